What follows belongs to an exercise in optimizing a design on an open flow for small area and a short achievable clock period; a production flow would make more cautious choices.
Where RTL was checked, it was by simulation tests only, not by an equivalence proof against the original.
Order is by start time. A run may have started before the one above it ended, and the first run may already hold edits.
Some runs may be left out. An edit can pass the tests and still lose a function that they never use.
No functional check of the RTL was part of runs 2 to 15, 18, 26, 30 and 31.
No activity file was given, so power comes from the tool's default toggle rates.

File: flow/run.sh
#!/bin/bash
# synth_recipe.tcl (not shown) runs the flow's synth.tcl, then flattens the netlist and writes it again
# the make line also repeats each setting of config.mk as NAME=value (left out here)
make -C /OpenROAD-flow-scripts/flow DESIGN_CONFIG=/design/flow/config.mk WORK_HOME=/design/flow/orfs CLKGATE_MAP_FILE= SYNTH_SCRIPT=/design/flow/synth_recipe.tcl finish
File: flow/config.mk
export PLATFORM = sky130hd
export DESIGN_NAME = multiplier
export DESIGN_NICKNAME = multiplier
export VERILOG_FILES = /design/flow/design.v
export SDC_FILE = /design/flow/constraint.sdc
export NUM_CORES = 4
export LEC_CHECK = 0
export CAP_MARGIN = 20
export CORE_MARGIN = 2
export CORE_UTILIZATION = 40
export SLEW_MARGIN = 20
File: flow/constraint.sdc
create_clock -name core_clock -period 3.6 [get_ports {CLK}]
set_input_delay 0.7200 -clock core_clock [delete_from_list [all_inputs] [get_ports {CLK}]]
set_output_delay 0.7200 -clock core_clock [all_outputs]
set_load 0.01 [all_outputs]
File: flow/design.v
module multiplier #(parameter N = 32) (
    input logic CLK, EN_mult, EN_blockRead, rst_n,
    input logic [15:0] mult_input0, 
    input logic [15:0] mult_input1,
    input logic [N - 1:0] readMem_val,
    output logic RDY_mult, EN_readMem, EN_writeMem, VALID_memVal,
    output logic [N - 1:0] writeMem_val, memVal_data,
    output logic [5:0] writeMem_addr, readMem_addr
    );
    typedef enum logic [1:0]{
        INIT,
        IDLE_WRITE,
        FULL,
        READ
    } state_t;
    state_t curr_state, next_state;
    logic [5:0] write_addr_reg, read_addr_reg;
    logic mem_full_flag;
	logic [7:0] p0r0, p0r1, p0r2, p0r3, p0r4, p0r5, p0r6, p0r7;
	logic [7:0] p0r8, p0r9, p0r10, p0r11, p0r12, p0r13, p0r14, p0r15;
	logic [19:0] p1sum0, p1sum1, p1sum2, p1sum3;
	logic [31:0] p2sum0, p2sum1;
	logic [31:0] p3out;
    logic pipe0_en, pipe1_en, pipe2_en, pipe3_en;
    logic valid_read_reg;
    assign memVal_data = readMem_val;
    always_ff @(posedge CLK) begin
		if (!rst_n) begin
			curr_state <= INIT;
			pipe0_en <= 0;
			pipe1_en <= 0;
			pipe2_en <= 0;
			pipe3_en <= 0;
			mem_full_flag <= 1'b0;
			write_addr_reg <= 6'b0;
			read_addr_reg <= 6'b0;
			valid_read_reg <= 1'b0;
		end else begin
			curr_state <= next_state;
			pipe0_en <= EN_mult;
			pipe1_en <= pipe0_en;
			pipe2_en <= pipe1_en;
			pipe3_en <= pipe2_en;
			p0r0 <= mult_input0[3:0]  * mult_input1[3:0];
			p0r1 <= mult_input0[3:0]  * mult_input1[7:4];
			p0r2 <= mult_input0[3:0]  * mult_input1[11:8];
			p0r3 <= mult_input0[3:0]  * mult_input1[15:12];
			p0r4 <= mult_input0[7:4]  * mult_input1[3:0];
			p0r5 <= mult_input0[7:4]  * mult_input1[7:4];
			p0r6 <= mult_input0[7:4]  * mult_input1[11:8];
			p0r7 <= mult_input0[7:4]  * mult_input1[15:12];
			p0r8 <= mult_input0[11:8]  * mult_input1[3:0];
			p0r9 <= mult_input0[11:8]  * mult_input1[7:4];
			p0r10 <= mult_input0[11:8]  * mult_input1[11:8];
			p0r11 <= mult_input0[11:8]  * mult_input1[15:12];
			p0r12 <= mult_input0[15:12]  * mult_input1[3:0];
			p0r13 <= mult_input0[15:12]  * mult_input1[7:4];
			p0r14 <= mult_input0[15:12]  * mult_input1[11:8];
			p0r15 <= mult_input0[15:12]  * mult_input1[15:12];
			p1sum0 <= {12'b0, p0r0} +
					  {8'b0, p0r1, 4'b0} +
					  {4'b0, p0r2, 8'b0} +
					  {p0r3, 12'b0};
			p1sum1 <= {12'b0, p0r4} +
					  {8'b0, p0r5, 4'b0} +
					  {4'b0, p0r6, 8'b0} +
					  {p0r7, 12'b0};
			p1sum2 <= {12'b0, p0r8} +
					  {8'b0, p0r9, 4'b0} +
					  {4'b0, p0r10, 8'b0} +
					  {p0r11, 12'b0};
			p1sum3 <= {12'b0, p0r12} +
					  {8'b0, p0r13, 4'b0} +
					  {4'b0, p0r14, 8'b0} +
					  {p0r15, 12'b0};
			p2sum0 <= {8'b0, ({4'b0, p1sum0} + {p1sum1, 4'b0})};
			p2sum1 <= ({4'b0, p1sum2} + {p1sum3, 4'b0}) << 8;
			p3out <= p2sum0 + p2sum1;
			valid_read_reg <= 1'b0;
			case (curr_state)
				INIT: begin
					valid_read_reg <= 1'b0;
					write_addr_reg <= 6'b0;
					read_addr_reg <= 6'b0;
					mem_full_flag <= 1'b0;
				end
				IDLE_WRITE: begin
					valid_read_reg <= 1'b0;
					if (pipe3_en && ~mem_full_flag) begin
						write_addr_reg <= write_addr_reg + 1;
						if (write_addr_reg == 6'h3f) begin
							read_addr_reg <= 6'b0;
							mem_full_flag <= 1'b1;
						end
					end
				end
				FULL: begin
					write_addr_reg <= 6'b0;
				end
				READ: begin
					valid_read_reg <= 1'b1;
					if (read_addr_reg == 6'h3f) begin
						write_addr_reg <= 6'b0;
						mem_full_flag <= 1'b0;
					end else begin
						read_addr_reg <= read_addr_reg + 1;
					end
				end
				default: begin
				end
			endcase 
		end
    end
    always_comb begin
        next_state = curr_state;
        RDY_mult = 1'b0;
        EN_writeMem = 1'b0;
        EN_readMem = 1'b0;
        writeMem_val = p3out;
        writeMem_addr = write_addr_reg;
        readMem_addr = read_addr_reg;
        VALID_memVal = valid_read_reg;
        case (curr_state)
            INIT: begin
                RDY_mult = 1'b0;
                if (~mem_full_flag)
                    next_state = IDLE_WRITE;
            end
            IDLE_WRITE: begin
                RDY_mult = 1'b1;
                if (pipe3_en && ~mem_full_flag)
                    EN_writeMem = 1'b1;
                if (mem_full_flag) begin 
                    RDY_mult = 1'b0;
                    next_state = FULL;
                end
            end
            FULL: begin
                RDY_mult = 1'b0;
                if (EN_blockRead && mem_full_flag)
                    next_state = READ;
            end
            READ: begin
                RDY_mult = 1'b0;
                EN_readMem = 1'b1;
                if (read_addr_reg == 6'h3f)
                    next_state = IDLE_WRITE;
            end
            default:
                next_state = INIT;
        endcase
    end
endmodule
==> run notes, run 1 <==
status = no timing/DRC/antenna violations
largest net degree at the start of global routing = 89
crit-path max FO = 16
Post-synth ARST share = 0%
Post-CTS Setup Bufs = 0
1st-iter DRT viols = 793
Mapped Area = 21,300 µm²
clock root buffer = clkbuf_16
die height = 235 µm
TritonCTS Buffers = 37
CTS tree = yes
I/O Buffers = 83
Starting Density = 40.5%
Max-slew headroom = 44.3%
min Tclk post-route = 3410 ps
Power Dens Cells = 615 nW/µm²
hold endpoint = p1sum1[1]$_DFFE_PP_
Routed WL = 41.7 mm
Mapped Cells = 1,878
Largest regs = p3out (32), p2sum0 (24), p2sum1 (24)
EDFF count, synth = 288
GPL Wtd Cong = 0.849
HP Class = reg -> reg
Fillers = 4,664
global route overflow = 0
via count = 13,700
post-synthesis sequential area ratio = 42.5%
yosys warns = 1
Via-to-Cell Ratio = 4.92
Worst VDD drop = 0.291 mV
DIE WIDTH = 235 µm
fin. max-slew vios = 0
wire per inst = 15.0 µm
maximum capacitance violations = 0
setup violators final = 0
max reg flops = 32
FF-to-FF End = p3out[30]$_DFFE_PP_
most common cell after layout, fill and taps aside = ha_1
post-route cell area = 25,200 µm²
arrival time worst endpoint = 3700 ps
number of global-route vias before repair = 13,700
Hold Violations, Final = 0
clock slew at reported path FFs = 60 ps
register-to-register setup slack = 680 ps
share of cells above drive strength 1 = 9.89%
Post-CTS Hold Buffers = 0
Mean Syn Cell Area = 11.3 µm²
worst hold path stage count = 0
Hold Slack = 415 ps
CTS resizes = 0
Final #Nets = 2,500
area post-placement = 23,900 µm²
H-Tree Level Count = 2
most frequent cells in the layout = ha_1 (295), edfxtp_1 (288), and2_1 (202)
DR pass1 iterations = 5
library cells used by synthesis = 66
n_diodes = 0
clock buffer depth = 3
clk_skew = 25.3 ps
Layout Cells excl Fill = 2,780
Critical Path RT = 3890 ps
clk sinks = 308
worst setup path class = in -> reg
global-route wire length before repair = 69.5 mm
I/O pin count = 148
synthesized flop and latch total = 308
hpwl dp = 32.1 mm
HP Start = p0r4[1]$_DFFE_PP_
Final ANT Viol Nets = 0
row cnt = 84
Die Area = 55,100 µm²
final core occ = 47.9%
Worst Tran Pin Value = 832 ps
CORE AREA = 52,700 µm²
layout overhead on the synthesized area = 18.5%
Clock Latency Late Sink = 560 ps
Final Cycle Share = 94.6%
Most flops, register = p3out
nature of the critical path endpoint = flop
drt drc = 0
r2r startpoint = p2sum0[8]$_DFFE_PP_
leakage = 11.0 nW
most common flop cell mapped by yosys = edfxtp_1
Global Route Usage Sum = 15.4%
fmax = 0.294 GHz
startpoint types = input port
initial antenna violation count = 1
dpl cells = 2,715
RSZ-0062 raised after global routing = no
cells on worst reg2reg path = 10
-- critical path: stages --
cell,delay (ps)
clkdlybuf4s50_1,500
buf_12,160
nand2_1,90
fa_1,540
inv_1,60
fa_1,530
ha_1,320
a21o_1,170
a21oi_1,210
o21bai_1,100
a21oi_1,200
xnor2_1,90
-- synth_stat cells, types with 4 or more instances --
cell / number / share of area (%)
a211oi_1: 18 / 0.63
a21boi_0: 4 / 0.14
a21o_1: 51 / 1.8
a21oi_1: 137 / 3.2
a31oi_1: 9 / 0.26
a41oi_1: 5 / 0.21
and2_1: 202 / 5.9
and3_1: 8 / 0.23
buf_4: 32 / 1.1
clkbuf_1: 37 / 0.65
dfxtp_1: 20 / 1.9
edfxtp_1: 288 / 41
fa_1: 71 / 6.7
ha_1: 295 / 17
inv_1: 130 / 2.3
nand2_1: 128 / 2.3
nand3_1: 17 / 0.40
nand4_1: 8 / 0.23
nor2_1: 62 / 1.1
nor2b_1: 19 / 0.56
nor3_1: 14 / 0.33
nor3b_1: 4 / 0.14
o21a_1: 17 / 0.60
o21ai_0: 45 / 1.1
o21ai_1: 4 / 0.094
o21bai_1: 27 / 0.95
o31a_1: 4 / 0.16
or2_2: 4 / 0.12
xnor2_1: 125 / 5.1
xor2_1: 38 / 1.6
-- metal layers --
layer	global-route usage [%]	vias to the layer above	part of all wire, %
met2	24.4	224	44
met1	21.5	6371	50
met3	3.02	53	3.8
met4	4.41	0	2.4
li1	-	7027	-
met5	0	-	0
-- power by group --
part	switching, mW	leakage (nW)	internal (mW)	total [mW]
Combinational	3.21	7.45	2.77	5.98
Sequential	0.357	2.97	5.21	5.57
Clock	1.46	0.630	2.51	3.97
Total	5.03	11.0	10.5	15.5
-- how the worst max path moves through the flow --
stage,start,endpoint,depth (start not counted)
after floorplan,mult_input1[3],p0r8[7]$_DFFE_PP_,11
after global placement,mult_input0[0],p0r2[7]$_DFFE_PP_,12
after detailed placement,mult_input1[11],p0r10[7]$_DFFE_PP_,12
after CTS,mult_input1[11],p0r10[7]$_DFFE_PP_,12
after global routing,mult_input1[11],p0r10[7]$_DFFE_PP_,12
final,mult_input1[11],p0r10[7]$_DFFE_PP_,12
-- metrics by stage --
| stage | power (mW) | setup TNS, ps | worst slack [ps] |
|---|---|---|---|
| global placement | 11.5 | -7660 | -241 |
| detailed placement | 11.6 | -10300 | -331 |
| CTS | 15.7 | 0 | 240 |
| floorplan | 9.78 | 0 | 222 |
| global route | 16.7 | 0 | 65.6 |
| finish | 15.5 | 0 | 193 |
-- final cells by class --
| cell class | count | area [µm²] | share of cell area (%) |
|---|---|---|---|
| well taps | 688 | 861 | 3.41 |
| inverters | 130 | 488 | 1.93 |
| clock inverters | 22 | 337 | 1.33 |
| multi-input cells | 1371 | 11400 | 45.1 |
| clock buffers | 43 | 970 | 3.84 |
| repair buffers | 218 | 2150 | 8.52 |
| flip-flops and latches | 308 | 9050 | 35.8 |
-- kinds of logic (layout without fill, tap and decap cells) --
family	Yosys count	after routing	share of synthesized area [%]
AOI/OAI and AO/OA	362	362	10.9
adders and majority gates	366	366	24.0
and+or+nand+nor	479	479	11.8
xor gates and xnor gates	163	163	6.70
DFF	308	308	42.5
muxes	1	1	0.0470
buffers and inverters	199	413	4.07
--- run 2: outline of the changes from run 1 ---
flow/design.v: 153 -> 1568 lines; modules unchanged: 0
  multiplier: edited, 153 -> 1560 lines, shown in part
  mul_fa: new, 4 lines
  mul_ha: new, 4 lines
==> module multiplier, changes in run 2, first 55 of 1701 lines <==
@@ -1,5 +1,5 @@
 module multiplier #(parameter N = 32) (
     input logic CLK, EN_mult, EN_blockRead, rst_n,
-    input logic [15:0] mult_input0, 
+    input logic [15:0] mult_input0,
     input logic [15:0] mult_input1,
     input logic [N - 1:0] readMem_val,
@@ -8,146 +8,1553 @@
     output logic [5:0] writeMem_addr, readMem_addr
     );
-    typedef enum logic [1:0]{
-        INIT,
-        IDLE_WRITE,
-        FULL,
-        READ
-    } state_t;
-    state_t curr_state, next_state;
-    logic [5:0] write_addr_reg, read_addr_reg;
-    logic mem_full_flag;
-	logic [7:0] p0r0, p0r1, p0r2, p0r3, p0r4, p0r5, p0r6, p0r7;
-	logic [7:0] p0r8, p0r9, p0r10, p0r11, p0r12, p0r13, p0r14, p0r15;
-	logic [19:0] p1sum0, p1sum1, p1sum2, p1sum3;
-	logic [31:0] p2sum0, p2sum1;
-	logic [31:0] p3out;
-    logic pipe0_en, pipe1_en, pipe2_en, pipe3_en;
-    logic valid_read_reg;
-    assign memVal_data = readMem_val;
+    logic st_init, st_w, st_wf, st_f, st_r;
+    logic [3:0] pipe_en;
+    logic [5:0] wa, ra;
+    logic vld;
+    wire wr = st_w & pipe_en[3];
     always_ff @(posedge CLK) begin
-		if (!rst_n) begin
-			curr_state <= INIT;
-			pipe0_en <= 0;
-			pipe1_en <= 0;
-			pipe2_en <= 0;
-			pipe3_en <= 0;
-			mem_full_flag <= 1'b0;
-			write_addr_reg <= 6'b0;
-			read_addr_reg <= 6'b0;
-			valid_read_reg <= 1'b0;
-		end else begin
-			curr_state <= next_state;
-			pipe0_en <= EN_mult;
-			pipe1_en <= pipe0_en;
-			pipe2_en <= pipe1_en;
-			pipe3_en <= pipe2_en;
-			p0r0 <= mult_input0[3:0]  * mult_input1[3:0];
-			p0r1 <= mult_input0[3:0]  * mult_input1[7:4];
-			p0r2 <= mult_input0[3:0]  * mult_input1[11:8];
-			p0r3 <= mult_input0[3:0]  * mult_input1[15:12];
-			p0r4 <= mult_input0[7:4]  * mult_input1[3:0];
-			p0r5 <= mult_input0[7:4]  * mult_input1[7:4];
==> module mul_fa as of run 2 <==
module mul_fa (input logic a, b, c, output logic s, co);
    assign s = a ^ b ^ c;
    assign co = (a & b) | (a & c) | (b & c);
endmodule
==> module mul_ha as of run 2 <==
module mul_ha (input logic a, b, output logic s, co);
    assign s = a ^ b;
    assign co = a & b;
endmodule
--- a/flow/config.mk
+++ b/flow/config.mk
@@ -10,2 +10,4 @@
 export CORE_UTILIZATION = 40
 export SLEW_MARGIN = 20
+export SYNTH_HIERARCHICAL = 1
+export SYNTH_MINIMUM_KEEP_SIZE = 0
==> run 2 against run 1 <==
Against the previous run:
- setup slack worse by 12 ps
- die area is 41% lower
- maximum frequency is 0.36% lower
- routed wire length is 39% lower
- global-route usage is 0.70 points higher
- sequential cell count is 102 lower
- power is 25% lower
- critical endpoint is now s0_671$_DFF_P_
- largest cell class unchanged
- largest power group unchanged
- highest routed layer unchanged
==> run notes, run 2 <==
via count = 7,100
post-synthesis sequential area ratio = 33.4%
Critical Path RT = 3970 ps
Sum Neg Setup Slack = 0 ps
Global Route Usage Sum = 16.1%
arrival time worst endpoint = 3790 ps
Max-slew headroom = 67.7%
global-route wire length before repair = 41.7 mm
CTS resizes = 0
wire per inst = 16.8 µm
Hold Violations, Final = 0
synth top area cells = dfxtp_1 (33%), fa_1 (32%), and2_1 (13%)
fin. max-slew vios = 0
fmax = 0.292 GHz
Final ANT Viol Nets = 0
clk sinks = 206
Power Dens Cells = 814 nW/µm²
largest net degree at the start of global routing = 17
most frequent cells in the layout = and2_1 (264), dfxtp_1 (206), fa_1 (196)
most common flop cell mapped by yosys = dfxtp_1
Sw Ratio = 36.6%
leakage = 6.11 nW
met3 wire length = 1.34 mm
metal2 WL = 11.3 mm
Mapped Cells = 1,049
n_diodes = 0
clock share of power = 21.0%
layout overhead on the synthesized area = 15.8%
setup violators final = 0
Largest regs = ra (6), wa (6), pipe_en (4)
I/O Buffers = 83
top post-synthesis cells by count = and2_1 (264), dfxtp_1 (206), fa_1 (196)
global route overflow = 0
CP startpoint = mult_input0[4]
min Tclk post-route = 3420 ps
Final Cycle Share = 95.0%
net switching power = 4.26 mW
largest family of logic cells by synthesized area = adder cells
synthesized flop and latch total = 206
initial antenna violation count = 0
DIE WIDTH = 180 µm
Post-synth ARST share = 0%
share of cells above drive strength 1 = 8.09%
EDFF count, synth = 0
highest metal used = met4
post-synthesis xor/xnor area fraction = 1.99%
pre-CTS setup slack = -338 ps
1st-iter DRT viols = 294
status = no timing/DRC/antenna violations
Starting Density = 40.4%
Worst Tran Pin Value = 484 ps
DR pass1 iterations = 4
Clock Latency Late Sink = 500 ps
hpwl dp = 19.7 mm
die height = 180 µm
adder-cell share of the synthesized area = 36.6%
most common cell in the synthesized netlist = and2_1
GPL Wtd Cong = 0.827
clock root buffer = clkbuf_16
post-synthesis compound-gate area fraction = 5.60%
TritonCTS Buffers = 22
mux contribution to synthesized area = 0.162%
maximum capacitance violations = 0
startpoint types = input port
Die Area = 32,300 µm²
CORE AREA = 30,500 µm²
Yosys top cell by area = dfxtp_1
simple-gate share of the synthesized area = 16.8%
nature of the critical path endpoint = flop
library cells used by synthesis = 52
combinational share of power = 49.0%
Metal-1 WL = 12.2 mm
row cnt = 64
I/O pin count = 148
HP Start = s1_775$_DFF_P_
Via-to-Cell Ratio = 4.71
RSZ-0062 raised after global routing = no
Worst VDD drop = 0.467 mV
internal cell power = 7.38 mW
drt drc = 0
Mapped Area = 12,300 µm²
number of global-route vias before repair = 7,755
Post-CTS Hold Buffers = 0
post-synth top area share = 33.4%
Routed WL = 25.3 mm
worst setup path class = in -> reg
Reg power frac = 30.0%
r2r startpoint = s0_645$_DFF_P_
Post-CTS Setup Bufs = 0
most common cell after layout, fill and taps aside = and2_1
Final #Nets = 1,408
HP Class = reg -> reg
Mean Syn Cell Area = 11.8 µm²
fin worst setup slack = 180 ps
crit-path max FO = 6
CTS tree = yes
H-Tree Level Count = 1
final core occ = 46.8%
clock buffer depth = 3
clk_skew = 12.0 ps
clock slew at reported path FFs = 60 ps
yosys warns = 7
run 2: modules after synthesis, one instance, submodules excluded:
| module | cell area, µm² | cells inside |
|---|---|---|
| mul_ha | 12.5 | 1 |
| multiplier | 8250 | 839 |
| mul_fa | 20.0 | 1 |
run 2: critical path, cell delays in order:
cell and delay, ps:
clkdlybuf4s50_1 510, and2_1 230, fa_1 560, fa_1 430, fa_1 460, fa_1 410, fa_1 470
run 2: final cells by class:
type                            count  area, µm²
Fill cell                        2807      16200
Multi-Input combinational cell    728       7540
Sequential cell                   206       4120
Timing Repair Buffer              127       1300
Clock buffer                       27        591
Tap cell                          396        495
Clock inverter                     12        200
Inverter                           12       45.0
run 2: kinds of logic (layout without fill, tap and decap cells):
kind of cell	after synthesis	count (layout)
compound gates	99	99
xor+xnor	28	28
fa+ha+maj	243	243
buf+inv	115	178
flops	206	206
mux	2	2
simple gates	356	356
run 2: stage by stage:
stage,power [mW],instances,cell area [µm²],hold slack [ps]
final,11.6,1508,14300,323
after global routing,12.6,1508,14300,328
after CTS,11.8,1508,14300,323
after detailed placement,9.27,1469,13500,312
after global placement,9.19,1469,13500,310
after floorplan,7.88,1049,12300,310
run 2: metal layers:
metal / track usage (%) / up-vias
li1: - / 3398
met1: 22.8 / 3490
met2: 25.6 / 177
met3: 2.71 / 35
met4: 4.72 / 0
met5: 0 / -
run 2: final timing paths:
| check | cells after the start | slack (ps) | to |
|---|---|---|---|
| max | 7 | 180 | s0_671$_DFF_P_ |
| min | 0 | 320 | s2_807$_DFF_P_ |
| max reg2reg | 9 | 650 | s1_798$_DFF_P_ |
| min reg2reg | 0 | 320 | s2_807$_DFF_P_ |
run 2: power by group through the flow:
stage / combinational, mW / sequential (mW) / clock [mW]
after floorplan: 4.42 / 3.46 / 0
after global placement: 5.66 / 3.53 / 0
after detailed placement: 5.72 / 3.55 / 0
after CTS: 5.77 / 3.50 / 2.51
after global routing: 6.46 / 3.58 / 2.59
final: 5.71 / 3.49 / 2.44
--- run 3: outline of the changes from run 2 ---
flow/design.v: 1568 -> 1764 lines; modules unchanged: 2
  multiplier: edited, 1560 -> 1756 lines, shown in part
==> module multiplier as of run 3, first 63 of 1756 lines <==
module multiplier #(parameter N = 32) (
    input logic CLK, EN_mult, EN_blockRead, rst_n,
    input logic [15:0] mult_input0,
    input logic [15:0] mult_input1,
    input logic [N - 1:0] readMem_val,
    output logic RDY_mult, EN_readMem, EN_writeMem, VALID_memVal,
    output logic [N - 1:0] writeMem_val, memVal_data,
    output logic [5:0] writeMem_addr, readMem_addr
    );
    logic st_init, st_w, st_wf, st_f, st_r;
    logic [3:0] pipe_en;
    logic [5:0] wa, ra;
    logic vld;
    wire wr = st_w & pipe_en[3];
    always_ff @(posedge CLK) begin
        if (!rst_n) begin
            st_init <= 1'b1; st_w <= 1'b0; st_wf <= 1'b0; st_f <= 1'b0; st_r <= 1'b0;
            pipe_en <= 4'b0;
            wa <= 6'd0;
            ra <= 6'd0;
            vld <= 1'b0;
        end else begin
            pipe_en <= {pipe_en[2:0], EN_mult};
            st_init <= 1'b0;
            st_w  <= st_init | (st_w & ~(pipe_en[3] & (&wa))) | (st_r & (&ra));
            st_wf <= wr & (&wa);
            st_f  <= st_wf | (st_f & ~EN_blockRead);
            st_r  <= (st_f & EN_blockRead) | (st_r & ~(&ra));
            if (wr) wa <= wa + 6'd1;
            if (st_r) ra <= ra + 6'd1;
            vld <= st_r;
        end
    end
    assign RDY_mult = st_w;
    assign EN_writeMem = wr;
    assign EN_readMem = st_r;
    assign VALID_memVal = vld;
    assign writeMem_addr = wa;
    assign readMem_addr = ra;
    assign memVal_data = readMem_val;
    logic pp1;
    logic pp2;
    logic pp3;
    logic pp4;
    logic pp5;
    logic pp6;
    logic pp7;
    logic pp8;
    logic pp9;
    logic pp10;
    logic pp11;
    logic pp12;
    logic pp13;
    logic pp14;
    logic pp15;
    logic pp16;
    logic pp17;
    logic pp18;
    logic pp19;
    logic pp20;
    logic pp21;
    logic pp22;
    logic pp23;
==> run 3 against run 2 <==
Against the previous run:
- still clean
- global-route usage grew 1.3 points
- sequential cell count grew 98
- sequential share of layout area up 7.5 points
- clock skew grew 1.7 ps
- routed wire length rose by 26%
- clock power grew 42%
- combinational power down 15%
- largest power group unchanged
==> run notes, run 3 <==
Global Route Usage Sum = 17.4%
Post-synth ARST share = 0%
global route overflow = 0
EDFF count, synth = 0
I/O Buffers = 83
Final ANT Viol Nets = 0
largest net degree at the start of global routing = 17
fin. max-slew vios = 0
die height = 195 µm
status = no timing/DRC/antenna violations
drt drc = 0
clk_skew = 13.7 ps
maximum capacitance violations = 0
nature of the critical path endpoint = flop
H-Tree Level Count = 2
initial antenna violation count = 0
CP startpoint = mult_input1[14]
crit-path max FO = 9
Final Cycle Share = 76.8%
Worst Tran Pin Value = 765 ps
Starting Density = 40.2%
Mapped Area = 14,600 µm²
clock root buffer = clkbuf_16
Hold Violations, Final = 0
Mean Syn Cell Area = 12.2 µm²
Post-CTS Hold Buffers = 0
wire per inst = 18.6 µm
yosys warns = 7
Mapped Cells = 1,194
worst setup path class = in -> reg
multi-input gate area in the final layout = 7810 µm²
Fillers = 3,303
most common cell after layout, fill and taps aside = dfxtp_1
internal cell power = 8.56 mW
library cells used by synthesis = 55
arrival time worst endpoint = 3140 ps
clock slew at reported path FFs = 60 ps
r2r startpoint = s1_835$_DFF_P_
min Tclk post-route = 2760 ps
Post-CTS Setup Bufs = 0
row cnt = 70
Die Area = 38,100 µm²
via count = 8,273
top post-synthesis cells by count = dfxtp_1 (304), and2_1 (264), fa_1 (196)
post-synthesis sequential area ratio = 41.6%
Worst VDD drop = 0.284 mV
clock buffer depth = 3
Sw Ratio = 33.8%
clk sinks = 304
HP Start = s2_912$_DFF_P_
register-to-register setup slack = 1160 ps
final core occ = 46.0%
n_diodes = 0
CTS resizes = 0
combinational share of power = 37.5%
Critical Path RT = 3970 ps
synth top area cells = dfxtp_1 (42%), fa_1 (27%), and2_1 (11%)
GPL Wtd Cong = 0.888
TritonCTS Buffers = 34
cells on worst reg2reg path = 8
Max-slew headroom = 48.8%
Power Dens Cells = 773 nW/µm²
CORE AREA = 36,300 µm²
layout overhead on the synthesized area = 14.4%
Reg power frac = 35.7%
clock share of power = 26.8%
hpwl dp = 23.7 mm
most common cell in the synthesized netlist = dfxtp_1
hold endpoint = s3_944$_DFF_P_
FF-to-FF End = s2_927$_DFF_P_
leakage = 7.02 nW
I/O pin count = 148
net switching power = 4.37 mW
Routed WL = 32.0 mm
DIE WIDTH = 195 µm
share of cells above drive strength 1 = 8.03%
Clock Latency Late Sink = 500 ps
Yosys top cell by area = dfxtp_1
Largest regs = ra (6), wa (6), pipe_en (4)
CP endpoint = s0_557$_DFF_P_
Sum Neg Setup Slack = 0 ps
1st-iter DRT viols = 335
RSZ-0062 raised after global routing = no
FF/Latch Area = 6090 µm²
synthesized flop and latch total = 304
Via-to-Cell Ratio = 4.79
HP Class = reg -> reg
worst hold path stage count = 0
number of global-route vias before repair = 9,163
most frequent cells in the layout = dfxtp_1 (304), and2_1 (264), fa_1 (196)
startpoint types = input port
most common flop cell mapped by yosys = dfxtp_1
setup violators final = 0
Final #Nets = 1,544
fmax = 0.362 GHz
post-synth top area share = 41.6%
global-route wire length before repair = 51.4 mm
CTS tree = yes
DR pass1 iterations = 4
-- run 3: cell types whose count changed after synthesis, sizes merged, moves of 4 or more --
cell / before / now
nor3: 9 / 5
o211ai: 1 / 5
a21oi: 28 / 46
a21o: 13 / 9
dfxtp: 206 / 304
a311oi: 0 / 4
o21bai: 3 / 7
nand4: 7 / 11
nor2: 31 / 26
nand2: 26 / 31
o21a: 3 / 8
o21ai: 26 / 22
-- run 3: cell type report --
type                       count  share of cell area [%]
inverter                      14                   0.314
clock buffer                  47                    5.81
timing repair buffer         112                    6.27
clock inverter                14                   0.988
sequential                   304                    36.4
multi-input combinational    767                    46.7
tap                          468                    3.50
-- run 3: metrics by stage --
| step | hold WS [ps] | total power [mW] | setup slack, ps | area, µm² | instances |
|---|---|---|---|---|---|
| floorplan | 310 | 8.18 | 1050 | 14600 | 1194 |
| global placement | 311 | 9.46 | 396 | 15600 | 1665 |
| detailed placement | 312 | 9.55 | 373 | 15600 | 1665 |
| CTS | 319 | 13.1 | 892 | 16700 | 1726 |
| global route | 331 | 13.9 | 835 | 16700 | 1726 |
| finish | 323 | 12.9 | 837 | 16700 | 1726 |
-- run 3: Yosys stat by module (local to each module, per instance) --
module,cells inside,cell area (µm²),times used,flip-flops and latches
multiplier,984,10500,1,304
mul_ha,1,12.5,15,0
mul_fa,1,20.0,195,0
-- run 3: worst max-delay path, cell delays in order --
cell	delay (ps)
clkdlybuf4s50_1	750
and2_1	240
fa_1	450
fa_1	560
fa_1	420
-- run 3: logic make-up (layout without fill, tap and decap cells) --
family,after synthesis,after routing,share of synthesized area [%]
AND/OR/NAND/NOR,362,362,14.5
flip-flops,304,304,41.6
adder cells (fa/ha/maj),243,243,30.9
AO/OA/AOI/OAI,129,129,6.08
buffers and inverters,123,187,4.95
XOR/XNOR,31,31,1.86
multiplexers,2,2,0.137
-- run 3: power by group through the flow --
stage	combinational [mW]	sequential [mW]	clock, mW
final	4.85	4.61	3.47
after global routing	5.48	4.70	3.72
after CTS	4.88	4.63	3.58
after detailed placement	4.85	4.70	0
after global placement	4.77	4.69	0
after floorplan	3.58	4.60	0
-- run 3: routing by layer --
metal	up-vias	wire length, µm	track usage [%]	part of all wire, %
li1	3861	-	-	-
met1	4161	15200	24.0	47
met2	203	14900	28.7	47
met3	48	1380	2.92	4.3
met4	0	580	4.44	1.8
met5	-	0	0	0
## Run 4: large edit since run 3, in outline
flow/design.v: 1764 -> 1618 lines; modules unchanged: 2
  multiplier: edited, 1756 -> 1610 lines, shown in part
==> module multiplier, changes in run 4, first 100 of 2391 lines <==
@@ -39,36 +39,36 @@
     assign readMem_addr = ra;
     assign memVal_data = readMem_val;
-    logic pp1;
-    logic pp2;
-    logic pp3;
-    logic pp4;
-    logic pp5;
-    logic pp6;
-    logic pp7;
-    logic pp8;
-    logic pp9;
-    logic pp10;
-    logic pp11;
-    logic pp12;
-    logic pp13;
-    logic pp14;
-    logic pp15;
-    logic pp16;
-    logic pp17;
-    logic pp18;
-    logic pp19;
-    logic pp20;
-    logic pp21;
-    logic pp22;
-    logic pp23;
-    logic pp24;
-    logic pp25;
-    logic pp26;
-    logic pp27;
-    logic pp28;
-    logic pp29;
-    logic pp30;
-    logic pp31;
-    logic pp32;
+    logic s0_1;
+    logic s0_2;
+    logic s0_3;
+    logic s0_4;
+    logic s0_5;
+    logic s0_6;
+    logic s0_7;
+    logic s0_8;
+    logic s0_9;
+    logic s0_10;
+    logic s0_11;
+    logic s0_12;
+    logic s0_13;
+    logic s0_14;
+    logic s0_15;
+    logic s0_16;
+    logic s0_17;
+    logic s0_18;
+    logic s0_19;
+    logic s0_20;
+    logic s0_21;
+    logic s0_22;
+    logic s0_23;
+    logic s0_24;
+    logic s0_25;
+    logic s0_26;
+    logic s0_27;
+    logic s0_28;
+    logic s0_29;
+    logic s0_30;
+    logic s0_31;
+    logic s0_32;
     logic pp33;
     logic pp34;
@@ -295,42 +295,42 @@
     logic pp255;
     logic pp256;
-    logic hs257;
-    logic hc258;
-    logic fs259;
-    logic fc260;
-    logic hs261;
-    logic hc262;
-    logic fs263;
-    logic fc264;
-    logic fs265;
-    logic fc266;
-    logic hs267;
-    logic hc268;
-    logic fs269;
-    logic fc270;
-    logic fs271;
-    logic fc272;
-    logic hs273;
-    logic hc274;
-    logic fs275;
-    logic fc276;
-    logic fs277;
-    logic fc278;
-    logic fs279;
-    logic fc280;
-    logic hs281;
-    logic hc282;
-    logic fs283;
-    logic fc284;
==> run 4 against run 3 <==
Against the previous run:
- core utilization fell by 0.12 points
- hold slack improved by 1.3 ps
- final cell count fell by 7.4%
- combinational power rose by 58%
- synthesized cell count fell by 7.4%
- global-route usage fell by 0.36 points
- sequential cell count fell by 73
- register-to-register slack got worse by 920 ps
- power rose by 6.1%
- critical path type is now reg -> reg
- via count fell by 7.6%
- area after synthesis fell by 11%
==> run notes, run 4 <==
status = no timing/DRC/antenna violations
fmax = 0.298 GHz
maximum capacitance violations = 0
Sum Neg Setup Slack = 0 ps
synth top area cells = dfxtp_1 (35%), fa_1 (30%), and2_1 (13%)
HP Start = s2_826$_DFF_P_
post-synth top area share = 35.4%
Worst Tran Pin Value = 803 ps
die height = 185 µm
Largest regs = ra (6), wa (6), pipe_en (4)
HP Class = reg -> reg
CTS tree = yes
clock root buffer = clkbuf_16
via count = 7,646
Final #Nets = 1,452
Power Dens Cells = 924 nW/µm²
Die Area = 34,100 µm²
Global Route Usage Sum = 17.0%
layout overhead on the synthesized area = 13.7%
H-Tree Level Count = 1
Mapped Cells = 1,106
n_diodes = 0
Post-CTS Hold Buffers = 0
EDFF count, synth = 0
leakage = 6.26 nW
Final ANT Viol Nets = 0
most frequent cells in the layout = and2_1 (263), dfxtp_1 (231), fa_1 (196)
final core occ = 45.9%
nature of the critical path endpoint = flop
worst setup path class = reg -> reg
RSZ-0062 raised after global routing = no
library cells used by synthesis = 53
initial antenna violation count = 1
GPL Wtd Cong = 0.813
number of global-route vias before repair = 8,472
top post-synthesis cells by count = and2_1 (263), dfxtp_1 (231), fa_1 (196)
share of cells above drive strength 1 = 7.52%
crit-path max FO = 7
r2r startpoint = s1_647$_DFF_P_
synthesized flop and latch total = 231
Hold Violations, Final = 0
min Tclk post-route = 3360 ps
CP startpoint = s1_647$_DFF_P_
I/O pin count = 148
1st-iter DRT viols = 304
clk sinks = 231
largest net degree at the start of global routing = 17
most common cell after layout, fill and taps aside = and2_1
global-route wire length before repair = 45.4 mm
I/O Buffers = 83
Final Cycle Share = 93.2%
clock buffer depth = 3
setup violators final = 0
Via-to-Cell Ratio = 4.78
Clock Latency Late Sink = 520 ps
most common cell in the synthesized netlist = and2_1
wire per inst = 17.4 µm
row cnt = 66
fin. max-slew vios = 0
CORE AREA = 32,400 µm²
Mapped Area = 13,100 µm²
drt drc = 0
most common flop cell mapped by yosys = dfxtp_1
DIE WIDTH = 185 µm
DR pass1 iterations = 5
yosys warns = 7
Post-synth ARST share = 0%
hpwl dp = 21.6 mm
clock slew at reported path FFs = 60 ps
Yosys top cell by area = dfxtp_1
Critical Path RT = 4000 ps
arrival time worst endpoint = 3760 ps
Worst VDD drop = 0.652 mV
post-synthesis sequential area ratio = 35.4%
TritonCTS Buffers = 26
Mean Syn Cell Area = 11.8 µm²
Starting Density = 40.4%
Routed WL = 27.8 mm
global route overflow = 0
Max-slew headroom = 46.4%
clk_skew = 9.73 ps
startpoint types = flop
post-route cell area = 14,900 µm²
area post-placement = 14,000 µm²
[run 4: layout make-up]
cell class | count | area [µm²]
multi-input cells | 757 | 7770
clock inverters | 11 | 72.6
flip-flops and latches | 231 | 4620
repair buffers | 114 | 1060
well taps | 442 | 553
clock buffers | 33 | 728
fillers | 2984 | 17500
inverters | 11 | 41.3
[run 4: worst max-delay path, stage by stage, from the launching register on]
cell       delay [ps]
dfxtp_1           310
fa_1              540
fa_1              410
ha_1              490
nand4_1           180
nor3_1            340
o2111ai_1         260
a311oi_2          300
buf_4             180
a311o_1           160
nand3_1            70
[run 4: modules after synthesis (local to each module, per instance)]
module,copies in the design,flops+latches,cells
multiplier,1,231,896
mul_fa,195,0,1
mul_ha,15,0,1
[run 4: stage by stage]
step	worst slack, ps	power [mW]	hold WS, ps	std cells
2_1_floorplan	518	9.35	310	1106
3_3_place_gp	245	11.1	310	1555
3_5_place_dp	207	11.2	312	1555
4_1_cts	198	13.7	326	1599
5_1_grt	1.84	14.9	330	1599
6_report	244	13.7	325	1599
[run 4: where the power goes]
| group | leakage (nW) | internal (mW) | switching (mW) |
|---|---|---|---|
| registers | 1.93 | 3.33 | 0.302 |
| clock network | 0.387 | 1.42 | 1.03 |
| logic | 3.95 | 3.32 | 4.31 |
| total | 6.26 | 8.08 | 5.65 |
[run 4: worst paths after layout]
kind / end / slack, ps / cells past startpoint
worst max-delay path: s2_851$_DFF_P_ / 240 / 10
worst min-delay path: s3_858$_DFF_P_ / 320 / 0
worst max register to register: s2_851$_DFF_P_ / 240 / 10
worst min register to register: s3_858$_DFF_P_ / 320 / 0
[run 4: cell families after synthesis]
kind of cell,Yosys count,synth area share (%)
muxes,3,0.230
buffers and inverters,118,5.25
AOI/OAI and AO/OA,109,5.97
DFF,231,35.4
xor gates and xnor gates,30,2.01
and+or+nand+nor,372,16.6
adders and majority gates,243,34.5
[run 4: timing repair]
action	4_1_cts	5_1_grt
endpoints found under the setup margin	0	1
buffers inserted	0	0
gates resized for setup	0	2
[run 4: layer usage]
layer,global-route usage [%],share of wire [%],up-vias
met5,0,0,-
met4,4.83,2.4,0
met3,2.61,5.1,60
met2,28.6,46,185
met1,23.0,46,3829
li1,-,-,3572
--- run 5: outline of the changes from run 4 ---
flow/design.v: 1618 -> 2028 lines; modules unchanged: 2
  multiplier: edited, 1610 -> 2020 lines, shown in part
==> module multiplier, changes in run 5, first 100 of 2980 lines <==
@@ -39,36 +39,36 @@
     assign readMem_addr = ra;
     assign memVal_data = readMem_val;
-    logic s0_1;
-    logic s0_2;
-    logic s0_3;
-    logic s0_4;
-    logic s0_5;
-    logic s0_6;
-    logic s0_7;
-    logic s0_8;
-    logic s0_9;
-    logic s0_10;
-    logic s0_11;
-    logic s0_12;
-    logic s0_13;
-    logic s0_14;
-    logic s0_15;
-    logic s0_16;
-    logic s0_17;
-    logic s0_18;
-    logic s0_19;
-    logic s0_20;
-    logic s0_21;
-    logic s0_22;
-    logic s0_23;
-    logic s0_24;
-    logic s0_25;
-    logic s0_26;
-    logic s0_27;
-    logic s0_28;
-    logic s0_29;
-    logic s0_30;
-    logic s0_31;
-    logic s0_32;
+    logic pp1;
+    logic pp2;
+    logic pp3;
+    logic pp4;
+    logic pp5;
+    logic pp6;
+    logic pp7;
+    logic pp8;
+    logic pp9;
+    logic pp10;
+    logic pp11;
+    logic pp12;
+    logic pp13;
+    logic pp14;
+    logic pp15;
+    logic pp16;
+    logic pp17;
+    logic pp18;
+    logic pp19;
+    logic pp20;
+    logic pp21;
+    logic pp22;
+    logic pp23;
+    logic pp24;
+    logic pp25;
+    logic pp26;
+    logic pp27;
+    logic pp28;
+    logic pp29;
+    logic pp30;
+    logic pp31;
+    logic pp32;
     logic pp33;
     logic pp34;
@@ -295,42 +295,42 @@
     logic pp255;
     logic pp256;
-    logic pp257;
-    logic pp258;
-    logic pp259;
-    logic pp260;
-    logic pp261;
-    logic pp262;
-    logic pp263;
-    logic pp264;
-    logic pp265;
-    logic pp266;
-    logic pp267;
-    logic pp268;
-    logic pp269;
-    logic pp270;
-    logic pp271;
-    logic pp272;
-    logic pp273;
-    logic pp274;
-    logic pp275;
-    logic pp276;
-    logic pp277;
-    logic pp278;
-    logic pp279;
-    logic pp280;
-    logic pp281;
-    logic pp282;
-    logic pp283;
-    logic pp284;
==> run 5 against run 4 <==
Against the previous run:
- final cell count grew 19%
- first-iteration DRC count grew 56%
- global-route usage shrank 0.61 points
- die area grew 30%
- design area grew 32%
- count of clock-buffer cells in the layout grew 31
- register-to-register slack gained 700 ps
- setup slack gained 700 ps
- area after synthesis grew 31%
- routed wire length grew 27%
- synthesized cell count grew 16%
- critical endpoint is now s3_1079$_DFF_P_
- largest cell class is now registers
- largest power group is now registers
- highest routed layer unchanged
==> run notes, run 5 <==
status = no timing/DRC/antenna violations
Yosys top cell by area = dfxtp_1
number of global-route vias before repair = 9,508
most common cell after layout, fill and taps aside = dfxtp_1
RSZ-0062 raised after global routing = no
library cells used by synthesis = 51
drt drc = 0
clock buffer depth = 3
Mean Syn Cell Area = 13.3 µm²
Via-to-Cell Ratio = 4.60
most frequent cells in the layout = dfxtp_1 (436), and2_1 (264), fa_1 (196)
Global Route Usage Sum = 16.4%
Layout Cells excl Fill = 1,897
Reg power frac = 40.7%
GPL Wtd Cong = 0.806
post-route cell area = 19,600 µm²
most common flop cell mapped by yosys = dfxtp_1
Final ANT Viol Nets = 0
dpl cells = 1,812
CTS tree = yes
EDFF count, synth = 0
die height = 211 µm
leakage = 8.38 nW
Die Area = 44,400 µm²
initial antenna violation count = 0
Critical-path top delay cell = a311oi_1
Routed WL = 35.3 mm
register-to-register setup slack = 940 ps
1st-iter DRT viols = 473
CP Buf/Inv Count = 0
TritonCTS Buffers = 46
arrival time worst endpoint = 3110 ps
setup violators final = 0
startpoint types = flop
row cnt = 75
DIE WIDTH = 211 µm
H-Tree Level Count = 2
clk_skew = 20.1 ps
min Tclk post-route = 2660 ps
fmax = 0.376 GHz
share of cells above drive strength 1 = 8.25%
Mapped Area = 17,100 µm²
combinational share of power = 27.8%
global-route wire length before repair = 55.1 mm
synth top area cells = dfxtp_1 (51%), fa_1 (23%), and2_1 (9.7%)
post-synth top area share = 51.1%
Hold Violations, Final = 0
Post-CTS Setup Bufs = 0
hold endpoint = s2_998$_DFF_P_
Worst VDD drop = 0.377 mV
hpwl dp = 25.6 mm
Pwr Total = 15.4 mW
Critical Path RT = 4050 ps
largest net degree at the start of global routing = 17
cells on worst reg2reg path = 9
Worst path top cell family by delay = compound AO/OA/AOI/OAI gates
Mapped Cells = 1,284
n_diodes = 0
net switching power = 4.68 mW
Hold Slack = 325 ps
Sw Ratio = 30.5%
synthesized flop and latch total = 436
clock root buffer = clkbuf_16
yosys warns = 7
Final #Nets = 1,632
layout overhead on the synthesized area = 14.9%
pre-CTS setup slack = 661 ps
CTS resizes = 0
maximum capacitance violations = 0
HP Class = reg -> reg
I/O pin count = 148
post-synthesis sequential area ratio = 51.1%
nature of the critical path endpoint = flop
r2r startpoint = s2_999$_DFF_P_
worst hold path stage count = 0
I/O Buffers = 83
final core occ = 46.7%
clk sinks = 436
Final Cycle Share = 73.8%
Power Dens Cells = 783 nW/µm²
clock share of power = 31.5%
Clock Latency Late Sink = 570 ps
clock slew at reported path FFs = 70 ps
HP Start = s1_777$_DFF_P_
Critical Path, Cell by Cell = ha_1 -> fa_1 -> a211o_1 -> a21oi_4 -> o21ba_2 -> a21oi_2 -> a311oi_1 -> o21ai_1 -> xor2_1
internal cell power = 10.7 mW
wire per inst = 18.6 µm
Largest regs = ra (6), wa (6), pipe_en (4)
Post-synth ARST share = 0%
most common cell in the synthesized netlist = dfxtp_1
Post-CTS Hold Buffers = 0
Sum Neg Setup Slack = 0 ps
top post-synthesis cells by count = dfxtp_1 (436), and2_1 (264), fa_1 (196)
fin worst setup slack = 943 ps
worst setup path class = reg -> reg
global route overflow = 0
FF-to-FF End = s3_1079$_DFF_P_
crit-path max FO = 3
Worst Tran Pin Value = 810 ps
Max-slew headroom = 45.8%
CP max stage delay = 480 ps
DR pass1 iterations = 4
CORE AREA = 42,000 µm²
via count = 8,723
fin. max-slew vios = 0
area post-placement = 18,000 µm²
Starting Density = 40.6%
## run 5: cell count changes after synthesis, sizes merged, moves of 3 or more
cell    previous run  this run
a21o               9        20
o31ai              0         3
clkbuf            43        40
nor2              36        32
nand2             27        19
and4               4         0
or3                7         2
a21oi             37        28
buf               64        67
dfxtp            231       436
## run 5: worst max-delay path by stage
stage          depth (start not counted)            from  slack (ps)              end
3_3_place_gp                           4  mult_input0[2]         740   s0_494$_DFF_P_
2_1_floorplan                          9  s2_999$_DFF_P_        1210  s3_1079$_DFF_P_
5_1_grt                                9  s2_999$_DFF_P_         830  s3_1079$_DFF_P_
4_1_cts                                9  s2_999$_DFF_P_         930  s3_1079$_DFF_P_
6_report                               9  s2_999$_DFF_P_         940  s3_1079$_DFF_P_
3_5_place_dp                           4  mult_input0[2]         660   s0_494$_DFF_P_
## run 5: final cells by class
class / instances / area (µm²)
clock buffers: 64 / 1340
clock inverters: 21 / 245
fillers: 3734 / 22400
inverters: 12 / 45.0
multi-input cells: 729 / 7670
flip-flops and latches: 436 / 8730
well taps: 539 / 674
repair buffers: 96 / 928
## run 5: kinds of logic (layout without fill, tap and decap cells)
family / after synthesis / in the layout / synth area share [%]
mux: 2 / 2 / 0.117
simple gates: 348 / 348 / 12.1
xor+xnor: 33 / 33 / 1.69
fa+ha+maj: 243 / 243 / 26.4
compound gates: 103 / 103 / 4.60
flops: 436 / 436 / 51.1
buf+inv: 119 / 193 / 4.03
## run 5: layer usage
metal,share of wire (%),track usage (%)
met1,50,23.9
met2,42,24.3
met3,6.0,4.27
met4,2.1,4.74
met5,0,0
## run 5: worst register-to-register path: cells and delay by family (launching register included)
kind,cells,cell delay [ps]
adder cells (fa/ha/maj),2,670
flip-flops,1,300
XOR/XNOR,1,160
AO/OA/AOI/OAI,6,1420
## run 5: Yosys stat by module, one instance, submodules excluded
module | cells | flops+latches | copies in the design | area [µm²]
mul_fa | 1 | 0 | 195 | 20.0
multiplier | 1074 | 436 | 1 | 13000
mul_ha | 1 | 0 | 15 | 12.5
## run 5: power by group through the flow
stage	clock (mW)	sequential (mW)	combinational [mW]
finish	4.84	6.25	4.28
floorplan	0	6.25	3.15
CTS	4.99	6.27	4.34
detailed placement	0	6.37	4.33
global route	5.17	6.36	4.85
global placement	0	6.35	4.28
==> run 6: changes to the inputs <==
==> flow/design.v: back to that of run 3 <==
--- a/flow/config.mk
+++ b/flow/config.mk
@@ -9,4 +9,5 @@
 export CORE_MARGIN = 2
 export CORE_UTILIZATION = 40
+export SETUP_SLACK_MARGIN = 1.5
 export SLEW_MARGIN = 20
 export SYNTH_HIERARCHICAL = 1
==> run 6 against run 5 <==
Against the previous run:
- design area shrank 12%
- maximum frequency grew 25%
- non-clock buffer count grew 31
- routed wire length shrank 7.8%
- final cell count shrank 8.2%
- clock skew shrank 11 ps
- combinational power grew about 20%
- die area shrank 14%
- global-route usage grew 1.1 points
- via count shrank 4.7%
- synthesized cell count shrank 7.0%
- sequential power shrank 26%
==> run notes, run 6 <==
most common cell in the synthesized netlist = dfxtp_1
Mapped Cells = 1,194
Final ANT Viol Nets = 0
Sum Neg Setup Slack = 0 ps
grt met3 use = 3.02%
Power Dens Cells = 777 nW/µm²
clock slew at reported path FFs = 60 ps
initial antenna violation count = 0
post-synthesis sequential area ratio = 41.6%
Die Area = 38,100 µm²
Yosys top cell by area = dfxtp_1
Layout Cells excl Fill = 1,742
yosys warns = 7
clock buffer depth = 3
startpoint types = flop
RSZ-0062 raised after global routing = yes
largest net degree at the start of global routing = 17
row cnt = 70
Max-slew headroom = 48.6%
post-synth top area share = 41.6%
global route overflow = 0
global-route wire length before repair = 51.6 mm
layout overhead on the synthesized area = 18.2%
EDFF count, synth = 0
most common cell after layout, fill and taps aside = dfxtp_1
Global Route Usage Sum = 17.5%
dpl cells = 1,663
most frequent cells in the layout = dfxtp_1 (300), and2_1 (243), fa_1 (186)
worst setup path class = reg -> reg
min Tclk post-route = 2120 ps
leakage = 7.43 nW
Worst VDD drop = 0.408 mV
CP max stage delay = 370 ps
gr busiest metal = met2
fin. max-slew vios = 0
Fillers = 3,253
clock root buffer = clkbuf_16
Critical-path top delay cell = fa_2
CORE AREA = 36,300 µm²
via count = 8,310
crit-path max FO = 5
multi-input gate area in the final layout = 8120 µm²
HP Class = reg -> reg
DIE WIDTH = 195 µm
H-Tree Level Count = 2
Post-synth ARST share = 0%
clk sinks = 304
DR pass1 iterations = 5
CTS tree = yes
hpwl dp = 23.5 mm
die height = 195 µm
TritonCTS Buffers = 35
GPL Wtd Cong = 0.882
Via-to-Cell Ratio = 4.77
status = no timing/DRC/antenna violations
Final #Nets = 1,560
number of global-route vias before repair = 9,294
1st-iter DRT viols = 397
setup violators final = 0
arrival time worst endpoint = 2550 ps
met1 Resource Use GR = 23.9%
Clock Latency Late Sink = 520 ps
Critical Path, Cell by Cell = ha_4 -> fa_2 -> a211oi_2 -> o211ai_1 -> nand2_2 -> a2111oi_4 -> o31a_1 -> a311oi_2
I/O Buffers = 83
maximum capacitance violations = 0
Hold Violations, Final = 0
Final Cycle Share = 58.9%
top post-synthesis cells by count = dfxtp_1 (304), and2_1 (264), fa_1 (196)
Hold Slack = 324 ps
library cells used by synthesis = 55
met2 GRT Util = 28.0%
nature of the critical path endpoint = flop
fmax = 0.472 GHz
n_diodes = 0
Post-CTS Hold Buffers = 0
most common flop cell mapped by yosys = dfxtp_1
share of cells above drive strength 1 = 17.0%
Worst Tran Pin Value = 762 ps
synthesized flop and latch total = 304
clk_skew = 9.38 ps
I/O pin count = 148
synth top area cells = dfxtp_1 (42%), fa_1 (27%), and2_1 (11%)
wire per inst = 18.7 µm
Critical Path RT = 4030 ps
Mean Syn Cell Area = 12.2 µm²
drt drc = 0
Mapped Area = 14,600 µm²
Starting Density = 40.2%
FF/Latch Area = 6090 µm²
Routed WL = 32.5 mm
Largest regs = ra (6), wa (6), pipe_en (4)
-- run 6: metal layers --
layer	share of wire, %	up-vias
met5	0	-
met4	2.8	0
met1	47	4135
met3	5.0	62
met2	46	217
li1	-	3896
-- run 6: what timing repair did --
action,in CTS,in global routing
cloned,0,2
endpoints found under the setup margin,124,38
buffers inserted,8,7
endpoints found under the hold margin,0,0
gates resized for setup,179,73
pin swaps,19,27
-- run 6: through the flow --
stage	power (mW)	area (µm²)	setup slack [ps]	util, %
final	13.4	17300	1480	47.6
after CTS	13.3	17000	1440	46.7
after global routing	14.4	17300	1360	47.6
after detailed placement	9.53	15600	370	43.0
after floorplan	8.20	14700	1090	-
after global placement	9.46	15600	427	43.0
-- run 6: per-module statistics from Yosys (local to each module, per instance) --
module,cells,copies in the design,area (µm²)
multiplier,984,1,10500
mul_fa,1,195,20.0
mul_ha,1,15,12.5
-- run 6: cells by family (layout without fill, tap and decap cells) --
group	Yosys count	count (layout)	synth area share [%]
adders and majority gates	243	243	30.9
and+or+nand+nor	362	362	14.5
buffers and inverters	123	203	4.95
DFF	304	304	41.6
muxes	2	2	0.137
xor gates and xnor gates	31	31	1.86
AOI/OAI and AO/OA	129	129	6.08
-- run 6: worst max-delay path: cells and delay by family, from the launching register on --
family | cells | cell delay [ps]
AOI/OAI and AO/OA | 5 | 950
adders and majority gates | 2 | 530
DFF | 1 | 330
and+or+nand+nor | 1 | 220
-- run 6: final cells by class --
type,count,share of cell area [%]
inverters,14,0.304
multi-input cells,767,47.0
repair buffers,127,7.01
well taps,468,3.39
clock inverters,14,0.977
flip-flops and latches,304,35.3
clock buffers,48,6.06
-- run 6: path summary, 6_finish.rpt --
kind | cells after the start | end | slack, ps | startpoint
worst max register to register | 8 | s2_927$_DFF_P_ | 1480 | s1_836$_DFF_P_
worst max-delay path | 8 | s2_927$_DFF_P_ | 1480 | s1_836$_DFF_P_
worst min register to register | 0 | s3_954$_DFF_P_ | 320 | s2_922$_DFF_P_
worst min-delay path | 0 | s3_954$_DFF_P_ | 320 | s2_922$_DFF_P_
-- run 6: power breakdown --
group / switching, mW / internal, mW
combinational: 2.86 / 2.26
clock: 1.42 / 2.26
sequential: 0.323 / 4.31
==> run 7: changes to the inputs <==
--- a/flow/config.mk
+++ b/flow/config.mk
@@ -9,5 +9,5 @@
 export CORE_MARGIN = 2
 export CORE_UTILIZATION = 40
-export SETUP_SLACK_MARGIN = 1.5
+export SETUP_SLACK_MARGIN = 1.0
 export SLEW_MARGIN = 20
 export SYNTH_HIERARCHICAL = 1
==> run 7 against run 6 <==
Against the previous run:
- register-to-register slack worse by 220 ps
- non-clock buffer count down 15
- final cell count down 0.92%
- core utilization down 1.6 points
- sequential cell count unchanged
- critical path depth down 3
- clock power down 5.7%
- maximum frequency down 18%
- largest power group unchanged
==> run notes, run 7 <==
most common cell in the synthesized netlist = dfxtp_1
I/O Buffers = 83
cells on worst reg2reg path = 8
yosys warns = 7
area post-placement = 15,600 µm²
post-synthesis xor/xnor area fraction = 1.86%
simple-gate share of the synthesized area = 14.5%
Critical-path top delay cell = fa_1
status = no timing/DRC/antenna violations
Metal-1 WL = 15.2 mm
Mean Syn Cell Area = 12.2 µm²
adder-cell share of the synthesized area = 30.9%
HP Start = s2_912$_DFF_P_
post-synth top area share = 41.6%
hold endpoint = s3_944$_DFF_P_
TritonCTS Buffers = 34
clk sinks = 304
Post-CTS Setup Bufs = 0
setup violators final = 0
Crit path top cell by count = fa_1
DR pass1 iterations = 4
crit-path max FO = 6
synth top area cells = dfxtp_1 (42%), fa_1 (27%), and2_1 (11%)
Mapped Cells = 1,194
nature of the critical path endpoint = flop
top post-synthesis cells by count = dfxtp_1 (304), and2_1 (264), fa_1 (196)
maximum capacitance violations = 0
final core occ = 46.0%
FF-to-FF End = s2_927$_DFF_P_
mux contribution to synthesized area = 0.137%
Worst VDD drop = 0.283 mV
Hold Violations, Final = 0
Clock Latency Late Sink = 500 ps
Sum Neg Setup Slack = 0 ps
I/O pin count = 148
RSZ-0062 raised after global routing = yes
highest metal used = met4
Max-slew headroom = 47.6%
EDFF count, synth = 0
r2r startpoint = s1_835$_DFF_P_
n_diodes = 0
Critical Path, Cell by Cell = clkdlybuf4s50_1 -> and2_1 -> fa_1 -> fa_1 -> fa_1
min Tclk post-route = 2570 ps
wire per inst = 18.6 µm
Global Route Usage Sum = 17.4%
worst hold path stage count = 0
largest family of logic cells by synthesized area = adder cells
Final #Nets = 1,544
HP Class = reg -> reg
Die Area = 38,100 µm²
most frequent cells in the layout = dfxtp_1 (304), and2_1 (264), fa_1 (196)
Routed WL = 32.0 mm
fmax = 0.389 GHz
met3 wire length = 1.33 mm
number of global-route vias before repair = 9,163
die height = 195 µm
Final ANT Viol Nets = 0
layout overhead on the synthesized area = 14.3%
Starting Density = 40.2%
H-Tree Level Count = 2
CP Buf/Inv Count = 1
hpwl dp = 23.7 mm
Yosys top cell by area = dfxtp_1
1st-iter DRT viols = 367
via count = 8,276
clk_skew = 13.9 ps
Worst path top cell family by delay = adder cells
global route overflow = 0
post-route cell area = 16,700 µm²
DIE WIDTH = 195 µm
Critical Path RT = 3980 ps
Post-synth ARST share = 0%
metal2 WL = 14.9 mm
fin. max-slew vios = 0
drt drc = 0
post-synthesis sequential area ratio = 41.6%
Power Dens Cells = 774 nW/µm²
GPL Wtd Cong = 0.888
clock root buffer = clkbuf_16
most common flop cell mapped by yosys = dfxtp_1
CTS tree = yes
global-route wire length before repair = 51.4 mm
Mapped Area = 14,600 µm²
Largest regs = ra (6), wa (6), pipe_en (4)
leakage = 7.04 nW
startpoint types = input port
most common cell after layout, fill and taps aside = dfxtp_1
synthesized flop and latch total = 304
post-synthesis compound-gate area fraction = 6.08%
Final Cycle Share = 71.4%
clock buffer depth = 3
CORE AREA = 36,300 µm²
Post-CTS Hold Buffers = 0
worst setup path class = in -> reg
register-to-register setup slack = 1260 ps
Via-to-Cell Ratio = 4.79
share of cells above drive strength 1 = 8.11%
initial antenna violation count = 0
clock slew at reported path FFs = 60 ps
largest net degree at the start of global routing = 17
Worst Tran Pin Value = 783 ps
library cells used by synthesis = 55
arrival time worst endpoint = 2950 ps
CP max stage delay = 560 ps
row cnt = 70
[run 7: cell counts after synthesis]
No cell type changed its count.
[run 7: worst max path at each step]
stage	from	to	slack (ps)	cells after the start
5_1_grt	mult_input0[6]	s0_569$_DFF_P_	990	5
3_5_place_dp	mult_input1[14]	s0_557$_DFF_P_	370	5
4_1_cts	mult_input0[4]	s0_569$_DFF_P_	1010	5
2_1_floorplan	mult_input1[15]	s0_563$_DFF_P_	1050	5
6_report	mult_input0[0]	s0_557$_DFF_P_	1030	5
3_3_place_gp	mult_input1[14]	s0_551$_DFF_P_	400	5
[run 7: worst register-to-register path, delay by kind of cell (launching register included)]
kind                       cells  cell delay [ps]
AOI/OAI and AO/OA              5             1120
DFF                            1              300
adders and majority gates      2              680
and+or+nand+nor                1              170
[run 7: cell families after synthesis]
group                    Yosys count
AND/OR/NAND/NOR                  362
multiplexers                       2
buffers and inverters            123
adder cells (fa/ha/maj)          243
AO/OA/AOI/OAI                    129
XOR/XNOR                          31
flip-flops                       304
[run 7: timing repair]
action / 4_1_cts / 5_1_grt
gates cloned: 0 / 0
gates resized for setup: 8 / 2
endpoints found under the setup margin: 10 / 7
[run 7: metal layers]
layer	vias to the layer above	track usage [%]
met2	205	28.7
met5	-	0
met3	50	2.92
met1	4159	24.0
met4	0	4.44
li1	3862	-
[run 7: final cells by class]
class | instances | area [µm²]
fillers | 3312 | 19600
multi-input cells | 767 | 7820
flip-flops and latches | 304 | 6090
repair buffers | 112 | 1040
clock buffers | 47 | 971
well taps | 468 | 586
clock inverters | 14 | 165
inverters | 14 | 52.6
[run 7: power by group]
part / switching, mW / internal (mW)
Sequential: 0.304 / 4.31
Combinational: 2.71 / 2.14
Clock: 1.35 / 2.11
[run 7: Yosys stat by module (local to each module, per instance)]
module	flip-flops and latches	cell area, µm²
multiplier	304	10500
mul_ha	0	12.5
mul_fa	0	20.0
[run 7: metrics by stage]
stage               instances  worst slack, ps  power (mW)  hold WS (ps)
finish                   1726             1030        12.9           323
global route             1726              991        13.9           331
CTS                      1726             1010        13.1           319
detailed placement       1665              373        9.55           312
global placement         1665              396        9.46           311
floorplan                1194             1050        8.18           310
==> run 8: changes to the inputs <==
--- a/flow/config.mk
+++ b/flow/config.mk
@@ -9,5 +9,5 @@
 export CORE_MARGIN = 2
 export CORE_UTILIZATION = 40
-export SETUP_SLACK_MARGIN = 1.0
+export SETUP_SLACK_MARGIN = 2.0
 export SLEW_MARGIN = 20
 export SYNTH_HIERARCHICAL = 1
==> run 8 against run 7 <==
Against the previous run:
- area after synthesis unchanged
- routed wire length increased by 9.2%
- maximum frequency rose by 22%
- final cell count up 4.9%
- critical endpoint is now s2_927$_DFF_P_
==> run notes, run 8 <==
synth top area cells = dfxtp_1 (42%), fa_1 (27%), and2_1 (11%)
Fillers = 3,046
global-route wire length before repair = 54.4 mm
n_diodes = 0
post-route cell area = 19,000 µm²
H-Tree Level Count = 2
final core occ = 52.1%
hold endpoint = s3_937$_DFF_P_
fin worst setup slack = 1500 ps
global route overflow = 0
setup violators final = 0
Via-to-Cell Ratio = 4.85
RSZ-0062 raised after global routing = yes
Post-synth ARST share = 0%
Clock Latency Late Sink = 520 ps
Worst Tran Pin Value = 726 ps
clk sinks = 304
largest net degree at the start of global routing = 17
EDFF count, synth = 0
Starting Density = 40.2%
clock slew at reported path FFs = 60 ps
post-synth top area share = 41.6%
clk_skew = 14.2 ps
1st-iter DRT viols = 353
Die Area = 38,100 µm²
die height = 195 µm
clock root buffer = clkbuf_16
Sum Neg Setup Slack = 0 ps
Largest regs = ra (6), wa (6), pipe_en (4)
FF-to-FF End = s2_927$_DFF_P_
Mean Syn Cell Area = 12.2 µm²
Critical Path RT = 4010 ps
r2r startpoint = s1_835$_DFF_P_
area post-placement = 16,300 µm²
initial antenna violation count = 1
worst setup path class = reg -> reg
most common cell in the synthesized netlist = dfxtp_1
min Tclk post-route = 2100 ps
pre-CTS setup slack = 358 ps
share of cells above drive strength 1 = 45.9%
CTS tree = yes
Mapped Area = 14,600 µm²
arrival time worst endpoint = 2510 ps
clock buffer depth = 3
multi-input gate area in the final layout = 8990 µm²
drt drc = 0
FF/Latch Area = 6190 µm²
HP Class = reg -> reg
register-to-register setup slack = 1500 ps
Yosys top cell by area = dfxtp_1
worst hold path stage count = 0
I/O Buffers = 83
Power Dens Cells = 779 nW/µm²
Final #Nets = 1,629
I/O pin count = 148
startpoint types = flop
crit-path max FO = 4
synthesized flop and latch total = 304
Routed WL = 35.0 mm
most frequent cells in the layout = dfxtp_1 (233), and2_1 (188), fa_2 (131)
Max-slew headroom = 51.1%
post-synthesis sequential area ratio = 41.6%
cells on worst reg2reg path = 8
hpwl dp = 24.6 mm
CORE AREA = 36,300 µm²
Pwr Total = 14.8 mW
layout overhead on the synthesized area = 29.6%
DIE WIDTH = 195 µm
yosys warns = 7
via count = 8,784
DR pass1 iterations = 4
fin. max-slew vios = 0
row cnt = 70
Final Cycle Share = 58.4%
status = no timing/DRC/antenna violations
most common flop cell mapped by yosys = dfxtp_1
Mapped Cells = 1,194
Post-CTS Hold Buffers = 0
TritonCTS Buffers = 35
library cells used by synthesis = 55
fmax = 0.476 GHz
top post-synthesis cells by count = dfxtp_1 (304), and2_1 (264), fa_1 (196)
nature of the critical path endpoint = flop
number of global-route vias before repair = 9,510
Global Route Usage Sum = 18.7%
leakage = 7.76 nW
maximum capacitance violations = 0
most common cell after layout, fill and taps aside = dfxtp_1
Hold Violations, Final = 0
wire per inst = 19.3 µm
HP Start = s2_905$_DFF_P_
GPL Wtd Cong = 0.849
Worst VDD drop = 0.364 mV
Final ANT Viol Nets = 0
## run 8: cell counts after synthesis
Identical to the previous run, type by type.
## run 8: kinds of logic after synthesis
logic type                 after synthesis  synth area share [%]
AOI/OAI and AO/OA                      129                  6.08
xor gates and xnor gates                31                  1.86
adders and majority gates              243                  30.9
buffers and inverters                  123                  4.95
DFF                                    304                  41.6
muxes                                    2                 0.137
and+or+nand+nor                        362                  14.5
## run 8: metrics by stage
stage,instances,hold WS (ps)
4_1_cts,1790,321
3_5_place_dp,1669,312
5_1_grt,1811,324
6_report,1811,320
3_3_place_gp,1669,312
2_1_floorplan,1194,310
## run 8: worst max path at each step
stage / end / startpoint / slack [ps] / cells after the start
finish: s2_927$_DFF_P_ / s1_835$_DFF_P_ / 1500 / 8
detailed placement: s0_557$_DFF_P_ / mult_input1[15] / 360 / 5
CTS: s2_927$_DFF_P_ / s1_835$_DFF_P_ / 1460 / 8
global route: s2_921$_DFF_P_ / s1_835$_DFF_P_ / 1440 / 9
global placement: s0_557$_DFF_P_ / mult_input1[15] / 380 / 5
floorplan: s0_563$_DFF_P_ / mult_input1[10] / 1090 / 5
## run 8: critical path, stage by stage, from the launching register on
cell and delay [ps]:
dfxtp_2 330, ha_4 160, fa_2 370, a211oi_4 230
o211ai_1 120, nand2_2 180, a2111oi_4 110, o31a_1 260
a311oi_2 220
## run 8: layer usage
layer / share of wire (%) / track usage, %
met3: 5.6 / 3.82
met2: 45 / 29.1
met5: 0 / 0
met4: 3.6 / 7.69
met1: 46 / 25.6
## run 8: timing repair
item	in CTS	in global routing
setup buffers	55	21
setup endpoints to repair	226	177
pin swaps	78	66
cloned	4	0
resized for setup	605	67
## run 8: cell type report
class                           count  share of cell area, %
Multi-Input combinational cell    767                   47.4
Sequential cell                   304                   32.6
Inverter                           14                  0.277
Clock buffer                       51                   5.53
Clock inverter                     11                  0.852
Tap cell                          468                   3.09
Timing Repair Buffer              196                   10.2
## run 8: where the power goes
part | internal [mW] | total [mW] | switching (mW)
Combinational | 3.09 | 6.30 | 3.21
Clock | 2.31 | 3.68 | 1.38
Sequential | 4.35 | 4.79 | 0.438
## run 8: modules after synthesis (local to each module, per instance)
| module | area (µm²) | flops+latches | copies in the design | cells |
|---|---|---|---|---|
| mul_fa | 20.0 | 0 | 195 | 1 |
| mul_ha | 12.5 | 0 | 15 | 1 |
| multiplier | 10500 | 304 | 1 | 984 |
==> run 9: changes to the inputs <==
==> flow/design.v: back to that of run 5 <==
==> run 9 against run 8 <==
Against the previous run:
- still clean
- sequential share of layout area is 9.9 points higher
- sequential power is 32% higher
- via count is 2.0% higher
- area after synthesis is 17% higher
- synthesized cell count is 7.5% higher
- critical path type unchanged
- largest power group is now registers
==> run notes, run 9 <==
DIE WIDTH = 211 µm
n_diodes = 0
Post-synth ARST share = 0%
global route overflow = 0
hold endpoint = s1_885$_DFF_P_
CTS tree = yes
fmax = 0.431 GHz
Mapped Cells = 1,284
HP Class = reg -> reg
clock root buffer = clkbuf_16
clock buffer depth = 3
I/O Buffers = 83
post-synthesis sequential area ratio = 51.1%
Worst VDD drop = 0.343 mV
Largest regs = ra (6), wa (6), pipe_en (4)
synth top area cells = dfxtp_1 (51%), fa_1 (23%), and2_1 (9.7%)
clock slew at reported path FFs = 60 ps
status = no timing/DRC/antenna violations
Worst Tran Pin Value = 577 ps
via count = 8,958
Pwr Total = 16.5 mW
1st-iter DRT viols = 413
post-synth top area share = 51.1%
share of cells above drive strength 1 = 26.5%
maximum capacitance violations = 0
Die Area = 44,400 µm²
clk sinks = 436
crit-path max FO = 4
Clock Latency Late Sink = 570 ps
largest net degree at the start of global routing = 17
most common flop cell mapped by yosys = dfxtp_1
nature of the critical path endpoint = flop
leakage = 8.95 nW
H-Tree Level Count = 2
clk_skew = 16.6 ps
DR pass1 iterations = 4
initial antenna violation count = 1
Sum Neg Setup Slack = 0 ps
fin. max-slew vios = 0
drt drc = 0
min Tclk post-route = 2320 ps
Max-slew headroom = 61.6%
Post-CTS Hold Buffers = 0
Global Route Usage Sum = 16.6%
synthesized flop and latch total = 436
Layout Cells excl Fill = 1,947
Hold Violations, Final = 0
EDFF count, synth = 0
worst setup path class = reg -> reg
Starting Density = 40.6%
Power Dens Cells = 799 nW/µm²
Via-to-Cell Ratio = 4.60
Mapped Area = 17,100 µm²
Mean Syn Cell Area = 13.3 µm²
number of global-route vias before repair = 9,736
dpl cells = 1,816
global-route wire length before repair = 55.8 mm
arrival time worst endpoint = 2750 ps
HP Start = s0_573$_DFF_P_
Yosys top cell by area = dfxtp_1
startpoint types = flop
hpwl dp = 25.2 mm
Final Cycle Share = 64.5%
I/O pin count = 148
Critical Path RT = 4030 ps
TritonCTS Buffers = 45
top post-synthesis cells by count = dfxtp_1 (436), and2_1 (264), fa_1 (196)
Routed WL = 35.9 mm
yosys warns = 7
worst hold path stage count = 0
r2r startpoint = s2_1000$_DFF_P_
Final #Nets = 1,682
FF/Latch Area = 8790 µm²
wire per inst = 18.4 µm
layout overhead on the synthesized area = 20.8%
Fillers = 3,696
row cnt = 75
FF-to-FF End = s3_1088$_DFF_P_
Hold Slack = 324 ps
library cells used by synthesis = 51
die height = 211 µm
GPL Wtd Cong = 0.807
most common cell after layout, fill and taps aside = dfxtp_1
most common cell in the synthesized netlist = dfxtp_1
multi-input gate area in the final layout = 8120 µm²
cells on worst reg2reg path = 13
CORE AREA = 42,000 µm²
RSZ-0062 raised after global routing = yes
Final ANT Viol Nets = 0
most frequent cells in the layout = dfxtp_1 (394), and2_1 (226), fa_1 (180)
register-to-register setup slack = 1280 ps
setup violators final = 0
final core occ = 49.1%
[run 9: report_power, final]
part	total [mW]	leakage (nW)	switching [mW]	internal, mW
logic	5.05	4.50	2.65	2.41
clock network	5.13	0.812	1.94	3.19
registers	6.31	3.65	0.446	5.87
total	16.5	8.95	5.03	11.5
[run 9: what timing repair did]
item,CTS,global route
endpoints found under the setup margin,164,86
resized for setup,415,59
setup buffers,30,17
pin swaps,34,24
[run 9: area by class of cell]
| class | instances | share of cell area (%) |
|---|---|---|
| Sequential cell | 436 | 42.6 |
| Multi-Input combinational cell | 729 | 39.3 |
| Timing Repair Buffer | 147 | 6.50 |
| Clock buffer | 61 | 6.48 |
| Tap cell | 539 | 3.27 |
| Clock inverter | 23 | 1.64 |
| Inverter | 12 | 0.218 |
[run 9: cell families (layout without fill, tap and decap cells)]
kind of cell | count (synthesis) | in the layout | share of synthesized area [%]
muxes | 2 | 2 | 0.117
and+or+nand+nor | 348 | 348 | 12.1
DFF | 436 | 436 | 51.1
buffers and inverters | 119 | 243 | 4.03
xor gates and xnor gates | 33 | 33 | 1.69
adders and majority gates | 243 | 243 | 26.4
AOI/OAI and AO/OA | 103 | 103 | 4.60
[run 9: Yosys stat by module (local to each module, per instance)]
module      flops+latches  cells  copies in the design
mul_fa                  0      1                   195
multiplier            436   1074                     1
mul_ha                  0      1                    15
[run 9: worst max path at each step]
stage / startpoint / end / slack (ps)
floorplan: s2_999$_DFF_P_ / s3_1079$_DFF_P_ / 1330
global placement: mult_input0[4] / s0_485$_DFF_P_ / 660
detailed placement: mult_input0[4] / s0_485$_DFF_P_ / 580
CTS: s2_999$_DFF_P_ / s3_1093$_DFF_P_ / 1250
global route: s2_999$_DFF_P_ / s3_1085$_DFF_P_ / 1190
finish: s2_1000$_DFF_P_ / s3_1088$_DFF_P_ / 1280
[run 9: layer usage]
layer	GRT usage, %	share of wire [%]
met5	0	0
met4	5.63	2.3
met3	3.29	5.5
met2	25.5	44
met1	23.6	48
[run 9: critical path, cell delays in order, from the launching register on]
cell and delay (ps):
dfxtp_1 320, ha_4 160, buf_4 130, buf_6 100, buf_6 100, buf_6 100
buf_6 110, a211oi_4 250, o21ai_2 110, nand4_1 140, o211ai_4 160, a21oi_4 250
o31ai_2 90, xor2_1 170
[run 9: metrics by stage]
stage,instance area [µm²],worst slack [ps]
after CTS,20300,1250
after detailed placement,18200,580
final,20600,1280
after global routing,20600,1190
after floorplan,17300,1330
after global placement,18200,657
==> run 10: too many edits to list; what changed since run 9 <==
flow/design.v: 2028 -> 2264 lines; modules unchanged: 2
  multiplier: edited, 2020 -> 2223 lines, shown in part
  mul_gn: new, 3 lines
  mul_gp: new, 3 lines
  mul_gpn: new, 4 lines
  mul_gpp: new, 4 lines, not shown
  mul_inv: new, 3 lines
  mul_nand: new, 3 lines
  mul_nor: new, 3 lines
  mul_pg0: new, 4 lines
  mul_xnor: new, 3 lines
  mul_xor: new, 3 lines
==> module multiplier, changes in run 10, first 33 of 2892 lines <==
@@ -9,19 +9,23 @@
     );
     logic st_init, st_w, st_wf, st_f, st_r;
-    logic [3:0] pipe_en;
+    logic [2:0] pipe_en;
     logic [5:0] wa, ra;
     logic vld;
-    wire wr = st_w & pipe_en[3];
+    logic wr;          
+    logic nxt_w;
+    assign nxt_w = st_init | (st_w & ~(wr & (&wa))) | (st_r & (&ra));
     always_ff @(posedge CLK) begin
         if (!rst_n) begin
             st_init <= 1'b1; st_w <= 1'b0; st_wf <= 1'b0; st_f <= 1'b0; st_r <= 1'b0;
-            pipe_en <= 4'b0;
+            pipe_en <= 3'b0;
+            wr <= 1'b0;
             wa <= 6'd0;
             ra <= 6'd0;
             vld <= 1'b0;
         end else begin
-            pipe_en <= {pipe_en[2:0], EN_mult};
+            pipe_en <= {pipe_en[1:0], EN_mult};
+            wr <= pipe_en[2] & nxt_w;
             st_init <= 1'b0;
-            st_w  <= st_init | (st_w & ~(pipe_en[3] & (&wa))) | (st_r & (&ra));
+            st_w  <= nxt_w;
             st_wf <= wr & (&wa);
             st_f  <= st_wf | (st_f & ~EN_blockRead);
@@ -295,22 +299,22 @@
     logic pp255;
     logic pp256;
-    logic hs257;
==> module mul_gn as of run 10 <==
module mul_gn (input logic gh, th, gl, output logic gn);
    assign gn = ~(gh | (th & gl));
endmodule
==> module mul_gp as of run 10 <==
module mul_gp (input logic ghn, thn, gln, output logic g);
    assign g = ~(ghn & (thn | gln));
endmodule
==> module mul_gpn as of run 10 <==
module mul_gpn (input logic gh, th, gl, tl, output logic gn, tn);
    assign gn = ~(gh | (th & gl));
    assign tn = ~(th & tl);
endmodule
==> module mul_inv as of run 10 <==
module mul_inv (input logic x, output logic y);
    assign y = ~x;
endmodule
==> module mul_nand as of run 10 <==
module mul_nand (input logic x, y, output logic z);
    assign z = ~(x & y);
endmodule
==> module mul_nor as of run 10 <==
module mul_nor (input logic x, y, output logic z);
    assign z = ~(x | y);
endmodule
==> module mul_pg0 as of run 10 <==
module mul_pg0 (input logic x, y, output logic gn, tn);
    assign gn = ~(x & y);
    assign tn = ~(x | y);
endmodule
==> module mul_xnor as of run 10 <==
module mul_xnor (input logic x, y, output logic s);
    assign s = ~(x ^ y);
endmodule
==> module mul_xor as of run 10 <==
module mul_xor (input logic x, y, output logic s);
    assign s = x ^ y;
endmodule
--- a/flow/config.mk
+++ b/flow/config.mk
@@ -9,5 +9,5 @@
 export CORE_MARGIN = 2
 export CORE_UTILIZATION = 40
-export SETUP_SLACK_MARGIN = 2.0
+export SETUP_SLACK_MARGIN = 1.6
 export SLEW_MARGIN = 20
 export SYNTH_HIERARCHICAL = 1
==> run 10 against run 9 <==
Against the previous run:
- combinational power rose by 2%
- sequential power fell by 34%
- core utilization up 1.8 points
- die area down 20%
- hold slack lost 3.8 ps
- setup slack gained 79 ps
- design area decreased by 17%
- clock power down 49%
- count of clock-buffer cells in the layout down 29
- final cell count is 8.7% lower
==> run notes, run 10 <==
CORE AREA = 33,400 µm²
nature of the critical path endpoint = flop
RSZ-0062 raised after global routing = yes
share of cells above drive strength 1 = 39.2%
Clock Latency Late Sink = 520 ps
CP max stage delay = 560 ps
HP Class = reg -> reg
n_diodes = 0
Largest regs = ra (6), wa (6), pipe_en (3)
leakage = 7.10 nW
hpwl dp = 23.8 mm
I/O Buffers = 83
Power Dens Cells = 701 nW/µm²
combinational share of power = 43.1%
die height = 188 µm
Via-to-Cell Ratio = 4.82
status = no timing/DRC/antenna violations
Critical Path RT = 3990 ps
CTS tree = yes
internal cell power = 7.42 mW
1st-iter DRT viols = 527
startpoint types = input port
Starting Density = 40.6%
net switching power = 4.52 mW
Worst Tran Pin Value = 442 ps
Hold Violations, Final = 0
Critical Path, Cell by Cell = buf_12 -> buf_12 -> buf_16 -> and2_4 -> fa_2 -> fa_2 -> fa_2
number of global-route vias before repair = 9,559
row cnt = 67
Critical-path top delay cell = fa_2
clock slew at reported path FFs = 60 ps
min Tclk post-route = 2240 ps
DR pass1 iterations = 5
clock share of power = 21.8%
Final ANT Viol Nets = 0
Max-slew headroom = 70.4%
Die Area = 35,400 µm²
fmax = 0.446 GHz
Pwr Total = 11.9 mW
Routed WL = 35.3 mm
Final Cycle Share = 62.3%
GPL Wtd Cong = 0.909
maximum capacitance violations = 0
DIE WIDTH = 188 µm
most frequent cells in the layout = dfxtp_1 (236), and2_1 (161), fa_2 (133)
Final #Nets = 1,592
clk sinks = 243
clk_skew = 12.7 ps
Post-CTS Hold Buffers = 0
arrival time worst endpoint = 2630 ps
H-Tree Level Count = 1
clock root buffer = clkbuf_16
worst setup path class = in -> reg
setup violators final = 0
Sw Ratio = 37.8%
yosys warns = 7
drt drc = 0
Crit path top cell by count = fa_2
layout overhead on the synthesized area = 25.6%
Fillers = 2,951
dpl cells = 1,655
clock buffer depth = 3
global route overflow = 0
wire per inst = 19.8 µm
Reg power frac = 35.1%
fin. max-slew vios = 0
Global Route Usage Sum = 20.3%
Layout Cells excl Fill = 1,777
Mapped Area = 13,600 µm²
Sum Neg Setup Slack = 0 ps
via count = 8,568
fin worst setup slack = 1360 ps
TritonCTS Buffers = 26
most common cell after layout, fill and taps aside = dfxtp_1
initial antenna violation count = 0
crit-path max FO = 7
Mapped Cells = 1,194
pre-CTS setup slack = 143 ps
global-route wire length before repair = 54.9 mm
largest net degree at the start of global routing = 18
Worst VDD drop = 0.464 mV
Mean Syn Cell Area = 11.4 µm²
I/O pin count = 148
[run 10: power by group through the flow]
| stage | Sequential, mW | Clock [mW] | Combinational, mW |
|---|---|---|---|
| after detailed placement | 4.28 | 0 | 5.10 |
| after floorplan | 4.14 | 0 | 3.75 |
| after global routing | 4.32 | 2.80 | 5.76 |
| after global placement | 4.27 | 0 | 5.04 |
| final | 4.19 | 2.61 | 5.14 |
| after CTS | 4.21 | 2.68 | 5.17 |
[run 10: layout make-up]
| class | count | area [µm²] | area share, % |
|---|---|---|---|
| clock buffer | 32 | 714 | 4.19 |
| clock inverter | 13 | 134 | 0.785 |
| inverter | 19 | 71.3 | 0.418 |
| multi-input combinational | 833 | 8610 | 50.5 |
| sequential | 243 | 4880 | 28.6 |
| tap | 448 | 561 | 3.29 |
| timing repair buffer | 189 | 2080 | 12.2 |
[run 10: path summary, 6_finish.rpt]
check	startpoint	end	slack [ps]	cells past startpoint
worst min register to register	s2_1196$_DFF_P_	s3_1228$_DFF_P_	320	0
worst min-delay path	s2_1196$_DFF_P_	s3_1228$_DFF_P_	320	0
worst max-delay path	mult_input1[6]	s0_583$_DFF_P_	1360	7
worst max register to register	s1_777$_DFF_P_	s2_1196$_DFF_P_	1720	9
[run 10: metrics by stage]
stage	hold slack [ps]	cell area, µm²	util [%]
finish	320	17000	51.0
global route	330	17000	51.0
CTS	321	16900	50.5
detailed placement	312	15000	44.8
global placement	312	15000	44.8
floorplan	310	14200	-
[run 10: critical path, delay by kind of cell]
kind,cells,cell delay (ps)
AND/OR/NAND/NOR,1,160
buffers and inverters,3,360
adder cells (fa/ha/maj),3,1390
[run 10: routing by layer]
layer,wire length (µm),track usage [%]
met5,0,0
met4,1490,9.69
met3,2380,3.46
met2,16100,32.6
met1,15300,26.8
[run 10: timing repair]
action                     4_1_cts  5_1_grt
setup endpoints to repair      144       56
gates resized for setup        377       36
pin swaps                       85       51
setup buffers                   50        5
hold endpoints to repair         0        0
cloned                          22        0
## Run 11: large edit since run 10, in outline
flow/design.v: 2264 -> 2382 lines; modules unchanged: 12
  multiplier: edited, 2223 -> 2341 lines, shown in part
==> module multiplier, changes in run 11, first 98 of 1827 lines <==
@@ -549,68 +549,68 @@
     logic fs505;
     logic fc506;
-    logic fs507;
-    logic fc508;
-    logic fs509;
-    logic fc510;
-    logic fs511;
-    logic fc512;
-    logic fs513;
-    logic fc514;
-    logic fs515;
-    logic fc516;
-    logic fs517;
-    logic fc518;
-    logic fs519;
-    logic fc520;
-    logic fs521;
-    logic fc522;
-    logic fs523;
-    logic fc524;
-    logic fs525;
-    logic fc526;
-    logic fs527;
-    logic fc528;
-    logic fs529;
-    logic fc530;
-    logic fs531;
-    logic fc532;
-    logic fs533;
-    logic fc534;
-    logic fs535;
-    logic fc536;
-    logic fs537;
-    logic fc538;
-    logic fs539;
-    logic fc540;
-    logic fs541;
-    logic fc542;
-    logic fs543;
-    logic fc544;
-    logic fs545;
-    logic fc546;
-    logic fs547;
-    logic fc548;
-    logic fs549;
-    logic fc550;
-    logic fs551;
-    logic fc552;
-    logic fs553;
-    logic fc554;
-    logic fs555;
-    logic fc556;
-    logic fs557;
-    logic fc558;
-    logic fs559;
-    logic fc560;
-    logic fs561;
-    logic fc562;
-    logic fs563;
-    logic fc564;
-    logic fs565;
-    logic fc566;
-    logic fs567;
-    logic fc568;
-    logic fs569;
-    logic fc570;
+    logic s0_507;
+    logic s0_508;
+    logic s0_509;
+    logic s0_510;
+    logic s0_511;
+    logic s0_512;
+    logic s0_513;
+    logic s0_514;
+    logic s0_515;
+    logic s0_516;
+    logic s0_517;
+    logic s0_518;
+    logic s0_519;
+    logic s0_520;
+    logic s0_521;
+    logic s0_522;
+    logic s0_523;
+    logic s0_524;
+    logic s0_525;
+    logic s0_526;
+    logic s0_527;
+    logic s0_528;
+    logic s0_529;
+    logic s0_530;
+    logic s0_531;
+    logic s0_532;
+    logic s0_533;
+    logic s0_534;
+    logic s0_535;
+    logic s0_536;
+    logic s0_537;
--- a/flow/config.mk
+++ b/flow/config.mk
@@ -9,5 +9,5 @@
 export CORE_MARGIN = 2
 export CORE_UTILIZATION = 40
-export SETUP_SLACK_MARGIN = 1.6
+export SETUP_SLACK_MARGIN = 2.0
 export SLEW_MARGIN = 20
 export SYNTH_HIERARCHICAL = 1
==> run 11 against run 10 <==
Against the previous run:
- clock power rose by 41%
- power rose by 19%
- global-route usage fell by 1.0 points
- sequential cell count rose by 60
- largest power group unchanged
- register-to-register slack got worse by 70 ps
==> run notes, run 11 <==
Sum Neg Setup Slack = 0 ps
hpwl dp = 24.5 mm
CORE AREA = 36,400 µm²
HP Class = reg -> reg
area post-placement = 16,200 µm²
Worst Tran Pin Value = 320 ps
Global Route Usage Sum = 19.3%
clock buffer depth = 3
Final #Nets = 1,619
Crit path top cell by count = fa_2
RSZ-0062 raised after global routing = yes
DR pass1 iterations = 4
arrival time worst endpoint = 2410 ps
H-Tree Level Count = 2
row cnt = 70
CP max stage delay = 570 ps
Via-to-Cell Ratio = 4.75
Final ANT Viol Nets = 0
Critical-path top delay cell = fa_2
Post-CTS Hold Buffers = 0
Max-slew headroom = 78.6%
CTS tree = yes
nature of the critical path endpoint = flop
via count = 8,698
leakage = 7.74 nW
n_diodes = 0
Mapped Area = 14,700 µm²
final core occ = 52.3%
most frequent cells in the layout = dfxtp_1 (238), fa_2 (143), and2_1 (131)
Hold Slack = 324 ps
I/O Buffers = 83
worst setup path class = reg -> reg
largest net degree at the start of global routing = 18
global route overflow = 0
Die Area = 38,300 µm²
Critical Path, Cell by Cell = fa_2 -> fa_2 -> fa_2
startpoint types = flop
dpl cells = 1,720
Largest regs = ra (6), wa (6), pipe_en (3)
fmax = 0.513 GHz
Hold Violations, Final = 0
maximum capacitance violations = 0
TritonCTS Buffers = 35
die height = 196 µm
Worst VDD drop = 0.338 mV
layout overhead on the synthesized area = 29.6%
clk sinks = 303
Power Dens Cells = 747 nW/µm²
Clock Latency Late Sink = 520 ps
Layout Cells excl Fill = 1,832
status = no timing/DRC/antenna violations
register-to-register setup slack = 1650 ps
I/O pin count = 148
1st-iter DRT viols = 392
clk_skew = 19.2 ps
yosys warns = 7
setup violators final = 0
wire per inst = 19.8 µm
GPL Wtd Cong = 0.859
Starting Density = 40.4%
Mapped Cells = 1,249
number of global-route vias before repair = 9,537
initial antenna violation count = 0
Final Cycle Share = 54.1%
clock root buffer = clkbuf_16
post-route cell area = 19,100 µm²
drt drc = 0
Mean Syn Cell Area = 11.8 µm²
clock slew at reported path FFs = 60 ps
most common cell after layout, fill and taps aside = dfxtp_1
DIE WIDTH = 196 µm
Critical Path RT = 4060 ps
global-route wire length before repair = 55.4 mm
fin. max-slew vios = 0
share of cells above drive strength 1 = 53.2%
min Tclk post-route = 1950 ps
Routed WL = 36.2 mm
crit-path max FO = 1
-- run 11: path summary, 6_finish.rpt --
check / from / endpoint / cells after the start
min reg2reg: s1_778$_DFF_P_ / s2_872$_DFF_P_ / 0
max: s0_581$_DFF_P_ / s1_808$_DFF_P_ / 3
min: s1_778$_DFF_P_ / s2_872$_DFF_P_ / 0
max reg2reg: s0_581$_DFF_P_ / s1_808$_DFF_P_ / 3
-- run 11: area by class of cell --
class	count	area (µm²)
Timing Repair Buffer	152	1940
Clock inverter	18	256
Fill cell	3113	17400
Clock buffer	44	961
Sequential cell	303	6180
Inverter	26	97.6
Multi-Input combinational cell	821	9050
Tap cell	468	586
-- run 11: layer usage --
| metal | GRT usage, % | routed length (µm) |
|---|---|---|
| met5 | 0 | 0 |
| met4 | 7.69 | 1300 |
| met3 | 3.64 | 2330 |
| met2 | 31.2 | 16800 |
| met1 | 25.7 | 15800 |
-- run 11: timing repair --
| action | 4_1_cts | 5_1_grt |
|---|---|---|
| buffers inserted | 26 | 8 |
| cloned | 15 | 1 |
| gates resized for setup | 645 | 144 |
| pin swaps | 91 | 67 |
| endpoints found under the setup margin | 223 | 146 |
-- run 11: report_power, final --
part	internal, mW	switching [mW]	total, mW
clock network	2.27	1.39	3.67
logic	2.35	3.08	5.43
registers	4.49	0.654	5.15
total	9.12	5.12	14.2
-- run 11: stage by stage --
step | total power [mW] | setup slack (ps)
6_report | 14.2 | 1650
5_1_grt | 15.2 | 1620
4_1_cts | 13.9 | 1660
3_5_place_dp | 9.90 | 534
3_3_place_gp | 9.81 | 554
2_1_floorplan | 8.39 | 1520
-- run 11: worst max-delay path: cells and delay by family, from the launching register on --
| family | cells | cell delay (ps) |
|---|---|---|
| flip-flops | 1 | 360 |
| adder cells (fa/ha/maj) | 3 | 1540 |
==> run 12: changes to the inputs <==
==> flow/design.v: back to that of run 10 <==
--- a/flow/config.mk
+++ b/flow/config.mk
@@ -8,6 +8,6 @@
 export CAP_MARGIN = 20
 export CORE_MARGIN = 2
-export CORE_UTILIZATION = 40
-export SETUP_SLACK_MARGIN = 2.0
+export CORE_UTILIZATION = 65
+export SETUP_SLACK_MARGIN = 1.3
 export SLEW_MARGIN = 20
 export SYNTH_HIERARCHICAL = 1
==> run 12 against run 11 <==
Against the previous run:
- clock skew fell by 11 ps
- sequential cell count decreased by 60
- area after synthesis is 7.8% lower
- core utilization rose by 25 points
- clock power is 28% lower
- die area shrank 42%
- global-route usage grew 11 points
- sequential power decreased by 18%
- maximum frequency decreased by 14%
- routed wire length decreased by 12%
==> run notes, run 12 <==
fmax = 0.439 GHz
Fillers = 1,352
most common cell after layout, fill and taps aside = dfxtp_1
pre-CTS setup slack = 206 ps
Via-to-Cell Ratio = 5.45
Critical Path RT = 4040 ps
Starting Density = 66.6%
area post-placement = 14,700 µm²
fin. max-slew vios = 0
CORE AREA = 20,400 µm²
startpoint types = input port
wire per inst = 20.5 µm
global route overflow = 0
DIE WIDTH = 148 µm
gr busiest metal = met2
largest net degree at the start of global routing = 18
grt met3 use = 6.66%
leakage = 6.52 nW
worst setup path class = in -> reg
global-route wire length before repair = 50.0 mm
Hold Violations, Final = 0
cells on worst reg2reg path = 9
Final ANT Viol Nets = 0
Pwr Total = 11.9 mW
status = no timing/DRC/antenna violations
initial antenna violation count = 1
fin worst setup slack = 1320 ps
clk sinks = 243
Max-slew headroom = 75.4%
number of global-route vias before repair = 9,162
Mean Syn Cell Area = 11.4 µm²
DR pass1 iterations = 4
I/O Buffers = 83
Mapped Cells = 1,194
HP Class = reg -> reg
Hold Slack = 324 ps
crit-path max FO = 8
post-route cell area = 15,800 µm²
most frequent cells in the layout = dfxtp_1 (241), and2_1 (212), fa_2 (110)
arrival time worst endpoint = 2720 ps
TritonCTS Buffers = 25
dpl cells = 1,477
Final Cycle Share = 63.2%
Layout Cells excl Fill = 1,556
CP startpoint = mult_input1[10]
min Tclk post-route = 2280 ps
Largest regs = ra (6), wa (6), pipe_en (3)
Global Route Usage Sum = 30.2%
setup violators final = 0
clock root buffer = clkbuf_16
drt drc = 0
met2 GRT Util = 48.8%
Final #Nets = 1,551
register-to-register setup slack = 1530 ps
CTS tree = yes
Worst Tran Pin Value = 366 ps
Routed WL = 31.9 mm
nature of the critical path endpoint = flop
FF-to-FF End = s2_1196$_DFF_P_
Post-CTS Hold Buffers = 0
layout overhead on the synthesized area = 16.6%
1st-iter DRT viols = 578
maximum capacitance violations = 0
Clock Latency Late Sink = 500 ps
n_diodes = 0
row cnt = 52
clk_skew = 8.33 ps
CP endpoint = s0_593$_DFF_P_
final core occ = 77.7%
Worst VDD drop = 0.421 mV
die height = 148 µm
r2r startpoint = s1_777$_DFF_P_
Power Dens Cells = 754 nW/µm²
Mapped Area = 13,600 µm²
clock slew at reported path FFs = 60 ps
via count = 8,485
share of cells above drive strength 1 = 30.7%
GPL Wtd Cong = 0.877
RSZ-0062 raised after global routing = yes
clock buffer depth = 3
met1 Resource Use GR = 40.6%
multi-input gate area in the final layout = 8400 µm²
hpwl dp = 22.0 mm
H-Tree Level Count = 1
I/O pin count = 148
FF/Latch Area = 4870 µm²
yosys warns = 7
Sum Neg Setup Slack = 0 ps
Die Area = 22,000 µm²
## run 12: per-layer routing
metal | up-vias | wire, µm
li1 | 3816 | -
met1 | 4163 | 13300
met4 | 2 | 1220
met2 | 402 | 14800
met3 | 102 | 2500
met5 | - | 13
## run 12: power breakdown
group | switching, mW | total [mW] | internal (mW)
Clock | 0.999 | 2.64 | 1.64
Sequential | 0.497 | 4.22 | 3.72
Combinational | 2.91 | 5.07 | 2.16
Total | 4.41 | 11.9 | 7.52
## run 12: worst min path at each step
stage / slack, ps / cells past startpoint / start / endpoint
after floorplan: 310 / 0 / s0_571$_DFF_P_ / s1_776$_DFF_P_
after global placement: 310 / 0 / s2_1181$_DFF_P_ / s3_1213$_DFF_P_
after detailed placement: 310 / 0 / s2_1180$_DFF_P_ / s3_1212$_DFF_P_
after CTS: 320 / 0 / s2_1185$_DFF_P_ / s3_1217$_DFF_P_
after global routing: 330 / 0 / s2_1177$_DFF_P_ / s3_1209$_DFF_P_
final: 320 / 0 / s2_1185$_DFF_P_ / s3_1217$_DFF_P_
## run 12: critical path, cell delays in order
cell	delay [ps]
buf_2	140
buf_6	150
and2_4	160
fa_2	570
fa_2	440
fa_2	530
## run 12: cell type report
type                       count  share of cell area (%)
tap                          270                    2.14
clock buffer                  32                    4.37
timing repair buffer         149                    8.17
inverter                      19                   0.451
multi-input combinational    833                    53.1
clock inverter                10                    1.02
sequential                   243                    30.8
## run 12: timing repair
action,CTS,global route
endpoints found under the setup margin,87,12
pin swaps,17,11
setup buffers,17,1
gates cloned,18,1
endpoints found under the hold margin,0,0
gates resized for setup,178,16
==> run 13: changes to the inputs <==
--- a/flow/config.mk
+++ b/flow/config.mk
@@ -9,4 +9,5 @@
 export CORE_MARGIN = 2
 export CORE_UTILIZATION = 65
+export CTS_BUF_LIST = sky130_fd_sc_hd__clkbuf_4 sky130_fd_sc_hd__clkbuf_8
 export SETUP_SLACK_MARGIN = 1.3
 export SLEW_MARGIN = 20
==> run 13 against run 12 <==
Against the previous run:
- combinational power fell by 1%
- first-iteration DRC count fell by 11%
- clock power fell by 7%
- via count rose by 0.11%
- critical path depth did not move
- area after synthesis did not move
- critical endpoint is now s0_610$_DFF_P_
==> run notes, run 13 <==
status = no timing/DRC/antenna violations
largest net degree at the start of global routing = 18
Fillers = 1,367
via count = 8,494
Die Area = 22,000 µm²
fmax = 0.428 GHz
most frequent cells in the layout = dfxtp_1 (240), and2_1 (214), fa_2 (110)
clk sinks = 243
startpoint types = input port
Hold Violations, Final = 0
pre-CTS setup slack = 206 ps
Global Route Usage Sum = 29.7%
most common cell after layout, fill and taps aside = dfxtp_1
TritonCTS Buffers = 38
wire per inst = 19.7 µm
DR pass1 iterations = 5
leakage = 6.53 nW
yosys warns = 7
H-Tree Level Count = 2
fin. max-slew vios = 0
1st-iter DRT viols = 516
clock slew at reported path FFs = 60 ps
hpwl dp = 22.0 mm
Final #Nets = 1,562
HP Class = reg -> reg
Mapped Area = 13,600 µm²
I/O pin count = 148
Routed WL = 31.1 mm
Power Dens Cells = 739 nW/µm²
Sum Neg Setup Slack = 0 ps
arrival time worst endpoint = 2740 ps
worst setup path class = in -> reg
area post-placement = 14,700 µm²
setup violators final = 0
Mean Syn Cell Area = 11.4 µm²
Final Cycle Share = 64.9%
Critical Path RT = 4000 ps
GPL Wtd Cong = 0.877
Worst VDD drop = 0.372 mV
Mapped Cells = 1,194
DIE WIDTH = 148 µm
number of global-route vias before repair = 9,121
Final ANT Viol Nets = 0
Largest regs = ra (6), wa (6), pipe_en (3)
layout overhead on the synthesized area = 16.3%
multi-input gate area in the final layout = 8400 µm²
Starting Density = 66.6%
clock buffer depth = 3
FF/Latch Area = 4870 µm²
CORE AREA = 20,400 µm²
Max-slew headroom = 75.5%
Worst Tran Pin Value = 365 ps
Clock Latency Late Sink = 530 ps
I/O Buffers = 83
initial antenna violation count = 0
clock root buffer = clkbuf_8
RSZ-0062 raised after global routing = yes
die height = 148 µm
min Tclk post-route = 2340 ps
maximum capacitance violations = 0
n_diodes = 0
row cnt = 52
clk_skew = 29.9 ps
share of cells above drive strength 1 = 31.8%
Via-to-Cell Ratio = 5.39
post-route cell area = 15,800 µm²
CTS tree = yes
drt drc = 0
crit-path max FO = 7
fin worst setup slack = 1260 ps
global-route wire length before repair = 49.1 mm
nature of the critical path endpoint = flop
global route overflow = 0
==> run 13: layout make-up <==
cell class	instances	share of cell area, %
multi-input combinational	833	53.2
sequential	243	30.9
timing repair buffer	147	8.18
clock buffer	53	4.31
tap	270	2.14
clock inverter	10	0.841
inverter	19	0.452
==> run 13: what timing repair did <==
action                     4_1_cts  5_1_grt
pin swaps                       15       22
gates cloned                    17        0
setup endpoints to repair       81       22
buffers inserted                18        0
resized for setup              159       22
hold buffers                     0        0
==> run 13: worst paths after layout <==
| path | from | slack, ps | cells past startpoint | to |
|---|---|---|---|---|
| worst max-delay path | mult_input1[3] | 1260 | 6 | s0_610$_DFF_P_ |
| worst min-delay path | s2_1174$_DFF_P_ | 320 | 0 | s3_1206$_DFF_P_ |
| worst max register to register | s1_777$_DFF_P_ | 1560 | 9 | s2_1196$_DFF_P_ |
| worst min register to register | s2_1174$_DFF_P_ | 320 | 0 | s3_1206$_DFF_P_ |
==> run 13: per-stage QoR <==
| stage | cells | hold WS, ps | util, % | power [mW] |
|---|---|---|---|---|
| floorplan | 1194 | 310 | - | 7.87 |
| global placement | 1477 | 310 | 72.2 | 9.07 |
| detailed placement | 1477 | 312 | 72.2 | 9.23 |
| CTS | 1575 | 325 | 77.7 | 11.8 |
| global route | 1575 | 328 | 77.5 | 12.5 |
| finish | 1575 | 325 | 77.5 | 11.7 |
==> run 13: where the power goes <==
| group | leakage (nW) | total (mW) | internal [mW] | switching (mW) |
|---|---|---|---|---|
| combinational | 4.07 | 5.01 | 2.14 | 2.87 |
| sequential | 2.04 | 4.21 | 3.72 | 0.486 |
| clock | 0.431 | 2.45 | 1.44 | 1.01 |
==> run 13: critical path, stage by stage <==
cell	delay [ps]
dlygate4sd2_1	260
buf_6	150
and2_4	140
fa_2	570
fa_1	430
fa_1	460
==> run 13: layer usage <==
layer	vias up	routed length, µm	part of all wire (%)	track usage (%)
li1	3843	-	-	-
met1	4155	13200	43	40.3
met2	390	14100	45	46.4
met3	106	2470	8.0	7.09
met4	0	1290	4.1	12.4
met5	-	0	0	0
--- run 14: outline of the changes from run 13 ---
flow/design.v: 2264 -> 1640 lines; modules unchanged: 2
  multiplier: edited, 2223 -> 1632 lines, shown in part
  removed: mul_gn, mul_gp, mul_gpn, mul_gpp, mul_inv, mul_nand, mul_nor, mul_pg0, mul_xnor, mul_xor
==> module multiplier, changes in run 14, first 98 of 1190 lines <==
@@ -712,20 +712,20 @@
     logic s0_668;
     logic s0_669;
-    logic hs670;
-    logic hc671;
-    logic hs672;
-    logic hc673;
-    logic hs674;
-    logic hc675;
-    logic hs676;
-    logic hc677;
+    logic fs670;
+    logic fc671;
+    logic fs672;
+    logic fc673;
+    logic fs674;
+    logic fc675;
+    logic fs676;
+    logic fc677;
     logic fs678;
     logic fc679;
-    logic hs680;
-    logic hc681;
+    logic fs680;
+    logic fc681;
     logic fs682;
     logic fc683;
-    logic hs684;
-    logic hc685;
+    logic fs684;
+    logic fc685;
     logic fs686;
     logic fc687;
@@ -734,14 +734,14 @@
     logic fs690;
     logic fc691;
-    logic fs692;
-    logic fc693;
+    logic hs692;
+    logic hc693;
     logic fs694;
     logic fc695;
-    logic hs696;
-    logic hc697;
-    logic hs698;
-    logic hc699;
-    logic hs700;
-    logic hc701;
+    logic fs696;
+    logic fc697;
+    logic fs698;
+    logic fc699;
+    logic fs700;
+    logic fc701;
     logic fs702;
     logic fc703;
@@ -772,10 +772,10 @@
     logic fs728;
     logic fc729;
-    logic hs730;
-    logic hc731;
-    logic hs732;
-    logic hc733;
-    logic hs734;
-    logic hc735;
+    logic fs730;
+    logic fc731;
+    logic fs732;
+    logic fc733;
+    logic fs734;
+    logic fc735;
     logic fs736;
     logic fc737;
@@ -790,20 +790,20 @@
     logic fs746;
     logic fc747;
-    logic fs748;
-    logic fc749;
-    logic fs750;
-    logic fc751;
-    logic fs752;
-    logic fc753;
-    logic fs754;
-    logic fc755;
-    logic fs756;
-    logic fc757;
-    logic fs758;
-    logic fc759;
-    logic fs760;
-    logic fc761;
-    logic fs762;
-    logic fc763;
+    logic hs748;
+    logic hc749;
+    logic hs750;
+    logic hc751;
+    logic hs752;
+    logic hc753;
--- a/flow/config.mk
+++ b/flow/config.mk
@@ -9,5 +9,4 @@
 export CORE_MARGIN = 2
 export CORE_UTILIZATION = 65
-export CTS_BUF_LIST = sky130_fd_sc_hd__clkbuf_4 sky130_fd_sc_hd__clkbuf_8
 export SETUP_SLACK_MARGIN = 1.3
 export SLEW_MARGIN = 20
==> run 14 against run 13 <==
Against the previous run:
- non-clock buffer count grew 23
- via count shrank 9.6%
- highest routed layer unchanged
- clock skew shrank 18 ps
- still clean on timing, DRC and antenna
- hold slack lost 2.9 ps
- first-iteration DRC count shrank 15%
- clock power grew 6%
- setup slack gained 27 ps
- core utilization grew 1.5 points
- area after synthesis shrank 5.9%
- final cell count shrank 9.7%
==> run notes, run 14 <==
status = no timing/DRC/antenna violations
I/O Buffers = 83
fmax = 0.433 GHz
final core occ = 79.0%
layout overhead on the synthesized area = 19.9%
H-Tree Level Count = 1
library cells used by synthesis = 44
worst setup path class = in -> reg
RSZ-0062 raised after global routing = yes
number of global-route vias before repair = 8,098
die height = 144 µm
Global Route Usage Sum = 29.1%
DIE WIDTH = 144 µm
post-synth top area share = 37.6%
most frequent cells in the layout = dfxtp_1 (238), and2_1 (204), fa_2 (105)
clk_skew = 11.6 ps
initial antenna violation count = 0
Metal-1 WL = 12.6 mm
Final #Nets = 1,444
Worst Tran Pin Value = 455 ps
Hold Violations, Final = 0
Clock Latency Late Sink = 500 ps
via count = 7,676
crit-path max FO = 7
wire per inst = 20.4 µm
arrival time worst endpoint = 2690 ps
Worst VDD drop = 0.457 mV
startpoint types = input port
Layout Cells excl Fill = 1,422
nature of the critical path endpoint = flop
fin. max-slew vios = 0
post-synthesis compound-gate area fraction = 3.63%
EDFF count, synth = 0
FF/Latch Area = 4810 µm²
CTS tree = yes
n_diodes = 0
I/O pin count = 148
clock root buffer = clkbuf_16
Hold Slack = 322 ps
adder-cell share of the synthesized area = 35.0%
Routed WL = 29.0 mm
Sum Neg Setup Slack = 0 ps
largest family of logic cells by synthesized area = adder cells
Max-slew headroom = 69.5%
Yosys top cell by area = dfxtp_1
hpwl dp = 18.6 mm
Mean Syn Cell Area = 12.3 µm²
register-to-register setup slack = 1410 ps
cells on worst reg2reg path = 8
GPL Wtd Cong = 0.833
Via-to-Cell Ratio = 5.40
Post-synth ARST share = 0%
most common flop cell mapped by yosys = dfxtp_1
Mapped Cells = 1,042
Critical Path RT = 3980 ps
met3 wire length = 3.00 mm
clock slew at reported path FFs = 60 ps
row cnt = 51
clock buffer depth = 3
largest net degree at the start of global routing = 18
most common cell after layout, fill and taps aside = dfxtp_1
leakage = 6.49 nW
Fillers = 1,261
top post-synthesis cells by count = and2_1 (262), dfxtp_1 (240), fa_1 (201)
share of cells above drive strength 1 = 29.0%
simple-gate share of the synthesized area = 16.2%
CORE AREA = 19,400 µm²
drt drc = 0
HP Start = s0_665$_DFF_P_
Largest regs = ra (6), wa (6), pipe_en (3)
yosys warns = 7
post-synthesis xor/xnor area fraction = 2.40%
dpl cells = 1,318
Mapped Area = 12,800 µm²
Die Area = 20,800 µm²
Final ANT Viol Nets = 0
hold endpoint = s1_825$_DFF_P_
mux contribution to synthesized area = 0.157%
Power Dens Cells = 704 nW/µm²
highest metal used = met4
Starting Density = 65.8%
worst hold path stage count = 0
1st-iter DRT viols = 439
Final Cycle Share = 64.1%
HP Class = reg -> reg
Post-CTS Hold Buffers = 0
FF-to-FF End = s2_863$_DFF_P_
maximum capacitance violations = 0
r2r startpoint = s1_787$_DFF_P_
global-route wire length before repair = 44.5 mm
most common cell in the synthesized netlist = and2_1
synth top area cells = dfxtp_1 (38%), fa_1 (32%), and2_1 (13%)
multi-input gate area in the final layout = 7760 µm²
metal2 WL = 12.5 mm
synthesized flop and latch total = 240
setup violators final = 0
min Tclk post-route = 2310 ps
post-synthesis sequential area ratio = 37.6%
clk sinks = 240
DR pass1 iterations = 5
global route overflow = 0
TritonCTS Buffers = 25
[run 14: changes by cell type in the layout (fill, tap and decap cells not counted), sizes merged, moves of 23 or more]
cell,delta
nor2,-61
nand2,-53
o21ai,-51
xor2,-33
buf,+24
a21oi,-23
[run 14: metal layers]
metal | track usage, % | vias to the layer above
met5 | 0 | -
met4 | 10.6 | 0
met3 | 8.15 | 80
met2 | 43.2 | 376
met1 | 41.5 | 3792
li1 | - | 3428
[run 14: cells by family after synthesis]
| logic type | count (synthesis) |
|---|---|
| muxes | 2 |
| buffers and inverters | 106 |
| and+or+nand+nor | 352 |
| adders and majority gates | 237 |
| DFF | 240 |
| AOI/OAI and AO/OA | 70 |
| xor gates and xnor gates | 35 |
[run 14: cell type report]
cell class              count  area share [%]
clock buffers              34            4.63
clock inverters            11           0.980
repair buffers            170            10.0
flip-flops and latches    240            31.4
inverters                   6           0.147
well taps                 265            2.16
multi-input cells         696            50.7
[run 14: power by group]
group / switching [mW] / internal, mW / total [mW]
Clock: 1.00 / 1.60 / 2.60
Sequential: 0.362 / 3.66 / 4.03
Combinational: 2.12 / 2.02 / 4.15
Total: 3.49 / 7.29 / 10.8
[run 14: through the flow]
stage / setup slack [ps] / cell area [µm²] / total power, mW
5_1_grt: 1270 / 15300 / 11.6
3_3_place_gp: 214 / 13900 / 7.92
3_5_place_dp: 205 / 13900 / 8.06
4_1_cts: 1300 / 15300 / 10.8
2_1_floorplan: 1040 / 13300 / 6.98
6_report: 1290 / 15300 / 10.8
[run 14: worst max-delay path: stages]
cell and delay, ps:
buf_2 140, buf_6 150, and2_4 160, fa_1 510, fa_2 570, fa_2 440
[run 14: worst max-delay path by stage]
stage                                 to             from  cells past startpoint  slack, ps
after floorplan           s0_644$_DFF_P_  mult_input1[10]                      5       1040
final                     s0_621$_DFF_P_   mult_input0[2]                      6       1290
after global routing      s2_864$_DFF_P_   s1_777$_DFF_P_                      8       1270
after detailed placement  s0_631$_DFF_P_   mult_input0[4]                      5        200
after global placement    s0_631$_DFF_P_   mult_input0[5]                      5        210
after CTS                 s0_631$_DFF_P_   mult_input0[9]                      6       1300
[run 14: repair_timing]
item / in CTS / in global routing
pin swaps: 30 / 20
gates cloned: 17 / 0
setup endpoints to repair: 86 / 16
gates resized for setup: 193 / 20
buffers inserted: 42 / 0
[run 14: per-module statistics from Yosys, one instance, submodules excluded]
module / cells inside / times used / area, µm²
mul_fa: 1 / 201 / 20.0
mul_ha: 1 / 9 / 12.5
multiplier: 832 / 1 / 8640
--- run 15: outline of the changes from run 14 ---
flow/design.v: 1640 -> 1324 lines; modules unchanged: 2
  multiplier: edited, 1632 -> 1316 lines, shown in part
==> module multiplier, changes in run 15, first 101 of 2550 lines <==
@@ -43,7 +43,7 @@
     assign readMem_addr = ra;
     assign memVal_data = readMem_val;
-    logic pp1;
-    logic pp2;
-    logic pp3;
+    logic bo1;
+    logic bt2;
+    logic bn3;
     logic pp4;
     logic pp5;
@@ -63,8 +63,8 @@
     logic pp19;
     logic pp20;
-    logic pp21;
-    logic pp22;
-    logic pp23;
-    logic pp24;
+    logic bs21;
+    logic bo22;
+    logic bt23;
+    logic bn24;
     logic pp25;
     logic pp26;
@@ -84,8 +84,8 @@
     logic pp40;
     logic pp41;
-    logic pp42;
-    logic pp43;
-    logic pp44;
-    logic pp45;
+    logic bs42;
+    logic bo43;
+    logic bt44;
+    logic bn45;
     logic pp46;
     logic pp47;
@@ -105,8 +105,8 @@
     logic pp61;
     logic pp62;
-    logic pp63;
-    logic pp64;
-    logic pp65;
-    logic pp66;
+    logic bs63;
+    logic bo64;
+    logic bt65;
+    logic bn66;
     logic pp67;
     logic pp68;
@@ -126,8 +126,8 @@
     logic pp82;
     logic pp83;
-    logic pp84;
-    logic pp85;
-    logic pp86;
-    logic pp87;
+    logic bs84;
+    logic bo85;
+    logic bt86;
+    logic bn87;
     logic pp88;
     logic pp89;
@@ -147,8 +147,8 @@
     logic pp103;
     logic pp104;
-    logic pp105;
-    logic pp106;
-    logic pp107;
-    logic pp108;
+    logic bs105;
+    logic bo106;
+    logic bt107;
+    logic bn108;
     logic pp109;
     logic pp110;
@@ -168,8 +168,8 @@
     logic pp124;
     logic pp125;
-    logic pp126;
-    logic pp127;
-    logic pp128;
-    logic pp129;
+    logic bs126;
+    logic bo127;
+    logic bt128;
+    logic bn129;
     logic pp130;
     logic pp131;
@@ -189,8 +189,8 @@
     logic pp145;
     logic pp146;
-    logic pp147;
-    logic pp148;
-    logic pp149;
-    logic pp150;
+    logic bs147;
+    logic bo148;
+    logic bt149;
+    logic bn150;
     logic pp151;
--- a/flow/config.mk
+++ b/flow/config.mk
@@ -9,5 +9,5 @@
 export CORE_MARGIN = 2
 export CORE_UTILIZATION = 65
-export SETUP_SLACK_MARGIN = 1.3
+export SETUP_SLACK_MARGIN = 1.5
 export SLEW_MARGIN = 20
 export SYNTH_HIERARCHICAL = 1
==> run 15 against run 14 <==
Against the previous run:
- clock power grew 2%
- area after synthesis grew 27%
- combinational power grew 34%
- hold slack gained 3.4 ps
- routed wire length grew 54%
- design area grew 25%
- power grew 18%
- first-iteration DRC count grew to 3.3 times the previous value
- count of clock-buffer cells in the layout is the same
- sequential cell count grew 31
- critical endpoint is now s0_335$_DFF_P_
- largest cell class unchanged
==> run notes, run 15 <==
CORE AREA = 24,500 µm²
layout overhead on the synthesized area = 17.5%
most common cell after layout, fill and taps aside = dfxtp_1
I/O Buffers = 83
drt drc = 0
Global Route Usage Sum = 30.6%
hold endpoint = s3_676$_DFF_P_
most common flop cell mapped by yosys = dfxtp_1
CTS resizes = 117
r2r startpoint = s1_589$_DFF_P_
CP startpoint = mult_input0[8]
Pwr Total = 12.7 mW
HP Class = reg -> reg
yosys warns = 7
leakage = 7.60 nW
top post-synthesis cells by count = dfxtp_1 (271), a21oi_1 (239), nand2_1 (154)
min Tclk post-route = 2090 ps
worst hold path stage count = 0
global route overflow = 0
1st-iter DRT viols = 1,463
die height = 162 µm
DR pass1 iterations = 7
Via-to-Cell Ratio = 6.37
Starting Density = 66.4%
Post-synth ARST share = 0%
Post-CTS Setup Bufs = 31
Worst Tran Pin Value = 627 ps
synth top area cells = dfxtp_1 (33%), fa_1 (14%), a21oi_1 (7.4%)
CP Buf/Inv Count = 2
Final #Nets = 1,975
global-route wire length before repair = 63.8 mm
HP Start = s2_644$_DFF_P_
number of global-route vias before repair = 11,600
FF-to-FF End = s2_665$_DFF_P_
post-synth top area share = 33.4%
Mapped Cells = 1,785
Routed WL = 44.9 mm
Crit path depth = 6
Worst path top cell family by delay = adder cells
Final ANT Viol Nets = 0
Mean Syn Cell Area = 9.10 µm²
Critical Path, Cell by Cell = dlygate4sd2_1 -> buf_12 -> maj3_1 -> o22ai_1 -> a21oi_2 -> fa_1
area post-placement = 16,900 µm²
most common cell in the synthesized netlist = dfxtp_1
EDFF count, synth = 0
clock buffer depth = 3
nature of the critical path endpoint = flop
post-route cell area = 19,100 µm²
Yosys top cell by area = dfxtp_1
I/O pin count = 148
clk sinks = 271
Fillers = 1,633
CP endpoint = s0_335$_DFF_P_
setup violators final = 0
post-synthesis sequential area ratio = 33.4%
Worst VDD drop = 0.603 mV
synthesized flop and latch total = 271
dpl cells = 1,993
largest net degree at the start of global routing = 96
n_diodes = 0
initial antenna violation count = 0
clock root buffer = clkbuf_16
fin. max-slew vios = 0
pre-CTS setup slack = 576 ps
H-Tree Level Count = 1
DIE WIDTH = 162 µm
status = no timing/DRC/antenna violations
crit-path max FO = 16
hpwl dp = 26.2 mm
fmax = 0.479 GHz
Sum Neg Setup Slack = 0 ps
Layout Cells excl Fill = 2,091
startpoint types = input port
CP max stage delay = 670 ps
register-to-register setup slack = 1550 ps
library cells used by synthesis = 54
Mapped Area = 16,200 µm²
Clock Latency Late Sink = 530 ps
GPL Wtd Cong = 0.881
CTS tree = yes
clk_skew = 17.5 ps
Die Area = 26,300 µm²
cells on worst reg2reg path = 7
TritonCTS Buffers = 26
Max-slew headroom = 58.2%
worst setup path class = in -> reg
Hold Slack = 325 ps
Critical-path top delay cell = fa_1
fin worst setup slack = 1510 ps
share of cells above drive strength 1 = 18.0%
maximum capacitance violations = 0
Post-CTS Hold Buffers = 0
arrival time worst endpoint = 2510 ps
RSZ-0062 raised after global routing = no
Final Cycle Share = 58.0%
wire per inst = 21.5 µm
row cnt = 57
final core occ = 78.1%
Power Dens Cells = 665 nW/µm²
most frequent cells in the layout = dfxtp_1 (264), a21oi_1 (214), nand2_1 (154)
via count = 13,300
Critical Path RT = 4020 ps
Largest regs = ra (6), wa (6), pipe_en (3)
Hold Violations, Final = 0
clock slew at reported path FFs = 60 ps
run 15: cell types whose count changed in the layout (fill, tap and decap cells not counted), sizes merged, moves of 27 or more:
cell / previous run / this run
a21oi: 28 / 242
and2: 262 / 21
buf: 112 / 85
clkdlybuf4s50: 51 / 12
dfxtp: 240 / 271
dlygate4sd2: 1 / 31
dlymetal6s2s: 0 / 29
fa: 201 / 117
maj3: 0 / 105
nand2: 21 / 154
nor2b: 2 / 105
o22ai: 0 / 105
o31ai: 2 / 93
run 15: worst reg2reg max path: cells and delay by family, from the launching register on:
family | cells | cell delay, ps
xor gates and xnor gates | 1 | 160
and+or+nand+nor | 1 | 80
DFF | 1 | 310
adders and majority gates | 1 | 380
AOI/OAI and AO/OA | 4 | 1080
run 15: per-module statistics from Yosys, one instance, submodules excluded:
| module | cell area [µm²] | copies in the design | cells inside |
|---|---|---|---|
| mul_fa | 20.0 | 117 | 1 |
| mul_ha | 12.5 | 15 | 1 |
| multiplier | 13700 | 1 | 1653 |
run 15: layout make-up:
type | count | area [µm²] | share of cell area, %
timing repair buffer | 176 | 2230 | 11.7
inverter | 23 | 133 | 0.695
multi-input combinational | 1249 | 10000 | 52.6
clock buffer | 34 | 722 | 3.78
tap | 324 | 405 | 2.12
clock inverter | 14 | 123 | 0.642
sequential | 271 | 5440 | 28.5
run 15: report_power, final:
| part | total [mW] | leakage (nW) | switching (mW) | internal (mW) |
|---|---|---|---|---|
| clock | 2.64 | 0.400 | 1.14 | 1.50 |
| sequential | 4.48 | 2.28 | 0.429 | 4.05 |
| combinational | 5.58 | 4.92 | 3.01 | 2.57 |
| total | 12.7 | 7.60 | 4.58 | 8.12 |
run 15: logic make-up (layout without fill, tap and decap cells):
| logic type | count (synthesis) | in the layout | synth area share, % |
|---|---|---|---|
| mux | 2 | 2 | 0.123 |
| other cells | 1 | 6 | 0.0231 |
| flops | 271 | 271 | 33.4 |
| xor+xnor | 54 | 54 | 2.91 |
| fa+ha+maj | 265 | 265 | 24.2 |
| simple gates | 394 | 394 | 11.8 |
| compound gates | 528 | 528 | 19.7 |
| buf+inv | 270 | 247 | 7.76 |
run 15: per-layer routing:
layer	vias up	global-route usage, %	routed length, µm
met5	-	0	0
met4	0	8.73	1630
met3	144	4.93	5000
met2	763	46.9	20000
met1	6294	45.0	18200
li1	6127	-	-
## Run 16: large edit since run 15, in outline
flow/design.v: 1324 -> 2408 lines; modules unchanged: 2
  multiplier: edited, 1316 -> 2367 lines, shown in part
  mul_gn: new, 3 lines
  mul_gp: new, 3 lines
  mul_gpn: new, 4 lines
  mul_gpp: new, 4 lines, not shown
  mul_inv: new, 3 lines
  mul_nand: new, 3 lines
  mul_nor: new, 3 lines
  mul_pg0: new, 4 lines
  mul_xnor: new, 3 lines
  mul_xor: new, 3 lines
==> module multiplier, changes in run 16, first 62 of 3285 lines <==
@@ -43,7 +43,7 @@
     assign readMem_addr = ra;
     assign memVal_data = readMem_val;
-    logic bo1;
-    logic bt2;
-    logic bn3;
+    logic pp1;
+    logic pp2;
+    logic pp3;
     logic pp4;
     logic pp5;
@@ -63,8 +63,8 @@
     logic pp19;
     logic pp20;
-    logic bs21;
-    logic bo22;
-    logic bt23;
-    logic bn24;
+    logic pp21;
+    logic pp22;
+    logic pp23;
+    logic pp24;
     logic pp25;
     logic pp26;
@@ -84,8 +84,8 @@
     logic pp40;
     logic pp41;
-    logic bs42;
-    logic bo43;
-    logic bt44;
-    logic bn45;
+    logic pp42;
+    logic pp43;
+    logic pp44;
+    logic pp45;
     logic pp46;
     logic pp47;
@@ -105,8 +105,8 @@
     logic pp61;
     logic pp62;
-    logic bs63;
-    logic bo64;
-    logic bt65;
-    logic bn66;
+    logic pp63;
+    logic pp64;
+    logic pp65;
+    logic pp66;
     logic pp67;
     logic pp68;
@@ -126,8 +126,8 @@
     logic pp82;
     logic pp83;
-    logic bs84;
-    logic bo85;
-    logic bt86;
-    logic bn87;
+    logic pp84;
+    logic pp85;
+    logic pp86;
+    logic pp87;
     logic pp88;
==> module mul_gn as of run 16 <==
module mul_gn (input logic gh, th, gl, output logic gn);
    assign gn = ~(gh | (th & gl));
endmodule
==> module mul_gp as of run 16 <==
module mul_gp (input logic ghn, thn, gln, output logic g);
    assign g = ~(ghn & (thn | gln));
endmodule
==> module mul_gpn as of run 16 <==
module mul_gpn (input logic gh, th, gl, tl, output logic gn, tn);
    assign gn = ~(gh | (th & gl));
    assign tn = ~(th & tl);
endmodule
==> module mul_inv as of run 16 <==
module mul_inv (input logic x, output logic y);
    assign y = ~x;
endmodule
==> module mul_nand as of run 16 <==
module mul_nand (input logic x, y, output logic z);
    assign z = ~(x & y);
endmodule
==> module mul_nor as of run 16 <==
module mul_nor (input logic x, y, output logic z);
    assign z = ~(x | y);
endmodule
==> module mul_pg0 as of run 16 <==
module mul_pg0 (input logic x, y, output logic gn, tn);
    assign gn = ~(x & y);
    assign tn = ~(x | y);
endmodule
==> module mul_xnor as of run 16 <==
module mul_xnor (input logic x, y, output logic s);
    assign s = ~(x ^ y);
endmodule
==> module mul_xor as of run 16 <==
module mul_xor (input logic x, y, output logic s);
    assign s = x ^ y;
endmodule
--- a/flow/config.mk
+++ b/flow/config.mk
@@ -9,5 +9,5 @@
 export CORE_MARGIN = 2
 export CORE_UTILIZATION = 65
-export SETUP_SLACK_MARGIN = 1.5
+export SETUP_SLACK_MARGIN = 2.0
 export SLEW_MARGIN = 20
 export SYNTH_HIERARCHICAL = 1
==> run 16 against run 15 <==
Against the previous run:
- critical path type is now reg -> out
- synthesized cell count shrank 29%
- maximum frequency is 20% higher
- clock power grew 28%
- final cell count down 22%
- setup slack gained 350 ps
- still clean
- via count fell by 34%
==> run notes, run 16 <==
startpoint types = flop
DR pass1 iterations = 4
number of global-route vias before repair = 9,660
n_diodes = 0
Pwr Total = 13.6 mW
Mean Syn Cell Area = 11.9 µm²
row cnt = 55
crit-path max FO = 2
global route overflow = 0
layout overhead on the synthesized area = 19.1%
dpl cells = 1,533
drt drc = 0
Layout Cells excl Fill = 1,621
I/O Buffers = 83
hold endpoint = s2_891$_DFF_P_
GPL Wtd Cong = 0.884
Final Cycle Share = 48.2%
fin. max-slew vios = 0
FF/Latch Area = 6420 µm²
CORE AREA = 22,600 µm²
RSZ-0062 raised after global routing = yes
CP Buf/Inv Count = 1
Worst VDD drop = 0.471 mV
global-route wire length before repair = 52.2 mm
worst setup path class = reg -> out
via count = 8,855
Power Dens Cells = 761 nW/µm²
cells on worst reg2reg path = 7
Critical Path, Cell by Cell = buf_6
clock slew at reported path FFs = 60 ps
fmax = 0.576 GHz
Hold Violations, Final = 0
clock buffer depth = 3
wire per inst = 21.2 µm
setup violators final = 0
Global Route Usage Sum = 28.6%
CP max stage delay = 350 ps
Critical Path RT = 2880 ps
die height = 156 µm
hpwl dp = 23.1 mm
share of cells above drive strength 1 = 42.4%
nature of the critical path endpoint = primary output
TritonCTS Buffers = 30
Largest regs = ra (6), wa (6), pipe_en (3)
min Tclk post-route = 1740 ps
1st-iter DRT viols = 382
r2r startpoint = s2_899$_DFF_P_
Hold Slack = 325 ps
HP Class = reg -> reg
clock root buffer = clkbuf_16
initial antenna violation count = 0
Final #Nets = 1,592
Die Area = 24,300 µm²
Sum Neg Setup Slack = 0 ps
leakage = 7.46 nW
largest net degree at the start of global routing = 18
worst hold path stage count = 0
Routed WL = 34.4 mm
CP startpoint = ra[2]$_SDFFE_PN0P_
yosys warns = 7
Via-to-Cell Ratio = 5.46
I/O pin count = 148
most frequent cells in the layout = dfxtp_1 (280), and2_1 (147), fa_1 (114)
Post-CTS Hold Buffers = 0
clk sinks = 317
multi-input gate area in the final layout = 8690 µm²
arrival time worst endpoint = 1020 ps
Starting Density = 66.1%
Max-slew headroom = 77.5%
Mapped Cells = 1,260
Mapped Area = 15,000 µm²
register-to-register setup slack = 1980 ps
FF-to-FF End = s3_1298$_DFF_P_
HP Start = s1_754$_DFF_P_
H-Tree Level Count = 1
Critical-path top delay cell = dfxtp_4
most common cell after layout, fill and taps aside = dfxtp_1
DIE WIDTH = 156 µm
clk_skew = 14.6 ps
Worst path top cell family by delay = flip-flops
Final ANT Viol Nets = 0
Worst Tran Pin Value = 338 ps
Fillers = 1,389
maximum capacitance violations = 0
Clock Latency Late Sink = 550 ps
status = no timing/DRC/antenna violations
CTS tree = yes
==> run 16: changes by cell type in the layout (fill, tap and decap cells not counted), moves of 28 or more <==
cell,delta
maj3_2,-81
buf_6,+36
nand2_1,-90
dlymetal6s2s_1,-28
and2_4,+112
nor2b_1,-98
and2_1,+126
o22ai_1,-102
o21ai_2,+46
fa_2,+85
o31ai_1,-92
nor2_2,+35
a21oi_1,-210
dlygate4sd2_1,-31
==> run 16: how the worst max path moves through the flow <==
| stage | end | slack [ps] | depth (start not counted) |
|---|---|---|---|
| 2_1_floorplan | s0_548$_DFF_P_ | 1520 | 4 |
| 3_3_place_gp | s0_617$_DFF_P_ | 450 | 4 |
| 3_5_place_dp | s0_617$_DFF_P_ | 450 | 4 |
| 4_1_cts | readMem_addr[2] | 1840 | 1 |
| 5_1_grt | writeMem_addr[2] | 1840 | 1 |
| 6_report | readMem_addr[2] | 1860 | 1 |
==> run 16: final cells by class <==
class,instances,share of cell area [%]
timing repair buffer,119,6.47
clock buffer,36,4.62
tap,285,2.00
inverter,29,0.625
multi-input combinational,815,48.8
clock inverter,20,1.49
sequential,317,36.0
==> run 16: what timing repair did <==
action                                  in CTS  in global routing
resized for setup                          524                 99
setup buffers                               18                 12
pin swaps                                   13                 38
cloned                                       0                  2
endpoints found under the setup margin     190                 81
==> run 16: per-stage QoR <==
step           area (µm²)  setup slack [ps]  util, %
2_1_floorplan       15700              1520        -
6_report            17800              1860     78.7
3_3_place_gp        16000               446     70.7
4_1_cts             17400              1840     76.7
3_5_place_dp        16000               452     70.7
5_1_grt             17800              1840     78.7
==> run 16: layer usage <==
metal	up-vias	track usage (%)	wire length [µm]
met2	334	47.9	16500
li1	3967	-	-
met1	4483	38.9	14900
met5	-	0	0
met3	71	4.67	2130
met4	0	8.34	784
==> run 16: report_power, final <==
group	internal (mW)	switching (mW)	total (mW)	leakage (nW)
combinational	2.04	2.79	4.83	4.27
clock	2.01	1.37	3.38	0.526
sequential	4.67	0.697	5.36	2.66
total	8.72	4.85	13.6	7.46
==> run 17: changes to the inputs <==
--- a/flow/config.mk
+++ b/flow/config.mk
@@ -9,5 +9,5 @@
 export CORE_MARGIN = 2
 export CORE_UTILIZATION = 65
-export SETUP_SLACK_MARGIN = 2.0
+export SETUP_SLACK_MARGIN = 1.8
 export SLEW_MARGIN = 20
 export SYNTH_HIERARCHICAL = 1
==> run 17 against run 16 <==
Against the previous run:
- combinational power is 11% lower
- largest power group unchanged
- sequential power decreased by 2%
- hold slack about the same
- critical endpoint is now s0_532$_DFF_P_
- power down 4.7%
- final cell count down 1.4%
- design area down 5.3%
- still clean on timing, DRC and antenna
- critical path depth increased by 3
- via count decreased by 3.8%
- sequential share of layout area increased by 1.8 points
- routed wire length down 6.9%
==> run notes, run 17 <==
Die Area = 24,300 µm²
FF/Latch Area = 6380 µm²
FF-to-FF End = s3_1295$_DFF_P_
clock root buffer = clkbuf_16
DR pass1 iterations = 5
worst hold path stage count = 0
maximum capacitance violations = 0
Final #Nets = 1,570
setup violators final = 0
dpl cells = 1,532
Mapped Cells = 1,260
Hold Violations, Final = 0
HP Class = reg -> reg
r2r startpoint = s2_913$_DFF_P_
leakage = 7.12 nW
share of cells above drive strength 1 = 33.3%
CORE AREA = 22,600 µm²
clock slew at reported path FFs = 60 ps
row cnt = 55
crit-path max FO = 16
met3 wire length = 2.10 mm
Hold Slack = 326 ps
CP max stage delay = 480 ps
fmax = 0.560 GHz
HP Start = s0_520$_DFF_P_
Final ANT Viol Nets = 0
layout overhead on the synthesized area = 12.7%
wire per inst = 20.0 µm
most common cell after layout, fill and taps aside = dfxtp_1
Largest regs = ra (6), wa (6), pipe_en (3)
n_diodes = 0
final core occ = 74.5%
multi-input gate area in the final layout = 8390 µm²
startpoint types = input port
highest metal used = met4
largest net degree at the start of global routing = 18
hold endpoint = s1_755$_DFF_P_
I/O pin count = 148
RSZ-0062 raised after global routing = yes
Sum Neg Setup Slack = 0 ps
Starting Density = 66.1%
metal2 WL = 14.7 mm
global route overflow = 0
clock buffer depth = 3
DIE WIDTH = 156 µm
H-Tree Level Count = 1
clk_skew = 12.9 ps
Power Dens Cells = 767 nW/µm²
cells on worst reg2reg path = 7
Worst Tran Pin Value = 397 ps
fin. max-slew vios = 0
Critical Path RT = 4020 ps
arrival time worst endpoint = 2210 ps
worst setup path class = in -> reg
Mapped Area = 15,000 µm²
register-to-register setup slack = 1870 ps
I/O Buffers = 83
most frequent cells in the layout = dfxtp_1 (301), and2_1 (167), fa_1 (120)
CP Buf/Inv Count = 1
Clock Latency Late Sink = 560 ps
status = no timing/DRC/antenna violations
hpwl dp = 22.8 mm
Fillers = 1,485
clk sinks = 317
number of global-route vias before repair = 9,437
Routed WL = 32.0 mm
nature of the critical path endpoint = flop
CTS tree = yes
Layout Cells excl Fill = 1,599
Worst path top cell family by delay = adder cells
Post-CTS Hold Buffers = 0
1st-iter DRT viols = 442
Worst VDD drop = 0.380 mV
GPL Wtd Cong = 0.935
Via-to-Cell Ratio = 5.33
Final Cycle Share = 49.6%
Critical-path top delay cell = fa_1
drt drc = 0
Metal-1 WL = 14.5 mm
yosys warns = 7
Global Route Usage Sum = 27.6%
min Tclk post-route = 1780 ps
initial antenna violation count = 0
global-route wire length before repair = 50.5 mm
die height = 156 µm
via count = 8,515
Mean Syn Cell Area = 11.9 µm²
Max-slew headroom = 73.5%
Critical Path, Cell by Cell = buf_2 -> and2_1 -> fa_2 -> fa_1
TritonCTS Buffers = 31
run 17: routing by layer:
layer	track usage [%]	vias to the layer above
li1	-	3906
met1	39.5	4247
met2	44.1	302
met3	4.72	60
met4	7.95	0
met5	0	-
run 17: where the power goes:
part           internal, mW  switching (mW)
clock                  1.99            1.36
combinational          1.76            2.55
sequential             4.63           0.637
total                  8.39            4.55
run 17: worst max-delay path by stage:
stage / start / endpoint / slack (ps) / depth (start not counted)
2_1_floorplan: mult_input1[4] / s0_548$_DFF_P_ / 1520 / 4
3_3_place_gp: mult_input0[10] / s0_602$_DFF_P_ / 530 / 4
3_5_place_dp: mult_input0[10] / s0_617$_DFF_P_ / 520 / 4
4_1_cts: s2_894$_DFF_P_ / s3_1299$_DFF_P_ / 1780 / 7
5_1_grt: s2_919$_DFF_P_ / s3_1290$_DFF_P_ / 1760 / 7
6_report: mult_input1[5] / s0_532$_DFF_P_ / 1820 / 4
run 17: layout make-up:
| class | count | share of cell area (%) |
|---|---|---|
| inverters | 29 | 0.645 |
| clock inverters | 21 | 1.58 |
| clock buffers | 36 | 4.83 |
| multi-input cells | 815 | 49.7 |
| well taps | 285 | 2.11 |
| repair buffers | 96 | 3.28 |
| flip-flops and latches | 317 | 37.8 |
run 17: per-stage QoR:
stage	power (mW)	instance area, µm²	worst slack, ps
floorplan	8.40	15700	1520
global placement	9.56	16000	530
detailed placement	9.68	16000	524
CTS	13.0	16800	1780
global route	13.7	16900	1760
finish	12.9	16900	1820
run 17: worst register-to-register path: stages (launching register included):
cell and delay [ps]:
dfxtp_1 360, nor2_1 90, nor2_1 240, nand2_1 180, nor2_1 310, nand2_1 90, o21ai_1 190, xor2_1 200
run 17: timing repair:
item,4_1_cts,5_1_grt
resized for setup,379,20
setup endpoints to repair,178,15
hold endpoints to repair,0,0
pin swaps,0,1
buffers inserted,8,2
==> run 18: changes to the inputs <==
--- a/flow/design.v
+++ b/flow/design.v
@@ -1193,5 +1193,4 @@
     logic q1149;
     logic q1150;
-    logic q1151;
     logic q1152;
     logic q1153;
@@ -1224,123 +1223,37 @@
     logic q1180;
     logic q1181;
-    logic q1182;
-    logic q1183;
-    logic q1184;
-    logic q1185;
-    logic q1186;
-    logic q1187;
-    logic q1188;
-    logic q1189;
-    logic q1190;
-    logic q1191;
-    logic q1192;
-    logic q1193;
-    logic q1194;
-    logic q1195;
-    logic q1196;
-    logic q1197;
-    logic q1198;
-    logic q1199;
-    logic q1200;
-    logic q1201;
-    logic q1202;
-    logic q1203;
-    logic q1204;
-    logic q1205;
-    logic q1206;
-    logic q1207;
-    logic q1208;
-    logic q1209;
-    logic q1210;
-    logic q1211;
-    logic q1212;
-    logic q1213;
-    logic q1214;
-    logic q1215;
-    logic q1216;
-    logic q1217;
-    logic q1218;
-    logic q1219;
-    logic q1220;
-    logic q1221;
-    logic q1222;
-    logic q1223;
-    logic q1224;
-    logic q1225;
-    logic q1226;
-    logic q1227;
-    logic q1228;
-    logic q1229;
-    logic q1230;
-    logic q1231;
-    logic q1232;
-    logic q1233;
-    logic q1234;
-    logic q1235;
-    logic q1236;
-    logic q1237;
-    logic q1238;
-    logic q1240;
-    logic q1241;
-    logic q1242;
-    logic q1243;
-    logic q1244;
-    logic q1245;
-    logic q1246;
-    logic q1247;
-    logic q1248;
-    logic q1249;
-    logic q1250;
-    logic q1251;
-    logic q1252;
-    logic q1253;
-    logic q1254;
-    logic q1255;
-    logic q1256;
-    logic q1257;
-    logic q1258;
-    logic q1259;
-    logic q1260;
-    logic q1261;
-    logic q1262;
-    logic q1263;
-    logic q1264;
-    logic q1265;
-    logic q1266;
-    logic q1267;
-    logic q1268;
-    logic s3_1269;
-    logic s3_1270;
-    logic s3_1271;
-    logic s3_1272;
-    logic s3_1273;
-    logic s3_1274;
-    logic s3_1275;
-    logic s3_1276;
-    logic s3_1277;
-    logic s3_1278;
-    logic s3_1279;
-    logic s3_1280;
-    logic s3_1281;
-    logic s3_1282;
-    logic s3_1283;
-    logic s3_1284;
-    logic s3_1285;
-    logic s3_1286;
-    logic s3_1287;
-    logic s3_1288;
-    logic s3_1289;
-    logic s3_1290;
-    logic s3_1291;
-    logic s3_1292;
-    logic s3_1293;
-    logic s3_1294;
-    logic s3_1295;
-    logic s3_1296;
-    logic s3_1297;
-    logic s3_1298;
-    logic s3_1299;
-    logic s3_1300;
-    logic [31:0] pr1239;
+    logic s3_1182;
+    logic s3_1183;
+    logic s3_1184;
+    logic s3_1185;
+    logic s3_1186;
+    logic s3_1187;
+    logic s3_1188;
+    logic s3_1189;
+    logic s3_1190;
+    logic s3_1191;
+    logic s3_1192;
+    logic s3_1193;
+    logic s3_1194;
+    logic s3_1195;
+    logic s3_1196;
+    logic s3_1197;
+    logic s3_1198;
+    logic s3_1199;
+    logic s3_1200;
+    logic s3_1201;
+    logic s3_1202;
+    logic s3_1203;
+    logic s3_1204;
+    logic s3_1205;
+    logic s3_1206;
+    logic s3_1207;
+    logic s3_1208;
+    logic s3_1209;
+    logic s3_1210;
+    logic s3_1211;
+    logic s3_1212;
+    logic s3_1213;
+    logic [31:0] pr1151;
     assign pp1 = mult_input0[0] & mult_input1[0];
     assign pp2 = mult_input0[0] & mult_input1[1];
@@ -1857,214 +1770,165 @@
     mul_pg0 u_mul_pg0_47 (s2_938, s2_939, q1009, q1010);
     mul_xor u_mul_xor_48 (s2_938, s2_939, q1011);
-    mul_inv u_mul_inv_49 (s2_888, q1012);
-    mul_nor u_mul_nor_50 (q1012, q940, q1013);
-    mul_nor u_mul_nor_51 (q1012, q941, q1014);
-    mul_nand u_mul_nand_52 (s2_889, s2_888, q1015);
-    mul_nand u_mul_nand_53 (s2_890, s2_889, q1016);
-    mul_nand u_mul_nand_54 (s2_891, s2_890, q1017);
-    mul_nand u_mul_nand_55 (s2_892, s2_891, q1018);
-    mul_nand u_mul_nand_56 (s2_893, s2_892, q1019);
-    mul_inv u_mul_inv_57 (s2_893, q1020);
-    mul_nor u_mul_nor_58 (q944, q1020, q1021);
-    mul_gpp u_mul_gpp_59 (q946, q947, q943, q944, q1022, q1023);
-    mul_gpp u_mul_gpp_60 (q949, q950, q946, q947, q1024, q1025);
-    mul_gpp u_mul_gpp_61 (q952, q953, q949, q950, q1026, q1027);
-    mul_gpp u_mul_gpp_62 (q955, q956, q952, q953, q1028, q1029);
-    mul_gpp u_mul_gpp_63 (q958, q959, q955, q956, q1030, q1031);
-    mul_gpp u_mul_gpp_64 (q961, q962, q958, q959, q1032, q1033);
-    mul_gpp u_mul_gpp_65 (q964, q965, q961, q962, q1034, q1035);
-    mul_gpp u_mul_gpp_66 (q967, q968, q964, q965, q1036, q1037);
-    mul_gpp u_mul_gpp_67 (q970, q971, q967, q968, q1038, q1039);
-    mul_gpp u_mul_gpp_68 (q973, q974, q970, q971, q1040, q1041);
-    mul_gpp u_mul_gpp_69 (q976, q977, q973, q974, q1042, q1043);
-    mul_gpp u_mul_gpp_70 (q979, q980, q976, q977, q1044, q1045);
-    mul_gpp u_mul_gpp_71 (q982, q983, q979, q980, q1046, q1047);
-    mul_gpp u_mul_gpp_72 (q985, q986, q982, q983, q1048, q1049);
-    mul_gpp u_mul_gpp_73 (q988, q989, q985, q986, q1050, q1051);
-    mul_gpp u_mul_gpp_74 (q991, q992, q988, q989, q1052, q1053);
-    mul_gpp u_mul_gpp_75 (q994, q995, q991, q992, q1054, q1055);
-    mul_gpp u_mul_gpp_76 (q997, q998, q994, q995, q1056, q1057);
-    mul_gpp u_mul_gpp_77 (q1000, q1001, q997, q998, q1058, q1059);
-    mul_gpp u_mul_gpp_78 (q1003, q1004, q1000, q1001, q1060, q1061);
-    mul_gpp u_mul_gpp_79 (q1006, q1007, q1003, q1004, q1062, q1063);
-    mul_gpp u_mul_gpp_80 (q1009, q1010, q1006, q1007, q1064, q1065);
-    mul_nor u_mul_nor_81 (q1015, q940, q1066);
-    mul_inv u_mul_inv_82 (q1013, q1067);
-    mul_nor u_mul_nor_83 (q1016, q1067, q1068);
-    mul_inv u_mul_inv_84 (q1014, q1069);
-    mul_nor u_mul_nor_85 (q1016, q1069, q1070);
-    mul_nor u_mul_nor_86 (q1017, q1015, q1071);
-    mul_nor u_mul_nor_87 (q1018, q1016, q1072);
-    mul_nor u_mul_nor_88 (q1019, q1017, q1073);
-    mul_inv u_mul_inv_89 (q1021, q1074);
-    mul_nor u_mul_nor_90 (q1074, q1018, q1075);
-    mul_inv u_mul_inv_91 (q1023, q1076);
-    mul_nor u_mul_nor_92 (q1076, q1019, q1077);
-    mul_inv u_mul_inv_93 (q943, q1078);
-    mul_gpn u_mul_gpn_94 (q1024, q1025, q1078, q1021, q1079, q1080);
-    mul_gpn u_mul_gpn_95 (q1026, q1027, q1022, q1023, q1081, q1082);
-    mul_gpn u_mul_gpn_96 (q1028, q1029, q1024, q1025, q1083, q1084);
-    mul_gpn u_mul_gpn_97 (q1030, q1031, q1026, q1027, q1085, q1086);
-    mul_gpn u_mul_gpn_98 (q1032, q1033, q1028, q1029, q1087, q1088);
-    mul_gpn u_mul_gpn_99 (q1034, q1035, q1030, q1031, q1089, q1090);
-    mul_gpn u_mul_gpn_100 (q1036, q1037, q1032, q1033, q1091, q1092);
-    mul_gpn u_mul_gpn_101 (q1038, q1039, q1034, q1035, q1093, q1094);
-    mul_gpn u_mul_gpn_102 (q1040, q1041, q1036, q1037, q1095, q1096);
-    mul_gpn u_mul_gpn_103 (q1042, q1043, q1038, q1039, q1097, q1098);
-    mul_gpn u_mul_gpn_104 (q1044, q1045, q1040, q1041, q1099, q1100);
-    mul_gpn u_mul_gpn_105 (q1046, q1047, q1042, q1043, q1101, q1102);
-    mul_gpn u_mul_gpn_106 (q1048, q1049, q1044, q1045, q1103, q1104);
-    mul_gpn u_mul_gpn_107 (q1050, q1051, q1046, q1047, q1105, q1106);
-    mul_gpn u_mul_gpn_108 (q1052, q1053, q1048, q1049, q1107, q1108);
-    mul_gpn u_mul_gpn_109 (q1054, q1055, q1050, q1051, q1109, q1110);
-    mul_gpn u_mul_gpn_110 (q1056, q1057, q1052, q1053, q1111, q1112);
-    mul_gpn u_mul_gpn_111 (q1058, q1059, q1054, q1055, q1113, q1114);
-    mul_gpn u_mul_gpn_112 (q1060, q1061, q1056, q1057, q1115, q1116);
-    mul_gpn u_mul_gpn_113 (q1062, q1063, q1058, q1059, q1117, q1118);
-    mul_gpn u_mul_gpn_114 (q1064, q1065, q1060, q1061, q1119, q1120);
-    mul_inv u_mul_inv_115 (q1071, q1121);
-    mul_nor u_mul_nor_116 (q1121, q940, q1122);
-    mul_nand u_mul_nand_117 (q1072, q1013, q1123);
-    mul_nand u_mul_nand_118 (q1073, q1066, q1124);
-    mul_inv u_mul_inv_119 (q1075, q1125);
-    mul_inv u_mul_inv_120 (q1068, q1126);
-    mul_inv u_mul_inv_121 (q1070, q1127);
-    mul_gpp u_mul_gpp_122 (q943, q1125, q1126, q1127, q1128, q1129);
-    mul_nand u_mul_nand_123 (q1077, q1071, q1130);
-    mul_inv u_mul_inv_124 (q1072, q1131);
-    mul_nor u_mul_nor_125 (q1080, q1131, q1132);
-    mul_inv u_mul_inv_126 (q1073, q1133);
-    mul_nor u_mul_nor_127 (q1082, q1133, q1134);
-    mul_gpp u_mul_gpp_128 (q1083, q1084, q943, q1125, q1135, q1136);
-    mul_inv u_mul_inv_129 (q1022, q1137);
-    mul_inv u_mul_inv_130 (q1077, q1138);
-    mul_gpp u_mul_gpp_131 (q1085, q1086, q1137, q1138, q1139, q1140);
-    mul_gpp u_mul_gpp_132 (q1087, q1088, q1079, q1080, q1141, q1142);
-    mul_gpp u_mul_gpp_133 (q1089, q1090, q1081, q1082, q1143, q1144);
-    mul_gpp u_mul_gpp_134 (q1091, q1092, q1083, q1084, q1145, q1146);
-    mul_gpp u_mul_gpp_135 (q1093, q1094, q1085, q1086, q1147, q1148);
-    mul_gpp u_mul_gpp_136 (q1095, q1096, q1087, q1088, q1149, q1150);
-    mul_gpp u_mul_gpp_137 (q1097, q1098, q1089, q1090, q1151, q1152);
-    mul_gpp u_mul_gpp_138 (q1099, q1100, q1091, q1092, q1153, q1154);
-    mul_gpp u_mul_gpp_139 (q1101, q1102, q1093, q1094, q1155, q1156);
-    mul_gpp u_mul_gpp_140 (q1103, q1104, q1095, q1096, q1157, q1158);
-    mul_gpp u_mul_gpp_141 (q1105, q1106, q1097, q1098, q1159, q1160);
-    mul_gpp u_mul_gpp_142 (q1107, q1108, q1099, q1100, q1161, q1162);
-    mul_gpp u_mul_gpp_143 (q1109, q1110, q1101, q1102, q1163, q1164);
-    mul_gpp u_mul_gpp_144 (q1111, q1112, q1103, q1104, q1165, q1166);
-    mul_gpp u_mul_gpp_145 (q1113, q1114, q1105, q1106, q1167, q1168);
-    mul_gpp u_mul_gpp_146 (q1115, q1116, q1107, q1108, q1169, q1170);
-    mul_gpp u_mul_gpp_147 (q1117, q1118, q1109, q1110, q1171, q1172);
-    mul_gpp u_mul_gpp_148 (q1119, q1120, q1111, q1112, q1173, q1174);
-    mul_inv u_mul_inv_149 (q1130, q1175);
-    mul_inv u_mul_inv_150 (q940, q1176);
-    mul_gn u_mul_gn_151 (q1022, q1175, q1176, q1177);
-    mul_inv u_mul_inv_152 (q1132, q1178);
-    mul_gp u_mul_gp_153 (q1079, q1178, q1067, q1179);
-    mul_inv u_mul_inv_154 (q1134, q1180);
-    mul_inv u_mul_inv_155 (q1066, q1181);
-    mul_gp u_mul_gp_156 (q1081, q1180, q1181, q1182);
-    mul_gn u_mul_gn_157 (q1135, q1136, q1068, q1183);
-    mul_gn u_mul_gn_158 (q1139, q1140, q1122, q1184);
-    mul_inv u_mul_inv_159 (q1123, q1185);
-    mul_gn u_mul_gn_160 (q1141, q1142, q1185, q1186);
-    mul_inv u_mul_inv_161 (q1124, q1187);
-    mul_gn u_mul_gn_162 (q1143, q1144, q1187, q1188);
-    mul_gpn u_mul_gpn_163 (q1145, q1146, q1128, q1129, q1189, q1190);
-    mul_gpn u_mul_gpn_164 (q1147, q1148, q1022, q1175, q1191, q1192);
-    mul_inv u_mul_inv_165 (q1079, q1193);
-    mul_gpn u_mul_gpn_166 (q1149, q1150, q1193, q1132, q1194, q1195);
-    mul_inv u_mul_inv_167 (q1081, q1196);
-    mul_gpn u_mul_gpn_168 (q1151, q1152, q1196, q1134, q1197, q1198);
-    mul_gpn u_mul_gpn_169 (q1153, q1154, q1135, q1136, q1199, q1200);
-    mul_gpn u_mul_gpn_170 (q1155, q1156, q1139, q1140, q1201, q1202);
-    mul_gpn u_mul_gpn_171 (q1157, q1158, q1141, q1142, q1203, q1204);
-    mul_gpn u_mul_gpn_172 (q1159, q1160, q1143, q1144, q1205, q1206);
-    mul_gpn u_mul_gpn_173 (q1161, q1162, q1145, q1146, q1207, q1208);
-    mul_gpn u_mul_gpn_174 (q1163, q1164, q1147, q1148, q1209, q1210);
-    mul_gpn u_mul_gpn_175 (q1165, q1166, q1149, q1150, q1211, q1212);
-    mul_gpn u_mul_gpn_176 (q1167, q1168, q1151, q1152, q1213, q1214);
-    mul_gpn u_mul_gpn_177 (q1169, q1170, q1153, q1154, q1215, q1216);
-    mul_gpn u_mul_gpn_178 (q1171, q1172, q1155, q1156, q1217, q1218);
-    mul_gpn u_mul_gpn_179 (q1173, q1174, q1157, q1158, q1219, q1220);
-    mul_gp u_mul_gp_180 (q1191, q1192, q940, q1221);
-    mul_gp u_mul_gp_181 (q1194, q1195, q1067, q1222);
-    mul_gp u_mul_gp_182 (q1197, q1198, q1181, q1223);
-    mul_gp u_mul_gp_183 (q1199, q1200, q1126, q1224);
-    mul_inv u_mul_inv_184 (q1122, q1225);
-    mul_gp u_mul_gp_185 (q1201, q1202, q1225, q1226);
-    mul_gp u_mul_gp_186 (q1203, q1204, q1123, q1227);
-    mul_gp u_mul_gp_187 (q1205, q1206, q1124, q1228);
-    mul_inv u_mul_inv_188 (q1128, q1229);
-    mul_gp u_mul_gp_189 (q1207, q1208, q1229, q1230);
-    mul_gp u_mul_gp_190 (q1209, q1210, q1177, q1231);
-    mul_inv u_mul_inv_191 (q1179, q1232);
-    mul_gp u_mul_gp_192 (q1211, q1212, q1232, q1233);
-    mul_inv u_mul_inv_193 (q1182, q1234);
-    mul_gp u_mul_gp_194 (q1213, q1214, q1234, q1235);
-    mul_gp u_mul_gp_195 (q1215, q1216, q1183, q1236);
-    mul_gp u_mul_gp_196 (q1217, q1218, q1184, q1237);
-    mul_gp u_mul_gp_197 (q1219, q1220, q1186, q1238);
-    assign pr1239[0] = s2_885;
-    assign pr1239[1] = q942;
-    mul_xnor u_mul_xnor_198 (s2_888, q940, q1240);
-    assign pr1239[2] = q1240;
-    mul_xor u_mul_xor_199 (s2_889, q1013, q1241);
-    assign pr1239[3] = q1241;
-    mul_xor u_mul_xor_200 (s2_890, q1066, q1242);
-    assign pr1239[4] = q1242;
-    mul_xor u_mul_xor_201 (s2_891, q1068, q1243);
-    assign pr1239[5] = q1243;
-    mul_xor u_mul_xor_202 (s2_892, q1122, q1244);
-    assign pr1239[6] = q1244;
-    mul_xnor u_mul_xnor_203 (s2_893, q1123, q1245);
-    assign pr1239[7] = q1245;
-    mul_xnor u_mul_xnor_204 (q945, q1124, q1246);
-    assign pr1239[8] = q1246;
-    mul_xor u_mul_xor_205 (q948, q1128, q1247);
-    assign pr1239[9] = q1247;
-    mul_xnor u_mul_xnor_206 (q951, q1177, q1248);
-    assign pr1239[10] = q1248;
-    mul_xor u_mul_xor_207 (q954, q1179, q1249);
-    assign pr1239[11] = q1249;
-    mul_xor u_mul_xor_208 (q957, q1182, q1250);
-    assign pr1239[12] = q1250;
-    mul_xnor u_mul_xnor_209 (q960, q1183, q1251);
-    assign pr1239[13] = q1251;
-    mul_xnor u_mul_xnor_210 (q963, q1184, q1252);
-    assign pr1239[14] = q1252;
-    mul_xnor u_mul_xnor_211 (q966, q1186, q1253);
-    assign pr1239[15] = q1253;
-    mul_xnor u_mul_xnor_212 (q969, q1188, q1254);
-    assign pr1239[16] = q1254;
-    mul_xnor u_mul_xnor_213 (q972, q1189, q1255);
-    assign pr1239[17] = q1255;
-    mul_xor u_mul_xor_214 (q975, q1221, q1256);
-    assign pr1239[18] = q1256;
-    mul_xor u_mul_xor_215 (q978, q1222, q1257);
-    assign pr1239[19] = q1257;
-    mul_xor u_mul_xor_216 (q981, q1223, q1258);
-    assign pr1239[20] = q1258;
-    mul_xor u_mul_xor_217 (q984, q1224, q1259);
-    assign pr1239[21] = q1259;
-    mul_xor u_mul_xor_218 (q987, q1226, q1260);
-    assign pr1239[22] = q1260;
-    mul_xor u_mul_xor_219 (q990, q1227, q1261);
-    assign pr1239[23] = q1261;
-    mul_xor u_mul_xor_220 (q993, q1228, q1262);
-    assign pr1239[24] = q1262;
-    mul_xor u_mul_xor_221 (q996, q1230, q1263);
-    assign pr1239[25] = q1263;
-    mul_xor u_mul_xor_222 (q999, q1231, q1264);
-    assign pr1239[26] = q1264;
-    mul_xor u_mul_xor_223 (q1002, q1233, q1265);
-    assign pr1239[27] = q1265;
-    mul_xor u_mul_xor_224 (q1005, q1235, q1266);
-    assign pr1239[28] = q1266;
-    mul_xor u_mul_xor_225 (q1008, q1236, q1267);
-    assign pr1239[29] = q1267;
-    mul_xor u_mul_xor_226 (q1011, q1237, q1268);
-    assign pr1239[30] = q1268;
-    assign pr1239[31] = q1238;
+    mul_nand u_mul_nand_49 (s2_889, s2_888, q1012);
+    mul_nand u_mul_nand_50 (s2_891, s2_890, q1013);
+    mul_nand u_mul_nand_51 (s2_893, s2_892, q1014);
+    mul_gpp u_mul_gpp_52 (q946, q947, q943, q944, q1015, q1016);
+    mul_gpp u_mul_gpp_53 (q952, q953, q949, q950, q1017, q1018);
+    mul_gpp u_mul_gpp_54 (q958, q959, q955, q956, q1019, q1020);
+    mul_gpp u_mul_gpp_55 (q964, q965, q961, q962, q1021, q1022);
+    mul_gpp u_mul_gpp_56 (q970, q971, q967, q968, q1023, q1024);
+    mul_gpp u_mul_gpp_57 (q976, q977, q973, q974, q1025, q1026);
+    mul_gpp u_mul_gpp_58 (q982, q983, q979, q980, q1027, q1028);
+    mul_gpp u_mul_gpp_59 (q988, q989, q985, q986, q1029, q1030);
+    mul_gpp u_mul_gpp_60 (q994, q995, q991, q992, q1031, q1032);
+    mul_gpp u_mul_gpp_61 (q1000, q1001, q997, q998, q1033, q1034);
+    mul_gpp u_mul_gpp_62 (q1006, q1007, q1003, q1004, q1035, q1036);
+    mul_inv u_mul_inv_63 (s2_888, q1037);
+    mul_nor u_mul_nor_64 (q1037, q940, q1038);
+    mul_nor u_mul_nor_65 (q1012, q940, q1039);
+    mul_inv u_mul_inv_66 (s2_892, q1040);
+    mul_nor u_mul_nor_67 (q1040, q1013, q1041);
+    mul_nor u_mul_nor_68 (q1014, q1013, q1042);
+    mul_inv u_mul_inv_69 (q1015, q1043);
+    mul_inv u_mul_inv_70 (q1016, q1044);
+    mul_gpp u_mul_gpp_71 (q949, q950, q1043, q1044, q1045, q1046);
+    mul_gpn u_mul_gpn_72 (q1017, q1018, q1015, q1016, q1047, q1048);
+    mul_inv u_mul_inv_73 (q1019, q1049);
+    mul_inv u_mul_inv_74 (q1020, q1050);
+    mul_gpp u_mul_gpp_75 (q961, q962, q1049, q1050, q1051, q1052);
+    mul_gpn u_mul_gpn_76 (q1021, q1022, q1019, q1020, q1053, q1054);
+    mul_inv u_mul_inv_77 (q1023, q1055);
+    mul_inv u_mul_inv_78 (q1024, q1056);
+    mul_gpp u_mul_gpp_79 (q973, q974, q1055, q1056, q1057, q1058);
+    mul_gpn u_mul_gpn_80 (q1025, q1026, q1023, q1024, q1059, q1060);
+    mul_inv u_mul_inv_81 (q1027, q1061);
+    mul_inv u_mul_inv_82 (q1028, q1062);
+    mul_gpp u_mul_gpp_83 (q985, q986, q1061, q1062, q1063, q1064);
+    mul_gpn u_mul_gpn_84 (q1029, q1030, q1027, q1028, q1065, q1066);
+    mul_inv u_mul_inv_85 (q1031, q1067);
+    mul_inv u_mul_inv_86 (q1032, q1068);
+    mul_gpp u_mul_gpp_87 (q997, q998, q1067, q1068, q1069, q1070);
+    mul_gpn u_mul_gpn_88 (q1033, q1034, q1031, q1032, q1071, q1072);
+    mul_inv u_mul_inv_89 (q1035, q1073);
+    mul_inv u_mul_inv_90 (q1036, q1074);
+    mul_gpp u_mul_gpp_91 (q1009, q1010, q1073, q1074, q1075, q1076);
+    mul_nand u_mul_nand_92 (s2_890, q1039, q1077);
+    mul_inv u_mul_inv_93 (q1039, q1078);
+    mul_nor u_mul_nor_94 (q1013, q1078, q1079);
+    mul_nand u_mul_nand_95 (q1041, q1039, q1080);
+    mul_nand u_mul_nand_96 (q1042, q1039, q1081);
+    mul_gpp u_mul_gpp_97 (q955, q956, q1047, q1048, q1082, q1083);
+    mul_inv u_mul_inv_98 (q1047, q1084);
+    mul_inv u_mul_inv_99 (q1048, q1085);
+    mul_gpn u_mul_gpn_100 (q1019, q1020, q1084, q1085, q1086, q1087);
+    mul_gpn u_mul_gpn_101 (q1051, q1052, q1084, q1085, q1088, q1089);
+    mul_gpp u_mul_gpp_102 (q1053, q1054, q1047, q1048, q1090, q1091);
+    mul_gpp u_mul_gpp_103 (q979, q980, q1059, q1060, q1092, q1093);
+    mul_inv u_mul_inv_104 (q1059, q1094);
+    mul_inv u_mul_inv_105 (q1060, q1095);
+    mul_gpn u_mul_gpn_106 (q1027, q1028, q1094, q1095, q1096, q1097);
+    mul_gpn u_mul_gpn_107 (q1063, q1064, q1094, q1095, q1098, q1099);
+    mul_gpp u_mul_gpp_108 (q1065, q1066, q1059, q1060, q1100, q1101);
+    mul_gpp u_mul_gpp_109 (q1003, q1004, q1071, q1072, q1102, q1103);
+    mul_inv u_mul_inv_110 (q1071, q1104);
+    mul_inv u_mul_inv_111 (q1072, q1105);
+    mul_gpn u_mul_gpn_112 (q1035, q1036, q1104, q1105, q1106, q1107);
+    mul_gpn u_mul_gpn_113 (q1075, q1076, q1104, q1105, q1108, q1109);
+    mul_gp u_mul_gp_114 (q943, q944, q1081, q1110);
+    mul_inv u_mul_inv_115 (q1081, q1111);
+    mul_gn u_mul_gn_116 (q1015, q1016, q1111, q1112);
+    mul_gn u_mul_gn_117 (q1045, q1046, q1111, q1113);
+    mul_gp u_mul_gp_118 (q1047, q1048, q1081, q1114);
+    mul_gn u_mul_gn_119 (q1082, q1083, q1111, q1115);
+    mul_gp u_mul_gp_120 (q1086, q1087, q1081, q1116);
+    mul_gp u_mul_gp_121 (q1088, q1089, q1081, q1117);
+    mul_gn u_mul_gn_122 (q1090, q1091, q1111, q1118);
+    mul_inv u_mul_inv_123 (q1100, q1119);
+    mul_inv u_mul_inv_124 (q1101, q1120);
+    mul_gpp u_mul_gpp_125 (q991, q992, q1119, q1120, q1121, q1122);
+    mul_gpn u_mul_gpn_126 (q1031, q1032, q1100, q1101, q1123, q1124);
+    mul_gpn u_mul_gpn_127 (q1069, q1070, q1100, q1101, q1125, q1126);
+    mul_gpp u_mul_gpp_128 (q1071, q1072, q1119, q1120, q1127, q1128);
+    mul_gpn u_mul_gpn_129 (q1102, q1103, q1100, q1101, q1129, q1130);
+    mul_gpp u_mul_gpp_130 (q1106, q1107, q1119, q1120, q1131, q1132);
+    mul_gpp u_mul_gpp_131 (q1108, q1109, q1119, q1120, q1133, q1134);
+    mul_gp u_mul_gp_132 (q967, q968, q1118, q1135);
+    mul_inv u_mul_inv_133 (q1118, q1136);
+    mul_gn u_mul_gn_134 (q1023, q1024, q1136, q1137);
+    mul_gn u_mul_gn_135 (q1057, q1058, q1136, q1138);
+    mul_gp u_mul_gp_136 (q1059, q1060, q1118, q1139);
+    mul_gn u_mul_gn_137 (q1092, q1093, q1136, q1140);
+    mul_gp u_mul_gp_138 (q1096, q1097, q1118, q1141);
+    mul_gp u_mul_gp_139 (q1098, q1099, q1118, q1142);
+    mul_gn u_mul_gn_140 (q1100, q1101, q1136, q1143);
+    mul_gn u_mul_gn_141 (q1121, q1122, q1136, q1144);
+    mul_gp u_mul_gp_142 (q1123, q1124, q1118, q1145);
+    mul_gp u_mul_gp_143 (q1125, q1126, q1118, q1146);
+    mul_gn u_mul_gn_144 (q1127, q1128, q1136, q1147);
+    mul_gp u_mul_gp_145 (q1129, q1130, q1118, q1148);
+    mul_gn u_mul_gn_146 (q1131, q1132, q1136, q1149);
+    mul_gn u_mul_gn_147 (q1133, q1134, q1136, q1150);
+    assign pr1151[0] = s2_885;
+    assign pr1151[1] = q942;
+    mul_xnor u_mul_xnor_148 (s2_888, q940, q1152);
+    assign pr1151[2] = q1152;
+    mul_xor u_mul_xor_149 (s2_889, q1038, q1153);
+    assign pr1151[3] = q1153;
+    mul_xor u_mul_xor_150 (s2_890, q1039, q1154);
+    assign pr1151[4] = q1154;
+    mul_xnor u_mul_xnor_151 (s2_891, q1077, q1155);
+    assign pr1151[5] = q1155;
+    mul_xor u_mul_xor_152 (s2_892, q1079, q1156);
+    assign pr1151[6] = q1156;
+    mul_xnor u_mul_xnor_153 (s2_893, q1080, q1157);
+    assign pr1151[7] = q1157;
+    mul_xnor u_mul_xnor_154 (q945, q1081, q1158);
+    assign pr1151[8] = q1158;
+    mul_xor u_mul_xor_155 (q948, q1110, q1159);
+    assign pr1151[9] = q1159;
+    mul_xnor u_mul_xnor_156 (q951, q1112, q1160);
+    assign pr1151[10] = q1160;
+    mul_xnor u_mul_xnor_157 (q954, q1113, q1161);
+    assign pr1151[11] = q1161;
+    mul_xor u_mul_xor_158 (q957, q1114, q1162);
+    assign pr1151[12] = q1162;
+    mul_xnor u_mul_xnor_159 (q960, q1115, q1163);
+    assign pr1151[13] = q1163;
+    mul_xor u_mul_xor_160 (q963, q1116, q1164);
+    assign pr1151[14] = q1164;
+    mul_xor u_mul_xor_161 (q966, q1117, q1165);
+    assign pr1151[15] = q1165;
+    mul_xnor u_mul_xnor_162 (q969, q1118, q1166);
+    assign pr1151[16] = q1166;
+    mul_xor u_mul_xor_163 (q972, q1135, q1167);
+    assign pr1151[17] = q1167;
+    mul_xnor u_mul_xnor_164 (q975, q1137, q1168);
+    assign pr1151[18] = q1168;
+    mul_xnor u_mul_xnor_165 (q978, q1138, q1169);
+    assign pr1151[19] = q1169;
+    mul_xor u_mul_xor_166 (q981, q1139, q1170);
+    assign pr1151[20] = q1170;
+    mul_xnor u_mul_xnor_167 (q984, q1140, q1171);
+    assign pr1151[21] = q1171;
+    mul_xor u_mul_xor_168 (q987, q1141, q1172);
+    assign pr1151[22] = q1172;
+    mul_xor u_mul_xor_169 (q990, q1142, q1173);
+    assign pr1151[23] = q1173;
+    mul_xnor u_mul_xnor_170 (q993, q1143, q1174);
+    assign pr1151[24] = q1174;
+    mul_xnor u_mul_xnor_171 (q996, q1144, q1175);
+    assign pr1151[25] = q1175;
+    mul_xor u_mul_xor_172 (q999, q1145, q1176);
+    assign pr1151[26] = q1176;
+    mul_xor u_mul_xor_173 (q1002, q1146, q1177);
+    assign pr1151[27] = q1177;
+    mul_xnor u_mul_xnor_174 (q1005, q1147, q1178);
+    assign pr1151[28] = q1178;
+    mul_xor u_mul_xor_175 (q1008, q1148, q1179);
+    assign pr1151[29] = q1179;
+    mul_xnor u_mul_xnor_176 (q1011, q1149, q1180);
+    assign pr1151[30] = q1180;
+    mul_inv u_mul_inv_177 (q1150, q1181);
+    assign pr1151[31] = q1181;
     always_ff @(posedge CLK) begin
         s0_507 <= pp1;
@@ -2331,38 +2195,38 @@
         s2_938 <= s1_823;
         s2_939 <= s1_824;
-        s3_1269 <= pr1239[0];
-        s3_1270 <= pr1239[1];
-        s3_1271 <= pr1239[2];
-        s3_1272 <= pr1239[3];
-        s3_1273 <= pr1239[4];
-        s3_1274 <= pr1239[5];
-        s3_1275 <= pr1239[6];
-        s3_1276 <= pr1239[7];
-        s3_1277 <= pr1239[8];
-        s3_1278 <= pr1239[9];
-        s3_1279 <= pr1239[10];
-        s3_1280 <= pr1239[11];
-        s3_1281 <= pr1239[12];
-        s3_1282 <= pr1239[13];
-        s3_1283 <= pr1239[14];
-        s3_1284 <= pr1239[15];
-        s3_1285 <= pr1239[16];
-        s3_1286 <= pr1239[17];
-        s3_1287 <= pr1239[18];
-        s3_1288 <= pr1239[19];
-        s3_1289 <= pr1239[20];
-        s3_1290 <= pr1239[21];
-        s3_1291 <= pr1239[22];
-        s3_1292 <= pr1239[23];
-        s3_1293 <= pr1239[24];
-        s3_1294 <= pr1239[25];
-        s3_1295 <= pr1239[26];
-        s3_1296 <= pr1239[27];
-        s3_1297 <= pr1239[28];
-        s3_1298 <= pr1239[29];
-        s3_1299 <= pr1239[30];
-        s3_1300 <= pr1239[31];
+        s3_1182 <= pr1151[0];
+        s3_1183 <= pr1151[1];
+        s3_1184 <= pr1151[2];
+        s3_1185 <= pr1151[3];
+        s3_1186 <= pr1151[4];
+        s3_1187 <= pr1151[5];
+        s3_1188 <= pr1151[6];
+        s3_1189 <= pr1151[7];
+        s3_1190 <= pr1151[8];
+        s3_1191 <= pr1151[9];
+        s3_1192 <= pr1151[10];
+        s3_1193 <= pr1151[11];
+        s3_1194 <= pr1151[12];
+        s3_1195 <= pr1151[13];
+        s3_1196 <= pr1151[14];
+        s3_1197 <= pr1151[15];
+        s3_1198 <= pr1151[16];
+        s3_1199 <= pr1151[17];
+        s3_1200 <= pr1151[18];
+        s3_1201 <= pr1151[19];
+        s3_1202 <= pr1151[20];
+        s3_1203 <= pr1151[21];
+        s3_1204 <= pr1151[22];
+        s3_1205 <= pr1151[23];
+        s3_1206 <= pr1151[24];
+        s3_1207 <= pr1151[25];
+        s3_1208 <= pr1151[26];
+        s3_1209 <= pr1151[27];
+        s3_1210 <= pr1151[28];
+        s3_1211 <= pr1151[29];
+        s3_1212 <= pr1151[30];
+        s3_1213 <= pr1151[31];
     end
-    assign writeMem_val = {s3_1300, s3_1299, s3_1298, s3_1297, s3_1296, s3_1295, s3_1294, s3_1293, s3_1292, s3_1291, s3_1290, s3_1289, s3_1288, s3_1287, s3_1286, s3_1285, s3_1284, s3_1283, s3_1282, s3_1281, s3_1280, s3_1279, s3_1278, s3_1277, s3_1276, s3_1275, s3_1274, s3_1273, s3_1272, s3_1271, s3_1270, s3_1269};
+    assign writeMem_val = {s3_1213, s3_1212, s3_1211, s3_1210, s3_1209, s3_1208, s3_1207, s3_1206, s3_1205, s3_1204, s3_1203, s3_1202, s3_1201, s3_1200, s3_1199, s3_1198, s3_1197, s3_1196, s3_1195, s3_1194, s3_1193, s3_1192, s3_1191, s3_1190, s3_1189, s3_1188, s3_1187, s3_1186, s3_1185, s3_1184, s3_1183, s3_1182};
 endmodule
 module mul_fa (input logic a, b, c, output logic s, co);
==> run 18 against run 17 <==
Against the previous run:
- still clean
- critical endpoint is now s0_560$_DFF_P_
- sequential share of layout area shrank 0.24 points
- maximum frequency fell by 0.33%
- global-route usage down 2.0 points
==> run notes, run 18 <==
cells on worst reg2reg path = 8
Max-slew headroom = 77.9%
FF/Latch Area = 6380 µm²
Mean Syn Cell Area = 12.3 µm²
clk_skew = 8.57 ps
FF-to-FF End = s3_1209$_DFF_P_
initial antenna violation count = 0
CP Buf/Inv Count = 1
Crit path top cell by count = fa_2
GPL Wtd Cong = 0.825
most common cell after layout, fill and taps aside = dfxtp_1
fmax = 0.559 GHz
share of cells above drive strength 1 = 33.4%
Die Area = 23,500 µm²
HP Class = reg -> reg
number of global-route vias before repair = 8,700
1st-iter DRT viols = 389
most frequent cells in the layout = dfxtp_1 (300), and2_1 (166), fa_1 (117)
DR pass1 iterations = 5
clock buffer depth = 3
Fillers = 1,356
largest net degree at the start of global routing = 18
arrival time worst endpoint = 2170 ps
Via-to-Cell Ratio = 5.31
TritonCTS Buffers = 34
Hold Slack = 324 ps
yosys warns = 7
clk sinks = 317
clock root buffer = clkbuf_16
Final Cycle Share = 49.7%
global route overflow = 0
Power Dens Cells = 745 nW/µm²
via count = 8,117
RSZ-0062 raised after global routing = yes
CORE AREA = 21,900 µm²
fin. max-slew vios = 0
HP Start = s0_520$_DFF_P_
hold endpoint = s1_755$_DFF_P_
Worst Tran Pin Value = 332 ps
worst hold path stage count = 0
clock slew at reported path FFs = 60 ps
setup violators final = 0
CTS tree = yes
Mapped Area = 14,500 µm²
nature of the critical path endpoint = flop
n_diodes = 0
Mapped Cells = 1,179
Critical Path RT = 3980 ps
r2r startpoint = s2_894$_DFF_P_
layout overhead on the synthesized area = 17.1%
DIE WIDTH = 153 µm
Critical Path, Cell by Cell = clkbuf_4 -> and2_1 -> fa_2 -> fa_2
maximum capacitance violations = 0
Worst path top cell family by delay = adder cells
final core occ = 77.6%
global-route wire length before repair = 46.5 mm
Clock Latency Late Sink = 500 ps
multi-input gate area in the final layout = 8040 µm²
startpoint types = input port
Routed WL = 29.4 mm
status = no timing/DRC/antenna violations
Pwr Total = 12.7 mW
Final ANT Viol Nets = 0
H-Tree Level Count = 2
CP max stage delay = 610 ps
min Tclk post-route = 1790 ps
Final #Nets = 1,508
leakage = 7.20 nW
Sum Neg Setup Slack = 0 ps
crit-path max FO = 16
wire per inst = 19.2 µm
Post-CTS Hold Buffers = 0
row cnt = 54
hpwl dp = 19.8 mm
Hold Violations, Final = 0
I/O Buffers = 83
I/O pin count = 148
Critical-path top delay cell = fa_2
Largest regs = ra (6), wa (6), pipe_en (3)
Starting Density = 66.2%
Worst VDD drop = 0.536 mV
register-to-register setup slack = 1810 ps
worst setup path class = in -> reg
drt drc = 0
Global Route Usage Sum = 25.6%
die height = 153 µm
## run 18: changes by cell type in the layout (fill, tap and decap cells not counted), moves of 22 or more
cell,delta
nor2_1,-36
o21ai_2,-22
buf_4,+22
a21oi_2,-22
buf_2,-65
clkdlybuf4s15_1,+22
nand2_1,-26
## run 18: layout make-up
| class | instances | share of cell area, % |
|---|---|---|
| Inverter | 29 | 0.663 |
| Timing Repair Buffer | 112 | 5.69 |
| Multi-Input combinational cell | 734 | 47.3 |
| Clock buffer | 49 | 6.00 |
| Tap cell | 280 | 2.06 |
| Clock inverter | 9 | 0.648 |
| Sequential cell | 317 | 37.6 |
## run 18: routing by layer
| metal | GRT usage (%) | wire length [µm] | vias to the layer above |
|---|---|---|---|
| met3 | 4.85 | 1690 | 53 |
| met2 | 40.9 | 13900 | 258 |
| met5 | 0 | 0 | - |
| li1 | - | - | 3666 |
| met4 | 6.38 | 618 | 0 |
| met1 | 36.7 | 13100 | 4140 |
## run 18: worst max-delay path by stage
stage	from	endpoint	depth (start not counted)
after CTS	s2_897$_DFF_P_	s3_1212$_DFF_P_	9
after floorplan	mult_input1[4]	s0_548$_DFF_P_	4
after global routing	s2_917$_DFF_P_	s3_1209$_DFF_P_	8
after global placement	mult_input1[7]	s0_523$_DFF_P_	4
final	mult_input0[0]	s0_560$_DFF_P_	4
after detailed placement	mult_input1[7]	s0_523$_DFF_P_	4
## run 18: where the power goes
part | internal (mW) | total, mW | leakage [nW] | switching [mW]
clock network | 2.11 | 3.47 | 0.559 | 1.36
registers | 4.64 | 5.28 | 2.66 | 0.636
logic | 1.80 | 3.91 | 3.98 | 2.11
total | 8.56 | 12.7 | 7.20 | 4.10
## run 18: repair_timing
action	in CTS	in global routing
resized for setup	314	84
endpoints found under the hold margin	0	0
setup endpoints to repair	194	63
buffers inserted	13	7
pin swaps	4	11
cloned	1	1
## run 18: through the flow
step                worst slack (ps)  instance area, µm²  std cells
floorplan                       1520               15200       1179
global placement                 553               15500       1450
detailed placement               524               15500       1450
CTS                             1780               16800       1522
global route                    1750               17000       1530
finish                          1810               17000       1530
==> run 19: changes to the inputs <==
==> flow/design.v: back to that of run 16 <==
--- a/flow/config.mk
+++ b/flow/config.mk
@@ -9,4 +9,5 @@
 export CORE_MARGIN = 2
 export CORE_UTILIZATION = 65
+export CTS_BUF_LIST = sky130_fd_sc_hd__clkbuf_8
 export SETUP_SLACK_MARGIN = 1.8
 export SLEW_MARGIN = 20
==> run 19 against run 18 <==
Against the previous run:
- clock power decreased by 7.2%
- hold slack about the same
- first-iteration DRC count rose by 3.9%
- power grew 0.51%
- largest power group unchanged
- still clean
- count of clock-buffer cells in the layout increased by 11
- global-route usage rose by 1.3 points
- register-to-register slack better by 50 ps
- sequential share of layout area grew 0.17 points
- sequential cell count stayed put
- design area decreased by 0.38%
- core utilization decreased by 2.9 points
==> run notes, run 19 <==
Starting Density = 66.1%
Critical-path top delay cell = fa_2
H-Tree Level Count = 2
Power Dens Cells = 752 nW/µm²
wire per inst = 18.9 µm
most frequent cells in the layout = dfxtp_1 (300), and2_1 (167), fa_1 (120)
Sum Neg Setup Slack = 0 ps
Routed WL = 30.8 mm
clock slew at reported path FFs = 60 ps
drt drc = 0
global-route wire length before repair = 49.3 mm
largest net degree at the start of global routing = 18
Final ANT Viol Nets = 0
Die Area = 24,300 µm²
Crit path top cell by count = fa_2
Critical Path RT = 4100 ps
FF-to-FF End = s3_1295$_DFF_P_
fin. max-slew vios = 0
clk_skew = 23.6 ps
RSZ-0062 raised after global routing = yes
Layout Cells excl Fill = 1,634
leakage = 7.24 nW
share of cells above drive strength 1 = 34.5%
nature of the critical path endpoint = flop
Via-to-Cell Ratio = 5.21
Crit path depth = 4
hpwl dp = 22.8 mm
arrival time worst endpoint = 2290 ps
Final #Nets = 1,591
DR pass1 iterations = 4
Mapped Area = 15,000 µm²
clk sinks = 317
TritonCTS Buffers = 50
startpoint types = input port
CP endpoint = s0_625$_DFF_P_
maximum capacitance violations = 0
Worst VDD drop = 0.312 mV
Post-CTS Hold Buffers = 0
layout overhead on the synthesized area = 13.0%
fmax = 0.560 GHz
area post-placement = 16,000 µm²
status = no timing/DRC/antenna violations
Critical Path, Cell by Cell = buf_2 -> and2_1 -> fa_2 -> fa_2
r2r startpoint = s2_910$_DFF_P_
Mapped Cells = 1,260
crit-path max FO = 16
I/O pin count = 148
yosys warns = 7
Max-slew headroom = 72.5%
post-route cell area = 16,900 µm²
CP Buf/Inv Count = 1
Hold Violations, Final = 0
CORE AREA = 22,600 µm²
Largest regs = ra (6), wa (6), pipe_en (3)
via count = 8,512
die height = 156 µm
CP max stage delay = 530 ps
worst setup path class = in -> reg
dpl cells = 1,532
number of global-route vias before repair = 9,533
n_diodes = 0
I/O Buffers = 83
Final Cycle Share = 49.6%
most common cell after layout, fill and taps aside = dfxtp_1
Global Route Usage Sum = 26.9%
Mean Syn Cell Area = 11.9 µm²
CP startpoint = mult_input0[11]
row cnt = 55
cells on worst reg2reg path = 7
Worst Tran Pin Value = 413 ps
initial antenna violation count = 0
1st-iter DRT viols = 404
final core occ = 74.7%
DIE WIDTH = 156 µm
setup violators final = 0
Clock Latency Late Sink = 570 ps
GPL Wtd Cong = 0.935
Worst path top cell family by delay = adder cells
min Tclk post-route = 1780 ps
Hold Slack = 324 ps
clock buffer depth = 3
global route overflow = 0
clock root buffer = clkbuf_8
HP Class = reg -> reg
register-to-register setup slack = 1860 ps
CTS tree = yes
run 19: cell count changes in the layout (fill, tap and decap cells not counted), sizes merged:
cell and delta:
buf +43, clkdlybuf4s15 -31, nand2 +23, nor2 +22
o21ai +21, inv +16, a21oi +15, clkbuf -13
xnor2 -6, xor2 +6, bufinv +3, dlygate4sd2 -2
clkinv +1, clkinvlp +1
run 19: stage by stage:
stage,power [mW],worst slack (ps)
after floorplan,8.40,1520
after global placement,9.56,530
after detailed placement,9.68,524
after CTS,12.8,1770
after global routing,13.6,1780
final,12.7,1820
run 19: layout make-up:
| cell class | count | area, µm² |
|---|---|---|
| clock buffers | 60 | 826 |
| clock inverters | 30 | 269 |
| well taps | 285 | 357 |
| fillers | 1507 | 5720 |
| multi-input cells | 815 | 8400 |
| repair buffers | 98 | 568 |
| inverters | 29 | 109 |
| flip-flops and latches | 317 | 6390 |
run 19: metal layers:
metal	share of wire, %	vias up	global-route usage [%]
met4	2.7	0	9.39
met3	7.2	67	5.94
li1	-	3958	-
met5	0	-	0
met2	44	303	41.6
met1	46	4184	38.0
run 19: power by group:
group | internal (mW) | total, mW | switching [mW] | leakage, nW
registers | 4.63 | 5.25 | 0.618 | 2.66
clock network | 1.88 | 3.22 | 1.34 | 0.615
logic | 1.74 | 4.25 | 2.51 | 3.96
run 19: worst min path at each step:
stage / from / end / slack, ps / cells past startpoint
after global placement: s2_885$_DFF_P_ / s3_1269$_DFF_P_ / 310 / 0
after global routing: s1_821$_DFF_P_ / s2_936$_DFF_P_ / 330 / 0
after detailed placement: s1_819$_DFF_P_ / s2_934$_DFF_P_ / 310 / 0
final: s1_752$_DFF_P_ / s2_889$_DFF_P_ / 320 / 0
after CTS: s1_752$_DFF_P_ / s2_889$_DFF_P_ / 330 / 0
after floorplan: s0_507$_DFF_P_ / s1_748$_DFF_P_ / 310 / 0
run 19: repair_timing:
item	in CTS	in global routing
pin swaps	0	1
endpoints found under the setup margin	178	15
hold endpoints to repair	0	0
setup buffers	11	1
gates resized for setup	384	22
--- run 20: outline of the changes from run 19 ---
flow/design.v: 2408 -> 2356 lines; modules unchanged: 12
  multiplier: edited, 2367 -> 2315 lines, shown in part
==> module multiplier, changes in run 20, first 97 of 1799 lines <==
@@ -299,6 +299,6 @@
     logic pp255;
     logic pp256;
-    logic fs257;
-    logic fc258;
+    logic hs257;
+    logic hc258;
     logic fs259;
     logic fc260;
@@ -451,6 +451,6 @@
     logic fs407;
     logic fc408;
-    logic fs409;
-    logic fc410;
+    logic hs409;
+    logic hc410;
     logic fs411;
     logic fc412;
@@ -549,8 +549,8 @@
     logic fs505;
     logic fc506;
-    logic s0_507;
-    logic s0_508;
-    logic s0_509;
-    logic s0_510;
+    logic fs507;
+    logic fc508;
+    logic fs509;
+    logic fc510;
     logic s0_511;
     logic s0_512;
@@ -680,10 +680,10 @@
     logic s0_636;
     logic s0_637;
-    logic fs638;
-    logic fc639;
-    logic fs640;
-    logic fc641;
-    logic fs642;
-    logic fc643;
+    logic s0_638;
+    logic s0_639;
+    logic s0_640;
+    logic s0_641;
+    logic hs642;
+    logic hc643;
     logic fs644;
     logic fc645;
@@ -750,6 +750,6 @@
     logic fs706;
     logic fc707;
-    logic fs708;
-    logic fc709;
+    logic hs708;
+    logic hc709;
     logic fs710;
     logic fc711;
@@ -766,6 +766,6 @@
     logic fs722;
     logic fc723;
-    logic hs724;
-    logic hc725;
+    logic fs724;
+    logic fc725;
     logic fs726;
     logic fc727;
@@ -774,6 +774,6 @@
     logic fs730;
     logic fc731;
-    logic fs732;
-    logic fc733;
+    logic hs732;
+    logic hc733;
     logic fs734;
     logic fc735;
@@ -790,12 +790,12 @@
     logic fs746;
     logic fc747;
-    logic s1_748;
-    logic s1_749;
-    logic s1_750;
-    logic s1_751;
-    logic s1_752;
-    logic s1_753;
-    logic s1_754;
-    logic s1_755;
+    logic fs748;
+    logic fc749;
+    logic fs750;
+    logic fc751;
+    logic fs752;
+    logic fc753;
+    logic fs754;
+    logic fc755;
     logic s1_756;
     logic s1_757;
@@ -867,14 +867,14 @@
--- a/flow/config.mk
+++ b/flow/config.mk
@@ -9,5 +9,4 @@
 export CORE_MARGIN = 2
 export CORE_UTILIZATION = 65
-export CTS_BUF_LIST = sky130_fd_sc_hd__clkbuf_8
 export SETUP_SLACK_MARGIN = 1.8
 export SLEW_MARGIN = 20
==> run 20 against run 19 <==
Against the previous run:
- non-clock buffer count fell by 1
- via count fell by 3.7%
- largest cell class unchanged
- sequential share of layout area fell by 0.058 points
- final cell count fell by 5.4%
- critical endpoint is now s0_573$_DFF_P_
- first-iteration DRC count rose by 4.5%
- maximum frequency fell by 1.1%
- core utilization rose by 0.67 points
- global-route usage rose by 0.24 points
- clock skew fell by 11 ps
- sequential cell count did not move
- hold slack improved by 0.91 ps
==> run notes, run 20 <==
status = no timing/DRC/antenna violations
clk sinks = 317
most frequent cells in the layout = dfxtp_1 (303), and2_1 (167), fa_1 (120)
GPL Wtd Cong = 0.849
fin. max-slew vios = 0
Largest regs = ra (6), wa (6), pipe_en (3)
row cnt = 55
Critical Path RT = 3980 ps
layout overhead on the synthesized area = 14.7%
Sum Neg Setup Slack = 0 ps
global route overflow = 0
Hold Violations, Final = 0
H-Tree Level Count = 2
setup violators final = 0
Routed WL = 31.3 mm
Final Cycle Share = 50.1%
crit-path max FO = 8
Worst Tran Pin Value = 351 ps
yosys warns = 7
nature of the critical path endpoint = flop
Mean Syn Cell Area = 12.3 µm²
RSZ-0062 raised after global routing = yes
Global Route Usage Sum = 27.1%
1st-iter DRT viols = 422
n_diodes = 0
Via-to-Cell Ratio = 5.30
clock buffer depth = 3
clock slew at reported path FFs = 50 ps
clk_skew = 12.7 ps
Starting Density = 65.8%
clock root buffer = clkbuf_16
share of cells above drive strength 1 = 31.8%
register-to-register setup slack = 1910 ps
leakage = 7.13 nW
Max-slew headroom = 76.6%
largest net degree at the start of global routing = 18
Final ANT Viol Nets = 0
Fillers = 1,493
Layout Cells excl Fill = 1,546
Hold Slack = 325 ps
post-route cell area = 16,900 µm²
HP Class = reg -> reg
CTS tree = yes
fmax = 0.554 GHz
Mapped Cells = 1,202
min Tclk post-route = 1800 ps
global-route wire length before repair = 49.0 mm
DR pass1 iterations = 4
I/O Buffers = 83
CORE AREA = 22,400 µm²
Power Dens Cells = 772 nW/µm²
Die Area = 23,900 µm²
most common cell after layout, fill and taps aside = dfxtp_1
via count = 8,196
arrival time worst endpoint = 2180 ps
die height = 155 µm
number of global-route vias before repair = 9,119
drt drc = 0
maximum capacitance violations = 0
worst setup path class = in -> reg
startpoint types = input port
wire per inst = 20.2 µm
Worst VDD drop = 0.420 mV
dpl cells = 1,475
final core occ = 75.4%
Clock Latency Late Sink = 510 ps
Final #Nets = 1,522
area post-placement = 15,800 µm²
DIE WIDTH = 155 µm
Mapped Area = 14,800 µm²
TritonCTS Buffers = 34
hpwl dp = 21.8 mm
initial antenna violation count = 0
I/O pin count = 148
## run 20: power by group
| group | switching, mW | internal, mW |
|---|---|---|
| clock network | 1.37 | 2.25 |
| registers | 0.610 | 4.64 |
| logic | 2.39 | 1.79 |
## run 20: final timing paths
kind,startpoint,to,cells after the start
worst max-delay path,mult_input0[7],s0_573$_DFF_P_,5
worst min-delay path,s1_758$_DFF_P_,s2_899$_DFF_P_,0
worst max register to register,s2_935$_DFF_P_,s3_1271$_DFF_P_,7
worst min register to register,s1_758$_DFF_P_,s2_899$_DFF_P_,0
## run 20: area by class of cell
cell class | instances | area (µm²) | area share [%]
clock inverter | 14 | 216 | 1.28
inverter | 11 | 41.3 | 0.244
sequential | 317 | 6380 | 37.7
tap | 285 | 357 | 2.11
timing repair buffer | 97 | 769 | 4.55
clock buffer | 47 | 970 | 5.73
multi-input combinational | 775 | 8180 | 48.4
## run 20: worst max-delay path, cell delays in order
cell	delay [ps]
buf_4	170
buf_8	150
and2_1	170
fa_2	550
fa_1	420
## run 20: what timing repair did
action | 4_1_cts | 5_1_grt
pin swaps | 1 | 3
cloned | 0 | 1
hold buffers | 0 | 0
gates resized for setup | 296 | 58
setup buffers | 8 | 1
setup endpoints to repair | 177 | 50
## run 20: metrics by stage
step           power, mW  setup slack [ps]
3_3_place_gp        9.38               542
5_1_grt             13.8              1780
6_report            13.1              1800
2_1_floorplan       8.31              1520
3_5_place_dp        9.55               551
4_1_cts             13.1              1800
## run 20: metal layers
layer | wire, µm | share of wire [%] | vias up | global-route usage, %
li1 | - | - | 3753 | -
met1 | 14100 | 45 | 4139 | 37.9
met2 | 14400 | 46 | 248 | 43.0
met3 | 2320 | 7.4 | 56 | 6.86
met4 | 503 | 1.6 | 0 | 6.92
met5 | 0 | 0 | - | 0
==> run 21: changes to the inputs <==
==> flow/design.v: back to that of run 16 <==
--- a/flow/config.mk
+++ b/flow/config.mk
@@ -9,4 +9,5 @@
 export CORE_MARGIN = 2
 export CORE_UTILIZATION = 65
+export CTS_CLUSTER_SIZE = 25
 export SETUP_SLACK_MARGIN = 1.8
 export SLEW_MARGIN = 20
==> run 21 against run 20 <==
Against the previous run:
- maximum frequency rose by 1.1%
- sequential share of layout area is 0.12 points higher
- hold slack barely moved
- combinational power rose by 3%
- die area up 1.4%
- clock power is 7.4% lower
- setup slack gained 19 ps
- first-iteration DRC count rose by 4.7%
- sequential power barely moved
- global-route usage is 0.49 points higher
- highest routed layer unchanged
==> run notes, run 21 <==
DIE WIDTH = 156 µm
hold endpoint = s1_755$_DFF_P_
pre-CTS setup slack = 524 ps
most frequent cells in the layout = dfxtp_1 (301), and2_1 (167), fa_1 (120)
CP startpoint = mult_input1[5]
Critical Path, Cell by Cell = buf_2 -> and2_1 -> fa_2 -> fa_1
Mean Syn Cell Area = 11.9 µm²
layout overhead on the synthesized area = 12.7%
register-to-register setup slack = 1870 ps
I/O Buffers = 83
yosys warns = 7
Fillers = 1,485
wire per inst = 20.0 µm
FF-to-FF End = s3_1295$_DFF_P_
maximum capacitance violations = 0
Final Cycle Share = 49.6%
Mapped Area = 15,000 µm²
GPL Wtd Cong = 0.935
fmax = 0.560 GHz
worst setup path class = in -> reg
Final #Nets = 1,570
clock root buffer = clkbuf_16
CP max stage delay = 480 ps
setup violators final = 0
die height = 156 µm
fin. max-slew vios = 0
Final ANT Viol Nets = 0
clock slew at reported path FFs = 60 ps
r2r startpoint = s2_913$_DFF_P_
worst hold path stage count = 0
arrival time worst endpoint = 2210 ps
global-route wire length before repair = 50.5 mm
Critical-path top delay cell = fa_1
RSZ-0062 raised after global routing = yes
CORE AREA = 22,600 µm²
startpoint types = input port
Worst Tran Pin Value = 397 ps
H-Tree Level Count = 1
crit-path max FO = 16
Via-to-Cell Ratio = 5.33
status = no timing/DRC/antenna violations
Power Dens Cells = 767 nW/µm²
Global Route Usage Sum = 27.6%
initial antenna violation count = 0
Critical Path RT = 4020 ps
post-route cell area = 16,900 µm²
TritonCTS Buffers = 31
Largest regs = ra (6), wa (6), pipe_en (3)
I/O pin count = 148
fin worst setup slack = 1820 ps
global route overflow = 0
clock buffer depth = 3
clk sinks = 317
Worst VDD drop = 0.380 mV
1st-iter DRT viols = 442
HP Start = s0_520$_DFF_P_
row cnt = 55
via count = 8,515
Mapped Cells = 1,260
Post-CTS Hold Buffers = 0
drt drc = 0
clk_skew = 12.9 ps
Hold Violations, Final = 0
Clock Latency Late Sink = 560 ps
Die Area = 24,300 µm²
largest net degree at the start of global routing = 18
min Tclk post-route = 1780 ps
Max-slew headroom = 73.5%
Starting Density = 66.1%
leakage = 7.12 nW
HP Class = reg -> reg
CTS tree = yes
multi-input gate area in the final layout = 8390 µm²
hpwl dp = 22.8 mm
FF/Latch Area = 6380 µm²
DR pass1 iterations = 5
Hold Slack = 326 ps
cells on worst reg2reg path = 7
n_diodes = 0
area post-placement = 16,000 µm²
most common cell after layout, fill and taps aside = dfxtp_1
Routed WL = 32.0 mm
number of global-route vias before repair = 9,437
Sum Neg Setup Slack = 0 ps
share of cells above drive strength 1 = 33.3%
nature of the critical path endpoint = flop
run 21: timing repair:
| item | in CTS | in global routing |
|---|---|---|
| buffers inserted | 8 | 2 |
| endpoints found under the setup margin | 178 | 15 |
| gates resized for setup | 379 | 20 |
| pin swaps | 0 | 1 |
| gates cloned | 0 | 0 |
run 21: how the worst max path moves through the flow:
stage | endpoint | cells after the start
3_5_place_dp | s0_617$_DFF_P_ | 4
4_1_cts | s3_1299$_DFF_P_ | 7
6_report | s0_532$_DFF_P_ | 4
3_3_place_gp | s0_602$_DFF_P_ | 4
5_1_grt | s3_1290$_DFF_P_ | 7
2_1_floorplan | s0_548$_DFF_P_ | 4
run 21: worst max-delay path, delay by kind of cell:
| kind | cells | cell delay, ps |
|---|---|---|
| fa+ha+maj | 2 | 930 |
| buf+inv | 1 | 330 |
| simple gates | 1 | 220 |
run 21: metal layers:
metal	share of wire (%)	global-route usage [%]
met5	0	0
met4	2.2	7.95
met3	6.6	4.72
met2	46	44.1
met1	45	39.5
run 21: stage by stage:
stage / power [mW] / std cells / utilization (%)
2_1_floorplan: 8.40 / 1260 / -
3_3_place_gp: 9.56 / 1532 / 70.6
3_5_place_dp: 9.68 / 1532 / 70.6
4_1_cts: 13.0 / 1597 / 74.2
5_1_grt: 13.7 / 1599 / 74.5
6_report: 12.9 / 1599 / 74.5
run 21: final cells by class:
| class | instances | area share [%] |
|---|---|---|
| multi-input combinational | 815 | 49.7 |
| clock buffer | 36 | 4.83 |
| tap | 285 | 2.11 |
| inverter | 29 | 0.645 |
| clock inverter | 21 | 1.58 |
| timing repair buffer | 96 | 3.28 |
| sequential | 317 | 37.8 |
run 21: power breakdown:
part | switching, mW | internal (mW)
Combinational | 2.55 | 1.76
Sequential | 0.637 | 4.63
Clock | 1.36 | 1.99
==> run 22: changes to the inputs <==
--- a/flow/config.mk
+++ b/flow/config.mk
@@ -6,8 +6,8 @@
 export NUM_CORES = 4
 export LEC_CHECK = 0
+export ABC_AREA = 1
 export CAP_MARGIN = 20
 export CORE_MARGIN = 2
 export CORE_UTILIZATION = 65
-export CTS_CLUSTER_SIZE = 25
 export SETUP_SLACK_MARGIN = 1.8
 export SLEW_MARGIN = 20
==> run 22 against run 21 <==
Against the previous run:
- first-iteration DRC count is 43% higher
- routed wire length increased by 10%
- largest cell class unchanged
- sequential power about the same
- sequential share of layout area decreased by 2.6 points
- sequential cell count unchanged
- synthesized cell count is 41% higher
- largest power group unchanged
- via count is 23% higher
- setup slack improved by 16 ps
- power rose by 4.3%
- final cell count up 35%
- area after synthesis rose by 6.9%
- still clean
- design area is 7.3% higher
==> run notes, run 22 <==
nature of the critical path endpoint = flop
clk sinks = 317
HP Class = reg -> reg
share of cells above drive strength 1 = 20.4%
Max-slew headroom = 65.0%
Starting Density = 66.0%
initial antenna violation count = 0
global-route wire length before repair = 56.0 mm
wire per inst = 16.3 µm
row cnt = 57
GPL Wtd Cong = 0.880
CTS tree = yes
register-to-register setup slack = 1890 ps
CORE AREA = 24,200 µm²
leakage = 9.80 nW
Global Route Usage Sum = 28.3%
maximum capacitance violations = 0
n_diodes = 0
cells on worst reg2reg path = 11
DIE WIDTH = 161 µm
Hold Violations, Final = 0
worst setup path class = in -> reg
Mapped Area = 16,000 µm²
clk_skew = 13.9 ps
Mean Syn Cell Area = 8.99 µm²
clock slew at reported path FFs = 60 ps
Via-to-Cell Ratio = 4.85
post-route cell area = 18,100 µm²
startpoint types = input port
Final Cycle Share = 49.1%
I/O Buffers = 83
area post-placement = 16,700 µm²
crit-path max FO = 16
yosys warns = 7
Worst Tran Pin Value = 523 ps
global route overflow = 0
Sum Neg Setup Slack = 0 ps
fmax = 0.566 GHz
arrival time worst endpoint = 2160 ps
RSZ-0062 raised after global routing = yes
H-Tree Level Count = 2
Mapped Cells = 1,779
DR pass1 iterations = 5
Die Area = 25,900 µm²
Largest regs = ra (6), wa (6), pipe_en (3)
1st-iter DRT viols = 634
most frequent cells in the layout = nand2_1 (494), inv_1 (386), dfxtp_1 (292)
fin. max-slew vios = 0
TritonCTS Buffers = 34
clock buffer depth = 3
HP Start = s1_817$_DFF_P_
I/O pin count = 148
setup violators final = 0
largest net degree at the start of global routing = 17
Post-CTS Hold Buffers = 0
fin worst setup slack = 1830 ps
drt drc = 0
layout overhead on the synthesized area = 13.1%
Final #Nets = 2,087
Routed WL = 35.3 mm
Final ANT Viol Nets = 0
hold endpoint = s2_932$_DFF_P_
via count = 10,500
hpwl dp = 25.1 mm
die height = 161 µm
status = no timing/DRC/antenna violations
number of global-route vias before repair = 10,800
Critical Path RT = 3990 ps
Power Dens Cells = 745 nW/µm²
most common cell after layout, fill and taps aside = nand2_1
FF-to-FF End = s3_1297$_DFF_P_
clock root buffer = clkbuf_16
r2r startpoint = s2_900$_DFF_P_
min Tclk post-route = 1770 ps
Clock Latency Late Sink = 510 ps
pre-CTS setup slack = 471 ps
Worst VDD drop = 0.408 mV
worst hold path stage count = 0
==> run 22: layout make-up <==
cell class                      instances  area, µm²
Timing Repair Buffer                  121       1020
Multi-Input combinational cell        933       7650
Clock inverter                         17        176
Fill cell                            1759       6150
Clock buffer                           45        952
Tap cell                              324        405
Inverter                              400       1500
Sequential cell                       317       6380
==> run 22: where the power goes <==
group	internal (mW)	switching, mW	total (mW)
Clock	2.04	1.41	3.44
Combinational	1.85	2.92	4.76
Sequential	4.63	0.652	5.28
Total	8.52	4.97	13.5
==> run 22: what timing repair did <==
action	in CTS	in global routing
pin swaps	2	11
resized for setup	328	73
endpoints found under the setup margin	182	59
setup buffers	15	4
gates cloned	3	0
==> run 22: how the worst max path moves through the flow <==
stage,start,to,slack (ps),cells past startpoint
after floorplan,mult_input0[2],s0_516$_DFF_P_,1440,6
after global placement,mult_input0[11],s0_608$_DFF_P_,500,5
after detailed placement,mult_input0[11],s0_576$_DFF_P_,470,5
after CTS,mult_input0[12],s0_602$_DFF_P_,1760,5
after global routing,s2_893$_DFF_P_,s3_1297$_DFF_P_,1730,11
final,mult_input0[9],s0_548$_DFF_P_,1830,5
==> run 22: layer usage <==
metal | up-vias | wire length [µm] | track usage, %
met4 | 0 | 1390 | 12.5
met2 | 420 | 16200 | 45.4
met3 | 99 | 2950 | 5.94
li1 | 5060 | - | -
met5 | - | 0 | 0
met1 | 4885 | 14700 | 37.7
==> run 22: worst max-delay path, stage by stage <==
cell and delay, ps:
clkbuf_4 240, nand2_1 120, inv_1 70, fa_1 570, fa_1 420
==> run 22: through the flow <==
step	total power [mW]	utilization (%)	hold slack, ps	cells
2_1_floorplan	8.64	-	310	1779
3_3_place_gp	9.82	69.0	310	2073
3_5_place_dp	10.0	69.0	312	2073
4_1_cts	13.5	74.4	325	2153
5_1_grt	14.5	74.6	328	2157
6_report	13.5	74.6	324	2157
==> run 23: changes to the inputs <==
--- a/flow/config.mk
+++ b/flow/config.mk
@@ -6,5 +6,4 @@
 export NUM_CORES = 4
 export LEC_CHECK = 0
-export ABC_AREA = 1
 export CAP_MARGIN = 20
 export CORE_MARGIN = 2
@@ -14,2 +13,3 @@
 export SYNTH_HIERARCHICAL = 1
 export SYNTH_MINIMUM_KEEP_SIZE = 0
+export TNS_END_PERCENT = 30
==> run 23 against run 22 <==
Against the previous run:
- final cell count shrank 26%
- clock power shrank 6%
- still clean
- non-clock buffer count shrank 24
- highest routed layer unchanged
- combinational power shrank about 10%
- synthesized cell count shrank 29%
- sequential cell count is the same
- global-route usage shrank 1.3 points
==> run notes, run 23 <==
status = no timing/DRC/antenna violations
global route overflow = 0
worst hold path stage count = 0
CP max stage delay = 330 ps
Hold Violations, Final = 0
Routed WL = 31.8 mm
dpl cells = 1,532
fin. max-slew vios = 0
row cnt = 55
most frequent cells in the layout = dfxtp_1 (303), and2_1 (195), fa_1 (191)
CTS tree = yes
setup violators final = 0
post-route cell area = 16,700 µm²
Sum Neg Setup Slack = 0 ps
layout overhead on the synthesized area = 11.6%
Max-slew headroom = 72.3%
yosys warns = 7
global-route wire length before repair = 49.4 mm
register-to-register setup slack = 1870 ps
startpoint types = flop
Final Cycle Share = 51.3%
Critical Path, Cell by Cell = clkdlybuf4s15_1
initial antenna violation count = 1
Mean Syn Cell Area = 11.9 µm²
Worst VDD drop = 0.339 mV
Worst Tran Pin Value = 415 ps
Starting Density = 66.1%
GPL Wtd Cong = 0.911
clock buffer depth = 3
share of cells above drive strength 1 = 23.5%
Hold Slack = 325 ps
min Tclk post-route = 1850 ps
worst setup path class = reg -> out
Clock Latency Late Sink = 550 ps
HP Class = reg -> reg
Via-to-Cell Ratio = 5.31
Mapped Area = 15,000 µm²
Mapped Cells = 1,260
arrival time worst endpoint = 1130 ps
Die Area = 24,300 µm²
Power Dens Cells = 765 nW/µm²
HP Start = s0_511$_DFF_P_
number of global-route vias before repair = 9,069
I/O Buffers = 83
CORE AREA = 22,600 µm²
RSZ-0062 raised after global routing = yes
maximum capacitance violations = 0
die height = 156 µm
largest net degree at the start of global routing = 18
leakage = 7.20 nW
I/O pin count = 148
n_diodes = 0
FF-to-FF End = s3_1294$_DFF_P_
clk sinks = 317
via count = 8,490
Critical-path top delay cell = dfxtp_1
most common cell after layout, fill and taps aside = dfxtp_1
Final ANT Viol Nets = 0
hold endpoint = s1_752$_DFF_P_
Critical Path RT = 2880 ps
Post-CTS Hold Buffers = 0
area post-placement = 15,700 µm²
DR pass1 iterations = 4
clk_skew = 10.1 ps
Final #Nets = 1,571
wire per inst = 19.9 µm
hpwl dp = 22.7 mm
clock root buffer = clkbuf_16
H-Tree Level Count = 1
Global Route Usage Sum = 27.0%
1st-iter DRT viols = 489
CP Buf/Inv Count = 1
nature of the critical path endpoint = primary output
DIE WIDTH = 156 µm
TritonCTS Buffers = 31
crit-path max FO = 1
fmax = 0.542 GHz
Worst path top cell family by delay = flip-flops
Layout Cells excl Fill = 1,599
clock slew at reported path FFs = 60 ps
r2r startpoint = s2_887$_DFF_P_
drt drc = 0
Largest regs = ra (6), wa (6), pipe_en (3)
cells on worst reg2reg path = 9
==> run 23: how the worst max path moves through the flow <==
stage	start	end	slack, ps	cells past startpoint
2_1_floorplan	mult_input1[4]	s0_548$_DFF_P_	1520	4
3_3_place_gp	mult_input1[4]	s0_576$_DFF_P_	500	4
3_5_place_dp	mult_input1[4]	s0_576$_DFF_P_	470	4
4_1_cts	ra[2]$_SDFFE_PN0P_	readMem_addr[2]	1710	1
5_1_grt	wa[1]$_SDFFE_PN0P_	writeMem_addr[1]	1710	1
6_report	s3_1270$_DFF_P_	writeMem_val[1]	1750	1
==> run 23: per-layer routing <==
| metal | track usage [%] | vias up | wire [µm] | part of all wire, % |
|---|---|---|---|---|
| li1 | - | 3905 | - | - |
| met1 | 39.0 | 4169 | 14300 | 45 |
| met2 | 41.6 | 340 | 14300 | 45 |
| met3 | 6.11 | 76 | 2440 | 7.7 |
| met4 | 8.04 | 0 | 825 | 2.6 |
| met5 | 0 | - | 0 | 0 |
==> run 23: area by class of cell <==
| type | count | area (µm²) |
|---|---|---|
| clock inverter | 14 | 193 |
| clock buffer | 42 | 847 |
| fill | 1592 | 5930 |
| tap | 285 | 357 |
| inverter | 29 | 109 |
| timing repair buffer | 97 | 674 |
| multi-input combinational | 815 | 8150 |
| sequential | 317 | 6380 |
==> run 23: power breakdown <==
part | switching (mW) | leakage [nW] | internal [mW] | total, mW
logic | 2.52 | 4.04 | 1.75 | 4.27
registers | 0.626 | 2.66 | 4.63 | 5.26
clock network | 1.31 | 0.499 | 1.94 | 3.25
total | 4.46 | 7.20 | 8.32 | 12.8
==> run 23: what timing repair did <==
action,4_1_cts,5_1_grt
setup endpoints to repair,180,74
buffers inserted,3,7
cloned,1,0
pin swaps,2,0
gates resized for setup,263,47
==> run 23: per-stage QoR <==
stage	power (mW)	setup slack (ps)	util, %
final	12.8	1750	73.8
after global routing	13.6	1710	73.8
after global placement	9.52	496	69.5
after detailed placement	9.66	470	69.5
after CTS	12.8	1710	73.6
after floorplan	8.36	1520	-
==> run 24: changes to the inputs <==
--- a/flow/config.mk
+++ b/flow/config.mk
@@ -8,8 +8,7 @@
 export CAP_MARGIN = 20
 export CORE_MARGIN = 2
-export CORE_UTILIZATION = 65
+export CORE_UTILIZATION = 75
 export SETUP_SLACK_MARGIN = 1.8
 export SLEW_MARGIN = 20
 export SYNTH_HIERARCHICAL = 1
 export SYNTH_MINIMUM_KEEP_SIZE = 0
-export TNS_END_PERCENT = 30
==> run 24 against run 23 <==
Against the previous run:
- final cell count shrank 1.2%
- die area shrank 13%
- sequential share of layout area shrank 0.45 points
- highest routed layer is now met5
- first-iteration DRC count grew 82%
- still clean
==> run notes, run 24 <==
status = no timing/DRC/antenna violations
row cnt = 51
worst setup path class = in -> reg
layout overhead on the synthesized area = 13.0%
I/O pin count = 148
Mapped Area = 15,000 µm²
wire per inst = 24.1 µm
clk sinks = 317
Starting Density = 76.7%
global route overflow = 0
RSZ-0062 raised after global routing = yes
most common cell after layout, fill and taps aside = dfxtp_1
setup violators final = 0
Critical Path RT = 4090 ps
Sum Neg Setup Slack = 0 ps
share of cells above drive strength 1 = 34.3%
Critical Path, Cell by Cell = buf_2 -> and2_1 -> fa_1 -> fa_2
Clock Latency Late Sink = 560 ps
r2r startpoint = s2_897$_DFF_P_
Max-slew headroom = 71.1%
TritonCTS Buffers = 30
Mapped Cells = 1,260
1st-iter DRT viols = 892
global-route wire length before repair = 58.0 mm
via count = 9,429
CP max stage delay = 560 ps
crit-path max FO = 16
Worst Tran Pin Value = 434 ps
Worst VDD drop = 0.512 mV
initial antenna violation count = 1
I/O Buffers = 83
Final #Nets = 1,571
Mean Syn Cell Area = 11.9 µm²
Final Cycle Share = 50.8%
clk_skew = 17.9 ps
Pwr Total = 13.5 mW
final core occ = 86.6%
HP Start = s1_754$_DFF_P_
CTS tree = yes
DR pass1 iterations = 5
leakage = 7.16 nW
Critical-path top delay cell = fa_2
clock buffer depth = 3
yosys warns = 7
hpwl dp = 23.8 mm
HP Class = reg -> reg
largest net degree at the start of global routing = 18
CP Buf/Inv Count = 1
Die Area = 21,100 µm²
register-to-register setup slack = 1790 ps
Hold Violations, Final = 0
cells on worst reg2reg path = 9
worst hold path stage count = 0
startpoint types = input port
fin. max-slew vios = 0
min Tclk post-route = 1830 ps
hold endpoint = s2_891$_DFF_P_
CORE AREA = 19,500 µm²
Fillers = 900
Largest regs = ra (6), wa (6), pipe_en (3)
Worst path top cell family by delay = adder cells
H-Tree Level Count = 1
n_diodes = 0
most frequent cells in the layout = dfxtp_1 (298), and2_1 (167), fa_1 (120)
GPL Wtd Cong = 0.924
FF-to-FF End = s3_1297$_DFF_P_
Crit path depth = 4
Global Route Usage Sum = 35.8%
clock root buffer = clkbuf_16
Final ANT Viol Nets = 0
DIE WIDTH = 145 µm
number of global-route vias before repair = 10,200
maximum capacitance violations = 0
clock slew at reported path FFs = 70 ps
Routed WL = 38.1 mm
drt drc = 0
Via-to-Cell Ratio = 5.97
arrival time worst endpoint = 2320 ps
nature of the critical path endpoint = flop
fmax = 0.546 GHz
Power Dens Cells = 796 nW/µm²
die height = 145 µm
-- run 24: worst max-delay path by stage --
stage | startpoint | endpoint | slack (ps)
6_report | mult_input0[3] | s0_575$_DFF_P_ | 1770
3_5_place_dp | mult_input1[6] | s0_532$_DFF_P_ | 500
5_1_grt | s2_897$_DFF_P_ | s3_1295$_DFF_P_ | 1760
3_3_place_gp | mult_input1[7] | s0_532$_DFF_P_ | 540
4_1_cts | mult_input1[0] | s0_516$_DFF_P_ | 1760
2_1_floorplan | mult_input1[4] | s0_548$_DFF_P_ | 1520
-- run 24: per-layer routing --
metal / GRT usage [%] / vias to the layer above / routed length [µm]
met5: 0 / - / 14
met4: 12.9 / 2 / 1510
met3: 7.39 / 159 / 3310
met2: 60.0 / 594 / 18600
met1: 46.8 / 4769 / 14700
li1: - / 3905 / -
-- run 24: per-stage QoR --
stage	hold slack (ps)	cell area [µm²]	instances	setup WS, ps
detailed placement	313	16000	1511	505
CTS	329	16900	1576	1760
floorplan	310	15700	1260	1520
global placement	311	16000	1511	535
finish	319	16900	1580	1770
global route	329	16900	1580	1760
-- run 24: layout make-up --
type | instances | area (µm²) | area share, %
Clock buffer | 37 | 838 | 4.96
Clock inverter | 19 | 251 | 1.49
Inverter | 29 | 109 | 0.644
Multi-Input combinational cell | 815 | 8410 | 49.7
Sequential cell | 317 | 6380 | 37.8
Tap cell | 265 | 332 | 1.96
Timing Repair Buffer | 98 | 587 | 3.47
-- run 24: report_power, final --
group          leakage (nW)  switching, mW  internal (mW)
Sequential             2.66          0.714           4.64
Combinational          3.97           2.79           1.86
Clock                 0.534           1.43           2.03
-- run 24: what timing repair did --
item / CTS / global route
endpoints found under the setup margin: 180 / 40
setup buffers: 9 / 4
gates resized for setup: 374 / 48
pin swaps: 0 / 2
cloned: 0 / 0
hold buffers: 0 / 0
==> run 25: changes to the inputs <==
--- a/flow/config.mk
+++ b/flow/config.mk
@@ -8,6 +8,6 @@
 export CAP_MARGIN = 20
 export CORE_MARGIN = 2
-export CORE_UTILIZATION = 75
-export SETUP_SLACK_MARGIN = 1.8
+export CORE_UTILIZATION = 65
+export SETUP_SLACK_MARGIN = 1.7
 export SLEW_MARGIN = 20
 export SYNTH_HIERARCHICAL = 1
==> run 25 against run 24 <==
Against the previous run:
- still clean on timing, DRC and antenna
- final cell count up 2.2%
- via count fell by 8.4%
- register-to-register slack improved by 30 ps
- non-clock buffer count increased by 15
- sequential share of layout area shrank 0.53 points
- maximum frequency decreased by 4.4%
- clock skew decreased by 6.0 ps
- area after synthesis is the same
- setup slack lost 84 ps
- largest power group unchanged
==> run notes, run 25 <==
Routed WL = 32.9 mm
clk_skew = 11.8 ps
fmax = 0.522 GHz
Mapped Cells = 1,260
Sum Neg Setup Slack = 0 ps
crit-path max FO = 16
clk sinks = 317
area post-placement = 16,000 µm²
Critical Path RT = 4010 ps
status = no timing/DRC/antenna violations
worst setup path class = in -> reg
clock slew at reported path FFs = 60 ps
Starting Density = 66.1%
wire per inst = 20.4 µm
Pwr Total = 12.8 mW
Worst Tran Pin Value = 425 ps
Final ANT Viol Nets = 0
TritonCTS Buffers = 31
number of global-route vias before repair = 9,346
internal cell power = 8.35 mW
Largest regs = ra (6), wa (6), pipe_en (3)
DIE WIDTH = 156 µm
H-Tree Level Count = 1
1st-iter DRT viols = 399
Final Cycle Share = 53.2%
share of cells above drive strength 1 = 28.7%
initial antenna violation count = 2
combinational share of power = 33.8%
clock buffer depth = 3
RSZ-0062 raised after global routing = yes
Worst VDD drop = 0.395 mV
hpwl dp = 22.7 mm
Power Dens Cells = 748 nW/µm²
Mapped Area = 15,000 µm²
Fillers = 1,531
via count = 8,634
min Tclk post-route = 1910 ps
leakage = 7.26 nW
clock share of power = 25.2%
GPL Wtd Cong = 0.899
Clock Latency Late Sink = 550 ps
die height = 156 µm
largest net degree at the start of global routing = 18
Sw Ratio = 34.9%
setup violators final = 0
Global Route Usage Sum = 28.2%
Final #Nets = 1,587
Max-slew headroom = 71.7%
register-to-register setup slack = 1820 ps
most common cell after layout, fill and taps aside = dfxtp_1
DR pass1 iterations = 7
CTS tree = yes
final core occ = 75.7%
global route overflow = 0
arrival time worst endpoint = 2330 ps
maximum capacitance violations = 0
clock root buffer = clkbuf_16
net switching power = 4.47 mW
Hold Violations, Final = 0
layout overhead on the synthesized area = 14.5%
drt drc = 0
post-route cell area = 17,100 µm²
Die Area = 24,300 µm²
startpoint types = input port
yosys warns = 7
Hold Slack = 325 ps
CORE AREA = 22,600 µm²
nature of the critical path endpoint = flop
I/O Buffers = 83
Reg power frac = 41.0%
Mean Syn Cell Area = 11.9 µm²
global-route wire length before repair = 51.4 mm
row cnt = 55
fin. max-slew vios = 0
Via-to-Cell Ratio = 5.35
I/O pin count = 148
most frequent cells in the layout = dfxtp_1 (305), and2_1 (171), fa_1 (138)
HP Class = reg -> reg
[run 25: cell type report]
cell class | instances | area, µm² | area share (%)
multi-input combinational | 815 | 8290 | 48.4
sequential | 317 | 6380 | 37.2
timing repair buffer | 113 | 970 | 5.66
clock buffer | 41 | 873 | 5.09
tap | 285 | 357 | 2.08
clock inverter | 13 | 159 | 0.927
inverter | 29 | 109 | 0.635
antenna | 1 | 2.50 | 0.0146
[run 25: stage by stage]
step | cells | setup WS, ps
2_1_floorplan | 1260 | 1520
3_3_place_gp | 1539 | 523
3_5_place_dp | 1539 | 495
4_1_cts | 1609 | 1700
5_1_grt | 1613 | 1690
6_report | 1614 | 1690
[run 25: final timing paths]
check                      start              end  cells after the start
setup / recovery  mult_input1[6]   s0_543$_DFF_P_                      4
setup reg to reg  s2_918$_DFF_P_  s3_1290$_DFF_P_                      7
hold reg to reg   s1_823$_DFF_P_   s2_938$_DFF_P_                      0
hold / removal    s1_823$_DFF_P_   s2_938$_DFF_P_                      0
[run 25: power by group through the flow]
stage	Combinational, mW	Clock [mW]	Sequential [mW]
after detailed placement	4.34	0	5.34
after global routing	4.85	3.42	5.37
after global placement	4.24	0	5.31
after floorplan	3.22	0	5.17
final	4.33	3.23	5.26
after CTS	4.34	3.29	5.27
[run 25: layer usage]
metal | vias to the layer above | track usage, % | share of wire [%]
li1 | 3948 | - | -
met1 | 4308 | 38.6 | 43
met2 | 309 | 46.1 | 48
met3 | 69 | 5.64 | 6.6
met4 | 0 | 8.87 | 2.5
met5 | - | 0 | 0
[run 25: worst max-delay path, cell delays in order]
cell and delay, ps:
clkdlybuf4s15_2 370, and2_4 240, fa_2 570, fa_1 420
[run 25: timing repair]
| item | in CTS | in global routing |
|---|---|---|
| gates cloned | 4 | 0 |
| pin swaps | 7 | 0 |
| hold buffers | 0 | 0 |
| gates resized for setup | 216 | 53 |
| setup buffers | 12 | 4 |
| endpoints found under the setup margin | 174 | 38 |
| hold endpoints to repair | 0 | 0 |
--- run 26: outline of the changes from run 25 ---
flow/design.v: 2408 -> 2067 lines; modules unchanged: 12
  multiplier: edited, 2367 -> 2019 lines, shown in part
  mul_benc: new, 4 lines
  mul_bsel: new, 3 lines
==> module multiplier, changes in run 26, first 101 of 3752 lines <==
@@ -43,7 +43,7 @@
     assign readMem_addr = ra;
     assign memVal_data = readMem_val;
-    logic pp1;
-    logic pp2;
-    logic pp3;
+    logic bo1;
+    logic bt2;
+    logic bn3;
     logic pp4;
     logic pp5;
@@ -63,8 +63,8 @@
     logic pp19;
     logic pp20;
-    logic pp21;
-    logic pp22;
-    logic pp23;
-    logic pp24;
+    logic bs21;
+    logic bo22;
+    logic bt23;
+    logic bn24;
     logic pp25;
     logic pp26;
@@ -84,8 +84,8 @@
     logic pp40;
     logic pp41;
-    logic pp42;
-    logic pp43;
-    logic pp44;
-    logic pp45;
+    logic bs42;
+    logic bo43;
+    logic bt44;
+    logic bn45;
     logic pp46;
     logic pp47;
@@ -105,8 +105,8 @@
     logic pp61;
     logic pp62;
-    logic pp63;
-    logic pp64;
-    logic pp65;
-    logic pp66;
+    logic bs63;
+    logic bo64;
+    logic bt65;
+    logic bn66;
     logic pp67;
     logic pp68;
@@ -126,8 +126,8 @@
     logic pp82;
     logic pp83;
-    logic pp84;
-    logic pp85;
-    logic pp86;
-    logic pp87;
+    logic bs84;
+    logic bo85;
+    logic bt86;
+    logic bn87;
     logic pp88;
     logic pp89;
@@ -147,8 +147,8 @@
     logic pp103;
     logic pp104;
-    logic pp105;
-    logic pp106;
-    logic pp107;
-    logic pp108;
+    logic bs105;
+    logic bo106;
+    logic bt107;
+    logic bn108;
     logic pp109;
     logic pp110;
@@ -168,8 +168,8 @@
     logic pp124;
     logic pp125;
-    logic pp126;
-    logic pp127;
-    logic pp128;
-    logic pp129;
+    logic bs126;
+    logic bo127;
+    logic bt128;
+    logic bn129;
     logic pp130;
     logic pp131;
@@ -189,8 +189,8 @@
     logic pp145;
     logic pp146;
-    logic pp147;
-    logic pp148;
-    logic pp149;
-    logic pp150;
+    logic bs147;
+    logic bo148;
+    logic bt149;
+    logic bn150;
     logic pp151;
==> module mul_benc as of run 26 <==
module mul_benc (input logic b1, b0, lo, output logic one, two);
    assign one = b0 ^ lo;
    assign two = (b1 & ~b0 & ~lo) | (~b1 & b0 & lo);
endmodule
==> module mul_bsel as of run 26 <==
module mul_bsel (input logic one, ak, two, ak1, neg, output logic pp);
    assign pp = ((one & ak) | (two & ak1)) ^ neg;
endmodule
--- a/flow/config.mk
+++ b/flow/config.mk
@@ -9,5 +9,5 @@
 export CORE_MARGIN = 2
 export CORE_UTILIZATION = 65
-export SETUP_SLACK_MARGIN = 1.7
+export SETUP_SLACK_MARGIN = 1.8
 export SLEW_MARGIN = 20
 export SYNTH_HIERARCHICAL = 1
==> run 26 against run 25 <==
Against the previous run:
- power grew 18%
- combinational power grew 43%
- synthesized cell count down 2.1%
- highest routed layer unchanged
- largest power group is now combinational cells
- critical path type unchanged
- critical endpoint is now s0_371$_DFF_P_
- routed wire length grew 23%
- via count grew 15%
- clock skew rose by 1.6 ps
- area after synthesis down 1.4%
- global-route usage increased by 2.0 points
- register-to-register slack better by 50 ps
- still clean
- final cell count rose by 5.0%
- core utilization rose by 7.2 points
- non-clock buffer count is 73 higher
==> run notes, run 26 <==
status = no timing/DRC/antenna violations
hold endpoint = s2_702$_DFF_P_
Sw Ratio = 37.9%
clock share of power = 21.9%
global route overflow = 0
Critical Path RT = 4010 ps
DR pass1 iterations = 5
FF/Latch Area = 6280 µm²
Hold Slack = 325 ps
largest net degree at the start of global routing = 36
I/O pin count = 148
clock slew at reported path FFs = 60 ps
maximum capacitance violations = 0
drt drc = 0
cells on worst reg2reg path = 7
Mapped Cells = 1,233
Clock Latency Late Sink = 550 ps
Worst Tran Pin Value = 537 ps
wire per inst = 24.0 µm
FF-to-FF End = s3_1091$_DFF_P_
clk_skew = 13.4 ps
initial antenna violation count = 1
register-to-register setup slack = 1870 ps
I/O Buffers = 83
via count = 9,963
CTS tree = yes
Power Dens Cells = 811 nW/µm²
most common cell after layout, fill and taps aside = dfxtp_1
GPL Wtd Cong = 0.911
Die Area = 23,900 µm²
CORE AREA = 22,400 µm²
DIE WIDTH = 155 µm
Final #Nets = 1,588
yosys warns = 7
dpl cells = 1,578
Final Cycle Share = 53.1%
number of global-route vias before repair = 10,200
HP Class = reg -> reg
CP startpoint = mult_input1[10]
arrival time worst endpoint = 2330 ps
Fillers = 1,169
Routed WL = 40.6 mm
global-route wire length before repair = 55.5 mm
Post-CTS Hold Buffers = 0
HP Start = s1_594$_DFF_P_
setup violators final = 0
min Tclk post-route = 1910 ps
worst setup path class = in -> reg
most frequent cells in the layout = dfxtp_1 (298), a22oi_2 (120), fa_1 (108)
1st-iter DRT viols = 641
combinational share of power = 41.0%
Via-to-Cell Ratio = 5.88
Worst VDD drop = 0.361 mV
RSZ-0062 raised after global routing = yes
Mapped Area = 14,800 µm²
Final ANT Viol Nets = 0
layout overhead on the synthesized area = 26.1%
Sum Neg Setup Slack = 0 ps
share of cells above drive strength 1 = 39.7%
pre-CTS setup slack = 452 ps
clock buffer depth = 3
fin. max-slew vios = 0
leakage = 7.50 nW
net switching power = 5.72 mW
crit-path max FO = 8
Layout Cells excl Fill = 1,695
startpoint types = input port
clock root buffer = clkbuf_16
multi-input gate area in the final layout = 8680 µm²
fin worst setup slack = 1690 ps
Starting Density = 65.8%
Max-slew headroom = 64.2%
Mean Syn Cell Area = 12.0 µm²
worst hold path stage count = 0
Largest regs = ra (6), wa (6), pipe_en (3)
clk sinks = 312
TritonCTS Buffers = 30
Hold Violations, Final = 0
Global Route Usage Sum = 30.2%
hpwl dp = 23.2 mm
r2r startpoint = s2_663$_DFF_P_
H-Tree Level Count = 1
internal cell power = 9.36 mW
Reg power frac = 37.1%
nature of the critical path endpoint = flop
die height = 155 µm
fmax = 0.523 GHz
row cnt = 55
Pwr Total = 15.1 mW
run 26: timing repair:
| item | 4_1_cts | 5_1_grt |
|---|---|---|
| setup endpoints to repair | 166 | 81 |
| resized for setup | 343 | 98 |
| pin swaps | 39 | 44 |
| setup buffers | 37 | 10 |
| gates cloned | 7 | 7 |
run 26: layout make-up:
class / count / area share (%)
Antenna cell: 1 / 0.0134
Clock buffer: 43 / 4.79
Clock inverter: 12 / 0.908
Inverter: 36 / 0.746
Multi-Input combinational cell: 820 / 46.7
Sequential cell: 312 / 33.7
Tap cell: 285 / 1.92
Timing Repair Buffer: 186 / 11.2
run 26: how the worst max path moves through the flow:
| stage | endpoint | slack, ps | cells after the start |
|---|---|---|---|
| global placement | s0_352$_DFF_P_ | 570 | 7 |
| finish | s0_371$_DFF_P_ | 1690 | 7 |
| global route | s0_331$_DFF_P_ | 1690 | 7 |
| floorplan | s0_406$_DFF_P_ | 1420 | 5 |
| detailed placement | s0_352$_DFF_P_ | 450 | 7 |
| CTS | s0_352$_DFF_P_ | 1770 | 8 |
run 26: layer usage:
metal  global-route usage (%)  share of wire (%)  wire (µm)
met5                        0                  0          0
met4                     11.2                6.2       2530
met3                     3.98                7.6       3070
met2                     52.5                 49      20000
met1                     38.9                 37      15000
run 26: power groups by stage:
stage	Clock [mW]	Combinational [mW]	Sequential, mW
floorplan	0	4.13	5.44
global placement	0	5.62	5.59
detailed placement	0	5.75	5.65
CTS	3.33	5.93	5.59
global route	3.47	6.71	5.72
finish	3.30	6.18	5.60
run 26: metrics by stage:
stage | cell area [µm²] | util [%]
after detailed placement | 16100 | 71.7
after global routing | 18600 | 82.9
final | 18600 | 82.9
after CTS | 18000 | 80.3
after floorplan | 15100 | -
after global placement | 16100 | 71.7
run 26: critical path: stages:
cell and delay (ps):
buf_6 110, nand2b_4 140, o22ai_4 320, buf_12 200, a22oi_2 70, xnor2_1 270, fa_1 480
==> run 27: changes to the inputs <==
==> flow/design.v: back to that of run 16 <==
--- a/flow/config.mk
+++ b/flow/config.mk
@@ -9,5 +9,5 @@
 export CORE_MARGIN = 2
 export CORE_UTILIZATION = 65
-export SETUP_SLACK_MARGIN = 1.8
+export SETUP_SLACK_MARGIN = 1.85
 export SLEW_MARGIN = 20
 export SYNTH_HIERARCHICAL = 1
==> run 27 against run 26 <==
Against the previous run:
- global-route usage down 2.4 points
- count of clock-buffer cells in the layout up 3
- design area down 8.0%
- sequential power down 5.7%
- die area up 1.4%
- clock skew down 2.7 ps
- still clean
- area after synthesis up 1.5%
- register-to-register slack better by 60 ps
- largest power group is now registers
- critical endpoint is now s0_555$_DFF_P_
- sequential cell count up 5
- hold slack about the same
==> run notes, run 27 <==
TritonCTS Buffers = 34
GPL Wtd Cong = 0.925
global route overflow = 0
hpwl dp = 22.9 mm
most frequent cells in the layout = dfxtp_1 (300), and2_1 (165), fa_1 (118)
CP Buf/Inv Count = 2
post-route cell area = 17,100 µm²
Pwr Total = 13.2 mW
worst setup path class = in -> reg
Mean Syn Cell Area = 11.9 µm²
DR pass1 iterations = 5
setup violators final = 0
clk sinks = 317
1st-iter DRT viols = 397
Starting Density = 66.1%
Final ANT Viol Nets = 0
wire per inst = 20.2 µm
leakage = 7.22 nW
arrival time worst endpoint = 2120 ps
clk_skew = 10.7 ps
share of cells above drive strength 1 = 35.0%
Sum Neg Setup Slack = 0 ps
fmax = 0.574 GHz
I/O Buffers = 83
crit-path max FO = 8
via count = 8,534
drt drc = 0
I/O pin count = 148
Power Dens Cells = 772 nW/µm²
clock buffer depth = 3
clock share of power = 26.9%
nature of the critical path endpoint = flop
startpoint types = input port
Reg power frac = 39.9%
Mapped Cells = 1,260
number of global-route vias before repair = 8,990
CTS tree = yes
Mapped Area = 15,000 µm²
global-route wire length before repair = 50.6 mm
Crit path top cell by count = buf_6
yosys warns = 7
Die Area = 24,300 µm²
dpl cells = 1,531
CORE AREA = 22,600 µm²
internal cell power = 8.63 mW
die height = 156 µm
fin worst setup slack = 1860 ps
DIE WIDTH = 156 µm
pre-CTS setup slack = 520 ps
clock root buffer = clkbuf_16
Worst VDD drop = 0.358 mV
HP Class = reg -> reg
area post-placement = 16,000 µm²
net switching power = 4.60 mW
Hold Violations, Final = 0
Critical-path top delay cell = fa_2
Largest regs = ra (6), wa (6), pipe_en (3)
most common cell after layout, fill and taps aside = dfxtp_1
Sw Ratio = 34.8%
row cnt = 55
Critical Path, Cell by Cell = buf_6 -> buf_6 -> and2_4 -> fa_2 -> fa_1
Via-to-Cell Ratio = 5.33
combinational share of power = 33.1%
maximum capacitance violations = 0
clock slew at reported path FFs = 60 ps
Worst Tran Pin Value = 352 ps
Final #Nets = 1,573
min Tclk post-route = 1740 ps
Final Cycle Share = 48.4%
status = no timing/DRC/antenna violations
initial antenna violation count = 0
largest net degree at the start of global routing = 18
H-Tree Level Count = 2
n_diodes = 0
Clock Latency Late Sink = 500 ps
fin. max-slew vios = 0
layout overhead on the synthesized area = 14.4%
Routed WL = 32.3 mm
Critical Path RT = 3980 ps
RSZ-0062 raised after global routing = no
Max-slew headroom = 76.4%
Global Route Usage Sum = 27.8%
CP max stage delay = 580 ps
Post-CTS Hold Buffers = 0
Layout Cells excl Fill = 1,602
Worst path top cell family by delay = adder cells
run 27: repair_timing:
action / 4_1_cts / 5_1_grt
pin swaps: 1 / 4
setup endpoints to repair: 183 / 44
buffers inserted: 10 / 0
gates resized for setup: 395 / 60
cloned: 1 / 0
run 27: path summary, 6_finish.rpt:
kind / startpoint / endpoint / slack [ps] / cells after the start
max: mult_input0[6] / s0_555$_DFF_P_ / 1860 / 5
min: s1_823$_DFF_P_ / s2_938$_DFF_P_ / 330 / 0
max reg2reg: s2_905$_DFF_P_ / s3_1299$_DFF_P_ / 1930 / 7
min reg2reg: s1_823$_DFF_P_ / s2_938$_DFF_P_ / 330 / 0
run 27: final cells by class:
type	instances	area, µm²
Multi-Input combinational cell	815	8450
Tap cell	285	357
Fill cell	1521	5520
Clock inverter	14	164
Inverter	29	109
Sequential cell	317	6380
Timing Repair Buffer	96	648
Clock buffer	46	1010
run 27: power by group through the flow:
stage	Sequential (mW)	Combinational [mW]	Clock (mW)
after global routing	5.39	4.91	3.76
after detailed placement	5.35	4.37	0
final	5.28	4.38	3.56
after CTS	5.29	4.39	3.61
after global placement	5.31	4.25	0
after floorplan	5.17	3.23	0
run 27: metrics by stage:
step                hold WS [ps]  utilization, %
floorplan                    310               -
global placement             311            70.6
detailed placement           312            70.6
CTS                          324            75.6
global route                 332            75.6
finish                       325            75.6
run 27: routing by layer:
metal	GRT usage [%]	vias up	part of all wire [%]
li1	-	3919	-
met4	6.47	0	1.4
met5	0	-	0
met3	5.72	41	6.9
met2	43.8	279	46
met1	40.3	4295	45
==> run 28: changes to the inputs <==
==> flow/flow/run.sh (new file) <==
#!/bin/bash
# The standard layout, with OpenROAD's power recovery after global routing
# (downsizes gates on paths that have slack to spare).
bash standard.sh RECOVER_POWER=40 finish > standard.log 2>&1
==> flow/standard.sh (new file) <==
#!/bin/bash
# synth_recipe.tcl (not shown) runs the flow's synth.tcl, then flattens the netlist and writes it again
# the make line also repeats each setting of config.mk as NAME=value (left out here)
make -C /OpenROAD-flow-scripts/flow DESIGN_CONFIG=/design/flow/config.mk WORK_HOME=/design/flow/orfs CLKGATE_MAP_FILE= SYNTH_SCRIPT=/design/flow/synth_recipe.tcl "${@:-finish}"
removed: flow/run.sh
==> run 28 against run 27 <==
Against the previous run:
- clock power about the same
- maximum frequency down 23%
- register-to-register slack got worse by 380 ps
- non-clock buffer count is the same
- largest power group unchanged
- critical endpoint is now s0_532$_DFF_P_
- routed wire length hardly changed
- critical path depth decreased by 1
- critical path type unchanged
- global-route usage is the same
- area after synthesis did not move
- still clean on timing, DRC and antenna
- combinational power barely moved
- power barely moved
==> run notes, run 28 <==
RSZ-0062 raised after global routing = no
Worst VDD drop = 0.358 mV
Max-slew headroom = 37.2%
cells on worst reg2reg path = 9
status = no timing/DRC/antenna violations
crit-path max FO = 16
global route overflow = 0
layout overhead on the synthesized area = 14.1%
Hold Violations, Final = 0
I/O pin count = 148
grt met3 use = 5.72%
fin. max-slew vios = 0
hpwl dp = 22.9 mm
I/O Buffers = 83
Worst Tran Pin Value = 941 ps
worst setup path class = in -> reg
HP Start = s1_823$_DFF_P_
Mapped Area = 15,000 µm²
register-to-register setup slack = 1550 ps
worst hold path stage count = 0
gr busiest metal = met2
FF/Latch Area = 6380 µm²
TritonCTS Buffers = 34
Via-to-Cell Ratio = 5.33
wire per inst = 20.2 µm
Mean Syn Cell Area = 11.9 µm²
Largest regs = ra (6), wa (6), pipe_en (3)
leakage = 7.17 nW
1st-iter DRT viols = 431
global-route wire length before repair = 50.6 mm
n_diodes = 0
pre-CTS setup slack = 520 ps
Critical Path RT = 3960 ps
setup violators final = 0
DR pass1 iterations = 5
Fillers = 1,529
Final #Nets = 1,573
die height = 156 µm
most common cell after layout, fill and taps aside = dfxtp_1
r2r startpoint = s2_887$_DFF_P_
maximum capacitance violations = 0
CP Buf/Inv Count = 1
GPL Wtd Cong = 0.925
share of cells above drive strength 1 = 34.1%
Starting Density = 66.1%
most frequent cells in the layout = dfxtp_1 (301), and2_1 (142), fa_1 (118)
Clock Latency Late Sink = 500 ps
min Tclk post-route = 2270 ps
drt drc = 0
clk sinks = 317
Die Area = 24,300 µm²
clock buffer depth = 3
FF-to-FF End = s3_1294$_DFF_P_
CTS tree = yes
Mapped Cells = 1,260
arrival time worst endpoint = 2640 ps
Global Route Usage Sum = 27.8%
CORE AREA = 22,600 µm²
HP Class = reg -> reg
Routed WL = 32.3 mm
initial antenna violation count = 0
met2 GRT Util = 43.8%
met1 Resource Use GR = 40.3%
fmax = 0.440 GHz
DIE WIDTH = 156 µm
Critical Path, Cell by Cell = clkbuf_1 -> and2_4 -> fa_2 -> fa_1
clock root buffer = clkbuf_16
clk_skew = 11.0 ps
Power Dens Cells = 775 nW/µm²
yosys warns = 7
Final Cycle Share = 63.2%
Sum Neg Setup Slack = 0 ps
CP max stage delay = 680 ps
fin worst setup slack = 1330 ps
number of global-route vias before repair = 8,990
Worst path top cell family by delay = adder cells
row cnt = 55
Critical-path top delay cell = clkbuf_1
nature of the critical path endpoint = flop
H-Tree Level Count = 2
clock slew at reported path FFs = 60 ps
Final ANT Viol Nets = 0
via count = 8,538
multi-input gate area in the final layout = 8430 µm²
largest net degree at the start of global routing = 18
hold endpoint = s2_938$_DFF_P_
Post-CTS Hold Buffers = 0
startpoint types = input port
[run 28: changes by cell type in the layout (fill, tap and decap cells not counted), moves of 2 or more]
cell	delta
nor2_1	+2
buf_4	-5
clkbuf_1	+6
and2_0	+24
and2_1	-23
nor2_4	-2
[run 28: timing repair]
action	4_1_cts	5_1_grt
gates cloned	1	0
gates resized for setup	395	60
buffers inserted	10	0
endpoints found under the hold margin	0	0
pin swaps	1	4
setup endpoints to repair	183	44
[run 28: how the worst max path moves through the flow]
stage	from	endpoint	slack, ps	cells past startpoint
after detailed placement	mult_input1[5]	s0_516$_DFF_P_	520	4
after CTS	s2_900$_DFF_P_	s3_1297$_DFF_P_	1780	9
after floorplan	mult_input1[4]	s0_548$_DFF_P_	1520	4
after global routing	mult_input0[10]	s0_548$_DFF_P_	1310	4
final	mult_input1[6]	s0_532$_DFF_P_	1330	4
after global placement	mult_input1[9]	s0_532$_DFF_P_	560	4
[run 28: routing by layer]
layer	vias up	wire length, µm
met2	273	15000
met1	4305	14700
met3	37	2180
li1	3923	-
met5	-	0
met4	0	410
[run 28: cell type report]
| class | instances | area share (%) |
|---|---|---|
| clock buffers | 46 | 5.91 |
| clock inverters | 14 | 0.960 |
| inverters | 29 | 0.638 |
| multi-input cells | 815 | 49.4 |
| flip-flops and latches | 317 | 37.4 |
| well taps | 285 | 2.09 |
| repair buffers | 96 | 3.66 |
[run 28: where the power goes]
group          switching, mW  internal (mW)
clock network           1.37           2.19
logic                   2.58           1.80
registers              0.645           4.63
total                   4.60           8.63
[run 28: through the flow]
stage               utilization, %  instance area [µm²]  power, mW  hold WS [ps]  std cells
floorplan                        -                15700       8.40           310       1260
global placement              70.6                16000       9.56           311       1531
detailed placement            70.6                16000       9.72           312       1531
CTS                           75.6                17100       13.3           324       1602
global route                  75.4                17100       14.1           332       1602
finish                        75.4                17100       13.2           325       1602
==> run 29: changes to the inputs <==
==> flow/flow/run.sh (replaced) <==
#!/bin/bash
# The standard layout, with OpenROAD's power recovery after global routing
# (downsizes gates on paths that have slack to spare).
bash standard.sh RECOVER_POWER=100 finish > standard.log 2>&1
==> run 29 against run 28 <==
Against the previous run:
- still clean on timing, DRC and antenna
- setup slack got worse by 130 ps
- design area fell by 1.6%
- sequential share of layout area is 0.56 points higher
- clock skew hardly changed
- via count fell by 0.32%
- combinational power shrank 4%
- synthesized cell count is the same
- clock power about the same
- sequential power is essentially flat
- final cell count unchanged
- non-clock buffer count is the same
- die area stayed put
- largest cell class unchanged
- highest routed layer unchanged
==> run notes, run 29 <==
grt met3 use = 5.72%
largest net degree at the start of global routing = 18
1st-iter DRT viols = 440
Worst VDD drop = 0.358 mV
clock buffer depth = 3
Worst Tran Pin Value = 897 ps
TritonCTS Buffers = 34
status = no timing/DRC/antenna violations
Critical-path top delay cell = o21ai_0
met2 GRT Util = 43.8%
Hold Slack = 325 ps
Via-to-Cell Ratio = 5.31
fmax = 0.415 GHz
register-to-register setup slack = 1190 ps
Clock Latency Late Sink = 500 ps
global-route wire length before repair = 50.6 mm
I/O Buffers = 83
area post-placement = 16,000 µm²
Worst path top cell family by delay = compound AO/OA/AOI/OAI gates
fin. max-slew vios = 0
leakage = 6.96 nW
met1 Resource Use GR = 40.3%
Critical Path, Cell by Cell = nand2_1 -> nor2_1 -> inv_1 -> nor2_1 -> inv_1 -> o21ai_0 -> inv_1 -> o21ai_0 -> xor2_1
CORE AREA = 22,600 µm²
row cnt = 55
hpwl dp = 22.9 mm
Starting Density = 66.1%
Post-CTS Hold Buffers = 0
maximum capacitance violations = 0
cells on worst reg2reg path = 9
Fillers = 1,609
global route overflow = 0
Die Area = 24,300 µm²
n_diodes = 0
Hold Violations, Final = 0
CTS tree = yes
Mapped Area = 15,000 µm²
clk_skew = 10.6 ps
share of cells above drive strength 1 = 25.4%
die height = 156 µm
layout overhead on the synthesized area = 12.3%
Largest regs = ra (6), wa (6), pipe_en (3)
DIE WIDTH = 156 µm
wire per inst = 20.3 µm
DR pass1 iterations = 6
Sum Neg Setup Slack = 0 ps
r2r startpoint = s2_887$_DFF_P_
arrival time worst endpoint = 2830 ps
most common cell after layout, fill and taps aside = dfxtp_1
Final ANT Viol Nets = 0
I/O pin count = 148
worst setup path class = reg -> reg
Mean Syn Cell Area = 11.9 µm²
HP Start = s1_823$_DFF_P_
Critical Path RT = 4020 ps
clock slew at reported path FFs = 60 ps
Power Dens Cells = 777 nW/µm²
nature of the critical path endpoint = flop
RSZ-0062 raised after global routing = no
fin worst setup slack = 1190 ps
Final #Nets = 1,573
most frequent cells in the layout = dfxtp_1 (304), fa_1 (141), and2_1 (126)
CP endpoint = s3_1294$_DFF_P_
H-Tree Level Count = 2
number of global-route vias before repair = 8,990
Crit path top cell by count = inv_1
Mapped Cells = 1,260
CP max stage delay = 460 ps
HP Class = reg -> reg
min Tclk post-route = 2410 ps
clock root buffer = clkbuf_16
pre-CTS setup slack = 520 ps
Max-slew headroom = 40.2%
CP Buf/Inv Count = 3
Routed WL = 32.5 mm
CP startpoint = s2_887$_DFF_P_
via count = 8,511
GPL Wtd Cong = 0.925
FF-to-FF End = s3_1294$_DFF_P_
gr busiest metal = met2
final core occ = 74.2%
post-route cell area = 16,800 µm²
drt drc = 0
startpoint types = flop
Global Route Usage Sum = 27.8%
setup violators final = 0
initial antenna violation count = 0
Final Cycle Share = 66.9%
crit-path max FO = 6
Crit path depth = 9
clk sinks = 317
yosys warns = 7
-- run 29: area by class of cell --
type | count | area, µm² | share of cell area, %
clock buffer | 46 | 1010 | 6.01
tap | 285 | 357 | 2.12
sequential | 317 | 6370 | 37.9
inverter | 29 | 109 | 0.648
multi-input combinational | 815 | 8230 | 49.0
timing repair buffer | 96 | 562 | 3.34
clock inverter | 14 | 164 | 0.975
-- run 29: what timing repair did --
action / in CTS / in global routing
resized for setup: 395 / 60
setup buffers: 10 / 0
endpoints found under the setup margin: 183 / 44
gates cloned: 1 / 0
pin swaps: 1 / 4
-- run 29: worst min-delay path by stage --
stage                           endpoint  cells after the start
after floorplan           s1_748$_DFF_P_                      0
after global placement    s1_824$_DFF_P_                      0
after detailed placement  s1_750$_DFF_P_                      0
after CTS                 s1_755$_DFF_P_                      0
after global routing      s2_934$_DFF_P_                      0
final                     s2_938$_DFF_P_                      0
-- run 29: layer usage --
layer | vias to the layer above | share of wire (%)
li1 | 3919 | -
met1 | 4292 | 45
met2 | 257 | 46
met3 | 43 | 6.7
met4 | 0 | 1.5
met5 | - | 0
-- run 29: report_power, final --
group          internal (mW)  leakage, nW  switching (mW)
sequential              4.64         2.66           0.648
clock                   2.19        0.572            1.37
combinational           1.69         3.73            2.52
-- run 29: worst reg2reg max path, delay by kind of cell, from the launching register on --
| family | cells | cell delay [ps] |
|---|---|---|
| buf+inv | 3 | 310 |
| flops | 1 | 360 |
| compound gates | 2 | 780 |
| xor+xnor | 1 | 170 |
| simple gates | 3 | 720 |
-- run 29: per-stage QoR --
stage | power [mW] | std cells
2_1_floorplan | 8.40 | 1260
3_3_place_gp | 9.56 | 1531
3_5_place_dp | 9.72 | 1531
4_1_cts | 13.3 | 1602
5_1_grt | 13.9 | 1602
6_report | 13.1 | 1602
--- run 30: outline of the changes from run 29 ---
flow/design.v: 2408 -> 2424 lines; modules unchanged: 11
  multiplier: edited, 2367 -> 2379 lines, shown in part
  mul_han: new, 4 lines
  mul_pg0i: new, 4 lines
  removed: mul_pg0
==> module multiplier, changes in run 30, first 54 of 1179 lines <==
@@ -1281,9 +1281,9 @@
     logic q1237;
     logic q1238;
+    logic q1239;
     logic q1240;
     logic q1241;
     logic q1242;
     logic q1243;
-    logic q1244;
     logic q1245;
     logic q1246;
@@ -1310,10 +1310,10 @@
     logic q1267;
     logic q1268;
-    logic s3_1269;
-    logic s3_1270;
-    logic s3_1271;
-    logic s3_1272;
-    logic s3_1273;
-    logic s3_1274;
+    logic q1269;
+    logic q1270;
+    logic q1271;
+    logic q1272;
+    logic q1273;
+    logic q1274;
     logic s3_1275;
     logic s3_1276;
@@ -1342,261 +1342,267 @@
     logic s3_1299;
     logic s3_1300;
-    logic [31:0] pr1239;
-    assign pp1 = mult_input0[0] & mult_input1[0];
-    assign pp2 = mult_input0[0] & mult_input1[1];
-    assign pp3 = mult_input0[0] & mult_input1[2];
-    assign pp4 = mult_input0[0] & mult_input1[3];
-    assign pp5 = mult_input0[0] & mult_input1[4];
-    assign pp6 = mult_input0[0] & mult_input1[5];
-    assign pp7 = mult_input0[0] & mult_input1[6];
-    assign pp8 = mult_input0[0] & mult_input1[7];
-    assign pp9 = mult_input0[0] & mult_input1[8];
-    assign pp10 = mult_input0[0] & mult_input1[9];
-    assign pp11 = mult_input0[0] & mult_input1[10];
-    assign pp12 = mult_input0[0] & mult_input1[11];
-    assign pp13 = mult_input0[0] & mult_input1[12];
-    assign pp14 = mult_input0[0] & mult_input1[13];
-    assign pp15 = mult_input0[0] & mult_input1[14];
-    assign pp16 = mult_input0[0] & mult_input1[15];
-    assign pp17 = mult_input0[1] & mult_input1[0];
-    assign pp18 = mult_input0[1] & mult_input1[1];
-    assign pp19 = mult_input0[1] & mult_input1[2];
-    assign pp20 = mult_input0[1] & mult_input1[3];
-    assign pp21 = mult_input0[1] & mult_input1[4];
-    assign pp22 = mult_input0[1] & mult_input1[5];
==> module mul_han as of run 30 <==
module mul_han (input logic an, bn, output logic sn, con);
    assign sn = ~(an ^ bn);
    assign con = an | bn;
endmodule
==> module mul_pg0i as of run 30 <==
module mul_pg0i (input logic xn, yn, output logic g, t);
    assign g = ~(xn | yn);
    assign t = ~(xn & yn);
endmodule
removed: flow/flow/run.sh
removed: flow/standard.sh
==> flow/run.sh (new file) <==
#!/bin/bash
# synth_recipe.tcl (not shown) runs the flow's synth.tcl, then flattens the netlist and writes it again
# the make line also repeats each setting of config.mk as NAME=value (left out here)
make -C /OpenROAD-flow-scripts/flow DESIGN_CONFIG=/design/flow/config.mk WORK_HOME=/design/flow/orfs CLKGATE_MAP_FILE= SYNTH_SCRIPT=/design/flow/synth_recipe.tcl finish
==> run 30 against run 29 <==
Against the previous run:
- non-clock buffer count is 96 higher
- final cell count is 6.6% higher
- sequential share of layout area is 2.0 points lower
- combinational power is 22% higher
- routed wire length is 19% higher
- first-iteration DRC count is 130% higher
- maximum frequency is 33% higher
- global-route usage is 5.9 points higher
- critical path depth is 4 lower
- via count is 14% higher
- power is 4.6% higher
==> run notes, run 30 <==
status = no timing/DRC/antenna violations
TritonCTS Buffers = 31
Power Dens Cells = 769 nW/µm²
wire per inst = 22.6 µm
drt drc = 0
fmax = 0.552 GHz
startpoint types = input port
DIE WIDTH = 154 µm
Final ANT Viol Nets = 0
Via-to-Cell Ratio = 5.66
layout overhead on the synthesized area = 22.2%
RSZ-0062 raised after global routing = yes
pre-CTS setup slack = 616 ps
dpl cells = 1,573
clock buffer depth = 3
cells on worst reg2reg path = 9
clock slew at reported path FFs = 60 ps
Starting Density = 66.5%
Worst VDD drop = 0.373 mV
DR pass1 iterations = 5
GPL Wtd Cong = 0.875
leakage = 7.12 nW
global route overflow = 0
HP Class = reg -> reg
Crit path top cell by count = fa_1
worst setup path class = in -> reg
hold endpoint = s2_934$_DFF_P_
share of cells above drive strength 1 = 31.9%
arrival time worst endpoint = 2250 ps
Largest regs = ra (6), wa (6), pipe_en (3)
Final #Nets = 1,681
fin. max-slew vios = 0
CP max stage delay = 510 ps
Mean Syn Cell Area = 11.2 µm²
clk sinks = 317
Final Cycle Share = 50.3%
Layout Cells excl Fill = 1,707
CORE AREA = 21,900 µm²
global-route wire length before repair = 60.3 mm
clock root buffer = clkbuf_16
Critical-path top delay cell = fa_1
register-to-register setup slack = 1950 ps
Clock Latency Late Sink = 560 ps
FF-to-FF End = s3_1301$_DFF_P_
Critical Path RT = 4040 ps
1st-iter DRT viols = 991
Global Route Usage Sum = 33.7%
die height = 154 µm
yosys warns = 7
CP Buf/Inv Count = 2
most frequent cells in the layout = dfxtp_1 (297), nand2_1 (284), fa_1 (168)
I/O pin count = 148
H-Tree Level Count = 1
Sum Neg Setup Slack = 0 ps
HP Start = s1_819$_DFF_P_
min Tclk post-route = 1810 ps
Pwr Total = 13.7 mW
Critical Path, Cell by Cell = clkdlybuf4s15_2 -> buf_8 -> nand2_1 -> fa_1 -> fa_1
CTS tree = yes
Hold Violations, Final = 0
initial antenna violation count = 3
Routed WL = 38.6 mm
largest net degree at the start of global routing = 18
setup violators final = 0
via count = 9,669
crit-path max FO = 8
hpwl dp = 22.4 mm
post-route cell area = 17,800 µm²
number of global-route vias before repair = 10,900
most common cell after layout, fill and taps aside = dfxtp_1
row cnt = 54
nature of the critical path endpoint = flop
clk_skew = 17.2 ps
Mapped Area = 14,600 µm²
Die Area = 23,600 µm²
Mapped Cells = 1,298
fin worst setup slack = 1790 ps
worst hold path stage count = 0
maximum capacitance violations = 0
I/O Buffers = 83
Worst path top cell family by delay = adder cells
r2r startpoint = s2_896$_DFF_P_
area post-placement = 15,600 µm²
## run 30: timing repair
action	CTS	global route
hold buffers	0	0
endpoints found under the setup margin	185	51
buffers inserted	45	7
gates cloned	23	0
gates resized for setup	454	53
pin swaps	16	15
## run 30: worst max-delay path by stage
stage                       to             from  slack [ps]  cells past startpoint
6_report        s0_548$_DFF_P_   mult_input1[2]        1790                      5
5_1_grt        s3_1295$_DFF_P_   s2_898$_DFF_P_        1820                      9
4_1_cts             EN_readMem  st_r$_SDFF_PN0_        1850                      1
3_5_place_dp    s0_625$_DFF_P_  mult_input0[14]         620                      5
3_3_place_gp    s0_631$_DFF_P_  mult_input0[14]         650                      4
2_1_floorplan   s0_543$_DFF_P_   mult_input1[3]        1480                      5
## run 30: final cells by class
cell class,count,area [µm²]
Clock inverter,14,145
Tap cell,280,350
Inverter,34,128
Clock buffer,43,871
Multi-Input combinational cell,825,7730
Sequential cell,317,6390
Antenna cell,2,5.00
Fill cell,1213,4110
Timing Repair Buffer,192,2160
## run 30: metrics by stage
stage               hold WS, ps  utilization [%]
floorplan                   310                -
global placement            310             71.1
detailed placement          312             71.1
CTS                         325             80.4
global route                326             81.2
finish                      324             81.2
## run 30: where the power goes
group          switching (mW)  internal (mW)  leakage [nW]
combinational            3.02           2.12          3.97
sequential              0.657           4.66          2.66
clock                    1.37           1.84         0.488
## run 30: worst register-to-register path, delay by kind of cell, from the launching register on
family / cells / cell delay [ps]
simple gates: 4 / 520
xor+xnor: 1 / 150
compound gates: 2 / 430
flops: 1 / 340
buf+inv: 2 / 120
## run 30: routing by layer
metal  vias up  part of all wire, %  global-route usage, %  wire length (µm)
li1       4128                    -                      -                 -
met1      4641                   36                   41.4             14100
met4         2                  6.4                   19.2              2460
met3       229                   11                   9.44              4250
met5         -                0.034                      0                13
met2       669                   46                   54.2             17800
--- run 31: outline of the changes from run 30 ---
flow/design.v: 2424 -> 2380 lines; modules unchanged: 13
  multiplier: edited, 2379 -> 2335 lines, shown in part
==> module multiplier, changes in run 31, first 97 of 1803 lines <==
@@ -299,6 +299,6 @@
     logic pp255;
     logic pp256;
-    logic fs257;
-    logic fc258;
+    logic hs257;
+    logic hc258;
     logic fs259;
     logic fc260;
@@ -451,6 +451,6 @@
     logic fs407;
     logic fc408;
-    logic fs409;
-    logic fc410;
+    logic hs409;
+    logic hc410;
     logic fs411;
     logic fc412;
@@ -549,8 +549,8 @@
     logic fs505;
     logic fc506;
-    logic s0_507;
-    logic s0_508;
-    logic s0_509;
-    logic s0_510;
+    logic fs507;
+    logic fc508;
+    logic fs509;
+    logic fc510;
     logic s0_511;
     logic s0_512;
@@ -680,10 +680,10 @@
     logic s0_636;
     logic s0_637;
-    logic fs638;
-    logic fc639;
-    logic fs640;
-    logic fc641;
-    logic fs642;
-    logic fc643;
+    logic s0_638;
+    logic s0_639;
+    logic s0_640;
+    logic s0_641;
+    logic hs642;
+    logic hc643;
     logic fs644;
     logic fc645;
@@ -750,6 +750,6 @@
     logic fs706;
     logic fc707;
-    logic fs708;
-    logic fc709;
+    logic hs708;
+    logic hc709;
     logic fs710;
     logic fc711;
@@ -766,6 +766,6 @@
     logic fs722;
     logic fc723;
-    logic hs724;
-    logic hc725;
+    logic fs724;
+    logic fc725;
     logic fs726;
     logic fc727;
@@ -774,6 +774,6 @@
     logic fs730;
     logic fc731;
-    logic fs732;
-    logic fc733;
+    logic hs732;
+    logic hc733;
     logic fs734;
     logic fc735;
@@ -790,12 +790,12 @@
     logic fs746;
     logic fc747;
-    logic s1_748;
-    logic s1_749;
-    logic s1_750;
-    logic s1_751;
-    logic s1_752;
-    logic s1_753;
-    logic s1_754;
-    logic s1_755;
+    logic fs748;
+    logic fc749;
+    logic fs750;
+    logic fc751;
+    logic fs752;
+    logic fc753;
+    logic fs754;
+    logic fc755;
     logic s1_756;
     logic s1_757;
@@ -867,14 +867,14 @@
==> run 31 against run 30 <==
Against the previous run:
- global-route usage is 4.7 points higher
- sequential power is 2% higher
- maximum frequency is 2.4% lower
- sequential cell count stayed put
- highest routed layer unchanged
- count of clock-buffer cells in the layout is 6 higher
- design area is 0.54% higher
- power is 5.5% higher
- area after synthesis is 1.2% lower
- hold slack worse by 0.65 ps
- largest cell class unchanged
- still clean on timing, DRC and antenna
- critical endpoint is now s0_565$_DFF_P_
- core utilization is 0.95 points higher
- largest power group is now combinational cells
- combinational power is 5.8% higher
==> run notes, run 31 <==
Final #Nets = 1,637
Power Dens Cells = 806 nW/µm²
DIE WIDTH = 153 µm
most frequent cells in the layout = dfxtp_1 (303), nand2_1 (255), fa_1 (160)
Clock Latency Late Sink = 520 ps
global route overflow = 0
multi-input gate area in the final layout = 7690 µm²
clk sinks = 317
RSZ-0062 raised after global routing = no
Final ANT Viol Nets = 0
area post-placement = 15,500 µm²
crit-path max FO = 8
pre-CTS setup slack = 604 ps
r2r startpoint = s2_907$_DFF_P_
1st-iter DRT viols = 945
final core occ = 82.2%
fin. max-slew vios = 0
largest net degree at the start of global routing = 18
GPL Wtd Cong = 0.876
Layout Cells excl Fill = 1,656
min Tclk post-route = 1860 ps
HP Class = reg -> reg
Die Area = 23,300 µm²
Sw Ratio = 37.5%
Post-CTS Hold Buffers = 0
I/O pin count = 148
worst hold path stage count = 0
initial antenna violation count = 4
row cnt = 54
internal cell power = 9.01 mW
global-route wire length before repair = 65.9 mm
net switching power = 5.41 mW
die height = 153 µm
post-route cell area = 17,900 µm²
clk_skew = 32.1 ps
maximum capacitance violations = 0
Mapped Cells = 1,242
Largest regs = ra (6), wa (6), pipe_en (3)
number of global-route vias before repair = 11,200
DR pass1 iterations = 8
I/O Buffers = 83
share of cells above drive strength 1 = 34.2%
CORE AREA = 21,800 µm²
Routed WL = 47.9 mm
Mean Syn Cell Area = 11.6 µm²
FF/Latch Area = 6380 µm²
drt drc = 0
fin worst setup slack = 1740 ps
nature of the critical path endpoint = flop
TritonCTS Buffers = 34
wire per inst = 28.9 µm
hold endpoint = s1_831$_DFF_P_
arrival time worst endpoint = 2220 ps
yosys warns = 7
Via-to-Cell Ratio = 6.17
Starting Density = 66.1%
fmax = 0.539 GHz
clock root buffer = clkbuf_16
FF-to-FF End = s3_1286$_DFF_P_
Worst VDD drop = 0.415 mV
Final Cycle Share = 51.5%
cells on worst reg2reg path = 7
combinational share of power = 37.7%
leakage = 7.20 nW
setup violators final = 0
most common cell after layout, fill and taps aside = dfxtp_1
startpoint types = input port
Critical Path RT = 3970 ps
CTS tree = yes
H-Tree Level Count = 2
Sum Neg Setup Slack = 0 ps
clock slew at reported path FFs = 60 ps
Fillers = 1,032
layout overhead on the synthesized area = 24.3%
via count = 10,200
Reg power frac = 37.5%
Hold Violations, Final = 0
worst setup path class = in -> reg
clock buffer depth = 3
hpwl dp = 22.6 mm
status = no timing/DRC/antenna violations
dpl cells = 1,524
Mapped Area = 14,400 µm²
register-to-register setup slack = 1960 ps
Global Route Usage Sum = 38.5%
HP Start = s0_640$_DFF_P_
clock share of power = 24.8%
CP startpoint = mult_input0[10]
-- run 31: worst max-delay path: stages --
cell	delay, ps
clkbuf_4	180
buf_12	170
nand2_1	100
fa_1	580
fa_1	450
-- run 31: timing repair --
| item | 4_1_cts | 5_1_grt |
|---|---|---|
| buffers inserted | 41 | 1 |
| setup endpoints to repair | 166 | 46 |
| pin swaps | 12 | 21 |
| gates resized for setup | 463 | 62 |
| gates cloned | 28 | 1 |
-- run 31: metal layers --
metal  track usage [%]  wire (µm)
met1              42.1      15200
met2              62.7      22200
met3              11.7       5580
met4              30.1       4790
met5             0.621        101
-- run 31: stage by stage --
step | power, mW | hold slack (ps)
after floorplan | 8.93 | 310
after global placement | 10.3 | 310
after detailed placement | 10.5 | 312
after CTS | 14.0 | 323
after global routing | 15.1 | 332
final | 14.4 | 323
-- run 31: worst max path at each step --
stage                                 to  slack, ps
after floorplan           s0_547$_DFF_P_       1480
after global placement    s0_565$_DFF_P_        640
after detailed placement  s0_520$_DFF_P_        600
after CTS                 s0_565$_DFF_P_       1820
after global routing      s0_573$_DFF_P_       1730
final                     s0_565$_DFF_P_       1740
-- run 31: power groups by stage --
stage | Clock [mW] | Sequential [mW] | Combinational [mW]
2_1_floorplan | 0 | 5.25 | 3.69
3_3_place_gp | 0 | 5.38 | 4.89
3_5_place_dp | 0 | 5.42 | 5.03
4_1_cts | 3.53 | 5.36 | 5.16
5_1_grt | 3.72 | 5.51 | 5.85
6_report | 3.57 | 5.41 | 5.44
-- run 31: area by class of cell --
type | instances | area share (%)
well taps | 280 | 1.96
clock inverters | 11 | 0.784
inverters | 18 | 0.378
diodes | 1 | 0.0140
multi-input cells | 791 | 43.0
flip-flops and latches | 317 | 35.7
repair buffers | 189 | 12.6
clock buffers | 49 | 5.53
==> run 32: changes to the inputs <==
==> flow/design.v: back to that of run 16 <==
--- a/flow/config.mk
+++ b/flow/config.mk
@@ -9,4 +9,5 @@
 export CORE_MARGIN = 2
 export CORE_UTILIZATION = 65
+export CTS_CLUSTER_SIZE = 32
 export SETUP_SLACK_MARGIN = 1.85
 export SLEW_MARGIN = 20
==> run 32 against run 31 <==
Against the previous run:
- still clean on timing, DRC and antenna
- power decreased by 8.2%
- combinational power decreased by 19%
- sequential power shrank 2%
- first-iteration DRC count is 58% lower
- design area is 4.2% lower
- core utilization fell by 6.5 points
- critical path depth stayed put
- die area increased by 4.0%
- critical endpoint is now s0_555$_DFF_P_
- largest power group is now registers
- highest routed layer is now met4
==> run notes, run 32 <==
drt drc = 0
RSZ-0062 raised after global routing = no
startpoint types = input port
largest net degree at the start of global routing = 18
1st-iter DRT viols = 397
H-Tree Level Count = 2
Hold Slack = 325 ps
Final Cycle Share = 48.4%
clk_skew = 10.7 ps
layout overhead on the synthesized area = 14.4%
Final #Nets = 1,573
Mapped Cells = 1,260
n_diodes = 0
maximum capacitance violations = 0
HP Class = reg -> reg
clock buffer depth = 3
CTS tree = yes
FF-to-FF End = s3_1299$_DFF_P_
Clock Latency Late Sink = 500 ps
Fillers = 1,521
Max-slew headroom = 76.4%
Post-CTS Hold Buffers = 0
most frequent cells in the layout = dfxtp_1 (300), and2_1 (165), fa_1 (118)
CORE AREA = 22,600 µm²
Hold Violations, Final = 0
fin. max-slew vios = 0
TritonCTS Buffers = 34
global route overflow = 0
Critical Path RT = 3980 ps
hpwl dp = 22.9 mm
status = no timing/DRC/antenna violations
setup violators final = 0
Sum Neg Setup Slack = 0 ps
Starting Density = 66.1%
Largest regs = ra (6), wa (6), pipe_en (3)
Mean Syn Cell Area = 11.9 µm²
Power Dens Cells = 772 nW/µm²
most common cell after layout, fill and taps aside = dfxtp_1
combinational share of power = 33.1%
net switching power = 4.60 mW
number of global-route vias before repair = 8,990
r2r startpoint = s2_905$_DFF_P_
via count = 8,534
final core occ = 75.6%
Worst Tran Pin Value = 352 ps
nature of the critical path endpoint = flop
cells on worst reg2reg path = 7
initial antenna violation count = 0
Die Area = 24,300 µm²
DR pass1 iterations = 5
wire per inst = 20.2 µm
Sw Ratio = 34.8%
clock share of power = 26.9%
clk sinks = 317
clock root buffer = clkbuf_16
Worst VDD drop = 0.358 mV
worst setup path class = in -> reg
fmax = 0.574 GHz
global-route wire length before repair = 50.6 mm
hold endpoint = s2_938$_DFF_P_
GPL Wtd Cong = 0.925
Final ANT Viol Nets = 0
row cnt = 55
yosys warns = 7
Reg power frac = 39.9%
min Tclk post-route = 1740 ps
Routed WL = 32.3 mm
Via-to-Cell Ratio = 5.33
worst hold path stage count = 0
HP Start = s1_823$_DFF_P_
die height = 156 µm
DIE WIDTH = 156 µm
Global Route Usage Sum = 27.8%
leakage = 7.22 nW
I/O pin count = 148
internal cell power = 8.63 mW
Mapped Area = 15,000 µm²
share of cells above drive strength 1 = 35.0%
crit-path max FO = 8
arrival time worst endpoint = 2120 ps
I/O Buffers = 83
register-to-register setup slack = 1930 ps
clock slew at reported path FFs = 60 ps
-- run 32: through the flow --
stage	setup slack [ps]	power [mW]	instances	cell area [µm²]
floorplan	1520	8.40	1260	15700
global placement	556	9.56	1531	16000
detailed placement	520	9.72	1531	16000
CTS	1780	13.3	1602	17100
global route	1850	14.1	1602	17100
finish	1860	13.2	1602	17100
-- run 32: final cells by class --
class | instances | area, µm² | area share, %
timing repair buffer | 96 | 648 | 3.79
clock inverter | 14 | 164 | 0.957
inverter | 29 | 109 | 0.636
tap | 285 | 357 | 2.08
clock buffer | 46 | 1010 | 5.90
sequential | 317 | 6380 | 37.3
multi-input combinational | 815 | 8450 | 49.4
-- run 32: how the worst max path moves through the flow --
stage	startpoint	end	slack [ps]	depth (start not counted)
3_3_place_gp	mult_input1[9]	s0_532$_DFF_P_	560	4
4_1_cts	s2_900$_DFF_P_	s3_1297$_DFF_P_	1780	9
5_1_grt	s2_902$_DFF_P_	s3_1292$_DFF_P_	1850	7
2_1_floorplan	mult_input1[4]	s0_548$_DFF_P_	1520	4
3_5_place_dp	mult_input1[5]	s0_516$_DFF_P_	520	4
6_report	mult_input0[6]	s0_555$_DFF_P_	1860	5
-- run 32: critical path, stage by stage --
cell and delay, ps:
buf_6 130, buf_6 130, and2_4 160, fa_2 580
fa_1 400
-- run 32: metal layers --
layer  global-route usage [%]  vias up  wire, µm
met5                        0        -         0
met4                     6.47        0       452
met3                     5.72       41      2220
met2                     43.8      279     15000
met1                     40.3     4295     14700
li1                         -     3919         -
-- run 32: power groups by stage --
stage	sequential (mW)	clock [mW]	combinational, mW
after floorplan	5.17	0	3.23
after global routing	5.39	3.76	4.91
after detailed placement	5.35	0	4.37
after global placement	5.31	0	4.25
after CTS	5.29	3.61	4.39
final	5.28	3.56	4.38
-- run 32: timing repair --
| item | 4_1_cts | 5_1_grt |
|---|---|---|
| endpoints found under the setup margin | 183 | 44 |
| resized for setup | 395 | 60 |
| gates cloned | 1 | 0 |
| buffers inserted | 10 | 0 |
| pin swaps | 1 | 4 |
==> run 33: changes to the inputs <==
==> flow/design.v: back to that of run 20 <==
--- a/flow/config.mk
+++ b/flow/config.mk
@@ -9,5 +9,4 @@
 export CORE_MARGIN = 2
 export CORE_UTILIZATION = 65
-export CTS_CLUSTER_SIZE = 32
 export SETUP_SLACK_MARGIN = 1.85
 export SLEW_MARGIN = 20
==> run 33 against run 32 <==
Against the previous run:
- synthesized cell count fell by 4.6%
- core utilization fell by 0.15 points
- sequential share of layout area rose by 0.45 points
- hold slack improved by 1.1 ps
- count of clock-buffer cells in the layout fell by 6
- maximum frequency fell by 0.77%
- critical path depth did not move
- sequential power fell by 0.8%
- power fell by 2.0%
==> run notes, run 33 <==
n_diodes = 0
clk_skew = 9.39 ps
CP max stage delay = 480 ps
Fillers = 1,437
HP Class = reg -> reg
Starting Density = 65.8%
most frequent cells in the layout = dfxtp_1 (299), and2_1 (167), fa_1 (117)
Die Area = 23,900 µm²
clock buffer depth = 3
DR pass1 iterations = 5
Sum Neg Setup Slack = 0 ps
Crit path top cell by count = fa_1
Power Dens Cells = 765 nW/µm²
I/O Buffers = 83
Post-CTS Hold Buffers = 0
maximum capacitance violations = 0
Mapped Area = 14,800 µm²
Clock Latency Late Sink = 550 ps
layout overhead on the synthesized area = 14.8%
GPL Wtd Cong = 0.865
clk sinks = 317
Final #Nets = 1,528
largest net degree at the start of global routing = 18
arrival time worst endpoint = 2170 ps
clock slew at reported path FFs = 60 ps
clock root buffer = clkbuf_16
yosys warns = 7
drt drc = 0
CP Buf/Inv Count = 2
fin. max-slew vios = 0
RSZ-0062 raised after global routing = yes
global route overflow = 0
Max-slew headroom = 75.9%
Final Cycle Share = 48.7%
Worst VDD drop = 0.386 mV
Mean Syn Cell Area = 12.3 µm²
Hold Violations, Final = 0
min Tclk post-route = 1750 ps
share of cells above drive strength 1 = 35.3%
CORE AREA = 22,400 µm²
wire per inst = 20.5 µm
most common cell after layout, fill and taps aside = dfxtp_1
CTS tree = yes
crit-path max FO = 7
Critical Path, Cell by Cell = dlygate4sd2_1 -> buf_6 -> and2_4 -> fa_1 -> fa_1
Worst path top cell family by delay = adder cells
startpoint types = input port
global-route wire length before repair = 50.4 mm
1st-iter DRT viols = 448
status = no timing/DRC/antenna violations
Worst Tran Pin Value = 361 ps
TritonCTS Buffers = 31
Critical Path RT = 4020 ps
Largest regs = ra (6), wa (6), pipe_en (3)
Routed WL = 31.8 mm
Critical-path top delay cell = fa_1
row cnt = 55
worst setup path class = in -> reg
number of global-route vias before repair = 9,311
Mapped Cells = 1,202
H-Tree Level Count = 1
Pwr Total = 13.0 mW
I/O pin count = 148
DIE WIDTH = 155 µm
die height = 155 µm
leakage = 7.15 nW
via count = 8,289
hpwl dp = 21.8 mm
Global Route Usage Sum = 27.7%
setup violators final = 0
fmax = 0.570 GHz
nature of the critical path endpoint = flop
Via-to-Cell Ratio = 5.34
initial antenna violation count = 1
final core occ = 75.5%
Final ANT Viol Nets = 0
-- run 33: layout make-up --
class	count	area (µm²)	area share, %
sequential	317	6390	37.7
clock inverter	18	249	1.47
inverter	11	41.3	0.244
multi-input combinational	775	8240	48.7
clock buffer	40	880	5.19
tap	285	357	2.11
timing repair buffer	106	778	4.60
-- run 33: layer usage --
| metal | global-route usage [%] | up-vias | share of wire, % | wire length [µm] |
|---|---|---|---|---|
| li1 | - | 3770 | - | - |
| met1 | 38.6 | 4175 | 44 | 14000 |
| met2 | 44.7 | 281 | 47 | 15000 |
| met3 | 6.33 | 63 | 7.0 | 2220 |
| met4 | 6.61 | 0 | 1.8 | 585 |
| met5 | 0 | - | 0 | 0 |
-- run 33: worst paths after layout --
kind	from	end	slack, ps	cells past startpoint
worst max-delay path	mult_input0[15]	s0_621$_DFF_P_	1850	5
worst min-delay path	s2_902$_DFF_P_	s3_1252$_DFF_P_	330	0
worst max register to register	s2_915$_DFF_P_	s3_1272$_DFF_P_	1940	7
worst min register to register	s2_902$_DFF_P_	s3_1252$_DFF_P_	330	0
-- run 33: metrics by stage --
step	hold WS (ps)	worst slack [ps]	instances	area [µm²]
3_5_place_dp	312	497	1474	15800
4_1_cts	328	1850	1549	16800
6_report	326	1850	1552	16900
2_1_floorplan	310	1520	1202	15500
3_3_place_gp	310	527	1474	15800
5_1_grt	330	1830	1552	16900
-- run 33: worst register-to-register path, stage by stage, from the launching register on --
cell and delay, ps:
dfxtp_1 330, nor2_1 270, nor2_1 160, a21oi_2 280, o21ai_2 120, a21oi_2 120
o21ai_1 110, xor2_1 170
-- run 33: report_power, final --
group	internal (mW)	switching (mW)	total [mW]	leakage [nW]
combinational	1.79	2.45	4.24	3.93
clock	2.10	1.38	3.47	0.554
sequential	4.64	0.606	5.24	2.66
total	8.52	4.44	13.0	7.15
-- run 33: repair_timing --
action                     4_1_cts  5_1_grt
setup buffers                   16        3
setup endpoints to repair      177       49
resized for setup              394       44
pin swaps                        5        2
gates cloned                     1        0
==> run 34: changes to the inputs <==
==> flow/design.v: back to that of run 16 <==
--- a/flow/config.mk
+++ b/flow/config.mk
@@ -9,4 +9,5 @@
 export CORE_MARGIN = 2
 export CORE_UTILIZATION = 65
+export PLACE_DENSITY = 0.75
 export SETUP_SLACK_MARGIN = 1.85
 export SLEW_MARGIN = 20
==> run 34 against run 33 <==
Against the previous run:
- global-route usage grew 0.53 points
- critical path depth fell by 1
- final cell count increased by 3.8%
==> run notes, run 34 <==
number of global-route vias before repair = 9,356
global-route wire length before repair = 51.5 mm
Final ANT Viol Nets = 0
clk sinks = 317
cells on worst reg2reg path = 9
Final Cycle Share = 48.6%
hpwl dp = 23.0 mm
Worst Tran Pin Value = 353 ps
most frequent cells in the layout = dfxtp_1 (293), and2_1 (167), fa_1 (118)
maximum capacitance violations = 0
crit-path max FO = 16
TritonCTS Buffers = 31
Power Dens Cells = 763 nW/µm²
clock slew at reported path FFs = 60 ps
I/O pin count = 148
multi-input gate area in the final layout = 8440 µm²
fin worst setup slack = 1850 ps
1st-iter DRT viols = 455
Critical Path RT = 4020 ps
DR pass1 iterations = 6
largest net degree at the start of global routing = 18
nature of the critical path endpoint = flop
Mean Syn Cell Area = 11.9 µm²
Post-CTS Hold Buffers = 0
n_diodes = 0
Final #Nets = 1,582
DIE WIDTH = 156 µm
CTS tree = yes
Fillers = 1,440
layout overhead on the synthesized area = 15.0%
arrival time worst endpoint = 2170 ps
GPL Wtd Cong = 0.917
Starting Density = 66.1%
worst hold path stage count = 0
most common cell after layout, fill and taps aside = dfxtp_1
CORE AREA = 22,600 µm²
global route overflow = 0
setup violators final = 0
clk_skew = 18.4 ps
H-Tree Level Count = 1
Sum Neg Setup Slack = 0 ps
CP startpoint = mult_input1[7]
r2r startpoint = s2_901$_DFF_P_
via count = 8,612
Max-slew headroom = 76.5%
Hold Violations, Final = 0
I/O Buffers = 83
worst setup path class = in -> reg
RSZ-0062 raised after global routing = yes
Mapped Cells = 1,260
wire per inst = 20.5 µm
row cnt = 55
status = no timing/DRC/antenna violations
startpoint types = input port
drt drc = 0
Die Area = 24,300 µm²
HP Start = s1_748$_DFF_P_
die height = 156 µm
clock root buffer = clkbuf_16
initial antenna violation count = 0
Mapped Area = 15,000 µm²
Clock Latency Late Sink = 550 ps
pre-CTS setup slack = 454 ps
fmax = 0.571 GHz
Largest regs = ra (6), wa (6), pipe_en (3)
share of cells above drive strength 1 = 36.2%
Global Route Usage Sum = 28.2%
clock buffer depth = 3
yosys warns = 7
HP Class = reg -> reg
FF/Latch Area = 6390 µm²
min Tclk post-route = 1750 ps
Worst VDD drop = 0.415 mV
fin. max-slew vios = 0
Via-to-Cell Ratio = 5.35
leakage = 7.25 nW
Routed WL = 33.1 mm
run 34: final timing paths:
path | end | slack, ps
worst max register to register | s3_1297$_DFF_P_ | 1910
worst max-delay path | s0_612$_DFF_P_ | 1850
worst min-delay path | s2_885$_DFF_P_ | 330
worst min register to register | s2_885$_DFF_P_ | 330
run 34: timing repair:
item                                    in CTS  in global routing
buffers inserted                            14                  3
pin swaps                                    1                  7
gates cloned                                 0                  2
gates resized for setup                    406                 66
endpoints found under the setup margin     184                 48
run 34: worst max-delay path: stages:
cell,delay (ps)
clkbuf_4,230
and2_4,220
fa_1,510
fa_1,480
run 34: through the flow:
stage	hold WS (ps)	total power [mW]	utilization [%]	instances	area, µm²
global route	331	13.9	76.0	1611	17200
finish	326	13.1	76.0	1611	17200
CTS	326	13.1	75.0	1606	17000
global placement	311	9.57	70.7	1535	16000
floorplan	310	8.40	-	1260	15700
detailed placement	312	9.77	70.7	1535	16000
run 34: cell type report:
cell class / count / area share, %
multi-input cells: 815 / 49.0
inverters: 29 / 0.632
repair buffers: 108 / 4.78
flip-flops and latches: 317 / 37.1
well taps: 285 / 2.07
clock buffers: 41 / 5.13
clock inverters: 16 / 1.21
run 34: per-layer routing:
metal  share of wire (%)  global-route usage (%)
met2                  48                    46.0
met3                 5.9                    4.69
met5                   0                       0
met4                 2.4                    8.48
met1                  44                    39.4
run 34: where the power goes:
part	internal, mW	leakage (nW)	switching [mW]
clock network	2.02	0.535	1.34
registers	4.64	2.66	0.644
logic	1.84	4.06	2.64
total	8.50	7.25	4.63
==> run 35: changes to the inputs <==
--- a/flow/config.mk
+++ b/flow/config.mk
@@ -9,5 +9,5 @@
 export CORE_MARGIN = 2
 export CORE_UTILIZATION = 65
-export PLACE_DENSITY = 0.75
+export GPL_TIMING_DRIVEN = 0
 export SETUP_SLACK_MARGIN = 1.85
 export SLEW_MARGIN = 20
==> run 35 against run 34 <==
Against the previous run:
- still clean on timing, DRC and antenna
- core utilization up 9.8 points
- maximum frequency is 4.3% lower
- routed wire length rose by 27%
- first-iteration DRC count is 90% higher
==> run notes, run 35 <==
TritonCTS Buffers = 31
cells on worst reg2reg path = 9
clk sinks = 317
worst hold path stage count = 0
Worst path top cell family by delay = adder cells
Hold Slack = 324 ps
fin. max-slew vios = 0
CP startpoint = mult_input1[12]
initial antenna violation count = 4
CTS tree = yes
Worst VDD drop = 0.474 mV
CP max stage delay = 650 ps
wire per inst = 23.5 µm
clk_skew = 24.5 ps
multi-input gate area in the final layout = 8480 µm²
HP Start = s1_816$_DFF_P_
dpl cells = 1,660
global route overflow = 0
number of global-route vias before repair = 10,700
r2r startpoint = s2_896$_DFF_P_
DIE WIDTH = 156 µm
status = no timing/DRC/antenna violations
Final ANT Viol Nets = 0
Final #Nets = 1,757
I/O Buffers = 115
Worst Tran Pin Value = 475 ps
Critical Path RT = 4050 ps
share of cells above drive strength 1 = 45.6%
Global Route Usage Sum = 33.2%
nature of the critical path endpoint = flop
Hold Violations, Final = 0
GPL Wtd Cong = 0.897
Mapped Cells = 1,260
maximum capacitance violations = 0
pre-CTS setup slack = 522 ps
yosys warns = 7
CORE AREA = 22,600 µm²
Via-to-Cell Ratio = 5.65
Clock Latency Late Sink = 570 ps
fmax = 0.547 GHz
I/O pin count = 148
via count = 10,100
largest net degree at the start of global routing = 16
startpoint types = input port
1st-iter DRT viols = 863
arrival time worst endpoint = 2280 ps
FF/Latch Area = 6410 µm²
row cnt = 55
Mean Syn Cell Area = 11.9 µm²
Mapped Area = 15,000 µm²
post-route cell area = 19,400 µm²
die height = 156 µm
Crit path depth = 5
Post-CTS Hold Buffers = 0
Critical Path, Cell by Cell = buf_12 -> buf_4 -> and2_1 -> fa_2 -> fa_1
fin worst setup slack = 1770 ps
clock root buffer = clkbuf_16
Final Cycle Share = 50.8%
Fillers = 1,045
RSZ-0062 raised after global routing = yes
Die Area = 24,300 µm²
hpwl dp = 25.1 mm
Sum Neg Setup Slack = 0 ps
DR pass1 iterations = 5
clock buffer depth = 3
drt drc = 0
most frequent cells in the layout = dfxtp_1 (277), and2_1 (151), fa_1 (117)
global-route wire length before repair = 59.9 mm
Routed WL = 42.0 mm
most common cell after layout, fill and taps aside = dfxtp_1
layout overhead on the synthesized area = 29.9%
Max-slew headroom = 68.3%
Starting Density = 66.1%
Power Dens Cells = 725 nW/µm²
Layout Cells excl Fill = 1,786
leakage = 8.43 nW
crit-path max FO = 4
n_diodes = 0
H-Tree Level Count = 1
min Tclk post-route = 1830 ps
Largest regs = ra (6), wa (6), pipe_en (3)
area post-placement = 17,200 µm²
CP Buf/Inv Count = 2
clock slew at reported path FFs = 80 ps
worst setup path class = in -> reg
Critical-path top delay cell = fa_2
HP Class = reg -> reg
setup violators final = 0
[run 35: changes by cell type in the layout (fill, tap and decap cells not counted), moves of 5 or more]
cell       previous run  this run
dfxtp_1             293       277
and2_1              167       151
buf_12                0        12
clkbuf_4             18        12
buf_6                13        90
dfxtp_2              17        34
clkbuf_8              7        17
buf_8                 3        17
and2_4               92       108
buf_2                41        36
clkbuf_16            33        47
buf_4                28        83
[run 35: final timing paths]
path,end,slack (ps)
hold / removal,s2_930$_DFF_P_,320
setup / recovery,s0_547$_DFF_P_,1770
setup reg to reg,s3_1296$_DFF_P_,1890
hold reg to reg,s2_930$_DFF_P_,320
[run 35: area by class of cell]
cell class / count / share of cell area [%]
Multi-Input combinational cell: 815 / 43.6
Sequential cell: 317 / 33.0
Timing Repair Buffer: 184 / 9.22
Buffer: 99 / 6.29
Clock buffer: 38 / 4.33
Tap cell: 285 / 1.83
Clock inverter: 19 / 1.13
Inverter: 29 / 0.560
[run 35: where the power goes]
| group | internal, mW | switching (mW) | total [mW] |
|---|---|---|---|
| clock network | 1.96 | 1.38 | 3.34 |
| logic | 2.51 | 2.91 | 5.42 |
| registers | 4.66 | 0.668 | 5.33 |
[run 35: metal layers]
metal | GRT usage (%) | vias up | routed length (µm)
met4 | 17.1 | 8 | 2660
met2 | 56.5 | 665 | 20400
met1 | 40.9 | 4926 | 15400
met3 | 6.06 | 213 | 3440
li1 | - | 4285 | -
met5 | 0 | - | 39
[run 35: what timing repair did]
item,4_1_cts,5_1_grt
setup endpoints to repair,205,79
pin swaps,23,40
gates cloned,20,4
resized for setup,651,124
setup buffers,29,16
[run 35: stage by stage]
| stage | power, mW | utilization (%) |
|---|---|---|
| finish | 14.1 | 85.9 |
| global route | 14.8 | 85.9 |
| CTS | 13.7 | 83.4 |
| detailed placement | 10.1 | 75.9 |
| global placement | 9.87 | 75.9 |
| floorplan | 8.40 | - |
==> run 36: changes to the inputs <==
--- a/flow/config.mk
+++ b/flow/config.mk
@@ -9,6 +9,5 @@
 export CORE_MARGIN = 2
 export CORE_UTILIZATION = 65
-export GPL_TIMING_DRIVEN = 0
-export SETUP_SLACK_MARGIN = 1.85
+export SETUP_SLACK_MARGIN = 1.9
 export SLEW_MARGIN = 20
 export SYNTH_HIERARCHICAL = 1
==> run 36 against run 35 <==
Against the previous run:
- still clean on timing, DRC and antenna
- count of clock-buffer cells in the layout is 2 higher
- setup slack improved by 110 ps
- via count is 15% lower
- final cell count fell by 9.9%
- critical path depth decreased by 4
- critical endpoint is now writeMem_addr[2]
- largest cell class unchanged
==> run notes, run 36 <==
global-route wire length before repair = 50.4 mm
maximum capacitance violations = 0
Hold Slack = 327 ps
TritonCTS Buffers = 31
Final #Nets = 1,586
clock slew at reported path FFs = 60 ps
Global Route Usage Sum = 27.5%
n_diodes = 0
register-to-register setup slack = 1970 ps
row cnt = 55
clock root buffer = clkbuf_16
FF-to-FF End = s3_1296$_DFF_P_
leakage = 7.27 nW
die height = 156 µm
Worst VDD drop = 0.371 mV
min Tclk post-route = 1720 ps
multi-input gate area in the final layout = 8510 µm²
crit-path max FO = 2
Post-CTS Hold Buffers = 0
drt drc = 0
Hold Violations, Final = 0
Largest regs = ra (6), wa (6), pipe_en (3)
Clock Latency Late Sink = 540 ps
startpoint types = flop
Fillers = 1,472
status = no timing/DRC/antenna violations
worst setup path class = reg -> out
Die Area = 24,300 µm²
CP max stage delay = 340 ps
Mapped Cells = 1,260
Routed WL = 32.2 mm
RSZ-0062 raised after global routing = yes
DR pass1 iterations = 5
cells on worst reg2reg path = 9
clock buffer depth = 3
Worst path top cell family by delay = flip-flops
Final Cycle Share = 47.8%
global route overflow = 0
I/O Buffers = 83
setup violators final = 0
largest net degree at the start of global routing = 18
CP Buf/Inv Count = 1
hold endpoint = s1_750$_DFF_P_
Sum Neg Setup Slack = 0 ps
post-route cell area = 17,400 µm²
clk_skew = 11.1 ps
HP Start = s0_509$_DFF_P_
Critical Path RT = 2880 ps
Critical Path, Cell by Cell = buf_6
hpwl dp = 23.1 mm
arrival time worst endpoint = 1000 ps
via count = 8,566
Critical-path top delay cell = dfxtp_4
r2r startpoint = s2_889$_DFF_P_
Starting Density = 66.1%
initial antenna violation count = 0
fmax = 0.582 GHz
FF/Latch Area = 6400 µm²
I/O pin count = 148
number of global-route vias before repair = 9,349
worst hold path stage count = 0
Mapped Area = 15,000 µm²
Max-slew headroom = 75.8%
Final ANT Viol Nets = 0
DIE WIDTH = 156 µm
layout overhead on the synthesized area = 16.0%
Power Dens Cells = 754 nW/µm²
CTS tree = yes
Via-to-Cell Ratio = 5.32
clk sinks = 317
nature of the critical path endpoint = primary output
yosys warns = 7
fin. max-slew vios = 0
wire per inst = 20.0 µm
area post-placement = 16,000 µm²
most frequent cells in the layout = dfxtp_1 (283), and2_1 (165), fa_1 (114)
GPL Wtd Cong = 0.902
H-Tree Level Count = 1
Worst Tran Pin Value = 361 ps
HP Class = reg -> reg
most common cell after layout, fill and taps aside = dfxtp_1
share of cells above drive strength 1 = 37.2%
CORE AREA = 22,600 µm²
Mean Syn Cell Area = 11.9 µm²
1st-iter DRT viols = 407
[run 36: stage by stage]
stage	total power [mW]	cells	setup slack [ps]	utilization, %
global route	13.9	1609	1850	76.7
CTS	13.0	1607	1840	75.7
floorplan	8.40	1260	1520	-
finish	13.1	1609	1880	76.7
detailed placement	9.74	1534	481	70.7
global placement	9.58	1534	496	70.7
[run 36: how the worst max path moves through the flow]
stage	startpoint	cells past startpoint	slack, ps	endpoint
final	wa[2]$_SDFFE_PN0P_	1	1880	writeMem_addr[2]
after global routing	wa[2]$_SDFFE_PN0P_	1	1850	writeMem_addr[2]
after CTS	s2_887$_DFF_P_	9	1840	s3_1294$_DFF_P_
after detailed placement	mult_input1[14]	4	480	s0_560$_DFF_P_
after global placement	mult_input0[10]	4	500	s0_552$_DFF_P_
after floorplan	mult_input1[4]	4	1520	s0_548$_DFF_P_
[run 36: cell type report]
type / instances / area share (%)
Clock inverter: 11 / 1.11
Sequential cell: 317 / 36.9
Timing Repair Buffer: 112 / 5.57
Tap cell: 285 / 2.05
Clock buffer: 40 / 4.78
Inverter: 29 / 0.627
Multi-Input combinational cell: 815 / 49.0
[run 36: where the power goes]
part	total (mW)	internal [mW]	switching (mW)
Clock	3.26	1.97	1.29
Combinational	4.54	1.90	2.65
Sequential	5.29	4.65	0.634
Total	13.1	8.52	4.57
[run 36: layer usage]
| metal | part of all wire [%] | GRT usage [%] |
|---|---|---|
| met5 | 0 | 0 |
| met4 | 2.3 | 7.95 |
| met3 | 5.5 | 4.61 |
| met2 | 47 | 44.6 |
| met1 | 45 | 38.7 |
[run 36: what timing repair did]
item,4_1_cts,5_1_grt
endpoints found under the setup margin,186,69
resized for setup,451,71
pin swaps,4,9
gates cloned,2,0
buffers inserted,20,2
==> run 37: changes to the inputs <==
==> flow/design.v: back to that of run 20 <==
==> run 37 against run 36 <==
Against the previous run:
- design area decreased by 1.4%
- register-to-register slack better by 20 ps
- core utilization down 0.38 points
- area after synthesis shrank 1.4%
- sequential share of layout area up 0.50 points
- maximum frequency fell by 0.19%
==> run notes, run 37 <==
Final ANT Viol Nets = 0
register-to-register setup slack = 1990 ps
pre-CTS setup slack = 447 ps
crit-path max FO = 4
H-Tree Level Count = 1
hpwl dp = 21.5 mm
RSZ-0062 raised after global routing = yes
Mapped Area = 14,800 µm²
TritonCTS Buffers = 30
Max-slew headroom = 77.9%
CP Buf/Inv Count = 1
clock buffer depth = 3
share of cells above drive strength 1 = 37.5%
Largest regs = ra (6), wa (6), pipe_en (3)
largest net degree at the start of global routing = 18
Power Dens Cells = 760 nW/µm²
layout overhead on the synthesized area = 16.1%
Worst path top cell family by delay = flip-flops
Critical-path top delay cell = dfxtp_4
row cnt = 55
fin worst setup slack = 1880 ps
Starting Density = 65.8%
DIE WIDTH = 155 µm
CP max stage delay = 350 ps
startpoint types = flop
initial antenna violation count = 0
Hold Violations, Final = 0
multi-input gate area in the final layout = 8270 µm²
I/O Buffers = 83
GPL Wtd Cong = 0.862
status = no timing/DRC/antenna violations
HP Class = reg -> reg
CORE AREA = 22,400 µm²
Fillers = 1,443
Final #Nets = 1,534
n_diodes = 0
drt drc = 0
Critical Path, Cell by Cell = buf_6
most common cell after layout, fill and taps aside = dfxtp_1
Die Area = 23,900 µm²
setup violators final = 0
arrival time worst endpoint = 1000 ps
number of global-route vias before repair = 9,164
global-route wire length before repair = 48.7 mm
die height = 155 µm
via count = 8,266
Via-to-Cell Ratio = 5.31
worst setup path class = reg -> out
Mapped Cells = 1,202
clock slew at reported path FFs = 60 ps
Critical Path RT = 2880 ps
wire per inst = 19.9 µm
Routed WL = 31.0 mm
Clock Latency Late Sink = 560 ps
I/O pin count = 148
Worst VDD drop = 0.486 mV
most frequent cells in the layout = dfxtp_1 (292), and2_1 (162), fa_1 (115)
global route overflow = 0
CTS tree = yes
clock root buffer = clkbuf_16
Mean Syn Cell Area = 12.3 µm²
min Tclk post-route = 1720 ps
yosys warns = 7
FF/Latch Area = 6400 µm²
nature of the critical path endpoint = primary output
Global Route Usage Sum = 26.5%
DR pass1 iterations = 4
Post-CTS Hold Buffers = 0
leakage = 7.21 nW
maximum capacitance violations = 0
fin. max-slew vios = 0
Worst Tran Pin Value = 331 ps
fmax = 0.581 GHz
Sum Neg Setup Slack = 0 ps
1st-iter DRT viols = 390
Final Cycle Share = 47.8%
clk_skew = 26.6 ps
clk sinks = 317
## run 37: cell count changes in the layout (fill, tap and decap cells not counted), sizes merged, moves of 3 or more
cell / before / now
inv: 31 / 15
a21oi: 45 / 42
o21ai: 61 / 54
nor2: 87 / 72
nand2: 74 / 59
xor2: 50 / 42
ha: 11 / 17
## run 37: final cells by class
type | instances | share of cell area [%]
sequential | 317 | 37.4
clock inverter | 16 | 1.61
tap | 285 | 2.08
inverter | 11 | 0.241
timing repair buffer | 113 | 5.45
clock buffer | 39 | 4.94
multi-input combinational | 775 | 48.3
## run 37: path summary, 6_finish.rpt
| check | cells past startpoint | end | from |
|---|---|---|---|
| worst min register to register | 0 | s2_898$_DFF_P_ | s1_757$_DFF_P_ |
| worst max register to register | 7 | s3_1272$_DFF_P_ | s2_915$_DFF_P_ |
| worst min-delay path | 0 | s2_898$_DFF_P_ | s1_757$_DFF_P_ |
| worst max-delay path | 1 | writeMem_addr[5] | wa[5]$_SDFFE_PN0P_ |
## run 37: routing by layer
layer  vias up  track usage [%]  part of all wire [%]
met2       247             44.1                    47
met3        62             5.44                   6.5
met1      4183             36.2                    44
met4         0             6.92                   2.0
met5         -                0                     0
li1       3774                -                     -
## run 37: what timing repair did
action                                 in CTS  in global routing
setup endpoints to repair                 179                 74
setup buffers                              18                  6
gates cloned                                1                  1
endpoints found under the hold margin       0                  0
pin swaps                                   1                  7
resized for setup                         433                 47
## run 37: through the flow
step	std cells	total power [mW]	utilization, %	hold WS, ps	instance area, µm²
final	1556	13.0	76.3	324	17100
after global routing	1556	13.8	76.3	330	17100
after CTS	1549	13.0	75.4	326	16900
after detailed placement	1475	9.55	70.4	312	15800
after global placement	1475	9.38	70.4	310	15800
after floorplan	1202	8.32	-	310	15500
## run 37: report_power, final
group / leakage, nW / internal, mW / switching, mW
logic: 4.01 / 1.83 / 2.43
clock network: 0.545 / 2.17 / 1.33
registers: 2.66 / 4.64 / 0.605
total: 7.21 / 8.64 / 4.37
==> run 38: changes to the inputs <==
--- a/flow/config.mk
+++ b/flow/config.mk
@@ -9,5 +9,5 @@
 export CORE_MARGIN = 2
 export CORE_UTILIZATION = 65
-export SETUP_SLACK_MARGIN = 1.9
+export SETUP_SLACK_MARGIN = 1.93
 export SLEW_MARGIN = 20
 export SYNTH_HIERARCHICAL = 1
==> run 38 against run 37 <==
Against the previous run:
- first-iteration DRC count rose by 8.7%
- die area did not move
- final cell count rose by 0.19%
- hold slack got worse by 0.90 ps
- critical endpoint unchanged
- largest power group unchanged
- highest routed layer unchanged
==> run notes, run 38 <==
status = no timing/DRC/antenna violations
HP Class = reg -> reg
Sum Neg Setup Slack = 0 ps
pre-CTS setup slack = 447 ps
most common cell after layout, fill and taps aside = dfxtp_1
number of global-route vias before repair = 9,173
via count = 8,344
clock root buffer = clkbuf_16
leakage = 7.27 nW
Mean Syn Cell Area = 12.3 µm²
DR pass1 iterations = 5
clk_skew = 24.9 ps
Worst VDD drop = 0.488 mV
Final #Nets = 1,537
post-route cell area = 17,200 µm²
layout overhead on the synthesized area = 16.9%
Mapped Area = 14,800 µm²
DIE WIDTH = 155 µm
yosys warns = 7
fin. max-slew vios = 0
n_diodes = 0
Routed WL = 31.1 mm
Via-to-Cell Ratio = 5.35
share of cells above drive strength 1 = 38.4%
FF/Latch Area = 6400 µm²
Largest regs = ra (6), wa (6), pipe_en (3)
most frequent cells in the layout = dfxtp_1 (292), and2_1 (158), fa_1 (115)
largest net degree at the start of global routing = 18
TritonCTS Buffers = 30
global-route wire length before repair = 48.7 mm
Hold Violations, Final = 0
Fillers = 1,424
HP Start = s1_757$_DFF_P_
Critical Path RT = 2880 ps
final core occ = 76.9%
clk sinks = 317
area post-placement = 15,800 µm²
clock buffer depth = 3
global route overflow = 0
Critical Path, Cell by Cell = buf_6
Layout Cells excl Fill = 1,559
Mapped Cells = 1,202
Starting Density = 65.8%
crit-path max FO = 4
Clock Latency Late Sink = 560 ps
CORE AREA = 22,400 µm²
GPL Wtd Cong = 0.862
Worst path top cell family by delay = flip-flops
Post-CTS Hold Buffers = 0
RSZ-0062 raised after global routing = yes
min Tclk post-route = 1720 ps
wire per inst = 19.9 µm
r2r startpoint = s2_915$_DFF_P_
I/O Buffers = 83
I/O pin count = 148
Die Area = 23,900 µm²
drt drc = 0
maximum capacitance violations = 0
1st-iter DRT viols = 424
CTS tree = yes
fmax = 0.580 GHz
Max-slew headroom = 77.7%
Final ANT Viol Nets = 0
Worst Tran Pin Value = 334 ps
worst setup path class = reg -> out
Critical-path top delay cell = dfxtp_4
Hold Slack = 323 ps
CP max stage delay = 350 ps
Pwr Total = 13.1 mW
CP Buf/Inv Count = 1
setup violators final = 0
clock slew at reported path FFs = 60 ps
Global Route Usage Sum = 26.5%
H-Tree Level Count = 1
Power Dens Cells = 758 nW/µm²
row cnt = 55
startpoint types = flop
CP startpoint = wa[5]$_SDFFE_PN0P_
multi-input gate area in the final layout = 8310 µm²
fin worst setup slack = 1880 ps
initial antenna violation count = 0
arrival time worst endpoint = 1000 ps
nature of the critical path endpoint = primary output
hpwl dp = 21.5 mm
dpl cells = 1,475
Final Cycle Share = 47.9%
die height = 155 µm
-- run 38: cell count changes in the layout (fill, tap and decap cells not counted), sizes merged --
cell    delta
buf        +4
clkbuf     -1
-- run 38: final timing paths --
path | end | slack, ps | depth (start not counted)
setup reg to reg | s3_1272$_DFF_P_ | 1990 | 7
hold reg to reg | s2_898$_DFF_P_ | 320 | 0
setup / recovery | writeMem_addr[5] | 1880 | 1
hold / removal | s2_898$_DFF_P_ | 320 | 0
-- run 38: per-layer routing --
layer | global-route usage, % | wire length, µm | part of all wire, %
met5 | 0 | 0 | 0
met4 | 7.05 | 537 | 1.7
met3 | 5.41 | 1980 | 6.4
met2 | 44.1 | 14800 | 48
met1 | 36.2 | 13800 | 44
-- run 38: worst register-to-register path, cell delays in order (launching register included) --
cell and delay [ps]:
dfxtp_1 330, nor2_1 270, nor2_2 110, a21oi_2 260, o21ai_2 120, a21oi_2 130, o21ai_1 120, xor2_1 180
-- run 38: cell type report --
| type | count | share of cell area, % |
|---|---|---|
| Clock buffer | 39 | 4.91 |
| Tap cell | 285 | 2.07 |
| Timing Repair Buffer | 116 | 5.90 |
| Sequential cell | 317 | 37.1 |
| Clock inverter | 16 | 1.60 |
| Multi-Input combinational cell | 775 | 48.2 |
| Inverter | 11 | 0.239 |
-- run 38: report_power, final --
| group | switching, mW | total [mW] | internal, mW |
|---|---|---|---|
| registers | 0.610 | 5.25 | 4.64 |
| logic | 2.46 | 4.32 | 1.86 |
| clock network | 1.33 | 3.50 | 2.17 |
| total | 4.40 | 13.1 | 8.67 |
-- run 38: repair_timing --
action                     CTS  global route
setup buffers               19             8
gates resized for setup    442            61
cloned                       1             1
pin swaps                    4            19
hold endpoints to repair     0             0
setup endpoints to repair  180            71
==> run 39: changes to the inputs <==
--- a/flow/config.mk
+++ b/flow/config.mk
@@ -9,5 +9,7 @@
 export CORE_MARGIN = 2
 export CORE_UTILIZATION = 65
-export SETUP_SLACK_MARGIN = 1.93
+export CTS_CLUSTER_DIAMETER = 65
+export CTS_CLUSTER_SIZE = 30
+export SETUP_SLACK_MARGIN = 1.9
 export SLEW_MARGIN = 20
 export SYNTH_HIERARCHICAL = 1
==> run 39 against run 38 <==
Against the previous run:
- still clean
- design area is 2.6% lower
- synthesized cell count stayed put
- non-clock buffer count fell by 6
- final cell count is 1.7% lower
- clock skew down 4.9 ps
- critical endpoint unchanged
- highest routed layer unchanged
==> run notes, run 39 <==
Routed WL = 30.3 mm
Mean Syn Cell Area = 12.3 µm²
clk_skew = 20.0 ps
worst setup path class = reg -> out
Worst path top cell family by delay = flip-flops
Max-slew headroom = 77.4%
number of global-route vias before repair = 8,970
clock slew at reported path FFs = 100 ps
maximum capacitance violations = 0
Mapped Cells = 1,202
Die Area = 23,900 µm²
Pwr Total = 12.1 mW
Reg power frac = 43.2%
wire per inst = 19.7 µm
multi-input gate area in the final layout = 8290 µm²
fin. max-slew vios = 0
yosys warns = 7
H-Tree Level Count = 1
row cnt = 55
HP Start = s2_903$_DFF_P_
Largest regs = ra (6), wa (6), pipe_en (3)
internal cell power = 7.68 mW
Power Dens Cells = 721 nW/µm²
Fillers = 1,477
Critical-path top delay cell = dfxtp_4
Mapped Area = 14,800 µm²
TritonCTS Buffers = 20
r2r startpoint = s2_915$_DFF_P_
Sum Neg Setup Slack = 0 ps
clock root buffer = clkbuf_16
most common cell after layout, fill and taps aside = dfxtp_1
clk sinks = 317
DR pass1 iterations = 5
Hold Violations, Final = 0
Worst Tran Pin Value = 338 ps
CTS tree = yes
setup violators final = 0
clock buffer depth = 3
I/O pin count = 148
fmax = 0.582 GHz
most frequent cells in the layout = dfxtp_1 (291), and2_1 (160), fa_1 (114)
clock share of power = 21.5%
GPL Wtd Cong = 0.862
RSZ-0062 raised after global routing = yes
FF/Latch Area = 6400 µm²
min Tclk post-route = 1720 ps
CP Buf/Inv Count = 1
Worst VDD drop = 0.446 mV
I/O Buffers = 83
die height = 155 µm
startpoint types = flop
combinational share of power = 35.3%
CORE AREA = 22,400 µm²
via count = 8,188
Global Route Usage Sum = 25.9%
net switching power = 4.42 mW
Critical Path, Cell by Cell = buf_6
Clock Latency Late Sink = 520 ps
Via-to-Cell Ratio = 5.34
Final #Nets = 1,521
nature of the critical path endpoint = primary output
Final Cycle Share = 47.8%
leakage = 7.04 nW
HP Class = reg -> reg
global route overflow = 0
Sw Ratio = 36.6%
drt drc = 0
Final ANT Viol Nets = 0
arrival time worst endpoint = 1000 ps
largest net degree at the start of global routing = 31
status = no timing/DRC/antenna violations
DIE WIDTH = 155 µm
initial antenna violation count = 0
global-route wire length before repair = 47.7 mm
Critical Path RT = 2880 ps
CP startpoint = wa[5]$_SDFFE_PN0P_
hpwl dp = 21.5 mm
Starting Density = 65.8%
1st-iter DRT viols = 396
CP max stage delay = 370 ps
share of cells above drive strength 1 = 37.1%
layout overhead on the synthesized area = 13.9%
crit-path max FO = 4
n_diodes = 0
run 39: final timing paths:
kind / endpoint / slack, ps / cells past startpoint
setup / recovery: writeMem_addr[5] / 1880 / 1
hold / removal: s3_1253$_DFF_P_ / 330 / 0
setup reg to reg: s3_1272$_DFF_P_ / 1960 / 7
hold reg to reg: s3_1253$_DFF_P_ / 330 / 0
run 39: final cells by class:
cell class | instances | area share [%]
clock buffer | 21 | 3.13
multi-input combinational | 775 | 49.4
inverter | 11 | 0.246
timing repair buffer | 110 | 5.58
clock inverter | 14 | 1.45
tap | 285 | 2.12
sequential | 317 | 38.1
run 39: power by group through the flow:
stage                     registers, mW  logic, mW  clock network (mW)
after floorplan                    5.16       3.15                   0
after detailed placement           5.32       4.23                   0
after global placement             5.27       4.11                   0
after global routing               5.36       4.75                2.78
after CTS                          5.23       4.13                2.66
final                              5.23       4.27                2.60
run 39: repair_timing:
item                                    4_1_cts  5_1_grt
hold buffers                                  0        0
gates resized for setup                     437       55
endpoints found under the setup margin      180       58
pin swaps                                     1        9
buffers inserted                             17        4
cloned                                        1        1
run 39: layer usage:
layer	up-vias	routed length (µm)	track usage [%]
met3	57	1910	4.79
li1	3743	-	-
met4	0	582	7.01
met5	-	0	0
met1	4138	13600	36.4
met2	250	14200	42.2
run 39: through the flow:
step	instances	hold WS (ps)	setup slack [ps]	util, %	instance area, µm²
detailed placement	1475	312	447	70.4	15800
global route	1533	334	1830	74.9	16800
floorplan	1202	310	1520	-	15500
finish	1533	332	1880	74.9	16800
CTS	1528	333	1860	73.8	16600
global placement	1475	310	512	70.4	15800
==> run 40: changes to the inputs <==
--- a/flow/config.mk
+++ b/flow/config.mk
@@ -9,6 +9,5 @@
 export CORE_MARGIN = 2
 export CORE_UTILIZATION = 65
-export CTS_CLUSTER_DIAMETER = 65
-export CTS_CLUSTER_SIZE = 30
+export CTS_CLUSTER_DIAMETER = 60
 export SETUP_SLACK_MARGIN = 1.9
 export SLEW_MARGIN = 20
==> run 40 against run 39 <==
Against the previous run:
- first-iteration DRC count increased by 0.51%
- still clean
- routed wire length increased by 1.2%
- clock skew increased by 1.4 ps
- non-clock buffer count increased by 4
- synthesized cell count unchanged
- final cell count increased by 1.8%
- combinational power about the same
- global-route usage increased by 0.26 points
- critical path depth unchanged
==> run notes, run 40 <==
Max-slew headroom = 77.8%
Final Cycle Share = 48.6%
global route overflow = 0
leakage = 7.19 nW
crit-path max FO = 4
Clock Latency Late Sink = 580 ps
clk sinks = 317
row cnt = 55
layout overhead on the synthesized area = 15.8%
clock slew at reported path FFs = 60 ps
most frequent cells in the layout = dfxtp_1 (292), and2_1 (164), fa_1 (117)
Final ANT Viol Nets = 0
Hold Violations, Final = 0
Starting Density = 65.8%
Fillers = 1,451
Via-to-Cell Ratio = 5.29
status = no timing/DRC/antenna violations
drt drc = 0
global-route wire length before repair = 48.2 mm
H-Tree Level Count = 1
fmax = 0.572 GHz
startpoint types = flop
Worst VDD drop = 0.466 mV
Final #Nets = 1,536
CP max stage delay = 350 ps
TritonCTS Buffers = 31
largest net degree at the start of global routing = 18
Power Dens Cells = 754 nW/µm²
most common cell after layout, fill and taps aside = dfxtp_1
n_diodes = 0
Global Route Usage Sum = 26.2%
fin. max-slew vios = 0
1st-iter DRT viols = 398
register-to-register setup slack = 1940 ps
GPL Wtd Cong = 0.862
dpl cells = 1,475
Largest regs = ra (6), wa (6), pipe_en (3)
Layout Cells excl Fill = 1,560
Worst path top cell family by delay = flip-flops
Mapped Cells = 1,202
Critical-path top delay cell = dfxtp_4
RSZ-0062 raised after global routing = yes
Mapped Area = 14,800 µm²
clock buffer depth = 3
DR pass1 iterations = 5
I/O Buffers = 83
HP Class = reg -> reg
via count = 8,260
setup violators final = 0
nature of the critical path endpoint = primary output
Routed WL = 30.6 mm
hpwl dp = 21.5 mm
maximum capacitance violations = 0
min Tclk post-route = 1750 ps
CTS tree = yes
Post-CTS Hold Buffers = 0
I/O pin count = 148
wire per inst = 19.6 µm
Mean Syn Cell Area = 12.3 µm²
Worst Tran Pin Value = 332 ps
worst setup path class = reg -> out
Critical Path RT = 2880 ps
DIE WIDTH = 155 µm
share of cells above drive strength 1 = 37.3%
yosys warns = 7
arrival time worst endpoint = 1030 ps
number of global-route vias before repair = 9,130
CORE AREA = 22,400 µm²
CP Buf/Inv Count = 1
clk_skew = 21.4 ps
initial antenna violation count = 0
Hold Slack = 324 ps
die height = 155 µm
clock root buffer = clkbuf_16
Die Area = 23,900 µm²
final core occ = 76.1%
Sum Neg Setup Slack = 0 ps
Critical Path, Cell by Cell = buf_6
==> run 40: changes by cell type in the layout (fill, tap and decap cells not counted), moves of 4 or more <==
cell | before | now
and2_1 | 160 | 164
clkbuf_8 | 0 | 7
buf_6 | 33 | 27
clkbuf_16 | 22 | 32
clkbuf_4 | 1 | 6
clkbuf_1 | 0 | 4
and2_4 | 99 | 95
buf_4 | 47 | 51
clkinvlp_4 | 0 | 7
==> run 40: layout make-up <==
class,instances,area (µm²),area share [%]
clock inverter,16,199,1.16
sequential,317,6400,37.5
tap,285,357,2.09
clock buffer,42,887,5.19
timing repair buffer,114,927,5.43
multi-input combinational,775,8270,48.4
inverter,11,41.3,0.242
==> run 40: final timing paths <==
| check | startpoint | cells past startpoint | end |
|---|---|---|---|
| max | wa[5]$_SDFFE_PN0P_ | 1 | writeMem_addr[5] |
| min | s1_757$_DFF_P_ | 0 | s2_898$_DFF_P_ |
| max reg2reg | s2_915$_DFF_P_ | 7 | s3_1272$_DFF_P_ |
| min reg2reg | s1_757$_DFF_P_ | 0 | s2_898$_DFF_P_ |
==> run 40: timing repair <==
action / 4_1_cts / 5_1_grt
buffers inserted: 17 / 8
gates cloned: 1 / 1
resized for setup: 423 / 55
pin swaps: 1 / 6
endpoints found under the setup margin: 179 / 79
==> run 40: per-stage QoR <==
step	cell area [µm²]	worst slack (ps)	power (mW)
finish	17100	1850	12.9
detailed placement	15800	447	9.55
floorplan	15500	1520	8.32
CTS	16800	1830	12.8
global placement	15800	512	9.38
global route	17100	1810	13.7
==> run 40: per-layer routing <==
layer | global-route usage (%) | vias up | part of all wire, %
li1 | - | 3785 | -
met1 | 36.0 | 4140 | 45
met2 | 43.0 | 257 | 47
met3 | 5.46 | 78 | 6.3
met4 | 6.88 | 0 | 2.4
met5 | 0 | - | 0
==> run 40: where the power goes <==
part	internal (mW)	switching (mW)	total [mW]
Combinational	1.85	2.45	4.30
Sequential	4.64	0.603	5.25
Clock	1.96	1.38	3.34
==> run 41: changes to the inputs <==
--- a/flow/config.mk
+++ b/flow/config.mk
@@ -9,5 +9,6 @@
 export CORE_MARGIN = 2
 export CORE_UTILIZATION = 65
-export CTS_CLUSTER_DIAMETER = 60
+export CTS_CLUSTER_DIAMETER = 70
+export CTS_CLUSTER_SIZE = 35
 export SETUP_SLACK_MARGIN = 1.9
 export SLEW_MARGIN = 20
==> run 41 against run 40 <==
Against the previous run:
- first-iteration DRC count rose by 10%
- maximum frequency rose by 0.61%
- routed wire length fell by 2.0%
- core utilization fell by 1.7 points
- non-clock buffer count fell by 5
- design area fell by 2.2%
- sequential cell count did not move
- still clean
- critical path depth did not move
- largest cell class unchanged
==> run notes, run 41 <==
maximum capacitance violations = 0
min Tclk post-route = 1740 ps
area post-placement = 15,800 µm²
RSZ-0062 raised after global routing = yes
Worst path top cell family by delay = flip-flops
I/O pin count = 148
crit-path max FO = 4
Critical Path, Cell by Cell = buf_6
fmax = 0.576 GHz
Post-CTS Hold Buffers = 0
register-to-register setup slack = 1950 ps
Mapped Area = 14,800 µm²
I/O Buffers = 83
wire per inst = 19.7 µm
Worst VDD drop = 0.488 mV
FF-to-FF End = s3_1272$_DFF_P_
Routed WL = 30.0 mm
number of global-route vias before repair = 8,852
n_diodes = 0
most frequent cells in the layout = dfxtp_1 (289), and2_1 (159), fa_1 (114)
DIE WIDTH = 155 µm
via count = 8,120
global-route wire length before repair = 47.3 mm
1st-iter DRT viols = 438
H-Tree Level Count = 1
r2r startpoint = s2_915$_DFF_P_
Fillers = 1,508
Die Area = 23,900 µm²
clock root buffer = clkbuf_16
Largest regs = ra (6), wa (6), pipe_en (3)
Crit path depth = 1
row cnt = 55
Hold Slack = 334 ps
Hold Violations, Final = 0
clk sinks = 317
clock slew at reported path FFs = 110 ps
Pwr Total = 11.9 mW
HP Class = reg -> reg
CP max stage delay = 370 ps
Critical Path RT = 2880 ps
largest net degree at the start of global routing = 36
pre-CTS setup slack = 447 ps
clock buffer depth = 3
Global Route Usage Sum = 25.8%
Final #Nets = 1,517
DR pass1 iterations = 4
setup violators final = 0
layout overhead on the synthesized area = 13.2%
GPL Wtd Cong = 0.862
initial antenna violation count = 0
Power Dens Cells = 710 nW/µm²
worst hold path stage count = 0
Sum Neg Setup Slack = 0 ps
Starting Density = 65.8%
Mean Syn Cell Area = 12.3 µm²
startpoint types = flop
CORE AREA = 22,400 µm²
CP startpoint = wa[5]$_SDFFE_PN0P_
Mapped Cells = 1,202
CTS tree = yes
leakage = 6.99 nW
most common cell after layout, fill and taps aside = dfxtp_1
Final Cycle Share = 48.3%
clk_skew = 24.3 ps
status = no timing/DRC/antenna violations
Worst Tran Pin Value = 332 ps
yosys warns = 7
arrival time worst endpoint = 1020 ps
Critical-path top delay cell = dfxtp_4
worst setup path class = reg -> out
Max-slew headroom = 77.8%
global route overflow = 0
Clock Latency Late Sink = 530 ps
fin. max-slew vios = 0
CP endpoint = writeMem_addr[5]
post-route cell area = 16,700 µm²
die height = 155 µm
cells on worst reg2reg path = 7
TritonCTS Buffers = 17
fin worst setup slack = 1860 ps
hpwl dp = 21.5 mm
share of cells above drive strength 1 = 37.0%
CP Buf/Inv Count = 1
nature of the critical path endpoint = primary output
Via-to-Cell Ratio = 5.32
drt drc = 0
Final ANT Viol Nets = 0
[run 41: what timing repair did]
action,4_1_cts,5_1_grt
pin swaps,3,7
buffers inserted,17,3
gates cloned,1,1
setup endpoints to repair,180,59
resized for setup,445,57
[run 41: where the power goes]
group	leakage, nW	total (mW)	switching [mW]	internal [mW]
clock network	0.301	2.34	1.29	1.05
registers	2.66	5.24	0.603	4.64
logic	4.03	4.28	2.43	1.85
[run 41: cell type report]
cell class	instances	area [µm²]	share of cell area (%)
multi-input cells	775	8290	49.6
repair buffers	109	978	5.86
clock inverters	11	205	1.23
flip-flops and latches	317	6400	38.3
inverters	11	41.3	0.247
well taps	285	357	2.14
clock buffers	17	425	2.55
[run 41: routing by layer]
| layer | part of all wire, % | routed length (µm) | GRT usage (%) | vias up |
|---|---|---|---|---|
| met3 | 5.0 | 1500 | 4.01 | 59 |
| met2 | 47 | 14100 | 42.6 | 212 |
| met1 | 46 | 13700 | 36.3 | 4119 |
| met5 | 0.25 | 74 | 2.28 | - |
| met4 | 2.1 | 635 | 6.04 | 2 |
| li1 | - | - | - | 3728 |
[run 41: worst min-delay path by stage]
stage	startpoint	to	slack [ps]
after floorplan	s0_511$_DFF_P_	s1_756$_DFF_P_	310
after global placement	s1_760$_DFF_P_	s2_901$_DFF_P_	310
after detailed placement	s1_824$_DFF_P_	s2_942$_DFF_P_	310
after CTS	s2_897$_DFF_P_	s3_1247$_DFF_P_	340
after global routing	s2_903$_DFF_P_	s3_1253$_DFF_P_	340
final	s2_903$_DFF_P_	s3_1253$_DFF_P_	330
[run 41: through the flow]
stage,util [%],instances
global route,74.4,1525
finish,74.4,1525
detailed placement,70.4,1475
floorplan,-,1202
global placement,70.4,1475
CTS,73.4,1521
==> run 42: changes to the inputs <==
--- a/flow/config.mk
+++ b/flow/config.mk
@@ -9,6 +9,6 @@
 export CORE_MARGIN = 2
 export CORE_UTILIZATION = 65
-export CTS_CLUSTER_DIAMETER = 70
-export CTS_CLUSTER_SIZE = 35
+export CTS_CLUSTER_DIAMETER = 75
+export CTS_CLUSTER_SIZE = 30
 export SETUP_SLACK_MARGIN = 1.9
 export SLEW_MARGIN = 20
==> run 42 against run 41 <==
Against the previous run:
- still clean
- design area down 0.76%
- global-route usage is 0.086 points higher
- critical path depth rose by 4
- setup slack improved by 12 ps
- power decreased by 2.0%
- highest routed layer is now met4
==> run notes, run 42 <==
combinational share of power = 36.6%
clock slew at reported path FFs = 100 ps
I/O pin count = 148
setup violators final = 0
Hold Violations, Final = 0
nature of the critical path endpoint = flop
CTS tree = yes
Max-slew headroom = 77.8%
Mapped Area = 14,800 µm²
Sw Ratio = 35.9%
Critical Path RT = 3990 ps
wire per inst = 19.7 µm
Mean Syn Cell Area = 12.3 µm²
largest net degree at the start of global routing = 31
Pwr Total = 11.6 mW
Starting Density = 65.8%
Worst Tran Pin Value = 332 ps
die height = 155 µm
Power Dens Cells = 701 nW/µm²
min Tclk post-route = 1730 ps
row cnt = 55
layout overhead on the synthesized area = 12.3%
register-to-register setup slack = 1950 ps
global route overflow = 0
arrival time worst endpoint = 2120 ps
H-Tree Level Count = 1
Reg power frac = 45.0%
initial antenna violation count = 0
leakage = 6.94 nW
I/O Buffers = 83
Critical-path top delay cell = fa_1
CP max stage delay = 570 ps
via count = 8,119
DR pass1 iterations = 5
Die Area = 23,900 µm²
net switching power = 4.18 mW
Worst path top cell family by delay = adder cells
clock share of power = 18.4%
area post-placement = 15,800 µm²
DIE WIDTH = 155 µm
Via-to-Cell Ratio = 5.34
CORE AREA = 22,400 µm²
worst setup path class = in -> reg
1st-iter DRT viols = 374
n_diodes = 0
Global Route Usage Sum = 25.9%
Mapped Cells = 1,202
TritonCTS Buffers = 16
most frequent cells in the layout = dfxtp_1 (293), and2_1 (161), fa_1 (114)
RSZ-0062 raised after global routing = yes
Final Cycle Share = 47.9%
fmax = 0.580 GHz
yosys warns = 7
global-route wire length before repair = 47.4 mm
Clock Latency Late Sink = 510 ps
Routed WL = 30.0 mm
CP Buf/Inv Count = 2
HP Class = reg -> reg
clock buffer depth = 3
clk_skew = 17.8 ps
drt drc = 0
status = no timing/DRC/antenna violations
Critical Path, Cell by Cell = buf_12 -> buf_8 -> and2_4 -> fa_1 -> fa_2
GPL Wtd Cong = 0.862
Fillers = 1,524
Final ANT Viol Nets = 0
startpoint types = input port
number of global-route vias before repair = 8,901
Sum Neg Setup Slack = 0 ps
internal cell power = 7.44 mW
clk sinks = 317
Worst VDD drop = 0.504 mV
Final #Nets = 1,517
share of cells above drive strength 1 = 36.3%
hpwl dp = 21.5 mm
most common cell after layout, fill and taps aside = dfxtp_1
post-route cell area = 16,600 µm²
fin. max-slew vios = 0
crit-path max FO = 5
Largest regs = ra (6), wa (6), pipe_en (3)
clock root buffer = clkbuf_16
maximum capacitance violations = 0
final core occ = 73.9%
## run 42: per-layer routing
metal / vias up / track usage (%) / share of wire, %
met4: 0 / 6.66 / 2.1
met2: 221 / 42.2 / 47
met1: 4119 / 36.9 / 46
met5: - / 0 / 0
met3: 55 / 4.03 / 5.4
li1: 3724 / - / -
## run 42: cell type report
type	instances	area, µm²	share of cell area (%)
well taps	285	357	2.15
clock buffers	17	425	2.57
flip-flops and latches	317	6400	38.6
repair buffers	110	953	5.75
multi-input cells	775	8290	50.0
inverters	11	41.3	0.249
clock inverters	6	105	0.634
## run 42: worst paths after layout
kind                   startpoint         endpoint  depth (start not counted)
setup reg to reg   s2_913$_DFF_P_  s3_1272$_DFF_P_                          7
setup / recovery  mult_input1[12]   s0_616$_DFF_P_                          5
hold / removal     s2_903$_DFF_P_  s3_1253$_DFF_P_                          0
hold reg to reg    s2_903$_DFF_P_  s3_1253$_DFF_P_                          0
## run 42: what timing repair did
item                                    in CTS  in global routing
cloned                                       2                  0
endpoints found under the setup margin     180                 51
pin swaps                                    4                  8
resized for setup                          441                 55
hold buffers                                 0                  0
setup buffers                               17                  4
## run 42: power by group through the flow
stage | registers, mW | logic [mW] | clock network (mW)
after CTS | 5.23 | 4.13 | 2.20
final | 5.23 | 4.25 | 2.14
after floorplan | 5.16 | 3.15 | 0
after global placement | 5.27 | 4.11 | 0
after detailed placement | 5.32 | 4.23 | 0
after global routing | 5.36 | 4.76 | 2.29
## run 42: stage by stage
| step | cells | hold slack, ps | setup WS (ps) |
|---|---|---|---|
| after floorplan | 1202 | 310 | 1520 |
| after global placement | 1475 | 310 | 512 |
| after detailed placement | 1475 | 312 | 447 |
| after CTS | 1517 | 336 | 1870 |
| after global routing | 1521 | 338 | 1840 |
| final | 1521 | 333 | 1870 |
==> run 43: changes to the inputs <==
--- a/flow/config.mk
+++ b/flow/config.mk
@@ -9,6 +9,6 @@
 export CORE_MARGIN = 2
 export CORE_UTILIZATION = 65
-export CTS_CLUSTER_DIAMETER = 75
-export CTS_CLUSTER_SIZE = 30
+export CTS_CLUSTER_DIAMETER = 90
+export CTS_CLUSTER_SIZE = 25
 export SETUP_SLACK_MARGIN = 1.9
 export SLEW_MARGIN = 20
==> run 43 against run 42 <==
Against the previous run:
- still clean
- design area decreased by 0.11%
- non-clock buffer count up 2
- register-to-register slack better by 20 ps
- critical path depth unchanged
- power decreased by 1.6%
- final cell count did not move
==> run notes, run 43 <==
Die Area = 23,900 µm²
n_diodes = 0
cells on worst reg2reg path = 7
nature of the critical path endpoint = flop
Mapped Area = 14,800 µm²
largest net degree at the start of global routing = 26
CP max stage delay = 570 ps
grt met3 use = 4.93%
register-to-register setup slack = 1970 ps
H-Tree Level Count = 1
Final #Nets = 1,520
Mean Syn Cell Area = 12.3 µm²
met1 Resource Use GR = 36.3%
FF-to-FF End = s3_1272$_DFF_P_
HP Start = s2_903$_DFF_P_
worst setup path class = in -> reg
Worst VDD drop = 0.353 mV
Mapped Cells = 1,202
drt drc = 0
yosys warns = 7
fin. max-slew vios = 0
CORE AREA = 22,400 µm²
clock buffer depth = 3
Critical Path RT = 3970 ps
HP Class = reg -> reg
startpoint types = input port
min Tclk post-route = 1740 ps
arrival time worst endpoint = 2110 ps
GPL Wtd Cong = 0.862
Worst Tran Pin Value = 329 ps
Clock Latency Late Sink = 510 ps
Routed WL = 29.7 mm
clock root buffer = clkbuf_16
Crit path depth = 5
initial antenna violation count = 0
area post-placement = 15,800 µm²
clk sinks = 317
clk_skew = 23.4 ps
Pwr Total = 11.4 mW
Hold Violations, Final = 0
crit-path max FO = 5
Critical-path top delay cell = fa_1
Largest regs = ra (6), wa (6), pipe_en (3)
via count = 8,084
share of cells above drive strength 1 = 36.4%
clock slew at reported path FFs = 90 ps
row cnt = 55
fmax = 0.575 GHz
die height = 155 µm
maximum capacitance violations = 0
Power Dens Cells = 691 nW/µm²
Worst path top cell family by delay = adder cells
Sum Neg Setup Slack = 0 ps
Hold Slack = 331 ps
I/O pin count = 148
layout overhead on the synthesized area = 12.2%
setup violators final = 0
r2r startpoint = s2_913$_DFF_P_
I/O Buffers = 83
CTS tree = yes
leakage = 6.93 nW
number of global-route vias before repair = 8,825
Final ANT Viol Nets = 0
met2 GRT Util = 41.1%
Max-slew headroom = 78.0%
CP startpoint = mult_input1[12]
global route overflow = 0
gr busiest metal = met2
most frequent cells in the layout = dfxtp_1 (293), and2_1 (160), fa_1 (114)
global-route wire length before repair = 47.0 mm
DR pass1 iterations = 4
most common cell after layout, fill and taps aside = dfxtp_1
Post-CTS Hold Buffers = 0
1st-iter DRT viols = 358
wire per inst = 19.5 µm
hpwl dp = 21.5 mm
status = no timing/DRC/antenna violations
TritonCTS Buffers = 17
Via-to-Cell Ratio = 5.31
Global Route Usage Sum = 25.6%
CP Buf/Inv Count = 2
RSZ-0062 raised after global routing = yes
Final Cycle Share = 48.3%
post-route cell area = 16,600 µm²
DIE WIDTH = 155 µm
CP endpoint = s0_616$_DFF_P_
Critical Path, Cell by Cell = buf_12 -> buf_8 -> and2_4 -> fa_1 -> fa_2
Starting Density = 65.8%
run 43: area by class of cell:
cell class | count | area (µm²)
clock inverter | 4 | 46.3
tap | 285 | 357
timing repair buffer | 112 | 982
fill | 1529 | 5880
sequential | 317 | 6400
multi-input combinational | 775 | 8300
clock buffer | 17 | 425
inverter | 11 | 41.3
run 43: how the worst min path moves through the flow:
stage | slack (ps) | cells past startpoint | to
finish | 330 | 0 | s3_1253$_DFF_P_
global route | 330 | 0 | s3_1253$_DFF_P_
CTS | 330 | 0 | s2_945$_DFF_P_
detailed placement | 310 | 0 | s2_942$_DFF_P_
global placement | 310 | 0 | s2_901$_DFF_P_
floorplan | 310 | 0 | s1_756$_DFF_P_
run 43: where the power goes:
group          total [mW]  internal (mW)  leakage [nW]  switching [mW]
Combinational        4.23           1.81          4.04            2.42
Clock                1.97          0.876         0.232            1.09
Sequential           5.23           4.63          2.66           0.597
Total                11.4           7.32          6.93            4.11
run 43: layer usage:
layer | up-vias | share of wire, % | wire, µm
met5 | - | 0 | 0
met4 | 0 | 2.0 | 587
met3 | 54 | 5.5 | 1640
met2 | 212 | 46 | 13600
met1 | 4088 | 47 | 13800
li1 | 3730 | - | -
run 43: per-stage QoR:
stage                     util, %  setup slack [ps]  std cells
after global placement       70.4               512       1475
after detailed placement     70.4               447       1475
after floorplan                 -              1520       1202
final                        73.8              1860       1521
after global routing         73.8              1860       1521
after CTS                    72.5              1860       1516
run 43: timing repair:
item | in CTS | in global routing
gates resized for setup | 434 | 69
setup endpoints to repair | 180 | 51
buffers inserted | 18 | 5
pin swaps | 5 | 15
cloned | 2 | 0
==> run 44: changes to the inputs <==
--- a/flow/config.mk
+++ b/flow/config.mk
@@ -9,6 +9,6 @@
 export CORE_MARGIN = 2
 export CORE_UTILIZATION = 65
-export CTS_CLUSTER_DIAMETER = 90
-export CTS_CLUSTER_SIZE = 25
+export CTS_CLUSTER_DIAMETER = 100
+export CTS_CLUSTER_SIZE = 20
 export SETUP_SLACK_MARGIN = 1.9
 export SLEW_MARGIN = 20
==> run 44 against run 43 <==
Against the previous run:
- sequential power about the same
- critical path type unchanged
- highest routed layer unchanged
- largest cell class unchanged
- largest power group unchanged
- maximum frequency increased by 0.34%
- critical path depth unchanged
==> run notes, run 44 <==
leakage = 6.94 nW
maximum capacitance violations = 0
Fillers = 1,546
initial antenna violation count = 0
Hold Violations, Final = 0
Critical Path RT = 3980 ps
Sw Ratio = 35.4%
largest net degree at the start of global routing = 21
Via-to-Cell Ratio = 5.31
Final ANT Viol Nets = 0
Worst VDD drop = 0.363 mV
Worst Tran Pin Value = 330 ps
HP Start = s2_897$_DFF_P_
highest metal used = met4
Critical-path top delay cell = fa_1
clock buffer depth = 3
Max-slew headroom = 77.9%
hpwl dp = 21.5 mm
status = no timing/DRC/antenna violations
most common cell after layout, fill and taps aside = dfxtp_1
DIE WIDTH = 155 µm
HP Class = reg -> reg
Reg power frac = 45.6%
DR pass1 iterations = 5
nature of the critical path endpoint = flop
Routed WL = 29.4 mm
clk_skew = 23.5 ps
Global Route Usage Sum = 25.5%
Final #Nets = 1,521
Mean Syn Cell Area = 12.3 µm²
most frequent cells in the layout = dfxtp_1 (296), and2_1 (154), fa_1 (114)
worst hold path stage count = 0
Die Area = 23,900 µm²
Final Cycle Share = 48.2%
clock share of power = 17.6%
CTS tree = yes
share of cells above drive strength 1 = 36.3%
global route overflow = 0
cells on worst reg2reg path = 7
GPL Wtd Cong = 0.862
CORE AREA = 22,400 µm²
Mapped Cells = 1,202
fin. max-slew vios = 0
I/O Buffers = 83
TritonCTS Buffers = 19
startpoint types = input port
internal cell power = 7.39 mW
number of global-route vias before repair = 8,833
arrival time worst endpoint = 2110 ps
fmax = 0.577 GHz
drt drc = 0
net switching power = 4.05 mW
layout overhead on the synthesized area = 12.1%
Mapped Area = 14,800 µm²
metal2 WL = 13.5 mm
CP max stage delay = 520 ps
met3 wire length = 1.79 mm
Clock Latency Late Sink = 510 ps
setup violators final = 0
hold endpoint = s3_1247$_DFF_P_
H-Tree Level Count = 1
wire per inst = 19.3 µm
Sum Neg Setup Slack = 0 ps
1st-iter DRT viols = 353
Power Dens Cells = 692 nW/µm²
via count = 8,067
min Tclk post-route = 1730 ps
register-to-register setup slack = 1960 ps
n_diodes = 0
I/O pin count = 148
row cnt = 55
clock root buffer = clkbuf_16
multi-input gate area in the final layout = 8300 µm²
post-route cell area = 16,500 µm²
clock slew at reported path FFs = 90 ps
crit-path max FO = 8
Largest regs = ra (6), wa (6), pipe_en (3)
Metal-1 WL = 13.5 mm
combinational share of power = 36.8%
Critical Path, Cell by Cell = buf_12 -> buf_8 -> and2_1 -> fa_1 -> fa_2
die height = 155 µm
FF/Latch Area = 6390 µm²
Starting Density = 65.8%
r2r startpoint = s2_915$_DFF_P_
clk sinks = 317
RSZ-0062 raised after global routing = yes
area post-placement = 15,800 µm²
worst setup path class = in -> reg
global-route wire length before repair = 46.8 mm
yosys warns = 7
FF-to-FF End = s3_1272$_DFF_P_
[run 44: how the worst max path moves through the flow]
stage              startpoint              end  slack, ps  cells past startpoint
2_1_floorplan  mult_input1[4]   s0_552$_DFF_P_       1520                      4
3_3_place_gp   mult_input1[9]   s0_536$_DFF_P_        510                      4
3_5_place_dp   mult_input1[9]   s0_536$_DFF_P_        450                      4
4_1_cts        mult_input1[7]   s0_616$_DFF_P_       1870                      4
5_1_grt        s2_935$_DFF_P_  s3_1272$_DFF_P_       1860                      7
6_report       mult_input0[5]   s0_564$_DFF_P_       1870                      5
[run 44: timing repair]
action,CTS,global route
hold endpoints to repair,0,0
cloned,2,0
buffers inserted,17,5
setup endpoints to repair,180,44
hold buffers,0,0
pin swaps,7,13
gates resized for setup,434,68
[run 44: power groups by stage]
stage	Clock, mW	Sequential [mW]	Combinational [mW]
CTS	2.08	5.22	4.12
floorplan	0	5.16	3.15
detailed placement	0	5.32	4.23
global route	2.18	5.34	4.70
global placement	0	5.27	4.11
finish	2.02	5.21	4.21
[run 44: critical path, delay by kind of cell]
family                   cells  cell delay [ps]
AND/OR/NAND/NOR              1              170
adder cells (fa/ha/maj)      2              960
buffers and inverters        2              250
[run 44: per-stage QoR]
stage	worst slack (ps)	cells	total power, mW	util, %	hold WS [ps]
detailed placement	447	1475	9.55	70.4	312
global placement	512	1475	9.38	70.4	310
CTS	1870	1515	11.4	72.5	322
floorplan	1520	1202	8.32	-	310
global route	1860	1520	12.2	73.7	327
finish	1870	1520	11.4	73.7	318
[run 44: metal layers]
metal	vias to the layer above	GRT usage (%)
met1	4047	36.3
met4	0	7.19
met3	57	4.48
li1	3726	-
met5	-	0
met2	237	41.0
[run 44: cell type report]
class,count,share of cell area (%)
flip-flops and latches,317,38.7
repair buffers,111,5.76
well taps,285,2.16
inverters,11,0.250
multi-input cells,775,50.2
clock buffers,21,2.98
==> run 45: changes to the inputs <==
--- a/flow/config.mk
+++ b/flow/config.mk
@@ -9,7 +9,7 @@
 export CORE_MARGIN = 2
 export CORE_UTILIZATION = 65
-export CTS_CLUSTER_DIAMETER = 100
-export CTS_CLUSTER_SIZE = 20
-export SETUP_SLACK_MARGIN = 1.9
+export CTS_CLUSTER_DIAMETER = 75
+export CTS_CLUSTER_SIZE = 25
+export SETUP_SLACK_MARGIN = 1.85
 export SLEW_MARGIN = 20
 export SYNTH_HIERARCHICAL = 1
==> run 45 against run 44 <==
Against the previous run:
- die area stayed put
- critical endpoint is now s0_639$_DFF_P_
- area after synthesis stayed put
- first-iteration DRC count is 36% higher
- non-clock buffer count is 7 lower
- routed wire length is 3.5% higher
- clock skew is 6.4 ps lower
- maximum frequency is 1.9% lower
- final cell count is 0.20% lower
- largest cell class unchanged
- setup slack worse by 34 ps
- sequential share of layout area is 0.65 points higher
- register-to-register slack hardly changed
==> run notes, run 45 <==
status = no timing/DRC/antenna violations
GPL Wtd Cong = 0.865
global route overflow = 0
clk_skew = 17.1 ps
row cnt = 55
clock slew at reported path FFs = 90 ps
arrival time worst endpoint = 2210 ps
via count = 8,063
Power Dens Cells = 708 nW/µm²
worst setup path class = in -> reg
leakage = 6.84 nW
hpwl dp = 21.8 mm
H-Tree Level Count = 1
fmax = 0.565 GHz
nature of the critical path endpoint = flop
Final Cycle Share = 49.1%
I/O Buffers = 83
Routed WL = 30.4 mm
RSZ-0062 raised after global routing = yes
Max-slew headroom = 76.2%
n_diodes = 0
fin worst setup slack = 1830 ps
Mapped Area = 14,800 µm²
share of cells above drive strength 1 = 33.7%
DR pass1 iterations = 4
Final #Nets = 1,513
layout overhead on the synthesized area = 10.1%
TritonCTS Buffers = 18
worst hold path stage count = 0
setup violators final = 0
global-route wire length before repair = 48.3 mm
min Tclk post-route = 1770 ps
Via-to-Cell Ratio = 5.32
clock buffer depth = 3
Reg power frac = 45.3%
crit-path max FO = 6
Global Route Usage Sum = 26.4%
final core occ = 72.4%
CORE AREA = 22,400 µm²
wire per inst = 20.1 µm
internal cell power = 7.37 mW
clock root buffer = clkbuf_16
Final ANT Viol Nets = 0
clk sinks = 317
Hold Violations, Final = 0
Largest regs = ra (6), wa (6), pipe_en (3)
largest net degree at the start of global routing = 26
pre-CTS setup slack = 497 ps
die height = 155 µm
Mean Syn Cell Area = 12.3 µm²
cells on worst reg2reg path = 7
Die Area = 23,900 µm²
Worst VDD drop = 0.348 mV
number of global-route vias before repair = 8,959
Mapped Cells = 1,202
Sw Ratio = 36.0%
most frequent cells in the layout = dfxtp_1 (300), and2_1 (166), fa_1 (117)
Post-CTS Hold Buffers = 0
CTS tree = yes
Clock Latency Late Sink = 510 ps
Sum Neg Setup Slack = 0 ps
yosys warns = 7
clock share of power = 18.7%
Starting Density = 65.8%
initial antenna violation count = 1
drt drc = 0
DIE WIDTH = 155 µm
most common cell after layout, fill and taps aside = dfxtp_1
fin. max-slew vios = 0
HP Class = reg -> reg
1st-iter DRT viols = 480
startpoint types = input port
Worst Tran Pin Value = 355 ps
I/O pin count = 148
net switching power = 4.14 mW
combinational share of power = 36.0%
maximum capacitance violations = 0
Critical Path RT = 4040 ps
run 45: final timing paths:
check,startpoint,endpoint,slack (ps)
worst max-delay path,mult_input0[15],s0_639$_DFF_P_,1830
worst min-delay path,s2_898$_DFF_P_,s3_1248$_DFF_P_,330
worst max register to register,s2_906$_DFF_P_,s3_1277$_DFF_P_,1950
worst min register to register,s2_898$_DFF_P_,s3_1248$_DFF_P_,330
run 45: layout make-up:
class,instances,area (µm²)
Multi-Input combinational cell,775,8240
Sequential cell,317,6390
Fill cell,1554,6190
Timing Repair Buffer,104,676
Clock buffer,19,475
Tap cell,285,357
Clock inverter,6,72.6
Inverter,11,41.3
run 45: per-layer routing:
| metal | global-route usage [%] | wire length [µm] |
|---|---|---|
| met4 | 6.48 | 572 |
| met3 | 4.62 | 1990 |
| met5 | 0 | 0 |
| met1 | 38.3 | 14000 |
| met2 | 42.1 | 13900 |
run 45: critical path, stage by stage:
cell and delay (ps):
clkdlybuf4s15_1 210, buf_6 160, and2_4 160, fa_2 340
fa_2 610
run 45: stage by stage:
stage	total power, mW	hold WS (ps)	cells	cell area [µm²]
after global placement	9.38	310	1474	15800
after detailed placement	9.56	312	1474	15800
after global routing	12.3	337	1517	16200
final	11.5	330	1517	16200
after CTS	11.6	333	1517	16200
after floorplan	8.31	310	1202	15500
run 45: timing repair:
| item | in CTS | in global routing |
|---|---|---|
| resized for setup | 402 | 25 |
| buffers inserted | 17 | 0 |
| cloned | 1 | 0 |
| setup endpoints to repair | 177 | 33 |
| pin swaps | 6 | 0 |
run 45: power groups by stage:
| stage | registers [mW] | logic, mW | clock network (mW) |
|---|---|---|---|
| 2_1_floorplan | 5.16 | 3.15 | 0 |
| 3_3_place_gp | 5.28 | 4.10 | 0 |
| 3_5_place_dp | 5.32 | 4.24 | 0 |
| 4_1_cts | 5.22 | 4.14 | 2.21 |
| 5_1_grt | 5.32 | 4.69 | 2.33 |
| 6_report | 5.22 | 4.14 | 2.15 |
==> run 46: changes to the inputs <==
--- a/flow/config.mk
+++ b/flow/config.mk
@@ -11,5 +11,5 @@
 export CTS_CLUSTER_DIAMETER = 75
 export CTS_CLUSTER_SIZE = 25
-export SETUP_SLACK_MARGIN = 1.85
+export SETUP_SLACK_MARGIN = 1.97
 export SLEW_MARGIN = 20
 export SYNTH_HIERARCHICAL = 1
==> run 46 against run 45 <==
Against the previous run:
- still clean
- setup slack better by 49 ps
- register-to-register slack improved by 60 ps
- via count up 0.55%
- critical path depth did not move
- hold slack gained 0.53 ps
- combinational power rose by 5%
- highest routed layer unchanged
==> run notes, run 46 <==
Hold Violations, Final = 0
via count = 8,107
setup violators final = 0
Global Route Usage Sum = 25.8%
RSZ-0062 raised after global routing = yes
global-route wire length before repair = 47.3 mm
Critical Path RT = 3990 ps
Final ANT Viol Nets = 0
Reg power frac = 45.3%
HP Class = reg -> reg
n_diodes = 0
min Tclk post-route = 1720 ps
I/O Buffers = 83
crit-path max FO = 8
Die Area = 23,900 µm²
DR pass1 iterations = 4
wire per inst = 19.6 µm
Final Cycle Share = 47.8%
CP startpoint = mult_input0[5]
Worst VDD drop = 0.391 mV
Max-slew headroom = 77.7%
Critical Path, Cell by Cell = buf_12 -> buf_8 -> and2_1 -> fa_1 -> fa_2
fmax = 0.581 GHz
worst setup path class = in -> reg
TritonCTS Buffers = 17
1st-iter DRT viols = 344
Worst path top cell family by delay = adder cells
nature of the critical path endpoint = flop
Routed WL = 29.9 mm
area post-placement = 15,800 µm²
post-route cell area = 16,700 µm²
internal cell power = 7.40 mW
Largest regs = ra (6), wa (6), pipe_en (3)
combinational share of power = 37.4%
row cnt = 55
final core occ = 74.7%
most common cell after layout, fill and taps aside = dfxtp_1
Worst Tran Pin Value = 333 ps
Final #Nets = 1,522
largest net degree at the start of global routing = 26
clock slew at reported path FFs = 90 ps
H-Tree Level Count = 1
r2r startpoint = s2_925$_DFF_P_
arrival time worst endpoint = 2110 ps
drt drc = 0
yosys warns = 7
initial antenna violation count = 0
CP Buf/Inv Count = 2
Clock Latency Late Sink = 500 ps
HP Start = s1_832$_DFF_P_
net switching power = 4.19 mW
clock share of power = 17.3%
CP max stage delay = 520 ps
Starting Density = 65.8%
Via-to-Cell Ratio = 5.32
global route overflow = 0
Mapped Cells = 1,202
leakage = 6.99 nW
Mean Syn Cell Area = 12.3 µm²
startpoint types = input port
number of global-route vias before repair = 8,843
Critical-path top delay cell = fa_1
share of cells above drive strength 1 = 38.7%
die height = 155 µm
status = no timing/DRC/antenna violations
Mapped Area = 14,800 µm²
hpwl dp = 21.5 mm
fin. max-slew vios = 0
clk sinks = 317
Pwr Total = 11.6 mW
clock buffer depth = 3
DIE WIDTH = 155 µm
most frequent cells in the layout = dfxtp_1 (291), and2_1 (156), fa_1 (114)
CTS tree = yes
I/O pin count = 148
CORE AREA = 22,400 µm²
layout overhead on the synthesized area = 13.5%
Sw Ratio = 36.1%
Sum Neg Setup Slack = 0 ps
clk_skew = 10.7 ps
maximum capacitance violations = 0
clock root buffer = clkbuf_16
Power Dens Cells = 692 nW/µm²
GPL Wtd Cong = 0.862
## run 46: final timing paths
kind | end | slack, ps | cells after the start
worst max-delay path | s0_564$_DFF_P_ | 1880 | 5
worst min register to register | s2_951$_DFF_P_ | 330 | 0
worst min-delay path | s2_951$_DFF_P_ | 330 | 0
worst max register to register | s3_1273$_DFF_P_ | 2010 | 7
## run 46: layer usage
layer	track usage, %	part of all wire [%]	vias to the layer above
met4	6.75	2.3	0
met1	36.4	46	4100
met3	4.62	5.0	61
met5	0	0	-
met2	42.1	47	215
li1	-	-	3731
## run 46: worst reg2reg max path: cells and delay by family (launching register included)
| family | cells | cell delay (ps) |
|---|---|---|
| AOI/OAI and AO/OA | 4 | 530 |
| xor gates and xnor gates | 1 | 200 |
| DFF | 1 | 340 |
| and+or+nand+nor | 2 | 400 |
## run 46: stage by stage
step           worst slack [ps]  std cells  hold WS [ps]
3_5_place_dp                447       1475           312
3_3_place_gp                512       1475           310
6_report                   1880       1525           331
4_1_cts                    1880       1519           331
2_1_floorplan              1520       1202           310
5_1_grt                    1850       1525           335
## run 46: power groups by stage
stage	Clock (mW)	Combinational, mW	Sequential, mW
detailed placement	0	4.23	5.32
finish	2.00	4.33	5.25
global route	2.16	4.84	5.38
floorplan	0	3.15	5.16
CTS	2.05	4.19	5.23
global placement	0	4.11	5.27
## run 46: cell type report
type / count / area (µm²)
sequential: 317 / 6400
clock buffer: 17 / 425
multi-input combinational: 775 / 8370
tap: 285 / 357
inverter: 11 / 41.3
clock inverter: 6 / 52.6
timing repair buffer: 114 / 1110
fill: 1508 / 5680
## run 46: repair_timing
action,in CTS,in global routing
setup buffers,19,6
pin swaps,16,20
gates resized for setup,486,69
hold buffers,0,0
endpoints found under the hold margin,0,0
gates cloned,2,0
setup endpoints to repair,185,75
==> run 47: changes to the inputs <==
--- a/flow/config.mk
+++ b/flow/config.mk
@@ -11,5 +11,5 @@
 export CTS_CLUSTER_DIAMETER = 75
 export CTS_CLUSTER_SIZE = 25
-export SETUP_SLACK_MARGIN = 1.97
+export SETUP_SLACK_MARGIN = 1.9
 export SLEW_MARGIN = 20
 export SYNTH_HIERARCHICAL = 1
==> run 47 against run 46 <==
Against the previous run:
- sequential power barely moved
- highest routed layer unchanged
- power fell by 1.0%
- hold slack barely moved
- count of clock-buffer cells in the layout did not move
- routed wire length fell by 0.67%
- setup slack barely moved
- critical path type unchanged
==> run notes, run 47 <==
fin. max-slew vios = 0
Mapped Area = 14,800 µm²
most frequent cells in the layout = dfxtp_1 (293), and2_1 (161), fa_1 (114)
status = no timing/DRC/antenna violations
Max-slew headroom = 78.0%
Via-to-Cell Ratio = 5.30
Power Dens Cells = 693 nW/µm²
Hold Violations, Final = 0
HP Class = reg -> reg
fmax = 0.582 GHz
via count = 8,070
multi-input gate area in the final layout = 8290 µm²
row cnt = 55
wire per inst = 19.5 µm
DR pass1 iterations = 4
most common cell after layout, fill and taps aside = dfxtp_1
Sum Neg Setup Slack = 0 ps
Mapped Cells = 1,202
hpwl dp = 21.5 mm
FF/Latch Area = 6400 µm²
clock slew at reported path FFs = 90 ps
I/O Buffers = 83
crit-path max FO = 8
Final Cycle Share = 47.8%
Worst Tran Pin Value = 328 ps
number of global-route vias before repair = 8,801
die height = 155 µm
global-route wire length before repair = 47.3 mm
1st-iter DRT viols = 382
TritonCTS Buffers = 17
layout overhead on the synthesized area = 12.2%
CTS tree = yes
Global Route Usage Sum = 25.8%
hold endpoint = s3_1252$_DFF_P_
yosys warns = 7
Pwr Total = 11.5 mW
clock root buffer = clkbuf_16
clk_skew = 9.79 ps
clock buffer depth = 3
Post-CTS Hold Buffers = 0
share of cells above drive strength 1 = 36.3%
Clock Latency Late Sink = 500 ps
min Tclk post-route = 1720 ps
Worst VDD drop = 0.386 mV
worst hold path stage count = 0
I/O pin count = 148
DIE WIDTH = 155 µm
Final #Nets = 1,520
cells on worst reg2reg path = 7
FF-to-FF End = s3_1272$_DFF_P_
nature of the critical path endpoint = flop
clk sinks = 317
drt drc = 0
final core occ = 73.8%
n_diodes = 0
Largest regs = ra (6), wa (6), pipe_en (3)
CORE AREA = 22,400 µm²
pre-CTS setup slack = 447 ps
leakage = 6.92 nW
worst setup path class = in -> reg
HP Start = s2_902$_DFF_P_
RSZ-0062 raised after global routing = yes
arrival time worst endpoint = 2110 ps
Starting Density = 65.8%
GPL Wtd Cong = 0.862
H-Tree Level Count = 1
Die Area = 23,900 µm²
maximum capacitance violations = 0
Routed WL = 29.7 mm
Critical Path RT = 3990 ps
register-to-register setup slack = 1970 ps
largest net degree at the start of global routing = 26
startpoint types = input port
initial antenna violation count = 0
fin worst setup slack = 1880 ps
Mean Syn Cell Area = 12.3 µm²
r2r startpoint = s2_913$_DFF_P_
Fillers = 1,538
Final ANT Viol Nets = 0
setup violators final = 0
global route overflow = 0
-- run 47: per-stage QoR --
stage                     area [µm²]  std cells  hold slack (ps)
after floorplan                15500       1202              310
final                          16500       1523              330
after global placement         15800       1475              310
after detailed placement       15800       1475              312
after CTS                      16300       1517              331
after global routing           16500       1523              335
-- run 47: final cells by class --
cell class | count | share of cell area, %
Clock buffer | 17 | 2.57
Clock inverter | 6 | 0.318
Inverter | 11 | 0.250
Multi-Input combinational cell | 775 | 50.1
Sequential cell | 317 | 38.7
Tap cell | 285 | 2.16
Timing Repair Buffer | 112 | 5.94
-- run 47: power by group --
part / internal (mW) / switching, mW / total, mW
Combinational: 1.82 / 2.42 / 4.24
Sequential: 4.63 / 0.593 / 5.23
Clock: 0.883 / 1.12 / 2.00
Total: 7.34 / 4.13 / 11.5
-- run 47: timing repair --
item / CTS / global route
buffers inserted: 17 / 6
pin swaps: 6 / 14
setup endpoints to repair: 180 / 48
endpoints found under the hold margin: 0 / 0
gates resized for setup: 443 / 56
gates cloned: 2 / 0
-- run 47: metal layers --
metal | part of all wire (%) | GRT usage, %
met1 | 45 | 36.4
met2 | 46 | 42.0
met3 | 6.3 | 4.76
met4 | 2.1 | 6.48
met5 | 0 | 0
-- run 47: how the worst max path moves through the flow --
stage,startpoint,end,cells past startpoint
floorplan,mult_input1[4],s0_552$_DFF_P_,4
global placement,mult_input1[9],s0_536$_DFF_P_,4
detailed placement,mult_input1[9],s0_536$_DFF_P_,4
CTS,mult_input1[9],s0_536$_DFF_P_,4
global route,s2_935$_DFF_P_,s3_1272$_DFF_P_,7
finish,mult_input0[5],s0_564$_DFF_P_,5
-- run 47: critical path, cell delays in order --
cell	delay [ps]
buf_12	120
buf_6	130
and2_1	170
fa_1	520
fa_2	440
==> run 48: changes to the inputs <==
--- a/flow/config.mk
+++ b/flow/config.mk
@@ -8,5 +8,5 @@
 export CAP_MARGIN = 20
 export CORE_MARGIN = 2
-export CORE_UTILIZATION = 65
+export CORE_UTILIZATION = 55
 export CTS_CLUSTER_DIAMETER = 75
 export CTS_CLUSTER_SIZE = 25
==> run 48 against run 47 <==
Against the previous run:
- still clean
- count of clock-buffer cells in the layout is 2 higher
- sequential cell count stayed put
- design area is 2.1% higher
- maximum frequency is 0.56% lower
- sequential power hardly changed
- clock skew is 9.9 ps higher
- via count is 0.57% lower
- routed wire length is 3.1% higher
- power is 1.8% higher
- core utilization is 9.3 points lower
- global-route usage is 3.4 points lower
- setup slack worse by 9.7 ps
- critical path type unchanged
- largest power group unchanged
==> run notes, run 48 <==
Critical Path RT = 3990 ps
Final #Nets = 1,528
n_diodes = 0
clk_skew = 19.7 ps
Largest regs = ra (6), wa (6), pipe_en (3)
leakage = 7.07 nW
HP Class = reg -> reg
nature of the critical path endpoint = flop
I/O pin count = 148
r2r startpoint = s2_905$_DFF_P_
Final Cycle Share = 48.0%
global-route wire length before repair = 48.5 mm
Global Route Usage Sum = 22.4%
global route overflow = 0
yosys warns = 7
clock slew at reported path FFs = 90 ps
DIE WIDTH = 168 µm
CORE AREA = 26,200 µm²
cells on worst reg2reg path = 7
DR pass1 iterations = 4
arrival time worst endpoint = 2110 ps
Worst Tran Pin Value = 327 ps
clock root buffer = clkbuf_16
CP startpoint = mult_input0[7]
FF-to-FF End = s3_1276$_DFF_P_
I/O Buffers = 83
Mapped Area = 14,800 µm²
maximum capacitance violations = 0
fin. max-slew vios = 0
initial antenna violation count = 0
Hold Violations, Final = 0
gr busiest metal = met2
Mapped Cells = 1,202
startpoint types = input port
row cnt = 59
RSZ-0062 raised after global routing = yes
Power Dens Cells = 691 nW/µm²
Die Area = 28,100 µm²
fmax = 0.578 GHz
Max-slew headroom = 78.1%
dpl cells = 1,531
wire per inst = 19.4 µm
Sum Neg Setup Slack = 0 ps
drt drc = 0
worst setup path class = in -> reg
CP max stage delay = 570 ps
Critical Path, Cell by Cell = buf_12 -> buf_12 -> and2_4 -> fa_2 -> fa_1
Final ANT Viol Nets = 0
Clock Latency Late Sink = 520 ps
min Tclk post-route = 1730 ps
pre-CTS setup slack = 491 ps
Routed WL = 30.7 mm
Fillers = 2,072
via count = 8,024
crit-path max FO = 8
Layout Cells excl Fill = 1,581
Pwr Total = 11.7 mW
Starting Density = 56.3%
clock buffer depth = 3
Via-to-Cell Ratio = 5.08
die height = 168 µm
largest net degree at the start of global routing = 26
setup violators final = 0
Crit path top cell by count = buf_12
Critical-path top delay cell = fa_2
met1 Resource Use GR = 33.1%
Mean Syn Cell Area = 12.3 µm²
fin worst setup slack = 1870 ps
hpwl dp = 22.0 mm
Post-CTS Hold Buffers = 0
clk sinks = 317
CTS tree = yes
Worst VDD drop = 0.340 mV
most frequent cells in the layout = dfxtp_1 (296), and2_1 (154), fa_1 (117)
H-Tree Level Count = 1
1st-iter DRT viols = 370
number of global-route vias before repair = 8,813
most common cell after layout, fill and taps aside = dfxtp_1
GPL Wtd Cong = 0.821
status = no timing/DRC/antenna violations
share of cells above drive strength 1 = 37.2%
grt met3 use = 4.84%
met2 GRT Util = 34.2%
register-to-register setup slack = 2000 ps
TritonCTS Buffers = 18
layout overhead on the synthesized area = 14.5%
CP endpoint = s0_606$_DFF_P_
==> run 48: what timing repair did <==
| item | CTS | global route |
|---|---|---|
| gates cloned | 5 | 0 |
| pin swaps | 20 | 12 |
| setup endpoints to repair | 180 | 52 |
| gates resized for setup | 458 | 54 |
| setup buffers | 18 | 3 |
==> run 48: area by class of cell <==
class | instances | area, µm² | share of cell area, %
Tap cell | 335 | 419 | 2.48
Clock buffer | 19 | 475 | 2.82
Inverter | 11 | 41.3 | 0.244
Timing Repair Buffer | 119 | 1150 | 6.81
Multi-Input combinational cell | 775 | 8330 | 49.3
Sequential cell | 317 | 6390 | 37.8
Clock inverter | 5 | 91.3 | 0.541
==> run 48: how the worst min path moves through the flow <==
stage,startpoint,to,slack (ps),cells past startpoint
3_5_place_dp,s0_512$_DFF_P_,s1_757$_DFF_P_,310,0
4_1_cts,s0_512$_DFF_P_,s1_757$_DFF_P_,330,0
2_1_floorplan,s0_511$_DFF_P_,s1_756$_DFF_P_,310,0
5_1_grt,s2_900$_DFF_P_,s3_1250$_DFF_P_,340,0
6_report,s1_760$_DFF_P_,s2_901$_DFF_P_,330,0
3_3_place_gp,s2_903$_DFF_P_,s3_1253$_DFF_P_,310,0
==> run 48: stage by stage <==
stage	hold WS, ps	instance area (µm²)	utilization [%]
3_5_place_dp	313	15900	60.7
3_3_place_gp	310	15900	60.7
5_1_grt	338	16900	64.4
2_1_floorplan	310	15500	-
4_1_cts	334	16700	63.7
6_report	329	16900	64.4
==> run 48: power by group <==
part	internal, mW	switching (mW)
registers	4.63	0.598
logic	1.82	2.40
clock network	1.06	1.17
total	7.52	4.16
==> run 48: critical path, delay by kind of cell <==
family | cells | cell delay [ps]
adder cells (fa/ha/maj) | 2 | 980
buffers and inverters | 2 | 250
AND/OR/NAND/NOR | 1 | 160
==> run 48: layer usage <==
layer | up-vias | part of all wire, %
met5 | - | 0.21
met4 | 2 | 1.3
met3 | 42 | 6.1
met2 | 191 | 44
met1 | 4043 | 48
li1 | 3746 | -
==> run 49: changes to the inputs <==
--- a/flow/config.mk
+++ b/flow/config.mk
@@ -8,7 +8,8 @@
 export CAP_MARGIN = 20
 export CORE_MARGIN = 2
-export CORE_UTILIZATION = 55
+export CORE_UTILIZATION = 65
 export CTS_CLUSTER_DIAMETER = 75
 export CTS_CLUSTER_SIZE = 25
+export GPL_ROUTABILITY_DRIVEN = 0
 export SETUP_SLACK_MARGIN = 1.9
 export SLEW_MARGIN = 20
==> run 49 against run 48 <==
Against the previous run:
- sequential cell count did not move
- synthesized cell count did not move
- setup slack improved by 9.7 ps
- critical path depth did not move
- highest routed layer is now met4
==> run notes, run 49 <==
status = no timing/DRC/antenna violations
post-route cell area = 16,500 µm²
Power Dens Cells = 693 nW/µm²
crit-path max FO = 8
pre-CTS setup slack = 447 ps
largest net degree at the start of global routing = 26
hpwl dp = 21.5 mm
combinational share of power = 37.0%
number of global-route vias before repair = 8,801
clock slew at reported path FFs = 90 ps
internal cell power = 7.34 mW
clk sinks = 317
fmax = 0.582 GHz
Max-slew headroom = 78.0%
clk_skew = 9.79 ps
Sw Ratio = 36.0%
nature of the critical path endpoint = flop
layout overhead on the synthesized area = 12.2%
Mapped Area = 14,800 µm²
fin. max-slew vios = 0
die height = 155 µm
area post-placement = 15,800 µm²
fin worst setup slack = 1880 ps
CTS tree = yes
global route overflow = 0
Final ANT Viol Nets = 0
DIE WIDTH = 155 µm
Starting Density = 65.8%
CP max stage delay = 520 ps
Critical Path RT = 3990 ps
Post-CTS Hold Buffers = 0
initial antenna violation count = 0
RSZ-0062 raised after global routing = yes
global-route wire length before repair = 47.3 mm
setup violators final = 0
arrival time worst endpoint = 2110 ps
clock buffer depth = 3
startpoint types = input port
1st-iter DRT viols = 382
HP Class = reg -> reg
Worst path top cell family by delay = adder cells
min Tclk post-route = 1720 ps
Final Cycle Share = 47.8%
share of cells above drive strength 1 = 36.3%
I/O pin count = 148
most frequent cells in the layout = dfxtp_1 (293), and2_1 (161), fa_1 (114)
I/O Buffers = 83
row cnt = 55
maximum capacitance violations = 0
clock root buffer = clkbuf_16
H-Tree Level Count = 1
worst setup path class = in -> reg
leakage = 6.92 nW
yosys warns = 7
net switching power = 4.13 mW
Clock Latency Late Sink = 500 ps
via count = 8,070
drt drc = 0
Worst VDD drop = 0.386 mV
Critical-path top delay cell = fa_1
CP Buf/Inv Count = 2
clock share of power = 17.4%
Die Area = 23,900 µm²
Global Route Usage Sum = 25.8%
Hold Violations, Final = 0
Final #Nets = 1,520
n_diodes = 0
Reg power frac = 45.6%
wire per inst = 19.5 µm
DR pass1 iterations = 4
CORE AREA = 22,400 µm²
Mean Syn Cell Area = 12.3 µm²
Sum Neg Setup Slack = 0 ps
TritonCTS Buffers = 17
Critical Path, Cell by Cell = buf_12 -> buf_6 -> and2_1 -> fa_1 -> fa_2
Routed WL = 29.7 mm
Mapped Cells = 1,202
Hold Slack = 330 ps
most common cell after layout, fill and taps aside = dfxtp_1
Worst Tran Pin Value = 328 ps
Via-to-Cell Ratio = 5.30
Largest regs = ra (6), wa (6), pipe_en (3)
## run 49: final timing paths
path,start,endpoint,slack [ps],cells after the start
worst max-delay path,mult_input0[5],s0_564$_DFF_P_,1880,5
worst min-delay path,s2_902$_DFF_P_,s3_1252$_DFF_P_,330,0
worst min register to register,s2_902$_DFF_P_,s3_1252$_DFF_P_,330,0
worst max register to register,s2_913$_DFF_P_,s3_1272$_DFF_P_,1970,7
## run 49: repair_timing
item                       in CTS  in global routing
setup buffers                  17                  6
gates resized for setup       443                 56
pin swaps                       6                 14
cloned                          2                  0
setup endpoints to repair     180                 48
## run 49: area by class of cell
| type | count | area (µm²) |
|---|---|---|
| clock buffers | 17 | 425 |
| clock inverters | 6 | 52.6 |
| fillers | 1538 | 5890 |
| inverters | 11 | 41.3 |
| multi-input cells | 775 | 8290 |
| flip-flops and latches | 317 | 6400 |
| well taps | 285 | 357 |
| repair buffers | 112 | 983 |
## run 49: per-stage QoR
stage          instances  total power, mW  utilization (%)
2_1_floorplan       1202             8.32                -
3_3_place_gp        1475             9.38             70.4
3_5_place_dp        1475             9.55             70.4
4_1_cts             1517             11.4             72.7
5_1_grt             1523             12.3             73.8
6_report            1523             11.5             73.8
## run 49: power by group through the flow
stage	sequential (mW)	clock [mW]	combinational [mW]
floorplan	5.16	0	3.15
global placement	5.27	0	4.11
detailed placement	5.32	0	4.23
CTS	5.23	2.05	4.14
global route	5.35	2.16	4.75
finish	5.23	2.00	4.24
## run 49: worst register-to-register path, cell delays in order (launching register included)
cell and delay, ps:
dfxtp_1 340, nor2_1 280, nor2_2 90, a21oi_2 260
o21ai_2 120, a21oi_2 130, o21ai_1 120, xor2_1 180
## run 49: routing by layer
metal,track usage (%),share of wire (%)
met5,0,0
met4,6.48,2.1
met3,4.76,6.3
met2,42.0,46
met1,36.4,45
==> run 50: changes to the inputs <==
--- a/flow/config.mk
+++ b/flow/config.mk
@@ -11,5 +11,5 @@
 export CTS_CLUSTER_DIAMETER = 75
 export CTS_CLUSTER_SIZE = 25
-export GPL_ROUTABILITY_DRIVEN = 0
+export PLACE_DENSITY_LB_ADDON = 0.15
 export SETUP_SLACK_MARGIN = 1.9
 export SLEW_MARGIN = 20
==> run 50 against run 49 <==
Against the previous run:
- still clean
- via count increased by 1.2%
- synthesized cell count unchanged
- sequential cell count unchanged
==> run notes, run 50 <==
most frequent cells in the layout = dfxtp_1 (295), and2_1 (152), fa_1 (116)
maximum capacitance violations = 0
clk_skew = 28.1 ps
arrival time worst endpoint = 2100 ps
gr busiest metal = met2
Hold Slack = 332 ps
CTS tree = yes
status = no timing/DRC/antenna violations
Via-to-Cell Ratio = 5.36
crit-path max FO = 8
Mean Syn Cell Area = 12.3 µm²
most common cell after layout, fill and taps aside = dfxtp_1
clk sinks = 317
met1 Resource Use GR = 35.8%
Max-slew headroom = 78.8%
worst hold path stage count = 0
Largest regs = ra (6), wa (6), pipe_en (3)
initial antenna violation count = 0
Routed WL = 31.0 mm
H-Tree Level Count = 1
I/O pin count = 148
met2 GRT Util = 43.9%
Final #Nets = 1,524
clock root buffer = clkbuf_16
fin. max-slew vios = 0
grt met3 use = 5.91%
DIE WIDTH = 155 µm
leakage = 6.97 nW
number of global-route vias before repair = 8,908
Power Dens Cells = 693 nW/µm²
hpwl dp = 21.7 mm
Fillers = 1,472
Worst VDD drop = 0.354 mV
worst setup path class = in -> reg
yosys warns = 7
TritonCTS Buffers = 17
1st-iter DRT viols = 449
clock buffer depth = 3
Reg power frac = 45.7%
global route overflow = 0
layout overhead on the synthesized area = 12.5%
row cnt = 55
Post-CTS Hold Buffers = 0
Die Area = 23,900 µm²
fmax = 0.574 GHz
global-route wire length before repair = 48.3 mm
Critical Path RT = 3950 ps
startpoint types = input port
drt drc = 0
Clock Latency Late Sink = 500 ps
Sum Neg Setup Slack = 0 ps
Final Cycle Share = 48.4%
internal cell power = 7.35 mW
largest net degree at the start of global routing = 26
Sw Ratio = 36.2%
I/O Buffers = 83
Mapped Cells = 1,202
Worst Tran Pin Value = 317 ps
Global Route Usage Sum = 26.6%
cells on worst reg2reg path = 7
Starting Density = 65.8%
net switching power = 4.16 mW
share of cells above drive strength 1 = 37.0%
nature of the critical path endpoint = flop
wire per inst = 20.3 µm
GPL Wtd Cong = 0.879
Final ANT Viol Nets = 0
die height = 155 µm
CORE AREA = 22,400 µm²
DR pass1 iterations = 5
RSZ-0062 raised after global routing = yes
HP Class = reg -> reg
via count = 8,170
Mapped Area = 14,800 µm²
setup violators final = 0
combinational share of power = 37.3%
n_diodes = 0
min Tclk post-route = 1740 ps
clock share of power = 17.1%
Hold Violations, Final = 0
clock slew at reported path FFs = 90 ps
## run 50: worst max-delay path: stages
cell and delay (ps):
buf_12 110, buf_12 140, and2_4 140, fa_2 560, fa_1 410
## run 50: cell type report
type                            instances  area, µm²  share of cell area (%)
Multi-Input combinational cell        775       8300                    50.0
Inverter                               11       43.8                   0.264
Clock buffer                           17        425                    2.56
Sequential cell                       317       6390                    38.5
Clock inverter                          4       46.3                   0.279
Timing Repair Buffer                  116       1040                    6.26
Tap cell                              285        357                    2.15
## run 50: worst paths after layout
check | from | end | slack [ps]
max | mult_input1[10] | s0_594$_DFF_P_ | 1860
min | s2_900$_DFF_P_ | s3_1250$_DFF_P_ | 330
max reg2reg | s2_911$_DFF_P_ | s3_1272$_DFF_P_ | 2000
min reg2reg | s2_900$_DFF_P_ | s3_1250$_DFF_P_ | 330
## run 50: per-layer routing
layer  vias to the layer above  part of all wire, %
li1                       3730                    -
met4                         0                  2.4
met1                      4080                   42
met3                        59                  7.7
met5                         -                    0
met2                       301                   48
## run 50: power groups by stage
stage          Combinational (mW)  Clock, mW  Sequential [mW]
6_report                     4.29       1.96             5.26
5_1_grt                      4.80       2.13             5.37
4_1_cts                      4.19       2.00             5.25
3_5_place_dp                 4.24          0             5.33
3_3_place_gp                 4.07          0             5.27
2_1_floorplan                3.15          0             5.16
## run 50: metrics by stage
stage	total power [mW]	instances	setup WS, ps	util [%]	area [µm²]
final	11.5	1525	1860	74.0	16600
after global routing	12.3	1525	1860	74.0	16600
after CTS	11.4	1518	1860	72.9	16400
after detailed placement	9.57	1477	531	70.5	15800
after global placement	9.34	1477	534	70.5	15800
after floorplan	8.32	1202	1520	-	15500
## run 50: repair_timing
item | in CTS | in global routing
cloned | 3 | 1
setup endpoints to repair | 180 | 44
pin swaps | 22 | 12
buffers inserted | 17 | 6
gates resized for setup | 449 | 59
==> run 51: changes to the inputs <==
--- a/flow/config.mk
+++ b/flow/config.mk
@@ -11,6 +11,5 @@
 export CTS_CLUSTER_DIAMETER = 75
 export CTS_CLUSTER_SIZE = 25
-export PLACE_DENSITY_LB_ADDON = 0.15
-export SETUP_SLACK_MARGIN = 1.9
+export SETUP_SLACK_MARGIN = 1.87
 export SLEW_MARGIN = 20
 export SYNTH_HIERARCHICAL = 1
==> run 51 against run 50 <==
Against the previous run:
- critical path depth is the same
- hold slack lost 1.7 ps
- combinational power shrank 3%
- die area is the same
- global-route usage shrank 0.18 points
- synthesized cell count is the same
- clock power grew about 10%
- critical path type unchanged
- largest power group unchanged
==> run notes, run 51 <==
clock buffer depth = 3
Largest regs = ra (6), wa (6), pipe_en (3)
Mapped Cells = 1,202
via count = 8,060
Routed WL = 30.5 mm
number of global-route vias before repair = 8,963
fmax = 0.571 GHz
Via-to-Cell Ratio = 5.31
hpwl dp = 21.8 mm
worst setup path class = in -> reg
1st-iter DRT viols = 478
Power Dens Cells = 706 nW/µm²
startpoint types = input port
Mapped Area = 14,800 µm²
Mean Syn Cell Area = 12.3 µm²
share of cells above drive strength 1 = 34.2%
Global Route Usage Sum = 26.4%
Sum Neg Setup Slack = 0 ps
H-Tree Level Count = 1
Fillers = 1,537
I/O pin count = 148
arrival time worst endpoint = 2190 ps
fin. max-slew vios = 0
highest metal used = met4
Starting Density = 65.8%
met3 wire length = 1.86 mm
Final #Nets = 1,515
Critical Path RT = 4040 ps
initial antenna violation count = 1
Max-slew headroom = 76.1%
Final ANT Viol Nets = 0
Post-CTS Hold Buffers = 0
die height = 155 µm
DR pass1 iterations = 5
min Tclk post-route = 1750 ps
setup violators final = 0
yosys warns = 7
CTS tree = yes
Pwr Total = 11.5 mW
most common cell after layout, fill and taps aside = dfxtp_1
most frequent cells in the layout = dfxtp_1 (300), and2_1 (164), fa_1 (117)
clock root buffer = clkbuf_16
clk sinks = 317
nature of the critical path endpoint = flop
global-route wire length before repair = 48.2 mm
Worst Tran Pin Value = 357 ps
Metal-1 WL = 14.0 mm
maximum capacitance violations = 0
multi-input gate area in the final layout = 8250 µm²
CORE AREA = 22,400 µm²
Hold Violations, Final = 0
Worst VDD drop = 0.349 mV
Final Cycle Share = 48.6%
wire per inst = 20.1 µm
RSZ-0062 raised after global routing = yes
DIE WIDTH = 155 µm
layout overhead on the synthesized area = 10.8%
metal2 WL = 14.0 mm
Die Area = 23,900 µm²
row cnt = 55
GPL Wtd Cong = 0.865
clock slew at reported path FFs = 90 ps
leakage = 6.87 nW
drt drc = 0
Clock Latency Late Sink = 510 ps
FF/Latch Area = 6390 µm²
TritonCTS Buffers = 18
crit-path max FO = 6
I/O Buffers = 83
HP Class = reg -> reg
largest net degree at the start of global routing = 26
status = no timing/DRC/antenna violations
clk_skew = 17.4 ps
global route overflow = 0
n_diodes = 0
## run 51: worst paths after layout
path	from	end	slack, ps	cells after the start
hold reg to reg	s2_898$_DFF_P_	s3_1248$_DFF_P_	330	0
setup reg to reg	s2_909$_DFF_P_	s3_1270$_DFF_P_	1980	6
hold / removal	s2_898$_DFF_P_	s3_1248$_DFF_P_	330	0
setup / recovery	mult_input0[15]	s0_639$_DFF_P_	1850	5
## run 51: layer usage
metal | vias up | global-route usage (%)
met2 | 225 | 42.0
li1 | 3714 | -
met4 | 0 | 6.48
met1 | 4066 | 38.2
met5 | - | 0
met3 | 55 | 4.62
## run 51: cell type report
cell class	count	share of cell area, %
Multi-Input combinational cell	775	50.5
Sequential cell	317	39.1
Timing Repair Buffer	106	4.61
Clock buffer	19	2.91
Tap cell	285	2.18
Clock inverter	6	0.444
Inverter	11	0.253
## run 51: critical path, cell delays in order
cell and delay (ps):
clkdlybuf4s15_2 200, buf_6 150, and2_4 160, fa_2 340
fa_2 610
## run 51: metrics by stage
stage	hold slack [ps]	std cells	util (%)	setup slack (ps)	instance area, µm²
global route	337	1519	72.8	1840	16300
global placement	310	1474	70.3	527	15800
detailed placement	312	1474	70.3	497	15800
floorplan	310	1202	-	1520	15500
CTS	333	1517	72.2	1870	16200
finish	330	1519	72.8	1850	16300
## run 51: where the power goes
group | total, mW | internal [mW] | switching, mW
Clock | 2.16 | 0.991 | 1.16
Combinational | 4.16 | 1.76 | 2.40
Sequential | 5.22 | 4.63 | 0.591
## run 51: timing repair
action	in CTS	in global routing
gates cloned	1	0
gates resized for setup	411	29
setup buffers	17	2
pin swaps	7	1
endpoints found under the setup margin	179	20
==> run 52: changes to the inputs <==
--- a/flow/config.mk
+++ b/flow/config.mk
@@ -11,5 +11,5 @@
 export CTS_CLUSTER_DIAMETER = 75
 export CTS_CLUSTER_SIZE = 25
-export SETUP_SLACK_MARGIN = 1.87
+export SETUP_SLACK_MARGIN = 1.92
 export SLEW_MARGIN = 20
 export SYNTH_HIERARCHICAL = 1
==> run 52 against run 51 <==
Against the previous run:
- critical path depth unchanged
- first-iteration DRC count down 26%
- sequential cell count unchanged
- area after synthesis unchanged
- combinational power up 3%
- sequential power about the same
- clock skew down 5.5 ps
- power down 0.11%
- clock power down 7%
- final cell count up 0.33%
- count of clock-buffer cells in the layout down 2
- critical path type unchanged
- critical endpoint is now s0_564$_DFF_P_
- largest cell class unchanged
==> run notes, run 52 <==
global route overflow = 0
I/O pin count = 148
CORE AREA = 22,400 µm²
clk_skew = 11.9 ps
H-Tree Level Count = 1
RSZ-0062 raised after global routing = yes
clock buffer depth = 3
Via-to-Cell Ratio = 5.31
die height = 155 µm
Mapped Cells = 1,202
Post-CTS Hold Buffers = 0
HP Class = reg -> reg
largest net degree at the start of global routing = 26
Critical Path RT = 3990 ps
drt drc = 0
CP max stage delay = 520 ps
most frequent cells in the layout = dfxtp_1 (291), and2_1 (158), fa_1 (114)
1st-iter DRT viols = 354
Sum Neg Setup Slack = 0 ps
Critical-path top delay cell = fa_1
most common cell after layout, fill and taps aside = dfxtp_1
via count = 8,096
Fillers = 1,533
Mean Syn Cell Area = 12.3 µm²
min Tclk post-route = 1740 ps
DR pass1 iterations = 4
row cnt = 55
worst hold path stage count = 0
initial antenna violation count = 0
crit-path max FO = 8
fin. max-slew vios = 0
leakage = 6.94 nW
HP Start = s2_902$_DFF_P_
clk sinks = 317
nature of the critical path endpoint = flop
GPL Wtd Cong = 0.862
r2r startpoint = s2_913$_DFF_P_
startpoint types = input port
Power Dens Cells = 694 nW/µm²
n_diodes = 0
wire per inst = 19.6 µm
final core occ = 74.0%
Hold Violations, Final = 0
Largest regs = ra (6), wa (6), pipe_en (3)
maximum capacitance violations = 0
hold endpoint = s3_1252$_DFF_P_
number of global-route vias before repair = 8,822
clock slew at reported path FFs = 90 ps
setup violators final = 0
DIE WIDTH = 155 µm
cells on worst reg2reg path = 7
Worst VDD drop = 0.385 mV
hpwl dp = 21.5 mm
Final Cycle Share = 48.3%
Crit path top cell by count = buf_6
global-route wire length before repair = 47.4 mm
layout overhead on the synthesized area = 12.5%
status = no timing/DRC/antenna violations
worst setup path class = in -> reg
arrival time worst endpoint = 2130 ps
yosys warns = 7
Routed WL = 29.9 mm
Starting Density = 65.8%
Final #Nets = 1,521
Worst Tran Pin Value = 337 ps
I/O Buffers = 83
Global Route Usage Sum = 25.8%
Max-slew headroom = 77.4%
Mapped Area = 14,800 µm²
register-to-register setup slack = 1970 ps
Final ANT Viol Nets = 0
Die Area = 23,900 µm²
CTS tree = yes
clock root buffer = clkbuf_16
Clock Latency Late Sink = 510 ps
Critical Path, Cell by Cell = buf_6 -> buf_6 -> and2_1 -> fa_1 -> fa_2
TritonCTS Buffers = 17
FF-to-FF End = s3_1272$_DFF_P_
fmax = 0.575 GHz
share of cells above drive strength 1 = 37.1%
## run 52: changes by cell type in the layout (fill, tap and decap cells not counted), sizes merged
cell,delta
clkinv,-3
inv,+1
buf,+8
clkdlybuf4s15,-1
clkinvlp,+2
clkbuf,-2
## run 52: worst max path at each step
stage / startpoint / endpoint / slack [ps]
after floorplan: mult_input1[4] / s0_552$_DFF_P_ / 1520
after global placement: mult_input1[9] / s0_536$_DFF_P_ / 510
after detailed placement: mult_input1[9] / s0_536$_DFF_P_ / 450
after CTS: mult_input1[9] / s0_536$_DFF_P_ / 1870
after global routing: s2_935$_DFF_P_ / s3_1272$_DFF_P_ / 1850
final: mult_input0[5] / s0_564$_DFF_P_ / 1860
## run 52: power by group
group	switching, mW	total [mW]	leakage [nW]	internal [mW]
Clock	1.12	2.00	0.229	0.883
Sequential	0.599	5.24	2.66	4.64
Combinational	2.43	4.28	4.05	1.85
## run 52: timing repair
item                                    4_1_cts  5_1_grt
endpoints found under the setup margin      180       71
gates cloned                                  2        0
pin swaps                                    11       12
resized for setup                           454       58
buffers inserted                             17        7
## run 52: routing by layer
| metal | up-vias | GRT usage [%] | wire, µm |
|---|---|---|---|
| met4 | 0 | 6.57 | 642 |
| met3 | 55 | 4.68 | 1660 |
| met2 | 211 | 42.1 | 13900 |
| met5 | - | 0 | 0 |
| li1 | 3734 | - | - |
| met1 | 4096 | 36.4 | 13700 |
## run 52: worst max-delay path, delay by kind of cell
| family | cells | cell delay [ps] |
|---|---|---|
| fa+ha+maj | 2 | 960 |
| buf+inv | 2 | 270 |
| simple gates | 1 | 170 |
## run 52: area by class of cell
class                           count  area (µm²)  share of cell area, %
Clock buffer                       17         425                   2.56
Clock inverter                      6        52.6                  0.317
Inverter                           11        41.3                  0.249
Multi-Input combinational cell    775        8310                   50.1
Sequential cell                   317        6400                   38.6
Tap cell                          285         357                   2.15
Timing Repair Buffer              113        1010                   6.07
## run 52: through the flow
step | cells | hold slack, ps | instance area [µm²] | power (mW) | setup slack [ps]
6_report | 1524 | 330 | 16600 | 11.5 | 1860
5_1_grt | 1524 | 335 | 16600 | 12.3 | 1850
4_1_cts | 1517 | 331 | 16400 | 11.4 | 1870
3_5_place_dp | 1475 | 312 | 15800 | 9.55 | 447
3_3_place_gp | 1475 | 310 | 15800 | 9.38 | 512
2_1_floorplan | 1202 | 310 | 15500 | 8.32 | 1520

-- what the ideal ports hide --
How much do the figures lean on ideal ports? The routed layouts below were timed once more, with nothing changed but the port constraints.
Step 1 (the two cells are an assumption about what drives the block):
set clk [get_ports {CLK}]
set_driving_cell -lib_cell sky130_fd_sc_hd__clkbuf_16 $clk
set_driving_cell -lib_cell sky130_fd_sc_hd__buf_2 [delete_from_list [all_inputs] $clk]
Step 2 moves the port delays by t, midway between the first and last clock arrival at a register: inputs arrive t later, outputs are due t later. That takes back most of the time a late clock gives input paths.
Slacks: ideal ports / drivers / drivers and shift; pairs: ideal ports / drivers.
run	t (ns)	slack for setup (ns)	clock arrival spread, ns	pins driven straight from the clock port
run 1	0.595	0.193 / 0.217 / -0.377	0.026 / 0.025	1
run 2	0.542	0.180 / 0.204 / -0.338	0.014 / 0.013	1
run 3	0.548	0.837 / 0.855 / 0.306	0.018 / 0.019	1
run 4	0.569	0.244 / 0.244 / 0.244	0.012 / 0.012	1
run 5	0.611	0.943 / 0.943 / 0.682	0.023 / 0.022	1
run 6	0.564	1.480 / 1.480 / 0.950	0.013 / 0.013	1
run 7	0.548	1.030 / 1.050 / 0.502	0.018 / 0.018	1
run 8	0.566	1.498 / 1.498 / 0.954	0.017 / 0.017	1
run 9	0.609	1.279 / 1.279 / 1.279	0.022 / 0.022	1
run 10	0.564	1.358 / 1.359 / 0.796	0.015 / 0.015	1
run 11	0.563	1.652 / 1.652 / 1.248	0.031 / 0.032	1
run 12	0.545	1.324 / 1.336 / 0.804	0.010 / 0.010	1
run 13	0.554	1.264 / 1.283 / 0.729	0.032 / 0.032	1
run 14	0.547	1.292 / 1.321 / 0.775	0.014 / 0.014	1
run 15	0.563	1.510 / 1.493 / 0.971	0.024 / 0.024	1
run 16	0.599	1.864 / 1.812 / 1.332	0.019 / 0.019	1
run 17	0.607	1.816 / 1.786 / 1.238	0.017 / 0.017	1
run 18	0.546	1.810 / 1.771 / 1.290	0.011 / 0.011	1
run 19	0.601	1.816 / 1.795 / 1.228	0.029 / 0.029	1
run 20	0.548	1.796 / 1.772 / 1.274	0.016 / 0.016	1
run 21	0.607	1.816 / 1.786 / 1.238	0.017 / 0.017	1
run 22	0.557	1.832 / 1.782 / 1.296	0.018 / 0.018	1
run 23	0.592	1.755 / 1.706 / 1.202	0.013 / 0.014	1
run 24	0.598	1.770 / 1.776 / 1.198	0.018 / 0.018	1
run 25	0.588	1.686 / 1.700 / 1.125	0.014 / 0.014	1
run 26	0.590	1.687 / 1.682 / 1.092	0.018 / 0.018	1
run 27	0.544	1.859 / 1.830 / 1.334	0.011 / 0.011	1
run 28	0.544	1.325 / 1.338 / 0.793	0.011 / 0.011	1
run 29	0.544	1.192 / 1.192 / 0.843	0.011 / 0.010	1
run 30	0.603	1.790 / 1.811 / 1.208	0.018 / 0.018	1
run 31	0.554	1.745 / 1.760 / 1.205	0.032 / 0.033	1
run 32	0.544	1.859 / 1.830 / 1.334	0.011 / 0.011	1
run 33	0.599	1.845 / 1.817 / 1.268	0.013 / 0.013	1
run 34	0.593	1.849 / 1.816 / 1.283	0.019 / 0.019	1
run 35	0.609	1.770 / 1.733 / 1.167	0.030 / 0.029	1
run 36	0.583	1.881 / 1.836 / 1.313	0.015 / 0.015	1
run 37	0.595	1.878 / 1.829 / 1.311	0.029 / 0.029	1
run 38	0.595	1.876 / 1.827 / 1.328	0.027 / 0.027	1
run 39	0.562	1.880 / 1.833 / 1.330	0.028 / 0.028	1
run 40	0.616	1.852 / 1.803 / 1.315	0.024 / 0.024	1
run 41	0.562	1.862 / 1.818 / 1.323	0.028 / 0.028	1
run 42	0.552	1.874 / 1.840 / 1.321	0.023 / 0.023	1
run 43	0.542	1.860 / 1.855 / 1.315	0.024 / 0.024	1
run 44	0.543	1.866 / 1.862 / 1.326	0.025 / 0.024	1
run 45	0.552	1.832 / 1.841 / 1.307	0.018 / 0.018	1
run 46	0.551	1.880 / 1.846 / 1.334	0.014 / 0.014	1
run 47	0.551	1.881 / 1.846 / 1.334	0.014 / 0.014	1
run 48	0.552	1.871 / 1.840 / 1.321	0.020 / 0.020	1
run 49	0.551	1.881 / 1.846 / 1.334	0.014 / 0.014	1
run 50	0.538	1.857 / 1.860 / 1.322	0.030 / 0.030	1
run 51	0.551	1.850 / 1.846 / 1.327	0.018 / 0.018	1
run 52	0.552	1.862 / 1.847 / 1.330	0.015 / 0.015	1
Met with ideal ports but missed after step 2: setup timing in run 1 and run 2. For run 35, which loses most, drivers alone change the setup slack by -0.037 ns; drivers and shift together by -0.603 ns.
